This design comes from an exercise in tuning for small area on the open sky130 flow, not from production work.
At most, simulation tests tie the RTL to the original design; equivalence was not proved.
Order is by start time. A run may have started before the one above it ended, and the first run may already hold edits.
Not every run is shown, and edits may drop behaviour that the tests do not exercise.
Only the layout flow was run in runs 2 to 9; the RTL was not checked for function there.
No activity file was given, so power comes from the tool's default toggle rates.

===== design/flow/config.mk =====
export PLATFORM = sky130hd
export DESIGN_NAME = systolic_array
export DESIGN_NICKNAME = systolic_array
export VERILOG_FILES = /design/flow/design.v
export SDC_FILE = /design/flow/constraint.sdc
export NUM_CORES = 4
export LEC_CHECK = 0
export CAP_MARGIN = 20
export CORE_MARGIN = 2
export CORE_UTILIZATION = 40
export SLEW_MARGIN = 20

===== design/flow/constraint.sdc =====
create_clock -name core_clock -period 6.0 [get_ports {clk}]
set_input_delay 1.2000 -clock core_clock [delete_from_list [all_inputs] [get_ports {clk}]]
set_output_delay 1.2000 -clock core_clock [all_outputs]
set_load 0.01 [all_outputs]

===== design/flow/design.v =====
module PE(
    input wire [7:0] inp_north, 
    input wire [7:0] inp_west,   
    input wire clk,              
    input wire rst,              
    output reg [7:0] outp_south, 
    output reg [7:0] outp_east,  
    output reg [15:0] result      
);
always @(posedge clk or posedge rst) begin
    if (rst) begin
        outp_south <= 0;
        outp_east <= 0;
        result <= 0;
    end
    else begin
        outp_south <= inp_north;  
        outp_east <= inp_west;    
        result <= result + (inp_north * inp_west);
    end
end
endmodule
module systolic_array(
    input wire[7:0] inp_west0,
    input wire[7:0] inp_west4,
    input wire[7:0] inp_west8,
    input wire[7:0] inp_west12,
    input wire[7:0] inp_north0,
    input wire[7:0] inp_north1,
    input wire[7:0] inp_north2,
    input wire[7:0] inp_north3,
    output reg [15:0] out00,
    output reg [15:0] out01,
    output reg [15:0] out02,
    output reg [15:0] out03,
    output reg [15:0] out04,
    output reg [15:0] out05,
    output reg [15:0] out06,
    output reg [15:0] out07,
    output reg [15:0] out08,
    output reg [15:0] out09,
    output reg [15:0] out10,
    output reg [15:0] out11,
    output reg [15:0] out12,
    output reg [15:0] out13,
    output reg [15:0] out14,
    output reg [15:0] out15,
	input wire clk, 
    input wire rst, 
    output reg done);
reg [3:0] cycle_counter;
wire [7:0] out_south[3:0][3:0]; 
wire [7:0] out_east[3:0][3:0];  
wire [15:0] res[3:0][3:0];
PE pe00 (.inp_north(inp_north0), .inp_west(inp_west0), .clk(clk), .rst(rst), .outp_south(out_south[0][0]), .outp_east(out_east[0][0]), .result(res[0][0]));
PE pe01 (.inp_north(inp_north1), .inp_west(out_east[0][0]), .clk(clk), .rst(rst), .outp_south(out_south[0][1]), .outp_east(out_east[0][1]), .result(res[0][1]));
PE pe02 (.inp_north(inp_north2), .inp_west(out_east[0][1]), .clk(clk), .rst(rst), .outp_south(out_south[0][2]), .outp_east(out_east[0][2]), .result(res[0][2]));
PE pe03 (.inp_north(inp_north3), .inp_west(out_east[0][2]), .clk(clk), .rst(rst), .outp_south(out_south[0][3]), .outp_east(out_east[0][3]), .result(res[0][3]));
PE pe04 (.inp_north(out_south[0][0]), .inp_west(inp_west4), .clk(clk), .rst(rst), .outp_south(out_south[1][0]), .outp_east(out_east[1][0]), .result(res[1][0]));
PE pe05 (.inp_north(out_south[0][1]), .inp_west(out_east[1][0]), .clk(clk), .rst(rst), .outp_south(out_south[1][1]), .outp_east(out_east[1][1]), .result(res[1][1]));
PE pe06 (.inp_north(out_south[0][2]), .inp_west(out_east[1][1]), .clk(clk), .rst(rst), .outp_south(out_south[1][2]), .outp_east(out_east[1][2]), .result(res[1][2]));
PE pe07 (.inp_north(out_south[0][3]), .inp_west(out_east[1][2]), .clk(clk), .rst(rst), .outp_south(out_south[1][3]), .outp_east(out_east[1][3]), .result(res[1][3]));
PE pe08 (.inp_north(out_south[1][0]), .inp_west(inp_west8), .clk(clk), .rst(rst), .outp_south(out_south[2][0]), .outp_east(out_east[2][0]), .result(res[2][0]));
PE pe09 (.inp_north(out_south[1][1]), .inp_west(out_east[2][0]), .clk(clk), .rst(rst), .outp_south(out_south[2][1]), .outp_east(out_east[2][1]), .result(res[2][1]));
PE pe10 (.inp_north(out_south[1][2]), .inp_west(out_east[2][1]), .clk(clk), .rst(rst), .outp_south(out_south[2][2]), .outp_east(out_east[2][2]), .result(res[2][2]));
PE pe11 (.inp_north(out_south[1][3]), .inp_west(out_east[2][2]), .clk(clk), .rst(rst), .outp_south(out_south[2][3]), .outp_east(out_east[2][3]), .result(res[2][3]));
PE pe12 (.inp_north(out_south[2][0]), .inp_west(inp_west12), .clk(clk), .rst(rst), .outp_south(out_south[3][0]), .outp_east(out_east[3][0]), .result(res[3][0]));
PE pe13 (.inp_north(out_south[2][1]), .inp_west(out_east[3][0]), .clk(clk), .rst(rst), .outp_south(out_south[3][1]), .outp_east(out_east[3][1]), .result(res[3][1]));
PE pe14 (.inp_north(out_south[2][2]), .inp_west(out_east[3][1]), .clk(clk), .rst(rst), .outp_south(out_south[3][2]), .outp_east(out_east[3][2]), .result(res[3][2]));
PE pe15 (.inp_north(out_south[2][3]), .inp_west(out_east[3][2]), .clk(clk), .rst(rst), .outp_south(out_south[3][3]), .outp_east(out_east[3][3]), .result(res[3][3]));
  always @(posedge clk or posedge rst) begin
    if (rst ) begin
      	out00 = 0; 
      out01 = 0; 
      out02 = 0; 
      out03 = 0;
      out04 = 0; 
      out05 = 0; 
      out06 = 0; 
      out07 = 0;
      out08 = 0; 
      out09 = 0; 
      out10 = 0; 
      out11 = 0;
      out12 = 0; 
      out13 = 0; 
      out14 = 0; 
      out15 = 0;
        done <= 0;
        cycle_counter <= 0;
    end else if (!done) begin
      	out00 = res[0][3]; 
        out01 = res[0][2]; 
        out02 = res[0][1]; 
        out03 = res[0][0];
        out04 = res[1][3]; 
        out05 = res[1][2]; 
        out06 = res[1][1]; 
        out07 = res[1][0];
        out08 = res[2][3]; 
        out09 = res[2][2]; 
        out10 = res[2][1]; 
        out11 = res[2][0];
        out12 = res[3][3]; 
        out13 = res[3][2]; 
        out14 = res[3][1]; 
        out15 = res[3][0];
      if (cycle_counter < 11) begin
            cycle_counter <= cycle_counter + 1;
        end else begin
            done <= 1;   
        end
    end
end
endmodule

===== design/flow/run.sh =====
#!/bin/bash
# synth_recipe.tcl (not shown) runs the flow's synth.tcl, then flattens the netlist and writes it again
# the make line also repeats each setting of config.mk as NAME=value (left out here)
make -C /OpenROAD-flow-scripts/flow DESIGN_CONFIG=/design/flow/config.mk WORK_HOME=/design/flow/orfs CLKGATE_MAP_FILE= SYNTH_SCRIPT=/design/flow/synth_recipe.tcl finish

==> flow_metrics.tcl, run 1 <==
set metrics [dict create \
    status "timing/DRC/antenna clean" \
    final_common_cell "inv_1" \
    placed_area_um2 66500 \
    ys_top_cells_by_area "dfrtp_1, fa_1, ha_1" \
    fillers 14200 \
    synth_cell_types 70 \
    antenna_found_initial 19 \
    dpl.hpwl_um 117000 \
    cts-root-buf "clkbuf_16" \
    core_area_um2 150000 \
    antenna_left 0 \
    gp_congestion 0.856 \
    first_iter_violations 1669 \
    hold_path.class "register to register" \
    stdcell_area_um2 69600 \
    fin_crit_ps 5170 \
    synth_area_leader_cell "dfrtp_1" \
    grt_start_max_net_pins 144 \
    clock_latency_ps 720 \
    arrival_ps 5780 \
    fmax_mhz 194 \
    p_per_area_nw_per_um2 653 \
    grt_pass1_vias 43700 \
    synth_cells 6088 \
    critPathMaxFanout 9 \
    ir_drop_uv 478 \
    ys.warnings.count 2 \
    placed_cells 8387 \
    drv_slew 0 \
    post-cts-setup-buffer-count 0 \
    viasPerCell 4.76 \
    yosys_register_bits 709 \
    fin_skew_ps 46.0 \
    num_vias 40700 \
    maxCapViolCount 0 \
    synth_edf_count 0 \
    endpoint_kind "register" \
    setup.worst_path.class "input pin to register" \
    layout.nets 7888 \
    ys_async_sr_fraction 1.00 \
    synth.cell_area_um2 60600 \
    hold_viol 0 \
    grt_setup_unrepaired "no" \
    power.leakage_nw 35.8 \
    rows 142 \
    port_buffers 322 \
    layout_setup_ws_ps 835 \
    worst_hold_slack_ps 479 \
    finalCritPeriodShare 0.861 \
    critPathRequiredTime_ps 6620 \
    first_pass_iters 5 \
    area_growth_pct 14.9 \
    grt_use_total 0.198 \
    routed_wl_um 145000 \
    cts_sinks 709 \
    globalRouteOverflowTotal 0 \
    cts.repair.resized 0 \
    io_pins 323 \
    grt_pass1_wl_um 240000 \
    cts_buffer_depth 3 \
    start_util 0.404 \
    setup_violations 0 \
    synth_flop_cell "dfrtp_1" \
    numCtsBuffers 88 \
    drc 0 \
    setup_tns_ps 0 \
    die_h_um 393 \
    cts_hold_buf 0 \
    tritoncts "done" \
    drive_above_1_share 0.0487 \
    finalNonFillerCells 8555 \
    drt-wirelength-per-cell_um 17.0 \
    dieArea_um2 155000 \
    dp_slack_ps 141 \
    netlist.area_leader.share 0.293 \
    die_w_um 393 \
    relSlewSlack 0.340 \
    path_clk_slew_ps 60 \
    worst_pin_slew_ps 990 \
    cts_max_level 3 \
    startpoint_type "input pin" \
    synth_area_per_cell_um2 9.95 \
    ys_seq_area_frac 0.293 \
    final_cell_mix "inv_1, fa_1, nand2_1" \
]
-- final timing paths --
check | start | cells after the start | endpoint | slack, ps
min in group asynchronous | rst | 2 | out09[3]$_DFFE_PP0N_ | 950
min | out09[7]$_DFFE_PP0N_ | 2 | out09[7]$_DFFE_PP0N_ | 480
max in group asynchronous | rst | 3 | pe04.outp_east[2]$_DFF_PP0_ | 3760
min reg2reg | out09[7]$_DFFE_PP0N_ | 2 | out09[7]$_DFFE_PP0N_ | 480
max | inp_north1[5] | 15 | pe01.result[13]$_DFF_PP0_ | 830
max reg2reg | pe01.outp_south[3]$_DFF_PP0_ | 15 | pe05.result[13]$_DFF_PP0_ | 1130
-- metal layers --
layer  wire, um  vias to the layer above  GRT usage
li1           -                    19000          -
met3       8320                      231     0.0411
met5        119                        -          0
met2      69400                      821      0.327
met4       4960                       20     0.0653
met1      62500                    20600      0.260
-- cells by family after synthesis --
family                   Yosys count  share of synthesized area
buffers and inverters           1691                      0.105
AND/OR/NAND/NOR                 1487                      0.120
adder cells (fa/ha/maj)         1361                      0.380
flip-flops                       709                      0.293
AO/OA/AOI/OAI                    537                     0.0541
XOR/XNOR                         198                     0.0286
multiplexers                     105                     0.0194
-- synthesized netlist by cell type (4+ instances only) --
cell,number
or4b_1,4
o41ai_1,5
a221oi_1,4
ha_1,561
nor2_1,87
dfrtp_1,709
nor3_1,22
and2_1,520
inv_1,1600
a2111oi_0,5
nand2_1,725
a211oi_1,12
mux2_2,99
xnor2_1,164
nand2b_1,20
fa_1,800
nand3_1,22
a21boi_0,7
o21bai_1,15
o21ai_1,6
o211ai_1,7
nand4b_1,4
nor2b_1,31
or2_2,6
or4_1,4
a31oi_1,21
a21o_1,41
or3_1,4
a211o_1,8
and4_1,4
nand4_1,12
a21oi_1,119
o311ai_0,6
xor2_1,34
o21ai_0,222
mux2i_1,6
clkbuf_1,88
and3_1,5
o21a_1,22
nor4_1,7
-- critical path, stage by stage --
cell             delay (ps)
clkdlybuf4s50_1         760
nand2_1                 150
fa_1                    530
fa_1                    560
inv_1                    50
fa_1                    480
inv_1                    50
fa_1                    480
inv_1                    50
ha_1                    310
o21ai_1                 210
a21oi_2                  90
o41ai_4                 280
or4b_1                  480
o211ai_1                110
-- power by group --
part           switching [mW]  total, mW  internal (mW)
Clock                    2.26       5.82           3.56
Sequential               1.34       8.51           7.16
Combinational            16.9       31.1           14.3
-- stage by stage --
stage	power [mW]	utilization
floorplan	31.8	-
global placement	39.1	0.443
detailed placement	39.8	0.443
CTS	46.1	0.464
global route	51.0	0.464
finish	45.4	0.464
-- cell type report --
| type | instances | area [um^2] | area share |
|---|---|---|---|
| Inverter | 1600 | 6010 | 0.0863 |
| Timing Repair Buffer | 374 | 3690 | 0.0530 |
| Clock inverter | 42 | 676 | 0.00970 |
| Clock buffer | 120 | 2480 | 0.0356 |
| Multi-Input combinational cell | 3688 | 36500 | 0.524 |
| Sequential cell | 709 | 17700 | 0.255 |
| Antenna cell | 6 | 15.0 | 0.000216 |
| Tap cell | 2016 | 2520 | 0.0362 |
==> run 2: changes to the inputs <==
==> design/flow/design.v (replaced) <==
module PE(
    input wire [7:0] a,
    input wire [7:0] b,
    input wire en,
    input wire clk,
    input wire rst,
    output reg [15:0] result
);
wire pp0_0 = a[0] & b[0] & en;
wire pp0_1 = a[0] & b[1] & en;
wire pp0_2 = a[0] & b[2] & en;
wire pp0_3 = a[0] & b[3] & en;
wire pp0_4 = a[0] & b[4] & en;
wire pp0_5 = a[0] & b[5] & en;
wire pp0_6 = a[0] & b[6] & en;
wire pp0_7 = a[0] & b[7] & en;
wire pp1_0 = a[1] & b[0] & en;
wire pp1_1 = a[1] & b[1] & en;
wire pp1_2 = a[1] & b[2] & en;
wire pp1_3 = a[1] & b[3] & en;
wire pp1_4 = a[1] & b[4] & en;
wire pp1_5 = a[1] & b[5] & en;
wire pp1_6 = a[1] & b[6] & en;
wire pp1_7 = a[1] & b[7] & en;
wire pp2_0 = a[2] & b[0] & en;
wire pp2_1 = a[2] & b[1] & en;
wire pp2_2 = a[2] & b[2] & en;
wire pp2_3 = a[2] & b[3] & en;
wire pp2_4 = a[2] & b[4] & en;
wire pp2_5 = a[2] & b[5] & en;
wire pp2_6 = a[2] & b[6] & en;
wire pp2_7 = a[2] & b[7] & en;
wire pp3_0 = a[3] & b[0] & en;
wire pp3_1 = a[3] & b[1] & en;
wire pp3_2 = a[3] & b[2] & en;
wire pp3_3 = a[3] & b[3] & en;
wire pp3_4 = a[3] & b[4] & en;
wire pp3_5 = a[3] & b[5] & en;
wire pp3_6 = a[3] & b[6] & en;
wire pp3_7 = a[3] & b[7] & en;
wire pp4_0 = a[4] & b[0] & en;
wire pp4_1 = a[4] & b[1] & en;
wire pp4_2 = a[4] & b[2] & en;
wire pp4_3 = a[4] & b[3] & en;
wire pp4_4 = a[4] & b[4] & en;
wire pp4_5 = a[4] & b[5] & en;
wire pp4_6 = a[4] & b[6] & en;
wire pp4_7 = a[4] & b[7] & en;
wire pp5_0 = a[5] & b[0] & en;
wire pp5_1 = a[5] & b[1] & en;
wire pp5_2 = a[5] & b[2] & en;
wire pp5_3 = a[5] & b[3] & en;
wire pp5_4 = a[5] & b[4] & en;
wire pp5_5 = a[5] & b[5] & en;
wire pp5_6 = a[5] & b[6] & en;
wire pp5_7 = a[5] & b[7] & en;
wire pp6_0 = a[6] & b[0] & en;
wire pp6_1 = a[6] & b[1] & en;
wire pp6_2 = a[6] & b[2] & en;
wire pp6_3 = a[6] & b[3] & en;
wire pp6_4 = a[6] & b[4] & en;
wire pp6_5 = a[6] & b[5] & en;
wire pp6_6 = a[6] & b[6] & en;
wire pp6_7 = a[6] & b[7] & en;
wire pp7_0 = a[7] & b[0] & en;
wire pp7_1 = a[7] & b[1] & en;
wire pp7_2 = a[7] & b[2] & en;
wire pp7_3 = a[7] & b[3] & en;
wire pp7_4 = a[7] & b[4] & en;
wire pp7_5 = a[7] & b[5] & en;
wire pp7_6 = a[7] & b[6] & en;
wire pp7_7 = a[7] & b[7] & en;
wire h0_0 = result[0] ^ pp0_0;
wire hc0_0 = result[0] & pp0_0;
wire s1_0, c1_0;
assign s1_0 = result[1] ^ pp0_1 ^ pp1_0;
assign c1_0 = (result[1] & pp0_1) | (pp1_0 & (result[1] ^ pp0_1));
wire h1_1 = hc0_0 ^ s1_0;
wire hc1_1 = hc0_0 & s1_0;
wire s2_1, c2_1;
assign s2_1 = result[2] ^ pp0_2 ^ pp1_1;
assign c2_1 = (result[2] & pp0_2) | (pp1_1 & (result[2] ^ pp0_2));
wire s2_2, c2_2;
assign s2_2 = pp2_0 ^ c1_0 ^ s2_1;
assign c2_2 = (pp2_0 & c1_0) | (s2_1 & (pp2_0 ^ c1_0));
wire h2_2 = hc1_1 ^ s2_2;
wire hc2_2 = hc1_1 & s2_2;
wire s3_3, c3_3;
assign s3_3 = result[3] ^ pp0_3 ^ pp1_2;
assign c3_3 = (result[3] & pp0_3) | (pp1_2 & (result[3] ^ pp0_3));
wire s3_4, c3_4;
assign s3_4 = pp2_1 ^ pp3_0 ^ c2_1;
assign c3_4 = (pp2_1 & pp3_0) | (c2_1 & (pp2_1 ^ pp3_0));
wire s3_5, c3_5;
assign s3_5 = s3_3 ^ c2_2 ^ s3_4;
assign c3_5 = (s3_3 & c2_2) | (s3_4 & (s3_3 ^ c2_2));
wire h3_3 = hc2_2 ^ s3_5;
wire hc3_3 = hc2_2 & s3_5;
wire s4_6, c4_6;
assign s4_6 = result[4] ^ pp0_4 ^ pp1_3;
assign c4_6 = (result[4] & pp0_4) | (pp1_3 & (result[4] ^ pp0_4));
wire s4_7, c4_7;
assign s4_7 = pp2_2 ^ pp3_1 ^ pp4_0;
assign c4_7 = (pp2_2 & pp3_1) | (pp4_0 & (pp2_2 ^ pp3_1));
wire s4_8, c4_8;
assign s4_8 = c3_3 ^ s4_6 ^ s4_7;
assign c4_8 = (c3_3 & s4_6) | (s4_7 & (c3_3 ^ s4_6));
wire s4_9, c4_9;
assign s4_9 = c3_4 ^ s4_8 ^ c3_5;
assign c4_9 = (c3_4 & s4_8) | (c3_5 & (c3_4 ^ s4_8));
wire h4_4 = hc3_3 ^ s4_9;
wire hc4_4 = hc3_3 & s4_9;
wire s5_10, c5_10;
assign s5_10 = result[5] ^ pp0_5 ^ pp1_4;
assign c5_10 = (result[5] & pp0_5) | (pp1_4 & (result[5] ^ pp0_5));
wire s5_11, c5_11;
assign s5_11 = pp2_3 ^ pp3_2 ^ pp4_1;
assign c5_11 = (pp2_3 & pp3_2) | (pp4_1 & (pp2_3 ^ pp3_2));
wire s5_12, c5_12;
assign s5_12 = pp5_0 ^ c4_6 ^ c4_7;
assign c5_12 = (pp5_0 & c4_6) | (c4_7 & (pp5_0 ^ c4_6));
wire s5_13, c5_13;
assign s5_13 = s5_10 ^ s5_11 ^ c4_8;
assign c5_13 = (s5_10 & s5_11) | (c4_8 & (s5_10 ^ s5_11));
wire s5_14, c5_14;
assign s5_14 = s5_12 ^ s5_13 ^ c4_9;
assign c5_14 = (s5_12 & s5_13) | (c4_9 & (s5_12 ^ s5_13));
wire h5_5 = hc4_4 ^ s5_14;
wire hc5_5 = hc4_4 & s5_14;
wire s6_15, c6_15;
assign s6_15 = result[6] ^ pp0_6 ^ pp1_5;
assign c6_15 = (result[6] & pp0_6) | (pp1_5 & (result[6] ^ pp0_6));
wire s6_16, c6_16;
assign s6_16 = pp2_4 ^ pp3_3 ^ pp4_2;
assign c6_16 = (pp2_4 & pp3_3) | (pp4_2 & (pp2_4 ^ pp3_3));
wire s6_17, c6_17;
assign s6_17 = pp5_1 ^ pp6_0 ^ c5_10;
assign c6_17 = (pp5_1 & pp6_0) | (c5_10 & (pp5_1 ^ pp6_0));
wire s6_18, c6_18;
assign s6_18 = c5_11 ^ s6_15 ^ s6_16;
assign c6_18 = (c5_11 & s6_15) | (s6_16 & (c5_11 ^ s6_15));
wire s6_19, c6_19;
assign s6_19 = c5_12 ^ s6_17 ^ s6_18;
assign c6_19 = (c5_12 & s6_17) | (s6_18 & (c5_12 ^ s6_17));
wire s6_20, c6_20;
assign s6_20 = c5_13 ^ s6_19 ^ c5_14;
assign c6_20 = (c5_13 & s6_19) | (c5_14 & (c5_13 ^ s6_19));
wire h6_6 = hc5_5 ^ s6_20;
wire hc6_6 = hc5_5 & s6_20;
wire s7_21, c7_21;
assign s7_21 = result[7] ^ pp0_7 ^ pp1_6;
assign c7_21 = (result[7] & pp0_7) | (pp1_6 & (result[7] ^ pp0_7));
wire s7_22, c7_22;
assign s7_22 = pp2_5 ^ pp3_4 ^ pp4_3;
assign c7_22 = (pp2_5 & pp3_4) | (pp4_3 & (pp2_5 ^ pp3_4));
wire s7_23, c7_23;
assign s7_23 = pp5_2 ^ pp6_1 ^ pp7_0;
assign c7_23 = (pp5_2 & pp6_1) | (pp7_0 & (pp5_2 ^ pp6_1));
wire s7_24, c7_24;
assign s7_24 = c6_15 ^ c6_16 ^ s7_21;
assign c7_24 = (c6_15 & c6_16) | (s7_21 & (c6_15 ^ c6_16));
wire s7_25, c7_25;
assign s7_25 = s7_22 ^ s7_23 ^ c6_17;
assign c7_25 = (s7_22 & s7_23) | (c6_17 & (s7_22 ^ s7_23));
wire s7_26, c7_26;
assign s7_26 = c6_18 ^ s7_24 ^ s7_25;
assign c7_26 = (c6_18 & s7_24) | (s7_25 & (c6_18 ^ s7_24));
wire s7_27, c7_27;
assign s7_27 = c6_19 ^ s7_26 ^ c6_20;
assign c7_27 = (c6_19 & s7_26) | (c6_20 & (c6_19 ^ s7_26));
wire h7_7 = hc6_6 ^ s7_27;
wire hc7_7 = hc6_6 & s7_27;
wire s8_28, c8_28;
assign s8_28 = result[8] ^ pp1_7 ^ pp2_6;
assign c8_28 = (result[8] & pp1_7) | (pp2_6 & (result[8] ^ pp1_7));
wire s8_29, c8_29;
assign s8_29 = pp3_5 ^ pp4_4 ^ pp5_3;
assign c8_29 = (pp3_5 & pp4_4) | (pp5_3 & (pp3_5 ^ pp4_4));
wire s8_30, c8_30;
assign s8_30 = pp6_2 ^ pp7_1 ^ c7_21;
assign c8_30 = (pp6_2 & pp7_1) | (c7_21 & (pp6_2 ^ pp7_1));
wire s8_31, c8_31;
assign s8_31 = c7_22 ^ c7_23 ^ s8_28;
assign c8_31 = (c7_22 & c7_23) | (s8_28 & (c7_22 ^ c7_23));
wire s8_32, c8_32;
assign s8_32 = s8_29 ^ c7_24 ^ s8_30;
assign c8_32 = (s8_29 & c7_24) | (s8_30 & (s8_29 ^ c7_24));
wire s8_33, c8_33;
assign s8_33 = s8_31 ^ c7_25 ^ s8_32;
assign c8_33 = (s8_31 & c7_25) | (s8_32 & (s8_31 ^ c7_25));
wire s8_34, c8_34;
assign s8_34 = c7_26 ^ s8_33 ^ c7_27;
assign c8_34 = (c7_26 & s8_33) | (c7_27 & (c7_26 ^ s8_33));
wire h8_8 = hc7_7 ^ s8_34;
wire hc8_8 = hc7_7 & s8_34;
wire s9_35, c9_35;
assign s9_35 = result[9] ^ pp2_7 ^ pp3_6;
assign c9_35 = (result[9] & pp2_7) | (pp3_6 & (result[9] ^ pp2_7));
wire s9_36, c9_36;
assign s9_36 = pp4_5 ^ pp5_4 ^ pp6_3;
assign c9_36 = (pp4_5 & pp5_4) | (pp6_3 & (pp4_5 ^ pp5_4));
wire s9_37, c9_37;
assign s9_37 = pp7_2 ^ c8_28 ^ c8_29;
assign c9_37 = (pp7_2 & c8_28) | (c8_29 & (pp7_2 ^ c8_28));
wire s9_38, c9_38;
assign s9_38 = s9_35 ^ s9_36 ^ c8_30;
assign c9_38 = (s9_35 & s9_36) | (c8_30 & (s9_35 ^ s9_36));
wire s9_39, c9_39;
assign s9_39 = c8_31 ^ s9_37 ^ c8_32;
assign c9_39 = (c8_31 & s9_37) | (c8_32 & (c8_31 ^ s9_37));
wire s9_40, c9_40;
assign s9_40 = s9_38 ^ c8_33 ^ s9_39;
assign c9_40 = (s9_38 & c8_33) | (s9_39 & (s9_38 ^ c8_33));
wire s9_41, c9_41;
assign s9_41 = s9_40 ^ c8_34 ^ hc8_8;
assign c9_41 = (s9_40 & c8_34) | (hc8_8 & (s9_40 ^ c8_34));
wire s10_42, c10_42;
assign s10_42 = result[10] ^ pp3_7 ^ pp4_6;
assign c10_42 = (result[10] & pp3_7) | (pp4_6 & (result[10] ^ pp3_7));
wire s10_43, c10_43;
assign s10_43 = pp5_5 ^ pp6_4 ^ pp7_3;
assign c10_43 = (pp5_5 & pp6_4) | (pp7_3 & (pp5_5 ^ pp6_4));
wire s10_44, c10_44;
assign s10_44 = c9_35 ^ c9_36 ^ s10_42;
assign c10_44 = (c9_35 & c9_36) | (s10_42 & (c9_35 ^ c9_36));
wire s10_45, c10_45;
assign s10_45 = s10_43 ^ c9_37 ^ s10_44;
assign c10_45 = (s10_43 & c9_37) | (s10_44 & (s10_43 ^ c9_37));
wire s10_46, c10_46;
assign s10_46 = c9_38 ^ s10_45 ^ c9_39;
assign c10_46 = (c9_38 & s10_45) | (c9_39 & (c9_38 ^ s10_45));
wire s10_47, c10_47;
assign s10_47 = c9_40 ^ s10_46 ^ c9_41;
assign c10_47 = (c9_40 & s10_46) | (c9_41 & (c9_40 ^ s10_46));
wire s11_48, c11_48;
assign s11_48 = result[11] ^ pp4_7 ^ pp5_6;
assign c11_48 = (result[11] & pp4_7) | (pp5_6 & (result[11] ^ pp4_7));
wire s11_49, c11_49;
assign s11_49 = pp6_5 ^ pp7_4 ^ c10_42;
assign c11_49 = (pp6_5 & pp7_4) | (c10_42 & (pp6_5 ^ pp7_4));
wire s11_50, c11_50;
assign s11_50 = c10_43 ^ s11_48 ^ c10_44;
assign c11_50 = (c10_43 & s11_48) | (c10_44 & (c10_43 ^ s11_48));
wire s11_51, c11_51;
assign s11_51 = s11_49 ^ c10_45 ^ s11_50;
assign c11_51 = (s11_49 & c10_45) | (s11_50 & (s11_49 ^ c10_45));
wire s11_52, c11_52;
assign s11_52 = s11_51 ^ c10_46 ^ c10_47;
assign c11_52 = (s11_51 & c10_46) | (c10_47 & (s11_51 ^ c10_46));
wire s12_53, c12_53;
assign s12_53 = result[12] ^ pp5_7 ^ pp6_6;
assign c12_53 = (result[12] & pp5_7) | (pp6_6 & (result[12] ^ pp5_7));
wire s12_54, c12_54;
assign s12_54 = pp7_5 ^ c11_48 ^ s12_53;
assign c12_54 = (pp7_5 & c11_48) | (s12_53 & (pp7_5 ^ c11_48));
wire s12_55, c12_55;
assign s12_55 = c11_49 ^ s12_54 ^ c11_50;
assign c12_55 = (c11_49 & s12_54) | (c11_50 & (c11_49 ^ s12_54));
wire s12_56, c12_56;
assign s12_56 = c11_51 ^ s12_55 ^ c11_52;
assign c12_56 = (c11_51 & s12_55) | (c11_52 & (c11_51 ^ s12_55));
wire s13_57, c13_57;
assign s13_57 = result[13] ^ pp6_7 ^ pp7_6;
assign c13_57 = (result[13] & pp6_7) | (pp7_6 & (result[13] ^ pp6_7));
wire s13_58, c13_58;
assign s13_58 = c12_53 ^ s13_57 ^ c12_54;
assign c13_58 = (c12_53 & s13_57) | (c12_54 & (c12_53 ^ s13_57));
wire s13_59, c13_59;
assign s13_59 = s13_58 ^ c12_55 ^ c12_56;
assign c13_59 = (s13_58 & c12_55) | (c12_56 & (s13_58 ^ c12_55));
wire s14_60, c14_60;
assign s14_60 = result[14] ^ pp7_7 ^ c13_57;
assign c14_60 = (result[14] & pp7_7) | (c13_57 & (result[14] ^ pp7_7));
wire s14_61, c14_61;
assign s14_61 = s14_60 ^ c13_58 ^ c13_59;
assign c14_61 = (s14_60 & c13_58) | (c13_59 & (s14_60 ^ c13_58));
wire s15_62 = result[15] ^ c14_60 ^ c14_61;
always @(posedge clk or posedge rst) begin
    if (rst)
        result <= 16'd0;
    else
        result <= {s15_62, s14_61, s13_59, s12_56, s11_52, s10_47, s9_41, h8_8, h7_7, h6_6, h5_5, h4_4, h3_3, h2_2, h1_1, h0_0};
end
endmodule
module systolic_array(
    input wire[7:0] inp_west0,
    input wire[7:0] inp_west4,
    input wire[7:0] inp_west8,
    input wire[7:0] inp_west12,
    input wire[7:0] inp_north0,
    input wire[7:0] inp_north1,
    input wire[7:0] inp_north2,
    input wire[7:0] inp_north3,
    output wire [15:0] out00,
    output wire [15:0] out01,
    output wire [15:0] out02,
    output wire [15:0] out03,
    output wire [15:0] out04,
    output wire [15:0] out05,
    output wire [15:0] out06,
    output wire [15:0] out07,
    output wire [15:0] out08,
    output wire [15:0] out09,
    output wire [15:0] out10,
    output wire [15:0] out11,
    output wire [15:0] out12,
    output wire [15:0] out13,
    output wire [15:0] out14,
    output wire [15:0] out15,
    input wire clk,
    input wire rst,
    output reg done);
reg [3:0] cycle_counter;
always @(posedge clk or posedge rst) begin
    if (rst) begin
        cycle_counter <= 4'd0;
        done <= 1'b0;
    end else if (cycle_counter != 4'd11) begin
        cycle_counter <= cycle_counter + 4'd1;
    end else begin
        done <= 1'b1;
    end
end
wire run = (cycle_counter != 4'd11);
wire [3:0] en;
assign en[0] = run;
assign en[1] = run & (cycle_counter != 4'd0);
assign en[2] = run & (cycle_counter[3:1] != 3'd0);
assign en[3] = run & (cycle_counter[3:2] != 2'd0 || cycle_counter[1:0] == 2'd3);
reg [7:0] west [0:3][1:3];
reg [7:0] north [1:3][0:3];
wire [7:0] w [0:3][0:3];
wire [7:0] n [0:3][0:3];
assign w[0][0] = inp_west0;
assign w[1][0] = inp_west4;
assign w[2][0] = inp_west8;
assign w[3][0] = inp_west12;
assign n[0][0] = inp_north0;
assign n[0][1] = inp_north1;
assign n[0][2] = inp_north2;
assign n[0][3] = inp_north3;
wire [15:0] res [0:3][0:3];
genvar i, j;
generate
    for (i = 0; i < 4; i = i + 1) begin : row
        for (j = 0; j < 4; j = j + 1) begin : col
            if (j > 0) begin : wp
                always @(posedge clk) west[i][j] <= w[i][j-1];
                assign w[i][j] = west[i][j];
            end
            if (i > 0) begin : np
                always @(posedge clk) north[i][j] <= n[i-1][j];
                assign n[i][j] = north[i][j];
            end
            PE pe (.a(w[i][j]), .b(n[i][j]), .en(en[(i > j) ? i : j]), .clk(clk), .rst(rst), .result(res[i][j]));
        end
    end
endgenerate
assign out00 = res[0][3];
assign out01 = res[0][2];
assign out02 = res[0][1];
assign out03 = res[0][0];
assign out04 = res[1][3];
assign out05 = res[1][2];
assign out06 = res[1][1];
assign out07 = res[1][0];
assign out08 = res[2][3];
assign out09 = res[2][2];
assign out10 = res[2][1];
assign out11 = res[2][0];
assign out12 = res[3][3];
assign out13 = res[3][2];
assign out14 = res[3][1];
assign out15 = res[3][0];
endmodule
==> flow_metrics.tcl, run 2 <==
set metrics [dict create \
    p_total_mw 15.4 \
    endpoint_kind "register" \
    tritoncts "done" \
    numCtsBuffers 60 \
    drt-wirelength-per-cell_um 20.2 \
    rows 118 \
    slowest_delay_ps 500 \
    layout.nets 5522 \
    ys_async_sr_fraction 0.576 \
    layout_setup_ws_ps -1440 \
    drv_slew 0 \
    cts_buffer_depth 3 \
    fmax_mhz 134 \
    start_util 0.402 \
    antenna_left 0 \
    die_h_um 326 \
    top_register "row.col.pe.result" \
    p_per_area_nw_per_um2 286 \
    fillers 9082 \
    first_iter_violations 1887 \
    grt_start_max_net_pins 117 \
    arrival_ps 7990 \
    final_util 0.519 \
    status "complete, but fails checks" \
    antenna_found_initial 4 \
    final_common_cell "fa_1" \
    globalRouteOverflowTotal 0 \
    synth_top_cells_by_count "fa_1, inv_1, nand3_1" \
    port_buffers 322 \
    viasPerCell 5.03 \
    cp_slowest_cell "fa_1" \
    cts_hold_buf 0 \
    cts_sinks 453 \
    finalCritPeriodShare 1.24 \
    largest_reg_flops 256 \
    final_cell_mix "fa_1, inv_1, nand3_1" \
    grt_pass1_vias 32200 \
    ys_top_cells_by_area "fa_1, dfrtp_1, dfxtp_1" \
    worst_pin_slew_ps 787 \
    stdcell_area_um2 53600 \
    synth_cells 3570 \
    gp_congestion 0.900 \
    fin_crit_ps 7440 \
    path_clk_slew_ps 60 \
    cts_max_level 2 \
    critPathRequiredTime_ps 6540 \
    routed_wl_um 116000 \
    die_w_um 326 \
    grt_pass1_wl_um 186000 \
    num_vias 28900 \
    dpl.hpwl_um 92500 \
    synth_area_per_cell_um2 11.6 \
    dieArea_um2 107000 \
    drive_above_1_share 0.218 \
    clock_latency_ps 670 \
    hold_path.class "register to register" \
    setup_tns_ps -65560 \
    hold_viol 0 \
    fin_skew_ps 15.8 \
    setup_violations 78 \
    relSlewSlack 0.475 \
    crit_top_cell "fa_2" \
    reg_top3 "row.col.pe.result x256, north x96, west x96" \
    synth.cell_area_um2 41600 \
    cts-root-buf "clkbuf_16" \
    synth_flop_cell "dfrtp_1" \
    ir_drop_uv 212 \
    io_pins 323 \
    synth_edf_count 0 \
    critPathMaxFanout 18 \
    maxCapViolCount 0 \
    core_area_um2 103000 \
    placed_area_um2 50100 \
    netlist.area_leader.share 0.478 \
    yosys_register_bits 453 \
    power.leakage_nw 22.3 \
    setup.worst_path.class "register to register" \
    violations "setup timing" \
    startpoint_type "register" \
    area_growth_pct 29.0 \
    multi_input_comb_area_um2 28700 \
    grt_use_total 0.227 \
    synth_area_leader_cell "fa_1" \
    first_pass_iters 6 \
    worst_hold_slack_ps 437 \
    ys.warnings.count 6 \
    grt_setup_unrepaired "yes" \
    drc 0 \
    regArea_um2 10400 \
    synth_cell_types 25 \
    ys_seq_area_frac 0.250 \
    yosysMostFrequentCell "fa_1" \
]
-- run 2: cell types whose count changed after synthesis, moves of 220 or more --
cell / before / now
o21ai_0: 222 / 2
dfrtp_1: 709 / 261
ha_1: 561 / 146
and2_1: 520 / 6
inv_1: 1600 / 737
nand3_1: 22 / 596
nand2_1: 725 / 36
and3_1: 5 / 394
-- run 2: area by class of cell --
type / instances / share of cell area
clock inverters: 33 / 0.00574
diodes: 1 / 0.0000467
flip-flops and latches: 453 / 0.193
multi-input cells: 2217 / 0.535
repair buffers: 849 / 0.148
well taps: 1380 / 0.0322
clock buffers: 81 / 0.0330
inverters: 737 / 0.0516
-- run 2: kinds of logic after synthesis --
family / after synthesis / share of synthesized area
fa+ha+maj: 1138 / 0.522
compound gates: 5 / 0.000963
flops: 453 / 0.250
simple gates: 1039 / 0.136
buf+inv: 901 / 0.0846
xor+xnor: 34 / 0.00716
-- run 2: final timing paths --
kind	start	endpoint	slack, ps	cells past startpoint
setup / recovery	cycle_counter[1]$_DFFE_PP0N_	row[1].col[3].pe.result[15]$_DFF_PP0_	-1440	28
hold / removal	west[6][6]$_DFF_P_	west[7][6]$_DFF_P_	440	0
hold reg to reg	west[6][6]$_DFF_P_	west[7][6]$_DFF_P_	440	0
max in group asynchronous	rst	row[0].col[3].pe.result[2]$_DFF_PP0_	4280	3
setup reg to reg	cycle_counter[1]$_DFFE_PP0N_	row[1].col[3].pe.result[15]$_DFF_PP0_	-1440	28
min in group asynchronous	rst	row[2].col[0].pe.result[0]$_DFF_PP0_	1020	3
-- run 2: metrics by stage --
stage | setup WS (ps) | instances
floorplan | -1500 | 3570
global placement | -2240 | 5561
detailed placement | -2220 | 5561
CTS | -1450 | 5723
global route | -1640 | 5750
finish | -1440 | 5751
-- run 2: power by group --
group / switching, mW / total, mW / internal, mW
logic: 3.26 / 6.52 / 3.27
registers: 1.05 / 5.04 / 3.99
clock network: 1.56 / 3.80 / 2.24
total: 5.86 / 15.4 / 9.49
-- run 2: what timing repair did --
action,CTS,global route
setup endpoints to repair,84,89
cloned,12,6
pin swaps,43,35
setup buffers,36,24
gates resized for setup,104,46
-- run 2: worst max-delay path, delay by kind of cell (launching register included) --
kind                       cells  cell delay [ps]
xor gates and xnor gates       2              270
buffers and inverters          7              830
DFF                            1              380
AOI/OAI and AO/OA              1               70
and+or+nand+nor                2              270
adders and majority gates     16             5470
-- run 2: metal layers --
metal,wire length [um],up-vias,track usage
met3,8380,196,0.0482
li1,-,12600,-
met1,47800,15200,0.308
met2,56300,976,0.370
met5,48,-,0
met4,3410,8,0.0624
==> run 3: changes to the inputs <==
==> design/flow/design.v (replaced) <==
module PE_in(
    input wire [7:0] a,
    input wire [7:0] b,
    input wire en,
    input wire clk,
    input wire rst,
    output reg [15:0] result
);
reg cy;
wire [7:0] ag = a & {8{en}};
wire [7:0] bg = b;
wire pp0_0 = ag[0] & bg[0];
wire pp0_1 = ag[0] & bg[1];
wire pp0_2 = ag[0] & bg[2];
wire pp0_3 = ag[0] & bg[3];
wire pp0_4 = ag[0] & bg[4];
wire pp0_5 = ag[0] & bg[5];
wire pp0_6 = ag[0] & bg[6];
wire pp0_7 = ag[0] & bg[7];
wire pp1_0 = ag[1] & bg[0];
wire pp1_1 = ag[1] & bg[1];
wire pp1_2 = ag[1] & bg[2];
wire pp1_3 = ag[1] & bg[3];
wire pp1_4 = ag[1] & bg[4];
wire pp1_5 = ag[1] & bg[5];
wire pp1_6 = ag[1] & bg[6];
wire pp1_7 = ag[1] & bg[7];
wire pp2_0 = ag[2] & bg[0];
wire pp2_1 = ag[2] & bg[1];
wire pp2_2 = ag[2] & bg[2];
wire pp2_3 = ag[2] & bg[3];
wire pp2_4 = ag[2] & bg[4];
wire pp2_5 = ag[2] & bg[5];
wire pp2_6 = ag[2] & bg[6];
wire pp2_7 = ag[2] & bg[7];
wire pp3_0 = ag[3] & bg[0];
wire pp3_1 = ag[3] & bg[1];
wire pp3_2 = ag[3] & bg[2];
wire pp3_3 = ag[3] & bg[3];
wire pp3_4 = ag[3] & bg[4];
wire pp3_5 = ag[3] & bg[5];
wire pp3_6 = ag[3] & bg[6];
wire pp3_7 = ag[3] & bg[7];
wire pp4_0 = ag[4] & bg[0];
wire pp4_1 = ag[4] & bg[1];
wire pp4_2 = ag[4] & bg[2];
wire pp4_3 = ag[4] & bg[3];
wire pp4_4 = ag[4] & bg[4];
wire pp4_5 = ag[4] & bg[5];
wire pp4_6 = ag[4] & bg[6];
wire pp4_7 = ag[4] & bg[7];
wire pp5_0 = ag[5] & bg[0];
wire pp5_1 = ag[5] & bg[1];
wire pp5_2 = ag[5] & bg[2];
wire pp5_3 = ag[5] & bg[3];
wire pp5_4 = ag[5] & bg[4];
wire pp5_5 = ag[5] & bg[5];
wire pp5_6 = ag[5] & bg[6];
wire pp5_7 = ag[5] & bg[7];
wire pp6_0 = ag[6] & bg[0];
wire pp6_1 = ag[6] & bg[1];
wire pp6_2 = ag[6] & bg[2];
wire pp6_3 = ag[6] & bg[3];
wire pp6_4 = ag[6] & bg[4];
wire pp6_5 = ag[6] & bg[5];
wire pp6_6 = ag[6] & bg[6];
wire pp6_7 = ag[6] & bg[7];
wire pp7_0 = ag[7] & bg[0];
wire pp7_1 = ag[7] & bg[1];
wire pp7_2 = ag[7] & bg[2];
wire pp7_3 = ag[7] & bg[3];
wire pp7_4 = ag[7] & bg[4];
wire pp7_5 = ag[7] & bg[5];
wire pp7_6 = ag[7] & bg[6];
wire pp7_7 = ag[7] & bg[7];
wire s5_0h = result[5] ^ pp0_5;
wire c5_0h = result[5] & pp0_5;
wire s6_0 = result[6] ^ pp0_6 ^ pp1_5;
wire c6_0 = (result[6] & pp0_6) | (pp1_5 & (result[6] ^ pp0_6));
wire s6_1h = pp2_4 ^ pp3_3;
wire c6_1h = pp2_4 & pp3_3;
wire s7_1 = result[7] ^ pp0_7 ^ pp1_6;
wire c7_1 = (result[7] & pp0_7) | (pp1_6 & (result[7] ^ pp0_7));
wire s7_2 = pp2_5 ^ pp3_4 ^ pp4_3;
wire c7_2 = (pp2_5 & pp3_4) | (pp4_3 & (pp2_5 ^ pp3_4));
wire s7_2h = pp5_2 ^ pp6_1;
wire c7_2h = pp5_2 & pp6_1;
wire s8_3 = result[8] ^ pp1_7 ^ pp2_6;
wire c8_3 = (result[8] & pp1_7) | (pp2_6 & (result[8] ^ pp1_7));
wire s8_4 = pp3_5 ^ pp4_4 ^ pp5_3;
wire c8_4 = (pp3_5 & pp4_4) | (pp5_3 & (pp3_5 ^ pp4_4));
wire s8_3h = pp6_2 ^ pp7_1;
wire c8_3h = pp6_2 & pp7_1;
wire s9_5 = result[9] ^ pp2_7 ^ pp3_6;
wire c9_5 = (result[9] & pp2_7) | (pp3_6 & (result[9] ^ pp2_7));
wire s9_6 = pp4_5 ^ pp5_4 ^ pp6_3;
wire c9_6 = (pp4_5 & pp5_4) | (pp6_3 & (pp4_5 ^ pp5_4));
wire s10_7 = result[10] ^ pp3_7 ^ pp4_6;
wire c10_7 = (result[10] & pp3_7) | (pp4_6 & (result[10] ^ pp3_7));
wire s3_4h = result[3] ^ pp0_3;
wire c3_4h = result[3] & pp0_3;
wire s4_8 = result[4] ^ pp0_4 ^ pp1_3;
wire c4_8 = (result[4] & pp0_4) | (pp1_3 & (result[4] ^ pp0_4));
wire s4_5h = pp2_2 ^ pp3_1;
wire c4_5h = pp2_2 & pp3_1;
wire s5_9 = pp1_4 ^ pp2_3 ^ pp3_2;
wire c5_9 = (pp1_4 & pp2_3) | (pp3_2 & (pp1_4 ^ pp2_3));
wire s5_10 = pp4_1 ^ pp5_0 ^ s5_0h;
wire c5_10 = (pp4_1 & pp5_0) | (s5_0h & (pp4_1 ^ pp5_0));
wire s6_11 = pp4_2 ^ pp5_1 ^ pp6_0;
wire c6_11 = (pp4_2 & pp5_1) | (pp6_0 & (pp4_2 ^ pp5_1));
wire s6_12 = c5_0h ^ s6_1h ^ s6_0;
wire c6_12 = (c5_0h & s6_1h) | (s6_0 & (c5_0h ^ s6_1h));
wire s7_13 = pp7_0 ^ c6_1h ^ s7_2h;
wire c7_13 = (pp7_0 & c6_1h) | (s7_2h & (pp7_0 ^ c6_1h));
wire s7_14 = c6_0 ^ s7_1 ^ s7_2;
wire c7_14 = (c6_0 & s7_1) | (s7_2 & (c6_0 ^ s7_1));
wire s8_15 = c7_2h ^ s8_3h ^ c7_1;
wire c8_15 = (c7_2h & s8_3h) | (c7_1 & (c7_2h ^ s8_3h));
wire s8_16 = c7_2 ^ s8_3 ^ s8_4;
wire c8_16 = (c7_2 & s8_3) | (s8_4 & (c7_2 ^ s8_3));
wire s9_17 = pp7_2 ^ c8_3h ^ c8_3;
wire c9_17 = (pp7_2 & c8_3h) | (c8_3 & (pp7_2 ^ c8_3h));
wire s9_18 = c8_4 ^ s9_5 ^ s9_6;
wire c9_18 = (c8_4 & s9_5) | (s9_6 & (c8_4 ^ s9_5));
wire s10_19 = pp5_5 ^ pp6_4 ^ pp7_3;
wire c10_19 = (pp5_5 & pp6_4) | (pp7_3 & (pp5_5 ^ pp6_4));
wire s10_20 = c9_5 ^ c9_6 ^ s10_7;
wire c10_20 = (c9_5 & c9_6) | (s10_7 & (c9_5 ^ c9_6));
wire s11_21 = result[11] ^ pp4_7 ^ pp5_6;
wire c11_21 = (result[11] & pp4_7) | (pp5_6 & (result[11] ^ pp4_7));
wire s11_22 = pp6_5 ^ pp7_4 ^ c10_7;
wire c11_22 = (pp6_5 & pp7_4) | (c10_7 & (pp6_5 ^ pp7_4));
wire s12_23 = result[12] ^ pp5_7 ^ pp6_6;
wire c12_23 = (result[12] & pp5_7) | (pp6_6 & (result[12] ^ pp5_7));
wire s2_6h = result[2] ^ pp0_2;
wire c2_6h = result[2] & pp0_2;
wire s3_24 = pp1_2 ^ pp2_1 ^ pp3_0;
wire c3_24 = (pp1_2 & pp2_1) | (pp3_0 & (pp1_2 ^ pp2_1));
wire s4_25 = pp4_0 ^ c3_4h ^ s4_5h;
wire c4_25 = (pp4_0 & c3_4h) | (s4_5h & (pp4_0 ^ c3_4h));
wire s5_26 = c4_5h ^ c4_8 ^ s5_9;
wire c5_26 = (c4_5h & c4_8) | (s5_9 & (c4_5h ^ c4_8));
wire s6_27 = c5_9 ^ s6_11 ^ c5_10;
wire c6_27 = (c5_9 & s6_11) | (c5_10 & (c5_9 ^ s6_11));
wire s7_28 = c6_11 ^ s7_13 ^ c6_12;
wire c7_28 = (c6_11 & s7_13) | (c6_12 & (c6_11 ^ s7_13));
wire s8_29 = c7_13 ^ s8_15 ^ c7_14;
wire c8_29 = (c7_13 & s8_15) | (c7_14 & (c7_13 ^ s8_15));
wire s9_30 = c8_15 ^ s9_17 ^ c8_16;
wire c9_30 = (c8_15 & s9_17) | (c8_16 & (c8_15 ^ s9_17));
wire s10_31 = s10_19 ^ c9_17 ^ c9_18;
wire c10_31 = (s10_19 & c9_17) | (c9_18 & (s10_19 ^ c9_17));
wire s11_32 = c10_19 ^ s11_21 ^ s11_22;
wire c11_32 = (c10_19 & s11_21) | (s11_22 & (c10_19 ^ s11_21));
wire s12_33 = pp7_5 ^ c11_21 ^ s12_23;
wire c12_33 = (pp7_5 & c11_21) | (s12_23 & (pp7_5 ^ c11_21));
wire s13_34 = result[13] ^ pp6_7 ^ pp7_6;
wire c13_34 = (result[13] & pp6_7) | (pp7_6 & (result[13] ^ pp6_7));
wire s1_7h = result[1] ^ pp0_1;
wire c1_7h = result[1] & pp0_1;
wire s2_35 = pp1_1 ^ pp2_0 ^ s2_6h;
wire c2_35 = (pp1_1 & pp2_0) | (s2_6h & (pp1_1 ^ pp2_0));
wire s3_36 = c2_6h ^ s3_4h ^ s3_24;
wire c3_36 = (c2_6h & s3_4h) | (s3_24 & (c2_6h ^ s3_4h));
wire s4_37 = c3_24 ^ s4_8 ^ s4_25;
wire c4_37 = (c3_24 & s4_8) | (s4_25 & (c3_24 ^ s4_8));
wire s5_38 = c4_25 ^ s5_10 ^ s5_26;
wire c5_38 = (c4_25 & s5_10) | (s5_26 & (c4_25 ^ s5_10));
wire s6_39 = c5_26 ^ s6_12 ^ s6_27;
wire c6_39 = (c5_26 & s6_12) | (s6_27 & (c5_26 ^ s6_12));
wire s7_40 = s7_14 ^ c6_27 ^ s7_28;
wire c7_40 = (s7_14 & c6_27) | (s7_28 & (s7_14 ^ c6_27));
wire s8_41 = s8_16 ^ c7_28 ^ s8_29;
wire c8_41 = (s8_16 & c7_28) | (s8_29 & (s8_16 ^ c7_28));
wire s9_42 = s9_18 ^ c8_29 ^ s9_30;
wire c9_42 = (s9_18 & c8_29) | (s9_30 & (s9_18 ^ c8_29));
wire s10_43 = s10_20 ^ c9_30 ^ s10_31;
wire c10_43 = (s10_20 & c9_30) | (s10_31 & (s10_20 ^ c9_30));
wire s11_44 = c10_20 ^ c10_31 ^ s11_32;
wire c11_44 = (c10_20 & c10_31) | (s11_32 & (c10_20 ^ c10_31));
wire s12_45 = c11_22 ^ s12_33 ^ c11_32;
wire c12_45 = (c11_22 & s12_33) | (c11_32 & (c11_22 ^ s12_33));
wire s13_46 = c12_23 ^ s13_34 ^ c12_33;
wire c13_46 = (c12_23 & s13_34) | (c12_33 & (c12_23 ^ s13_34));
wire s14_47 = result[14] ^ pp7_7 ^ c13_34;
wire c14_47 = (result[14] & pp7_7) | (c13_34 & (result[14] ^ pp7_7));
wire r0 = result[0] ^ pp0_0;
wire rc0 = result[0] & pp0_0;
wire r1 = pp1_0 ^ rc0 ^ s1_7h;
wire rc1 = (pp1_0 & rc0) | (s1_7h & (pp1_0 ^ rc0));
wire r2 = c1_7h ^ rc1 ^ s2_35;
wire rc2 = (c1_7h & rc1) | (s2_35 & (c1_7h ^ rc1));
wire r3 = c2_35 ^ s3_36 ^ rc2;
wire rc3 = (c2_35 & s3_36) | (rc2 & (c2_35 ^ s3_36));
wire r4 = c3_36 ^ s4_37 ^ rc3;
wire rc4 = (c3_36 & s4_37) | (rc3 & (c3_36 ^ s4_37));
wire r5 = c4_37 ^ s5_38 ^ rc4;
wire rc5 = (c4_37 & s5_38) | (rc4 & (c4_37 ^ s5_38));
wire r6 = c5_38 ^ s6_39 ^ rc5;
wire rc6 = (c5_38 & s6_39) | (rc5 & (c5_38 ^ s6_39));
wire r7 = c6_39 ^ s7_40 ^ rc6;
wire rc7 = (c6_39 & s7_40) | (rc6 & (c6_39 ^ s7_40));
wire r8 = c7_40 ^ s8_41 ^ rc7;
wire rc8 = (c7_40 & s8_41) | (rc7 & (c7_40 ^ s8_41));
wire r9 = c8_41 ^ s9_42 ^ rc8;
wire rc9 = (c8_41 & s9_42) | (rc8 & (c8_41 ^ s9_42));
wire cy_next = rc9;
wire r10 = cy ^ c9_42 ^ s10_43;
wire rc10 = (cy & c9_42) | (s10_43 & (cy ^ c9_42));
wire r11 = c10_43 ^ s11_44 ^ rc10;
wire rc11 = (c10_43 & s11_44) | (rc10 & (c10_43 ^ s11_44));
wire r12 = c11_44 ^ s12_45 ^ rc11;
wire rc12 = (c11_44 & s12_45) | (rc11 & (c11_44 ^ s12_45));
wire r13 = s13_46 ^ c12_45 ^ rc12;
wire rc13 = (s13_46 & c12_45) | (rc12 & (s13_46 ^ c12_45));
wire r14 = s14_47 ^ c13_46 ^ rc13;
wire rc14 = (s14_47 & c13_46) | (rc13 & (s14_47 ^ c13_46));
wire r15 = result[15] ^ c14_47 ^ rc14;
always @(posedge clk or posedge rst) begin
    if (rst) begin
        result <= 16'd0;
        cy <= 1'b0;
    end else begin
        result <= {r15, r14, r13, r12, r11, r10, r9, r8, r7, r6, r5, r4, r3, r2, r1, r0};
        cy <= cy_next;
    end
end
endmodule
module PE_w(
    input wire [7:0] a,
    input wire [7:0] b,
    input wire en,
    input wire clk,
    input wire rst,
    output reg [15:0] result
);
reg cy;
wire [7:0] ag = a;
wire [7:0] bg = b & {8{en}};
wire pp0_0 = ag[0] & bg[0];
wire pp0_1 = ag[0] & bg[1];
wire pp0_2 = ag[0] & bg[2];
wire pp0_3 = ag[0] & bg[3];
wire pp0_4 = ag[0] & bg[4];
wire pp0_5 = ag[0] & bg[5];
wire pp0_6 = ag[0] & bg[6];
wire pp0_7 = ag[0] & bg[7];
wire pp1_0 = ag[1] & bg[0];
wire pp1_1 = ag[1] & bg[1];
wire pp1_2 = ag[1] & bg[2];
wire pp1_3 = ag[1] & bg[3];
wire pp1_4 = ag[1] & bg[4];
wire pp1_5 = ag[1] & bg[5];
wire pp1_6 = ag[1] & bg[6];
wire pp1_7 = ag[1] & bg[7];
wire pp2_0 = ag[2] & bg[0];
wire pp2_1 = ag[2] & bg[1];
wire pp2_2 = ag[2] & bg[2];
wire pp2_3 = ag[2] & bg[3];
wire pp2_4 = ag[2] & bg[4];
wire pp2_5 = ag[2] & bg[5];
wire pp2_6 = ag[2] & bg[6];
wire pp2_7 = ag[2] & bg[7];
wire pp3_0 = ag[3] & bg[0];
wire pp3_1 = ag[3] & bg[1];
wire pp3_2 = ag[3] & bg[2];
wire pp3_3 = ag[3] & bg[3];
wire pp3_4 = ag[3] & bg[4];
wire pp3_5 = ag[3] & bg[5];
wire pp3_6 = ag[3] & bg[6];
wire pp3_7 = ag[3] & bg[7];
wire pp4_0 = ag[4] & bg[0];
wire pp4_1 = ag[4] & bg[1];
wire pp4_2 = ag[4] & bg[2];
wire pp4_3 = ag[4] & bg[3];
wire pp4_4 = ag[4] & bg[4];
wire pp4_5 = ag[4] & bg[5];
wire pp4_6 = ag[4] & bg[6];
wire pp4_7 = ag[4] & bg[7];
wire pp5_0 = ag[5] & bg[0];
wire pp5_1 = ag[5] & bg[1];
wire pp5_2 = ag[5] & bg[2];
wire pp5_3 = ag[5] & bg[3];
wire pp5_4 = ag[5] & bg[4];
wire pp5_5 = ag[5] & bg[5];
wire pp5_6 = ag[5] & bg[6];
wire pp5_7 = ag[5] & bg[7];
wire pp6_0 = ag[6] & bg[0];
wire pp6_1 = ag[6] & bg[1];
wire pp6_2 = ag[6] & bg[2];
wire pp6_3 = ag[6] & bg[3];
wire pp6_4 = ag[6] & bg[4];
wire pp6_5 = ag[6] & bg[5];
wire pp6_6 = ag[6] & bg[6];
wire pp6_7 = ag[6] & bg[7];
wire pp7_0 = ag[7] & bg[0];
wire pp7_1 = ag[7] & bg[1];
wire pp7_2 = ag[7] & bg[2];
wire pp7_3 = ag[7] & bg[3];
wire pp7_4 = ag[7] & bg[4];
wire pp7_5 = ag[7] & bg[5];
wire pp7_6 = ag[7] & bg[6];
wire pp7_7 = ag[7] & bg[7];
wire s5_0h = result[5] ^ pp0_5;
wire c5_0h = result[5] & pp0_5;
wire s6_0 = result[6] ^ pp0_6 ^ pp1_5;
wire c6_0 = (result[6] & pp0_6) | (pp1_5 & (result[6] ^ pp0_6));
wire s6_1h = pp2_4 ^ pp3_3;
wire c6_1h = pp2_4 & pp3_3;
wire s7_1 = result[7] ^ pp0_7 ^ pp1_6;
wire c7_1 = (result[7] & pp0_7) | (pp1_6 & (result[7] ^ pp0_7));
wire s7_2 = pp2_5 ^ pp3_4 ^ pp4_3;
wire c7_2 = (pp2_5 & pp3_4) | (pp4_3 & (pp2_5 ^ pp3_4));
wire s7_2h = pp5_2 ^ pp6_1;
wire c7_2h = pp5_2 & pp6_1;
wire s8_3 = result[8] ^ pp1_7 ^ pp2_6;
wire c8_3 = (result[8] & pp1_7) | (pp2_6 & (result[8] ^ pp1_7));
wire s8_4 = pp3_5 ^ pp4_4 ^ pp5_3;
wire c8_4 = (pp3_5 & pp4_4) | (pp5_3 & (pp3_5 ^ pp4_4));
wire s8_3h = pp6_2 ^ pp7_1;
wire c8_3h = pp6_2 & pp7_1;
wire s9_5 = result[9] ^ pp2_7 ^ pp3_6;
wire c9_5 = (result[9] & pp2_7) | (pp3_6 & (result[9] ^ pp2_7));
wire s9_6 = pp4_5 ^ pp5_4 ^ pp6_3;
wire c9_6 = (pp4_5 & pp5_4) | (pp6_3 & (pp4_5 ^ pp5_4));
wire s10_7 = result[10] ^ pp3_7 ^ pp4_6;
wire c10_7 = (result[10] & pp3_7) | (pp4_6 & (result[10] ^ pp3_7));
wire s3_4h = result[3] ^ pp0_3;
wire c3_4h = result[3] & pp0_3;
wire s4_8 = result[4] ^ pp0_4 ^ pp1_3;
wire c4_8 = (result[4] & pp0_4) | (pp1_3 & (result[4] ^ pp0_4));
wire s4_5h = pp2_2 ^ pp3_1;
wire c4_5h = pp2_2 & pp3_1;
wire s5_9 = pp1_4 ^ pp2_3 ^ pp3_2;
wire c5_9 = (pp1_4 & pp2_3) | (pp3_2 & (pp1_4 ^ pp2_3));
wire s5_10 = pp4_1 ^ pp5_0 ^ s5_0h;
wire c5_10 = (pp4_1 & pp5_0) | (s5_0h & (pp4_1 ^ pp5_0));
wire s6_11 = pp4_2 ^ pp5_1 ^ pp6_0;
wire c6_11 = (pp4_2 & pp5_1) | (pp6_0 & (pp4_2 ^ pp5_1));
wire s6_12 = c5_0h ^ s6_1h ^ s6_0;
wire c6_12 = (c5_0h & s6_1h) | (s6_0 & (c5_0h ^ s6_1h));
wire s7_13 = pp7_0 ^ c6_1h ^ s7_2h;
wire c7_13 = (pp7_0 & c6_1h) | (s7_2h & (pp7_0 ^ c6_1h));
wire s7_14 = c6_0 ^ s7_1 ^ s7_2;
wire c7_14 = (c6_0 & s7_1) | (s7_2 & (c6_0 ^ s7_1));
wire s8_15 = c7_2h ^ s8_3h ^ c7_1;
wire c8_15 = (c7_2h & s8_3h) | (c7_1 & (c7_2h ^ s8_3h));
wire s8_16 = c7_2 ^ s8_3 ^ s8_4;
wire c8_16 = (c7_2 & s8_3) | (s8_4 & (c7_2 ^ s8_3));
wire s9_17 = pp7_2 ^ c8_3h ^ c8_3;
wire c9_17 = (pp7_2 & c8_3h) | (c8_3 & (pp7_2 ^ c8_3h));
wire s9_18 = c8_4 ^ s9_5 ^ s9_6;
wire c9_18 = (c8_4 & s9_5) | (s9_6 & (c8_4 ^ s9_5));
wire s10_19 = pp5_5 ^ pp6_4 ^ pp7_3;
wire c10_19 = (pp5_5 & pp6_4) | (pp7_3 & (pp5_5 ^ pp6_4));
wire s10_20 = c9_5 ^ c9_6 ^ s10_7;
wire c10_20 = (c9_5 & c9_6) | (s10_7 & (c9_5 ^ c9_6));
wire s11_21 = result[11] ^ pp4_7 ^ pp5_6;
wire c11_21 = (result[11] & pp4_7) | (pp5_6 & (result[11] ^ pp4_7));
wire s11_22 = pp6_5 ^ pp7_4 ^ c10_7;
wire c11_22 = (pp6_5 & pp7_4) | (c10_7 & (pp6_5 ^ pp7_4));
wire s12_23 = result[12] ^ pp5_7 ^ pp6_6;
wire c12_23 = (result[12] & pp5_7) | (pp6_6 & (result[12] ^ pp5_7));
wire s2_6h = result[2] ^ pp0_2;
wire c2_6h = result[2] & pp0_2;
wire s3_24 = pp1_2 ^ pp2_1 ^ pp3_0;
wire c3_24 = (pp1_2 & pp2_1) | (pp3_0 & (pp1_2 ^ pp2_1));
wire s4_25 = pp4_0 ^ c3_4h ^ s4_5h;
wire c4_25 = (pp4_0 & c3_4h) | (s4_5h & (pp4_0 ^ c3_4h));
wire s5_26 = c4_5h ^ c4_8 ^ s5_9;
wire c5_26 = (c4_5h & c4_8) | (s5_9 & (c4_5h ^ c4_8));
wire s6_27 = c5_9 ^ s6_11 ^ c5_10;
wire c6_27 = (c5_9 & s6_11) | (c5_10 & (c5_9 ^ s6_11));
wire s7_28 = c6_11 ^ s7_13 ^ c6_12;
wire c7_28 = (c6_11 & s7_13) | (c6_12 & (c6_11 ^ s7_13));
wire s8_29 = c7_13 ^ c7_14 ^ s8_15;
wire c8_29 = (c7_13 & c7_14) | (s8_15 & (c7_13 ^ c7_14));
wire s9_30 = c8_15 ^ c8_16 ^ s9_17;
wire c9_30 = (c8_15 & c8_16) | (s9_17 & (c8_15 ^ c8_16));
wire s10_31 = s10_19 ^ c9_17 ^ c9_18;
wire c10_31 = (s10_19 & c9_17) | (c9_18 & (s10_19 ^ c9_17));
wire s11_32 = c10_19 ^ s11_21 ^ c10_20;
wire c11_32 = (c10_19 & s11_21) | (c10_20 & (c10_19 ^ s11_21));
wire s12_33 = pp7_5 ^ c11_21 ^ s12_23;
wire c12_33 = (pp7_5 & c11_21) | (s12_23 & (pp7_5 ^ c11_21));
wire s13_34 = result[13] ^ pp6_7 ^ pp7_6;
wire c13_34 = (result[13] & pp6_7) | (pp7_6 & (result[13] ^ pp6_7));
wire s1_7h = result[1] ^ pp0_1;
wire c1_7h = result[1] & pp0_1;
wire s2_35 = pp1_1 ^ pp2_0 ^ s2_6h;
wire c2_35 = (pp1_1 & pp2_0) | (s2_6h & (pp1_1 ^ pp2_0));
wire s3_36 = c2_6h ^ s3_4h ^ s3_24;
wire c3_36 = (c2_6h & s3_4h) | (s3_24 & (c2_6h ^ s3_4h));
wire s4_37 = c3_24 ^ s4_8 ^ s4_25;
wire c4_37 = (c3_24 & s4_8) | (s4_25 & (c3_24 ^ s4_8));
wire s5_38 = c4_25 ^ s5_10 ^ s5_26;
wire c5_38 = (c4_25 & s5_10) | (s5_26 & (c4_25 ^ s5_10));
wire s6_39 = c5_26 ^ s6_12 ^ s6_27;
wire c6_39 = (c5_26 & s6_12) | (s6_27 & (c5_26 ^ s6_12));
wire s7_40 = s7_14 ^ c6_27 ^ s7_28;
wire c7_40 = (s7_14 & c6_27) | (s7_28 & (s7_14 ^ c6_27));
wire s8_41 = s8_16 ^ c7_28 ^ s8_29;
wire c8_41 = (s8_16 & c7_28) | (s8_29 & (s8_16 ^ c7_28));
wire s9_42 = s9_18 ^ c8_29 ^ s9_30;
wire c9_42 = (s9_18 & c8_29) | (s9_30 & (s9_18 ^ c8_29));
wire s10_43 = s10_20 ^ c9_30 ^ s10_31;
wire c10_43 = (s10_20 & c9_30) | (s10_31 & (s10_20 ^ c9_30));
wire s11_44 = s11_22 ^ c10_31 ^ s11_32;
wire c11_44 = (s11_22 & c10_31) | (s11_32 & (s11_22 ^ c10_31));
wire s12_45 = c11_22 ^ s12_33 ^ c11_32;
wire c12_45 = (c11_22 & s12_33) | (c11_32 & (c11_22 ^ s12_33));
wire s13_46 = c12_23 ^ s13_34 ^ c12_33;
wire c13_46 = (c12_23 & s13_34) | (c12_33 & (c12_23 ^ s13_34));
wire s14_47 = result[14] ^ pp7_7 ^ c13_34;
wire c14_47 = (result[14] & pp7_7) | (c13_34 & (result[14] ^ pp7_7));
wire r0 = result[0] ^ pp0_0;
wire rc0 = result[0] & pp0_0;
wire r1 = pp1_0 ^ rc0 ^ s1_7h;
wire rc1 = (pp1_0 & rc0) | (s1_7h & (pp1_0 ^ rc0));
wire r2 = c1_7h ^ rc1 ^ s2_35;
wire rc2 = (c1_7h & rc1) | (s2_35 & (c1_7h ^ rc1));
wire r3 = c2_35 ^ s3_36 ^ rc2;
wire rc3 = (c2_35 & s3_36) | (rc2 & (c2_35 ^ s3_36));
wire r4 = c3_36 ^ s4_37 ^ rc3;
wire rc4 = (c3_36 & s4_37) | (rc3 & (c3_36 ^ s4_37));
wire r5 = c4_37 ^ s5_38 ^ rc4;
wire rc5 = (c4_37 & s5_38) | (rc4 & (c4_37 ^ s5_38));
wire r6 = c5_38 ^ s6_39 ^ rc5;
wire rc6 = (c5_38 & s6_39) | (rc5 & (c5_38 ^ s6_39));
wire r7 = c6_39 ^ s7_40 ^ rc6;
wire rc7 = (c6_39 & s7_40) | (rc6 & (c6_39 ^ s7_40));
wire r8 = c7_40 ^ s8_41 ^ rc7;
wire rc8 = (c7_40 & s8_41) | (rc7 & (c7_40 ^ s8_41));
wire r9 = c8_41 ^ s9_42 ^ rc8;
wire rc9 = (c8_41 & s9_42) | (rc8 & (c8_41 ^ s9_42));
wire cy_next = rc9;
wire r10 = cy ^ c9_42 ^ s10_43;
wire rc10 = (cy & c9_42) | (s10_43 & (cy ^ c9_42));
wire r11 = c10_43 ^ s11_44 ^ rc10;
wire rc11 = (c10_43 & s11_44) | (rc10 & (c10_43 ^ s11_44));
wire r12 = c11_44 ^ s12_45 ^ rc11;
wire rc12 = (c11_44 & s12_45) | (rc11 & (c11_44 ^ s12_45));
wire r13 = s13_46 ^ c12_45 ^ rc12;
wire rc13 = (s13_46 & c12_45) | (rc12 & (s13_46 ^ c12_45));
wire r14 = s14_47 ^ c13_46 ^ rc13;
wire rc14 = (s14_47 & c13_46) | (rc13 & (s14_47 ^ c13_46));
wire r15 = result[15] ^ c14_47 ^ rc14;
always @(posedge clk or posedge rst) begin
    if (rst) begin
        result <= 16'd0;
        cy <= 1'b0;
    end else begin
        result <= {r15, r14, r13, r12, r11, r10, r9, r8, r7, r6, r5, r4, r3, r2, r1, r0};
        cy <= cy_next;
    end
end
endmodule
module PE_n(
    input wire [7:0] a,
    input wire [7:0] b,
    input wire en,
    input wire clk,
    input wire rst,
    output reg [15:0] result
);
reg cy;
wire [7:0] ag = a & {8{en}};
wire [7:0] bg = b;
wire pp0_0 = ag[0] & bg[0];
wire pp0_1 = ag[0] & bg[1];
wire pp0_2 = ag[0] & bg[2];
wire pp0_3 = ag[0] & bg[3];
wire pp0_4 = ag[0] & bg[4];
wire pp0_5 = ag[0] & bg[5];
wire pp0_6 = ag[0] & bg[6];
wire pp0_7 = ag[0] & bg[7];
wire pp1_0 = ag[1] & bg[0];
wire pp1_1 = ag[1] & bg[1];
wire pp1_2 = ag[1] & bg[2];
wire pp1_3 = ag[1] & bg[3];
wire pp1_4 = ag[1] & bg[4];
wire pp1_5 = ag[1] & bg[5];
wire pp1_6 = ag[1] & bg[6];
wire pp1_7 = ag[1] & bg[7];
wire pp2_0 = ag[2] & bg[0];
wire pp2_1 = ag[2] & bg[1];
wire pp2_2 = ag[2] & bg[2];
wire pp2_3 = ag[2] & bg[3];
wire pp2_4 = ag[2] & bg[4];
wire pp2_5 = ag[2] & bg[5];
wire pp2_6 = ag[2] & bg[6];
wire pp2_7 = ag[2] & bg[7];
wire pp3_0 = ag[3] & bg[0];
wire pp3_1 = ag[3] & bg[1];
wire pp3_2 = ag[3] & bg[2];
wire pp3_3 = ag[3] & bg[3];
wire pp3_4 = ag[3] & bg[4];
wire pp3_5 = ag[3] & bg[5];
wire pp3_6 = ag[3] & bg[6];
wire pp3_7 = ag[3] & bg[7];
wire pp4_0 = ag[4] & bg[0];
wire pp4_1 = ag[4] & bg[1];
wire pp4_2 = ag[4] & bg[2];
wire pp4_3 = ag[4] & bg[3];
wire pp4_4 = ag[4] & bg[4];
wire pp4_5 = ag[4] & bg[5];
wire pp4_6 = ag[4] & bg[6];
wire pp4_7 = ag[4] & bg[7];
wire pp5_0 = ag[5] & bg[0];
wire pp5_1 = ag[5] & bg[1];
wire pp5_2 = ag[5] & bg[2];
wire pp5_3 = ag[5] & bg[3];
wire pp5_4 = ag[5] & bg[4];
wire pp5_5 = ag[5] & bg[5];
wire pp5_6 = ag[5] & bg[6];
wire pp5_7 = ag[5] & bg[7];
wire pp6_0 = ag[6] & bg[0];
wire pp6_1 = ag[6] & bg[1];
wire pp6_2 = ag[6] & bg[2];
wire pp6_3 = ag[6] & bg[3];
wire pp6_4 = ag[6] & bg[4];
wire pp6_5 = ag[6] & bg[5];
wire pp6_6 = ag[6] & bg[6];
wire pp6_7 = ag[6] & bg[7];
wire pp7_0 = ag[7] & bg[0];
wire pp7_1 = ag[7] & bg[1];
wire pp7_2 = ag[7] & bg[2];
wire pp7_3 = ag[7] & bg[3];
wire pp7_4 = ag[7] & bg[4];
wire pp7_5 = ag[7] & bg[5];
wire pp7_6 = ag[7] & bg[6];
wire pp7_7 = ag[7] & bg[7];
wire s5_0h = result[5] ^ pp0_5;
wire c5_0h = result[5] & pp0_5;
wire s6_0 = result[6] ^ pp0_6 ^ pp1_5;
wire c6_0 = (result[6] & pp0_6) | (pp1_5 & (result[6] ^ pp0_6));
wire s6_1h = pp2_4 ^ pp3_3;
wire c6_1h = pp2_4 & pp3_3;
wire s7_1 = result[7] ^ pp0_7 ^ pp1_6;
wire c7_1 = (result[7] & pp0_7) | (pp1_6 & (result[7] ^ pp0_7));
wire s7_2 = pp2_5 ^ pp3_4 ^ pp4_3;
wire c7_2 = (pp2_5 & pp3_4) | (pp4_3 & (pp2_5 ^ pp3_4));
wire s7_2h = pp5_2 ^ pp6_1;
wire c7_2h = pp5_2 & pp6_1;
wire s8_3 = result[8] ^ pp1_7 ^ pp2_6;
wire c8_3 = (result[8] & pp1_7) | (pp2_6 & (result[8] ^ pp1_7));
wire s8_4 = pp3_5 ^ pp4_4 ^ pp5_3;
wire c8_4 = (pp3_5 & pp4_4) | (pp5_3 & (pp3_5 ^ pp4_4));
wire s8_3h = pp6_2 ^ pp7_1;
wire c8_3h = pp6_2 & pp7_1;
wire s9_5 = result[9] ^ pp2_7 ^ pp3_6;
wire c9_5 = (result[9] & pp2_7) | (pp3_6 & (result[9] ^ pp2_7));
wire s9_6 = pp4_5 ^ pp5_4 ^ pp6_3;
wire c9_6 = (pp4_5 & pp5_4) | (pp6_3 & (pp4_5 ^ pp5_4));
wire s10_7 = result[10] ^ pp3_7 ^ pp4_6;
wire c10_7 = (result[10] & pp3_7) | (pp4_6 & (result[10] ^ pp3_7));
wire s3_4h = result[3] ^ pp0_3;
wire c3_4h = result[3] & pp0_3;
wire s4_8 = result[4] ^ pp0_4 ^ pp1_3;
wire c4_8 = (result[4] & pp0_4) | (pp1_3 & (result[4] ^ pp0_4));
wire s4_5h = pp2_2 ^ pp3_1;
wire c4_5h = pp2_2 & pp3_1;
wire s5_9 = pp1_4 ^ pp2_3 ^ pp3_2;
wire c5_9 = (pp1_4 & pp2_3) | (pp3_2 & (pp1_4 ^ pp2_3));
wire s5_10 = pp4_1 ^ pp5_0 ^ s5_0h;
wire c5_10 = (pp4_1 & pp5_0) | (s5_0h & (pp4_1 ^ pp5_0));
wire s6_11 = pp4_2 ^ pp5_1 ^ pp6_0;
wire c6_11 = (pp4_2 & pp5_1) | (pp6_0 & (pp4_2 ^ pp5_1));
wire s6_12 = c5_0h ^ s6_1h ^ s6_0;
wire c6_12 = (c5_0h & s6_1h) | (s6_0 & (c5_0h ^ s6_1h));
wire s7_13 = pp7_0 ^ c6_1h ^ s7_2h;
wire c7_13 = (pp7_0 & c6_1h) | (s7_2h & (pp7_0 ^ c6_1h));
wire s7_14 = c6_0 ^ s7_1 ^ s7_2;
wire c7_14 = (c6_0 & s7_1) | (s7_2 & (c6_0 ^ s7_1));
wire s8_15 = c7_2h ^ s8_3h ^ c7_1;
wire c8_15 = (c7_2h & s8_3h) | (c7_1 & (c7_2h ^ s8_3h));
wire s8_16 = c7_2 ^ s8_3 ^ s8_4;
wire c8_16 = (c7_2 & s8_3) | (s8_4 & (c7_2 ^ s8_3));
wire s9_17 = pp7_2 ^ c8_3h ^ c8_3;
wire c9_17 = (pp7_2 & c8_3h) | (c8_3 & (pp7_2 ^ c8_3h));
wire s9_18 = c8_4 ^ s9_5 ^ s9_6;
wire c9_18 = (c8_4 & s9_5) | (s9_6 & (c8_4 ^ s9_5));
wire s10_19 = pp5_5 ^ pp6_4 ^ pp7_3;
wire c10_19 = (pp5_5 & pp6_4) | (pp7_3 & (pp5_5 ^ pp6_4));
wire s10_20 = c9_5 ^ c9_6 ^ s10_7;
wire c10_20 = (c9_5 & c9_6) | (s10_7 & (c9_5 ^ c9_6));
wire s11_21 = result[11] ^ pp4_7 ^ pp5_6;
wire c11_21 = (result[11] & pp4_7) | (pp5_6 & (result[11] ^ pp4_7));
wire s11_22 = pp6_5 ^ pp7_4 ^ c10_7;
wire c11_22 = (pp6_5 & pp7_4) | (c10_7 & (pp6_5 ^ pp7_4));
wire s12_23 = result[12] ^ pp5_7 ^ pp6_6;
wire c12_23 = (result[12] & pp5_7) | (pp6_6 & (result[12] ^ pp5_7));
wire s2_6h = result[2] ^ pp0_2;
wire c2_6h = result[2] & pp0_2;
wire s3_24 = pp1_2 ^ pp2_1 ^ pp3_0;
wire c3_24 = (pp1_2 & pp2_1) | (pp3_0 & (pp1_2 ^ pp2_1));
wire s4_25 = pp4_0 ^ c3_4h ^ s4_5h;
wire c4_25 = (pp4_0 & c3_4h) | (s4_5h & (pp4_0 ^ c3_4h));
wire s5_26 = c4_5h ^ c4_8 ^ s5_9;
wire c5_26 = (c4_5h & c4_8) | (s5_9 & (c4_5h ^ c4_8));
wire s6_27 = c5_9 ^ s6_11 ^ c5_10;
wire c6_27 = (c5_9 & s6_11) | (c5_10 & (c5_9 ^ s6_11));
wire s7_28 = c6_11 ^ s7_13 ^ c6_12;
wire c7_28 = (c6_11 & s7_13) | (c6_12 & (c6_11 ^ s7_13));
wire s8_29 = c7_13 ^ c7_14 ^ s8_15;
wire c8_29 = (c7_13 & c7_14) | (s8_15 & (c7_13 ^ c7_14));
wire s9_30 = c8_15 ^ c8_16 ^ s9_17;
wire c9_30 = (c8_15 & c8_16) | (s9_17 & (c8_15 ^ c8_16));
wire s10_31 = s10_19 ^ c9_17 ^ c9_18;
wire c10_31 = (s10_19 & c9_17) | (c9_18 & (s10_19 ^ c9_17));
wire s11_32 = c10_19 ^ s11_21 ^ c10_20;
wire c11_32 = (c10_19 & s11_21) | (c10_20 & (c10_19 ^ s11_21));
wire s12_33 = pp7_5 ^ c11_21 ^ s12_23;
wire c12_33 = (pp7_5 & c11_21) | (s12_23 & (pp7_5 ^ c11_21));
wire s13_34 = result[13] ^ pp6_7 ^ pp7_6;
wire c13_34 = (result[13] & pp6_7) | (pp7_6 & (result[13] ^ pp6_7));
wire s1_7h = result[1] ^ pp0_1;
wire c1_7h = result[1] & pp0_1;
wire s2_35 = pp1_1 ^ pp2_0 ^ s2_6h;
wire c2_35 = (pp1_1 & pp2_0) | (s2_6h & (pp1_1 ^ pp2_0));
wire s3_36 = c2_6h ^ s3_4h ^ s3_24;
wire c3_36 = (c2_6h & s3_4h) | (s3_24 & (c2_6h ^ s3_4h));
wire s4_37 = c3_24 ^ s4_8 ^ s4_25;
wire c4_37 = (c3_24 & s4_8) | (s4_25 & (c3_24 ^ s4_8));
wire s5_38 = c4_25 ^ s5_10 ^ s5_26;
wire c5_38 = (c4_25 & s5_10) | (s5_26 & (c4_25 ^ s5_10));
wire s6_39 = c5_26 ^ s6_12 ^ s6_27;
wire c6_39 = (c5_26 & s6_12) | (s6_27 & (c5_26 ^ s6_12));
wire s7_40 = s7_14 ^ c6_27 ^ s7_28;
wire c7_40 = (s7_14 & c6_27) | (s7_28 & (s7_14 ^ c6_27));
wire s8_41 = s8_16 ^ c7_28 ^ s8_29;
wire c8_41 = (s8_16 & c7_28) | (s8_29 & (s8_16 ^ c7_28));
wire s9_42 = s9_18 ^ c8_29 ^ s9_30;
wire c9_42 = (s9_18 & c8_29) | (s9_30 & (s9_18 ^ c8_29));
wire s10_43 = s10_20 ^ c9_30 ^ s10_31;
wire c10_43 = (s10_20 & c9_30) | (s10_31 & (s10_20 ^ c9_30));
wire s11_44 = s11_22 ^ c10_31 ^ s11_32;
wire c11_44 = (s11_22 & c10_31) | (s11_32 & (s11_22 ^ c10_31));
wire s12_45 = c11_22 ^ s12_33 ^ c11_32;
wire c12_45 = (c11_22 & s12_33) | (c11_32 & (c11_22 ^ s12_33));
wire s13_46 = c12_23 ^ s13_34 ^ c12_33;
wire c13_46 = (c12_23 & s13_34) | (c12_33 & (c12_23 ^ s13_34));
wire s14_47 = result[14] ^ pp7_7 ^ c13_34;
wire c14_47 = (result[14] & pp7_7) | (c13_34 & (result[14] ^ pp7_7));
wire r0 = result[0] ^ pp0_0;
wire rc0 = result[0] & pp0_0;
wire r1 = pp1_0 ^ rc0 ^ s1_7h;
wire rc1 = (pp1_0 & rc0) | (s1_7h & (pp1_0 ^ rc0));
wire r2 = c1_7h ^ rc1 ^ s2_35;
wire rc2 = (c1_7h & rc1) | (s2_35 & (c1_7h ^ rc1));
wire r3 = c2_35 ^ s3_36 ^ rc2;
wire rc3 = (c2_35 & s3_36) | (rc2 & (c2_35 ^ s3_36));
wire r4 = c3_36 ^ s4_37 ^ rc3;
wire rc4 = (c3_36 & s4_37) | (rc3 & (c3_36 ^ s4_37));
wire r5 = c4_37 ^ s5_38 ^ rc4;
wire rc5 = (c4_37 & s5_38) | (rc4 & (c4_37 ^ s5_38));
wire r6 = c5_38 ^ s6_39 ^ rc5;
wire rc6 = (c5_38 & s6_39) | (rc5 & (c5_38 ^ s6_39));
wire r7 = c6_39 ^ s7_40 ^ rc6;
wire rc7 = (c6_39 & s7_40) | (rc6 & (c6_39 ^ s7_40));
wire r8 = c7_40 ^ s8_41 ^ rc7;
wire rc8 = (c7_40 & s8_41) | (rc7 & (c7_40 ^ s8_41));
wire r9 = c8_41 ^ s9_42 ^ rc8;
wire rc9 = (c8_41 & s9_42) | (rc8 & (c8_41 ^ s9_42));
wire cy_next = rc9;
wire r10 = cy ^ c9_42 ^ s10_43;
wire rc10 = (cy & c9_42) | (s10_43 & (cy ^ c9_42));
wire r11 = c10_43 ^ s11_44 ^ rc10;
wire rc11 = (c10_43 & s11_44) | (rc10 & (c10_43 ^ s11_44));
wire r12 = c11_44 ^ s12_45 ^ rc11;
wire rc12 = (c11_44 & s12_45) | (rc11 & (c11_44 ^ s12_45));
wire r13 = s13_46 ^ c12_45 ^ rc12;
wire rc13 = (s13_46 & c12_45) | (rc12 & (s13_46 ^ c12_45));
wire r14 = s14_47 ^ c13_46 ^ rc13;
wire rc14 = (s14_47 & c13_46) | (rc13 & (s14_47 ^ c13_46));
wire r15 = result[15] ^ c14_47 ^ rc14;
always @(posedge clk or posedge rst) begin
    if (rst) begin
        result <= 16'd0;
        cy <= 1'b0;
    end else begin
        result <= {r15, r14, r13, r12, r11, r10, r9, r8, r7, r6, r5, r4, r3, r2, r1, r0};
        cy <= cy_next;
    end
end
endmodule
module PE_c(
    input wire [7:0] a,
    input wire [7:0] b,
    input wire en,
    input wire clk,
    input wire rst,
    output reg [15:0] result
);
reg cy;
wire [7:0] ag = a & {8{en}};
wire [7:0] bg = b;
wire pp0_0 = ag[0] & bg[0];
wire pp0_1 = ag[0] & bg[1];
wire pp0_2 = ag[0] & bg[2];
wire pp0_3 = ag[0] & bg[3];
wire pp0_4 = ag[0] & bg[4];
wire pp0_5 = ag[0] & bg[5];
wire pp0_6 = ag[0] & bg[6];
wire pp0_7 = ag[0] & bg[7];
wire pp1_0 = ag[1] & bg[0];
wire pp1_1 = ag[1] & bg[1];
wire pp1_2 = ag[1] & bg[2];
wire pp1_3 = ag[1] & bg[3];
wire pp1_4 = ag[1] & bg[4];
wire pp1_5 = ag[1] & bg[5];
wire pp1_6 = ag[1] & bg[6];
wire pp1_7 = ag[1] & bg[7];
wire pp2_0 = ag[2] & bg[0];
wire pp2_1 = ag[2] & bg[1];
wire pp2_2 = ag[2] & bg[2];
wire pp2_3 = ag[2] & bg[3];
wire pp2_4 = ag[2] & bg[4];
wire pp2_5 = ag[2] & bg[5];
wire pp2_6 = ag[2] & bg[6];
wire pp2_7 = ag[2] & bg[7];
wire pp3_0 = ag[3] & bg[0];
wire pp3_1 = ag[3] & bg[1];
wire pp3_2 = ag[3] & bg[2];
wire pp3_3 = ag[3] & bg[3];
wire pp3_4 = ag[3] & bg[4];
wire pp3_5 = ag[3] & bg[5];
wire pp3_6 = ag[3] & bg[6];
wire pp3_7 = ag[3] & bg[7];
wire pp4_0 = ag[4] & bg[0];
wire pp4_1 = ag[4] & bg[1];
wire pp4_2 = ag[4] & bg[2];
wire pp4_3 = ag[4] & bg[3];
wire pp4_4 = ag[4] & bg[4];
wire pp4_5 = ag[4] & bg[5];
wire pp4_6 = ag[4] & bg[6];
wire pp4_7 = ag[4] & bg[7];
wire pp5_0 = ag[5] & bg[0];
wire pp5_1 = ag[5] & bg[1];
wire pp5_2 = ag[5] & bg[2];
wire pp5_3 = ag[5] & bg[3];
wire pp5_4 = ag[5] & bg[4];
wire pp5_5 = ag[5] & bg[5];
wire pp5_6 = ag[5] & bg[6];
wire pp5_7 = ag[5] & bg[7];
wire pp6_0 = ag[6] & bg[0];
wire pp6_1 = ag[6] & bg[1];
wire pp6_2 = ag[6] & bg[2];
wire pp6_3 = ag[6] & bg[3];
wire pp6_4 = ag[6] & bg[4];
wire pp6_5 = ag[6] & bg[5];
wire pp6_6 = ag[6] & bg[6];
wire pp6_7 = ag[6] & bg[7];
wire pp7_0 = ag[7] & bg[0];
wire pp7_1 = ag[7] & bg[1];
wire pp7_2 = ag[7] & bg[2];
wire pp7_3 = ag[7] & bg[3];
wire pp7_4 = ag[7] & bg[4];
wire pp7_5 = ag[7] & bg[5];
wire pp7_6 = ag[7] & bg[6];
wire pp7_7 = ag[7] & bg[7];
wire s5_0h = result[5] ^ pp0_5;
wire c5_0h = result[5] & pp0_5;
wire s6_0 = result[6] ^ pp0_6 ^ pp1_5;
wire c6_0 = (result[6] & pp0_6) | (pp1_5 & (result[6] ^ pp0_6));
wire s6_1h = pp2_4 ^ pp3_3;
wire c6_1h = pp2_4 & pp3_3;
wire s7_1 = result[7] ^ pp0_7 ^ pp1_6;
wire c7_1 = (result[7] & pp0_7) | (pp1_6 & (result[7] ^ pp0_7));
wire s7_2 = pp2_5 ^ pp3_4 ^ pp4_3;
wire c7_2 = (pp2_5 & pp3_4) | (pp4_3 & (pp2_5 ^ pp3_4));
wire s7_2h = pp5_2 ^ pp6_1;
wire c7_2h = pp5_2 & pp6_1;
wire s8_3 = result[8] ^ pp1_7 ^ pp2_6;
wire c8_3 = (result[8] & pp1_7) | (pp2_6 & (result[8] ^ pp1_7));
wire s8_4 = pp3_5 ^ pp4_4 ^ pp5_3;
wire c8_4 = (pp3_5 & pp4_4) | (pp5_3 & (pp3_5 ^ pp4_4));
wire s8_3h = pp6_2 ^ pp7_1;
wire c8_3h = pp6_2 & pp7_1;
wire s9_5 = result[9] ^ pp2_7 ^ pp3_6;
wire c9_5 = (result[9] & pp2_7) | (pp3_6 & (result[9] ^ pp2_7));
wire s9_6 = pp4_5 ^ pp5_4 ^ pp6_3;
wire c9_6 = (pp4_5 & pp5_4) | (pp6_3 & (pp4_5 ^ pp5_4));
wire s10_7 = result[10] ^ pp3_7 ^ pp4_6;
wire c10_7 = (result[10] & pp3_7) | (pp4_6 & (result[10] ^ pp3_7));
wire s3_4h = result[3] ^ pp0_3;
wire c3_4h = result[3] & pp0_3;
wire s4_8 = result[4] ^ pp0_4 ^ pp1_3;
wire c4_8 = (result[4] & pp0_4) | (pp1_3 & (result[4] ^ pp0_4));
wire s4_5h = pp2_2 ^ pp3_1;
wire c4_5h = pp2_2 & pp3_1;
wire s5_9 = pp1_4 ^ pp2_3 ^ pp3_2;
wire c5_9 = (pp1_4 & pp2_3) | (pp3_2 & (pp1_4 ^ pp2_3));
wire s5_10 = pp4_1 ^ pp5_0 ^ s5_0h;
wire c5_10 = (pp4_1 & pp5_0) | (s5_0h & (pp4_1 ^ pp5_0));
wire s6_11 = pp4_2 ^ pp5_1 ^ pp6_0;
wire c6_11 = (pp4_2 & pp5_1) | (pp6_0 & (pp4_2 ^ pp5_1));
wire s6_12 = c5_0h ^ s6_1h ^ s6_0;
wire c6_12 = (c5_0h & s6_1h) | (s6_0 & (c5_0h ^ s6_1h));
wire s7_13 = pp7_0 ^ c6_1h ^ s7_2h;
wire c7_13 = (pp7_0 & c6_1h) | (s7_2h & (pp7_0 ^ c6_1h));
wire s7_14 = c6_0 ^ s7_1 ^ s7_2;
wire c7_14 = (c6_0 & s7_1) | (s7_2 & (c6_0 ^ s7_1));
wire s8_15 = c7_2h ^ s8_3h ^ c7_1;
wire c8_15 = (c7_2h & s8_3h) | (c7_1 & (c7_2h ^ s8_3h));
wire s8_16 = c7_2 ^ s8_3 ^ s8_4;
wire c8_16 = (c7_2 & s8_3) | (s8_4 & (c7_2 ^ s8_3));
wire s9_17 = pp7_2 ^ c8_3h ^ c8_3;
wire c9_17 = (pp7_2 & c8_3h) | (c8_3 & (pp7_2 ^ c8_3h));
wire s9_18 = c8_4 ^ s9_5 ^ s9_6;
wire c9_18 = (c8_4 & s9_5) | (s9_6 & (c8_4 ^ s9_5));
wire s10_19 = pp5_5 ^ pp6_4 ^ pp7_3;
wire c10_19 = (pp5_5 & pp6_4) | (pp7_3 & (pp5_5 ^ pp6_4));
wire s10_20 = c9_5 ^ c9_6 ^ s10_7;
wire c10_20 = (c9_5 & c9_6) | (s10_7 & (c9_5 ^ c9_6));
wire s11_21 = result[11] ^ pp4_7 ^ pp5_6;
wire c11_21 = (result[11] & pp4_7) | (pp5_6 & (result[11] ^ pp4_7));
wire s11_22 = pp6_5 ^ pp7_4 ^ c10_7;
wire c11_22 = (pp6_5 & pp7_4) | (c10_7 & (pp6_5 ^ pp7_4));
wire s12_23 = result[12] ^ pp5_7 ^ pp6_6;
wire c12_23 = (result[12] & pp5_7) | (pp6_6 & (result[12] ^ pp5_7));
wire s2_6h = result[2] ^ pp0_2;
wire c2_6h = result[2] & pp0_2;
wire s3_24 = pp1_2 ^ pp2_1 ^ pp3_0;
wire c3_24 = (pp1_2 & pp2_1) | (pp3_0 & (pp1_2 ^ pp2_1));
wire s4_25 = pp4_0 ^ c3_4h ^ s4_5h;
wire c4_25 = (pp4_0 & c3_4h) | (s4_5h & (pp4_0 ^ c3_4h));
wire s5_26 = c4_5h ^ c4_8 ^ s5_9;
wire c5_26 = (c4_5h & c4_8) | (s5_9 & (c4_5h ^ c4_8));
wire s6_27 = c5_9 ^ s6_11 ^ c5_10;
wire c6_27 = (c5_9 & s6_11) | (c5_10 & (c5_9 ^ s6_11));
wire s7_28 = c6_11 ^ s7_13 ^ c6_12;
wire c7_28 = (c6_11 & s7_13) | (c6_12 & (c6_11 ^ s7_13));
wire s8_29 = c7_13 ^ c7_14 ^ s8_15;
wire c8_29 = (c7_13 & c7_14) | (s8_15 & (c7_13 ^ c7_14));
wire s9_30 = c8_15 ^ c8_16 ^ s9_17;
wire c9_30 = (c8_15 & c8_16) | (s9_17 & (c8_15 ^ c8_16));
wire s10_31 = s10_19 ^ c9_17 ^ c9_18;
wire c10_31 = (s10_19 & c9_17) | (c9_18 & (s10_19 ^ c9_17));
wire s11_32 = c10_19 ^ s11_21 ^ c10_20;
wire c11_32 = (c10_19 & s11_21) | (c10_20 & (c10_19 ^ s11_21));
wire s12_33 = pp7_5 ^ c11_21 ^ s12_23;
wire c12_33 = (pp7_5 & c11_21) | (s12_23 & (pp7_5 ^ c11_21));
wire s13_34 = result[13] ^ pp6_7 ^ pp7_6;
wire c13_34 = (result[13] & pp6_7) | (pp7_6 & (result[13] ^ pp6_7));
wire s1_7h = result[1] ^ pp0_1;
wire c1_7h = result[1] & pp0_1;
wire s2_35 = pp1_1 ^ pp2_0 ^ s2_6h;
wire c2_35 = (pp1_1 & pp2_0) | (s2_6h & (pp1_1 ^ pp2_0));
wire s3_36 = c2_6h ^ s3_4h ^ s3_24;
wire c3_36 = (c2_6h & s3_4h) | (s3_24 & (c2_6h ^ s3_4h));
wire s4_37 = c3_24 ^ s4_8 ^ s4_25;
wire c4_37 = (c3_24 & s4_8) | (s4_25 & (c3_24 ^ s4_8));
wire s5_38 = c4_25 ^ s5_10 ^ s5_26;
wire c5_38 = (c4_25 & s5_10) | (s5_26 & (c4_25 ^ s5_10));
wire s6_39 = c5_26 ^ s6_12 ^ s6_27;
wire c6_39 = (c5_26 & s6_12) | (s6_27 & (c5_26 ^ s6_12));
wire s7_40 = s7_14 ^ c6_27 ^ s7_28;
wire c7_40 = (s7_14 & c6_27) | (s7_28 & (s7_14 ^ c6_27));
wire s8_41 = s8_16 ^ c7_28 ^ s8_29;
wire c8_41 = (s8_16 & c7_28) | (s8_29 & (s8_16 ^ c7_28));
wire s9_42 = s9_18 ^ c8_29 ^ s9_30;
wire c9_42 = (s9_18 & c8_29) | (s9_30 & (s9_18 ^ c8_29));
wire s10_43 = s10_20 ^ c9_30 ^ s10_31;
wire c10_43 = (s10_20 & c9_30) | (s10_31 & (s10_20 ^ c9_30));
wire s11_44 = s11_22 ^ c10_31 ^ s11_32;
wire c11_44 = (s11_22 & c10_31) | (s11_32 & (s11_22 ^ c10_31));
wire s12_45 = c11_22 ^ s12_33 ^ c11_32;
wire c12_45 = (c11_22 & s12_33) | (c11_32 & (c11_22 ^ s12_33));
wire s13_46 = c12_23 ^ s13_34 ^ c12_33;
wire c13_46 = (c12_23 & s13_34) | (c12_33 & (c12_23 ^ s13_34));
wire s14_47 = result[14] ^ pp7_7 ^ c13_34;
wire c14_47 = (result[14] & pp7_7) | (c13_34 & (result[14] ^ pp7_7));
wire r0 = result[0] ^ pp0_0;
wire rc0 = result[0] & pp0_0;
wire r1 = pp1_0 ^ rc0 ^ s1_7h;
wire rc1 = (pp1_0 & rc0) | (s1_7h & (pp1_0 ^ rc0));
wire r2 = c1_7h ^ rc1 ^ s2_35;
wire rc2 = (c1_7h & rc1) | (s2_35 & (c1_7h ^ rc1));
wire r3 = c2_35 ^ s3_36 ^ rc2;
wire rc3 = (c2_35 & s3_36) | (rc2 & (c2_35 ^ s3_36));
wire r4 = c3_36 ^ s4_37 ^ rc3;
wire rc4 = (c3_36 & s4_37) | (rc3 & (c3_36 ^ s4_37));
wire r5 = c4_37 ^ s5_38 ^ rc4;
wire rc5 = (c4_37 & s5_38) | (rc4 & (c4_37 ^ s5_38));
wire r6 = c5_38 ^ s6_39 ^ rc5;
wire rc6 = (c5_38 & s6_39) | (rc5 & (c5_38 ^ s6_39));
wire r7 = c6_39 ^ s7_40 ^ rc6;
wire rc7 = (c6_39 & s7_40) | (rc6 & (c6_39 ^ s7_40));
wire r8 = c7_40 ^ s8_41 ^ rc7;
wire rc8 = (c7_40 & s8_41) | (rc7 & (c7_40 ^ s8_41));
wire r9 = c8_41 ^ s9_42 ^ rc8;
wire rc9 = (c8_41 & s9_42) | (rc8 & (c8_41 ^ s9_42));
wire cy_next = rc9;
wire r10 = cy ^ c9_42 ^ s10_43;
wire rc10 = (cy & c9_42) | (s10_43 & (cy ^ c9_42));
wire r11 = c10_43 ^ s11_44 ^ rc10;
wire rc11 = (c10_43 & s11_44) | (rc10 & (c10_43 ^ s11_44));
wire r12 = c11_44 ^ s12_45 ^ rc11;
wire rc12 = (c11_44 & s12_45) | (rc11 & (c11_44 ^ s12_45));
wire r13 = s13_46 ^ c12_45 ^ rc12;
wire rc13 = (s13_46 & c12_45) | (rc12 & (s13_46 ^ c12_45));
wire r14 = s14_47 ^ c13_46 ^ rc13;
wire rc14 = (s14_47 & c13_46) | (rc13 & (s14_47 ^ c13_46));
wire r15 = result[15] ^ c14_47 ^ rc14;
always @(posedge clk or posedge rst) begin
    if (rst) begin
        result <= 16'd0;
        cy <= 1'b0;
    end else begin
        result <= {r15, r14, r13, r12, r11, r10, r9, r8, r7, r6, r5, r4, r3, r2, r1, r0};
        cy <= cy_next;
    end
end
endmodule
module systolic_array(
    input wire[7:0] inp_west0,
    input wire[7:0] inp_west4,
    input wire[7:0] inp_west8,
    input wire[7:0] inp_west12,
    input wire[7:0] inp_north0,
    input wire[7:0] inp_north1,
    input wire[7:0] inp_north2,
    input wire[7:0] inp_north3,
    output wire [15:0] out00,
    output wire [15:0] out01,
    output wire [15:0] out02,
    output wire [15:0] out03,
    output wire [15:0] out04,
    output wire [15:0] out05,
    output wire [15:0] out06,
    output wire [15:0] out07,
    output wire [15:0] out08,
    output wire [15:0] out09,
    output wire [15:0] out10,
    output wire [15:0] out11,
    output wire [15:0] out12,
    output wire [15:0] out13,
    output wire [15:0] out14,
    output wire [15:0] out15,
    input wire clk,
    input wire rst,
    output reg done);
reg [3:0] cycle_counter;
always @(posedge clk or posedge rst) begin
    if (rst) begin
        cycle_counter <= 4'd0;
        done <= 1'b0;
    end else if (cycle_counter != 4'd11) begin
        cycle_counter <= cycle_counter + 4'd1;
    end else begin
        done <= 1'b1;
    end
end
wire run = (cycle_counter != 4'd11);
wire [3:0] en;
assign en[0] = run;
assign en[1] = run & (cycle_counter != 4'd0);
assign en[2] = run & (cycle_counter[3:1] != 3'd0);
assign en[3] = run & ((cycle_counter[3:2] != 2'd0) | (cycle_counter[1:0] == 2'd3));
reg [7:0] west [0:3][1:3];
reg [7:0] north [1:3][0:3];
wire [7:0] w [0:3][0:3];
wire [7:0] n [0:3][0:3];
assign w[0][0] = inp_west0;
assign w[1][0] = inp_west4;
assign w[2][0] = inp_west8;
assign w[3][0] = inp_west12;
assign n[0][0] = inp_north0;
assign n[0][1] = inp_north1;
assign n[0][2] = inp_north2;
assign n[0][3] = inp_north3;
wire [15:0] res [0:3][0:3];
genvar i, j;
generate
    for (i = 0; i < 4; i = i + 1) begin : row
        for (j = 0; j < 4; j = j + 1) begin : col
            if (j > 0) begin : wp
                always @(posedge clk) west[i][j] <= w[i][j-1];
                assign w[i][j] = west[i][j];
            end
            if (i > 0) begin : np
                always @(posedge clk) north[i][j] <= n[i-1][j];
                assign n[i][j] = north[i][j];
            end
            if (i == 0 && j == 0) begin : c
                PE_c pe (.a(w[i][j]), .b(n[i][j]), .en(en[0]), .clk(clk), .rst(rst), .result(res[i][j]));
            end else if (i == 0) begin : n0
                PE_n pe (.a(w[i][j]), .b(n[i][j]), .en(en[j]), .clk(clk), .rst(rst), .result(res[i][j]));
            end else if (j == 0) begin : w0
                PE_w pe (.a(w[i][j]), .b(n[i][j]), .en(en[i]), .clk(clk), .rst(rst), .result(res[i][j]));
            end else begin : in
                PE_in pe (.a(w[i][j]), .b(n[i][j]), .en(en[(i > j) ? i : j]), .clk(clk), .rst(rst), .result(res[i][j]));
            end
        end
    end
endgenerate
assign out00 = res[0][3];
assign out01 = res[0][2];
assign out02 = res[0][1];
assign out03 = res[0][0];
assign out04 = res[1][3];
assign out05 = res[1][2];
assign out06 = res[1][1];
assign out07 = res[1][0];
assign out08 = res[2][3];
assign out09 = res[2][2];
assign out10 = res[2][1];
assign out11 = res[2][0];
assign out12 = res[3][3];
assign out13 = res[3][2];
assign out14 = res[3][1];
assign out15 = res[3][0];
endmodule
==> design/flow/flow/run.sh (new file) <==
#!/bin/bash
# Standard layout, but with Yosys's quick ABC pass inside `synth` turned off (-noabc) so the
# explicit full-adder trees in the RTL reach extract_fa unchanged and map to fa/ha cells
# without inverters between them.  Everything else is standard.sh.
set -euo pipefail
export SYNTH_ARGS=-noabc
bash standard.sh > standard.log 2>&1
==> design/flow/standard.sh (new file) <==
#!/bin/bash
# synth_recipe.tcl (not shown) runs the flow's synth.tcl, then flattens the netlist and writes it again
# the make line also repeats each setting of config.mk as NAME=value (left out here)
make -C /OpenROAD-flow-scripts/flow DESIGN_CONFIG=/design/flow/config.mk WORK_HOME=/design/flow/orfs CLKGATE_MAP_FILE= SYNTH_SCRIPT=/design/flow/synth_recipe.tcl "${@:-finish}"
removed: design/flow/run.sh
==> flow_metrics.tcl, run 3 <==
set metrics [dict create \
    reg_top3 "row.col.genblk3.genblk1.in.pe.result x144, north x96, west x96" \
    seqPwrFrac 0.360 \
    final_cell_mix "and3_1, fa_1, clkdlybuf4s50_1" \
    grt_pass1_wl_um 177000 \
    arrival_ps 6410 \
    layout_setup_ws_ps 135 \
    synth_top_cells_by_count "and3_1, fa_1, dfrtp_1" \
    relSlewSlack 0.331 \
    worst_pin_slew_ps 1000 \
    port_buffers 322 \
    critPathMaxFanout 21 \
    power.leakage_nw 26.6 \
    layout.nets 4554 \
    path_clk_slew_ps 70 \
    numCtsBuffers 60 \
    setup_tns_ps 0 \
    dpl.hpwl_um 87800 \
    drv_slew 0 \
    critPathRequiredTime_ps 6540 \
    rows 115 \
    multi_input_comb_area_um2 29300 \
    status "timing/DRC/antenna clean" \
    drt-wirelength-per-cell_um 24.4 \
    hold_viol 0 \
    hold_path.class "register to register" \
    drc 0 \
    io_pins 323 \
    netSwitchingPower_mw 5.35 \
    placed_area_um2 46200 \
    ir_drop_uv 236 \
    cts-root-buf "clkbuf_16" \
    p_per_area_nw_per_um2 295 \
    cts_sinks 469 \
    area_growth_pct 25.0 \
    maxCapViolCount 0 \
    fin_skew_ps 27.1 \
    drive_above_1_share 0.195 \
    yosys_register_bits 469 \
    stdcell_area_um2 49800 \
    startpoint_type "register" \
    yosysMostFrequentCell "and3_1" \
    antenna_found_initial 8 \
    dieArea_um2 102000 \
    endpoint_kind "register" \
    r2r_end "row[0].col[1].genblk3.n0.pe.result[9]$_DFF_PP0_" \
    dp_slack_ps -694 \
    clock_latency_ps 680 \
    top_register "row.col.genblk3.genblk1.in.pe.result" \
    start_util 0.405 \
    timing.rr.start "cycle_counter[1]$_DFFE_PP0P_" \
    finalCritPeriodShare 0.978 \
    clockPowerShare 0.267 \
    grt_pass1_vias 29000 \
    power.share.switching 0.363 \
    core_area_um2 98600 \
    ys_async_sr_fraction 0.591 \
    grt_start_max_net_pins 133 \
    fin_crit_ps 5870 \
    fillers 8457 \
    setup_violations 0 \
    ys.warnings.count 9 \
    cts_hold_buf 0 \
    first_iter_violations 1631 \
    die_h_um 320 \
    min_to "west[8][6]$_DFF_P_" \
    die_w_um 320 \
    cts_max_level 2 \
    grt_use_total 0.229 \
    holdCritStartpoint "west[7][6]$_DFF_P_" \
    largest_reg_flops 144 \
    rrSetupSlack_ps 130 \
    synth.cell_area_um2 39900 \
    setup.worst_path.class "register to register" \
    viasPerCell 5.43 \
    regArea_um2 10800 \
    final_common_cell "and3_1" \
    fmax_mhz 170 \
    grt_setup_unrepaired "yes" \
    worst_hold_slack_ps 446 \
    netlist.area_leader.share 0.498 \
    rr_worst_depth 17 \
    first_pass_iters 5 \
    worstHoldPathCells 0 \
    routed_wl_um 114000 \
    synth_cell_types 22 \
    num_vias 25500 \
    globalRouteOverflowTotal 0 \
    internal_power_mw 9.37 \
    synth_edf_count 0 \
    synth_area_leader_cell "fa_1" \
    synth_cells 2797 \
    synth_flop_cell "dfrtp_1" \
    gp_congestion 0.882 \
    ys_top_cells_by_area "fa_1, dfrtp_1, and3_1" \
    antenna_left 0 \
    tritoncts "done" \
    ys_seq_area_frac 0.270 \
    final_util 0.506 \
    p_comb_frac 0.373 \
    synth_area_per_cell_um2 14.3 \
    cts_buffer_depth 3 \
]
## run 3: changes by cell type after synthesis, moves of 34 or more
cell / previous run / this run
nand3_1: 596 / 2
inv_1: 737 / 4
buf_1: 51 / 0
nand2_1: 36 / 2
and3_1: 394 / 1024
clkbuf_2: 10 / 88
buf_2: 88 / 3
## run 3: kinds of logic after synthesis
group,synth area share
AO/OA/AOI/OAI,0.00113
XOR/XNOR,0.00747
adder cells (fa/ha/maj),0.544
buffers and inverters,0.0151
flip-flops,0.270
AND/OR/NAND/NOR,0.162
## run 3: cell type report
cell class	instances	share of cell area
diodes	1	0.0000502
clock inverters	36	0.00853
repair buffers	601	0.120
inverters	4	0.000377
flip-flops and latches	469	0.216
clock buffers	78	0.0346
well taps	1287	0.0323
multi-input cells	2213	0.587
## run 3: repair_timing
action                                  in CTS  in global routing
buffers inserted                            11                  5
endpoints found under the hold margin        0                  0
pin swaps                                   39                130
endpoints found under the setup margin      56                 53
cloned                                       7                  8
gates resized for setup                    166                147
## run 3: metrics by stage
stage / power (mW) / cells
6_report: 14.7 / 4689
5_1_grt: 15.8 / 4688
4_1_cts: 14.9 / 4675
3_5_place_dp: 10.8 / 4543
3_3_place_gp: 10.7 / 4543
2_1_floorplan: 7.42 / 2797
## run 3: per-layer routing
| layer | GRT usage | up-vias | wire length [um] |
|---|---|---|---|
| li1 | - | 10700 | - |
| met1 | 0.305 | 13800 | 46900 |
| met5 | 0 | - | 40 |
| met2 | 0.377 | 802 | 56500 |
| met3 | 0.0457 | 189 | 6990 |
| met4 | 0.0770 | 6 | 4090 |
## run 3: worst max-delay path by stage
stage | start | to | slack, ps | cells past startpoint
4_1_cts | cycle_counter[0]$_DFFE_PP0P_ | row[1].col[3].genblk3.genblk1.in.pe.result[9]$_DFF_PP0_ | 3 | 19
3_5_place_dp | inp_north2[7] | row[0].col[2].genblk3.n0.pe.result[15]$_DFF_PP0_ | -690 | 13
6_report | cycle_counter[1]$_DFFE_PP0P_ | row[0].col[1].genblk3.n0.pe.result[9]$_DFF_PP0_ | 130 | 17
2_1_floorplan | cycle_counter[0]$_DFFE_PP0P_ | row[1].col[1].genblk3.genblk1.in.pe.result[15]$_DFF_PP0_ | -10 | 17
5_1_grt | cycle_counter[1]$_DFFE_PP0P_ | row[2].col[2].genblk3.genblk1.in.pe.result[15]$_DFF_PP0_ | -40 | 17
3_3_place_gp | inp_north2[7] | row[0].col[2].genblk3.n0.pe.result[15]$_DFF_PP0_ | -580 | 13
## run 3: critical path, cell delays in order, from the launching register on
cell	delay (ps)
dfrtp_1	410
ha_2	190
and2_4	190
buf_12	140
o21ai_4	200
buf_12	170
buf_12	150
and3_1	160
ha_1	240
fa_1	440
fa_2	420
fa_2	420
fa_2	410
fa_2	420
fa_2	430
fa_2	410
fa_1	450
fa_1	490
## run 3: power by group through the flow
| stage | Sequential, mW | Combinational [mW] | Clock (mW) |
|---|---|---|---|
| detailed placement | 5.37 | 5.40 | 0 |
| finish | 5.29 | 5.49 | 3.93 |
| global route | 5.47 | 6.13 | 4.16 |
| global placement | 5.38 | 5.28 | 0 |
| CTS | 5.34 | 5.55 | 4.05 |
| floorplan | 5.30 | 2.12 | 0 |
==> run 4: changes to the inputs <==
==> design/flow/design.v (replaced) <==
module PE(
    input wire [7:0] a,
    input wire [7:0] b,
    input wire en,
    input wire clk,
    input wire rst,
    output reg [15:0] result
);
reg cy;
wire pp0_0 = a[0] & b[0] & en;
wire pp0_1 = a[0] & b[1] & en;
wire pp0_2 = a[0] & b[2] & en;
wire pp0_3 = a[0] & b[3] & en;
wire pp0_4 = a[0] & b[4] & en;
wire pp0_5 = a[0] & b[5] & en;
wire pp0_6 = a[0] & b[6] & en;
wire pp0_7 = a[0] & b[7] & en;
wire pp1_0 = a[1] & b[0] & en;
wire pp1_1 = a[1] & b[1] & en;
wire pp1_2 = a[1] & b[2] & en;
wire pp1_3 = a[1] & b[3] & en;
wire pp1_4 = a[1] & b[4] & en;
wire pp1_5 = a[1] & b[5] & en;
wire pp1_6 = a[1] & b[6] & en;
wire pp1_7 = a[1] & b[7] & en;
wire pp2_0 = a[2] & b[0] & en;
wire pp2_1 = a[2] & b[1] & en;
wire pp2_2 = a[2] & b[2] & en;
wire pp2_3 = a[2] & b[3] & en;
wire pp2_4 = a[2] & b[4] & en;
wire pp2_5 = a[2] & b[5] & en;
wire pp2_6 = a[2] & b[6] & en;
wire pp2_7 = a[2] & b[7] & en;
wire pp3_0 = a[3] & b[0] & en;
wire pp3_1 = a[3] & b[1] & en;
wire pp3_2 = a[3] & b[2] & en;
wire pp3_3 = a[3] & b[3] & en;
wire pp3_4 = a[3] & b[4] & en;
wire pp3_5 = a[3] & b[5] & en;
wire pp3_6 = a[3] & b[6] & en;
wire pp3_7 = a[3] & b[7] & en;
wire pp4_0 = a[4] & b[0] & en;
wire pp4_1 = a[4] & b[1] & en;
wire pp4_2 = a[4] & b[2] & en;
wire pp4_3 = a[4] & b[3] & en;
wire pp4_4 = a[4] & b[4] & en;
wire pp4_5 = a[4] & b[5] & en;
wire pp4_6 = a[4] & b[6] & en;
wire pp4_7 = a[4] & b[7] & en;
wire pp5_0 = a[5] & b[0] & en;
wire pp5_1 = a[5] & b[1] & en;
wire pp5_2 = a[5] & b[2] & en;
wire pp5_3 = a[5] & b[3] & en;
wire pp5_4 = a[5] & b[4] & en;
wire pp5_5 = a[5] & b[5] & en;
wire pp5_6 = a[5] & b[6] & en;
wire pp5_7 = a[5] & b[7] & en;
wire pp6_0 = a[6] & b[0] & en;
wire pp6_1 = a[6] & b[1] & en;
wire pp6_2 = a[6] & b[2] & en;
wire pp6_3 = a[6] & b[3] & en;
wire pp6_4 = a[6] & b[4] & en;
wire pp6_5 = a[6] & b[5] & en;
wire pp6_6 = a[6] & b[6] & en;
wire pp6_7 = a[6] & b[7] & en;
wire pp7_0 = a[7] & b[0] & en;
wire pp7_1 = a[7] & b[1] & en;
wire pp7_2 = a[7] & b[2] & en;
wire pp7_3 = a[7] & b[3] & en;
wire pp7_4 = a[7] & b[4] & en;
wire pp7_5 = a[7] & b[5] & en;
wire pp7_6 = a[7] & b[6] & en;
wire pp7_7 = a[7] & b[7] & en;
wire s5_0h = result[5] ^ pp0_5;
wire c5_0h = result[5] & pp0_5;
wire s6_0 = result[6] ^ pp0_6 ^ pp1_5;
wire c6_0 = (result[6] & pp0_6) | (pp1_5 & (result[6] ^ pp0_6));
wire s6_1h = pp2_4 ^ pp3_3;
wire c6_1h = pp2_4 & pp3_3;
wire s7_1 = result[7] ^ pp0_7 ^ pp1_6;
wire c7_1 = (result[7] & pp0_7) | (pp1_6 & (result[7] ^ pp0_7));
wire s7_2 = pp2_5 ^ pp3_4 ^ pp4_3;
wire c7_2 = (pp2_5 & pp3_4) | (pp4_3 & (pp2_5 ^ pp3_4));
wire s7_2h = pp5_2 ^ pp6_1;
wire c7_2h = pp5_2 & pp6_1;
wire s8_3 = result[8] ^ pp1_7 ^ pp2_6;
wire c8_3 = (result[8] & pp1_7) | (pp2_6 & (result[8] ^ pp1_7));
wire s8_4 = pp3_5 ^ pp4_4 ^ pp5_3;
wire c8_4 = (pp3_5 & pp4_4) | (pp5_3 & (pp3_5 ^ pp4_4));
wire s8_3h = pp6_2 ^ pp7_1;
wire c8_3h = pp6_2 & pp7_1;
wire s9_5 = result[9] ^ pp2_7 ^ pp3_6;
wire c9_5 = (result[9] & pp2_7) | (pp3_6 & (result[9] ^ pp2_7));
wire s9_6 = pp4_5 ^ pp5_4 ^ pp6_3;
wire c9_6 = (pp4_5 & pp5_4) | (pp6_3 & (pp4_5 ^ pp5_4));
wire s10_7 = result[10] ^ pp3_7 ^ pp4_6;
wire c10_7 = (result[10] & pp3_7) | (pp4_6 & (result[10] ^ pp3_7));
wire s3_4h = result[3] ^ pp0_3;
wire c3_4h = result[3] & pp0_3;
wire s4_8 = result[4] ^ pp0_4 ^ pp1_3;
wire c4_8 = (result[4] & pp0_4) | (pp1_3 & (result[4] ^ pp0_4));
wire s4_5h = pp2_2 ^ pp3_1;
wire c4_5h = pp2_2 & pp3_1;
wire s5_9 = pp1_4 ^ pp2_3 ^ pp3_2;
wire c5_9 = (pp1_4 & pp2_3) | (pp3_2 & (pp1_4 ^ pp2_3));
wire s5_10 = pp4_1 ^ pp5_0 ^ s5_0h;
wire c5_10 = (pp4_1 & pp5_0) | (s5_0h & (pp4_1 ^ pp5_0));
wire s6_11 = pp4_2 ^ pp5_1 ^ pp6_0;
wire c6_11 = (pp4_2 & pp5_1) | (pp6_0 & (pp4_2 ^ pp5_1));
wire s6_12 = c5_0h ^ s6_1h ^ s6_0;
wire c6_12 = (c5_0h & s6_1h) | (s6_0 & (c5_0h ^ s6_1h));
wire s7_13 = pp7_0 ^ c6_1h ^ s7_2h;
wire c7_13 = (pp7_0 & c6_1h) | (s7_2h & (pp7_0 ^ c6_1h));
wire s7_14 = c6_0 ^ s7_1 ^ s7_2;
wire c7_14 = (c6_0 & s7_1) | (s7_2 & (c6_0 ^ s7_1));
wire s8_15 = c7_2h ^ s8_3h ^ c7_1;
wire c8_15 = (c7_2h & s8_3h) | (c7_1 & (c7_2h ^ s8_3h));
wire s8_16 = c7_2 ^ s8_3 ^ s8_4;
wire c8_16 = (c7_2 & s8_3) | (s8_4 & (c7_2 ^ s8_3));
wire s9_17 = pp7_2 ^ c8_3h ^ c8_3;
wire c9_17 = (pp7_2 & c8_3h) | (c8_3 & (pp7_2 ^ c8_3h));
wire s9_18 = c8_4 ^ s9_5 ^ s9_6;
wire c9_18 = (c8_4 & s9_5) | (s9_6 & (c8_4 ^ s9_5));
wire s10_19 = pp5_5 ^ pp6_4 ^ pp7_3;
wire c10_19 = (pp5_5 & pp6_4) | (pp7_3 & (pp5_5 ^ pp6_4));
wire s10_20 = c9_5 ^ c9_6 ^ s10_7;
wire c10_20 = (c9_5 & c9_6) | (s10_7 & (c9_5 ^ c9_6));
wire s11_21 = result[11] ^ pp4_7 ^ pp5_6;
wire c11_21 = (result[11] & pp4_7) | (pp5_6 & (result[11] ^ pp4_7));
wire s11_22 = pp6_5 ^ pp7_4 ^ c10_7;
wire c11_22 = (pp6_5 & pp7_4) | (c10_7 & (pp6_5 ^ pp7_4));
wire s12_23 = result[12] ^ pp5_7 ^ pp6_6;
wire c12_23 = (result[12] & pp5_7) | (pp6_6 & (result[12] ^ pp5_7));
wire s2_6h = result[2] ^ pp0_2;
wire c2_6h = result[2] & pp0_2;
wire s3_24 = pp1_2 ^ pp2_1 ^ pp3_0;
wire c3_24 = (pp1_2 & pp2_1) | (pp3_0 & (pp1_2 ^ pp2_1));
wire s4_25 = pp4_0 ^ c3_4h ^ s4_5h;
wire c4_25 = (pp4_0 & c3_4h) | (s4_5h & (pp4_0 ^ c3_4h));
wire s5_26 = c4_5h ^ c4_8 ^ s5_9;
wire c5_26 = (c4_5h & c4_8) | (s5_9 & (c4_5h ^ c4_8));
wire s6_27 = c5_9 ^ s6_11 ^ c5_10;
wire c6_27 = (c5_9 & s6_11) | (c5_10 & (c5_9 ^ s6_11));
wire s7_28 = c6_11 ^ s7_13 ^ c6_12;
wire c7_28 = (c6_11 & s7_13) | (c6_12 & (c6_11 ^ s7_13));
wire s8_29 = c7_13 ^ c7_14 ^ s8_15;
wire c8_29 = (c7_13 & c7_14) | (s8_15 & (c7_13 ^ c7_14));
wire s9_30 = c8_15 ^ c8_16 ^ s9_17;
wire c9_30 = (c8_15 & c8_16) | (s9_17 & (c8_15 ^ c8_16));
wire s10_31 = s10_19 ^ c9_17 ^ c9_18;
wire c10_31 = (s10_19 & c9_17) | (c9_18 & (s10_19 ^ c9_17));
wire s11_32 = c10_19 ^ s11_21 ^ c10_20;
wire c11_32 = (c10_19 & s11_21) | (c10_20 & (c10_19 ^ s11_21));
wire s12_33 = pp7_5 ^ c11_21 ^ s12_23;
wire c12_33 = (pp7_5 & c11_21) | (s12_23 & (pp7_5 ^ c11_21));
wire s13_34 = result[13] ^ pp6_7 ^ pp7_6;
wire c13_34 = (result[13] & pp6_7) | (pp7_6 & (result[13] ^ pp6_7));
wire s1_7h = result[1] ^ pp0_1;
wire c1_7h = result[1] & pp0_1;
wire s2_35 = pp1_1 ^ pp2_0 ^ s2_6h;
wire c2_35 = (pp1_1 & pp2_0) | (s2_6h & (pp1_1 ^ pp2_0));
wire s3_36 = c2_6h ^ s3_4h ^ s3_24;
wire c3_36 = (c2_6h & s3_4h) | (s3_24 & (c2_6h ^ s3_4h));
wire s4_37 = c3_24 ^ s4_8 ^ s4_25;
wire c4_37 = (c3_24 & s4_8) | (s4_25 & (c3_24 ^ s4_8));
wire s5_38 = c4_25 ^ s5_10 ^ s5_26;
wire c5_38 = (c4_25 & s5_10) | (s5_26 & (c4_25 ^ s5_10));
wire s6_39 = c5_26 ^ s6_12 ^ s6_27;
wire c6_39 = (c5_26 & s6_12) | (s6_27 & (c5_26 ^ s6_12));
wire s7_40 = s7_14 ^ c6_27 ^ s7_28;
wire c7_40 = (s7_14 & c6_27) | (s7_28 & (s7_14 ^ c6_27));
wire s8_41 = s8_16 ^ c7_28 ^ s8_29;
wire c8_41 = (s8_16 & c7_28) | (s8_29 & (s8_16 ^ c7_28));
wire s9_42 = s9_18 ^ c8_29 ^ s9_30;
wire c9_42 = (s9_18 & c8_29) | (s9_30 & (s9_18 ^ c8_29));
wire s10_43 = s10_20 ^ c9_30 ^ s10_31;
wire c10_43 = (s10_20 & c9_30) | (s10_31 & (s10_20 ^ c9_30));
wire s11_44 = s11_22 ^ c10_31 ^ s11_32;
wire c11_44 = (s11_22 & c10_31) | (s11_32 & (s11_22 ^ c10_31));
wire s12_45 = c11_22 ^ s12_33 ^ c11_32;
wire c12_45 = (c11_22 & s12_33) | (c11_32 & (c11_22 ^ s12_33));
wire s13_46 = c12_23 ^ s13_34 ^ c12_33;
wire c13_46 = (c12_23 & s13_34) | (c12_33 & (c12_23 ^ s13_34));
wire s14_47 = result[14] ^ pp7_7 ^ c13_34;
wire c14_47 = (result[14] & pp7_7) | (c13_34 & (result[14] ^ pp7_7));
wire r0 = result[0] ^ pp0_0;
wire rc0 = result[0] & pp0_0;
wire r1 = pp1_0 ^ rc0 ^ s1_7h;
wire rc1 = (pp1_0 & rc0) | (s1_7h & (pp1_0 ^ rc0));
wire r2 = c1_7h ^ rc1 ^ s2_35;
wire rc2 = (c1_7h & rc1) | (s2_35 & (c1_7h ^ rc1));
wire r3 = c2_35 ^ s3_36 ^ rc2;
wire rc3 = (c2_35 & s3_36) | (rc2 & (c2_35 ^ s3_36));
wire r4 = c3_36 ^ s4_37 ^ rc3;
wire rc4 = (c3_36 & s4_37) | (rc3 & (c3_36 ^ s4_37));
wire r5 = c4_37 ^ s5_38 ^ rc4;
wire rc5 = (c4_37 & s5_38) | (rc4 & (c4_37 ^ s5_38));
wire r6 = c5_38 ^ s6_39 ^ rc5;
wire rc6 = (c5_38 & s6_39) | (rc5 & (c5_38 ^ s6_39));
wire r7 = c6_39 ^ s7_40 ^ rc6;
wire rc7 = (c6_39 & s7_40) | (rc6 & (c6_39 ^ s7_40));
wire r8 = c7_40 ^ s8_41 ^ rc7;
wire rc8 = (c7_40 & s8_41) | (rc7 & (c7_40 ^ s8_41));
wire r9 = c8_41 ^ s9_42 ^ rc8;
wire rc9 = (c8_41 & s9_42) | (rc8 & (c8_41 ^ s9_42));
wire cy_next = rc9;
wire r10 = cy ^ c9_42 ^ s10_43;
wire rc10 = (cy & c9_42) | (s10_43 & (cy ^ c9_42));
wire r11 = c10_43 ^ s11_44 ^ rc10;
wire rc11 = (c10_43 & s11_44) | (rc10 & (c10_43 ^ s11_44));
wire r12 = c11_44 ^ s12_45 ^ rc11;
wire rc12 = (c11_44 & s12_45) | (rc11 & (c11_44 ^ s12_45));
wire r13 = s13_46 ^ c12_45 ^ rc12;
wire rc13 = (s13_46 & c12_45) | (rc12 & (s13_46 ^ c12_45));
wire r14 = s14_47 ^ c13_46 ^ rc13;
wire rc14 = (s14_47 & c13_46) | (rc13 & (s14_47 ^ c13_46));
wire r15 = result[15] ^ c14_47 ^ rc14;
always @(posedge clk or posedge rst) begin
    if (rst) begin
        result <= 16'd0;
        cy <= 1'b0;
    end else begin
        result <= {r15, r14, r13, r12, r11, r10, r9, r8, r7, r6, r5, r4, r3, r2, r1, r0};
        cy <= cy_next;
    end
end
endmodule
module systolic_array(
    input wire[7:0] inp_west0,
    input wire[7:0] inp_west4,
    input wire[7:0] inp_west8,
    input wire[7:0] inp_west12,
    input wire[7:0] inp_north0,
    input wire[7:0] inp_north1,
    input wire[7:0] inp_north2,
    input wire[7:0] inp_north3,
    output wire [15:0] out00,
    output wire [15:0] out01,
    output wire [15:0] out02,
    output wire [15:0] out03,
    output wire [15:0] out04,
    output wire [15:0] out05,
    output wire [15:0] out06,
    output wire [15:0] out07,
    output wire [15:0] out08,
    output wire [15:0] out09,
    output wire [15:0] out10,
    output wire [15:0] out11,
    output wire [15:0] out12,
    output wire [15:0] out13,
    output wire [15:0] out14,
    output wire [15:0] out15,
    input wire clk,
    input wire rst,
    output reg done);
reg [3:0] cycle_counter;
always @(posedge clk or posedge rst) begin
    if (rst) begin
        cycle_counter <= 4'd0;
        done <= 1'b0;
    end else if (cycle_counter != 4'd11) begin
        cycle_counter <= cycle_counter + 4'd1;
    end else begin
        done <= 1'b1;
    end
end
wire [3:0] count_next = (cycle_counter != 4'd11) ? cycle_counter + 4'd1 : cycle_counter;
reg [3:0] en;
always @(posedge clk or posedge rst) begin
    if (rst)
        en <= 4'b0001;
    else begin
        en[0] <= (count_next != 4'd11);
        en[1] <= (count_next != 4'd11) & (count_next >= 4'd1);
        en[2] <= (count_next != 4'd11) & (count_next >= 4'd2);
        en[3] <= (count_next != 4'd11) & (count_next >= 4'd3);
    end
end
reg [7:0] west [0:3][1:3];
reg [7:0] north [1:3][0:3];
wire [7:0] w [0:3][0:3];
wire [7:0] n [0:3][0:3];
assign w[0][0] = inp_west0;
assign w[1][0] = inp_west4;
assign w[2][0] = inp_west8;
assign w[3][0] = inp_west12;
assign n[0][0] = inp_north0;
assign n[0][1] = inp_north1;
assign n[0][2] = inp_north2;
assign n[0][3] = inp_north3;
wire [15:0] res [0:3][0:3];
genvar i, j;
generate
    for (i = 0; i < 4; i = i + 1) begin : row
        for (j = 0; j < 4; j = j + 1) begin : col
            if (j > 0) begin : wp
                always @(posedge clk) west[i][j] <= w[i][j-1];
                assign w[i][j] = west[i][j];
            end
            if (i > 0) begin : np
                always @(posedge clk) north[i][j] <= n[i-1][j];
                assign n[i][j] = north[i][j];
            end
            PE pe (.a(w[i][j]), .b(n[i][j]), .en(en[(i > j) ? i : j]), .clk(clk), .rst(rst), .result(res[i][j]));
        end
    end
endgenerate
assign out00 = res[0][3];
assign out01 = res[0][2];
assign out02 = res[0][1];
assign out03 = res[0][0];
assign out04 = res[1][3];
assign out05 = res[1][2];
assign out06 = res[1][1];
assign out07 = res[1][0];
assign out08 = res[2][3];
assign out09 = res[2][2];
assign out10 = res[2][1];
assign out11 = res[2][0];
assign out12 = res[3][3];
assign out13 = res[3][2];
assign out14 = res[3][1];
assign out15 = res[3][0];
endmodule
==> design/flow/flow/run.sh (replaced) <==
#!/bin/bash
# The standard layout (standard.sh) with two changes:
#  - SYNTH_ARGS=-noabc: Yosys's quick ABC pass inside `synth` is skipped, so the explicit
#    full-adder trees in the RTL reach extract_fa unchanged and map to fa/ha cells without
#    inverters between them (the final ABC mapping still runs as usual);
#  - port buffers are buf_1 instead of the 10 um2 delay buffers buffer_ports picks by default
#    (every input and output port still gets its own buffer).
set -euo pipefail
export SYNTH_ARGS=-noabc
export BUFFER_PORTS_ARGS="-inputs -outputs -buffer_cell sky130_fd_sc_hd__buf_1"
bash standard.sh > standard.log 2>&1
==> flow_metrics.tcl, run 4 <==
set metrics [dict create \
    cts-root-buf "clkbuf_16" \
    status "timing/DRC/antenna clean" \
    grt_pass1_wl_um 166000 \
    worst_pin_slew_ps 939 \
    ir_drop_uv 244 \
    die_h_um 320 \
    p_per_area_nw_per_um2 291 \
    globalRouteOverflowTotal 0 \
    ys_seq_area_frac 0.272 \
    synth_flop_cell "dfrtp_1" \
    p_total_mw 13.4 \
    crit_family "adder cells" \
    critPathMaxFanout 54 \
    r2r_end "row[0].col[2].pe.result[9]$_DFF_PP0_" \
    synth_top_cells_by_count "and3_1, fa_1, dfrtp_1" \
    rrSetupSlack_ps 250 \
    power.leakage_nw 25.7 \
    dieArea_um2 102000 \
    routed_wl_um 103000 \
    stdcell_area_um2 46200 \
    diodes 0 \
    io_pins 323 \
    hold_path.class "register to register" \
    synth_edf_count 0 \
    grt_setup_unrepaired "no" \
    fmax_mhz 174 \
    synth.cell_area_um2 40000 \
    cts_hold_buf 0 \
    port_buffers 322 \
    antenna_left 0 \
    fin_skew_ps 42.3 \
    setup_violations 0 \
    timing.rr.start "en[2]$_DFF_PP0_" \
    startpoint_type "register" \
    top_register "row.col.pe.result" \
    ys_async_sr_fraction 0.594 \
    drv_slew 0 \
    area_growth_pct 15.5 \
    rows 115 \
    cts_max_level 2 \
    synth_area_per_cell_um2 14.2 \
    numCtsBuffers 60 \
    grtUsageMet2 0.333 \
    drt-wirelength-per-cell_um 22.4 \
    crit_cells 13 \
    slowest_delay_ps 600 \
    final_cell_mix "and3_1, fa_1, buf_1" \
    finalNonFillerCells 4612 \
    gp_congestion 0.853 \
    num_vias 24700 \
    cts_buffer_depth 3 \
    placed_area_um2 43800 \
    core_area_um2 98700 \
    drc 0 \
    relSlewSlack 0.374 \
    hold_viol 0 \
    maxCapViolCount 0 \
    ys.warnings.count 6 \
    first_iter_violations 1518 \
    worst_hold_slack_ps 400 \
    synth_cell_types 35 \
    crit_buf_inv 2 \
    placed_cells 4491 \
    cp_slowest_cell "dfrtp_4" \
    crit_top_cell "fa_1" \
    tritoncts "done" \
    fin_crit_ps 5750 \
    arrival_ps 6340 \
    grt_use_met1 0.288 \
    clock_latency_ps 670 \
    netlist.area_leader.share 0.497 \
    holdCritStartpoint "west[3][5]$_DFF_P_" \
    met3_usage 0.0439 \
    grt_use_total 0.208 \
    drive_above_1_share 0.0926 \
    first_pass_iters 5 \
    ys_top_cells_by_area "fa_1, dfrtp_1, and3_1" \
    cts_sinks 473 \
    setup.worst_path.class "register to register" \
    grt_pass1_vias 28500 \
    grt-busiest-layer "met2" \
    endpoint_kind "register" \
    rr_worst_depth 13 \
    yosys_register_bits 473 \
    viasPerCell 5.36 \
    die_w_um 320 \
    worstPathCellList "buf_12, buf_12, and3_1, ha_1, fa_1, fa_1, fa_1, fa_1, fa_1, fa_1, fa_1, fa_1, fa_1" \
    critPathRequiredTime_ps 6590 \
    min_to "west[4][5]$_DFF_P_" \
    grt_start_max_net_pins 130 \
    dpl.hpwl_um 78800 \
    antenna_found_initial 0 \
    yosysMostFrequentCell "and3_1" \
    start_util 0.405 \
    largest_reg_flops 256 \
    final_common_cell "and3_1" \
    synth_cells 2817 \
    synth_area_leader_cell "fa_1" \
    reg_top3 "row.col.pe.result x256, north x96, west x96" \
    finalCritPeriodShare 0.958 \
    path_clk_slew_ps 60 \
    worstHoldPathCells 0 \
    layout.nets 4478 \
]
==> run 4: changes by cell type after synthesis, sizes merged, moves of 2 or more <==
cell / previous run / this run
clkbuf: 99 / 102
dfrtp: 277 / 280
a2bb2oi: 0 / 2
nand2: 2 / 4
o21ai: 6 / 4
==> run 4: power breakdown <==
group          internal (mW)  total, mW  switching (mW)
clock network           2.46       4.03            1.57
registers               4.12       5.19            1.07
logic                   1.70       4.19            2.49
total                   8.28       13.4            5.13
==> run 4: kinds of logic (layout without fill, tap and decap cells) <==
group,Yosys count,after routing,synth area share
flops,473,473,0.272
fa+ha+maj,1138,1138,0.542
compound gates,13,13,0.00257
xor+xnor,36,36,0.00789
buf+inv,117,625,0.0119
simple gates,1040,1040,0.163
==> run 4: worst max path at each step <==
stage / endpoint / from / slack, ps
final: row[0].col[2].pe.result[9]$_DFF_PP0_ / en[2]$_DFF_PP0_ / 250
after global placement: row[1].col[0].pe.result[15]$_DFF_PP0_ / inp_west4[5] / -250
after global routing: row[0].col[1].pe.result[15]$_DFF_PP0_ / en[1]$_DFF_PP0_ / 6
after detailed placement: row[1].col[0].pe.result[15]$_DFF_PP0_ / inp_west4[5] / -320
after floorplan: row[1].col[0].pe.result[15]$_DFF_PP0_ / inp_west4[6] / 40
after CTS: row[2].col[3].pe.result[15]$_DFF_PP0_ / en[3]$_DFF_PP0_ / 70
==> run 4: cell type report <==
| cell class | count | area [um^2] |
|---|---|---|
| sequential | 473 | 10900 |
| fill | 8778 | 52500 |
| inverter | 3 | 15.0 |
| clock inverter | 37 | 512 |
| tap | 1287 | 1610 |
| multi-input combinational | 2227 | 28600 |
| clock buffer | 76 | 1690 |
| timing repair buffer | 509 | 2810 |
==> run 4: repair_timing <==
item	CTS	global route
endpoints found under the hold margin	0	0
setup endpoints to repair	0	15
gates resized for setup	0	2
buffers inserted	0	8
==> run 4: through the flow <==
stage               setup WS (ps)  TNS (ps)  utilization
finish                        254         0        0.468
global route                 5.60         0        0.468
CTS                          66.3         0        0.466
detailed placement           -316     -3960        0.444
global placement             -249     -2800        0.444
floorplan                    40.5         0            -
==> run 4: layer usage <==
metal	part of all wire	routed length, um
met3	0.061	6290
met5	0	0
met1	0.43	44400
met2	0.48	49700
met4	0.026	2670
==> run 5: changes to the inputs <==
--- a/design/flow/design.v
+++ b/design/flow/design.v
@@ -6,7 +6,7 @@
     input wire rst,
     output reg [15:0] result
 );
-reg cy;
+reg cy1, cy2;
 wire pp0_0 = a[0] & b[0] & en;
 wire pp0_1 = a[0] & b[1] & en;
 wire pp0_2 = a[0] & b[2] & en;
@@ -71,54 +71,55 @@
 wire pp7_5 = a[7] & b[5] & en;
 wire pp7_6 = a[7] & b[6] & en;
 wire pp7_7 = a[7] & b[7] & en;
-wire s5_0h = result[5] ^ pp0_5;
-wire c5_0h = result[5] & pp0_5;
+wire fold = cy1 & ~en & (&result[11:8]);
+wire h5_0 = result[5] ^ pp0_5;
+wire hc5_0 = result[5] & pp0_5;
 wire s6_0 = result[6] ^ pp0_6 ^ pp1_5;
 wire c6_0 = (result[6] & pp0_6) | (pp1_5 & (result[6] ^ pp0_6));
-wire s6_1h = pp2_4 ^ pp3_3;
-wire c6_1h = pp2_4 & pp3_3;
+wire h6_1 = pp2_4 ^ pp3_3;
+wire hc6_1 = pp2_4 & pp3_3;
 wire s7_1 = result[7] ^ pp0_7 ^ pp1_6;
 wire c7_1 = (result[7] & pp0_7) | (pp1_6 & (result[7] ^ pp0_7));
 wire s7_2 = pp2_5 ^ pp3_4 ^ pp4_3;
 wire c7_2 = (pp2_5 & pp3_4) | (pp4_3 & (pp2_5 ^ pp3_4));
-wire s7_2h = pp5_2 ^ pp6_1;
-wire c7_2h = pp5_2 & pp6_1;
+wire h7_2 = pp5_2 ^ pp6_1;
+wire hc7_2 = pp5_2 & pp6_1;
 wire s8_3 = result[8] ^ pp1_7 ^ pp2_6;
 wire c8_3 = (result[8] & pp1_7) | (pp2_6 & (result[8] ^ pp1_7));
 wire s8_4 = pp3_5 ^ pp4_4 ^ pp5_3;
 wire c8_4 = (pp3_5 & pp4_4) | (pp5_3 & (pp3_5 ^ pp4_4));
-wire s8_3h = pp6_2 ^ pp7_1;
-wire c8_3h = pp6_2 & pp7_1;
+wire h8_3 = pp6_2 ^ pp7_1;
+wire hc8_3 = pp6_2 & pp7_1;
 wire s9_5 = result[9] ^ pp2_7 ^ pp3_6;
 wire c9_5 = (result[9] & pp2_7) | (pp3_6 & (result[9] ^ pp2_7));
 wire s9_6 = pp4_5 ^ pp5_4 ^ pp6_3;
 wire c9_6 = (pp4_5 & pp5_4) | (pp6_3 & (pp4_5 ^ pp5_4));
 wire s10_7 = result[10] ^ pp3_7 ^ pp4_6;
 wire c10_7 = (result[10] & pp3_7) | (pp4_6 & (result[10] ^ pp3_7));
-wire s3_4h = result[3] ^ pp0_3;
-wire c3_4h = result[3] & pp0_3;
+wire h3_4 = result[3] ^ pp0_3;
+wire hc3_4 = result[3] & pp0_3;
 wire s4_8 = result[4] ^ pp0_4 ^ pp1_3;
 wire c4_8 = (result[4] & pp0_4) | (pp1_3 & (result[4] ^ pp0_4));
-wire s4_5h = pp2_2 ^ pp3_1;
-wire c4_5h = pp2_2 & pp3_1;
+wire h4_5 = pp2_2 ^ pp3_1;
+wire hc4_5 = pp2_2 & pp3_1;
 wire s5_9 = pp1_4 ^ pp2_3 ^ pp3_2;
 wire c5_9 = (pp1_4 & pp2_3) | (pp3_2 & (pp1_4 ^ pp2_3));
-wire s5_10 = pp4_1 ^ pp5_0 ^ s5_0h;
-wire c5_10 = (pp4_1 & pp5_0) | (s5_0h & (pp4_1 ^ pp5_0));
+wire s5_10 = pp4_1 ^ pp5_0 ^ h5_0;
+wire c5_10 = (pp4_1 & pp5_0) | (h5_0 & (pp4_1 ^ pp5_0));
 wire s6_11 = pp4_2 ^ pp5_1 ^ pp6_0;
 wire c6_11 = (pp4_2 & pp5_1) | (pp6_0 & (pp4_2 ^ pp5_1));
-wire s6_12 = c5_0h ^ s6_1h ^ s6_0;
-wire c6_12 = (c5_0h & s6_1h) | (s6_0 & (c5_0h ^ s6_1h));
-wire s7_13 = pp7_0 ^ c6_1h ^ s7_2h;
-wire c7_13 = (pp7_0 & c6_1h) | (s7_2h & (pp7_0 ^ c6_1h));
+wire s6_12 = hc5_0 ^ h6_1 ^ s6_0;
+wire c6_12 = (hc5_0 & h6_1) | (s6_0 & (hc5_0 ^ h6_1));
+wire s7_13 = pp7_0 ^ hc6_1 ^ h7_2;
+wire c7_13 = (pp7_0 & hc6_1) | (h7_2 & (pp7_0 ^ hc6_1));
 wire s7_14 = c6_0 ^ s7_1 ^ s7_2;
 wire c7_14 = (c6_0 & s7_1) | (s7_2 & (c6_0 ^ s7_1));
-wire s8_15 = c7_2h ^ s8_3h ^ c7_1;
-wire c8_15 = (c7_2h & s8_3h) | (c7_1 & (c7_2h ^ s8_3h));
+wire s8_15 = hc7_2 ^ h8_3 ^ c7_1;
+wire c8_15 = (hc7_2 & h8_3) | (c7_1 & (hc7_2 ^ h8_3));
 wire s8_16 = c7_2 ^ s8_3 ^ s8_4;
 wire c8_16 = (c7_2 & s8_3) | (s8_4 & (c7_2 ^ s8_3));
-wire s9_17 = pp7_2 ^ c8_3h ^ c8_3;
-wire c9_17 = (pp7_2 & c8_3h) | (c8_3 & (pp7_2 ^ c8_3h));
+wire s9_17 = pp7_2 ^ hc8_3 ^ c8_3;
+wire c9_17 = (pp7_2 & hc8_3) | (c8_3 & (pp7_2 ^ hc8_3));
 wire s9_18 = c8_4 ^ s9_5 ^ s9_6;
 wire c9_18 = (c8_4 & s9_5) | (s9_6 & (c8_4 ^ s9_5));
 wire s10_19 = pp5_5 ^ pp6_4 ^ pp7_3;
@@ -129,16 +130,20 @@
 wire c11_21 = (result[11] & pp4_7) | (pp5_6 & (result[11] ^ pp4_7));
 wire s11_22 = pp6_5 ^ pp7_4 ^ c10_7;
 wire c11_22 = (pp6_5 & pp7_4) | (c10_7 & (pp6_5 ^ pp7_4));
-wire s12_23 = result[12] ^ pp5_7 ^ pp6_6;
-wire c12_23 = (result[12] & pp5_7) | (pp6_6 & (result[12] ^ pp5_7));
-wire s2_6h = result[2] ^ pp0_2;
-wire c2_6h = result[2] & pp0_2;
+wire s12_23 = result[12] ^ fold ^ pp5_7;
+wire c12_23 = (result[12] & fold) | (pp5_7 & (result[12] ^ fold));
+wire h12_6 = pp6_6 ^ pp7_5;
+wire hc12_6 = pp6_6 & pp7_5;
+wire h13_7 = result[13] ^ pp6_7;
+wire hc13_7 = result[13] & pp6_7;
+wire h2_8 = result[2] ^ pp0_2;
+wire hc2_8 = result[2] & pp0_2;
 wire s3_24 = pp1_2 ^ pp2_1 ^ pp3_0;
 wire c3_24 = (pp1_2 & pp2_1) | (pp3_0 & (pp1_2 ^ pp2_1));
-wire s4_25 = pp4_0 ^ c3_4h ^ s4_5h;
-wire c4_25 = (pp4_0 & c3_4h) | (s4_5h & (pp4_0 ^ c3_4h));
-wire s5_26 = c4_5h ^ c4_8 ^ s5_9;
-wire c5_26 = (c4_5h & c4_8) | (s5_9 & (c4_5h ^ c4_8));
+wire s4_25 = pp4_0 ^ hc3_4 ^ h4_5;
+wire c4_25 = (pp4_0 & hc3_4) | (h4_5 & (pp4_0 ^ hc3_4));
+wire s5_26 = hc4_5 ^ c4_8 ^ s5_9;
+wire c5_26 = (hc4_5 & c4_8) | (s5_9 & (hc4_5 ^ c4_8));
 wire s6_27 = c5_9 ^ s6_11 ^ c5_10;
 wire c6_27 = (c5_9 & s6_11) | (c5_10 & (c5_9 ^ s6_11));
 wire s7_28 = c6_11 ^ s7_13 ^ c6_12;
@@ -151,16 +156,18 @@
 wire c10_31 = (s10_19 & c9_17) | (c9_18 & (s10_19 ^ c9_17));
 wire s11_32 = c10_19 ^ s11_21 ^ c10_20;
 wire c11_32 = (c10_19 & s11_21) | (c10_20 & (c10_19 ^ s11_21));
-wire s12_33 = pp7_5 ^ c11_21 ^ s12_23;
-wire c12_33 = (pp7_5 & c11_21) | (s12_23 & (pp7_5 ^ c11_21));
-wire s13_34 = result[13] ^ pp6_7 ^ pp7_6;
-wire c13_34 = (result[13] & pp6_7) | (pp7_6 & (result[13] ^ pp6_7));
-wire s1_7h = result[1] ^ pp0_1;
-wire c1_7h = result[1] & pp0_1;
-wire s2_35 = pp1_1 ^ pp2_0 ^ s2_6h;
-wire c2_35 = (pp1_1 & pp2_0) | (s2_6h & (pp1_1 ^ pp2_0));
-wire s3_36 = c2_6h ^ s3_4h ^ s3_24;
-wire c3_36 = (c2_6h & s3_4h) | (s3_24 & (c2_6h ^ s3_4h));
+wire s12_33 = h12_6 ^ c11_21 ^ s12_23;
+wire c12_33 = (h12_6 & c11_21) | (s12_23 & (h12_6 ^ c11_21));
+wire s13_34 = pp7_6 ^ hc12_6 ^ h13_7;
+wire c13_34 = (pp7_6 & hc12_6) | (h13_7 & (pp7_6 ^ hc12_6));
+wire h14_9 = result[14] ^ pp7_7;
+wire hc14_9 = result[14] & pp7_7;
+wire h1_10 = result[1] ^ pp0_1;
+wire hc1_10 = result[1] & pp0_1;
+wire s2_35 = pp1_1 ^ pp2_0 ^ h2_8;
+wire c2_35 = (pp1_1 & pp2_0) | (h2_8 & (pp1_1 ^ pp2_0));
+wire s3_36 = hc2_8 ^ h3_4 ^ s3_24;
+wire c3_36 = (hc2_8 & h3_4) | (s3_24 & (hc2_8 ^ h3_4));
 wire s4_37 = c3_24 ^ s4_8 ^ s4_25;
 wire c4_37 = (c3_24 & s4_8) | (s4_25 & (c3_24 ^ s4_8));
 wire s5_38 = c4_25 ^ s5_10 ^ s5_26;
@@ -181,14 +188,15 @@
 wire c12_45 = (c11_22 & s12_33) | (c11_32 & (c11_22 ^ s12_33));
 wire s13_46 = c12_23 ^ s13_34 ^ c12_33;
 wire c13_46 = (c12_23 & s13_34) | (c12_33 & (c12_23 ^ s13_34));
-wire s14_47 = result[14] ^ pp7_7 ^ c13_34;
-wire c14_47 = (result[14] & pp7_7) | (c13_34 & (result[14] ^ pp7_7));
+wire s14_47 = hc13_7 ^ h14_9 ^ c13_34;
+wire c14_47 = (hc13_7 & h14_9) | (c13_34 & (hc13_7 ^ h14_9));
+wire h15_11 = result[15] ^ hc14_9;
 wire r0 = result[0] ^ pp0_0;
 wire rc0 = result[0] & pp0_0;
-wire r1 = pp1_0 ^ rc0 ^ s1_7h;
-wire rc1 = (pp1_0 & rc0) | (s1_7h & (pp1_0 ^ rc0));
-wire r2 = c1_7h ^ rc1 ^ s2_35;
-wire rc2 = (c1_7h & rc1) | (s2_35 & (c1_7h ^ rc1));
+wire r1 = pp1_0 ^ rc0 ^ h1_10;
+wire rc1 = (pp1_0 & rc0) | (h1_10 & (pp1_0 ^ rc0));
+wire r2 = hc1_10 ^ rc1 ^ s2_35;
+wire rc2 = (hc1_10 & rc1) | (s2_35 & (hc1_10 ^ rc1));
 wire r3 = c2_35 ^ s3_36 ^ rc2;
 wire rc3 = (c2_35 & s3_36) | (rc2 & (c2_35 ^ s3_36));
 wire r4 = c3_36 ^ s4_37 ^ rc3;
@@ -199,29 +207,30 @@
 wire rc6 = (c5_38 & s6_39) | (rc5 & (c5_38 ^ s6_39));
 wire r7 = c6_39 ^ s7_40 ^ rc6;
 wire rc7 = (c6_39 & s7_40) | (rc6 & (c6_39 ^ s7_40));
-wire r8 = c7_40 ^ s8_41 ^ rc7;
-wire rc8 = (c7_40 & s8_41) | (rc7 & (c7_40 ^ s8_41));
+wire r8 = cy1 ^ c7_40 ^ s8_41;
+wire rc8 = (cy1 & c7_40) | (s8_41 & (cy1 ^ c7_40));
 wire r9 = c8_41 ^ s9_42 ^ rc8;
 wire rc9 = (c8_41 & s9_42) | (rc8 & (c8_41 ^ s9_42));
-wire cy_next = rc9;
-wire r10 = cy ^ c9_42 ^ s10_43;
-wire rc10 = (cy & c9_42) | (s10_43 & (cy ^ c9_42));
+wire r10 = c9_42 ^ s10_43 ^ rc9;
+wire rc10 = (c9_42 & s10_43) | (rc9 & (c9_42 ^ s10_43));
 wire r11 = c10_43 ^ s11_44 ^ rc10;
 wire rc11 = (c10_43 & s11_44) | (rc10 & (c10_43 ^ s11_44));
-wire r12 = c11_44 ^ s12_45 ^ rc11;
-wire rc12 = (c11_44 & s12_45) | (rc11 & (c11_44 ^ s12_45));
+wire r12 = cy2 ^ c11_44 ^ s12_45;
+wire rc12 = (cy2 & c11_44) | (s12_45 & (cy2 ^ c11_44));
 wire r13 = s13_46 ^ c12_45 ^ rc12;
 wire rc13 = (s13_46 & c12_45) | (rc12 & (s13_46 ^ c12_45));
 wire r14 = s14_47 ^ c13_46 ^ rc13;
 wire rc14 = (s14_47 & c13_46) | (rc13 & (s14_47 ^ c13_46));
-wire r15 = result[15] ^ c14_47 ^ rc14;
+wire r15 = h15_11 ^ c14_47 ^ rc14;
 always @(posedge clk or posedge rst) begin
     if (rst) begin
         result <= 16'd0;
-        cy <= 1'b0;
+        cy1 <= 1'b0;
+        cy2 <= 1'b0;
     end else begin
         result <= {r15, r14, r13, r12, r11, r10, r9, r8, r7, r6, r5, r4, r3, r2, r1, r0};
-        cy <= cy_next;
+        cy1 <= rc7;
+        cy2 <= rc11 & en;
     end
 end
 endmodule
==> flow_metrics.tcl, run 5 <==
set metrics [dict create \
    status "timing/DRC/antenna clean" \
    ir_drop_uv 274 \
    yosysMostFrequentCell "and3_1" \
    drv_slew 0 \
    cts_max_level 3 \
    setup_violations 0 \
    top_register "row.col.pe.result" \
    crit_buf_inv 1 \
    finalCritPeriodShare 0.908 \
    setup.worst_path.class "register to register" \
    fmax_mhz 184 \
    p_total_mw 13.9 \
    slowest_delay_ps 1030 \
    routed_wl_um 106000 \
    worstPathCellList "buf_4, and3_1, ha_1, fa_1, fa_1, fa_1, fa_1, fa_1, fa_1, fa_1, and2_1" \
    area_growth_pct 12.9 \
    endpoint_kind "register" \
    cts_buffer_depth 3 \
    diodes 0 \
    cp_slowest_cell "dfrtp_4" \
    fillers 9349 \
    antenna_left 0 \
    maxCapViolCount 0 \
    port_buffers 322 \
    cts-root-buf "clkbuf_16" \
    rows 118 \
    cts.repair.resized 0 \
    critPathMaxFanout 119 \
    fin_crit_ps 5450 \
    post-cts-setup-buffer-count 0 \
    cts_hold_buf 0 \
    drc 0 \
    dpl.hpwl_um 80500 \
    grt_setup_unrepaired "no" \
    first_pass_iters 5 \
    relSlewSlack 0.347 \
    largest_reg_flops 256 \
    path_clk_slew_ps 60 \
    startpoint_type "register" \
    start_util 0.402 \
    die_h_um 326 \
    num_vias 25400 \
    ys_top_cells_by_area "fa_1, dfrtp_1, and3_1" \
    dieArea_um2 106000 \
    die_w_um 326 \
    gp_congestion 0.879 \
    synth_area_per_cell_um2 14.1 \
    synth_cell_types 30 \
    first_iter_violations 1717 \
    synth_top_cells_by_count "and3_1, fa_1, dfrtp_1" \
    clock_latency_ps 620 \
    hold_viol 0 \
    synth_flop_cell "dfrtp_1" \
    drt-wirelength-per-cell_um 22.5 \
    synth.cell_area_um2 41400 \
    crit_top_cell "fa_1" \
    ys_async_sr_fraction 0.607 \
    setup_tns_ps 0 \
    cts_sinks 489 \
    numCtsBuffers 66 \
    critPathRequiredTime_ps 6500 \
    worst_hold_slack_ps 469 \
    ys.warnings.count 6 \
    tritoncts "done" \
    p_per_area_nw_per_um2 296 \
    ys_seq_area_frac 0.272 \
    final_cell_mix "and3_1, fa_1, buf_1" \
    reg_top3 "row.col.pe.result x256, north x96, west x96" \
    crit_family "adder cells" \
    final_common_cell "and3_1" \
    hold_path.class "register to register" \
    drive_above_1_share 0.0526 \
    viasPerCell 5.37 \
    fin_skew_ps 18.9 \
    layout.nets 4542 \
    synth_area_leader_cell "fa_1" \
    arrival_ps 5940 \
    yosys_register_bits 489 \
    io_pins 323 \
    netlist.area_leader.share 0.479 \
    power.leakage_nw 26.0 \
    antenna_found_initial 0 \
    grt_use_total 0.209 \
    grt_pass1_wl_um 173000 \
    globalRouteOverflowTotal 0 \
    grt_pass1_vias 29100 \
    core_area_um2 103000 \
    worst_pin_slew_ps 979 \
    synth_edf_count 0 \
    synth_cells 2942 \
    grt_start_max_net_pins 127 \
]
run 5: changes by cell type after synthesis, sizes merged, moves of 2 or more:
cell	before	now
a2bb2oi	2	0
and2	1	17
buf	12	63
clkbuf	102	53
dfrtp	280	296
ha	146	194
nand4	0	17
nor3b	1	16
o21ai	4	1
o22ai	0	2
xor2	1	17
run 5: cells by family after synthesis:
group | after synthesis | share of synthesized area
adders and majority gates | 1186 | 0.538
and+or+nand+nor | 1088 | 0.164
DFF | 489 | 0.272
buffers and inverters | 119 | 0.0127
xor gates and xnor gates | 51 | 0.0108
AOI/OAI and AO/OA | 8 | 0.00148
muxes | 1 | 0.000242
run 5: worst paths after layout:
path / endpoint / start / cells after the start / slack (ps)
setup reg to reg: row[1].col[1].pe.cy2$_DFF_PP0_ / en[1]$_DFF_PP0_ / 11 / 550
hold / removal: west[8][0]$_DFF_P_ / west[7][0]$_DFF_P_ / 0 / 470
max in group asynchronous: en[1]$_DFF_PP0_ / rst / 4 / 4000
hold reg to reg: west[8][0]$_DFF_P_ / west[7][0]$_DFF_P_ / 0 / 470
setup / recovery: row[1].col[1].pe.cy2$_DFF_PP0_ / en[1]$_DFF_PP0_ / 11 / 550
min in group asynchronous: row[0].col[0].pe.cy2$_DFF_PP0_ / rst / 2 / 560
run 5: area by class of cell:
type	count	area [um^2]	share of cell area
multi-input cells	2334	29600	0.633
inverters	3	15.0	0.000321
clock inverters	10	180	0.00385
well taps	1380	1730	0.0369
flip-flops and latches	489	11300	0.241
clock buffers	111	2090	0.0447
repair buffers	396	1850	0.0396
run 5: power by group:
group          leakage, nW  total [mW]  switching (mW)  internal [mW]
sequential            5.15        5.38            1.15           4.23
clock                 1.10        4.13            1.55           2.58
combinational         19.7        4.34            2.59           1.75
run 5: worst register-to-register path: stages, from the launching register on:
cell and delay (ps):
dfrtp_4 1030, buf_4 480, and3_1 210, ha_1 260, fa_1 460, fa_1 420, fa_1 510, fa_1 460
fa_1 480, fa_1 470, fa_1 410, and2_1 160
run 5: stage by stage:
stage               area, um^2  setup slack [ps]  instances   util
floorplan                41400               639       2942      -
CTS                      46800               548       4723  0.454
detailed placement       44500               189       4602  0.432
global route             46800               286       4723  0.454
global placement         44500               288       4602  0.432
finish                   46800               554       4723  0.454
run 5: metal layers:
layer	track usage	routed length (um)	vias to the layer above
met2	0.332	51200	702
met1	0.289	45600	13700
met3	0.0463	6470	143
li1	-	-	10800
met4	0.0643	3210	0
met5	0	0	-
==> run 6: changes to the inputs <==
==> design/flow/design.v: back to that of run 4 <==
==> design/flow/flow/run.sh (replaced) <==
#!/bin/bash
set -euo pipefail
export SYNTH_ARGS=-noabc
export BUFFER_PORTS_ARGS="-inputs -outputs -buffer_cell sky130_fd_sc_hd__buf_1"
export CTS_ARGS="-sink_clustering_enable -repair_clock_nets -dont_use_dummy_load -buf_list {sky130_fd_sc_hd__clkbuf_4 sky130_fd_sc_hd__clkbuf_8}"
bash standard.sh > standard.log 2>&1
==> flow_metrics.tcl, run 6 <==
set metrics [dict create \
    yosysMostFrequentCell "and3_1" \
    placed_area_um2 43800 \
    rows 115 \
    hold_path.class "register to register" \
    synth.cell_area_um2 40000 \
    arrival_ps 6420 \
    cts-root-buf "clkbuf_8" \
    fin_skew_ps 72.8 \
    synth_xor_area_frac 0.00789 \
    relSlewSlack 0.380 \
    tritoncts "done" \
    startpoint_type "register" \
    worst_pin_slew_ps 930 \
    netlist.area_leader.share 0.497 \
    maxCapViolCount 0 \
    dieArea_um2 102000 \
    first_pass_iters 5 \
    synth_top_family_by_area "adder cells" \
    final_util 0.459 \
    timing.rr.start "en[2]$_DFF_PP0_" \
    fin_crit_ps 5780 \
    hold_viol 0 \
    setup_tns_ps 0 \
    die_h_um 320 \
    grt_use_total 0.209 \
    synth_area_leader_cell "fa_1" \
    core_area_um2 98700 \
    die_w_um 320 \
    drv_slew 0 \
    ys_async_sr_fraction 0.594 \
    synth_edf_count 0 \
    final_cell_mix "and3_1, fa_1, buf_1" \
    ir_drop_uv 193 \
    worst_hold_slack_ps 384 \
    synthMuxAreaShare 0 \
    endpoint_kind "register" \
    critPathRequiredTime_ps 6630 \
    synthAdderAreaFrac 0.542 \
    fmax_mhz 173 \
    port_buffers 322 \
    globalRouteOverflowTotal 0 \
    layout.nets 4515 \
    setup_violations 0 \
    grt_start_max_net_pins 130 \
    path_clk_slew_ps 50 \
    setup.worst_path.class "register to register" \
    synth_area_per_cell_um2 14.2 \
    stdcell_area_um2 45300 \
    antenna_found_initial 1 \
    ys_seq_area_frac 0.272 \
    dpl.hpwl_um 78800 \
    num_vias 24800 \
    drc 0 \
    synth_top_cells_by_count "and3_1, fa_1, dfrtp_1" \
    ys_top_cells_by_area "fa_1, dfrtp_1, and3_1" \
    synth_cells 2817 \
    crit_start "en[2]$_DFF_PP0_" \
    ys.warnings.count 6 \
    drt-wirelength-per-cell_um 22.4 \
    cts_max_level 3 \
    holdCritStartpoint "west[3][5]$_DFF_P_" \
    top_register "row.col.pe.result" \
    synth-compound-area-share 0.00257 \
    synthSimpleGateAreaFrac 0.163 \
    drive_above_1_share 0.0907 \
    rrSetupSlack_ps 220 \
    cts_sinks 473 \
    viasPerCell 5.39 \
    power.leakage_nw 25.3 \
    reg_top3 "row.col.pe.result x256, north x96, west x96" \
    routed_wl_um 103000 \
    synth_flop_cell "dfrtp_1" \
    start_util 0.405 \
    antenna_left 0 \
    io_pins 323 \
    clock_latency_ps 740 \
    grt_pass1_wl_um 166000 \
    critPathMaxFanout 41 \
    synth_cell_types 35 \
    finalCritPeriodShare 0.964 \
    gp_congestion 0.853 \
    p_per_area_nw_per_um2 267 \
    p_total_mw 12.1 \
    status "timing/DRC/antenna clean" \
    first_iter_violations 1581 \
    grt_pass1_vias 28700 \
    yosys_register_bits 473 \
    final_common_cell "and3_1" \
    numCtsBuffers 93 \
    cts_buffer_depth 3 \
    area_growth_pct 13.3 \
    largest_reg_flops 256 \
]
## run 6: cell count changes after synthesis, sizes merged, moves of 2 or more
cell,before,now
a2bb2oi,0,2
and2,17,1
buf,63,12
clkbuf,53,102
dfrtp,296,280
ha,194,146
nand4,17,0
nor3b,16,1
o21ai,1,4
o22ai,2,0
xor2,17,1
## run 6: final timing paths
path | cells after the start | endpoint
max reg2reg | 14 | row[2].col[0].pe.result[15]$_DFF_PP0_
max in group asynchronous | 3 | row[1].col[3].pe.result[6]$_DFF_PP0_
min | 0 | west[4][5]$_DFF_P_
max | 14 | row[2].col[0].pe.result[15]$_DFF_PP0_
min in group asynchronous | 2 | row[1].col[0].pe.result[7]$_DFF_PP0_
min reg2reg | 0 | west[4][5]$_DFF_P_
## run 6: cell families after synthesis
| logic type | count (synthesis) |
|---|---|
| adder cells (fa/ha/maj) | 1138 |
| flip-flops | 473 |
| XOR/XNOR | 36 |
| AND/OR/NAND/NOR | 1040 |
| buffers and inverters | 117 |
| AO/OA/AOI/OAI | 13 |
## run 6: metrics by stage
| stage | instances | setup WS [ps] |
|---|---|---|
| 2_1_floorplan | 2817 | 40.5 |
| 3_3_place_gp | 4491 | -249 |
| 3_5_place_dp | 4491 | -316 |
| 4_1_cts | 4584 | 44.7 |
| 5_1_grt | 4597 | -1.37 |
| 6_report | 4597 | 216 |
## run 6: area by class of cell
cell class                      count  area (um^2)
Antenna cell                        1         2.50
Clock buffer                       93         1280
Fill cell                        8875        53400
Inverter                            3         15.0
Multi-Input combinational cell   2227        28600
Sequential cell                   473        10900
Tap cell                         1287         1610
Timing Repair Buffer              513         2840
## run 6: worst max-delay path: stages, from the launching register on
cell     delay [ps]
dfrtp_4         580
buf_4           190
buf_12          150
and3_1          180
fa_1            520
fa_1            460
fa_1            500
fa_1            520
fa_1            470
fa_1            460
fa_1            460
fa_1            460
fa_1            450
xnor2_1         180
xnor2_1         130
## run 6: timing repair
action	4_1_cts	5_1_grt
hold buffers	0	0
resized for setup	0	3
setup endpoints to repair	0	17
buffers inserted	0	12
## run 6: routing by layer
| layer | wire, um | global-route usage |
|---|---|---|
| met2 | 48900 | 0.331 |
| met1 | 43900 | 0.286 |
| met3 | 7340 | 0.0503 |
| met4 | 2970 | 0.0632 |
| met5 | 0 | 0 |
## run 6: power by group
group / switching, mW / leakage, nW / total [mW] / internal (mW)
combinational: 2.49 / 19.7 / 4.19 / 1.70
clock: 1.34 / 0.669 / 2.70 / 1.35
sequential: 1.07 / 4.92 / 5.20 / 4.13
total: 4.91 / 25.3 / 12.1 / 7.18
==> run 7: changes to the inputs <==
==> design/flow/flow/run.sh (replaced) <==
#!/bin/bash
set -euo pipefail
export SYNTH_ARGS=-noabc
export PRE_GLOBAL_PLACE_TCL=$PWD/flow/ports.tcl
export CTS_ARGS="-sink_clustering_enable -repair_clock_nets -dont_use_dummy_load -buf_list {sky130_fd_sc_hd__clkbuf_4 sky130_fd_sc_hd__clkbuf_8}"
bash standard.sh > standard.log 2>&1
==> design/flow/flow/ports.tcl (new file) <==
rename buffer_ports my_buffer_ports_orig
proc buffer_ports {args} {
  my_buffer_ports_orig -inputs -buffer_cell sky130_fd_sc_hd__buf_4
  my_buffer_ports_orig -outputs -buffer_cell sky130_fd_sc_hd__buf_1
}
==> flow_metrics.tcl, run 7 <==
set metrics [dict create \
    status "timing/DRC/antenna clean" \
    drc 0 \
    hold_viol 0 \
    drt-wirelength-per-cell_um 22.4 \
    setup_violations 0 \
    fin_crit_ps 5820 \
    final_common_cell "and3_1" \
    power.leakage_nw 25.4 \
    endpoint_kind "register" \
    tritoncts "done" \
    synth_cell_types 35 \
    die_h_um 320 \
    start_util 0.405 \
    p_comb_frac 0.347 \
    first_pass_iters 6 \
    netSwitchingPower_mw 4.93 \
    netlist.area_leader.share 0.497 \
    placed_cells 4474 \
    port_buffers 322 \
    power.share.switching 0.404 \
    synth_edf_count 0 \
    ys_seq_area_frac 0.272 \
    synth_flop_cell "dfrtp_1" \
    viasPerCell 5.38 \
    routed_wl_um 102000 \
    p_per_area_nw_per_um2 269 \
    gp_congestion 0.857 \
    cts_max_level 3 \
    finalCritPeriodShare 0.970 \
    rows 115 \
    ys.warnings.count 6 \
    ys_async_sr_fraction 0.594 \
    antenna_found_initial 2 \
    layout.nets 4492 \
    synth.cell_area_um2 40000 \
    cts_buffer_depth 3 \
    clock_latency_ps 720 \
    relSlewSlack 0.421 \
    critPathRequiredTime_ps 6600 \
    numCtsBuffers 98 \
    num_vias 24600 \
    yosys_register_bits 473 \
    maxCapViolCount 0 \
    cts_sinks 473 \
    fillers 8959 \
    top_register "row.col.pe.result" \
    yosysMostFrequentCell "and3_1" \
    finalNonFillerCells 4574 \
    final_cell_mix "and3_1, fa_1, dfrtp_1" \
    area_growth_pct 13.4 \
    reg_top3 "row.col.pe.result x256, north x96, west x96" \
    setup.worst_path.class "register to register" \
    globalRouteOverflowTotal 0 \
    synth_area_per_cell_um2 14.2 \
    critPathMaxFanout 47 \
    grt_pass1_vias 28800 \
    fmax_mhz 172 \
    cts-root-buf "clkbuf_8" \
    arrival_ps 6420 \
    grt_start_max_net_pins 130 \
    largest_reg_flops 256 \
    dieArea_um2 102000 \
    worst_pin_slew_ps 868 \
    die_w_um 320 \
    drv_slew 0 \
    fin_skew_ps 47.0 \
    core_area_um2 98700 \
    clockPowerShare 0.227 \
    cts_hold_buf 0 \
    antenna_left 0 \
    ir_drop_uv 225 \
    grt_use_total 0.209 \
    final_util 0.459 \
    synth_area_leader_cell "fa_1" \
    grt_pass1_wl_um 166000 \
    seqPwrFrac 0.426 \
    first_iter_violations 1592 \
    drive_above_1_share 0.104 \
    synth_top_cells_by_count "and3_1, fa_1, dfrtp_1" \
    io_pins 323 \
    ys_top_cells_by_area "fa_1, dfrtp_1, and3_1" \
    worst_hold_slack_ps 414 \
    dpl.hpwl_um 79500 \
    hold_path.class "register to register" \
    path_clk_slew_ps 60 \
    internal_power_mw 7.27 \
    startpoint_type "register" \
    synth_cells 2817 \
]
[run 7: area by class of cell]
cell class	instances	area (um^2)	area share
Clock buffer	98	1350	0.0297
Antenna cell	1	2.50	0.0000552
Inverter	3	15.0	0.000331
Sequential cell	473	10900	0.240
Timing Repair Buffer	485	2830	0.0625
Multi-Input combinational cell	2227	28600	0.632
Tap cell	1287	1610	0.0355
[run 7: final timing paths]
| path | start | to | slack, ps | cells past startpoint |
|---|---|---|---|---|
| max | en[3]$_DFF_PP0_ | row[3].col[3].pe.result[15]$_DFF_PP0_ | 180 | 14 |
| min reg2reg | west[3][5]$_DFF_P_ | west[4][5]$_DFF_P_ | 410 | 0 |
| max reg2reg | en[3]$_DFF_PP0_ | row[3].col[3].pe.result[15]$_DFF_PP0_ | 180 | 14 |
| min | west[3][5]$_DFF_P_ | west[4][5]$_DFF_P_ | 410 | 0 |
| min in group asynchronous | rst | cycle_counter[1]$_DFF_PP0_ | 620 | 2 |
| max in group asynchronous | rst | row[0].col[2].pe.result[10]$_DFF_PP0_ | 4150 | 3 |
[run 7: timing repair]
item,in CTS,in global routing
setup endpoints to repair,0,3
gates resized for setup,0,2
setup buffers,0,1
[run 7: worst max-delay path, cell delays in order (launching register included)]
cell     delay, ps
dfrtp_4        500
buf_12         180
buf_12         180
and3_1         170
fa_1           520
fa_1           480
fa_1           510
fa_1           540
fa_1           470
fa_1           460
fa_1           470
fa_1           460
fa_1           470
xnor2_2        160
xnor2_1        120
[run 7: through the flow]
stage | TNS [ps] | instance area, um^2 | setup slack (ps) | total power, mW
2_1_floorplan | 0 | 40000 | 40.5 | 7.46
3_3_place_gp | -2270 | 43900 | -232 | 9.47
3_5_place_dp | -3530 | 43900 | -259 | 9.57
4_1_cts | 0 | 45300 | 138 | 12.5
5_1_grt | -1.85 | 45300 | -1.85 | 13.3
6_report | 0 | 45300 | 180 | 12.2
[run 7: kinds of logic (layout without fill, tap and decap cells)]
family                     after synthesis  in the layout  synth area share
adders and majority gates             1138           1138             0.542
buffers and inverters                  117            586            0.0119
and+or+nand+nor                       1040           1040             0.163
xor gates and xnor gates                36             36           0.00789
other                                    0              1                 0
DFF                                    473            473             0.272
AOI/OAI and AO/OA                       13             13           0.00257
[run 7: power by group through the flow]
stage / Sequential [mW] / Combinational (mW) / Clock [mW]
2_1_floorplan: 5.33 / 2.13 / 0
3_3_place_gp: 5.26 / 4.20 / 0
3_5_place_dp: 5.26 / 4.31 / 0
4_1_cts: 5.23 / 4.34 / 2.93
5_1_grt: 5.36 / 4.86 / 3.05
6_report: 5.19 / 4.23 / 2.77
[run 7: metal layers]
layer	share of wire	global-route usage	vias to the layer above
li1	-	-	10500
met1	0.43	0.282	13300
met2	0.48	0.339	654
met3	0.067	0.0515	158
met4	0.025	0.0591	2
met5	0.00013	0	-
==> run 8: changes to the inputs <==
==> design/flow/design.v (replaced) <==
module PE(
    input wire [7:0] a,
    input wire [7:0] b,
    input wire en,
    input wire clk,
    input wire rst,
    output reg [15:0] result
);
reg cy1, cy2;
wire pp0_0 = a[0] & b[0] & en;
wire pp0_1 = a[0] & b[1] & en;
wire pp0_2 = a[0] & b[2] & en;
wire pp0_3 = a[0] & b[3] & en;
wire pp0_4 = a[0] & b[4] & en;
wire pp0_5 = a[0] & b[5] & en;
wire pp0_6 = a[0] & b[6] & en;
wire pp0_7 = a[0] & b[7] & en;
wire pp1_0 = a[1] & b[0] & en;
wire pp1_1 = a[1] & b[1] & en;
wire pp1_2 = a[1] & b[2] & en;
wire pp1_3 = a[1] & b[3] & en;
wire pp1_4 = a[1] & b[4] & en;
wire pp1_5 = a[1] & b[5] & en;
wire pp1_6 = a[1] & b[6] & en;
wire pp1_7 = a[1] & b[7] & en;
wire pp2_0 = a[2] & b[0] & en;
wire pp2_1 = a[2] & b[1] & en;
wire pp2_2 = a[2] & b[2] & en;
wire pp2_3 = a[2] & b[3] & en;
wire pp2_4 = a[2] & b[4] & en;
wire pp2_5 = a[2] & b[5] & en;
wire pp2_6 = a[2] & b[6] & en;
wire pp2_7 = a[2] & b[7] & en;
wire pp3_0 = a[3] & b[0] & en;
wire pp3_1 = a[3] & b[1] & en;
wire pp3_2 = a[3] & b[2] & en;
wire pp3_3 = a[3] & b[3] & en;
wire pp3_4 = a[3] & b[4] & en;
wire pp3_5 = a[3] & b[5] & en;
wire pp3_6 = a[3] & b[6] & en;
wire pp3_7 = a[3] & b[7] & en;
wire pp4_0 = a[4] & b[0] & en;
wire pp4_1 = a[4] & b[1] & en;
wire pp4_2 = a[4] & b[2] & en;
wire pp4_3 = a[4] & b[3] & en;
wire pp4_4 = a[4] & b[4] & en;
wire pp4_5 = a[4] & b[5] & en;
wire pp4_6 = a[4] & b[6] & en;
wire pp4_7 = a[4] & b[7] & en;
wire pp5_0 = a[5] & b[0] & en;
wire pp5_1 = a[5] & b[1] & en;
wire pp5_2 = a[5] & b[2] & en;
wire pp5_3 = a[5] & b[3] & en;
wire pp5_4 = a[5] & b[4] & en;
wire pp5_5 = a[5] & b[5] & en;
wire pp5_6 = a[5] & b[6] & en;
wire pp5_7 = a[5] & b[7] & en;
wire pp6_0 = a[6] & b[0] & en;
wire pp6_1 = a[6] & b[1] & en;
wire pp6_2 = a[6] & b[2] & en;
wire pp6_3 = a[6] & b[3] & en;
wire pp6_4 = a[6] & b[4] & en;
wire pp6_5 = a[6] & b[5] & en;
wire pp6_6 = a[6] & b[6] & en;
wire pp6_7 = a[6] & b[7] & en;
wire pp7_0 = a[7] & b[0] & en;
wire pp7_1 = a[7] & b[1] & en;
wire pp7_2 = a[7] & b[2] & en;
wire pp7_3 = a[7] & b[3] & en;
wire pp7_4 = a[7] & b[4] & en;
wire pp7_5 = a[7] & b[5] & en;
wire pp7_6 = a[7] & b[6] & en;
wire pp7_7 = a[7] & b[7] & en;
wire fold = cy1 & ~en & (&result[11:8]);
wire h5_0 = result[5] ^ pp0_5;
wire hc5_0 = result[5] & pp0_5;
wire s6_0 = result[6] ^ pp0_6 ^ pp1_5;
wire c6_0 = (result[6] & pp0_6) | (pp1_5 & (result[6] ^ pp0_6));
wire h6_1 = pp2_4 ^ pp3_3;
wire hc6_1 = pp2_4 & pp3_3;
wire s7_1 = result[7] ^ pp0_7 ^ pp1_6;
wire c7_1 = (result[7] & pp0_7) | (pp1_6 & (result[7] ^ pp0_7));
wire s7_2 = pp2_5 ^ pp3_4 ^ pp4_3;
wire c7_2 = (pp2_5 & pp3_4) | (pp4_3 & (pp2_5 ^ pp3_4));
wire h7_2 = pp5_2 ^ pp6_1;
wire hc7_2 = pp5_2 & pp6_1;
wire s8_3 = result[8] ^ pp1_7 ^ pp2_6;
wire c8_3 = (result[8] & pp1_7) | (pp2_6 & (result[8] ^ pp1_7));
wire s8_4 = pp3_5 ^ pp4_4 ^ pp5_3;
wire c8_4 = (pp3_5 & pp4_4) | (pp5_3 & (pp3_5 ^ pp4_4));
wire h8_3 = pp6_2 ^ pp7_1;
wire hc8_3 = pp6_2 & pp7_1;
wire s9_5 = result[9] ^ pp2_7 ^ pp3_6;
wire c9_5 = (result[9] & pp2_7) | (pp3_6 & (result[9] ^ pp2_7));
wire s9_6 = pp4_5 ^ pp5_4 ^ pp6_3;
wire c9_6 = (pp4_5 & pp5_4) | (pp6_3 & (pp4_5 ^ pp5_4));
wire s10_7 = result[10] ^ pp3_7 ^ pp4_6;
wire c10_7 = (result[10] & pp3_7) | (pp4_6 & (result[10] ^ pp3_7));
wire h3_4 = result[3] ^ pp0_3;
wire hc3_4 = result[3] & pp0_3;
wire s4_8 = result[4] ^ pp0_4 ^ pp1_3;
wire c4_8 = (result[4] & pp0_4) | (pp1_3 & (result[4] ^ pp0_4));
wire h4_5 = pp2_2 ^ pp3_1;
wire hc4_5 = pp2_2 & pp3_1;
wire s5_9 = pp1_4 ^ pp2_3 ^ pp3_2;
wire c5_9 = (pp1_4 & pp2_3) | (pp3_2 & (pp1_4 ^ pp2_3));
wire s5_10 = pp4_1 ^ pp5_0 ^ h5_0;
wire c5_10 = (pp4_1 & pp5_0) | (h5_0 & (pp4_1 ^ pp5_0));
wire s6_11 = pp4_2 ^ pp5_1 ^ pp6_0;
wire c6_11 = (pp4_2 & pp5_1) | (pp6_0 & (pp4_2 ^ pp5_1));
wire s6_12 = hc5_0 ^ h6_1 ^ s6_0;
wire c6_12 = (hc5_0 & h6_1) | (s6_0 & (hc5_0 ^ h6_1));
wire s7_13 = pp7_0 ^ hc6_1 ^ h7_2;
wire c7_13 = (pp7_0 & hc6_1) | (h7_2 & (pp7_0 ^ hc6_1));
wire s7_14 = c6_0 ^ s7_1 ^ s7_2;
wire c7_14 = (c6_0 & s7_1) | (s7_2 & (c6_0 ^ s7_1));
wire s8_15 = hc7_2 ^ h8_3 ^ c7_1;
wire c8_15 = (hc7_2 & h8_3) | (c7_1 & (hc7_2 ^ h8_3));
wire s8_16 = c7_2 ^ s8_3 ^ s8_4;
wire c8_16 = (c7_2 & s8_3) | (s8_4 & (c7_2 ^ s8_3));
wire s9_17 = pp7_2 ^ hc8_3 ^ c8_3;
wire c9_17 = (pp7_2 & hc8_3) | (c8_3 & (pp7_2 ^ hc8_3));
wire s9_18 = c8_4 ^ s9_5 ^ s9_6;
wire c9_18 = (c8_4 & s9_5) | (s9_6 & (c8_4 ^ s9_5));
wire s10_19 = pp5_5 ^ pp6_4 ^ pp7_3;
wire c10_19 = (pp5_5 & pp6_4) | (pp7_3 & (pp5_5 ^ pp6_4));
wire s10_20 = c9_5 ^ c9_6 ^ s10_7;
wire c10_20 = (c9_5 & c9_6) | (s10_7 & (c9_5 ^ c9_6));
wire s11_21 = result[11] ^ pp4_7 ^ pp5_6;
wire c11_21 = (result[11] & pp4_7) | (pp5_6 & (result[11] ^ pp4_7));
wire s11_22 = pp6_5 ^ pp7_4 ^ c10_7;
wire c11_22 = (pp6_5 & pp7_4) | (c10_7 & (pp6_5 ^ pp7_4));
wire s12_23 = result[12] ^ fold ^ pp5_7;
wire c12_23 = (result[12] & fold) | (pp5_7 & (result[12] ^ fold));
wire h12_6 = pp6_6 ^ pp7_5;
wire hc12_6 = pp6_6 & pp7_5;
wire h13_7 = result[13] ^ pp6_7;
wire hc13_7 = result[13] & pp6_7;
wire h2_8 = result[2] ^ pp0_2;
wire hc2_8 = result[2] & pp0_2;
wire s3_24 = pp1_2 ^ pp2_1 ^ pp3_0;
wire c3_24 = (pp1_2 & pp2_1) | (pp3_0 & (pp1_2 ^ pp2_1));
wire s4_25 = pp4_0 ^ hc3_4 ^ h4_5;
wire c4_25 = (pp4_0 & hc3_4) | (h4_5 & (pp4_0 ^ hc3_4));
wire s5_26 = hc4_5 ^ c4_8 ^ s5_9;
wire c5_26 = (hc4_5 & c4_8) | (s5_9 & (hc4_5 ^ c4_8));
wire s6_27 = c5_9 ^ s6_11 ^ c5_10;
wire c6_27 = (c5_9 & s6_11) | (c5_10 & (c5_9 ^ s6_11));
wire s7_28 = c6_11 ^ s7_13 ^ c6_12;
wire c7_28 = (c6_11 & s7_13) | (c6_12 & (c6_11 ^ s7_13));
wire s8_29 = c7_13 ^ c7_14 ^ s8_15;
wire c8_29 = (c7_13 & c7_14) | (s8_15 & (c7_13 ^ c7_14));
wire s9_30 = c8_15 ^ c8_16 ^ s9_17;
wire c9_30 = (c8_15 & c8_16) | (s9_17 & (c8_15 ^ c8_16));
wire s10_31 = s10_19 ^ c9_17 ^ c9_18;
wire c10_31 = (s10_19 & c9_17) | (c9_18 & (s10_19 ^ c9_17));
wire s11_32 = c10_19 ^ s11_21 ^ c10_20;
wire c11_32 = (c10_19 & s11_21) | (c10_20 & (c10_19 ^ s11_21));
wire s12_33 = h12_6 ^ c11_21 ^ s12_23;
wire c12_33 = (h12_6 & c11_21) | (s12_23 & (h12_6 ^ c11_21));
wire s13_34 = pp7_6 ^ hc12_6 ^ h13_7;
wire c13_34 = (pp7_6 & hc12_6) | (h13_7 & (pp7_6 ^ hc12_6));
wire h14_9 = result[14] ^ pp7_7;
wire hc14_9 = result[14] & pp7_7;
wire h1_10 = result[1] ^ pp0_1;
wire hc1_10 = result[1] & pp0_1;
wire s2_35 = pp1_1 ^ pp2_0 ^ h2_8;
wire c2_35 = (pp1_1 & pp2_0) | (h2_8 & (pp1_1 ^ pp2_0));
wire s3_36 = hc2_8 ^ h3_4 ^ s3_24;
wire c3_36 = (hc2_8 & h3_4) | (s3_24 & (hc2_8 ^ h3_4));
wire s4_37 = c3_24 ^ s4_8 ^ s4_25;
wire c4_37 = (c3_24 & s4_8) | (s4_25 & (c3_24 ^ s4_8));
wire s5_38 = c4_25 ^ s5_10 ^ s5_26;
wire c5_38 = (c4_25 & s5_10) | (s5_26 & (c4_25 ^ s5_10));
wire s6_39 = c5_26 ^ s6_12 ^ s6_27;
wire c6_39 = (c5_26 & s6_12) | (s6_27 & (c5_26 ^ s6_12));
wire s7_40 = s7_14 ^ c6_27 ^ s7_28;
wire c7_40 = (s7_14 & c6_27) | (s7_28 & (s7_14 ^ c6_27));
wire s8_41 = s8_16 ^ c7_28 ^ s8_29;
wire c8_41 = (s8_16 & c7_28) | (s8_29 & (s8_16 ^ c7_28));
wire s9_42 = s9_18 ^ c8_29 ^ s9_30;
wire c9_42 = (s9_18 & c8_29) | (s9_30 & (s9_18 ^ c8_29));
wire s10_43 = s10_20 ^ c9_30 ^ s10_31;
wire c10_43 = (s10_20 & c9_30) | (s10_31 & (s10_20 ^ c9_30));
wire s11_44 = s11_22 ^ c10_31 ^ s11_32;
wire c11_44 = (s11_22 & c10_31) | (s11_32 & (s11_22 ^ c10_31));
wire s12_45 = c11_22 ^ s12_33 ^ c11_32;
wire c12_45 = (c11_22 & s12_33) | (c11_32 & (c11_22 ^ s12_33));
wire s13_46 = c12_23 ^ s13_34 ^ c12_33;
wire c13_46 = (c12_23 & s13_34) | (c12_33 & (c12_23 ^ s13_34));
wire s14_47 = hc13_7 ^ h14_9 ^ c13_34;
wire c14_47 = (hc13_7 & h14_9) | (c13_34 & (hc13_7 ^ h14_9));
wire h15_11 = result[15] ^ hc14_9;
wire r0 = result[0] ^ pp0_0;
wire rc0 = result[0] & pp0_0;
wire r1 = pp1_0 ^ rc0 ^ h1_10;
wire rc1 = (pp1_0 & rc0) | (h1_10 & (pp1_0 ^ rc0));
wire r2 = hc1_10 ^ rc1 ^ s2_35;
wire rc2 = (hc1_10 & rc1) | (s2_35 & (hc1_10 ^ rc1));
wire r3 = c2_35 ^ s3_36 ^ rc2;
wire rc3 = (c2_35 & s3_36) | (rc2 & (c2_35 ^ s3_36));
wire r4 = c3_36 ^ s4_37 ^ rc3;
wire rc4 = (c3_36 & s4_37) | (rc3 & (c3_36 ^ s4_37));
wire r5 = c4_37 ^ s5_38 ^ rc4;
wire rc5 = (c4_37 & s5_38) | (rc4 & (c4_37 ^ s5_38));
wire r6 = c5_38 ^ s6_39 ^ rc5;
wire rc6 = (c5_38 & s6_39) | (rc5 & (c5_38 ^ s6_39));
wire r7 = c6_39 ^ s7_40 ^ rc6;
wire rc7 = (c6_39 & s7_40) | (rc6 & (c6_39 ^ s7_40));
wire r8 = cy1 ^ c7_40 ^ s8_41;
wire rc8 = (cy1 & c7_40) | (s8_41 & (cy1 ^ c7_40));
wire r9 = c8_41 ^ s9_42 ^ rc8;
wire rc9 = (c8_41 & s9_42) | (rc8 & (c8_41 ^ s9_42));
wire r10 = c9_42 ^ s10_43 ^ rc9;
wire rc10 = (c9_42 & s10_43) | (rc9 & (c9_42 ^ s10_43));
wire r11 = c10_43 ^ s11_44 ^ rc10;
wire rc11 = (c10_43 & s11_44) | (rc10 & (c10_43 ^ s11_44));
wire r12 = cy2 ^ c11_44 ^ s12_45;
wire rc12 = (cy2 & c11_44) | (s12_45 & (cy2 ^ c11_44));
wire r13 = s13_46 ^ c12_45 ^ rc12;
wire rc13 = (s13_46 & c12_45) | (rc12 & (s13_46 ^ c12_45));
wire r14 = s14_47 ^ c13_46 ^ rc13;
wire rc14 = (s14_47 & c13_46) | (rc13 & (s14_47 ^ c13_46));
wire r15 = h15_11 ^ c14_47 ^ rc14;
always @(posedge clk or posedge rst) begin
    if (rst) begin
        result <= 16'd0;
        cy1 <= 1'b0;
        cy2 <= 1'b0;
    end else begin
        result <= {r15, r14, r13, r12, r11, r10, r9, r8, r7, r6, r5, r4, r3, r2, r1, r0};
        cy1 <= rc7;
        cy2 <= rc11 & en;
    end
end
endmodule
module systolic_array(
    input wire[7:0] inp_west0,
    input wire[7:0] inp_west4,
    input wire[7:0] inp_west8,
    input wire[7:0] inp_west12,
    input wire[7:0] inp_north0,
    input wire[7:0] inp_north1,
    input wire[7:0] inp_north2,
    input wire[7:0] inp_north3,
    output wire [15:0] out00,
    output wire [15:0] out01,
    output wire [15:0] out02,
    output wire [15:0] out03,
    output wire [15:0] out04,
    output wire [15:0] out05,
    output wire [15:0] out06,
    output wire [15:0] out07,
    output wire [15:0] out08,
    output wire [15:0] out09,
    output wire [15:0] out10,
    output wire [15:0] out11,
    output wire [15:0] out12,
    output wire [15:0] out13,
    output wire [15:0] out14,
    output wire [15:0] out15,
    input wire clk,
    input wire rst,
    output reg done);
reg [3:0] cycle_counter;
always @(posedge clk or posedge rst) begin
    if (rst) begin
        cycle_counter <= 4'd0;
        done <= 1'b0;
    end else if (cycle_counter != 4'd11) begin
        cycle_counter <= cycle_counter + 4'd1;
    end else begin
        done <= 1'b1;
    end
end
wire [3:0] count_next = (cycle_counter != 4'd11) ? cycle_counter + 4'd1 : cycle_counter;
reg [7:0] win;
always @(posedge clk or posedge rst) begin
    if (rst)
        win <= 8'b00000011;
    else begin
        win[0] <= (count_next >= 4'd0) & (count_next <= 4'd7);   
        win[1] <= (count_next >= 4'd0) & (count_next <= 4'd10);   
        win[2] <= (count_next >= 4'd1) & (count_next <= 4'd8);   
        win[3] <= (count_next >= 4'd1) & (count_next <= 4'd9);   
        win[4] <= (count_next >= 4'd1) & (count_next <= 4'd10);   
        win[5] <= (count_next >= 4'd2) & (count_next <= 4'd9);   
        win[6] <= (count_next >= 4'd2) & (count_next <= 4'd10);   
        win[7] <= (count_next >= 4'd3) & (count_next <= 4'd10);   
    end
end
wire [7:0] W0 = inp_west0, W1 = inp_west4, W2 = inp_west8, W3 = inp_west12;
wire [7:0] N0 = inp_north0, N1 = inp_north1, N2 = inp_north2, N3 = inp_north3;
reg [7:0] wd0_1;
reg [7:0] wd0_2;
reg [7:0] wd0_3;
reg [7:0] wd1_1;
reg [7:0] wd1_2;
reg [7:0] wd2_1;
reg [7:0] nd0_1;
reg [7:0] nd0_2;
reg [7:0] nd0_3;
reg [7:0] nd1_1;
reg [7:0] nd1_2;
reg [7:0] nd2_1;
always @(posedge clk) begin
    wd0_1 <= W0;
    wd0_2 <= wd0_1;
    wd0_3 <= wd0_2;
    wd1_1 <= W1;
    wd1_2 <= wd1_1;
    wd2_1 <= W2;
    nd0_1 <= N0;
    nd0_2 <= nd0_1;
    nd0_3 <= nd0_2;
    nd1_1 <= N1;
    nd1_2 <= nd1_1;
    nd2_1 <= N2;
end
wire [15:0] c00;
PE pe00 (.a(W0), .b(N0), .en(win[1]), .clk(clk), .rst(rst), .result(c00));   
wire [15:0] c01;
PE pe01 (.a(wd0_1), .b(N1), .en(win[4]), .clk(clk), .rst(rst), .result(c01));   
wire [15:0] c02;
PE pe02 (.a(wd0_2), .b(N2), .en(win[6]), .clk(clk), .rst(rst), .result(c02));   
wire [15:0] c03;
PE pe03 (.a(wd0_3), .b(N3), .en(win[7]), .clk(clk), .rst(rst), .result(c03));   
wire [15:0] c10;
PE pe10 (.a(W1), .b(nd0_1), .en(win[4]), .clk(clk), .rst(rst), .result(c10));   
wire [15:0] c11;
PE pe11 (.a(wd1_1), .b(nd1_1), .en(win[4]), .clk(clk), .rst(rst), .result(c11));   
wire [15:0] c12;
PE pe12 (.a(wd1_2), .b(nd2_1), .en(win[6]), .clk(clk), .rst(rst), .result(c12));   
wire [15:0] c13;
PE pe13 (.a(wd1_2), .b(N3), .en(win[5]), .clk(clk), .rst(rst), .result(c13));   
wire [15:0] c20;
PE pe20 (.a(W2), .b(nd0_2), .en(win[6]), .clk(clk), .rst(rst), .result(c20));   
wire [15:0] c21;
PE pe21 (.a(wd2_1), .b(nd1_2), .en(win[6]), .clk(clk), .rst(rst), .result(c21));   
wire [15:0] c22;
PE pe22 (.a(wd2_1), .b(nd2_1), .en(win[3]), .clk(clk), .rst(rst), .result(c22));   
wire [15:0] c23;
PE pe23 (.a(wd2_1), .b(N3), .en(win[2]), .clk(clk), .rst(rst), .result(c23));   
wire [15:0] c30;
PE pe30 (.a(W3), .b(nd0_3), .en(win[7]), .clk(clk), .rst(rst), .result(c30));   
wire [15:0] c31;
PE pe31 (.a(W3), .b(nd1_2), .en(win[5]), .clk(clk), .rst(rst), .result(c31));   
wire [15:0] c32;
PE pe32 (.a(W3), .b(nd2_1), .en(win[2]), .clk(clk), .rst(rst), .result(c32));   
wire [15:0] c33;
PE pe33 (.a(W3), .b(N3), .en(win[0]), .clk(clk), .rst(rst), .result(c33));   
assign out03 = c00;
assign out02 = c01;
assign out01 = c02;
assign out00 = c03;
assign out07 = c10;
assign out06 = c11;
assign out05 = c12;
assign out04 = c13;
assign out11 = c20;
assign out10 = c21;
assign out09 = c22;
assign out08 = c23;
assign out15 = c30;
assign out14 = c31;
assign out13 = c32;
assign out12 = c33;
endmodule
==> design/flow/flow/run.sh (replaced) <==
#!/bin/bash
# The standard layout (standard.sh) with two changes:
#  - SYNTH_ARGS=-noabc: Yosys's quick ABC pass inside `synth` is skipped, so the explicit
#    full-adder trees in the RTL reach extract_fa unchanged and map to fa/ha cells without
#    inverters between them (the final ABC mapping still runs as usual);
#  - port buffers are buf_1 instead of the 10 um2 delay buffers buffer_ports picks by default
#    (every input and output port still gets its own buffer).
set -euo pipefail
export SYNTH_ARGS=-noabc
export BUFFER_PORTS_ARGS="-inputs -outputs -buffer_cell sky130_fd_sc_hd__buf_1"
bash standard.sh > standard.log 2>&1
removed: design/flow/flow/ports.tcl
==> flow_metrics.tcl, run 8 <==
set metrics [dict create \
    cts_hold_buf 0 \
    synth_flop_cell "dfrtp_1" \
    rrSetupSlack_ps 620 \
    drc 0 \
    port_buffers 322 \
    fillers 8945 \
    post-cts-setup-buffer-count 0 \
    status "timing/DRC/antenna clean" \
    ys.warnings.count 2 \
    synth.cell_area_um2 39900 \
    start_util 0.405 \
    viasPerCell 5.47 \
    endpoint "pe10.cy2$_DFF_PP0_" \
    synth_area_per_cell_um2 13.5 \
    ys_async_sr_fraction 0.758 \
    layout_setup_ws_ps 621 \
    grt_use_total 0.223 \
    first_pass_iters 5 \
    endpoint_kind "register" \
    fmax_mhz 186 \
    dieArea_um2 102000 \
    yosysMostFrequentCell "and3_1" \
    finalCritPeriodShare 0.896 \
    cts_buffer_depth 3 \
    netlist.area_leader.share 0.497 \
    drive_above_1_share 0.0732 \
    hold_viol 0 \
    num_vias 25100 \
    maxCapViolCount 0 \
    ir_drop_uv 216 \
    arrival_ps 5890 \
    rr_worst_depth 11 \
    timing.rr.start "win[4]$_DFF_PP0_" \
    ys_top_cells_by_area "fa_1, dfrtp_1, and3_1" \
    dpl.hpwl_um 82500 \
    critPathMaxFanout 82 \
    routed_wl_um 109000 \
    dp_slack_ps 168 \
    ys_seq_area_frac 0.237 \
    clock_latency_ps 650 \
    numCtsBuffers 53 \
    worst_pin_slew_ps 912 \
    die_h_um 320 \
    r2r_end "pe10.cy2$_DFF_PP0_" \
    grt_pass1_vias 28400 \
    cts-root-buf "clkbuf_16" \
    drt-wirelength-per-cell_um 23.8 \
    crit_top_cell "fa_1" \
    p_per_area_nw_per_um2 280 \
    die_w_um 320 \
    worstPathCellList "buf_4, and3_1, ha_1, fa_1, fa_1, fa_1, fa_1, fa_1, fa_1, fa_1, and2_1" \
    startpoint_type "register" \
    first_iter_violations 1924 \
    final_cell_mix "and3_1, fa_1, buf_1" \
    drv_slew 0 \
    power.leakage_nw 25.4 \
    antenna_found_initial 6 \
    synth_area_leader_cell "fa_1" \
    hold_path.class "register to register" \
    cts_sinks 397 \
    synth_cell_types 41 \
    setup_tns_ps 0 \
    setup_violations 0 \
    path_clk_slew_ps 60 \
    critPathRequiredTime_ps 6520 \
    slowest_delay_ps 850 \
    fin_crit_ps 5380 \
    grt_setup_unrepaired "no" \
    tritoncts "done" \
    grt_pass1_wl_um 175000 \
    gp_congestion 0.848 \
    worst_hold_slack_ps 481 \
    synth_top_cells_by_count "and3_1, fa_1, dfrtp_1" \
    area_growth_pct 13.1 \
    antenna_left 0 \
    relSlewSlack 0.391 \
    layout.nets 4512 \
    fin_skew_ps 25.5 \
    core_area_um2 98700 \
    cp_slowest_cell "dfrtp_4" \
    final_common_cell "and3_1" \
    setup.worst_path.class "register to register" \
    grt_start_max_net_pins 123 \
    io_pins 323 \
    rows 115 \
    cts_max_level 2 \
    crit_start "win[4]$_DFF_PP0_" \
    globalRouteOverflowTotal 0 \
    synth_edf_count 0 \
    yosys_register_bits 397 \
    cts.repair.resized 0 \
    synth_cells 2953 \
]
[run 8: cell families after synthesis]
family / count (synthesis) / share of synthesized area
fa+ha+maj: 1186 / 0.558
simple gates: 1092 / 0.171
flops: 397 / 0.237
buf+inv: 213 / 0.0201
xor+xnor: 50 / 0.0113
compound gates: 14 / 0.00257
mux: 1 / 0.000282
[run 8: routing by layer]
layer	vias to the layer above	share of wire	GRT usage
met5	-	0.00011	0
met4	2	0.031	0.0689
met3	140	0.068	0.0498
met2	721	0.48	0.354
met1	13600	0.42	0.306
li1	10700	-	-
[run 8: critical path: cells and delay by family, from the launching register on]
family / cells / cell delay, ps
and+or+nand+nor: 2 / 350
DFF: 1 / 850
buffers and inverters: 1 / 370
adders and majority gates: 8 / 3660
[run 8: worst min path at each step]
| stage | from | to | slack (ps) | cells after the start |
|---|---|---|---|---|
| floorplan | wd1_1[0]$_DFF_P_ | wd1_2[0]$_DFF_P_ | 390 | 0 |
| global placement | done$_DFFE_PP0N_ | done$_DFFE_PP0N_ | 460 | 1 |
| detailed placement | done$_DFFE_PP0N_ | done$_DFFE_PP0N_ | 460 | 1 |
| CTS | done$_DFFE_PP0N_ | done$_DFFE_PP0N_ | 490 | 1 |
| global route | done$_DFFE_PP0N_ | done$_DFFE_PP0N_ | 510 | 1 |
| finish | done$_DFFE_PP0N_ | done$_DFFE_PP0N_ | 480 | 1 |
[run 8: layout make-up]
class	instances	area (um^2)	share of cell area
Antenna cell	2	5.00	0.000111
Clock buffer	72	1500	0.0332
Clock inverter	27	384	0.00851
Inverter	4	18.8	0.000416
Multi-Input combinational cell	2343	29700	0.657
Sequential cell	397	9470	0.210
Tap cell	1287	1610	0.0357
Timing Repair Buffer	461	2490	0.0551
[run 8: metrics by stage]
step                power (mW)  instances  instance area (um^2)  utilization
floorplan                 7.08       2953                 39900            -
global placement          9.20       4492                 43300        0.438
detailed placement        9.31       4492                 43300        0.438
CTS                       12.9       4591                 45200        0.457
global route              13.7       4591                 45200        0.457
finish                    12.6       4593                 45200        0.457
[run 8: power by group]
part           switching (mW)  internal, mW  total [mW]  leakage (nW)
Combinational            2.64          1.78        4.42          20.1
Sequential               1.15          3.58        4.73          4.39
Clock                    1.35          2.13        3.49         0.919
==> run 9: changes to the inputs <==
==> design/flow/flow/run.sh (replaced) <==
#!/bin/bash
# The standard layout (standard.sh) with these changes:
#  - SYNTH_ARGS=-noabc: Yosys's quick ABC pass inside `synth` is skipped, so the explicit
#    full-adder trees in the RTL reach extract_fa unchanged and map to fa/ha cells without
#    inverters between them (the final ABC mapping still runs as usual);
#  - port buffers are buf_1 instead of the 10 um2 delay buffers buffer_ports picks by default
#    (every input and output port still gets its own buffer);
#  - clock tree: no dummy loads, clkbuf_8/16 only, larger sink clusters.
set -euo pipefail
export SYNTH_ARGS=-noabc
export BUFFER_PORTS_ARGS="-inputs -outputs -buffer_cell sky130_fd_sc_hd__buf_1"
export CTS_ARGS="-sink_clustering_enable -repair_clock_nets -dont_use_dummy_load -sink_clustering_size 20 -sink_clustering_max_diameter 60 -buf_list {sky130_fd_sc_hd__clkbuf_8 sky130_fd_sc_hd__clkbuf_16}"
bash standard.sh > standard.log 2>&1
--- a/design/flow/config.mk
+++ b/design/flow/config.mk
@@ -7,5 +7,6 @@
 export LEC_CHECK = 0
 export CAP_MARGIN = 20
 export CORE_MARGIN = 2
-export CORE_UTILIZATION = 40
+export CORE_UTILIZATION = 65
+export GPL_TIMING_DRIVEN = 0
 export SLEW_MARGIN = 20
==> flow_metrics.tcl, run 9 <==
set metrics [dict create \
    layout.nets 4585 \
    dieArea_um2 63400 \
    grt_start_max_net_pins 35 \
    globalRouteOverflowTotal 0 \
    drv_slew 0 \
    grt_pass1_vias 30400 \
    arrival_ps 6340 \
    hold_viol 0 \
    met2_length_um 53500 \
    start_util 0.659 \
    cts_buffer_depth 3 \
    drc 0 \
    first_iter_violations 2568 \
    antenna_left 0 \
    fmax_mhz 171 \
    final_common_cell "and3_1" \
    ys.warnings.count 2 \
    p_total_mw 11.5 \
    final_cell_mix "and3_1, fa_1, buf_1" \
    dp_slack_ps -375 \
    viasPerCell 6.53 \
    synth_cells 2953 \
    stdcell_area_um2 43500 \
    drt-wirelength-per-cell_um 27.1 \
    path_clk_slew_ps 80 \
    rows 90 \
    topRoutingLayerUsed "met5" \
    grt_use_total 0.372 \
    cts_sinks 397 \
    ir_drop_uv 242 \
    core_area_um2 60600 \
    grt_setup_unrepaired "yes" \
    gp_congestion 0.948 \
    die_h_um 252 \
    cts_max_level 2 \
    dpl.hpwl_um 89100 \
    worst_pin_slew_ps 1050 \
    yosysMostFrequentCell "and3_1" \
    cts_hold_buf 0 \
    yosys_register_bits 397 \
    clock_latency_ps 600 \
    fin_skew_ps 38.8 \
    startpoint_type "register" \
    setup.worst_path.class "register to register" \
    antenna_found_initial 2 \
    routed_wl_um 112000 \
    num_vias 26800 \
    tritoncts "done" \
    ys_top_cells_by_area "fa_1, dfrtp_1, and3_1" \
    relSlewSlack 0.298 \
    layout_setup_ws_ps 150 \
    p_per_area_nw_per_um2 263 \
    fillers 4323 \
    synth_top_cells_by_count "and3_1, fa_1, dfrtp_1" \
    hold_path.class "register to register" \
    endpoint_kind "register" \
    met3WireLength_um 10300 \
    io_pins 323 \
    drive_above_1_share 0.0219 \
    setup_violations 0 \
    ys_async_sr_fraction 0.758 \
    synth_edf_count 0 \
    critPathRequiredTime_ps 6490 \
    netlist.area_leader.share 0.497 \
    grt_pass1_wl_um 177000 \
    synth.cell_area_um2 39900 \
    power.leakage_nw 24.7 \
    synth_flop_cell "dfrtp_1" \
    finalCritPeriodShare 0.975 \
    placed_area_um2 42400 \
    met1_length_um 42500 \
    cts-root-buf "clkbuf_16" \
    area_growth_pct 8.88 \
    maxCapViolCount 0 \
    synth_cell_types 41 \
    die_w_um 252 \
    critPathMaxFanout 10 \
    fin_crit_ps 5850 \
    first_pass_iters 8 \
    numCtsBuffers 45 \
    ys_seq_area_frac 0.237 \
    synth_area_per_cell_um2 13.5 \
    status "timing/DRC/antenna clean" \
    port_buffers 322 \
    post-cts-setup-buffer-count 0 \
    synth_area_leader_cell "fa_1" \
]
## run 9: critical path, stage by stage (launching register included)
cell,delay [ps]
dfrtp_1,530
clkbuf_1,510
clkbuf_1,550
and3_1,270
fa_1,440
fa_1,470
fa_1,510
fa_1,520
fa_1,470
fa_1,460
fa_1,460
fa_1,410
and2_1,160
## run 9: power by group
group          switching, mW  total [mW]  internal [mW]
logic                   2.59        4.37           1.78
registers               1.12        4.70           3.58
clock network           1.08        2.39           1.31
## run 9: path summary, 6_finish.rpt
check | cells past startpoint | start | endpoint | slack, ps
max in group asynchronous | 7 | rst | pe30.result[13]$_DFF_PP0_ | 4180
max reg2reg | 12 | win[5]$_DFF_PP0_ | pe13.cy2$_DFF_PP0_ | 150
min | 0 | wd0_1[1]$_DFF_P_ | wd0_2[1]$_DFF_P_ | 450
max | 12 | win[5]$_DFF_PP0_ | pe13.cy2$_DFF_PP0_ | 150
min in group asynchronous | 2 | rst | pe02.result[7]$_DFF_PP0_ | 500
min reg2reg | 0 | wd0_1[1]$_DFF_P_ | wd0_2[1]$_DFF_P_ | 450
## run 9: cell families after synthesis
| family | count (synthesis) | share of synthesized area |
|---|---|---|
| AOI/OAI and AO/OA | 14 | 0.00257 |
| xor gates and xnor gates | 50 | 0.0113 |
| DFF | 397 | 0.237 |
| muxes | 1 | 0.000282 |
| and+or+nand+nor | 1092 | 0.171 |
| buffers and inverters | 213 | 0.0201 |
| adders and majority gates | 1186 | 0.558 |
## run 9: final cells by class
| type | count | area [um^2] | share of cell area |
|---|---|---|---|
| Antenna cell | 1 | 2.50 | 0.0000575 |
| Buffer | 209 | 793 | 0.0182 |
| Clock buffer | 45 | 1130 | 0.0259 |
| Inverter | 4 | 18.8 | 0.000432 |
| Multi-Input combinational cell | 2343 | 29700 | 0.683 |
| Sequential cell | 397 | 9460 | 0.217 |
| Tap cell | 782 | 978 | 0.0225 |
| Timing Repair Buffer | 333 | 1430 | 0.0329 |
## run 9: timing repair
item / CTS / global route
resized for setup: 2 / 6
endpoints found under the hold margin: 0 / 0
endpoints found under the setup margin: 2 / 5
## run 9: layer usage
metal	vias to the layer above	global-route usage
met4	2	0.161
met2	1570	0.581
met3	293	0.0726
li1	10800	-
met5	-	0
met1	14200	0.519
## run 9: per-stage QoR
step	TNS (ps)	utilization	cells	hold WS [ps]
final	0	0.718	4114	447
after global routing	-42.2	0.718	4114	437
after CTS	0	0.718	4113	434
after detailed placement	-2980	0.699	4068	451
after global placement	-393580	0.695	4057	449
after floorplan	0	-	2953	390
==> run 10: changes to the inputs <==
--- a/design/flow/design.v
+++ b/design/flow/design.v
@@ -6,7 +6,7 @@
     input wire rst,
     output reg [15:0] result
 );
-reg cy1, cy2;
+reg cy;
 wire pp0_0 = a[0] & b[0] & en;
 wire pp0_1 = a[0] & b[1] & en;
 wire pp0_2 = a[0] & b[2] & en;
@@ -71,55 +71,54 @@
 wire pp7_5 = a[7] & b[5] & en;
 wire pp7_6 = a[7] & b[6] & en;
 wire pp7_7 = a[7] & b[7] & en;
-wire fold = cy1 & ~en & (&result[11:8]);
-wire h5_0 = result[5] ^ pp0_5;
-wire hc5_0 = result[5] & pp0_5;
+wire s5_0h = result[5] ^ pp0_5;
+wire c5_0h = result[5] & pp0_5;
 wire s6_0 = result[6] ^ pp0_6 ^ pp1_5;
 wire c6_0 = (result[6] & pp0_6) | (pp1_5 & (result[6] ^ pp0_6));
-wire h6_1 = pp2_4 ^ pp3_3;
-wire hc6_1 = pp2_4 & pp3_3;
+wire s6_1h = pp2_4 ^ pp3_3;
+wire c6_1h = pp2_4 & pp3_3;
 wire s7_1 = result[7] ^ pp0_7 ^ pp1_6;
 wire c7_1 = (result[7] & pp0_7) | (pp1_6 & (result[7] ^ pp0_7));
 wire s7_2 = pp2_5 ^ pp3_4 ^ pp4_3;
 wire c7_2 = (pp2_5 & pp3_4) | (pp4_3 & (pp2_5 ^ pp3_4));
-wire h7_2 = pp5_2 ^ pp6_1;
-wire hc7_2 = pp5_2 & pp6_1;
+wire s7_2h = pp5_2 ^ pp6_1;
+wire c7_2h = pp5_2 & pp6_1;
 wire s8_3 = result[8] ^ pp1_7 ^ pp2_6;
 wire c8_3 = (result[8] & pp1_7) | (pp2_6 & (result[8] ^ pp1_7));
 wire s8_4 = pp3_5 ^ pp4_4 ^ pp5_3;
 wire c8_4 = (pp3_5 & pp4_4) | (pp5_3 & (pp3_5 ^ pp4_4));
-wire h8_3 = pp6_2 ^ pp7_1;
-wire hc8_3 = pp6_2 & pp7_1;
+wire s8_3h = pp6_2 ^ pp7_1;
+wire c8_3h = pp6_2 & pp7_1;
 wire s9_5 = result[9] ^ pp2_7 ^ pp3_6;
 wire c9_5 = (result[9] & pp2_7) | (pp3_6 & (result[9] ^ pp2_7));
 wire s9_6 = pp4_5 ^ pp5_4 ^ pp6_3;
 wire c9_6 = (pp4_5 & pp5_4) | (pp6_3 & (pp4_5 ^ pp5_4));
 wire s10_7 = result[10] ^ pp3_7 ^ pp4_6;
 wire c10_7 = (result[10] & pp3_7) | (pp4_6 & (result[10] ^ pp3_7));
-wire h3_4 = result[3] ^ pp0_3;
-wire hc3_4 = result[3] & pp0_3;
+wire s3_4h = result[3] ^ pp0_3;
+wire c3_4h = result[3] & pp0_3;
 wire s4_8 = result[4] ^ pp0_4 ^ pp1_3;
 wire c4_8 = (result[4] & pp0_4) | (pp1_3 & (result[4] ^ pp0_4));
-wire h4_5 = pp2_2 ^ pp3_1;
-wire hc4_5 = pp2_2 & pp3_1;
+wire s4_5h = pp2_2 ^ pp3_1;
+wire c4_5h = pp2_2 & pp3_1;
 wire s5_9 = pp1_4 ^ pp2_3 ^ pp3_2;
 wire c5_9 = (pp1_4 & pp2_3) | (pp3_2 & (pp1_4 ^ pp2_3));
-wire s5_10 = pp4_1 ^ pp5_0 ^ h5_0;
-wire c5_10 = (pp4_1 & pp5_0) | (h5_0 & (pp4_1 ^ pp5_0));
+wire s5_10 = pp4_1 ^ pp5_0 ^ s5_0h;
+wire c5_10 = (pp4_1 & pp5_0) | (s5_0h & (pp4_1 ^ pp5_0));
 wire s6_11 = pp4_2 ^ pp5_1 ^ pp6_0;
 wire c6_11 = (pp4_2 & pp5_1) | (pp6_0 & (pp4_2 ^ pp5_1));
-wire s6_12 = hc5_0 ^ h6_1 ^ s6_0;
-wire c6_12 = (hc5_0 & h6_1) | (s6_0 & (hc5_0 ^ h6_1));
-wire s7_13 = pp7_0 ^ hc6_1 ^ h7_2;
-wire c7_13 = (pp7_0 & hc6_1) | (h7_2 & (pp7_0 ^ hc6_1));
+wire s6_12 = c5_0h ^ s6_1h ^ s6_0;
+wire c6_12 = (c5_0h & s6_1h) | (s6_0 & (c5_0h ^ s6_1h));
+wire s7_13 = pp7_0 ^ c6_1h ^ s7_2h;
+wire c7_13 = (pp7_0 & c6_1h) | (s7_2h & (pp7_0 ^ c6_1h));
 wire s7_14 = c6_0 ^ s7_1 ^ s7_2;
 wire c7_14 = (c6_0 & s7_1) | (s7_2 & (c6_0 ^ s7_1));
-wire s8_15 = hc7_2 ^ h8_3 ^ c7_1;
-wire c8_15 = (hc7_2 & h8_3) | (c7_1 & (hc7_2 ^ h8_3));
+wire s8_15 = c7_2h ^ s8_3h ^ c7_1;
+wire c8_15 = (c7_2h & s8_3h) | (c7_1 & (c7_2h ^ s8_3h));
 wire s8_16 = c7_2 ^ s8_3 ^ s8_4;
 wire c8_16 = (c7_2 & s8_3) | (s8_4 & (c7_2 ^ s8_3));
-wire s9_17 = pp7_2 ^ hc8_3 ^ c8_3;
-wire c9_17 = (pp7_2 & hc8_3) | (c8_3 & (pp7_2 ^ hc8_3));
+wire s9_17 = pp7_2 ^ c8_3h ^ c8_3;
+wire c9_17 = (pp7_2 & c8_3h) | (c8_3 & (pp7_2 ^ c8_3h));
 wire s9_18 = c8_4 ^ s9_5 ^ s9_6;
 wire c9_18 = (c8_4 & s9_5) | (s9_6 & (c8_4 ^ s9_5));
 wire s10_19 = pp5_5 ^ pp6_4 ^ pp7_3;
@@ -130,20 +129,16 @@
 wire c11_21 = (result[11] & pp4_7) | (pp5_6 & (result[11] ^ pp4_7));
 wire s11_22 = pp6_5 ^ pp7_4 ^ c10_7;
 wire c11_22 = (pp6_5 & pp7_4) | (c10_7 & (pp6_5 ^ pp7_4));
-wire s12_23 = result[12] ^ fold ^ pp5_7;
-wire c12_23 = (result[12] & fold) | (pp5_7 & (result[12] ^ fold));
-wire h12_6 = pp6_6 ^ pp7_5;
-wire hc12_6 = pp6_6 & pp7_5;
-wire h13_7 = result[13] ^ pp6_7;
-wire hc13_7 = result[13] & pp6_7;
-wire h2_8 = result[2] ^ pp0_2;
-wire hc2_8 = result[2] & pp0_2;
+wire s12_23 = result[12] ^ pp5_7 ^ pp6_6;
+wire c12_23 = (result[12] & pp5_7) | (pp6_6 & (result[12] ^ pp5_7));
+wire s2_6h = result[2] ^ pp0_2;
+wire c2_6h = result[2] & pp0_2;
 wire s3_24 = pp1_2 ^ pp2_1 ^ pp3_0;
 wire c3_24 = (pp1_2 & pp2_1) | (pp3_0 & (pp1_2 ^ pp2_1));
-wire s4_25 = pp4_0 ^ hc3_4 ^ h4_5;
-wire c4_25 = (pp4_0 & hc3_4) | (h4_5 & (pp4_0 ^ hc3_4));
-wire s5_26 = hc4_5 ^ c4_8 ^ s5_9;
-wire c5_26 = (hc4_5 & c4_8) | (s5_9 & (hc4_5 ^ c4_8));
+wire s4_25 = pp4_0 ^ c3_4h ^ s4_5h;
+wire c4_25 = (pp4_0 & c3_4h) | (s4_5h & (pp4_0 ^ c3_4h));
+wire s5_26 = c4_5h ^ c4_8 ^ s5_9;
+wire c5_26 = (c4_5h & c4_8) | (s5_9 & (c4_5h ^ c4_8));
 wire s6_27 = c5_9 ^ s6_11 ^ c5_10;
 wire c6_27 = (c5_9 & s6_11) | (c5_10 & (c5_9 ^ s6_11));
 wire s7_28 = c6_11 ^ s7_13 ^ c6_12;
@@ -156,18 +151,16 @@
 wire c10_31 = (s10_19 & c9_17) | (c9_18 & (s10_19 ^ c9_17));
 wire s11_32 = c10_19 ^ s11_21 ^ c10_20;
 wire c11_32 = (c10_19 & s11_21) | (c10_20 & (c10_19 ^ s11_21));
-wire s12_33 = h12_6 ^ c11_21 ^ s12_23;
-wire c12_33 = (h12_6 & c11_21) | (s12_23 & (h12_6 ^ c11_21));
-wire s13_34 = pp7_6 ^ hc12_6 ^ h13_7;
-wire c13_34 = (pp7_6 & hc12_6) | (h13_7 & (pp7_6 ^ hc12_6));
-wire h14_9 = result[14] ^ pp7_7;
-wire hc14_9 = result[14] & pp7_7;
-wire h1_10 = result[1] ^ pp0_1;
-wire hc1_10 = result[1] & pp0_1;
-wire s2_35 = pp1_1 ^ pp2_0 ^ h2_8;
-wire c2_35 = (pp1_1 & pp2_0) | (h2_8 & (pp1_1 ^ pp2_0));
-wire s3_36 = hc2_8 ^ h3_4 ^ s3_24;
-wire c3_36 = (hc2_8 & h3_4) | (s3_24 & (hc2_8 ^ h3_4));
+wire s12_33 = pp7_5 ^ c11_21 ^ s12_23;
+wire c12_33 = (pp7_5 & c11_21) | (s12_23 & (pp7_5 ^ c11_21));
+wire s13_34 = result[13] ^ pp6_7 ^ pp7_6;
+wire c13_34 = (result[13] & pp6_7) | (pp7_6 & (result[13] ^ pp6_7));
+wire s1_7h = result[1] ^ pp0_1;
+wire c1_7h = result[1] & pp0_1;
+wire s2_35 = pp1_1 ^ pp2_0 ^ s2_6h;
+wire c2_35 = (pp1_1 & pp2_0) | (s2_6h & (pp1_1 ^ pp2_0));
+wire s3_36 = c2_6h ^ s3_4h ^ s3_24;
+wire c3_36 = (c2_6h & s3_4h) | (s3_24 & (c2_6h ^ s3_4h));
 wire s4_37 = c3_24 ^ s4_8 ^ s4_25;
 wire c4_37 = (c3_24 & s4_8) | (s4_25 & (c3_24 ^ s4_8));
 wire s5_38 = c4_25 ^ s5_10 ^ s5_26;
@@ -188,15 +181,14 @@
 wire c12_45 = (c11_22 & s12_33) | (c11_32 & (c11_22 ^ s12_33));
 wire s13_46 = c12_23 ^ s13_34 ^ c12_33;
 wire c13_46 = (c12_23 & s13_34) | (c12_33 & (c12_23 ^ s13_34));
-wire s14_47 = hc13_7 ^ h14_9 ^ c13_34;
-wire c14_47 = (hc13_7 & h14_9) | (c13_34 & (hc13_7 ^ h14_9));
-wire h15_11 = result[15] ^ hc14_9;
+wire s14_47 = result[14] ^ pp7_7 ^ c13_34;
+wire c14_47 = (result[14] & pp7_7) | (c13_34 & (result[14] ^ pp7_7));
 wire r0 = result[0] ^ pp0_0;
 wire rc0 = result[0] & pp0_0;
-wire r1 = pp1_0 ^ rc0 ^ h1_10;
-wire rc1 = (pp1_0 & rc0) | (h1_10 & (pp1_0 ^ rc0));
-wire r2 = hc1_10 ^ rc1 ^ s2_35;
-wire rc2 = (hc1_10 & rc1) | (s2_35 & (hc1_10 ^ rc1));
+wire r1 = pp1_0 ^ rc0 ^ s1_7h;
+wire rc1 = (pp1_0 & rc0) | (s1_7h & (pp1_0 ^ rc0));
+wire r2 = c1_7h ^ rc1 ^ s2_35;
+wire rc2 = (c1_7h & rc1) | (s2_35 & (c1_7h ^ rc1));
 wire r3 = c2_35 ^ s3_36 ^ rc2;
 wire rc3 = (c2_35 & s3_36) | (rc2 & (c2_35 ^ s3_36));
 wire r4 = c3_36 ^ s4_37 ^ rc3;
@@ -207,30 +199,29 @@
 wire rc6 = (c5_38 & s6_39) | (rc5 & (c5_38 ^ s6_39));
 wire r7 = c6_39 ^ s7_40 ^ rc6;
 wire rc7 = (c6_39 & s7_40) | (rc6 & (c6_39 ^ s7_40));
-wire r8 = cy1 ^ c7_40 ^ s8_41;
-wire rc8 = (cy1 & c7_40) | (s8_41 & (cy1 ^ c7_40));
+wire r8 = c7_40 ^ s8_41 ^ rc7;
+wire rc8 = (c7_40 & s8_41) | (rc7 & (c7_40 ^ s8_41));
 wire r9 = c8_41 ^ s9_42 ^ rc8;
 wire rc9 = (c8_41 & s9_42) | (rc8 & (c8_41 ^ s9_42));
-wire r10 = c9_42 ^ s10_43 ^ rc9;
-wire rc10 = (c9_42 & s10_43) | (rc9 & (c9_42 ^ s10_43));
+wire cy_next = rc9;
+wire r10 = cy ^ c9_42 ^ s10_43;
+wire rc10 = (cy & c9_42) | (s10_43 & (cy ^ c9_42));
 wire r11 = c10_43 ^ s11_44 ^ rc10;
 wire rc11 = (c10_43 & s11_44) | (rc10 & (c10_43 ^ s11_44));
-wire r12 = cy2 ^ c11_44 ^ s12_45;
-wire rc12 = (cy2 & c11_44) | (s12_45 & (cy2 ^ c11_44));
+wire r12 = c11_44 ^ s12_45 ^ rc11;
+wire rc12 = (c11_44 & s12_45) | (rc11 & (c11_44 ^ s12_45));
 wire r13 = s13_46 ^ c12_45 ^ rc12;
 wire rc13 = (s13_46 & c12_45) | (rc12 & (s13_46 ^ c12_45));
 wire r14 = s14_47 ^ c13_46 ^ rc13;
 wire rc14 = (s14_47 & c13_46) | (rc13 & (s14_47 ^ c13_46));
-wire r15 = h15_11 ^ c14_47 ^ rc14;
+wire r15 = result[15] ^ c14_47 ^ rc14;
 always @(posedge clk or posedge rst) begin
     if (rst) begin
         result <= 16'd0;
-        cy1 <= 1'b0;
-        cy2 <= 1'b0;
+        cy <= 1'b0;
     end else begin
         result <= {r15, r14, r13, r12, r11, r10, r9, r8, r7, r6, r5, r4, r3, r2, r1, r0};
-        cy1 <= rc7;
-        cy2 <= rc11 & en;
+        cy <= cy_next;
     end
 end
 endmodule
==> flow_metrics.tcl, run 10 <==
set metrics [dict create \
    fmax_mhz 169 \
    numCtsBuffers 43 \
    critPathMaxFanout 10 \
    grt_setup_unrepaired "yes" \
    power.leakage_nw 24.3 \
    p_total_mw 11.1 \
    routed_wl_um 106000 \
    cts_hold_buf 0 \
    netlist.area_leader.share 0.517 \
    crit_buf_inv 2 \
    synth_cell_types 25 \
    maxCapViolCount 0 \
    yosys_register_bits 381 \
    globalRouteOverflowTotal 0 \
    worst_pin_slew_ps 668 \
    ir_drop_uv 248 \
    rows 89 \
    synth.cell_area_um2 38400 \
    layout_setup_ws_ps 99.7 \
    area_growth_pct 10.2 \
    worstPathCellList "clkbuf_4, buf_4, and3_1, fa_1, fa_1, fa_1, fa_1, fa_2, fa_1, fa_1, fa_1, fa_1, xnor2_1, xnor2_1" \
    relSlewSlack 0.555 \
    dp_slack_ps -1000 \
    status "timing/DRC/antenna clean" \
    path_clk_slew_ps 80 \
    clock_latency_ps 620 \
    slowest_delay_ps 520 \
    start_util 0.654 \
    ys_seq_area_frac 0.236 \
    tritoncts "done" \
    fin_crit_ps 5900 \
    grt_pass1_vias 29200 \
    fin_skew_ps 73.2 \
    cts_sinks 381 \
    synth_area_leader_cell "fa_1" \
    endpoint_kind "register" \
    io_pins 323 \
    final_util 0.721 \
    ys_top_cells_by_area "fa_1, dfrtp_1, and3_1" \
    port_buffers 322 \
    drive_above_1_share 0.0807 \
    hold_viol 0 \
    grt_start_max_net_pins 34 \
    dpl.hpwl_um 84000 \
    drv_slew 0 \
    core_area_um2 58700 \
    first_pass_iters 6 \
    final_cell_mix "and3_1, fa_1, buf_1" \
    final_common_cell "and3_1" \
    viasPerCell 6.46 \
    cp_slowest_cell "fa_1" \
    arrival_ps 6390 \
    setup_violations 0 \
    gp_congestion 0.940 \
    startpoint_type "input pin" \
    critPathRequiredTime_ps 6490 \
    crit_family "adder cells" \
    cts_buffer_depth 3 \
    setup.worst_path.class "input pin to register" \
    grt_use_total 0.371 \
    p_per_area_nw_per_um2 261 \
    synth_area_per_cell_um2 13.7 \
    die_w_um 247 \
    crit_top_cell "fa_1" \
    dieArea_um2 61100 \
    yosysMostFrequentCell "and3_1" \
    synth_cells 2810 \
    antenna_found_initial 5 \
    num_vias 25600 \
    synth_flop_cell "dfrtp_1" \
    setup_tns_ps 0 \
    synth_edf_count 0 \
    hold_path.class "register to register" \
    drt-wirelength-per-cell_um 26.9 \
    layout.nets 4390 \
    drc 0 \
    grt_pass1_wl_um 169000 \
    first_iter_violations 2334 \
    ys.warnings.count 2 \
    cts-root-buf "clkbuf_16" \
    finalCritPeriodShare 0.983 \
    ys_async_sr_fraction 0.748 \
    synth_top_cells_by_count "and3_1, fa_1, dfrtp_1" \
    die_h_um 247 \
    antenna_left 0 \
    cts_max_level 2 \
]
## run 10: kinds of logic (layout without fill, tap and decap cells)
family / Yosys count / count (layout) / synth area share
adders and majority gates: 1138 / 1138 / 0.565
and+or+nand+nor: 1036 / 1036 / 0.169
DFF: 381 / 381 / 0.236
buffers and inverters: 210 / 584 / 0.0205
xor gates and xnor gates: 37 / 37 / 0.00863
AOI/OAI and AO/OA: 6 / 6 / 0.00104
muxes: 2 / 2 / 0.000684
other: 0 / 2 / 0
## run 10: path summary, 6_finish.rpt
check | start | to | slack, ps | depth (start not counted)
max | inp_north3[3] | pe13.result[15]$_DFF_PP0_ | 100 | 14
min | wd1_1[3]$_DFF_P_ | wd1_2[3]$_DFF_P_ | 470 | 0
max reg2reg | nd2_1[4]$_DFF_P_ | pe32.result[15]$_DFF_PP0_ | 140 | 13
min reg2reg | wd1_1[3]$_DFF_P_ | wd1_2[3]$_DFF_P_ | 470 | 0
max in group asynchronous | rst | pe20.cy$_DFF_PP0_ | 4110 | 6
min in group asynchronous | rst | pe03.result[14]$_DFF_PP0_ | 630 | 2
## run 10: cell type report
type | instances | area (um^2)
Antenna cell | 2 | 5.00
Buffer | 205 | 1110
Clock buffer | 43 | 1080
Fill cell | 4103 | 16300
Inverter | 3 | 15.0
Multi-Input combinational cell | 2219 | 28700
Sequential cell | 381 | 9060
Tap cell | 773 | 967
Timing Repair Buffer | 333 | 1430
## run 10: stage by stage
step / instances / area (um^2) / hold slack (ps)
after floorplan: 2810 / 38500 / 390
after global placement: 3905 / 40600 / 456
after detailed placement: 3914 / 40800 / 461
after CTS: 3955 / 42000 / 445
after global routing: 3959 / 42300 / 466
final: 3959 / 42300 / 469
## run 10: power breakdown
| group | internal (mW) | switching, mW | leakage [nW] | total [mW] |
|---|---|---|---|---|
| combinational | 1.73 | 2.56 | 19.6 | 4.29 |
| clock | 1.25 | 1.04 | 0.530 | 2.29 |
| sequential | 3.48 | 1.02 | 4.17 | 4.49 |
| total | 6.46 | 4.61 | 24.3 | 11.1 |
## run 10: routing by layer
layer	track usage	up-vias	share of wire
met1	0.513	13600	0.38
met2	0.569	1470	0.48
met4	0.141	4	0.042
met3	0.101	251	0.10
met5	0	-	0.00023
li1	-	10200	-
## run 10: timing repair
item                       CTS  global route
gates resized for setup     76           305
pin swaps                    0             5
buffers inserted             0             1
setup endpoints to repair   51            47
cloned                       0             1
==> run 11: changes to the inputs <==
--- a/design/flow/flow/run.sh
+++ b/design/flow/flow/run.sh
@@ -9,5 +9,5 @@
 set -euo pipefail
 export SYNTH_ARGS=-noabc
 export BUFFER_PORTS_ARGS="-inputs -outputs -buffer_cell sky130_fd_sc_hd__buf_1"
-export CTS_ARGS="-sink_clustering_enable -repair_clock_nets -dont_use_dummy_load -sink_clustering_size 20 -sink_clustering_max_diameter 60 -buf_list {sky130_fd_sc_hd__clkbuf_8 sky130_fd_sc_hd__clkbuf_16}"
+export CTS_ARGS="-sink_clustering_enable -repair_clock_nets -dont_use_dummy_load -sink_clustering_size 30 -sink_clustering_max_diameter 80 -buf_list {sky130_fd_sc_hd__clkbuf_16}"
 bash standard.sh > standard.log 2>&1
==> flow_metrics.tcl, run 11 <==
set metrics [dict create \
    status "timing/DRC/antenna clean" \
    maxCapViolCount 0 \
    area_growth_pct 9.57 \
    worst_hold_slack_ps 430 \
    synth_area_leader_cell "fa_1" \
    arrival_ps 6410 \
    grt_setup_unrepaired "yes" \
    slowest_delay_ps 560 \
    finalNonFillerCells 3951 \
    setup.worst_path.class "input pin to register" \
    routed_wl_um 106000 \
    drive_above_1_share 0.0750 \
    fmax_mhz 169 \
    num_vias 25600 \
    grt_use_total 0.369 \
    seqPwrFrac 0.417 \
    die_h_um 247 \
    ys_seq_area_frac 0.236 \
    rows 89 \
    synth_flop_cell "dfrtp_1" \
    ys_top_cells_by_area "fa_1, dfrtp_1, and3_1" \
    start_util 0.654 \
    numCtsBuffers 35 \
    crit_top_cell "fa_1" \
    setup_violations 0 \
    post-cts-setup-buffer-count 0 \
    endpoint_kind "register" \
    yosys_register_bits 381 \
    hold_path.class "register to register" \
    critPathRequiredTime_ps 6500 \
    gp_congestion 0.940 \
    synth_cell_types 25 \
    power.leakage_nw 24.1 \
    p_per_area_nw_per_um2 256 \
    critPathMaxFanout 10 \
    globalRouteOverflowTotal 0 \
    port_buffers 322 \
    drv_slew 0 \
    cts_max_level 2 \
    worstPathCellList "buf_2, clkbuf_4, and3_1, fa_1, fa_1, fa_1, fa_1, fa_2, fa_1, fa_1, fa_1, fa_1, xnor2_2, xnor2_1" \
    grt_pass1_vias 29200 \
    p_comb_frac 0.396 \
    layout.nets 4381 \
    power.share.switching 0.422 \
    fin_skew_ps 49.0 \
    clock_latency_ps 570 \
    antenna_found_initial 8 \
    die_w_um 247 \
    dieArea_um2 61100 \
    cp_slowest_cell "fa_1" \
    clockPowerShare 0.187 \
    ys_async_sr_fraction 0.748 \
    dpl.hpwl_um 84000 \
    drc 0 \
    viasPerCell 6.47 \
    first_pass_iters 6 \
    path_clk_slew_ps 100 \
    final_common_cell "and3_1" \
    synth_cells 2810 \
    relSlewSlack 0.585 \
    grt_start_max_net_pins 34 \
    tritoncts "done" \
    finalCritPeriodShare 0.985 \
    hold_viol 0 \
    netSwitchingPower_mw 4.55 \
    cts-root-buf "clkbuf_16" \
    placed_cells 3914 \
    synth_edf_count 0 \
    synth_area_per_cell_um2 13.7 \
    fin_crit_ps 5910 \
    cts_hold_buf 0 \
    netlist.area_leader.share 0.517 \
    internal_power_mw 6.23 \
    cts_buffer_depth 3 \
    antenna_left 0 \
    cts_sinks 381 \
    first_iter_violations 2349 \
    io_pins 323 \
    synth_top_cells_by_count "and3_1, fa_1, dfrtp_1" \
    core_area_um2 58700 \
    ir_drop_uv 272 \
    drt-wirelength-per-cell_um 26.8 \
    worst_pin_slew_ps 622 \
    ys.warnings.count 2 \
    yosysMostFrequentCell "and3_1" \
    synth.cell_area_um2 38400 \
    startpoint_type "input pin" \
    grt_pass1_wl_um 169000 \
    final_cell_mix "and3_1, fa_1, buf_1" \
]
-- run 11: cell counts after synthesis --
Identical to the previous run, type by type.
-- run 11: logic make-up after synthesis --
logic type,share of synthesized area
adder cells (fa/ha/maj),0.565
XOR/XNOR,0.00863
buffers and inverters,0.0205
flip-flops,0.236
AO/OA/AOI/OAI,0.00104
multiplexers,0.000684
AND/OR/NAND/NOR,0.169
-- run 11: layer usage --
layer | track usage | part of all wire | vias up
li1 | - | - | 10200
met1 | 0.511 | 0.38 | 13700
met2 | 0.569 | 0.48 | 1407
met3 | 0.103 | 0.10 | 244
met4 | 0.133 | 0.040 | 8
met5 | 0 | 0.00051 | -
-- run 11: what timing repair did --
action | 4_1_cts | 5_1_grt
endpoints found under the hold margin | 0 | 0
pin swaps | 0 | 2
gates resized for setup | 78 | 280
setup endpoints to repair | 50 | 46
gates cloned | 0 | 1
-- run 11: path summary, 6_finish.rpt --
check,startpoint,to,slack [ps],cells after the start
max,inp_north3[6],pe33.result[15]$_DFF_PP0_,90,14
min,nd0_1[4]$_DFF_P_,nd0_2[4]$_DFF_P_,430,0
max reg2reg,win[6]$_DFF_PP0_,pe02.result[9]$_DFF_PP0_,110,13
min reg2reg,nd0_1[4]$_DFF_P_,nd0_2[4]$_DFF_P_,430,0
max in group asynchronous,rst,pe31.result[7]$_DFF_PP0_,4110,6
min in group asynchronous,rst,pe02.result[9]$_DFF_PP0_,650,2
-- run 11: worst max-delay path, delay by kind of cell --
family                   cells  cell delay [ps]
adder cells (fa/ha/maj)      9             4200
buffers and inverters        2              450
XOR/XNOR                     2              360
AND/OR/NAND/NOR              1              200
-- run 11: area by class of cell --
cell class / count / area (um^2)
repair buffers: 332 / 1430
fillers: 4107 / 16600
plain buffers: 205 / 1090
diodes: 3 / 7.51
multi-input cells: 2219 / 28600
inverters: 3 / 15.0
well taps: 773 / 967
clock buffers: 35 / 876
flip-flops and latches: 381 / 9060
-- run 11: power groups by stage --
stage               Sequential, mW  Combinational, mW  Clock [mW]
floorplan                     4.63               2.19           0
global placement              4.51               4.02           0
detailed placement            4.53               4.23           0
CTS                           4.50               4.29        2.07
global route                  4.62               4.86        2.15
finish                        4.49               4.27        2.01
-- run 11: per-stage QoR --
step	cell area, um^2	util	TNS (ps)	worst slack (ps)	total power, mW
2_1_floorplan	38500	-	0	1.46	6.82
3_3_place_gp	40600	0.692	-312040	-1050	8.53
3_5_place_dp	40800	0.695	-33290	-1000	8.76
4_1_cts	41800	0.712	0	3.17	10.9
5_1_grt	42100	0.717	-136	-40.2	11.6
6_report	42100	0.717	0	90.8	10.8
==> run 12: changes to the inputs <==
--- a/design/flow/flow/run.sh
+++ b/design/flow/flow/run.sh
@@ -9,5 +9,5 @@
 set -euo pipefail
 export SYNTH_ARGS=-noabc
 export BUFFER_PORTS_ARGS="-inputs -outputs -buffer_cell sky130_fd_sc_hd__buf_1"
-export CTS_ARGS="-sink_clustering_enable -repair_clock_nets -dont_use_dummy_load -sink_clustering_size 30 -sink_clustering_max_diameter 80 -buf_list {sky130_fd_sc_hd__clkbuf_16}"
+export CTS_ARGS="-sink_clustering_enable -repair_clock_nets -dont_use_dummy_load -sink_clustering_size 20 -sink_clustering_max_diameter 60 -buf_list {sky130_fd_sc_hd__clkbuf_8 sky130_fd_sc_hd__clkbuf_16}"
 bash standard.sh > standard.log 2>&1
--- a/design/flow/config.mk
+++ b/design/flow/config.mk
@@ -5,8 +5,10 @@
 export SDC_FILE = /design/flow/constraint.sdc
 export NUM_CORES = 4
 export LEC_CHECK = 0
+export ABC_AREA = 1
 export CAP_MARGIN = 20
 export CORE_MARGIN = 2
 export CORE_UTILIZATION = 65
 export GPL_TIMING_DRIVEN = 0
+export SETUP_SLACK_MARGIN = 0.15
 export SLEW_MARGIN = 20
==> flow_metrics.tcl, run 12 <==
set metrics [dict create \
    status "timing/DRC/antenna clean" \
    p_comb_frac 0.389 \
    viasPerCell 5.79 \
    io_pins 323 \
    multi_input_comb_area_um2 27000 \
    die_h_um 240 \
    start_util 0.658 \
    grt_setup_unrepaired "yes" \
    yosysMostFrequentCell "nor2_1" \
    fillers 3939 \
    core_area_um2 55100 \
    grt_start_max_net_pins 33 \
    layout.nets 4508 \
    drc 0 \
    ys_seq_area_frac 0.250 \
    cts_sinks 381 \
    synth_area_per_cell_um2 12.4 \
    synth_cell_types 23 \
    cts-root-buf "clkbuf_16" \
    grt_pass1_vias 27100 \
    p_total_mw 11.0 \
    critPathMaxFanout 5 \
    netlist.area_leader.share 0.547 \
    met3_usage 0.0757 \
    fin_crit_ps 5740 \
    synth_flop_cell "dfrtp_1" \
    synth_area_leader_cell "fa_1" \
    area_growth_pct 11.4 \
    rows 86 \
    fin_skew_ps 55.7 \
    synth_cells 2915 \
    grt-busiest-layer "met2" \
    hold_path.class "register to register" \
    routed_wl_um 92300 \
    first_iter_violations 1719 \
    p_per_area_nw_per_um2 273 \
    final_util 0.733 \
    arrival_ps 6200 \
    gp_congestion 0.941 \
    clock_latency_ps 600 \
    finalCritPeriodShare 0.957 \
    synth.cell_area_um2 36300 \
    cts_buffer_depth 3 \
    yosys_register_bits 381 \
    port_buffers 322 \
    final_cell_mix "nor2_1, fa_1, buf_1" \
    antenna_found_initial 0 \
    grt_use_met1 0.476 \
    seqPwrFrac 0.403 \
    hold_viol 0 \
    antenna_left 0 \
    critPathRequiredTime_ps 6460 \
    drive_above_1_share 0.0927 \
    path_clk_slew_ps 80 \
    maxCapViolCount 0 \
    dieArea_um2 57700 \
    numCtsBuffers 44 \
    ir_drop_uv 247 \
    first_pass_iters 8 \
    drv_slew 0 \
    die_w_um 240 \
    grt_use_total 0.347 \
    grt_pass1_wl_um 149000 \
    internal_power_mw 6.51 \
    ys_async_sr_fraction 0.748 \
    synth_top_cells_by_count "nor2_1, fa_1, dfrtp_1" \
    drt-wirelength-per-cell_um 22.8 \
    power.share.switching 0.410 \
    netSwitchingPower_mw 4.53 \
    dpl.hpwl_um 75300 \
    startpoint_type "input pin" \
    worst_pin_slew_ps 622 \
    ys.warnings.count 2 \
    clockPowerShare 0.208 \
    num_vias 23400 \
    regArea_um2 9060 \
    diodes 0 \
    fmax_mhz 174 \
    grtUsageMet2 0.537 \
    globalRouteOverflowTotal 0 \
    final_common_cell "nor2_1" \
    setup.worst_path.class "input pin to register" \
    cts_max_level 2 \
    setup_violations 0 \
    tritoncts "done" \
    power.leakage_nw 20.7 \
    relSlewSlack 0.585 \
    ys_top_cells_by_area "fa_1, dfrtp_1, nor2_1" \
    endpoint_kind "register" \
    synth_edf_count 0 \
]
[run 12: cell types whose count changed in the layout (fill, tap and decap cells not counted), sizes merged, moves of 7 or more]
cell	change
clkbuf	-127
nor2	+1026
inv	+92
clkinvlp	+7
nand2	+160
and3	-1024
[run 12: area by class of cell]
type	instances	share of cell area
clock buffers	44	0.0272
plain buffers	61	0.00997
inverters	102	0.0102
well taps	748	0.0232
flip-flops and latches	381	0.224
multi-input cells	2370	0.667
repair buffers	344	0.0381
[run 12: path summary, 6_finish.rpt]
check | slack, ps | from | depth (start not counted) | to
worst max-delay path | 260 | inp_west0[0] | 13 | pe00.result[9]$_DFF_PP0_
worst min-delay path | 330 | nd0_1[0]$_DFF_P_ | 0 | nd0_2[0]$_DFF_P_
worst max register to register | 290 | win[6]$_DFF_PP0_ | 13 | pe21.result[9]$_DFF_PP0_
worst min register to register | 330 | nd0_1[0]$_DFF_P_ | 0 | nd0_2[0]$_DFF_P_
max in group asynchronous | 4280 | rst | 6 | pe22.result[8]$_DFF_PP0_
min in group asynchronous | 540 | rst | 2 | pe13.result[5]$_DFF_PP0_
[run 12: logic make-up after synthesis]
logic type | after synthesis | synth area share
flip-flops | 381 | 0.250
buffers and inverters | 164 | 0.0174
AND/OR/NAND/NOR | 1199 | 0.127
adder cells (fa/ha/maj) | 1138 | 0.598
XOR/XNOR | 32 | 0.00773
AO/OA/AOI/OAI | 1 | 0.000138
[run 12: timing repair]
action                     CTS  global route
hold buffers                 0             0
resized for setup           33           160
buffers inserted             2            10
setup endpoints to repair   39            57
gates cloned                 0             0
[run 12: per-layer routing]
layer / vias to the layer above / routed length, um
li1: 9563 / -
met1: 12600 / 35100
met2: 1077 / 44900
met3: 233 / 7480
met4: 0 / 4910
met5: - / 0
[run 12: through the flow]
step                instances  setup slack (ps)  hold slack [ps]  setup TNS, ps  instance area, um^2
CTS                      4040               107              322              0                40000
finish                   4050               259              334              0                40400
floorplan                2915              -185              331          -1240                36500
global placement         3985             -1020              339        -305400                38600
detailed placement       3995              -993              338         -29160                38800
global route             4050              99.6              340              0                40400
[run 12: critical path, stage by stage]
cell and delay (ps):
buf_1 210, clkinvlp_4 200, nor2_1 130, ha_1 250, fa_1 530, fa_2 390
fa_1 460, fa_1 470, fa_1 460, fa_1 460, fa_1 520, fa_2 430
fa_1 480
[run 12: power groups by stage]
stage | clock [mW] | combinational [mW] | sequential (mW)
2_1_floorplan | 0 | 2.26 | 4.61
3_3_place_gp | 0 | 4.08 | 4.46
3_5_place_dp | 0 | 4.27 | 4.48
4_1_cts | 2.34 | 4.35 | 4.46
5_1_grt | 2.44 | 4.89 | 4.58
6_report | 2.30 | 4.30 | 4.45
==> run 13: changes to the inputs <==
==> design/flow/flow/run.sh (replaced) <==
#!/bin/bash
# The standard layout (standard.sh) with these changes:
#  - SYNTH_ARGS=-noabc: Yosys's quick ABC pass inside `synth` is skipped, so the explicit
#    full-adder trees in the RTL reach extract_fa unchanged and map to fa/ha cells without
#    inverters between them (the final ABC mapping still runs as usual);
#  - port buffers are buf_1 instead of the 10 um2 delay buffers buffer_ports picks by default
#    (every input and output port still gets its own buffer);
#  - clock tree: no dummy loads, clkbuf_16 only, sink clusters of up to 30 within 80 um.
set -euo pipefail
export SYNTH_ARGS=-noabc
export BUFFER_PORTS_ARGS="-inputs -outputs -buffer_cell sky130_fd_sc_hd__buf_1"
export CTS_ARGS="-sink_clustering_enable -repair_clock_nets -dont_use_dummy_load -sink_clustering_size 30 -sink_clustering_max_diameter 80 -buf_list {sky130_fd_sc_hd__clkbuf_16}"
bash standard.sh > standard.log 2>&1
==> flow_metrics.tcl, run 13 <==
set metrics [dict create \
    setup.worst_path.class "input pin to register" \
    maxCapViolCount 0 \
    synth_cells 2915 \
    cts-root-buf "clkbuf_16" \
    yosysMostFrequentCell "nor2_1" \
    antenna_left 0 \
    first_iter_violations 1747 \
    ys_async_sr_fraction 0.748 \
    grt_pass1_wl_um 148000 \
    p_comb_frac 0.402 \
    dpl.hpwl_um 75300 \
    rows 86 \
    layout.nets 4498 \
    setup_violations 0 \
    yosys_register_bits 381 \
    synth_cell_types 23 \
    p_per_area_nw_per_um2 266 \
    worstPathCellList "buf_1, inv_2, nor2_1, fa_1, fa_1, fa_1, fa_1, fa_1, fa_1, fa_1, fa_1, fa_1, xnor2_1" \
    grt_pass1_vias 27000 \
    fmax_mhz 173 \
    path_clk_slew_ps 100 \
    hold_path.class "register to register" \
    diodes 0 \
    arrival_ps 6270 \
    final_cell_mix "nor2_1, fa_1, buf_1" \
    cts_sinks 381 \
    drive_above_1_share 0.0930 \
    port_buffers 322 \
    io_pins 323 \
    worst_pin_slew_ps 604 \
    synth_edf_count 0 \
    start_util 0.658 \
    viasPerCell 5.76 \
    num_vias 23300 \
    core_area_um2 55100 \
    clockPowerShare 0.182 \
    die_h_um 240 \
    netlist.area_leader.share 0.547 \
    ys_top_cells_by_area "fa_1, dfrtp_1, nor2_1" \
    drv_slew 0 \
    grt_use_total 0.344 \
    endpoint_kind "register" \
    cp_slowest_cell "fa_1" \
    slowest_delay_ps 530 \
    dieArea_um2 57700 \
    ys_seq_area_frac 0.250 \
    critPathRequiredTime_ps 6490 \
    netSwitchingPower_mw 4.46 \
    ir_drop_uv 214 \
    cts_buffer_depth 3 \
    synth_area_per_cell_um2 12.4 \
    grt_start_max_net_pins 33 \
    area_growth_pct 10.9 \
    stdcell_area_um2 40200 \
    synth_area_leader_cell "fa_1" \
    ys.warnings.count 2 \
    critPathMaxFanout 8 \
    p_total_mw 10.7 \
    routed_wl_um 91700 \
    synth_top_cells_by_count "nor2_1, fa_1, dfrtp_1" \
    placed_cells 3995 \
    hold_viol 0 \
    fin_skew_ps 56.2 \
    crit_top_cell "fa_1" \
    synth_flop_cell "dfrtp_1" \
    die_w_um 240 \
    first_pass_iters 7 \
    power.leakage_nw 20.7 \
    drt-wirelength-per-cell_um 22.7 \
    numCtsBuffers 34 \
    antenna_found_initial 0 \
    cts_max_level 2 \
    tritoncts "done" \
    worst_hold_slack_ps 315 \
    status "timing/DRC/antenna clean" \
    fin_crit_ps 5780 \
    placed_area_um2 38800 \
    clock_latency_ps 570 \
    internal_power_mw 6.23 \
    gp_congestion 0.941 \
    startpoint_type "input pin" \
    grt_setup_unrepaired "yes" \
    relSlewSlack 0.598 \
    final_common_cell "nor2_1" \
    rrSetupSlack_ps 310 \
    synth.cell_area_um2 36300 \
    finalNonFillerCells 4040 \
    seqPwrFrac 0.416 \
    finalCritPeriodShare 0.963 \
    power.share.switching 0.417 \
    globalRouteOverflowTotal 0 \
    drc 0 \
]
## run 13: area by class of cell
type / instances / area (um^2)
sequential: 381 / 9060
inverter: 102 / 413
buffer: 61 / 404
multi-input combinational: 2370 / 27000
clock buffer: 34 / 851
timing repair buffer: 344 / 1550
fill: 3968 / 14900
tap: 748 / 936
## run 13: repair_timing
| item | 4_1_cts | 5_1_grt |
|---|---|---|
| setup buffers | 5 | 7 |
| gates resized for setup | 40 | 172 |
| pin swaps | 0 | 0 |
| setup endpoints to repair | 43 | 55 |
| hold buffers | 0 | 0 |
## run 13: power groups by stage
stage	clock network, mW	logic [mW]	registers [mW]
detailed placement	0	4.27	4.48
global route	2.09	4.89	4.57
CTS	2.00	4.34	4.45
finish	1.95	4.29	4.44
floorplan	0	2.26	4.61
global placement	0	4.08	4.46
## run 13: worst paths after layout
check / startpoint / endpoint / cells past startpoint
worst max register to register: win[6]$_DFF_PP0_ / pe12.result[9]$_DFF_PP0_ / 13
max in group asynchronous: rst / pe03.result[9]$_DFF_PP0_ / 6
worst min register to register: nd0_1[6]$_DFF_P_ / nd0_2[6]$_DFF_P_ / 0
worst max-delay path: inp_west8[5] / pe20.result[15]$_DFF_PP0_ / 13
min in group asynchronous: rst / pe13.result[5]$_DFF_PP0_ / 2
worst min-delay path: nd0_1[6]$_DFF_P_ / nd0_2[6]$_DFF_P_ / 0
## run 13: worst max-delay path, delay by kind of cell
kind / cells / cell delay (ps)
xor gates and xnor gates: 1 / 200
buffers and inverters: 2 / 390
and+or+nand+nor: 1 / 170
adders and majority gates: 9 / 4300
## run 13: metrics by stage
stage	util	TNS, ps	setup slack (ps)
floorplan	-	-1240	-185
global placement	0.701	-305400	-1020
detailed placement	0.705	-29160	-993
CTS	0.722	0	123
global route	0.730	0	102
finish	0.730	0	223
## run 13: cells by family (layout without fill, tap and decap cells)
kind of cell,count (synthesis),in the layout,share of synthesized area
and+or+nand+nor,1199,1199,0.127
AOI/OAI and AO/OA,1,1,0.000138
DFF,381,381,0.250
adders and majority gates,1138,1138,0.598
buffers and inverters,164,541,0.0174
xor gates and xnor gates,32,32,0.00773
## run 13: routing by layer
| metal | vias up | track usage | wire, um |
|---|---|---|---|
| li1 | 9536 | - | - |
| met1 | 12400 | 0.475 | 34900 |
| met2 | 1073 | 0.531 | 44300 |
| met3 | 243 | 0.0746 | 7390 |
| met4 | 0 | 0.168 | 5170 |
| met5 | - | 0 | 0 |
==> run 14: changes to the inputs <==
--- a/design/flow/flow/run.sh
+++ b/design/flow/flow/run.sh
@@ -5,9 +5,12 @@
 #    inverters between them (the final ABC mapping still runs as usual);
 #  - port buffers are buf_1 instead of the 10 um2 delay buffers buffer_ports picks by default
 #    (every input and output port still gets its own buffer);
+#  - REMOVE_ABC_BUFFERS=1: the floorplan step removes the buffers ABC inserted instead of
+#    resizing for timing that early (repair_design and repair_timing run later as usual);
 #  - clock tree: no dummy loads, clkbuf_16 only, sink clusters of up to 30 within 80 um.
 set -euo pipefail
 export SYNTH_ARGS=-noabc
+export REMOVE_ABC_BUFFERS=1
 export BUFFER_PORTS_ARGS="-inputs -outputs -buffer_cell sky130_fd_sc_hd__buf_1"
 export CTS_ARGS="-sink_clustering_enable -repair_clock_nets -dont_use_dummy_load -sink_clustering_size 30 -sink_clustering_max_diameter 80 -buf_list {sky130_fd_sc_hd__clkbuf_16}"
 bash standard.sh > standard.log 2>&1
==> flow_metrics.tcl, run 14 <==
set metrics [dict create \
    clock_latency_ps 650 \
    yosysMostFrequentCell "nor2_1" \
    synth_edf_count 0 \
    setup_tns_ps 0 \
    synth.cell_area_um2 36300 \
    setup.worst_path.class "input pin to register" \
    routed_wl_um 91600 \
    dpl.hpwl_um 71700 \
    status "timing/DRC/antenna clean" \
    startpoint_type "input pin" \
    layout.nets 4446 \
    worstHoldPathCells 0 \
    p_per_area_nw_per_um2 265 \
    ys_async_sr_fraction 0.748 \
    yosys_register_bits 381 \
    synth_cells 2915 \
    holdCritStartpoint "wd0_1[6]$_DFF_P_" \
    numCtsBuffers 31 \
    drv_slew 0 \
    finalCritPeriodShare 0.966 \
    cts-root-buf "clkbuf_16" \
    gp_congestion 0.923 \
    path_clk_slew_ps 110 \
    dieArea_um2 57700 \
    critPathRequiredTime_ps 6520 \
    drc 0 \
    antenna_found_initial 5 \
    fin_crit_ps 5800 \
    regArea_um2 9070 \
    cts_buffer_depth 3 \
    antenna_left 0 \
    critPathMaxFanout 8 \
    synth_area_per_cell_um2 12.4 \
    dp_slack_ps -1040 \
    die_h_um 240 \
    core_area_um2 55100 \
    die_w_um 240 \
    fin_skew_ps 73.8 \
    grt_start_max_net_pins 96 \
    p_total_mw 10.5 \
    cts_max_level 1 \
    min_to "wd0_2[6]$_DFF_P_" \
    netlist.area_leader.share 0.547 \
    rrSetupSlack_ps 280 \
    final_util 0.721 \
    ys_seq_area_frac 0.250 \
    worst_pin_slew_ps 933 \
    synth_top_cells_by_count "nor2_1, fa_1, dfrtp_1" \
    start_util 0.658 \
    drive_above_1_share 0.0673 \
    port_buffers 322 \
    grt_pass1_wl_um 148000 \
    maxCapViolCount 0 \
    arrival_ps 6310 \
    ir_drop_uv 251 \
    cts_hold_buf 0 \
    ys.warnings.count 2 \
    synth_flop_cell "dfrtp_1" \
    area_growth_pct 9.44 \
    ys_top_cells_by_area "fa_1, dfrtp_1, nor2_1" \
    drt-wirelength-per-cell_um 23.0 \
    io_pins 323 \
    hold_viol 0 \
    synth_cell_types 23 \
    tritoncts "done" \
    globalRouteOverflowTotal 0 \
    viasPerCell 5.78 \
    power.leakage_nw 20.3 \
    setup_violations 0 \
    multi_input_comb_area_um2 26800 \
    hold_path.class "register to register" \
    rr_worst_depth 12 \
    final_common_cell "nor2_1" \
    relSlewSlack 0.377 \
    fillers 4011 \
    grt_use_total 0.342 \
    grt_pass1_vias 26500 \
    first_pass_iters 5 \
    endpoint_kind "register" \
    cts_sinks 381 \
    num_vias 23100 \
    final_cell_mix "nor2_1, fa_1, buf_1" \
    first_iter_violations 1563 \
    synth_area_leader_cell "fa_1" \
    fmax_mhz 173 \
    grt_setup_unrepaired "yes" \
    timing.rr.start "nd2_1[3]$_DFF_P_" \
    layout_setup_ws_ps 204 \
    r2r_end "pe32.result[15]$_DFF_PP0_" \
    rows 86 \
]
-- run 14: cell count changes in the layout (fill, tap and decap cells not counted), moves of 11 or more --
| cell | previous run | this run |
|---|---|---|
| fa_1 | 964 | 982 |
| fa_2 | 28 | 10 |
| nand2_4 | 24 | 13 |
| nand2_1 | 57 | 80 |
| nand2_2 | 82 | 70 |
| clkbuf_2 | 32 | 3 |
-- run 14: what timing repair did --
item | in CTS | in global routing
endpoints found under the setup margin | 59 | 52
buffers inserted | 7 | 21
pin swaps | 0 | 0
gates cloned | 1 | 2
hold endpoints to repair | 0 | 0
gates resized for setup | 28 | 116
-- run 14: worst max path at each step --
| stage | to | startpoint | slack, ps |
|---|---|---|---|
| 2_1_floorplan | cycle_counter[0]$_DFF_PP0_ | rst | -3060 |
| 3_3_place_gp | pe13.result[1]$_DFF_PP0_ | rst | -6900 |
| 3_5_place_dp | pe30.result[9]$_DFF_PP0_ | inp_west12[0] | -1040 |
| 4_1_cts | pe23.result[9]$_DFF_PP0_ | inp_north3[2] | 150 |
| 5_1_grt | pe23.result[15]$_DFF_PP0_ | inp_north3[7] | 80 |
| 6_report | pe33.result[15]$_DFF_PP0_ | inp_north3[7] | 200 |
-- run 14: routing by layer --
layer | vias to the layer above | part of all wire | GRT usage
met5 | - | 0 | 0
met4 | 0 | 0.048 | 0.135
met3 | 188 | 0.080 | 0.0638
met2 | 1046 | 0.49 | 0.538
met1 | 12400 | 0.39 | 0.483
li1 | 9440 | - | -
-- run 14: worst max-delay path, cell delays in order --
cell,delay [ps]
buf_2,250
nand2_2,200
nor2_1,170
fa_1,450
fa_1,440
fa_1,530
fa_1,520
fa_1,470
fa_1,460
fa_1,490
fa_1,480
fa_1,460
xnor2_1,190
-- run 14: final cells by class --
cell class | count | share of cell area
Inverter | 102 | 0.0119
Timing Repair Buffer | 353 | 0.0399
Tap cell | 748 | 0.0236
Multi-Input combinational cell | 2370 | 0.676
Sequential cell | 381 | 0.229
Clock buffer | 31 | 0.0195
Antenna cell | 3 | 0.000189
Timing Repair inverter | 3 | 0.000441
-- run 14: cell families (layout without fill, tap and decap cells) --
logic type,Yosys count,in the layout,share of synthesized area
simple gates,1199,1199,0.127
fa+ha+maj,1138,1138,0.598
flops,381,381,0.250
buf+inv,164,489,0.0174
xor+xnor,32,32,0.00773
compound gates,1,1,0.000138
other cells,0,3,0
-- run 14: where the power goes --
group / internal, mW / total, mW / leakage, nW / switching, mW
clock: 0.901 / 1.85 / 0.382 / 0.948
sequential: 3.47 / 4.40 / 4.16 / 0.927
combinational: 1.72 / 4.26 / 15.8 / 2.54
total: 6.09 / 10.5 / 20.3 / 4.42
-- run 14: stage by stage --
stage | cell area (um^2) | instances | hold slack [ps]
6_report | 39700 | 3991 | 338
5_1_grt | 39700 | 3990 | 348
4_1_cts | 39200 | 3965 | 340
2_1_floorplan | 36000 | 2853 | 331
3_3_place_gp | 38200 | 3923 | 339
3_5_place_dp | 38300 | 3926 | 337
==> run 15: changes to the inputs <==
--- a/design/flow/config.mk
+++ b/design/flow/config.mk
@@ -8,7 +8,8 @@
 export ABC_AREA = 1
 export CAP_MARGIN = 20
 export CORE_MARGIN = 2
-export CORE_UTILIZATION = 65
+export CORE_UTILIZATION = 75
 export GPL_TIMING_DRIVEN = 0
+export PLACE_DENSITY = 0.78
 export SETUP_SLACK_MARGIN = 0.15
 export SLEW_MARGIN = 20
==> flow_metrics.tcl, run 15 <==
set metrics [dict create \
    synth_cell_types 23 \
    critPathRequiredTime_ps 6490 \
    met1_length_um 33200 \
    tritoncts "done" \
    maxCapViolCount 0 \
    p_total_mw 10.6 \
    cts_sinks 381 \
    first_iter_violations 2140 \
    netlist.area_leader.share 0.547 \
    synth_cells 2915 \
    grt_pass1_vias 27400 \
    met2_length_um 45000 \
    num_vias 24100 \
    antenna_left 0 \
    area_growth_pct 8.90 \
    fin_skew_ps 67.3 \
    setup_violations 0 \
    ys_async_sr_fraction 0.748 \
    synth_area_leader_cell "fa_1" \
    die_h_um 224 \
    io_pins 323 \
    fmax_mhz 174 \
    ys.warnings.count 2 \
    multi_input_comb_area_um2 26800 \
    grt_use_total 0.400 \
    power.leakage_nw 20.2 \
    final_cell_mix "nor2_1, fa_1, buf_1" \
    hold_path.class "register to register" \
    layout.nets 4436 \
    ir_drop_uv 254 \
    drv_slew 0 \
    ys_seq_area_frac 0.250 \
    synth_edf_count 0 \
    worst_pin_slew_ps 962 \
    topRoutingLayerUsed "met4" \
    finalNonFillerCells 3846 \
    arrival_ps 6250 \
    rows 80 \
    startpoint_type "input pin" \
    dpl.hpwl_um 71600 \
    cts-root-buf "clkbuf_16" \
    placed_cells 3795 \
    dieArea_um2 50100 \
    antenna_found_initial 1 \
    yosys_register_bits 381 \
    grt_setup_unrepaired "yes" \
    grt_start_max_net_pins 98 \
    setup_tns_ps 0 \
    endpoint_kind "register" \
    synth.cell_area_um2 36300 \
    fillers 2657 \
    drive_above_1_share 0.0684 \
    relSlewSlack 0.358 \
    setup.worst_path.class "input pin to register" \
    cts_buffer_depth 3 \
    fin_crit_ps 5760 \
    path_clk_slew_ps 110 \
    die_w_um 224 \
    ys_top_cells_by_area "fa_1, dfrtp_1, nor2_1" \
    synth_top_cells_by_count "nor2_1, fa_1, dfrtp_1" \
    globalRouteOverflowTotal 0 \
    core_area_um2 47700 \
    port_buffers 322 \
    gp_congestion 0.928 \
    hold_viol 0 \
    layout_setup_ws_ps 237 \
    synth_flop_cell "dfrtp_1" \
    critPathMaxFanout 7 \
    cts_hold_buf 0 \
    worst_hold_slack_ps 344 \
    start_util 0.760 \
    viasPerCell 6.26 \
    met3WireLength_um 9470 \
    drc 0 \
    finalCritPeriodShare 0.961 \
    p_per_area_nw_per_um2 267 \
    final_common_cell "nor2_1" \
    yosysMostFrequentCell "nor2_1" \
    grt_pass1_wl_um 150000 \
    routed_wl_um 93200 \
    numCtsBuffers 30 \
    dp_slack_ps -1080 \
    status "timing/DRC/antenna clean" \
    synth_area_per_cell_um2 12.4 \
    regArea_um2 9080 \
    cts_max_level 1 \
    clock_latency_ps 640 \
    drt-wirelength-per-cell_um 24.2 \
    first_pass_iters 6 \
]
[run 15: cell counts after synthesis]
No cell type changed its count.
[run 15: cell families after synthesis]
kind of cell               count (synthesis)  synth area share
and+or+nand+nor                         1199             0.127
AOI/OAI and AO/OA                          1          0.000138
xor gates and xnor gates                  32           0.00773
buffers and inverters                    164            0.0174
adders and majority gates               1138             0.598
DFF                                      381             0.250
[run 15: power by group]
group          leakage (nW)  switching, mW  internal [mW]
Sequential             4.16          0.962           3.47
Clock                 0.370          0.929          0.874
Combinational          15.7           2.57           1.74
[run 15: layout make-up]
class                   instances  share of cell area
flip-flops and latches        381               0.230
multi-input cells            2370               0.680
well taps                     615              0.0195
inverters                     102              0.0111
clock buffers                  30              0.0190
diodes                          1           0.0000633
repair buffers                344              0.0405
repair inverters                3            0.000507
[run 15: timing repair]
action | 4_1_cts | 5_1_grt
gates resized for setup | 36 | 116
setup endpoints to repair | 60 | 61
pin swaps | 0 | 8
cloned | 2 | 1
buffers inserted | 12 | 5
[run 15: critical path, stage by stage]
cell and delay, ps:
buf_2 270, nand2_2 190, nor2_1 170, fa_1 470
fa_1 460, fa_1 510, fa_1 520, fa_1 460
fa_1 480, fa_1 470, fa_1 480, fa_1 440
xnor2_1 140
[run 15: path summary, 6_finish.rpt]
check	slack (ps)	end	start	depth (start not counted)
max	240	pe13.result[15]$_DFF_PP0_	inp_north3[5]	13
min	340	nd0_2[5]$_DFF_P_	nd0_1[5]$_DFF_P_	0
max reg2reg	250	pe12.result[15]$_DFF_PP0_	win[6]$_DFF_PP0_	13
min reg2reg	340	nd0_2[5]$_DFF_P_	nd0_1[5]$_DFF_P_	0
max in group asynchronous	4210	pe33.result[5]$_DFF_PP0_	rst	4
min in group asynchronous	600	pe01.result[4]$_DFF_PP0_	rst	2
[run 15: metal layers]
metal	GRT usage	up-vias
met3	0.0950	333
met1	0.558	12800
met5	0	-
li1	-	9425
met4	0.180	0
met2	0.619	1549
[run 15: through the flow]
stage / utilization / cell area, um^2
floorplan: - / 36000
global placement: 0.796 / 38000
detailed placement: 0.799 / 38200
CTS: 0.820 / 39200
global route: 0.827 / 39500
finish: 0.827 / 39500
==> run 16: changes to the inputs <==
--- a/design/flow/design.v
+++ b/design/flow/design.v
@@ -225,6 +225,232 @@
     end
 end
 endmodule
+module PE_late(
+    input wire [7:0] a,
+    input wire [7:0] b,
+    input wire en,
+    input wire clk,
+    input wire rst,
+    output reg [15:0] result
+);
+reg cy;
+wire pp0_0 = a[0] & b[0] & en;
+wire pp0_1 = a[0] & b[1] & en;
+wire pp0_2 = a[0] & b[2] & en;
+wire pp0_3 = a[0] & b[3] & en;
+wire pp0_4 = a[0] & b[4] & en;
+wire pp0_5 = a[0] & b[5] & en;
+wire pp0_6 = a[0] & b[6] & en;
+wire pp0_7 = a[0] & b[7] & en;
+wire pp1_0 = a[1] & b[0] & en;
+wire pp1_1 = a[1] & b[1] & en;
+wire pp1_2 = a[1] & b[2] & en;
+wire pp1_3 = a[1] & b[3] & en;
+wire pp1_4 = a[1] & b[4] & en;
+wire pp1_5 = a[1] & b[5] & en;
+wire pp1_6 = a[1] & b[6] & en;
+wire pp1_7 = a[1] & b[7] & en;
+wire pp2_0 = a[2] & b[0] & en;
+wire pp2_1 = a[2] & b[1] & en;
+wire pp2_2 = a[2] & b[2] & en;
+wire pp2_3 = a[2] & b[3] & en;
+wire pp2_4 = a[2] & b[4] & en;
+wire pp2_5 = a[2] & b[5] & en;
+wire pp2_6 = a[2] & b[6] & en;
+wire pp2_7 = a[2] & b[7] & en;
+wire pp3_0 = a[3] & b[0] & en;
+wire pp3_1 = a[3] & b[1] & en;
+wire pp3_2 = a[3] & b[2] & en;
+wire pp3_3 = a[3] & b[3] & en;
+wire pp3_4 = a[3] & b[4] & en;
+wire pp3_5 = a[3] & b[5] & en;
+wire pp3_6 = a[3] & b[6] & en;
+wire pp3_7 = a[3] & b[7] & en;
+wire pp4_0 = a[4] & b[0] & en;
+wire pp4_1 = a[4] & b[1] & en;
+wire pp4_2 = a[4] & b[2] & en;
+wire pp4_3 = a[4] & b[3] & en;
+wire pp4_4 = a[4] & b[4] & en;
+wire pp4_5 = a[4] & b[5] & en;
+wire pp4_6 = a[4] & b[6] & en;
+wire pp4_7 = a[4] & b[7] & en;
+wire pp5_0 = a[5] & b[0] & en;
+wire pp5_1 = a[5] & b[1] & en;
+wire pp5_2 = a[5] & b[2] & en;
+wire pp5_3 = a[5] & b[3] & en;
+wire pp5_4 = a[5] & b[4] & en;
+wire pp5_5 = a[5] & b[5] & en;
+wire pp5_6 = a[5] & b[6] & en;
+wire pp5_7 = a[5] & b[7] & en;
+wire pp6_0 = a[6] & b[0] & en;
+wire pp6_1 = a[6] & b[1] & en;
+wire pp6_2 = a[6] & b[2] & en;
+wire pp6_3 = a[6] & b[3] & en;
+wire pp6_4 = a[6] & b[4] & en;
+wire pp6_5 = a[6] & b[5] & en;
+wire pp6_6 = a[6] & b[6] & en;
+wire pp6_7 = a[6] & b[7] & en;
+wire pp7_0 = a[7] & b[0] & en;
+wire pp7_1 = a[7] & b[1] & en;
+wire pp7_2 = a[7] & b[2] & en;
+wire pp7_3 = a[7] & b[3] & en;
+wire pp7_4 = a[7] & b[4] & en;
+wire pp7_5 = a[7] & b[5] & en;
+wire pp7_6 = a[7] & b[6] & en;
+wire pp7_7 = a[7] & b[7] & en;
+wire s5_0h = result[5] ^ pp0_5;
+wire c5_0h = result[5] & pp0_5;
+wire s6_0 = result[6] ^ pp0_6 ^ pp1_5;
+wire c6_0 = (result[6] & pp0_6) | (pp1_5 & (result[6] ^ pp0_6));
+wire s6_1h = pp2_4 ^ pp3_3;
+wire c6_1h = pp2_4 & pp3_3;
+wire s7_1 = result[7] ^ pp0_7 ^ pp1_6;
+wire c7_1 = (result[7] & pp0_7) | (pp1_6 & (result[7] ^ pp0_7));
+wire s7_2 = pp2_5 ^ pp3_4 ^ pp4_3;
+wire c7_2 = (pp2_5 & pp3_4) | (pp4_3 & (pp2_5 ^ pp3_4));
+wire s7_2h = pp5_2 ^ pp6_1;
+wire c7_2h = pp5_2 & pp6_1;
+wire s8_3 = result[8] ^ pp1_7 ^ pp2_6;
+wire c8_3 = (result[8] & pp1_7) | (pp2_6 & (result[8] ^ pp1_7));
+wire s8_4 = pp3_5 ^ pp4_4 ^ pp5_3;
+wire c8_4 = (pp3_5 & pp4_4) | (pp5_3 & (pp3_5 ^ pp4_4));
+wire s8_3h = pp6_2 ^ pp7_1;
+wire c8_3h = pp6_2 & pp7_1;
+wire s9_5 = result[9] ^ pp2_7 ^ pp3_6;
+wire c9_5 = (result[9] & pp2_7) | (pp3_6 & (result[9] ^ pp2_7));
+wire s9_6 = pp4_5 ^ pp5_4 ^ pp6_3;
+wire c9_6 = (pp4_5 & pp5_4) | (pp6_3 & (pp4_5 ^ pp5_4));
+wire s10_7 = result[10] ^ pp3_7 ^ pp4_6;
+wire c10_7 = (result[10] & pp3_7) | (pp4_6 & (result[10] ^ pp3_7));
+wire s3_4h = result[3] ^ pp0_3;
+wire c3_4h = result[3] & pp0_3;
+wire s4_8 = result[4] ^ pp0_4 ^ pp1_3;
+wire c4_8 = (result[4] & pp0_4) | (pp1_3 & (result[4] ^ pp0_4));
+wire s4_5h = pp2_2 ^ pp3_1;
+wire c4_5h = pp2_2 & pp3_1;
+wire s5_9 = pp1_4 ^ pp2_3 ^ pp3_2;
+wire c5_9 = (pp1_4 & pp2_3) | (pp3_2 & (pp1_4 ^ pp2_3));
+wire s5_10 = pp4_1 ^ pp5_0 ^ s5_0h;
+wire c5_10 = (pp4_1 & pp5_0) | (s5_0h & (pp4_1 ^ pp5_0));
+wire s6_11 = pp4_2 ^ pp5_1 ^ pp6_0;
+wire c6_11 = (pp4_2 & pp5_1) | (pp6_0 & (pp4_2 ^ pp5_1));
+wire s6_12 = c5_0h ^ s6_1h ^ s6_0;
+wire c6_12 = (c5_0h & s6_1h) | (s6_0 & (c5_0h ^ s6_1h));
+wire s7_13 = pp7_0 ^ c6_1h ^ s7_2h;
+wire c7_13 = (pp7_0 & c6_1h) | (s7_2h & (pp7_0 ^ c6_1h));
+wire s7_14 = c6_0 ^ s7_1 ^ s7_2;
+wire c7_14 = (c6_0 & s7_1) | (s7_2 & (c6_0 ^ s7_1));
+wire s8_15 = c7_2h ^ s8_3h ^ c7_1;
+wire c8_15 = (c7_2h & s8_3h) | (c7_1 & (c7_2h ^ s8_3h));
+wire s8_16 = c7_2 ^ s8_3 ^ s8_4;
+wire c8_16 = (c7_2 & s8_3) | (s8_4 & (c7_2 ^ s8_3));
+wire s9_17 = pp7_2 ^ c8_3h ^ c8_3;
+wire c9_17 = (pp7_2 & c8_3h) | (c8_3 & (pp7_2 ^ c8_3h));
+wire s9_18 = c8_4 ^ s9_5 ^ s9_6;
+wire c9_18 = (c8_4 & s9_5) | (s9_6 & (c8_4 ^ s9_5));
+wire s10_19 = pp5_5 ^ pp6_4 ^ pp7_3;
+wire c10_19 = (pp5_5 & pp6_4) | (pp7_3 & (pp5_5 ^ pp6_4));
+wire s10_20 = c9_5 ^ c9_6 ^ s10_7;
+wire c10_20 = (c9_5 & c9_6) | (s10_7 & (c9_5 ^ c9_6));
+wire s11_21 = result[11] ^ pp4_7 ^ pp5_6;
+wire c11_21 = (result[11] & pp4_7) | (pp5_6 & (result[11] ^ pp4_7));
+wire s11_22 = pp6_5 ^ pp7_4 ^ c10_7;
+wire c11_22 = (pp6_5 & pp7_4) | (c10_7 & (pp6_5 ^ pp7_4));
+wire s12_23 = result[12] ^ pp5_7 ^ pp6_6;
+wire c12_23 = (result[12] & pp5_7) | (pp6_6 & (result[12] ^ pp5_7));
+wire s2_6h = result[2] ^ pp0_2;
+wire c2_6h = result[2] & pp0_2;
+wire s3_24 = pp1_2 ^ pp2_1 ^ pp3_0;
+wire c3_24 = (pp1_2 & pp2_1) | (pp3_0 & (pp1_2 ^ pp2_1));
+wire s4_25 = pp4_0 ^ c3_4h ^ s4_5h;
+wire c4_25 = (pp4_0 & c3_4h) | (s4_5h & (pp4_0 ^ c3_4h));
+wire s5_26 = c4_5h ^ c4_8 ^ s5_9;
+wire c5_26 = (c4_5h & c4_8) | (s5_9 & (c4_5h ^ c4_8));
+wire s6_27 = c5_9 ^ s6_11 ^ c5_10;
+wire c6_27 = (c5_9 & s6_11) | (c5_10 & (c5_9 ^ s6_11));
+wire s7_28 = c6_11 ^ s7_13 ^ c6_12;
+wire c7_28 = (c6_11 & s7_13) | (c6_12 & (c6_11 ^ s7_13));
+wire s8_29 = c7_13 ^ c7_14 ^ s8_15;
+wire c8_29 = (c7_13 & c7_14) | (s8_15 & (c7_13 ^ c7_14));
+wire s9_30 = c8_15 ^ c8_16 ^ s9_17;
+wire c9_30 = (c8_15 & c8_16) | (s9_17 & (c8_15 ^ c8_16));
+wire s10_31 = s10_19 ^ c9_17 ^ c9_18;
+wire c10_31 = (s10_19 & c9_17) | (c9_18 & (s10_19 ^ c9_17));
+wire s11_32 = c10_19 ^ s11_21 ^ c10_20;
+wire c11_32 = (c10_19 & s11_21) | (c10_20 & (c10_19 ^ s11_21));
+wire s12_33 = pp7_5 ^ c11_21 ^ s12_23;
+wire c12_33 = (pp7_5 & c11_21) | (s12_23 & (pp7_5 ^ c11_21));
+wire s13_34 = result[13] ^ pp6_7 ^ pp7_6;
+wire c13_34 = (result[13] & pp6_7) | (pp7_6 & (result[13] ^ pp6_7));
+wire s1_7h = result[1] ^ pp0_1;
+wire c1_7h = result[1] & pp0_1;
+wire s2_35 = pp1_1 ^ pp2_0 ^ s2_6h;
+wire c2_35 = (pp1_1 & pp2_0) | (s2_6h & (pp1_1 ^ pp2_0));
+wire s3_36 = c2_6h ^ s3_4h ^ s3_24;
+wire c3_36 = (c2_6h & s3_4h) | (s3_24 & (c2_6h ^ s3_4h));
+wire s4_37 = c3_24 ^ s4_8 ^ s4_25;
+wire c4_37 = (c3_24 & s4_8) | (s4_25 & (c3_24 ^ s4_8));
+wire s5_38 = c4_25 ^ s5_10 ^ s5_26;
+wire c5_38 = (c4_25 & s5_10) | (s5_26 & (c4_25 ^ s5_10));
+wire s6_39 = c5_26 ^ s6_12 ^ s6_27;
+wire c6_39 = (c5_26 & s6_12) | (s6_27 & (c5_26 ^ s6_12));
+wire s7_40 = s7_14 ^ c6_27 ^ s7_28;
+wire c7_40 = (s7_14 & c6_27) | (s7_28 & (s7_14 ^ c6_27));
+wire s8_41 = s8_16 ^ c7_28 ^ s8_29;
+wire c8_41 = (s8_16 & c7_28) | (s8_29 & (s8_16 ^ c7_28));
+wire s9_42 = s9_18 ^ c8_29 ^ s9_30;
+wire c9_42 = (s9_18 & c8_29) | (s9_30 & (s9_18 ^ c8_29));
+wire s10_43 = s10_20 ^ c9_30 ^ s10_31;
+wire c10_43 = (s10_20 & c9_30) | (s10_31 & (s10_20 ^ c9_30));
+wire s11_44 = s11_22 ^ c10_31 ^ s11_32;
+wire c11_44 = (s11_22 & c10_31) | (s11_32 & (s11_22 ^ c10_31));
+wire s12_45 = c11_22 ^ s12_33 ^ c11_32;
+wire c12_45 = (c11_22 & s12_33) | (c11_32 & (c11_22 ^ s12_33));
+wire s13_46 = c12_23 ^ s13_34 ^ c12_33;
+wire c13_46 = (c12_23 & s13_34) | (c12_33 & (c12_23 ^ s13_34));
+wire s14_47 = result[14] ^ pp7_7 ^ c13_34;
+wire c14_47 = (result[14] & pp7_7) | (c13_34 & (result[14] ^ pp7_7));
+wire r0 = result[0] ^ pp0_0;
+wire rc0 = result[0] & pp0_0;
+wire r1 = pp1_0 ^ rc0 ^ s1_7h;
+wire rc1 = (pp1_0 & rc0) | (s1_7h & (pp1_0 ^ rc0));
+wire r2 = c1_7h ^ rc1 ^ s2_35;
+wire rc2 = (c1_7h & rc1) | (s2_35 & (c1_7h ^ rc1));
+wire r3 = c2_35 ^ s3_36 ^ rc2;
+wire rc3 = (c2_35 & s3_36) | (rc2 & (c2_35 ^ s3_36));
+wire r4 = c3_36 ^ s4_37 ^ rc3;
+wire rc4 = (c3_36 & s4_37) | (rc3 & (c3_36 ^ s4_37));
+wire r5 = c4_37 ^ s5_38 ^ rc4;
+wire rc5 = (c4_37 & s5_38) | (rc4 & (c4_37 ^ s5_38));
+wire r6 = c5_38 ^ s6_39 ^ rc5;
+wire rc6 = (c5_38 & s6_39) | (rc5 & (c5_38 ^ s6_39));
+wire r7 = c6_39 ^ s7_40 ^ rc6;
+wire rc7 = (c6_39 & s7_40) | (rc6 & (c6_39 ^ s7_40));
+wire r8 = c7_40 ^ s8_41 ^ rc7;
+wire rc8 = (c7_40 & s8_41) | (rc7 & (c7_40 ^ s8_41));
+wire r9 = c8_41 ^ s9_42 ^ rc8;
+wire rc9 = (c8_41 & s9_42) | (rc8 & (c8_41 ^ s9_42));
+wire cy_next = rc9;
+wire r10 = cy ^ c9_42 ^ s10_43;
+wire rc10 = (cy & c9_42) | (s10_43 & (cy ^ c9_42));
+wire r11 = c10_43 ^ s11_44 ^ rc10;
+wire rc11 = (c10_43 & s11_44) | (rc10 & (c10_43 ^ s11_44));
+wire r12 = c11_44 ^ s12_45 ^ rc11;
+wire rc12 = (c11_44 & s12_45) | (rc11 & (c11_44 ^ s12_45));
+wire r13 = s13_46 ^ c12_45 ^ rc12;
+wire rc13 = (s13_46 & c12_45) | (rc12 & (s13_46 ^ c12_45));
+wire r14 = s14_47 ^ c13_46 ^ rc13;
+wire rc14 = (s14_47 & c13_46) | (rc13 & (s14_47 ^ c13_46));
+wire r15 = result[15] ^ c14_47 ^ rc14;
+always @(posedge clk or posedge rst) begin
+    if (rst)
+        result <= 16'd0;
+    else
+        result <= {r15, r14, r13, r12, r11, r10, r9, r8, r7, r6, r5, r4, r3, r2, r1, r0};
+end
+always @(posedge clk)
+    cy <= cy_next;
+endmodule
 module systolic_array(
     input wire[7:0] inp_west0,
     input wire[7:0] inp_west4,
@@ -311,33 +537,33 @@
 wire [15:0] c00;
 PE pe00 (.a(W0), .b(N0), .en(win[1]), .clk(clk), .rst(rst), .result(c00));   
 wire [15:0] c01;
-PE pe01 (.a(wd0_1), .b(N1), .en(win[4]), .clk(clk), .rst(rst), .result(c01));   
+PE_late pe01 (.a(wd0_1), .b(N1), .en(win[4]), .clk(clk), .rst(rst), .result(c01));   
 wire [15:0] c02;
-PE pe02 (.a(wd0_2), .b(N2), .en(win[6]), .clk(clk), .rst(rst), .result(c02));   
+PE_late pe02 (.a(wd0_2), .b(N2), .en(win[6]), .clk(clk), .rst(rst), .result(c02));   
 wire [15:0] c03;
-PE pe03 (.a(wd0_3), .b(N3), .en(win[7]), .clk(clk), .rst(rst), .result(c03));   
+PE_late pe03 (.a(wd0_3), .b(N3), .en(win[7]), .clk(clk), .rst(rst), .result(c03));   
 wire [15:0] c10;
-PE pe10 (.a(W1), .b(nd0_1), .en(win[4]), .clk(clk), .rst(rst), .result(c10));   
+PE_late pe10 (.a(W1), .b(nd0_1), .en(win[4]), .clk(clk), .rst(rst), .result(c10));   
 wire [15:0] c11;
-PE pe11 (.a(wd1_1), .b(nd1_1), .en(win[4]), .clk(clk), .rst(rst), .result(c11));   
+PE_late pe11 (.a(wd1_1), .b(nd1_1), .en(win[4]), .clk(clk), .rst(rst), .result(c11));   
 wire [15:0] c12;
-PE pe12 (.a(wd1_2), .b(nd2_1), .en(win[6]), .clk(clk), .rst(rst), .result(c12));   
+PE_late pe12 (.a(wd1_2), .b(nd2_1), .en(win[6]), .clk(clk), .rst(rst), .result(c12));   
 wire [15:0] c13;
-PE pe13 (.a(wd1_2), .b(N3), .en(win[5]), .clk(clk), .rst(rst), .result(c13));   
+PE_late pe13 (.a(wd1_2), .b(N3), .en(win[5]), .clk(clk), .rst(rst), .result(c13));   
 wire [15:0] c20;
-PE pe20 (.a(W2), .b(nd0_2), .en(win[6]), .clk(clk), .rst(rst), .result(c20));   
+PE_late pe20 (.a(W2), .b(nd0_2), .en(win[6]), .clk(clk), .rst(rst), .result(c20));   
 wire [15:0] c21;
-PE pe21 (.a(wd2_1), .b(nd1_2), .en(win[6]), .clk(clk), .rst(rst), .result(c21));   
+PE_late pe21 (.a(wd2_1), .b(nd1_2), .en(win[6]), .clk(clk), .rst(rst), .result(c21));   
 wire [15:0] c22;
-PE pe22 (.a(wd2_1), .b(nd2_1), .en(win[3]), .clk(clk), .rst(rst), .result(c22));   
+PE_late pe22 (.a(wd2_1), .b(nd2_1), .en(win[3]), .clk(clk), .rst(rst), .result(c22));   
 wire [15:0] c23;
-PE pe23 (.a(wd2_1), .b(N3), .en(win[2]), .clk(clk), .rst(rst), .result(c23));   
+PE_late pe23 (.a(wd2_1), .b(N3), .en(win[2]), .clk(clk), .rst(rst), .result(c23));   
 wire [15:0] c30;
-PE pe30 (.a(W3), .b(nd0_3), .en(win[7]), .clk(clk), .rst(rst), .result(c30));   
+PE_late pe30 (.a(W3), .b(nd0_3), .en(win[7]), .clk(clk), .rst(rst), .result(c30));   
 wire [15:0] c31;
-PE pe31 (.a(W3), .b(nd1_2), .en(win[5]), .clk(clk), .rst(rst), .result(c31));   
+PE_late pe31 (.a(W3), .b(nd1_2), .en(win[5]), .clk(clk), .rst(rst), .result(c31));   
 wire [15:0] c32;
-PE pe32 (.a(W3), .b(nd2_1), .en(win[2]), .clk(clk), .rst(rst), .result(c32));   
+PE_late pe32 (.a(W3), .b(nd2_1), .en(win[2]), .clk(clk), .rst(rst), .result(c32));   
 wire [15:0] c33;
 PE pe33 (.a(W3), .b(N3), .en(win[0]), .clk(clk), .rst(rst), .result(c33));   
 assign out03 = c00;
--- a/design/flow/config.mk
+++ b/design/flow/config.mk
@@ -8,8 +8,7 @@
 export ABC_AREA = 1
 export CAP_MARGIN = 20
 export CORE_MARGIN = 2
-export CORE_UTILIZATION = 75
+export CORE_UTILIZATION = 65
 export GPL_TIMING_DRIVEN = 0
-export PLACE_DENSITY = 0.78
 export SETUP_SLACK_MARGIN = 0.15
 export SLEW_MARGIN = 20
==> flow_metrics.tcl, run 16 <==
set metrics [dict create \
    holdCritStartpoint "wd0_2[2]$_DFF_P_" \
    setup.worst_path.class "input pin to register" \
    drt-wirelength-per-cell_um 22.9 \
    cts_max_level 2 \
    layout.nets 4474 \
    synth_top_cells_by_count "nor2_1, fa_1, dfrtp_1" \
    final_cell_mix "nor2_1, fa_1, buf_1" \
    synth_area_per_cell_um2 12.4 \
    first_pass_iters 5 \
    gp_congestion 0.924 \
    worstHoldPathCells 0 \
    slowest_delay_ps 500 \
    port_buffers 322 \
    cp_slowest_cell "fa_1" \
    cts-root-buf "clkbuf_16" \
    crit_buf_inv 3 \
    worstPathCellList "buf_2, clkinvlp_4, buf_12, nor2_1, ha_1, fa_1, fa_1, fa_2, fa_1, fa_2, fa_1, fa_1, fa_1, fa_1" \
    fmax_mhz 175 \
    grt_setup_unrepaired "yes" \
    ys_async_sr_fraction 0.711 \
    first_iter_violations 1700 \
    start_util 0.657 \
    drive_above_1_share 0.0762 \
    grt_use_total 0.343 \
    power.leakage_nw 20.4 \
    hold_path.class "register to register" \
    fin_skew_ps 56.6 \
    dpl.hpwl_um 73600 \
    io_pins 323 \
    relSlewSlack 0.493 \
    die_h_um 240 \
    arrival_ps 6110 \
    ys_top_cells_by_area "fa_1, dfrtp_1, nor2_1" \
    grt_pass1_vias 26300 \
    finalNonFillerCells 4017 \
    endpoint_kind "register" \
    synth.cell_area_um2 36200 \
    synth_edf_count 0 \
    ys.warnings.count 3 \
    synth_flop_cell "dfrtp_1" \
    core_area_um2 55100 \
    clock_latency_ps 580 \
    critPathRequiredTime_ps 6390 \
    globalRouteOverflowTotal 0 \
    cts_hold_buf 0 \
    worst_pin_slew_ps 759 \
    yosys_register_bits 381 \
    placed_cells 3944 \
    crit_family "adder cells" \
    min_to "wd0_3[2]$_DFF_P_" \
    cts_sinks 381 \
    drv_slew 0 \
    antenna_left 0 \
    r2r_end "pe21.result[9]$_DFF_PP0_" \
    fillers 3981 \
    rows 86 \
    area_growth_pct 10.3 \
    rrSetupSlack_ps 320 \
    critPathMaxFanout 13 \
    drc 0 \
    dieArea_um2 57600 \
    numCtsBuffers 34 \
    setup_violations 0 \
    finalCritPeriodShare 0.953 \
    synth_cell_types 24 \
    num_vias 23300 \
    startpoint_type "input pin" \
    status "timing/DRC/antenna clean" \
    timing.rr.start "win[6]$_DFF_PP0_" \
    rr_worst_depth 13 \
    routed_wl_um 91900 \
    netlist.area_leader.share 0.549 \
    antenna_found_initial 5 \
    ys_seq_area_frac 0.248 \
    final_common_cell "nor2_1" \
    ir_drop_uv 259 \
    path_clk_slew_ps 110 \
    grt_start_max_net_pins 96 \
    maxCapViolCount 0 \
    die_w_um 240 \
    fin_crit_ps 5720 \
    worst_hold_slack_ps 298 \
    cts_buffer_depth 3 \
    hold_viol 0 \
    synth_cells 2925 \
    tritoncts "done" \
    p_per_area_nw_per_um2 267 \
    yosysMostFrequentCell "nor2_1" \
    crit_top_cell "fa_1" \
    viasPerCell 5.80 \
    synth_area_leader_cell "fa_1" \
    grt_pass1_wl_um 147000 \
]
==> run 16: cell types whose count changed in the layout (fill, tap and decap cells not counted), moves of 8 or more <==
| cell | delta |
|---|---|
| dfrtp_1 | -14 |
| buf_4 | +25 |
| nand2_1 | -8 |
| dfxtp_1 | +15 |
| inv_1 | +11 |
==> run 16: power breakdown <==
part | internal (mW) | total (mW) | switching [mW] | leakage [nW]
clock network | 1.00 | 1.98 | 0.977 | 0.419
logic | 1.73 | 4.31 | 2.58 | 15.9
registers | 3.47 | 4.38 | 0.913 | 4.08
total | 6.21 | 10.7 | 4.47 | 20.4
==> run 16: kinds of logic (layout without fill, tap and decap cells) <==
kind of cell / after synthesis / after routing / synth area share
and+or+nand+nor: 1200 / 1200 / 0.126
adders and majority gates: 1138 / 1138 / 0.599
DFF: 381 / 381 / 0.248
buffers and inverters: 170 / 513 / 0.0180
xor gates and xnor gates: 32 / 32 / 0.00774
AOI/OAI and AO/OA: 4 / 4 / 0.000657
other: 0 / 1 / 0
==> run 16: final cells by class <==
cell class | count | area, um^2 | share of cell area
timing repair inverter | 1 | 7.51 | 0.000188
clock buffer | 34 | 851 | 0.0213
sequential | 381 | 9000 | 0.226
timing repair buffer | 363 | 1710 | 0.0428
multi-input combinational | 2374 | 26900 | 0.674
inverter | 115 | 493 | 0.0124
antenna | 1 | 2.50 | 0.0000627
tap | 748 | 936 | 0.0234
==> run 16: per-stage QoR <==
stage | power [mW] | setup TNS [ps] | setup slack [ps] | area, um^2 | utilization
after floorplan | 6.84 | -721990 | -2660 | 36000 | -
after global placement | 8.49 | -1777830 | -6490 | 38100 | 0.692
after detailed placement | 8.70 | -38310 | -1000 | 38200 | 0.694
after CTS | 10.8 | 0 | 119 | 39300 | 0.713
after global routing | 11.5 | 0 | 124 | 39900 | 0.724
final | 10.7 | 0 | 281 | 39900 | 0.725
==> run 16: worst max-delay path by stage <==
stage | slack [ps] | depth (start not counted) | startpoint | to
2_1_floorplan | -2660 | 1 | rst | cycle_counter[0]$_DFF_PP0_
3_3_place_gp | -6490 | 2 | rst | pe32.result[6]$_DFF_PP0_
3_5_place_dp | -1000 | 13 | inp_west12[0] | pe33.result[9]$_DFF_PP0_
4_1_cts | 120 | 12 | win[6]$_DFF_PP0_ | pe12.result[9]$_DFF_PP0_
5_1_grt | 120 | 13 | win[6]$_DFF_PP0_ | pe20.result[9]$_DFF_PP0_
6_report | 280 | 14 | inp_west12[0] | pe30.result[9]$_DFF_PP0_
==> run 16: timing repair <==
item	in CTS	in global routing
setup endpoints to repair	71	61
setup buffers	7	30
cloned	1	0
pin swaps	0	6
gates resized for setup	47	139
==> run 16: routing by layer <==
layer / vias up / share of wire / track usage
met2: 1059 / 0.48 / 0.533
met3: 235 / 0.086 / 0.0868
li1: 9529 / - / -
met4: 8 / 0.051 / 0.144
met5: - / 0.00057 / 0
met1: 12500 / 0.38 / 0.471
==> run 17: changes to the inputs <==
--- a/design/flow/config.mk
+++ b/design/flow/config.mk
@@ -10,5 +10,5 @@
 export CORE_MARGIN = 2
 export CORE_UTILIZATION = 65
 export GPL_TIMING_DRIVEN = 0
-export SETUP_SLACK_MARGIN = 0.15
+export SETUP_SLACK_MARGIN = 0.08
 export SLEW_MARGIN = 20
==> flow_metrics.tcl, run 17 <==
set metrics [dict create \
    status "timing/DRC/antenna clean" \
    viasPerCell 5.79 \
    fillers 4024 \
    synth_cell_types 24 \
    cts_sinks 381 \
    setup_tns_ps 0 \
    relSlewSlack 0.483 \
    maxCapViolCount 0 \
    synth_edf_count 0 \
    ys.warnings.count 3 \
    worst_pin_slew_ps 775 \
    final_util 0.719 \
    grt_use_total 0.342 \
    antenna_found_initial 5 \
    grt_setup_unrepaired "yes" \
    layout_setup_ws_ps 184 \
    worst_hold_slack_ps 294 \
    critPathMaxFanout 16 \
    synth.cell_area_um2 36200 \
    ys_seq_area_frac 0.248 \
    netlist.area_leader.share 0.549 \
    port_buffers 322 \
    globalRouteOverflowTotal 0 \
    endpoint_kind "register" \
    drt-wirelength-per-cell_um 22.9 \
    regArea_um2 9000 \
    clock_latency_ps 570 \
    synth_cells 2925 \
    multi_input_comb_area_um2 26800 \
    die_h_um 240 \
    synth_top_cells_by_count "nor2_1, fa_1, dfrtp_1" \
    final_common_cell "nor2_1" \
    ir_drop_uv 259 \
    numCtsBuffers 34 \
    first_iter_violations 1747 \
    gp_congestion 0.924 \
    arrival_ps 6240 \
    num_vias 23100 \
    start_util 0.657 \
    yosys_register_bits 381 \
    antenna_left 0 \
    synth_area_per_cell_um2 12.4 \
    startpoint_type "register" \
    area_growth_pct 9.35 \
    synth_area_leader_cell "fa_1" \
    drv_slew 0 \
    cts_hold_buf 0 \
    routed_wl_um 91600 \
    critPathRequiredTime_ps 6420 \
    first_pass_iters 7 \
    ys_async_sr_fraction 0.711 \
    power.leakage_nw 20.2 \
    fin_crit_ps 5820 \
    cts_buffer_depth 3 \
    p_total_mw 10.6 \
    grt_pass1_vias 26300 \
    drive_above_1_share 0.0530 \
    path_clk_slew_ps 110 \
    layout.nets 4454 \
    synth_flop_cell "dfrtp_1" \
    yosysMostFrequentCell "nor2_1" \
    fin_skew_ps 56.7 \
    grt_start_max_net_pins 96 \
    cts_max_level 2 \
    setup.worst_path.class "register to register" \
    core_area_um2 55100 \
    hold_viol 0 \
    dpl.hpwl_um 73600 \
    grt_pass1_wl_um 147000 \
    fmax_mhz 172 \
    p_per_area_nw_per_um2 269 \
    hold_path.class "register to register" \
    setup_violations 0 \
    die_w_um 240 \
    dp_slack_ps -1000 \
    rows 86 \
    cts-root-buf "clkbuf_16" \
    finalCritPeriodShare 0.969 \
    final_cell_mix "nor2_1, fa_1, buf_1" \
    io_pins 323 \
    ys_top_cells_by_area "fa_1, dfrtp_1, nor2_1" \
    tritoncts "done" \
    drc 0 \
    dieArea_um2 57600 \
]
[run 17: cell families (layout without fill, tap and decap cells)]
| kind of cell | after synthesis | count (layout) | synth area share |
|---|---|---|---|
| other cells | 0 | 2 | 0 |
| simple gates | 1200 | 1200 | 0.126 |
| xor+xnor | 32 | 32 | 0.00774 |
| flops | 381 | 381 | 0.248 |
| buf+inv | 170 | 493 | 0.0180 |
| compound gates | 4 | 4 | 0.000657 |
| fa+ha+maj | 1138 | 1138 | 0.599 |
[run 17: path summary, 6_finish.rpt]
| path | start | to | slack, ps | depth (start not counted) |
|---|---|---|---|---|
| worst max register to register | win[6]$_DFF_PP0_ | pe21.result[9]$_DFF_PP0_ | 180 | 13 |
| worst min register to register | wd0_2[2]$_DFF_P_ | wd0_3[2]$_DFF_P_ | 290 | 0 |
| max in group asynchronous | rst | pe33.result[5]$_DFF_PP0_ | 4210 | 4 |
| worst max-delay path | win[6]$_DFF_PP0_ | pe21.result[9]$_DFF_PP0_ | 180 | 13 |
| worst min-delay path | wd0_2[2]$_DFF_P_ | wd0_3[2]$_DFF_P_ | 290 | 0 |
| min in group asynchronous | rst | pe01.result[3]$_DFF_PP0_ | 630 | 2 |
[run 17: worst max-delay path, cell delays in order (launching register included)]
cell and delay [ps]:
dfrtp_4 560, clkbuf_16 220, nand2_1 290, nor2_1 90, ha_1 320, fa_1 430
fa_1 480, fa_1 480, fa_1 480, fa_1 460, fa_1 460, fa_1 460
fa_1 460, fa_1 490
[run 17: timing repair]
action / in CTS / in global routing
hold endpoints to repair: 0 / 0
setup buffers: 5 / 12
setup endpoints to repair: 66 / 54
cloned: 1 / 0
pin swaps: 0 / 2
resized for setup: 31 / 84
[run 17: area by class of cell]
type,count,area share
multi-input cells,2374,0.676
flip-flops and latches,381,0.227
repair buffers,343,0.0392
well taps,748,0.0236
clock buffers,34,0.0215
inverters,115,0.0119
repair inverters,1,0.000190
diodes,2,0.000126
[run 17: routing by layer]
metal,vias up,GRT usage,wire (um)
li1,9486,-,-
met1,12400,0.470,34900
met2,1048,0.530,44000
met3,234,0.0851,7920
met4,8,0.146,4690
met5,-,0.00433,52
[run 17: through the flow]
step                area, um^2  cells
CTS                      39200   3984
finish                   39600   3998
detailed placement       38200   3944
global route             39600   3996
floorplan                36000   2870
global placement         38100   3940
[run 17: report_power, final]
group,switching [mW],total [mW],internal [mW]
combinational,2.57,4.29,1.72
clock,0.971,1.97,1.00
sequential,0.909,4.38,3.47
total,4.45,10.6,6.20
==> run 18: changes to the inputs <==
--- a/design/flow/flow/run.sh
+++ b/design/flow/flow/run.sh
@@ -7,10 +7,10 @@
 #    (every input and output port still gets its own buffer);
 #  - REMOVE_ABC_BUFFERS=1: the floorplan step removes the buffers ABC inserted instead of
 #    resizing for timing that early (repair_design and repair_timing run later as usual);
-#  - clock tree: no dummy loads, clkbuf_16 only, sink clusters of up to 30 within 80 um.
+#  - clock tree: no dummy loads, clkbuf_16 only, sink clusters of up to 30 within 100 um.
 set -euo pipefail
 export SYNTH_ARGS=-noabc
 export REMOVE_ABC_BUFFERS=1
 export BUFFER_PORTS_ARGS="-inputs -outputs -buffer_cell sky130_fd_sc_hd__buf_1"
-export CTS_ARGS="-sink_clustering_enable -repair_clock_nets -dont_use_dummy_load -sink_clustering_size 30 -sink_clustering_max_diameter 80 -buf_list {sky130_fd_sc_hd__clkbuf_16}"
+export CTS_ARGS="-sink_clustering_enable -repair_clock_nets -dont_use_dummy_load -sink_clustering_size 30 -sink_clustering_max_diameter 100 -buf_list {sky130_fd_sc_hd__clkbuf_16}"
 bash standard.sh > standard.log 2>&1
==> flow_metrics.tcl, run 18 <==
set metrics [dict create \
    status "timing/DRC/antenna clean" \
    fin_skew_ps 61.4 \
    setup_violations 0 \
    multi_input_comb_area_um2 26700 \
    ys_seq_area_frac 0.248 \
    fillers 4058 \
    dpl.hpwl_um 73600 \
    synth_flop_cell "dfrtp_1" \
    cts_sinks 381 \
    netSwitchingPower_mw 4.41 \
    grt_start_max_net_pins 96 \
    finalNonFillerCells 3989 \
    drive_above_1_share 0.0444 \
    port_buffers 322 \
    yosys_register_bits 381 \
    critPathRequiredTime_ps 6430 \
    layout_setup_ws_ps 189 \
    worstHoldPathCells 0 \
    layout.nets 4446 \
    ys.warnings.count 3 \
    p_comb_frac 0.414 \
    globalRouteOverflowTotal 0 \
    fmax_mhz 172 \
    regArea_um2 9000 \
    numCtsBuffers 26 \
    min_to "nd0_2[0]$_DFF_P_" \
    endpoint_kind "register" \
    rrSetupSlack_ps 260 \
    synth_edf_count 0 \
    clockPowerShare 0.164 \
    antenna_found_initial 5 \
    cts_max_level 1 \
    synth_area_leader_cell "fa_1" \
    p_per_area_nw_per_um2 263 \
    relSlewSlack 0.480 \
    timing.rr.start "win[6]$_DFF_PP0_" \
    first_pass_iters 6 \
    dieArea_um2 57600 \
    r2r_end "pe21.result[9]$_DFF_PP0_" \
    setup_tns_ps 0 \
    synth_cell_types 24 \
    finalCritPeriodShare 0.968 \
    arrival_ps 6240 \
    synth_cells 2925 \
    internal_power_mw 5.95 \
    core_area_um2 55100 \
    seqPwrFrac 0.423 \
    ys_top_cells_by_area "fa_1, dfrtp_1, nor2_1" \
    dp_slack_ps -1000 \
    gp_congestion 0.924 \
    cts-root-buf "clkbuf_16" \
    final_common_cell "nor2_1" \
    worst_pin_slew_ps 779 \
    rr_worst_depth 13 \
    hold_viol 0 \
    p_total_mw 10.4 \
    grt_pass1_wl_um 147000 \
    routed_wl_um 91500 \
    ir_drop_uv 273 \
    maxCapViolCount 0 \
    ys_async_sr_fraction 0.711 \
    io_pins 323 \
    path_clk_slew_ps 110 \
    holdCritStartpoint "nd0_1[0]$_DFF_P_" \
    drv_slew 0 \
    num_vias 23100 \
    power.share.switching 0.425 \
    netlist.area_leader.share 0.549 \
    cts_hold_buf 0 \
    viasPerCell 5.80 \
    drc 0 \
    fin_crit_ps 5810 \
    power.leakage_nw 20.1 \
    placed_cells 3944 \
    tritoncts "done" \
    die_h_um 240 \
    first_iter_violations 1747 \
    yosysMostFrequentCell "nor2_1" \
    die_w_um 240 \
    synth_top_cells_by_count "nor2_1, fa_1, dfrtp_1" \
    drt-wirelength-per-cell_um 22.9 \
    area_growth_pct 8.60 \
    grt_setup_unrepaired "yes" \
    clock_latency_ps 610 \
    antenna_left 0 \
    rows 86 \
    hold_path.class "register to register" \
    startpoint_type "input pin" \
    synth.cell_area_um2 36200 \
    setup.worst_path.class "input pin to register" \
    critPathMaxFanout 8 \
    cts_buffer_depth 3 \
    final_cell_mix "nor2_1, fa_1, buf_1" \
    start_util 0.657 \
    grt_pass1_vias 26300 \
    synth_area_per_cell_um2 12.4 \
    grt_use_total 0.341 \
]
-- run 18: through the flow --
stage	hold slack, ps	utilization	instance area [um^2]
2_1_floorplan	331	-	36000
3_3_place_gp	339	0.692	38100
3_5_place_dp	341	0.694	38200
4_1_cts	316	0.708	39000
5_1_grt	326	0.714	39300
6_report	321	0.714	39300
-- run 18: power by group through the flow --
stage	Combinational [mW]	Clock (mW)	Sequential [mW]
floorplan	2.24	0	4.61
global placement	4.08	0	4.41
detailed placement	4.26	0	4.44
CTS	4.32	1.73	4.40
global route	4.88	1.82	4.52
finish	4.29	1.69	4.38
-- run 18: cell type report --
class	instances	area share
repair buffers	343	0.0392
well taps	748	0.0238
repair inverters	1	0.000191
inverters	115	0.0122
multi-input cells	2374	0.679
flip-flops and latches	381	0.229
clock buffers	26	0.0165
diodes	1	0.0000637
-- run 18: routing by layer --
layer  GRT usage  share of wire  up-vias
li1            -              -     9455
met1       0.472           0.38    12400
met2       0.530           0.48     1033
met3      0.0821          0.086      219
met4       0.139          0.052        8
met5     0.00433        0.00058        -
-- run 18: worst max-delay path by stage --
stage / startpoint / cells past startpoint / endpoint
final: inp_north3[4] / 13 / pe03.result[15]$_DFF_PP0_
after floorplan: rst / 1 / cycle_counter[0]$_DFF_PP0_
after global routing: inp_north3[4] / 13 / pe03.result[15]$_DFF_PP0_
after detailed placement: inp_west12[0] / 13 / pe33.result[9]$_DFF_PP0_
after global placement: rst / 2 / pe32.result[6]$_DFF_PP0_
after CTS: inp_north3[2] / 13 / pe03.result[9]$_DFF_PP0_
-- run 18: cells by family after synthesis --
| group | Yosys count | share of synthesized area |
|---|---|---|
| simple gates | 1200 | 0.126 |
| fa+ha+maj | 1138 | 0.599 |
| flops | 381 | 0.248 |
| buf+inv | 170 | 0.0180 |
| xor+xnor | 32 | 0.00774 |
| compound gates | 4 | 0.000657 |
-- run 18: critical path, stage by stage --
cell     delay, ps
buf_2          260
nand2_2        220
nor2_1         180
fa_1           460
fa_1           460
fa_1           500
fa_1           520
fa_1           460
fa_1           470
fa_1           460
fa_1           470
fa_1           440
xnor2_1        130
-- run 18: repair_timing --
item / 4_1_cts / 5_1_grt
gates resized for setup: 27 / 62
buffers inserted: 5 / 12
endpoints found under the setup margin: 61 / 44
gates cloned: 1 / 0
pin swaps: 0 / 1
==> run 19: changes to the inputs <==
--- a/design/flow/flow/run.sh
+++ b/design/flow/flow/run.sh
@@ -7,10 +7,10 @@
 #    (every input and output port still gets its own buffer);
 #  - REMOVE_ABC_BUFFERS=1: the floorplan step removes the buffers ABC inserted instead of
 #    resizing for timing that early (repair_design and repair_timing run later as usual);
-#  - clock tree: no dummy loads, clkbuf_16 only, sink clusters of up to 30 within 100 um.
+#  - clock tree: no dummy loads, clkbuf_16 only, sink clusters of up to 30 within 120 um.
 set -euo pipefail
 export SYNTH_ARGS=-noabc
 export REMOVE_ABC_BUFFERS=1
 export BUFFER_PORTS_ARGS="-inputs -outputs -buffer_cell sky130_fd_sc_hd__buf_1"
-export CTS_ARGS="-sink_clustering_enable -repair_clock_nets -dont_use_dummy_load -sink_clustering_size 30 -sink_clustering_max_diameter 100 -buf_list {sky130_fd_sc_hd__clkbuf_16}"
+export CTS_ARGS="-sink_clustering_enable -repair_clock_nets -dont_use_dummy_load -sink_clustering_size 30 -sink_clustering_max_diameter 120 -buf_list {sky130_fd_sc_hd__clkbuf_16}"
 bash standard.sh > standard.log 2>&1
==> flow_metrics.tcl, run 19 <==
set metrics [dict create \
    status "timing/DRC/antenna clean" \
    numCtsBuffers 17 \
    netlist.area_leader.share 0.549 \
    dieArea_um2 57600 \
    arrival_ps 6250 \
    critPathRequiredTime_ps 6400 \
    drc 0 \
    port_buffers 322 \
    path_clk_slew_ps 110 \
    grt_pass1_vias 26100 \
    critPathMaxFanout 8 \
    synth_edf_count 0 \
    die_w_um 240 \
    grt_pass1_wl_um 146000 \
    grt_setup_unrepaired "yes" \
    worst_pin_slew_ps 779 \
    final_util 0.710 \
    synth_area_leader_cell "fa_1" \
    setup_tns_ps 0 \
    start_util 0.657 \
    core_area_um2 55100 \
    cts_hold_buf 0 \
    final_cell_mix "nor2_1, fa_1, buf_1" \
    ys_async_sr_fraction 0.711 \
    area_growth_pct 7.99 \
    num_vias 23000 \
    grt_start_max_net_pins 96 \
    power.leakage_nw 20.0 \
    synth.cell_area_um2 36200 \
    layout.nets 4438 \
    antenna_left 0 \
    cts_buffer_depth 3 \
    setup_violations 0 \
    routed_wl_um 90900 \
    ys_top_cells_by_area "fa_1, dfrtp_1, nor2_1" \
    fin_crit_ps 5850 \
    p_total_mw 10.0 \
    io_pins 323 \
    yosysMostFrequentCell "nor2_1" \
    synth_top_cells_by_count "nor2_1, fa_1, dfrtp_1" \
    synth_flop_cell "dfrtp_1" \
    fin_skew_ps 49.9 \
    endpoint_kind "register" \
    hold_viol 0 \
    worst_hold_slack_ps 334 \
    tritoncts "done" \
    fmax_mhz 171 \
    antenna_found_initial 4 \
    drv_slew 0 \
    rows 86 \
    drive_above_1_share 0.0436 \
    relSlewSlack 0.480 \
    die_h_um 240 \
    gp_congestion 0.924 \
    globalRouteOverflowTotal 0 \
    cts_max_level 1 \
    cts-root-buf "clkbuf_16" \
    first_pass_iters 5 \
    ys_seq_area_frac 0.248 \
    yosys_register_bits 381 \
    dpl.hpwl_um 73600 \
    ys.warnings.count 3 \
    finalCritPeriodShare 0.975 \
    hold_path.class "register to register" \
    grt_use_total 0.339 \
    first_iter_violations 1780 \
    p_per_area_nw_per_um2 256 \
    synth_area_per_cell_um2 12.4 \
    fillers 4078 \
    ir_drop_uv 204 \
    viasPerCell 5.79 \
    setup.worst_path.class "input pin to register" \
    synth_cell_types 24 \
    cts_sinks 381 \
    maxCapViolCount 0 \
    drt-wirelength-per-cell_um 22.8 \
    clock_latency_ps 570 \
    final_common_cell "nor2_1" \
    synth_cells 2925 \
    startpoint_type "input pin" \
]
run 19: worst paths after layout:
path                                  start  cells past startpoint                        end  slack (ps)
hold / removal             wd0_2[2]$_DFF_P_                      0           wd0_3[2]$_DFF_P_         330
setup / recovery              inp_north1[1]                     13   pe01.result[9]$_DFF_PP0_         150
hold reg to reg            wd0_2[2]$_DFF_P_                      0           wd0_3[2]$_DFF_P_         330
setup reg to reg           win[6]$_DFF_PP0_                     13   pe02.result[9]$_DFF_PP0_         280
min in group asynchronous               rst                      2  pe20.result[12]$_DFF_PP0_         620
max in group asynchronous               rst                      4   pe21.result[3]$_DFF_PP0_        4240
run 19: what timing repair did:
action                                  in CTS  in global routing
endpoints found under the setup margin      66                 49
gates resized for setup                     30                 67
setup buffers                                5                 13
pin swaps                                    0                  2
cloned                                       1                  0
run 19: kinds of logic (layout without fill, tap and decap cells):
group | after synthesis | count (layout) | synth area share
xor+xnor | 32 | 32 | 0.00774
simple gates | 1200 | 1200 | 0.126
buf+inv | 170 | 477 | 0.0180
fa+ha+maj | 1138 | 1138 | 0.599
flops | 381 | 381 | 0.248
other cells | 0 | 1 | 0
compound gates | 4 | 4 | 0.000657
run 19: routing by layer:
| layer | routed length [um] | track usage | share of wire |
|---|---|---|---|
| met4 | 4760 | 0.137 | 0.052 |
| met1 | 34800 | 0.471 | 0.38 |
| met2 | 43400 | 0.526 | 0.48 |
| met3 | 7880 | 0.0815 | 0.087 |
| met5 | 55 | 0 | 0.00061 |
run 19: final cells by class:
| type | count | area [um^2] | share of cell area |
|---|---|---|---|
| diodes | 1 | 2.50 | 0.0000640 |
| clock buffers | 17 | 425 | 0.0109 |
| inverters | 115 | 475 | 0.0122 |
| multi-input cells | 2374 | 26700 | 0.683 |
| flip-flops and latches | 381 | 9000 | 0.230 |
| well taps | 748 | 936 | 0.0239 |
| repair buffers | 344 | 1530 | 0.0392 |
| repair inverters | 1 | 7.51 | 0.000192 |
run 19: critical path, stage by stage:
cell and delay, ps:
buf_1 110, nand2_1 230, nor2_1 160, ha_1 260, fa_1 450, fa_1 480
fa_1 470, fa_1 470, fa_1 470, fa_1 490, fa_1 470, fa_1 480
fa_1 500
run 19: report_power, final:
part	switching, mW	internal, mW
logic	2.56	1.72
clock network	0.846	0.516
registers	0.908	3.46
run 19: through the flow:
stage               instances  instance area, um^2  setup WS (ps)
floorplan                2870                36000          -2660
global placement         3940                38100          -6490
detailed placement       3944                38200          -1000
CTS                      3967                38800           61.6
global route             3980                39100           12.4
finish                   3981                39100            153
==> run 20: changes to the inputs <==
--- a/design/flow/config.mk
+++ b/design/flow/config.mk
@@ -10,5 +10,5 @@
 export CORE_MARGIN = 2
 export CORE_UTILIZATION = 65
 export GPL_TIMING_DRIVEN = 0
-export SETUP_SLACK_MARGIN = 0.08
+export SETUP_SLACK_MARGIN = 0.05
 export SLEW_MARGIN = 20
==> flow_metrics.tcl, run 20 <==
set metrics [dict create \
    status "timing/DRC/antenna clean" \
    met3_usage 0.0815 \
    cts_buffer_depth 3 \
    path_clk_slew_ps 110 \
    core_area_um2 55100 \
    clock_latency_ps 570 \
    gp_congestion 0.924 \
    synth_area_leader_cell "fa_1" \
    grt-busiest-layer "met2" \
    ys_top_cells_by_area "fa_1, dfrtp_1, nor2_1" \
    synth-compound-area-share 0.000657 \
    synth_flop_cell "dfrtp_1" \
    synthAdderAreaFrac 0.599 \
    fin_skew_ps 54.4 \
    relSlewSlack 0.480 \
    crit_family "adder cells" \
    critPathMaxFanout 4 \
    regArea_um2 9000 \
    layout_setup_ws_ps 158 \
    globalRouteOverflowTotal 0 \
    drt-wirelength-per-cell_um 22.9 \
    multi_input_comb_area_um2 26700 \
    synth_cell_types 24 \
    grt_setup_unrepaired "yes" \
    dp_slack_ps -1000 \
    antenna_left 0 \
    cts_hold_buf 0 \
    final_cell_mix "nor2_1, fa_1, buf_1" \
    critPathRequiredTime_ps 6510 \
    die_w_um 240 \
    setup.worst_path.class "input pin to register" \
    first_iter_violations 1802 \
    ys_async_sr_fraction 0.711 \
    fillers 4081 \
    tritoncts "done" \
    viasPerCell 5.81 \
    cts-root-buf "clkbuf_16" \
    synth_top_cells_by_count "nor2_1, fa_1, dfrtp_1" \
    arrival_ps 6350 \
    synthMuxAreaShare 0 \
    io_pins 323 \
    port_buffers 322 \
    worst_hold_slack_ps 333 \
    p_per_area_nw_per_um2 257 \
    first_pass_iters 6 \
    die_h_um 240 \
    antenna_found_initial 4 \
    numCtsBuffers 17 \
    num_vias 23100 \
    startpoint_type "input pin" \
    finalNonFillerCells 3978 \
    drv_slew 0 \
    grt_start_max_net_pins 96 \
    synth_cells 2925 \
    setup_tns_ps 0 \
    grt_use_met1 0.471 \
    cts_sinks 381 \
    synth_edf_count 0 \
    netlist.area_leader.share 0.549 \
    placed_cells 3944 \
    ys_seq_area_frac 0.248 \
    synthSimpleGateAreaFrac 0.126 \
    maxCapViolCount 0 \
    start_util 0.657 \
    grt_pass1_vias 26100 \
    ir_drop_uv 205 \
    synth_xor_area_frac 0.00774 \
    fin_crit_ps 5840 \
    worst_pin_slew_ps 778 \
    final_common_cell "nor2_1" \
    placed_area_um2 38200 \
    power.leakage_nw 19.9 \
    synth_area_per_cell_um2 12.4 \
    crit_top_cell "fa_1" \
    grt_pass1_wl_um 146000 \
    setup_violations 0 \
    synth.cell_area_um2 36200 \
    crit_buf_inv 2 \
    fmax_mhz 171 \
    cp_slowest_cell "fa_1" \
    yosysMostFrequentCell "nor2_1" \
    cts_max_level 1 \
    endpoint_kind "register" \
    layout.nets 4436 \
    routed_wl_um 90900 \
    hold_viol 0 \
    area_growth_pct 7.79 \
    slowest_delay_ps 550 \
    diodes 0 \
    synth_top_family_by_area "adder cells" \
    rows 86 \
    dpl.hpwl_um 73600 \
    hold_path.class "register to register" \
    yosys_register_bits 381 \
    stdcell_area_um2 39000 \
    grtUsageMet2 0.526 \
    drive_above_1_share 0.0387 \
    worstPathCellList "buf_4, clkinvlp_4, nor2_1, ha_1, fa_1, fa_1, fa_1, fa_1, fa_1, fa_1, fa_1, fa_1, fa_1" \
    drc 0 \
    finalCritPeriodShare 0.974 \
    ys.warnings.count 3 \
    dieArea_um2 57600 \
    grt_use_total 0.339 \
]
-- run 20: worst paths after layout --
check	cells after the start	startpoint	to	slack, ps
min in group asynchronous	2	rst	pe20.result[12]$_DFF_PP0_	610
worst min register to register	0	wd0_2[2]$_DFF_P_	wd0_3[2]$_DFF_P_	330
worst max-delay path	13	inp_north3[2]	pe13.result[9]$_DFF_PP0_	160
worst max register to register	13	win[4]$_DFF_PP0_	pe10.result[15]$_DFF_PP0_	240
max in group asynchronous	4	rst	pe21.result[3]$_DFF_PP0_	4240
worst min-delay path	0	wd0_2[2]$_DFF_P_	wd0_3[2]$_DFF_P_	330
-- run 20: layer usage --
metal	vias up	wire length (um)	share of wire
met1	12400	34900	0.38
met5	-	54	0.00059
met4	8	4640	0.051
met3	208	7670	0.084
li1	9429	-	-
met2	1025	43600	0.48
-- run 20: power by group --
part / switching (mW) / internal [mW]
registers: 0.909 / 3.46
logic: 2.56 / 1.72
clock network: 0.849 / 0.516
-- run 20: logic make-up after synthesis --
| family | after synthesis |
|---|---|
| and+or+nand+nor | 1200 |
| adders and majority gates | 1138 |
| DFF | 381 |
| buffers and inverters | 170 |
| xor gates and xnor gates | 32 |
| AOI/OAI and AO/OA | 4 |
-- run 20: layout make-up --
type	count	area share
well taps	748	0.0240
repair inverters	1	0.000192
inverters	115	0.0122
multi-input cells	2374	0.683
clock buffers	17	0.0109
repair buffers	342	0.0385
flip-flops and latches	381	0.231
-- run 20: through the flow --
stage | total power, mW | utilization
3_5_place_dp | 8.70 | 0.694
3_3_place_gp | 8.49 | 0.692
5_1_grt | 10.9 | 0.708
6_report | 10.0 | 0.708
4_1_cts | 10.1 | 0.704
2_1_floorplan | 6.84 | -
-- run 20: what timing repair did --
| action | 4_1_cts | 5_1_grt |
|---|---|---|
| resized for setup | 28 | 53 |
| setup endpoints to repair | 63 | 41 |
| buffers inserted | 5 | 11 |
| pin swaps | 0 | 2 |
| gates cloned | 1 | 0 |

afterwards: timing with drivers on the ports:
How much do the figures lean on ideal ports? The routed layouts below were timed once more, with nothing changed but the port constraints.
Step 1, drivers: a clkbuf_16 drives clk and a buf_2 each remaining input, both assumed.
Step 2 also shifts input and output timing later by t, the mid clock arrival at the registers, as if the neighbouring blocks saw the same clock.
Slacks: ideal / step 1 / step 2; pairs: ideal / step 1.
run	t, ns	setup WS [ns]	hold WS [ns]	worst data-port slew with drivers (ns)	cell pins on the clock port's net
run 1	0.769	0.835 / 0.865 / 0.096	0.479 / 0.479 / 0.479	0.20	1
run 2	0.730	-1.444 / -1.444 / -1.834	0.437 / 0.437 / 0.437	0.08	1
run 3	0.737	0.135 / 0.135 / -0.343	0.446 / 0.446 / 0.446	0.13	1
run 4	0.714	0.254 / 0.254 / -0.342	0.400 / 0.400 / 0.400	0.06	1
run 5	0.679	0.554 / 0.554 / 0.222	0.469 / 0.469 / 0.469	0.05	1
run 6	0.764	0.216 / 0.216 / -0.332	0.384 / 0.382 / 0.384	0.06	1
run 7	0.758	0.180 / 0.180 / -0.300	0.414 / 0.414 / 0.414	0.06	1
run 8	0.705	0.621 / 0.621 / 0.171	0.481 / 0.481 / 0.481	0.06	1
run 9	0.642	0.150 / 0.150 / -0.370	0.447 / 0.447 / 0.447	0.08	1
run 10	0.641	0.100 / 0.124 / -0.517	0.469 / 0.469 / 0.469	0.09	1
run 11	0.619	0.091 / 0.068 / -0.551	0.430 / 0.430 / 0.430	0.09	1
run 12	0.631	0.259 / 0.292 / -0.333	0.334 / 0.334 / 0.334	0.06	1
run 13	0.603	0.223 / 0.254 / -0.349	0.315 / 0.315 / 0.315	0.06	1
run 14	0.675	0.204 / 0.239 / -0.437	0.338 / 0.338 / 0.338	0.08	1
run 15	0.669	0.237 / 0.248 / -0.404	0.344 / 0.344 / 0.344	0.07	1
run 16	0.611	0.281 / 0.318 / -0.289	0.298 / 0.298 / 0.298	0.12	1
run 17	0.613	0.184 / 0.184 / -0.368	0.294 / 0.294 / 0.294	0.13	1
run 18	0.640	0.189 / 0.222 / -0.418	0.321 / 0.321 / 0.321	0.12	1
run 19	0.605	0.153 / 0.176 / -0.429	0.334 / 0.334 / 0.334	0.12	1
run 20	0.606	0.158 / 0.193 / -0.413	0.333 / 0.333 / 0.333	0.12	1
With both steps, setup timing fails in 16 of these runs, where it was met with ideal ports. The setup slack of run 1, which loses most, moves by +0.030 ns with the drivers and by -0.739 ns with both steps.
